This is an optimization exercise on Yosys and OpenROAD, whose aim is small area, not a production implementation.
The RTL was checked by simulation tests, not by an equivalence proof against the original design.
Runs are listed by start time; runs that overlapped did not see each other's results, and the first one shown may already differ from the original design.
Some runs may be left out. An edit can pass the tests and still lose a function that they never use.

==> run.sh <==
#!/bin/bash
# synth_recipe.tcl (not shown) runs the flow's synth.tcl, then flattens the netlist and writes it again
# the make line also repeats each setting of config.mk as NAME=value (left out here)
make -C /OpenROAD-flow-scripts/flow DESIGN_CONFIG=/design/flow/config.mk WORK_HOME=/design/flow/orfs CLKGATE_MAP_FILE= SYNTH_SCRIPT=/design/flow/synth_recipe.tcl finish
==> config.mk <==
export PLATFORM = sky130hd
export DESIGN_NAME = tresholding
export DESIGN_NICKNAME = tresholding
export VERILOG_FILES = /design/flow/design.v
export SDC_FILE = /design/flow/constraint.sdc
export NUM_CORES = 4
export LEC_CHECK = 0
export CAP_MARGIN = 20
export CORE_MARGIN = 2
export CORE_UTILIZATION = 40
export PLACE_DENSITY = 0.6
export SLEW_MARGIN = 20
==> constraint.sdc <==
create_clock -name core_clock -period 8.0 [get_ports {clk}]
set_input_delay 1.6000 -clock core_clock [delete_from_list [all_inputs] [get_ports {clk}]]
set_output_delay 1.6000 -clock core_clock [all_outputs]
set_load 0.01 [all_outputs]
==> design.v <==
`timescale 1ns / 1ps
module median_searcher_i # 
(
    parameter ADC_WIDTH= 14,  
    parameter MAX_WINDOW_SIZE = 1024,  
    localparam MAX_WINDOW_LOG = $clog2(MAX_WINDOW_SIZE)  
)
(
    input  [ADC_WIDTH-1:0]  		median_i,
	input  [ADC_WIDTH-1:0]			detail_level,
	input  [MAX_WINDOW_LOG-1:0]		window_size_cfg,
    input                   		clk,
    input                           rst,
    input                           reset,
    output [MAX_WINDOW_LOG:0]    median_i_out,
	output reg						a_or_b
);
    reg	[MAX_WINDOW_LOG:0]      bigger_than_cnt;
	reg	[MAX_WINDOW_LOG:0]      smaller_than_cnt;
	reg [MAX_WINDOW_LOG:0]	   substact_reg;
	wire 							a_or_b_temp;
	wire 							biggen_than;
	wire [MAX_WINDOW_LOG:0]  	a_bigger_than_b;
	wire [MAX_WINDOW_LOG:0]  	b_biger_than_a;
	assign biggen_than = detail_level>=median_i;
	assign a_or_b_temp = bigger_than_cnt>=smaller_than_cnt;
	assign a_bigger_than_b = a_or_b_temp ? bigger_than_cnt : smaller_than_cnt;
	assign b_biger_than_a = a_or_b_temp ?  smaller_than_cnt : bigger_than_cnt;
	assign median_i_out = substact_reg;
always @(posedge clk) 
    begin
        if(rst | reset)
			bigger_than_cnt <= {{MAX_WINDOW_LOG{1'b0}}};
		else begin
			if(biggen_than)
				bigger_than_cnt <= bigger_than_cnt + {{MAX_WINDOW_LOG-1{1'b0}},1'b1};
		    else
				bigger_than_cnt <= bigger_than_cnt;
		end 
    end 
always @(posedge clk) 
    begin
		if(rst | reset)
			smaller_than_cnt <= {{MAX_WINDOW_LOG{1'b0}}};
		else begin
			if(~biggen_than)
				smaller_than_cnt <= smaller_than_cnt + {{MAX_WINDOW_LOG-1{1'b0}},1'b1};
		    else
				smaller_than_cnt <= smaller_than_cnt;
		end
    end 	
always@(posedge clk)
	if(rst)
        begin
            substact_reg <= 'b0;
            a_or_b <= 1'b0;
        end
	else if(reset)
        begin
            substact_reg <= a_bigger_than_b-b_biger_than_a;
            a_or_b <= a_or_b_temp;
        end
endmodule
`timescale 1ns / 1ps
module median_searcher # 
(
    parameter ADC_WIDTH = 14,
    parameter MAX_WINDOW_SIZE = 1024,
    localparam MAX_WINDOW_LOG = $clog2(MAX_WINDOW_SIZE)
)
(
    input [ADC_WIDTH*8 - 1:0] median_i,
    input [ADC_WIDTH-1:0] detail_level,
    input [MAX_WINDOW_LOG-1:0] window_size_cfg,
    input clk,
    input rst,
    input denoised_en,
    output reg median_dist_i_valid_out,
    output [(MAX_WINDOW_LOG+1)*8 -1:0] median_dist_i_out,
    output[7:0] a_or_b
);
	reg	[MAX_WINDOW_LOG-1:0]	   rst_cnt;
    wire reset;
    reg not_first;
    wire [ADC_WIDTH - 1:0] median_i_array[7:0];
    wire [MAX_WINDOW_LOG:0] median_i_out_array[7:0];
genvar i;
generate
  for (i = 0; i < 8; i = i + 1) begin
    assign median_i_array[i] = median_i[(i+1)*ADC_WIDTH - 1:i*ADC_WIDTH];
  end
endgenerate
assign reset = rst_cnt == 'b0;
always @(posedge clk) begin
    if(rst)
        rst_cnt <= 'b0;
    else if(reset | ~denoised_en)
        rst_cnt <= window_size_cfg;
	else
        rst_cnt <= rst_cnt-1'b1;
    end
always @(posedge clk) begin
        if(rst) begin
            not_first <= 1'b0;
            median_dist_i_valid_out <= 1'b0;
        end else if(not_first)
            median_dist_i_valid_out <= reset;
        else
            not_first <= 1'b1;
    end
generate
    for (i = 0; i < 8; i = i + 1) begin : median_searcher_i_inst
        median_searcher_i #(
            .ADC_WIDTH(ADC_WIDTH),
            .MAX_WINDOW_SIZE(MAX_WINDOW_SIZE)
        ) median_inst (
            .median_i(median_i_array[i]),
            .detail_level(detail_level),
            .window_size_cfg(window_size_cfg),
            .clk(clk),
            .rst(rst),
            .reset(reset),
            .median_i_out(median_i_out_array[i]),
            .a_or_b(a_or_b[i])
        );
    end
endgenerate
assign median_dist_i_out = {median_i_out_array[7],median_i_out_array[6],median_i_out_array[5],median_i_out_array[4],median_i_out_array[3],median_i_out_array[2],median_i_out_array[1],median_i_out_array[0]};
endmodule
`timescale 1ns / 1ps
module find_min # 
(
    parameter ADC_WIDTH = 14,
    parameter MAX_WINDOW_SIZE = 1024,
    localparam MAX_WINDOW_LOG = $clog2(MAX_WINDOW_SIZE)
)
(
    input clk,
    input rst,
    input [(MAX_WINDOW_LOG+1)*8 -1:0] median_i,
    input                    median_i_valid_in,
    output [MAX_WINDOW_LOG:0] min_median_out,
    output reg                   min_median_valid_out,
    output [2:0] min_index
);
wire [MAX_WINDOW_LOG:0] median_i_array[7:0];
genvar i;
generate
  for (i = 0; i < 8; i = i + 1) begin
    assign median_i_array[i] = median_i[(i+1)*(MAX_WINDOW_LOG+1) - 1:i*(MAX_WINDOW_LOG+1)];
  end
endgenerate
    reg [MAX_WINDOW_LOG:0] sampled_median_i[7:0];
    reg [MAX_WINDOW_LOG:0] median_i_stage_1[3:0];
    reg [MAX_WINDOW_LOG:0] median_i_stage_2[1:0];
    reg [MAX_WINDOW_LOG:0] median_i_stage_3;
    reg [2:0] i_stage_1[3:0];
    reg [2:0] i_stage_2[1:0];
    reg [2:0] i_stage_3;
    reg sampled_1_median_i_valid;
    reg sampled_2_median_i_valid;
    reg sampled_3_median_i_valid;
    always @(posedge clk) begin
        sampled_median_i[0] <= median_i_array[0];
        sampled_median_i[1] <= median_i_array[1];
        sampled_median_i[2] <= median_i_array[2];
        sampled_median_i[3] <= median_i_array[3];
        sampled_median_i[4] <= median_i_array[4];
        sampled_median_i[5] <= median_i_array[5];
        sampled_median_i[6] <= median_i_array[6];
        sampled_median_i[7] <= median_i_array[7];
        if (rst) begin
            sampled_1_median_i_valid <= 1'b0;
            sampled_2_median_i_valid <= 1'b0;
            sampled_3_median_i_valid <= 1'b0;
            min_median_valid_out <= 1'b0;
        end else begin
            sampled_1_median_i_valid <= median_i_valid_in;
            sampled_2_median_i_valid <= sampled_1_median_i_valid;
            sampled_3_median_i_valid <= sampled_2_median_i_valid;
            min_median_valid_out <= sampled_3_median_i_valid;
        end
    end
    genvar j;
    generate
        for (j = 0; j < 4; j = j + 1) begin : stage1
            always @(posedge clk) begin
                if (sampled_median_i[j*2] <= sampled_median_i[j*2 + 1]) begin
                    median_i_stage_1[j] <= sampled_median_i[j*2];
                    i_stage_1[j] <= j*2;
                end else begin
                    median_i_stage_1[j] <= sampled_median_i[j*2 + 1];
                    i_stage_1[j] <= j*2 + 1;
                end
            end
        end
    endgenerate
    genvar k;
    generate
        for (k = 0; k < 2; k = k + 1) begin : stage2
            always @(posedge clk) begin
                if (median_i_stage_1[k*2] <= median_i_stage_1[k*2 + 1]) begin
                    median_i_stage_2[k] <= median_i_stage_1[k*2];
                    i_stage_2[k] <= i_stage_1[k*2];
                end else begin
                    median_i_stage_2[k] <= median_i_stage_1[k*2 + 1];
                    i_stage_2[k] <= i_stage_1[k*2 + 1];
                end
            end
        end
    endgenerate
    always @(posedge clk) begin
        if (median_i_stage_2[0] <= median_i_stage_2[1]) begin
            median_i_stage_3 <= median_i_stage_2[0];
            i_stage_3 <= i_stage_2[0];
        end else begin
            median_i_stage_3 <= median_i_stage_2[1];
            i_stage_3 <= i_stage_2[1];
        end
    end
    assign min_median_out = median_i_stage_3;
    assign min_index =  i_stage_3;
endmodule
`timescale 1ns / 1ps
module binary_searcher # 
(
    parameter ADC_WIDTH = 14,
    parameter MAX_WINDOW_SIZE = 1024,
    localparam MAX_WINDOW_LOG = $clog2(MAX_WINDOW_SIZE),
    localparam ADC_WIDTH_LOG = $clog2(ADC_WIDTH)
)
(
    input clk,
    input rst,
    input [ADC_WIDTH*8 -1:0] median_i,
    input [(ADC_WIDTH_LOG+1)*8 -1:0] median_log_i,
    input [7:0]median_a_or_b,
    input [2:0] min_index,
    input[ADC_WIDTH-1:0] min_median_out,
    input min_median_valid,
    input [ADC_WIDTH-1:0] detail_level,
    input [MAX_WINDOW_LOG-1:0] window_size_cfg,
    output   lock_median_posedge,
    output reg [ADC_WIDTH:0] median_out
);
    reg[2:0] sampled_index;
    reg reset_median;
    reg [ADC_WIDTH-1:0] sampled_median_i_array;
    reg [ADC_WIDTH-1:0] sampled_median_low;
    reg [ADC_WIDTH-1:0] sampled_median_high;
    reg [ADC_WIDTH_LOG:0] sampled_median_log_i;
    reg[ADC_WIDTH-1:0] sampled_min_median_out;
    reg sample_median_a_or_b;
    reg not_first;
    reg [ADC_WIDTH-1:0] sampled_final_median_i;
    reg [ADC_WIDTH-1:0] sampled_final_median_low;
    reg [ADC_WIDTH-1:0] sampled_final_median_high;
    reg [ADC_WIDTH-1:0] sampled_final_median_log_i_array;
    reg [ADC_WIDTH-1:0] sampled_min_median_out_2;
     reg [ADC_WIDTH-1:0] bs_dist_median_i_sampled;
     reg [ADC_WIDTH-1:0] prev_bs_dist_median_i_sampled;
    reg                  lock_median;
    reg                  lock_median_s1;
    reg [ADC_WIDTH-1:0]  final_avg_low;
    reg [ADC_WIDTH-1:0]  final_avg_high;
    reg [ADC_WIDTH-1:0] bs_median_i;
    wire  bs_median_a_or_b;
    wire [MAX_WINDOW_LOG:0] bs_dist_median_i;
    reg [1:0] state;
    parameter IDLE = 2'b00;
    parameter CAL_VALUES_1 = 2'b01;
    parameter CAL_VALUES_2 = 2'b10;
    parameter CAL_AVG = 2'b11;
    reg[ADC_WIDTH_LOG:0] iter_cnt; 
    always @(posedge clk) begin
        case (state)
            IDLE: begin
                if (min_median_valid && ~(lock_median)) begin
                    state <= CAL_VALUES_1;
                end
            end       
            CAL_VALUES_1: begin
                state <= CAL_VALUES_2;
            end
            CAL_VALUES_2: begin
                state <= CAL_AVG;              
            end
            CAL_AVG: begin  
                state <= IDLE;              
            end
            default: begin 
                state <= IDLE;
            end
        endcase
        if (rst) begin
            state <= 'd0;
        end
    end
wire [ADC_WIDTH - 1:0] median_i_array[7:0];
wire [ADC_WIDTH_LOG:0] median_log_i_array[7:0];
genvar i;
generate
  for (i = 0; i < 8; i = i + 1) begin
    assign median_i_array[i] = median_i[(i+1)*ADC_WIDTH - 1:i*ADC_WIDTH];
  end
endgenerate
generate
  for (i = 0; i < 8; i = i + 1) begin
    assign median_log_i_array[i] = median_log_i[(i+1)*(ADC_WIDTH_LOG+1) - 1:i*(ADC_WIDTH_LOG+1)];
  end
endgenerate    
    always @(posedge clk) begin
        case (min_index)  
            3'd0: begin
                if(min_median_valid) begin
                    sampled_median_i_array <= median_i_array[0];  
                    sampled_median_low <= median_i_array[0] >> 1;  
                    sampled_median_high <= median_i_array[1];    
                    sampled_median_log_i <= median_log_i_array[0];  
                    sample_median_a_or_b <= median_a_or_b[0];  
                end
            end
            3'd1: begin
                if(min_median_valid) begin
                    sampled_median_i_array <= median_i_array[1];
                    sampled_median_low <= median_i_array[0];
                    sampled_median_high <= median_i_array[2];
                    sampled_median_log_i <= median_log_i_array[1];
                    sample_median_a_or_b <= median_a_or_b[1];
                end
            end
            3'd2: begin
                if(min_median_valid) begin
                    sampled_median_i_array <= median_i_array[2];
                    sampled_median_low <= median_i_array[1];
                    sampled_median_high <= median_i_array[3];
                    sampled_median_log_i <= median_log_i_array[2];
                    sample_median_a_or_b <= median_a_or_b[2];
                end
            end
            3'd3: begin
                if(min_median_valid) begin
                    sampled_median_i_array <= median_i_array[3];
                    sampled_median_low <= median_i_array[2];
                    sampled_median_high <= median_i_array[4];
                    sampled_median_log_i <= median_log_i_array[3];
                    sample_median_a_or_b <= median_a_or_b[3];
                end
            end
            3'd4: begin
                if(min_median_valid) begin
                    sampled_median_i_array <= median_i_array[4];
                    sampled_median_low <= median_i_array[3];
                    sampled_median_high <= median_i_array[5];
                    sampled_median_log_i <= median_log_i_array[4];
                    sample_median_a_or_b <= median_a_or_b[4];
                end
            end
            3'd5: begin
                if(min_median_valid) begin
                    sampled_median_i_array <= median_i_array[5];
                    sampled_median_low <= median_i_array[4];
                    sampled_median_high <= median_i_array[6];
                    sampled_median_log_i <= median_log_i_array[5];
                    sample_median_a_or_b <= median_a_or_b[5];
                end
            end
            3'd6: begin
                if(min_median_valid) begin
                    sampled_median_i_array <= median_i_array[6];
                    sampled_median_low <= median_i_array[5];
                    sampled_median_high <= median_i_array[7];
                    sampled_median_log_i <= median_log_i_array[6];
                    sample_median_a_or_b <= median_a_or_b[6];
                end
            end
            3'd7: begin
                if(min_median_valid) begin
                    sampled_median_i_array <= median_i_array[7];
                    sampled_median_low <= median_i_array[6];
                    sampled_median_high <= median_i_array[7] << 1;
                    sampled_median_log_i <= median_log_i_array[7];
                    sample_median_a_or_b <= median_a_or_b[7];
                end
            end
            default: begin
                    sampled_median_i_array <= median_i_array[3];
                    sampled_median_low <= median_i_array[2];
                    sampled_median_high <= median_i_array[4];
                    sampled_median_log_i <= median_log_i_array[3];
                    sample_median_a_or_b <= median_a_or_b[3];
                end
        endcase
        if (rst) begin
            sampled_median_i_array <= 'd0;
            sampled_median_low <= 'd0;
            sampled_median_high <= 'd0;
            sampled_median_log_i <= 'd0;
            sample_median_a_or_b <= 'd0;
        end
    end
    always @(posedge clk) begin
        if(min_median_valid) begin  
            sampled_index <= min_index;  
            sampled_min_median_out <= min_median_out;  
            if(iter_cnt != 0) begin  
                if(state == CAL_VALUES_1)  
                    reset_median <= 1'b0;
                if((state == IDLE) && (sampled_index != min_index))  
                    reset_median <=1'b1;  
            end
        end
        if (rst) begin
            sampled_index <= 'd0;
            sampled_min_median_out <= 'd0;
            reset_median <= 'd0;
        end
    end
    always @(posedge clk) begin
        if(state == CAL_VALUES_1) begin  
            if (~reset_median && not_first) begin  
                iter_cnt <= iter_cnt +1;  
                sampled_final_median_log_i_array <= sampled_final_median_log_i_array;  
                if (bs_median_a_or_b) begin  
                    sampled_final_median_low <= bs_median_i;
                    sampled_final_median_high <= sampled_final_median_high;
                end else begin
                    sampled_final_median_low <= sampled_final_median_low;
                    sampled_final_median_high <= bs_median_i;
                end 
            end else begin
                iter_cnt <= 0;  
                if (sample_median_a_or_b) begin  
                    sampled_final_median_low <= sampled_median_i_array;
                    sampled_final_median_high <= sampled_median_high;
                    sampled_final_median_log_i_array <= sampled_median_log_i + 14'd1;
                end else begin
                    sampled_final_median_low <= sampled_median_low;
                    sampled_final_median_high <= sampled_median_i_array;
                    sampled_final_median_log_i_array <= sampled_median_log_i;
                end
            end
        end
        if (rst) begin
            iter_cnt <= 'd0;
            sampled_final_median_low <= 'd0;
            sampled_final_median_high <= 'd0;
            sampled_final_median_log_i_array <= 'd0;
        end
    end
    always @(posedge clk) begin
        if(state == CAL_VALUES_1) begin
            bs_dist_median_i_sampled <= bs_dist_median_i;
            sampled_min_median_out_2 <= sampled_min_median_out;
            not_first <= 1'b1;  
        end
        if (rst) begin
            bs_dist_median_i_sampled <= 'd0;
            sampled_min_median_out_2 <= 'd0;
            not_first <= 'd0;
        end
    end
        always @(posedge clk) begin
            if(state == CAL_VALUES_1) begin
                if (reset_median || ~not_first) begin  
                    lock_median <= 0;
                    median_out <= sampled_median_i_array;
                    prev_bs_dist_median_i_sampled <=sampled_median_i_array;
                end
            end
            if((state == CAL_VALUES_2)) begin   
                if(iter_cnt !=0 && bs_dist_median_i_sampled == 0 || bs_dist_median_i_sampled == {{(ADC_WIDTH-1){1'b0}},1'b1}) begin 
                    lock_median <= 1'b1;
                    median_out <= bs_median_i;
                end
                else if(sampled_min_median_out_2 == 0 || sampled_min_median_out_2 == {{(ADC_WIDTH-1){1'b0}},1'b1}) begin
                    lock_median <= 1'b1;
                    median_out <= sampled_median_i_array;
                end
                else if(iter_cnt == sampled_final_median_log_i_array-14'b1) begin
                    lock_median <= 1'b1;
                    median_out <= median_out;
                end
                else begin  
                    if(iter_cnt ==0 || prev_bs_dist_median_i_sampled < bs_dist_median_i_sampled) begin
                        median_out <= median_out;
                    end else begin
                        median_out <= bs_median_i;  
                        prev_bs_dist_median_i_sampled <= bs_dist_median_i_sampled;  
                    end
                end
            end
            if (rst) begin
            lock_median <= 'd0;
            median_out <= 'd0;
            prev_bs_dist_median_i_sampled <= 'd0;
            end
        end
    always @(posedge clk) begin
        if (rst)
            lock_median_s1 <= 1'b0;
        else
            lock_median_s1 <= lock_median;
    end
assign lock_median_posedge = lock_median & ~lock_median_s1;
        wire reset_bs_median;
        assign reset_bs_median = (state == CAL_AVG) & ~lock_median;  
        always @(posedge clk) begin
            if(reset_bs_median) begin 
                bs_median_i <= (sampled_final_median_high + sampled_final_median_low) >> 1;  
            end
            if (rst) begin
            bs_median_i <= 'd0;
            end
         end
    median_searcher_i #(
        .ADC_WIDTH(ADC_WIDTH),
        .MAX_WINDOW_SIZE(MAX_WINDOW_SIZE)
    ) median_i_arraynst (
        .median_i(bs_median_i),
        .detail_level(detail_level),
        .window_size_cfg(window_size_cfg), 
        .clk(clk),
        .rst(rst),
        .reset(min_median_valid | reset_bs_median),
        .median_i_out(bs_dist_median_i),
        .a_or_b(bs_median_a_or_b)
    );
endmodule
`timescale 1ns / 1ps
module median_estimator # 
(
    parameter ADC_WIDTH = 14,
    parameter MAX_WINDOW_SIZE = 1024,
    localparam MAX_WINDOW_LOG = $clog2(MAX_WINDOW_SIZE),
    localparam ADC_WIDTH_LOG = $clog2(ADC_WIDTH)
)
(
    input                   		clk,
    input                           rst,
    input [ADC_WIDTH*8-1:0] median_i,
    input [(ADC_WIDTH_LOG+1)*8-1:0] median_log_i,
	input  [ADC_WIDTH-1:0]			detail_level,
	input  [MAX_WINDOW_LOG-1:0]		window_size_cfg,
    input    denoised_en,
    output    lock_median_posedge,
    output [ADC_WIDTH:0] median_out
);
wire median_dist_i_valid_out;
wire [(MAX_WINDOW_LOG+1)*8-1:0] median_dist_i_out;
wire [7:0] a_or_b;
median_searcher #(ADC_WIDTH, MAX_WINDOW_SIZE) inst_median_searcher (
    .median_i(median_i),    
    .detail_level(detail_level),
    .window_size_cfg(window_size_cfg),
    .denoised_en(denoised_en),
    .clk(clk),
    .rst(rst),
    .median_dist_i_valid_out(median_dist_i_valid_out),
    .median_dist_i_out(median_dist_i_out),    
    .a_or_b(a_or_b)
);
wire [MAX_WINDOW_LOG:0] min_median_out;
wire                    min_median_valid_out;
wire [2:0]              min_index;
find_min #(ADC_WIDTH, MAX_WINDOW_SIZE) inst_find_min (
    .clk(clk),
    .rst(rst),
    .median_i(median_dist_i_out),
    .median_i_valid_in(median_dist_i_valid_out),
    .min_median_out(min_median_out),
    .min_median_valid_out(min_median_valid_out),
    .min_index(min_index)
);
binary_searcher #(ADC_WIDTH, MAX_WINDOW_SIZE) inst_binary_searcher (
    .clk(clk),
    .rst(rst),
    .median_i(median_i),
    .median_log_i(median_log_i),
    .median_a_or_b(a_or_b),
    .min_index(min_index),
    .min_median_out(min_median_out),
    .min_median_valid(min_median_valid_out),
    .detail_level(detail_level),
    .window_size_cfg(window_size_cfg),
    .lock_median_posedge(lock_median_posedge),
    .median_out(median_out)
);
endmodule
`timescale 1ns / 1ps
module apply_thresholding #(
    parameter ADC_WIDTH = 14,
    parameter MAX_WINDOW_SIZE = 1024,
    localparam MAX_WINDOW_LOG = $clog2(MAX_WINDOW_SIZE)
)
(
    input clk,
    input [ADC_WIDTH-1:0] detail_level,
    input soft_or_hard,
    input signed[ADC_WIDTH-1:0] universal_threshold_positive,
    input signed[ADC_WIDTH-1:0] universal_threshold_negative,
    output reg [ADC_WIDTH-1:0] threshold_detail_level
);
    reg [ADC_WIDTH-1:0] soft_threshold_detail_level_reg;
    reg [ADC_WIDTH-1:0] hard_threshold_detail_level_reg;
    always @(posedge clk) begin
        if (detail_level[ADC_WIDTH-1] == 1'b0) begin
            if ($signed(detail_level) >= $signed(universal_threshold_positive))
                soft_threshold_detail_level_reg <= detail_level - universal_threshold_positive;
            else
                soft_threshold_detail_level_reg <= 0;
        end
        else begin
            if ($signed(detail_level) <= $signed(universal_threshold_negative))
                soft_threshold_detail_level_reg <= detail_level - universal_threshold_negative;
            else
                soft_threshold_detail_level_reg <= 0;
        end
        if (detail_level[ADC_WIDTH-1] == 1'b0) begin
            if ($signed(detail_level) >= $signed(universal_threshold_positive))
                hard_threshold_detail_level_reg <= detail_level;
            else
                hard_threshold_detail_level_reg <= 0;
        end
        else begin
            if ($signed(detail_level) <= $signed(universal_threshold_negative))
                hard_threshold_detail_level_reg <= detail_level;
            else
                hard_threshold_detail_level_reg <= 0;
        end
    end
    always @(posedge clk) begin
        if (soft_or_hard)
            threshold_detail_level <= soft_threshold_detail_level_reg;
        else
            threshold_detail_level <= hard_threshold_detail_level_reg;
    end
endmodule
`timescale 1ns / 1ps
module tresholding # 
(
    parameter ADC_WIDTH = 14
)
(
    input                   		        clk,
    input                                   rst,
	input  signed[ADC_WIDTH-1:0]			detail_level,
	input  [31:0]		                    gpio_cfg,
	input  [31:0]		                    gpio_cfg_2,
	input  [27:0]		                    multresult,
    output [ADC_WIDTH-1:0]                  threshold_detail_level,
	output  [ADC_WIDTH-1:0]			        median_out,
	output  [ADC_WIDTH-1:0]			        threshold_out_dbg,
	output  [5:0]universal_threshold_constant_level_1,
	output  [5:0]universal_threshold_constant_level_2,
    output  [31:0]window_len,
    output      window_len_valid,
	output  denoise_lvl_1,	
	output  denoise_lvl_2,	
	output  reconsruct_lvl_2
);
    localparam MAX_WINDOW_SIZE = 17'h1_FFFF;
    localparam MAX_WINDOW_LOG = $clog2(MAX_WINDOW_SIZE);
    localparam ADC_WIDTH_LOG = $clog2(ADC_WIDTH);
    wire [ADC_WIDTH-1:0] median_i[7:0];
    wire [ADC_WIDTH_LOG:0] median_log_i[7:0];
    wire[MAX_WINDOW_LOG-1:0]		window_size_cfg;
    wire                            soft_or_hard;
    wire                            one_time_lock;
    wire                            release_median;
	reg  [ADC_WIDTH-1:0]			abs_detail_level;
    assign {median_i[0],median_i[1],median_i[2],median_i[3],median_i[4],median_i[5],median_i[6],median_i[7]} = {14'd8,14'd16,14'd32,14'd64,14'd128,14'd256,14'd512,14'd1024};
    assign {median_log_i[0],median_log_i[1],median_log_i[2],median_log_i[3],median_log_i[4],median_log_i[5],median_log_i[6],median_log_i[7]} = {5'd3,5'd4,5'd5,5'd6,5'd7,5'd8,5'd9,5'd10};
    assign window_size_cfg = gpio_cfg_2[MAX_WINDOW_LOG-1:0];
    assign universal_threshold_constant_level_1 = gpio_cfg[30:25];
    assign universal_threshold_constant_level_2 = gpio_cfg[24:19];
    assign soft_or_hard = gpio_cfg[31];
    assign denoise_lvl_1 =  gpio_cfg[14];
    assign denoise_lvl_2 =  gpio_cfg[15];
    assign reconsruct_lvl_2 =  gpio_cfg[16];
    assign one_time_lock =  gpio_cfg[17];
    assign release_median =  gpio_cfg[18];
    assign window_len = window_size_cfg; 
    assign window_len_valid = 1'b1; 
    always @(posedge clk) begin
        if ($signed(detail_level) < 0) begin
            abs_detail_level <= -detail_level;
        end else begin
            abs_detail_level <= detail_level;
    end
    end
wire lock_median_posedge;
median_estimator #(
    .ADC_WIDTH(ADC_WIDTH),
    .MAX_WINDOW_SIZE(MAX_WINDOW_SIZE)
) median_inst (
    .clk(clk),
    .rst(rst),
    .median_i({median_i[7],median_i[6],median_i[5],median_i[4],median_i[3],median_i[2],median_i[1],median_i[0]}),
    .median_log_i({median_log_i[7],median_log_i[6],median_log_i[5],median_log_i[4],median_log_i[3],median_log_i[2],median_log_i[1],median_log_i[0]}),
    .detail_level(abs_detail_level),
    .window_size_cfg(window_size_cfg),
    .denoised_en(denoise_lvl_1),
    .lock_median_posedge(lock_median_posedge),
    .median_out(median_out)
);
    wire [27:0] shifted_value;
    wire [27:0] positive_value;
    wire [27:0] negative_value;
    reg [ADC_WIDTH-1:0] universal_threshold_positive;
    reg [ADC_WIDTH-1:0] universal_threshold_negative;
assign shifted_value = multresult >> 28'd4;
assign threshold_out_dbg = shifted_value[ADC_WIDTH-1:0];
assign positive_value = shifted_value;
assign negative_value = -shifted_value;
reg lock_threshold;
always @(posedge clk) begin
    if (rst) begin
        lock_threshold <= 1'b0;
    end else begin
     if(release_median) begin
        lock_threshold <= 1'b0;
    end
    if(lock_median_posedge && one_time_lock) begin
        lock_threshold <= 1'b1;
    end
    end
end
always @(posedge clk) begin
    if(~lock_threshold) begin
        universal_threshold_positive <= positive_value[ADC_WIDTH-1:0];
        universal_threshold_negative <=    negative_value[ADC_WIDTH-1:0];
    end else begin
        universal_threshold_positive <= universal_threshold_positive;
        universal_threshold_negative <= universal_threshold_negative;
    end
end
apply_thresholding instance_name (
    .clk(clk),
    .detail_level(detail_level),
    .soft_or_hard(soft_or_hard),
    .universal_threshold_positive(universal_threshold_positive),
    .universal_threshold_negative(universal_threshold_negative),
    .threshold_detail_level(threshold_detail_level)
);  
endmodule
==> results of run 1 <==
## critical path, stage by stage (launching register included)
cell and delay, ns:
dfxtp_1 0.38, inv_1 0.10, ha_1 0.38, a21oi_1 0.17, o21ai_1 0.10, a221oi_1 0.70, nand2b_1 0.64, o31a_1 0.44
ha_1 0.20, a2bb2oi_1 0.14, o211ai_1 0.15, o31ai_1 0.43, a21oi_1 0.13, or4_1 0.62, a221oi_1 0.44, o21ai_1 0.13
xnor2_1 0.17, o21ai_1 0.07
## kinds of logic after synthesis
logic type / count (synthesis) / share of synthesized area [%]
and+or+nand+nor: 2231 / 19.7
xor gates and xnor gates: 443 / 7.19
muxes: 250 / 4.98
other: 2 / 0.0139
DFF: 1012 / 38.0
buffers and inverters: 765 / 5.89
adders and majority gates: 395 / 9.20
AOI/OAI and AO/OA: 1227 / 15.0
## per-layer routing
metal / routed length (um) / share of wire (%) / vias up
li1: - / - / 21900
met1: 65700 / 50 / 20300
met2: 58700 / 45 / 540
met3: 4090 / 3.1 / 154
met4: 2930 / 2.2 / 0
met5: 0 / 0 / -
## final cells by class
class,instances,area (um^2)
clock inverter,48,599
fill,12900,73700
inverter,446,1670
multi-input combinational,4563,30400
clock buffer,148,3120
sequential,1012,20500
tap,1768,2210
timing repair buffer,148,1410
## Yosys cell counts (all sizes together), types with 19 or more instances
cell type	n
dfxtp	985
mux2i	104
xor2	163
o21ai	220
or4	20
nor2	622
o21bai	22
and3	90
nand3b	21
and4	24
o21a	27
nor4	28
o31ai	22
inv	446
a211oi	83
nand2b	103
a21oi	341
nand4	157
a311oi	26
mux2	146
nand3	188
a211o	19
a221o	23
ha	392
o211ai	44
nand2	630
nor2b	72
buf	117
a21o	112
nor3	141
a31oi	54
edfxtp	27
a221oi	23
or3	54
and2	29
o22ai	54
xnor2	280
clkbuf	202
nor3b	27
## stage by stage
step / cell area, um^2 / util [%] / instances / setup slack, ns / hold slack [ns]
after floorplan: 54000 / - / 6340 / 3.16 / 0.323
after global placement: 56200 / 42.1 / 7936 / 2.23 / 0.333
after detailed placement: 56200 / 42.1 / 7936 / 2.18 / 0.333
after CTS: 59900 / 44.8 / 8132 / 2.53 / 0.301
after global routing: 59900 / 44.9 / 8133 / 2.01 / 0.313
final: 59900 / 44.9 / 8133 / 2.43 / 0.306
## layout by cell type, fill, tap and decap left out, types with 24 or more instances in the layout
master           count
edfxtp_1            27
clkbuf_16          111
o21a_1              26
o21ai_0            191
buf_4               37
ha_1               391
a211oi_1            81
a21o_1             112
xnor2_1            280
and2_1              26
xor2_1             163
nor3b_1             27
mux2_2             145
a311oi_1            24
o22ai_1             54
nand2_1            628
nor4_1              27
o211ai_1            44
nor3_1             139
o21ai_1             25
or3_1               54
nand4_1            157
a31oi_1             52
nand2b_1           103
inv_1              444
nor2b_1             72
a21oi_1            340
clkdlybuf4s50_1    108
nor2_1             616
mux2i_1            104
nand3_1            188
and3_1              90
dfxtp_1            984
## worst max path at each step
stage	start	end	slack, ns	cells after the start
4_1_cts	flop	flop	2.53	17
3_3_place_gp	detail_level[0]	instance_name.hard_threshold_detail_level_reg[2]$_DFF_P_	2.23	18
3_5_place_dp	detail_level[0]	instance_name.hard_threshold_detail_level_reg[11]$_DFF_P_	2.18	18
5_1_grt	flop	flop	2.01	17
2_1_floorplan	detail_level[0]	instance_name.hard_threshold_detail_level_reg[10]$_DFF_P_	3.16	17
6_report	flop	flop	2.43	17
==> impl_results.md, run 1 <==
- Final WL: 131000 um
- Setup Buffers After CTS: 0
- Total track usage: 18.8%
- Final period demand of the worst path: 5.57 ns
- Reg2Reg Setup Slack: 2.43 ns
- Clock sinks: 1012
- Syn-to-layout area delta: 11.1%
- Total vias in the final route: 42900
- Pin count of the biggest net entering global routing: 113
- Period utilization: 69.7%
- Worst reg-to-reg path cell count: 17
- Max cap viols: 0
- Synth top area cells: dfxtp_1 (37%), ha_1 (9.1%), xnor2_1 (4.5%), nand2_1 (4.4%), nor2_1 (4.3%)
- First-pass GRT wire length: 214000 um
- Clock tree buffer depth: 3
- CTS tree: built
- Resize count post-CTS: 0
- Fraction of registers with async set/reset: 0%
- Max-slew violations: 0
- Post-synthesis cell type count: 96
- Cts hold-fix bufs: 0
- Worst EP required: 8.54 ns
- CTS Root Cell: clkbuf_16
- Initial Utilization: 40.4%
- NumNets Final: 6782
- Post-route ant nets: 0
- Register area share after synthesis: 38.0%
- Flops & latches, synth: 1012
- H-tree Lvls: 3
- Worst-path clk slew: 0.06 ns
- Worst slew pin tran: 1.06 ns
- Syn Inst Count: 6325
- 1st-iter DRT viols: 2591
- Synthesis Warnings: 13
- Vias per Instance: 5.28
- Post-synth top area cell: dfxtp_1
- IO Pins: 198
- Routed len/inst: 16.2 um
- Drt first pass iters: 6
- Latest clock arrival within the worst-skew pair: 0.74 ns
- Max Clk Rate: 0.179 GHz
- Vias in the first global route: 40900
- Number of synthesized flops with an enable pin: 27
- Met3 usage: 2.14%
- Yosys top cell area share: 36.5%
- M2 GR Usage: 29.8%
- Hold Crit Class: reg -> reg
- Met1 Use GR: 26.7%
- Chip Height: 371 um
- Initial antenna violation count: 0
- CTS Buf Count: 108
- DRC Markers: 0
- Die Area: 138000 um^2
- Global placement routability congestion: 0.864
- Crit Path Category: reg -> reg
- Die width: 371 um
- Worst setup EP type: flop
- Hold Vio Cnt, Final: 0
- I/O Buffers: 109
- Max Clock Skew: 0.0577 ns
- Arrival time worst endpoint: 6.11 ns
- FP Rows: 134
- Startpoint types: flop
- Most common flop cell mapped by yosys: dfxtp_1
- Rel. slew slack: 29.1%
- Critical-path maximum fanout: 20
- Setup violations, final: 0
- Dpl hpwl: 95200 um
- Antenna Cells: 0
- Placeable Area: 134000 um^2
- Hold Path Sink: median_inst.inst_find_min.sampled_median_i[5][16]$_DFF_P_
- Status: finished clean
- Layout cells sized above 1: 6.76%
- Cell Area, Synth: 54000 um^2
- Mean Syn Cell Area: 8.53 um^2
- Hold Path Depth: 0
- Layer with the highest usage: met2
- Overflow after GRT: 0
- RSZ-0062 raised after global routing: no
- Fin Setup TNS: 0 ns
Power of run 1 is not shown: the default activity estimate is doubtful for this run.
==> run 2, diff against run 1 <==
==> design.v (replaced) <==
`timescale 1ns / 1ps
module tresholding #
(
    parameter ADC_WIDTH = 14
)
(
    input                                   clk,
    input                                   rst,
    input  signed [ADC_WIDTH-1:0]           detail_level,
    input  [31:0]                           gpio_cfg,
    input  [31:0]                           gpio_cfg_2,
    input  [27:0]                           multresult,
    output [ADC_WIDTH-1:0]                  threshold_detail_level,
    output [ADC_WIDTH-1:0]                  median_out,
    output [ADC_WIDTH-1:0]                  threshold_out_dbg,
    output [5:0]                            universal_threshold_constant_level_1,
    output [5:0]                            universal_threshold_constant_level_2,
    output [31:0]                           window_len,
    output                                  window_len_valid,
    output                                  denoise_lvl_1,
    output                                  denoise_lvl_2,
    output                                  reconsruct_lvl_2
);
    wire [16:0] window_size_cfg = gpio_cfg_2[16:0];
    wire        soft_or_hard    = gpio_cfg[31];
    wire        one_time_lock   = gpio_cfg[17];
    wire        release_median  = gpio_cfg[18];
    wire        denoised_en     = gpio_cfg[14];
    assign universal_threshold_constant_level_1 = gpio_cfg[30:25];
    assign universal_threshold_constant_level_2 = gpio_cfg[24:19];
    assign denoise_lvl_1    = gpio_cfg[14];
    assign denoise_lvl_2    = gpio_cfg[15];
    assign reconsruct_lvl_2 = gpio_cfg[16];
    assign window_len       = {15'd0, window_size_cfg};
    assign window_len_valid = 1'b1;
    assign threshold_out_dbg = multresult[17:4];
    wire [13:0] dabs = detail_level[13] ? (14'd0 - detail_level) : detail_level;
    reg  [7:0]  ge;         
    reg         bs_ge;      
    wire [10:0] bs_median_nx;
    reg  [10:0] bs_median;
    always @(posedge clk) begin
        ge[0] <= |dabs[13:3];
        ge[1] <= |dabs[13:4];
        ge[2] <= |dabs[13:5];
        ge[3] <= |dabs[13:6];
        ge[4] <= |dabs[13:7];
        ge[5] <= |dabs[13:8];
        ge[6] <= |dabs[13:9];
        ge[7] <= |dabs[13:10];
        bs_ge <= dabs >= {3'd0, bs_median_nx};
    end
    reg  [16:0] rst_cnt;
    wire        wend = (rst_cnt == 17'd0);
    reg         ms_not_first;
    reg  [4:0]  vpipe;       
    always @(posedge clk) begin
        if (rst)
            rst_cnt <= 17'd0;
        else if (wend | ~denoised_en)
            rst_cnt <= window_size_cfg;
        else
            rst_cnt <= rst_cnt - 17'd1;
    end
    always @(posedge clk) begin
        if (rst) begin
            ms_not_first <= 1'b0;
            vpipe        <= 5'd0;
        end else begin
            ms_not_first <= 1'b1;
            vpipe        <= {vpipe[3:0], ms_not_first & wend};
        end
    end
    reg  [17:0] cnt_all;
    reg  [17:0] cnt_ge [0:7];
    reg  [7:0]  a_or_b;
    wire [17:0] cdist [0:7];
    wire [7:0]  a_or_b_nx;
    always @(posedge clk) begin
        if (wend)
            cnt_all <= 18'd0;
        else
            cnt_all <= cnt_all + 18'd1;
    end
    genvar k;
    generate
        for (k = 0; k < 8; k = k + 1) begin : srch
            wire [17:0] big = cnt_ge[k];
            wire [17:0] sml = cnt_all - cnt_ge[k];
            assign a_or_b_nx[k] = big >= sml;
            assign cdist[k] = a_or_b_nx[k] ? (big - sml) : (sml - big);
            always @(posedge clk) begin
                if (wend)
                    cnt_ge[k] <= 18'd0;
                else
                    cnt_ge[k] <= cnt_ge[k] + {17'd0, ge[k]};
                if (wend)
                    a_or_b[k] <= a_or_b_nx[k];
            end
        end
    endgenerate
    wire        c10 = cdist[0] <= cdist[1];
    wire        c11 = cdist[2] <= cdist[3];
    wire        c12 = cdist[4] <= cdist[5];
    wire        c13 = cdist[6] <= cdist[7];
    wire [17:0] m10 = c10 ? cdist[0] : cdist[1];
    wire [17:0] m11 = c11 ? cdist[2] : cdist[3];
    wire [17:0] m12 = c12 ? cdist[4] : cdist[5];
    wire [17:0] m13 = c13 ? cdist[6] : cdist[7];
    wire [2:0]  i10 = c10 ? 3'd0 : 3'd1;
    wire [2:0]  i11 = c11 ? 3'd2 : 3'd3;
    wire [2:0]  i12 = c12 ? 3'd4 : 3'd5;
    wire [2:0]  i13 = c13 ? 3'd6 : 3'd7;
    wire        c20 = m10 <= m11;
    wire        c21 = m12 <= m13;
    wire [17:0] m20 = c20 ? m10 : m11;
    wire [17:0] m21 = c21 ? m12 : m13;
    wire [2:0]  i20 = c20 ? i10 : i11;
    wire [2:0]  i21 = c21 ? i12 : i13;
    wire        c30 = m20 <= m21;
    wire [17:0] m30 = c30 ? m20 : m21;
    wire [2:0]  i30 = c30 ? i20 : i21;
    wire        min_le1 = (m30[13:1] == 13'd0);
    reg  [3:0]  pd1, pd2, pd3, pd4, pd5;
    always @(posedge clk) begin
        pd1 <= {i30, min_le1};
        pd2 <= pd1;
        pd3 <= pd2;
        pd4 <= pd3;
        pd5 <= pd4;
    end
    wire        min_valid = vpipe[4];
    wire [2:0]  min_index = pd5[3:1];
    wire        min_flag  = pd5[0];
    localparam IDLE = 2'd0, CAL1 = 2'd1, CAL2 = 2'd2, CAVG = 2'd3;
    reg  [1:0]  state;
    reg         lock_median;
    reg         lock_median_s1;
    reg  [2:0]  sidx;           
    reg         sa;             
    reg         reset_median;
    reg         bs_not_first;
    reg         iter_nz;
    reg  [3:0]  rcode;          
    reg  [10:0] flow;           
    reg  [13:0] bsd;            
    reg         bsa;            
    reg         mm_flag;        
    reg  [13:0] prev_bsd;
    reg  [10:0] med;
    wire        go = min_valid & ~lock_median & (state == IDLE);
    wire [10:0] smi = 11'd8 << sidx;
    wire        reset_bs = (state == CAVG) & ~lock_median;
    wire [10:0] half_rng = (rcode == 4'd0) ? 11'd0 : (11'd1 << (rcode - 4'd1));
    wire [10:0] mid = flow | half_rng;
    assign bs_median_nx = rst ? 11'd0 : (reset_bs ? mid : bs_median);
    always @(posedge clk) begin
        if (rst)
            state <= IDLE;
        else case (state)
            IDLE: if (go) state <= CAL1;
            CAL1: state <= CAL2;
            CAL2: state <= CAVG;
            default: state <= IDLE;
        endcase
    end
    always @(posedge clk) begin
        if (min_valid)
            sidx <= min_index;
        if (go)
            sa <= a_or_b[min_index];
    end
    always @(posedge clk) begin
        if (rst)
            reset_median <= 1'b0;
        else if (min_valid & iter_nz) begin
            if (state == CAL1)
                reset_median <= 1'b0;
            if ((state == IDLE) && (sidx != min_index))
                reset_median <= 1'b1;
        end
    end
    always @(posedge clk) begin
        if (state == CAL1) begin
            if (~reset_median & bs_not_first) begin
                iter_nz <= 1'b1;
                rcode   <= rcode - 4'd1;
                if (bsa)
                    flow <= bs_median;
            end else begin
                iter_nz <= 1'b0;
                rcode   <= {1'b0, sidx} + 4'd2 + {3'd0, sa};
                flow    <= (sa ? 11'd8 : 11'd4) << sidx;
            end
        end
        if (rst)
            iter_nz <= 1'b0;
    end
    always @(posedge clk) begin
        if (rst)
            bs_not_first <= 1'b0;
        else if (state == CAL1)
            bs_not_first <= 1'b1;
    end
    reg  [17:0] bs_big, bs_sml;
    wire        bs_clr = min_valid | reset_bs;
    wire        bsa_nx = bs_big >= bs_sml;
    wire [17:0] bsd_nx = bsa_nx ? (bs_big - bs_sml) : (bs_sml - bs_big);
    always @(posedge clk) begin
        if (rst | bs_clr) begin
            bs_big <= 18'd0;
            bs_sml <= 18'd0;
        end else if (bs_ge)
            bs_big <= bs_big + 18'd1;
        else
            bs_sml <= bs_sml + 18'd1;
    end
    always @(posedge clk) begin
        if (go) begin
            bsd     <= bsd_nx[13:0];
            bsa     <= bsa_nx;
            mm_flag <= min_flag;
        end
    end
    always @(posedge clk) begin
        if (state == CAL1) begin
            if (reset_median | ~bs_not_first) begin
                med      <= smi;
                prev_bsd <= {3'd0, smi};
            end
        end
        if (state == CAL2) begin
            if ((iter_nz && bsd == 14'd0) || bsd == 14'd1) begin
                lock_median <= 1'b1;
                med         <= bs_median;
            end else if (mm_flag) begin
                lock_median <= 1'b1;
                med         <= smi;
            end else if (rcode == 4'd0) begin
                lock_median <= 1'b1;
            end else if (iter_nz && !(prev_bsd < bsd)) begin
                med      <= bs_median;
                prev_bsd <= bsd;
            end
        end
        if (rst) begin
            lock_median <= 1'b0;
            med         <= 11'd0;
        end
    end
    always @(posedge clk) begin
        if (rst)
            lock_median_s1 <= 1'b0;
        else
            lock_median_s1 <= lock_median;
        bs_median <= bs_median_nx;
    end
    assign median_out = {3'd0, med};
    wire lock_median_posedge = lock_median & ~lock_median_s1;
    reg         lock_threshold;
    reg  [13:0] thr_pos;
    wire [13:0] thr_neg = 14'd0 - thr_pos;
    always @(posedge clk) begin
        if (rst)
            lock_threshold <= 1'b0;
        else if (lock_median_posedge && one_time_lock)
            lock_threshold <= 1'b1;
        else if (release_median)
            lock_threshold <= 1'b0;
    end
    always @(posedge clk) begin
        if (~lock_threshold)
            thr_pos <= multresult[17:4];
    end
    reg  [13:0] soft_r, hard_r, thr_out;
    wire        pass = detail_level[13] ? ($signed(detail_level) <= $signed(thr_neg))
                                        : ($signed(detail_level) >= $signed(thr_pos));
    wire [13:0] soft_val = detail_level - (detail_level[13] ? thr_neg : thr_pos);
    always @(posedge clk) begin
        soft_r  <= pass ? soft_val : 14'd0;
        hard_r  <= pass ? detail_level : 14'd0;
        thr_out <= soft_or_hard ? soft_r : hard_r;
    end
    assign threshold_detail_level = thr_out;
endmodule
==> run 2 against run 1 <==
- now fails the layout checks on setup timing
- cell count is 1.9% higher
- synthesized cell count is 16% lower
- non-clock buffer count is 1570 higher
- critical path type unchanged
- maximum frequency is 50% lower
- via count is 1.0% lower
- sequential share of layout area is 20 points lower
- area after synthesis is 22% lower
- first-iteration DRC count is 6.0% lower
==> impl_results.md, run 2 <==
- Dpl hpwl: 112000 um (+18%)
- Register area share after synthesis: 20.0% (-18 points)
- Most frequent cells in the layout: buf_4 (1552), ha_1 (655), inv_1 (514)
- Max Clk Rate: 0.0902 GHz (-50%)
- Critical-path maximum fanout: 6 (-70%)
- Vias per Instance: 5.12 (-2.9%)
- Fillers: 9616 (-26%)
- Worst EP required: 8.58 ns (+0.04 ns)
- Drt first pass iters: 5 (-1)
- Compound-gate portion of the synthesized area: 19.2% (+4.2 points)
- Die Area: 108000 um^2 (-21%)
- Post-Synth Simple-Gate Area: 17.6% (-2.0 points)
- Post-synthesis cell type count: 106 (+10%)
- Syn-to-layout area delta: 41.1%
- CTS Buf Count: 49 (-55%)
- First-pass GRT wire length: 221000 um (+3.0%)
- CTS tree: built
- Post-route ant nets: 0 (unchanged)
- Cell Area, Synth: 42200 um^2 (-22%)
- Number of synthesized flops with an enable pin: 57 (+110%)
- IO Pins: 198 (unchanged)
- Synth top area cells: ha_1 (20%), dfxtp_1 (16%), xnor2_1 (6.9%), inv_1 (4.6%), a21oi_1 (4.4%)
- Rel. slew slack: 29.9% (+0.88 points)
- Status: complete, but fails checks
- Max cap viols: 0 (unchanged)
- Final WL: 139000 um (+5.7%)
- Worst-path clk slew: 0.07 ns (about the same)
- Fraction of registers with async set/reset: 0% (unchanged)
- Flops & latches, synth: 393 (-61%)
- Hold Crit Class: reg -> reg
- Worst setup EP type: flop
- Chip Height: 329 um (-11%)
- Clock sinks: 393 (-61%)
- Mux cell area share after synthesis: 4.06% (-0.92 points)
- Placeable Area: 105000 um^2 (-21%)
- Arrival time worst endpoint: 11.67 ns (+5.56 ns)
- Max reg flops: 144
- Setup violations, final: 4 (+4)
- DRC Markers: 0 (unchanged)
- Post-synth top area cell: ha_1
- Die width: 329 um (-11%)
- Routed len/inst: 16.8 um (+3.8%)
- Overflow after GRT: 0 (unchanged)
- Post-synth top cells: ha_1 (671), inv_1 (519), nor2_1 (471), a21oi_1 (371), dfxtp_1 (336)
- Crit path top cell by count: buf_4
- Latest clock arrival within the worst-skew pair: 0.67 ns (-0.07 ns)
- Startpoint types: flop
- Fin worst setup slack: -3.09 ns (-5.51 ns)
- CTS Root Cell: clkbuf_16
- Synthesis Warnings: 2 (-11)
- FP Rows: 119 (-11%)
- Initial Utilization: 40.2% (-0.13 points)
- RSZ-0062 raised after global routing: yes
- XOR/XNOR share of the synthesized area: 10.5% (+3.4 points)
- Main combinational cell family by area after synthesis: adder cells
- Worst slew pin tran: 1.04 ns (-0.0227 ns)
- Cts hold-fix bufs: 0 (unchanged)
- Placed cell areas: 55600 um^2 (-1.1%)
- Final period demand of the worst path: 11.09 ns (+5.51 ns)
- Antenna Cells: 0 (unchanged)
- Total track usage: 25.2% (+6.4 points)
- Pin count of the biggest net entering global routing: 71 (-37%)
- Most common flop cell mapped by yosys: dfxtp_1
- Clock tree buffer depth: 3 (unchanged)
- Max Clock Skew: 0.0430 ns (-0.0147 ns)
- Register with the most flip-flops: cnt_ge
- Yosys top cell area share: 19.9% (-17 points)
- CP max stage delay: 0.55 ns (-0.15 ns)
- Total vias in the final route: 42500 (-1.0%)
- Most common cell in the netlist: ha_1
- Most common cell after layout, fill and taps aside: buf_4
- Vias in the first global route: 42200 (+3.2%)
- Mean Syn Cell Area: 7.98 um^2 (-6.4%)
- Crit Path Category: reg -> reg
- Slowest cell on crit path: or4_4
- Max-slew violations: 0 (unchanged)
- H-tree Lvls: 2 (-1)
- Hold Vio Cnt, Final: 0 (unchanged)
- Global placement routability congestion: 0.966 (+12%)
- Period utilization: 139% (+69 points)
- 1st-iter DRT viols: 2435 (-6.0%)
- I/O Buffers: 107 (-1.8%)
- Layout cells sized above 1: 29.0% (+22 points)
- Initial antenna violation count: 2 (+2)
- NumNets Final: 7663 (+13%)
- SO Faults: setup timing
- Post-synthesis adder-cell area fraction: 21.2% (+12 points)
- Syn Inst Count: 5291 (-16%)
- Post-route cell area: 59600 um^2 (-0.53%)
==> run 2: changes by cell type after synthesis, moves of 46 or more <==
cell and delta:
inv_1 +74, o21ai_0 +47, nand3_1 -56, xnor2_1 +54
mux2_2 -108, dfxtp_1 -649, ha_1 +279, nor2_1 -149
clkbuf_1 -103, a21o_1 +78, nor2b_1 +56, nand4_1 -66
and3_1 -46, nand2_1 -328
==> run 2: layer usage <==
layer	vias up	wire (um)	part of all wire (%)	track usage [%]
li1	21500	-	-	-
met5	-	20	0.014	0
met4	2	4570	3.3	7.80
met3	206	6710	4.8	3.17
met2	915	61800	44	41.2
met1	19800	65900	47	34.4
==> run 2: layout make-up <==
cell class	count	area, um^2	share of cell area [%]
inverter	524	1990	3.33
clock buffer	71	1430	2.40
tap	1391	1740	2.92
clock inverter	20	265	0.445
timing repair buffer	1718	13600	22.9
multi-input combinational	4171	32100	53.9
sequential	393	8450	14.2
==> run 2: path summary, 6_finish.rpt <==
check	end	from	slack, ns	cells after the start
hold reg to reg	pd3[2]$_DFF_P_	pd2[2]$_DFF_P_	0.32	0
setup reg to reg	pd1[0]$_DFF_P_	cnt_all[1]$_SDFF_PP0_	-3.09	65
hold / removal	pd3[2]$_DFF_P_	pd2[2]$_DFF_P_	0.32	0
setup / recovery	pd1[0]$_DFF_P_	cnt_all[1]$_SDFF_PP0_	-3.09	65
==> run 2: kinds of logic after synthesis <==
group,Yosys count
and+or+nand+nor,1529
AOI/OAI and AO/OA,1254
buffers and inverters,744
adders and majority gates,698
xor gates and xnor gates,507
DFF,393
muxes,164
other,2
==> run 2: metrics by stage <==
stage	instances	hold WS (ns)	setup WS [ns]	util [%]	setup TNS (ns)
6_report	8288	0.319	-3.09	56.8	-10.81
3_3_place_gp	8073	0.311	-3.54	53.0	-12.52
4_1_cts	8274	0.324	-2.79	56.2	-9.63
2_1_floorplan	5308	0.310	-2.57	-	-8.06
3_5_place_dp	8073	0.314	-3.67	53.0	-12.93
5_1_grt	8288	0.330	-3.69	56.8	-13.10
==> run 2: critical path, delay by kind of cell (launching register included) <==
kind,cells,cell delay (ns)
AND/OR/NAND/NOR,18,2.99
AO/OA/AOI/OAI,17,2.98
buffers and inverters,22,2.36
adder cells (fa/ha/maj),5,1.42
multiplexers,3,0.79
flip-flops,1,0.43
==> run 2: what timing repair did <==
| item | CTS | global route |
|---|---|---|
| buffers inserted | 107 | 16 |
| cloned | 4 | 0 |
| pin swaps | 131 | 81 |
| endpoints found under the setup margin | 4 | 4 |
| resized for setup | 222 | 96 |
| hold endpoints to repair | 0 | 0 |
Power of run 2 is left out: the tool's default activity adds up to more than one toggle a clock period on the data nets, which glitch-free logic cannot reach.
==> run 3, diff against run 2 <==
--- a/design.v
+++ b/design.v
@@ -73,61 +73,126 @@
     end
     reg  [17:0] cnt_all;
     reg  [17:0] cnt_ge [0:7];
+    reg  [2:0]  y_all;           
+    reg  [2:0]  y_ge [0:7];
     reg  [7:0]  a_or_b;
-    wire [17:0] cdist [0:7];
-    wire [7:0]  a_or_b_nx;
-    always @(posedge clk) begin
-        if (wend)
-            cnt_all <= 18'd0;
-        else
-            cnt_all <= cnt_all + 18'd1;
-    end
+    reg  [2:0]  ph;              
+    reg         cancel;          
+    reg  [17:0] run_min;
+    reg  [2:0]  run_idx;
+    wire        young  = (y_all != 3'd5);
+    wire        frozen = (ph == 3'd1) || (ph == 3'd2) || (ph == 3'd3);
+    wire        start_long = (ph == 3'd0) & wend & ~young;
+    wire [2:0]  y_all_nx = wend ? 3'd0 : ((y_all == 3'd5) ? 3'd5 : y_all + 3'd1);
+    wire [2:0]  y_ge_nx [0:7];
+    wire [2:0]  sd [0:7];
+    wire [7:0]  sa_nx;
     genvar k;
     generate
         for (k = 0; k < 8; k = k + 1) begin : srch
-            wire [17:0] big = cnt_ge[k];
-            wire [17:0] sml = cnt_all - cnt_ge[k];
-            assign a_or_b_nx[k] = big >= sml;
-            assign cdist[k] = a_or_b_nx[k] ? (big - sml) : (sml - big);
+            wire signed [4:0] sx = $signed({1'b0, y_ge[k], 1'b0}) - $signed({2'b0, y_all});
+            assign sa_nx[k] = ~sx[4];
+            assign sd[k] = sx[4] ? -sx[2:0] : sx[2:0];
+            assign y_ge_nx[k] = wend ? 3'd0 : y_ge[k] + {2'd0, ge[k]};
             always @(posedge clk) begin
-                if (wend)
-                    cnt_ge[k] <= 18'd0;
-                else
-                    cnt_ge[k] <= cnt_ge[k] + {17'd0, ge[k]};
-                if (wend)
-                    a_or_b[k] <= a_or_b_nx[k];
+                y_ge[k] <= y_ge_nx[k];
+                if (ph == 3'd3)
+                    cnt_ge[k] <= {15'd0, y_ge_nx[k]};
+                else if (!frozen) begin
+                    if (wend) begin
+                        if (young)
+                            cnt_ge[k] <= 18'd0;
+                    end else
+                        cnt_ge[k] <= cnt_ge[k] + {17'd0, ge[k]};
+                end
             end
         end
     endgenerate
-    wire        c10 = cdist[0] <= cdist[1];
-    wire        c11 = cdist[2] <= cdist[3];
-    wire        c12 = cdist[4] <= cdist[5];
-    wire        c13 = cdist[6] <= cdist[7];
-    wire [17:0] m10 = c10 ? cdist[0] : cdist[1];
-    wire [17:0] m11 = c11 ? cdist[2] : cdist[3];
-    wire [17:0] m12 = c12 ? cdist[4] : cdist[5];
-    wire [17:0] m13 = c13 ? cdist[6] : cdist[7];
+    always @(posedge clk) begin
+        y_all <= y_all_nx;
+        if (ph == 3'd3)
+            cnt_all <= {15'd0, y_all_nx};
+        else if (!frozen) begin
+            if (wend) begin
+                if (young)
+                    cnt_all <= 18'd0;
+            end else
+                cnt_all <= cnt_all + 18'd1;
+        end
+    end
+    always @(posedge clk) begin
+        if (rst)
+            ph <= 3'd0;
+        else if (ph == 3'd0)
+            ph <= start_long ? 3'd1 : 3'd0;
+        else
+            ph <= (ph == 3'd4) ? 3'd0 : ph + 3'd1;
+    end
+    wire [17:0] lb0 = cnt_ge[{ph[1:0], 1'b0}];
+    wire [17:0] lb1 = cnt_ge[{ph[1:0], 1'b1}];
+    wire [17:0] ls0 = cnt_all - lb0;
+    wire [17:0] ls1 = cnt_all - lb1;
+    wire [18:0] lx0 = {1'b0, lb0} - {1'b0, ls0};
+    wire [18:0] lx1 = {1'b0, lb1} - {1'b0, ls1};
+    wire        la0 = ~lx0[18];
+    wire        la1 = ~lx1[18];
+    wire [17:0] ld0 = la0 ? lx0[17:0] : (18'd0 - lx0[17:0]);
+    wire [17:0] ld1 = la1 ? lx1[17:0] : (18'd0 - lx1[17:0]);
+    wire        lc  = ld0 <= ld1;
+    wire [17:0] lpd = lc ? ld0 : ld1;
+    wire [2:0]  lpi = {ph[1:0], ~lc};
+    always @(posedge clk) begin
+        if (ph == 3'd0) begin
+            run_min <= lpd;
+            run_idx <= lpi;
+        end else if (lpd < run_min) begin
+            run_min <= lpd;
+            run_idx <= lpi;
+        end
+    end
+    always @(posedge clk) begin
+        if (ph == 3'd0)
+            cancel <= 1'b0;
+        else if (wend)
+            cancel <= 1'b1;
+    end
+    always @(posedge clk) begin
+        if (start_long || (frozen && !cancel)) begin
+            a_or_b[{ph[1:0], 1'b0}] <= la0;
+            a_or_b[{ph[1:0], 1'b1}] <= la1;
+        end
+        if (wend && young)
+            a_or_b <= sa_nx;
+    end
+    wire        c10 = sd[0] <= sd[1];
+    wire        c11 = sd[2] <= sd[3];
+    wire        c12 = sd[4] <= sd[5];
+    wire        c13 = sd[6] <= sd[7];
+    wire [2:0]  m10 = c10 ? sd[0] : sd[1];
+    wire [2:0]  m11 = c11 ? sd[2] : sd[3];
+    wire [2:0]  m12 = c12 ? sd[4] : sd[5];
+    wire [2:0]  m13 = c13 ? sd[6] : sd[7];
     wire [2:0]  i10 = c10 ? 3'd0 : 3'd1;
     wire [2:0]  i11 = c11 ? 3'd2 : 3'd3;
     wire [2:0]  i12 = c12 ? 3'd4 : 3'd5;
     wire [2:0]  i13 = c13 ? 3'd6 : 3'd7;
     wire        c20 = m10 <= m11;
     wire        c21 = m12 <= m13;
-    wire [17:0] m20 = c20 ? m10 : m11;
-    wire [17:0] m21 = c21 ? m12 : m13;
+    wire [2:0]  m20 = c20 ? m10 : m11;
+    wire [2:0]  m21 = c21 ? m12 : m13;
     wire [2:0]  i20 = c20 ? i10 : i11;
     wire [2:0]  i21 = c21 ? i12 : i13;
     wire        c30 = m20 <= m21;
-    wire [17:0] m30 = c30 ? m20 : m21;
+    wire [2:0]  m30 = c30 ? m20 : m21;
     wire [2:0]  i30 = c30 ? i20 : i21;
-    wire        min_le1 = (m30[13:1] == 13'd0);
+    wire        min_le1 = (m30[2:1] == 2'd0);
     reg  [3:0]  pd1, pd2, pd3, pd4, pd5;
     always @(posedge clk) begin
         pd1 <= {i30, min_le1};
         pd2 <= pd1;
         pd3 <= pd2;
         pd4 <= pd3;
-        pd5 <= pd4;
+        pd5 <= (ph == 3'd4) ? {run_idx, run_min[13:1] == 13'd0} : pd4;
     end
     wire        min_valid = vpipe[4];
     wire [2:0]  min_index = pd5[3:1];
==> run 3 against run 2 <==
- the layout still fails its checks (setup timing)
- clock-buffer cell count rose by 1
- maximum frequency increased by 22%
- flip-flop and latch count is 52 higher
- largest cell class unchanged
- highest routed layer is now met4
==> impl_results.md, run 3 <==
- Latest clock arrival within the worst-skew pair: 0.61 ns (-0.06 ns)
- Mean Syn Cell Area: 8.70 um^2 (+8.9%)
- CP max stage delay: 0.61 ns (+0.06 ns)
- Dpl hpwl: 57700 um (-48%)
- Final WL: 76200 um (-45%)
- NumNets Final: 4299 (-44%)
- Max Clock Skew: 0.0355 ns (-0.00745 ns)
- Largest regs: cnt_ge (144), y_ge (24)
- CTS tree: built
- Drt first pass iters: 6 (+1)
- Total track usage: 19.3% (-5.9 points)
- Pin count of the biggest net entering global routing: 50 (-30%)
- Startpoint types: flop
- 1st-iter DRT viols: 1370 (-44%)
- Fraction of registers with async set/reset: 0% (unchanged)
- Synthesis Warnings: 3 (+1)
- Most frequent cells in the layout: buf_4 (453), dfxtp_1 (338), nor2_1 (336)
- Antenna Cells: 0 (unchanged)
- Reg2Reg Setup Slack: -1.06 ns (+2.03 ns)
- Overflow after GRT: 0 (unchanged)
- Crit path top cell by count: a21o_1
- Post-synth top area cell: dfxtp_1
- Pre-CTS setup slack: -1.56 ns (+2.11 ns)
- Status: complete, but fails checks
- Yosys top cell area share: 22.8% (+2.9 points)
- Syn Inst Count: 3430 (-35%)
- Die Area: 76800 um^2 (-29%)
- Cell Area, Synth: 29800 um^2 (-29%)
- Syn-to-layout area delta: 24.6%
- Crit Path Category: reg -> reg
- Layout cells sized above 1: 18.9% (-10 points)
- Max-slew violations: 0 (unchanged)
- I/O Buffers: 107 (unchanged)
- Vias in the first global route: 24200 (-43%)
- Period utilization: 113% (-25 points)
- Reg area: 9970 um^2 (+18%)
- CTS Buf Count: 51 (+4.1%)
- Most common cell in the netlist: nor2_1
- Clock tree buffer depth: 3 (unchanged)
- Max reg flops: 144 (unchanged)
- Total vias in the final route: 25100 (-41%)
- Post-layout util: 50.1% (-6.7 points)
- Fillers: 6968 (-28%)
- Worst-path clk slew: 0.06 ns (about the same)
- Post-synth top cells: nor2_1 (342), dfxtp_1 (340), ha_1 (291), nand2_1 (250), inv_1 (219)
- Final period demand of the worst path: 9.06 ns (-2.03 ns)
- Critical-path maximum fanout: 8 (+2)
- CTS Root Cell: clkbuf_16
- SO Faults: setup timing
- Placed cell areas: 34600 um^2 (-38%)
- Post-synthesis cell type count: 98 (-7.5%)
- RR Endpoint: run_min[2]$_DFFE_PP_
- Number of synthesized flops with an enable pin: 105 (+84%)
- Initial antenna violation count: 1 (-1)
- Hold Vio Cnt, Final: 0 (unchanged)
- Worst reg-to-reg path cell count: 50 (-23%)
- First-pass GRT wire length: 123000 um (-44%)
- Vias per Instance: 5.13 (+0.12%)
- Max cap viols: 0 (unchanged)
- Most common cell after layout, fill and taps aside: buf_4
- Hold Path Depth: 0 (unchanged)
- Fin worst setup slack: -1.06 ns (+2.03 ns)
- Slowest cell on crit path: or4_4
- Register area share after synthesis: 33.4% (+13 points)
- R2R Path Start: ph[1]$_SDFF_PP0_
- DRC Markers: 0 (unchanged)
- Register with the most flip-flops: cnt_ge
- Routed len/inst: 15.6 um (-7.2%)
- Worst slew pin tran: 1.04 ns (-0.00477 ns)
- Worst setup EP type: flop
- Initial Utilization: 40.2% (-0.042 points)
- Min-delay src: pd2[1]$_DFF_P_
- Post-route ant nets: 0 (unchanged)
- Max Clk Rate: 0.110 GHz (+22%)
- Post-route cell area: 37200 um^2 (-38%)
- IO Pins: 198 (unchanged)
- Rel. slew slack: 30.7% (+0.77 points)
- Setup violations, final: 21 (+17)
- Die width: 277 um (-16%)
- H-tree Lvls: 2 (unchanged)
- Clock sinks: 445 (+13%)
- Synth top area cells: dfxtp_1 (23%), ha_1 (12%), edfxtp_1 (11%), xnor2_1 (5.2%), xor2_1 (4.6%)
- Hold Path Sink: pd3[1]$_DFF_P_
- Area occupied by multi-input gates: 18800 um^2 (-41%)
- Arrival time worst endpoint: 9.35 ns (-2.32 ns)
- Worst EP required: 8.30 ns (-0.28 ns)
- Global placement routability congestion: 0.908 (-6.1%)
- FP Rows: 100 (-16%)
- Hold Crit Class: reg -> reg
- RSZ-0062 raised after global routing: yes
- Flops & latches, synth: 445 (+13%)
- Placeable Area: 74200 um^2 (-29%)
- Cts hold-fix bufs: 0 (unchanged)
- Chip Height: 277 um (-16%)
- Most common flop cell mapped by yosys: dfxtp_1
run 3: worst max path at each step:
stage,startpoint,end,slack [ns]
final,ph[1]$_SDFF_PP0_,run_min[2]$_DFFE_PP_,-1.06
after global routing,ph[1]$_SDFF_PP0_,run_min[4]$_DFFE_PP_,-1.59
after CTS,ph[1]$_SDFF_PP0_,run_min[7]$_DFFE_PP_,-1.20
after detailed placement,ph[0]$_SDFF_PP0_,run_idx[1]$_DFFE_PP_,-1.56
after global placement,ph[1]$_SDFF_PP0_,run_idx[0]$_DFFE_PP_,-1.40
after floorplan,ph[0]$_SDFF_PP0_,run_idx[0]$_DFFE_PP_,-1.18
run 3: repair_timing:
item | 4_1_cts | 5_1_grt
gates cloned | 3 | 0
endpoints found under the setup margin | 21 | 24
setup buffers | 17 | 15
pin swaps | 20 | 44
resized for setup | 39 | 59
run 3: area by class of cell:
cell class	instances	share of cell area [%]
multi-input combinational	2596	50.6
sequential	445	26.8
timing repair buffer	569	12.3
clock buffer	72	4.15
tap	969	3.26
inverter	222	2.25
clock inverter	23	0.586
run 3: cells by family (layout without fill, tap and decap cells):
family          Yosys count  after routing  synth area share, %
compound gates          698            701                 15.5
xor+xnor                331            331                 9.72
fa+ha+maj               309            309                 13.3
buf+inv                 409            886                 6.02
flops                   445            445                 33.4
mux                      95             95                 3.49
other cells               2             19               0.0252
simple gates           1141           1141                 18.5
run 3: layer usage:
metal  wire length, um  GRT usage [%]
met5                 0              0
met4              1400           4.42
met3              2720           2.30
met2             34900           32.0
met1             37200           26.9
run 3: critical path, delay by kind of cell, from the launching register on:
kind	cells	cell delay [ns]
AO/OA/AOI/OAI	31	4.90
adder cells (fa/ha/maj)	6	1.49
buffers and inverters	7	0.87
AND/OR/NAND/NOR	4	0.80
flip-flops	1	0.37
XOR/XNOR	2	0.31
run 3: through the flow:
step / cells / hold WS (ns) / setup TNS (ns)
2_1_floorplan: 3447 / 0.310 / -24.87
3_3_place_gp: 4766 / 0.312 / -29.35
3_5_place_dp: 4766 / 0.312 / -32.73
4_1_cts: 4881 / 0.326 / -24.04
5_1_grt: 4896 / 0.330 / -32.95
6_report: 4896 / 0.323 / -21.91
Power of run 3 is left out for the same reason.
==> run 4, diff against run 3 <==
--- a/design.v
+++ b/design.v
@@ -83,6 +83,8 @@
     wire        young  = (y_all != 3'd5);
     wire        frozen = (ph == 3'd1) || (ph == 3'd2) || (ph == 3'd3);
     wire        start_long = (ph == 3'd0) & wend & ~young;
+    wire        cnt_clr = ~frozen & wend & young;
+    wire        cnt_en  = ~frozen & ~wend;
     wire [2:0]  y_all_nx = wend ? 3'd0 : ((y_all == 3'd5) ? 3'd5 : y_all + 3'd1);
     wire [2:0]  y_ge_nx [0:7];
     wire [2:0]  sd [0:7];
@@ -98,13 +100,10 @@
                 y_ge[k] <= y_ge_nx[k];
                 if (ph == 3'd3)
                     cnt_ge[k] <= {15'd0, y_ge_nx[k]};
-                else if (!frozen) begin
-                    if (wend) begin
-                        if (young)
-                            cnt_ge[k] <= 18'd0;
-                    end else
-                        cnt_ge[k] <= cnt_ge[k] + {17'd0, ge[k]};
-                end
+                else if (cnt_clr)
+                    cnt_ge[k] <= 18'd0;
+                else
+                    cnt_ge[k] <= cnt_ge[k] + {17'd0, ge[k] & cnt_en};
             end
         end
     endgenerate
@@ -112,13 +111,10 @@
         y_all <= y_all_nx;
         if (ph == 3'd3)
             cnt_all <= {15'd0, y_all_nx};
-        else if (!frozen) begin
-            if (wend) begin
-                if (young)
-                    cnt_all <= 18'd0;
-            end else
-                cnt_all <= cnt_all + 18'd1;
-        end
+        else if (cnt_clr)
+            cnt_all <= 18'd0;
+        else
+            cnt_all <= cnt_all + {17'd0, cnt_en};
     end
     always @(posedge clk) begin
         if (rst)
@@ -130,14 +126,16 @@
     end
     wire [17:0] lb0 = cnt_ge[{ph[1:0], 1'b0}];
     wire [17:0] lb1 = cnt_ge[{ph[1:0], 1'b1}];
-    wire [17:0] ls0 = cnt_all - lb0;
-    wire [17:0] ls1 = cnt_all - lb1;
-    wire [18:0] lx0 = {1'b0, lb0} - {1'b0, ls0};
-    wire [18:0] lx1 = {1'b0, lb1} - {1'b0, ls1};
-    wire        la0 = ~lx0[18];
-    wire        la1 = ~lx1[18];
-    wire [17:0] ld0 = la0 ? lx0[17:0] : (18'd0 - lx0[17:0]);
-    wire [17:0] ld1 = la1 ? lx1[17:0] : (18'd0 - lx1[17:0]);
+    wire [19:0] lu0 = {1'b0, lb0, 1'b0} - {2'b0, cnt_all};
+    wire [19:0] lu1 = {1'b0, lb1, 1'b0} - {2'b0, cnt_all};
+    wire [17:0] lv0 = cnt_all - {lb0[16:0], 1'b0};
+    wire [17:0] lv1 = cnt_all - {lb1[16:0], 1'b0};
+    wire        lw0 = lb0 > cnt_all;
+    wire        lw1 = lb1 > cnt_all;
+    wire        la0 = lw0 ? (~lu0[19] & lu0[18]) : ~lu0[19];
+    wire        la1 = lw1 ? (~lu1[19] & lu1[18]) : ~lu1[19];
+    wire [17:0] ld0 = la0 ? lu0[17:0] : lv0;
+    wire [17:0] ld1 = la1 ? lu1[17:0] : lv1;
     wire        lc  = ld0 <= ld1;
     wire [17:0] lpd = lc ? ld0 : ld1;
     wire [2:0]  lpi = {ph[1:0], ~lc};
@@ -324,7 +322,6 @@
     wire lock_median_posedge = lock_median & ~lock_median_s1;
     reg         lock_threshold;
     reg  [13:0] thr_pos;
-    wire [13:0] thr_neg = 14'd0 - thr_pos;
     always @(posedge clk) begin
         if (rst)
             lock_threshold <= 1'b0;
@@ -338,11 +335,14 @@
             thr_pos <= multresult[17:4];
     end
     reg  [13:0] soft_r, hard_r, thr_out;
-    wire        pass = detail_level[13] ? ($signed(detail_level) <= $signed(thr_neg))
-                                        : ($signed(detail_level) >= $signed(thr_pos));
-    wire [13:0] soft_val = detail_level - (detail_level[13] ? thr_neg : thr_pos);
+    wire        dneg = detail_level[13];
+    wire [14:0] thr_x = {thr_pos[13], thr_pos} ^ {15{~dneg}};
+    wire [14:0] tsum  = {detail_level[13], detail_level} + thr_x + {14'd0, ~dneg};
+    wire        tsum_lo0 = (tsum[13:0] == 14'd0);
+    wire        p_min = (thr_pos == 14'h2000);
+    wire        pass = dneg ? (tsum_lo0 | (tsum[14] & ~p_min)) : ~tsum[14];
     always @(posedge clk) begin
-        soft_r  <= pass ? soft_val : 14'd0;
+        soft_r  <= pass ? tsum[13:0] : 14'd0;
         hard_r  <= pass ? detail_level : 14'd0;
         thr_out <= soft_or_hard ? soft_r : hard_r;
     end
==> run 4 against run 3 <==
- the layout still fails its checks (setup timing)
- die area shrank 4.7%
- area after synthesis shrank 4.8%
- flip-flop and latch count is the same
- worst hold slack gained 0.0027 ns
- maximum frequency grew 12%
- global-route usage shrank 0.16 points
- sequential share of layout area grew 2.1 points
- core utilization shrank 2.4 points
- clock skew grew 0.025 ns
- highest routed layer unchanged
==> impl_results.md, run 4 <==
- Status: complete, but fails checks
- SO Faults: setup timing
- Cell Area, Synth: 28400 um^2 (-4.8%)
- Max-slew violations: 0 (unchanged)
- Startpoint types: flop
- Fin worst setup slack: -0.0516 ns (+1.00 ns)
- Drt first pass iters: 5 (-1)
- Register with the most flip-flops: cnt_ge
- Hold Crit Class: reg -> reg
- Post-synthesis adder-cell area fraction: 14.4% (+1.0 points)
- NumNets Final: 3842 (-11%)
- Antenna Cells: 0 (unchanged)
- Worst hold margin: 0.326 ns (+0.00268 ns)
- Max Clock Skew: 0.0607 ns (+0.0252 ns)
- Max Clk Rate: 0.124 GHz (+12%)
- Chip Height: 270 um (-2.4%)
- Post-layout util: 47.7% (-2.4 points)
- Post-route cell area: 33500 um^2 (-9.9%)
- Mux cell area share after synthesis: 4.07% (+0.58 points)
- Cts hold-fix bufs: 0 (unchanged)
- Vias per Instance: 5.19 (+1.2%)
- Dpl hpwl: 53500 um (-7.4%)
- CTS Root Cell: clkbuf_16
- Most common cell after layout, fill and taps aside: nor2_1
- DRC Markers: 0 (unchanged)
- Clock tree buffer depth: 3 (unchanged)
- Post-route ant nets: 0 (unchanged)
- Syn-to-layout area delta: 17.9%
- Total vias in the final route: 22800 (-9.1%)
- 1st-iter DRT viols: 1522 (+11%)
- Placed cell areas: 31100 um^2 (-10%)
- Final period demand of the worst path: 8.05 ns (-1.00 ns)
- Crit Path Category: reg -> reg
- Worst reg-to-reg path cell count: 40 (-20%)
- Main combinational cell family by area after synthesis: simple AND/OR/NAND/NOR gates
- CTS tree: built
- RSZ-0062 raised after global routing: yes
- Overflow after GRT: 0 (unchanged)
- Post-synth top area cell: dfxtp_1
- Flops & latches, synth: 445 (unchanged)
- Critical-path maximum fanout: 12 (+4)
- FP Rows: 97 (-3.0%)
- Hold Path Depth: 0 (unchanged)
- Final WL: 71000 um (-6.9%)
- Worst slew pin tran: 1.10 ns (+0.0662 ns)
- Hold Path Sink: pd2[1]$_DFF_P_
- Largest regs: cnt_ge (144), y_ge (24)
- Worst EP required: 8.29 ns (about the same)
- Period utilization: 101% (-13 points)
- Compound-gate portion of the synthesized area: 14.6% (-0.85 points)
- Placeable Area: 70100 um^2 (-5.5%)
- R2R Path Start: ph[1]$_SDFF_PP0_
- Die width: 270 um (-2.4%)
- First-pass GRT wire length: 116000 um (-6.1%)
- Pin count of the biggest net entering global routing: 107 (+110%)
- CP max stage delay: 0.58 ns (-0.03 ns)
- Worst setup EP type: flop
- Setup violations, final: 17 (-19%)
- Post-synth top cells: nor2_1 (382), dfxtp_1 (367), ha_1 (302), inv_1 (214), nand2_1 (208)
- Clock sinks: 445 (unchanged)
- Yosys top cell area share: 25.9% (+3.0 points)
- IO Pins: 198 (unchanged)
- I/O Buffers: 107 (unchanged)
- Routed len/inst: 16.1 um (+3.7%)
- Worst-path clk slew: 0.06 ns (about the same)
- CTS Buf Count: 51 (unchanged)
- Total track usage: 19.2% (-0.16 points)
- Reg2Reg Setup Slack: -0.05 ns (+1.00 ns)
- Die Area: 73200 um^2 (-4.7%)
- Initial antenna violation count: 0 (-1)
- Initial Utilization: 40.5% (+0.29 points)
- Hold Vio Cnt, Final: 0 (unchanged)
- Most frequent cells in the layout: nor2_1 (382), dfxtp_1 (365), ha_1 (289)
- Most common flop cell mapped by yosys: dfxtp_1
- Rel. slew slack: 26.5% (-4.2 points)
- Fraction of registers with async set/reset: 0% (unchanged)
- Slowest cell on crit path: or4_4
- Crit path top cell by count: buf_4
- RR Endpoint: run_min[9]$_DFFE_PP_
- Syn Inst Count: 3238 (-5.6%)
- Vias in the first global route: 22200 (-8.5%)
- Fillers: 6761 (-3.0%)
- Max reg flops: 144 (unchanged)
- Layout cells sized above 1: 11.1% (-7.8 points)
- Mean Syn Cell Area: 8.77 um^2 (+0.86%)
- Min-delay src: pd1[1]$_DFF_P_
- Max cap viols: 0 (unchanged)
- Global placement routability congestion: 0.854 (-5.9%)
- Synthesis Warnings: 3 (unchanged)
- Latest clock arrival within the worst-skew pair: 0.63 ns (+0.02 ns)
- Most common cell in the netlist: nor2_1
- Synth top area cells: dfxtp_1 (26%), ha_1 (13%), edfxtp_1 (8.2%), xnor2_1 (5.4%), nor2_1 (5.0%)
- Number of synthesized flops with an enable pin: 78 (-26%)
- Register area share after synthesis: 34.1% (+0.73 points)
- Post-Synth Simple-Gate Area: 17.7% (-0.89 points)
- Post-synthesis cell type count: 87 (-11%)
- H-tree Lvls: 2 (unchanged)
- Arrival time worst endpoint: 8.34 ns (-1.01 ns)
- XOR/XNOR share of the synthesized area: 9.06% (-0.66 points)
[run 4: cell types whose count changed in the layout (fill, tap and decap cells not counted), sizes merged, moves of 18 or more]
| cell | change |
|---|---|
| nand3 | +32 |
| and2 | +18 |
| nand2 | -43 |
| or3 | -39 |
| xor2 | -38 |
| nand4 | -24 |
| dfxtp | +27 |
| buf | -285 |
| nor3 | -26 |
| nor2b | -26 |
| nor2 | +37 |
| o21ai | -46 |
| edfxtp | -27 |
| a21oi | -47 |
[run 4: worst max-delay path by stage]
stage                     start                     to  slack, ns  depth (start not counted)
3_5_place_dp   ph[1]$_SDFF_PP0_   run_idx[2]$_DFFE_PP_      -0.15                         39
5_1_grt        ph[1]$_SDFF_PP0_   run_min[3]$_DFFE_PP_      -0.40                         41
6_report       ph[1]$_SDFF_PP0_   run_min[9]$_DFFE_PP_      -0.05                         40
4_1_cts        ph[0]$_SDFF_PP0_  run_min[17]$_DFFE_PP_      0.003                         39
3_3_place_gp   ph[1]$_SDFF_PP0_   run_idx[1]$_DFFE_PP_      -0.14                         40
2_1_floorplan  ph[0]$_SDFF_PP0_   run_idx[0]$_DFFE_PP_      -0.17                         40
[run 4: logic make-up after synthesis]
| logic type | count (synthesis) |
|---|---|
| XOR/XNOR | 293 |
| other | 2 |
| multiplexers | 108 |
| AND/OR/NAND/NOR | 1065 |
| AO/OA/AOI/OAI | 616 |
| adder cells (fa/ha/maj) | 317 |
| buffers and inverters | 392 |
| flip-flops | 445 |
[run 4: final cells by class]
type,instances,area (um^2),share of cell area [%]
sequential,445,9700,29.0
inverter,215,812,2.42
tap,940,1180,3.51
clock inverter,31,382,1.14
timing repair buffer,286,2560,7.66
multi-input combinational,2418,17500,52.3
clock buffer,63,1350,4.04
[run 4: critical path, delay by kind of cell, from the launching register on]
family / cells / cell delay, ns
AO/OA/AOI/OAI: 15 / 2.58
XOR/XNOR: 1 / 0.18
adder cells (fa/ha/maj): 4 / 1.04
buffers and inverters: 11 / 1.63
flip-flops: 1 / 0.39
multiplexers: 1 / 0.32
AND/OR/NAND/NOR: 8 / 1.57
[run 4: metrics by stage]
step | instances | setup slack [ns] | TNS, ns
2_1_floorplan | 3255 | -0.174 | -3.65
3_3_place_gp | 4276 | -0.140 | -2.77
3_5_place_dp | 4276 | -0.145 | -2.89
4_1_cts | 4388 | 0.00254 | 0
5_1_grt | 4398 | -0.398 | -7.68
6_report | 4398 | -0.0516 | -0.726
[run 4: timing repair]
action	in CTS	in global routing
buffers inserted	13	11
cloned	5	0
pin swaps	6	2
gates resized for setup	45	28
setup endpoints to repair	21	21
[run 4: layer usage]
layer  vias up  part of all wire (%)  GRT usage [%]
met2       437                    44           30.3
met5         -                     0              0
met4         0                   1.9           4.54
met1     10700                    50           27.4
met3        81                   4.3           2.79
li1      11600                     -              -
Power of run 4 is not shown: the default activity estimate is doubtful for this run.
==> run 5, diff against run 4 <==
--- a/design.v
+++ b/design.v
@@ -124,8 +124,15 @@
         else
             ph <= (ph == 3'd4) ? 3'd0 : ph + 3'd1;
     end
-    wire [17:0] lb0 = cnt_ge[{ph[1:0], 1'b0}];
-    wire [17:0] lb1 = cnt_ge[{ph[1:0], 1'b1}];
+    reg  [17:0] lb0, lb1;
+    always @(*) begin
+        case (ph[1:0])
+            2'd0:    begin lb0 = cnt_ge[0]; lb1 = cnt_ge[1]; end
+            2'd1:    begin lb0 = cnt_ge[2]; lb1 = cnt_ge[3]; end
+            2'd2:    begin lb0 = cnt_ge[4]; lb1 = cnt_ge[5]; end
+            default: begin lb0 = cnt_ge[6]; lb1 = cnt_ge[7]; end
+        endcase
+    end
     wire [19:0] lu0 = {1'b0, lb0, 1'b0} - {2'b0, cnt_all};
     wire [19:0] lu1 = {1'b0, lb1, 1'b0} - {2'b0, cnt_all};
     wire [17:0] lv0 = cnt_all - {lb0[16:0], 1'b0};
@@ -139,11 +146,11 @@
     wire        lc  = ld0 <= ld1;
     wire [17:0] lpd = lc ? ld0 : ld1;
     wire [2:0]  lpi = {ph[1:0], ~lc};
+    wire        lt0 = ld0 < run_min;
+    wire        lt1 = ld1 < run_min;
+    wire        upd = (ph == 3'd0) | (lc ? lt0 : lt1);
     always @(posedge clk) begin
-        if (ph == 3'd0) begin
-            run_min <= lpd;
-            run_idx <= lpi;
-        end else if (lpd < run_min) begin
+        if (upd) begin
             run_min <= lpd;
             run_idx <= lpi;
         end
==> run 5 against run 4 <==
- sequential share of layout area rose by 0.71 points
- now clean on timing, DRC and antenna
- maximum frequency grew 6.7%
- highest routed layer is now met5
- first-iteration DRC count fell by 0.72%
==> impl_results.md, run 5 <==
- Crit path top cell by count: a21o_1
- CTS Buf Count: 51 (unchanged)
- Hold Crit Class: reg -> reg
- Initial antenna violation count: 1 (+1)
- Global placement routability congestion: 0.896 (+4.9%)
- Initial Utilization: 40.5% (about the same)
- Worst setup EP type: flop
- Max cap viols: 0 (unchanged)
- Die width: 273 um (+1.0%)
- Pin count of the biggest net entering global routing: 90 (-16%)
- H-tree Lvls: 2 (unchanged)
- CTS Root Cell: clkbuf_16
- Total vias in the final route: 22900 (+0.19%)
- Placeable Area: 71600 um^2 (+2.1%)
- Hold Path Sink: pd4[0]$_DFF_P_
- FP Rows: 98 (+1.0%)
- Flops & latches, synth: 445 (unchanged)
- Drt first pass iters: 5 (unchanged)
- CP Launch Point: ph[1]$_SDFF_PP0_
- Most common flop cell mapped by yosys: dfxtp_1
- Fillers: 7095 (+4.9%)
- Worst hold margin: 0.323 ns (-0.00282 ns)
- Yosys top cell area share: 25.3% (-0.54 points)
- I/O Buffers: 107 (unchanged)
- Syn Inst Count: 3324 (+2.7%)
- Syn-to-layout area delta: 12.6%
- Clock sinks: 445 (unchanged)
- Post-synth top cells: dfxtp_1 (367), nor2_1 (327), ha_1 (315), nand2_1 (259), inv_1 (235)
- Hold Vio Cnt, Final: 0 (unchanged)
- Area occupied by multi-input gates: 17600 um^2 (+0.53%)
- Min-delay src: pd3[0]$_DFF_P_
- Routed len/inst: 16.4 um (+1.8%)
- Setup violations, final: 0 (-17)
- Total track usage: 19.0% (-0.19 points)
- Mean Syn Cell Area: 8.73 um^2 (-0.52%)
- Status: finished clean
- CP max stage delay: 0.51 ns (-0.07 ns)
- Synth top area cells: dfxtp_1 (25%), ha_1 (14%), edfxtp_1 (8.1%), xnor2_1 (5.9%), nor2_1 (4.2%)
- Latest clock arrival within the worst-skew pair: 0.60 ns (-0.03 ns)
- Hold Path Depth: 0 (unchanged)
- Register with the most flip-flops: cnt_ge
- Post-synthesis cell type count: 81 (-6.9%)
- Max Clk Rate: 0.133 GHz (+6.7%)
- Register area share after synthesis: 33.4% (-0.71 points)
- Post-route ant nets: 0 (unchanged)
- Final WL: 71600 um (+0.86%)
- Cts hold-fix bufs: 0 (unchanged)
- Fraction of registers with async set/reset: 0% (unchanged)
- Chip Height: 273 um (+1.0%)
- Vias in the first global route: 22100 (-0.36%)
- Critical-path maximum fanout: 19 (+7)
- Arrival time worst endpoint: 7.89 ns (-0.45 ns)
- DRC Markers: 0 (unchanged)
- Final period demand of the worst path: 7.54 ns (-0.508 ns)
- Period utilization: 94.3% (-6.3 points)
- R2R Path Start: ph[1]$_SDFF_PP0_
- Most frequent cells in the layout: dfxtp_1 (367), nor2_1 (327), ha_1 (310)
- Max-slew violations: 0 (unchanged)
- Slowest cell on crit path: a221oi_1
- Antenna Cells: 0 (unchanged)
- RR Endpoint: run_min[15]$_DFFE_PP_
- Crit Path Category: reg -> reg
- Overflow after GRT: 0 (unchanged)
- Reg2Reg Setup Slack: 0.46 ns (+0.51 ns)
- Post-synth top area cell: dfxtp_1
- Reg area: 9690 um^2 (about the same)
- Synthesis Warnings: 3 (unchanged)
- Vias per Instance: 5.25 (+1.1%)
- CTS tree: built
- Startpoint types: flop
- Dpl hpwl: 54400 um (+1.8%)
- Layout cells sized above 1: 6.99% (-4.1 points)
- First-pass GRT wire length: 116000 um (about the same)
- Fin Setup TNS: 0 ns (+0.726 ns)
- Most common cell after layout, fill and taps aside: dfxtp_1
- Worst EP required: 8.34 ns (+0.05 ns)
- Rel. slew slack: 29.7% (+3.2 points)
- Max reg flops: 144 (unchanged)
- Largest regs: cnt_ge (144), y_ge (24)
- Worst slew pin tran: 1.05 ns (-0.0521 ns)
- Number of synthesized flops with an enable pin: 78 (unchanged)
- Cell Area, Synth: 29000 um^2 (+2.1%)
- Worst-path clk slew: 0.06 ns (about the same)
- Clock tree buffer depth: 3 (unchanged)
- Most common cell in the netlist: dfxtp_1
- Die Area: 74700 um^2 (+2.1%)
- NumNets Final: 3803 (-1.0%)
- 1st-iter DRT viols: 1511 (-0.72%)
- Worst reg-to-reg path cell count: 29 (-28%)
- Max Clock Skew: 0.0152 ns (-0.0455 ns)
- IO Pins: 198 (unchanged)
==> run 5: worst max path at each step <==
stage / endpoint / slack (ns) / depth (start not counted)
floorplan: run_idx[0]$_DFFE_PP_ / 0.31 / 30
global placement: run_min[10]$_DFFE_PP_ / 0.35 / 29
detailed placement: run_min[1]$_DFFE_PP_ / 0.31 / 29
CTS: run_min[11]$_DFFE_PP_ / 0.26 / 29
global route: run_min[9]$_DFFE_PP_ / -0.004 / 30
finish: run_min[15]$_DFFE_PP_ / 0.46 / 29
==> run 5: cell families after synthesis <==
logic type	after synthesis	share of synthesized area, %
other	2	0.0259
buffers and inverters	421	6.33
AND/OR/NAND/NOR	1054	17.3
XOR/XNOR	298	9.00
adder cells (fa/ha/maj)	331	14.7
AO/OA/AOI/OAI	650	14.7
flip-flops	445	33.4
multiplexers	123	4.61
==> run 5: layer usage <==
| metal | vias up | global-route usage [%] | part of all wire, % |
|---|---|---|---|
| met5 | - | 0 | 0.011 |
| met4 | 2 | 4.60 | 1.9 |
| met3 | 85 | 2.68 | 4.2 |
| met2 | 452 | 30.4 | 44 |
| met1 | 10700 | 26.8 | 50 |
| li1 | 11600 | - | - |
==> run 5: final cells by class <==
class                   instances  share of cell area [%]
clock buffers                  72                    4.72
clock inverters                23                   0.931
inverters                     235                    2.70
multi-input cells            2476                    53.9
flip-flops and latches        445                    29.7
well taps                     950                    3.64
repair buffers                156                    4.47
==> run 5: worst max-delay path: cells and delay by family (launching register included) <==
family / cells / cell delay [ns]
adders and majority gates: 3 / 0.87
muxes: 3 / 0.98
and+or+nand+nor: 4 / 0.44
xor gates and xnor gates: 1 / 0.21
DFF: 1 / 0.47
AOI/OAI and AO/OA: 14 / 3.39
buffers and inverters: 4 / 0.86
==> run 5: timing repair <==
item                       CTS  global route
buffers inserted             0             2
setup endpoints to repair    0            36
gates resized for setup      0             3
==> run 5: stage by stage <==
| stage | util [%] | instances | setup WS [ns] | instance area, um^2 |
|---|---|---|---|---|
| after CTS | 45.6 | 4354 | 0.263 | 32600 |
| after floorplan | - | 3341 | 0.314 | 29100 |
| final | 45.6 | 4357 | 0.456 | 32700 |
| after global routing | 45.6 | 4357 | -0.00385 | 32700 |
| after detailed placement | 43.0 | 4259 | 0.307 | 30800 |
| after global placement | 43.0 | 4259 | 0.345 | 30800 |
Power of run 5 is not shown: the default activity estimate is doubtful for this run.
==> run 6, diff against run 5 <==
--- a/config.mk
+++ b/config.mk
@@ -7,6 +7,6 @@
 export LEC_CHECK = 0
 export CAP_MARGIN = 20
 export CORE_MARGIN = 2
-export CORE_UTILIZATION = 40
-export PLACE_DENSITY = 0.6
+export CORE_UTILIZATION = 60
+export PLACE_DENSITY = 0.75
 export SLEW_MARGIN = 20
==> run 6 against run 5 <==
- first-iteration DRC count up 8.2%
- maximum frequency shrank 2.0%
- worst hold slack better by 0.0036 ns
- core utilization grew 21 points
- die area fell by 33%
- design area decreased by 2.0%
- area after synthesis unchanged
==> impl_results.md, run 6 <==
- Total vias in the final route: 23900 (+4.4%)
- Drt first pass iters: 7 (+2)
- Layout cells sized above 1: 6.49% (-0.50 points)
- CP Launch Point: ph[0]$_SDFF_PP0_
- Register area share after synthesis: 33.4% (unchanged)
- Worst setup endpoint: run_min[3]$_DFFE_PP_
- Reg area: 9690 um^2 (unchanged)
- RR Endpoint: run_min[3]$_DFFE_PP_
- Die width: 224 um (-18%)
- CTS tree: built
- Flops & latches, synth: 445 (unchanged)
- Register with the most flip-flops: cnt_ge
- Hold Path Depth: 0 (unchanged)
- RSZ-0062 raised after global routing: no
- Rel. slew slack: 24.5% (-5.2 points)
- H-tree Lvls: 2 (unchanged)
- Hold Vio Cnt, Final: 0 (unchanged)
- IO Pins: 198 (unchanged)
- Post-synthesis cell type count: 81 (unchanged)
- NumNets Final: 3793 (-0.26%)
- DRC Markers: 0 (unchanged)
- Arrival time worst endpoint: 8.01 ns (+0.12 ns)
- Overflow after GRT: 0 (unchanged)
- Period utilization: 96.2% (+1.9 points)
- Mean Syn Cell Area: 8.73 um^2 (unchanged)
- Clock sinks: 445 (unchanged)
- Slowest cell on crit path: a222oi_1
- Worst reg-to-reg path cell count: 30 (+3.4%)
- Cell Area, Synth: 29000 um^2 (unchanged)
- Max Clk Rate: 0.130 GHz (-2.0%)
- Post-route ant nets: 0 (unchanged)
- Routed len/inst: 18.3 um (+11%)
- Status: finished clean
- Fillers: 3875 (-45%)
- Routed met2 length: 34000 um (+7.2%)
- CTS Root Cell: clkbuf_16
- Dpl hpwl: 55900 um (+2.7%)
- Critical-path maximum fanout: 22 (+3)
- Most common flop cell mapped by yosys: dfxtp_1
- Setup Buffers After CTS: 0 (unchanged)
- M1 WL: 33100 um (-6.7%)
- Syn Inst Count: 3324 (unchanged)
- Area occupied by multi-input gates: 17600 um^2 (about the same)
- FP Rows: 80 (-18%)
- Met3 routed WL: 4170 um (+38%)
- Max Clock Skew: 0.0114 ns (-0.00379 ns)
- Max Used Layer: met4
- Most common cell in the netlist: dfxtp_1
- Fin Setup TNS: 0 ns (unchanged)
- Clock tree buffer depth: 3 (unchanged)
- Worst EP required: 8.31 ns (-0.03 ns)
- CP max stage delay: 0.59 ns (+0.08 ns)
- Worst slew pin tran: 1.12 ns (+0.0669 ns)
- Setup violations, final: 0 (unchanged)
- I/O Buffers: 107 (unchanged)
- Global placement routability congestion: 0.894 (-0.27%)
- Hold Crit Class: reg -> reg
- Max cap viols: 0 (unchanged)
- Post-synth top area cell: dfxtp_1
- Total track usage: 28.8% (+9.8 points)
- Number of synthesized flops with an enable pin: 78 (unchanged)
- Max-slew violations: 0 (unchanged)
- Initial antenna violation count: 1 (unchanged)
- Initial Utilization: 60.8% (+20 points)
- Final period demand of the worst path: 7.70 ns (+0.155 ns)
- Final WL: 73200 um (+2.2%)
- Crit path top cell by count: a21o_1
- Reg2Reg Setup Slack: 0.30 ns (-0.15 ns)
- Syn-to-layout area delta: 10.3%
- Synthesis Warnings: 3 (unchanged)
- Die Area: 50100 um^2 (-33%)
- CTS Buf Count: 49 (-3.9%)
- Vias in the first global route: 23300 (+5.7%)
- Chip Height: 224 um (-18%)
- Worst setup EP type: flop
- Most common cell after layout, fill and taps aside: dfxtp_1
- Vias per Instance: 5.96 (+13%)
- 1st-iter DRT viols: 1635 (+8.2%)
- First-pass GRT wire length: 118000 um (+1.7%)
- Largest regs: cnt_ge (144), y_ge (24)
- Placeable Area: 47700 um^2 (-33%)
- Worst-path clk slew: 0.06 ns (about the same)
- Most frequent cells in the layout: dfxtp_1 (367), nor2_1 (327), ha_1 (313)
- Yosys top cell area share: 25.3% (unchanged)
- Max reg flops: 144 (unchanged)
- R2R Path Start: ph[0]$_SDFF_PP0_
- Latest clock arrival within the worst-skew pair: 0.60 ns (about the same)
- Startpoint types: flop
- Synth top area cells: dfxtp_1 (25%), ha_1 (14%), edfxtp_1 (8.1%), xnor2_1 (5.9%), nor2_1 (4.2%)
- Pin count of the biggest net entering global routing: 80 (-11%)
- Crit Path Category: reg -> reg
- Fraction of registers with async set/reset: 0% (unchanged)
- Post-synth top cells: dfxtp_1 (367), nor2_1 (327), ha_1 (315), nand2_1 (259), inv_1 (235)
## run 6: cell counts after synthesis
Identical to the previous run, type by type.
## run 6: worst min path at each step
stage	startpoint	end
final	pd1[3]$_DFF_P_	pd2[3]$_DFF_P_
after global routing	pd3[1]$_DFF_P_	pd4[1]$_DFF_P_
after CTS	pd3[1]$_DFF_P_	pd4[1]$_DFF_P_
after detailed placement	pd1[2]$_DFF_P_	pd2[2]$_DFF_P_
after global placement	pd1[1]$_DFF_P_	pd2[1]$_DFF_P_
after floorplan	pd1[0]$_DFF_P_	pd2[0]$_DFF_P_
## run 6: cell families (layout without fill, tap and decap cells)
logic type | count (synthesis) | after routing | synth area share (%)
DFF | 445 | 445 | 33.4
and+or+nand+nor | 1054 | 1054 | 17.3
adders and majority gates | 331 | 331 | 14.7
AOI/OAI and AO/OA | 650 | 650 | 14.7
other | 2 | 20 | 0.0259
muxes | 123 | 123 | 4.61
xor gates and xnor gates | 298 | 298 | 9.00
buffers and inverters | 421 | 472 | 6.33
## run 6: what timing repair did
item                                   CTS  global route
gates resized for setup                  0             3
hold buffers                             0             0
endpoints found under the hold margin    0             0
setup endpoints to repair                0            31
## run 6: layout make-up
| cell class | instances | share of cell area, % |
|---|---|---|
| repair buffers | 149 | 4.57 |
| multi-input cells | 2475 | 54.9 |
| clock inverters | 16 | 0.547 |
| diodes | 1 | 0.00782 |
| well taps | 615 | 2.40 |
| flip-flops and latches | 445 | 30.3 |
| inverters | 235 | 2.76 |
| clock buffers | 72 | 4.51 |
## run 6: through the flow
stage / hold WS, ns / util [%] / setup WS, ns / instances / instance area [um^2]
floorplan: 0.310 / - / 0.314 / 3341 / 29100
CTS: 0.327 / 67.0 / 0.415 / 4007 / 32000
global placement: 0.315 / 63.6 / 0.583 / 3919 / 30400
finish: 0.326 / 67.0 / 0.301 / 4008 / 32000
global route: 0.331 / 67.0 / 0.0155 / 4008 / 32000
detailed placement: 0.312 / 63.6 / 0.476 / 3919 / 30400
## run 6: per-layer routing
| layer | up-vias | track usage [%] |
|---|---|---|
| met1 | 11500 | 38.6 |
| met3 | 126 | 4.09 |
| met4 | 0 | 8.09 |
| li1 | 11600 | - |
| met5 | - | 0 |
| met2 | 724 | 48.4 |
## run 6: worst max-delay path: cells and delay by family, from the launching register on
family          cells  cell delay (ns)
xor+xnor            1             0.34
flops               1             0.53
buf+inv             6             1.14
fa+ha+maj           3             0.99
mux                 3             0.87
compound gates     12             2.58
simple gates        5             0.91
Power of run 6 is not shown: the default activity estimate is doubtful for this run.
==> run 7, diff against run 6 <==
--- a/design.v
+++ b/design.v
@@ -74,32 +74,32 @@
     reg  [17:0] cnt_all;
     reg  [17:0] cnt_ge [0:7];
     reg  [2:0]  y_all;           
-    reg  [2:0]  y_ge [0:7];
+    reg  [1:0]  y_ge [0:7];
     reg  [7:0]  a_or_b;
     reg  [2:0]  ph;              
     reg         cancel;          
     reg  [17:0] run_min;
     reg  [2:0]  run_idx;
-    wire        young  = (y_all != 3'd5);
+    wire        young  = (y_all != 3'd4);
     wire        frozen = (ph == 3'd1) || (ph == 3'd2) || (ph == 3'd3);
     wire        start_long = (ph == 3'd0) & wend & ~young;
     wire        cnt_clr = ~frozen & wend & young;
     wire        cnt_en  = ~frozen & ~wend;
-    wire [2:0]  y_all_nx = wend ? 3'd0 : ((y_all == 3'd5) ? 3'd5 : y_all + 3'd1);
-    wire [2:0]  y_ge_nx [0:7];
-    wire [2:0]  sd [0:7];
+    wire [2:0]  y_all_nx = wend ? 3'd0 : ((y_all == 3'd4) ? 3'd4 : y_all + 3'd1);
+    wire [1:0]  y_ge_nx [0:7];
+    wire [7:0]  smid;
     wire [7:0]  sa_nx;
     genvar k;
     generate
         for (k = 0; k < 8; k = k + 1) begin : srch
-            wire signed [4:0] sx = $signed({1'b0, y_ge[k], 1'b0}) - $signed({2'b0, y_all});
-            assign sa_nx[k] = ~sx[4];
-            assign sd[k] = sx[4] ? -sx[2:0] : sx[2:0];
-            assign y_ge_nx[k] = wend ? 3'd0 : y_ge[k] + {2'd0, ge[k]};
+            assign sa_nx[k] = {y_ge[k], 1'b0} >= y_all;
+            assign smid[k] = (y_all[1:0] == 2'd2) ? (y_ge[k] == 2'd1) :
+                             (y_all[1:0] == 2'd3) ? (y_ge[k] == 2'd1 || y_ge[k] == 2'd2) : 1'b1;
+            assign y_ge_nx[k] = wend ? 2'd0 : y_ge[k] + {1'd0, ge[k]};
             always @(posedge clk) begin
                 y_ge[k] <= y_ge_nx[k];
                 if (ph == 3'd3)
-                    cnt_ge[k] <= {15'd0, y_ge_nx[k]};
+                    cnt_ge[k] <= {16'd0, y_ge_nx[k]};
                 else if (cnt_clr)
                     cnt_ge[k] <= 18'd0;
                 else
@@ -169,28 +169,21 @@
         if (wend && young)
             a_or_b <= sa_nx;
     end
-    wire        c10 = sd[0] <= sd[1];
-    wire        c11 = sd[2] <= sd[3];
-    wire        c12 = sd[4] <= sd[5];
-    wire        c13 = sd[6] <= sd[7];
-    wire [2:0]  m10 = c10 ? sd[0] : sd[1];
-    wire [2:0]  m11 = c11 ? sd[2] : sd[3];
-    wire [2:0]  m12 = c12 ? sd[4] : sd[5];
-    wire [2:0]  m13 = c13 ? sd[6] : sd[7];
-    wire [2:0]  i10 = c10 ? 3'd0 : 3'd1;
-    wire [2:0]  i11 = c11 ? 3'd2 : 3'd3;
-    wire [2:0]  i12 = c12 ? 3'd4 : 3'd5;
-    wire [2:0]  i13 = c13 ? 3'd6 : 3'd7;
-    wire        c20 = m10 <= m11;
-    wire        c21 = m12 <= m13;
-    wire [2:0]  m20 = c20 ? m10 : m11;
-    wire [2:0]  m21 = c21 ? m12 : m13;
-    wire [2:0]  i20 = c20 ? i10 : i11;
-    wire [2:0]  i21 = c21 ? i12 : i13;
-    wire        c30 = m20 <= m21;
-    wire [2:0]  m30 = c30 ? m20 : m21;
-    wire [2:0]  i30 = c30 ? i20 : i21;
-    wire        min_le1 = (m30[2:1] == 2'd0);
+    reg  [2:0]  i30;
+    always @(*) begin
+        casez (smid)
+            8'b???????1: i30 = 3'd0;
+            8'b??????10: i30 = 3'd1;
+            8'b?????100: i30 = 3'd2;
+            8'b????1000: i30 = 3'd3;
+            8'b???10000: i30 = 3'd4;
+            8'b??100000: i30 = 3'd5;
+            8'b?1000000: i30 = 3'd6;
+            8'b10000000: i30 = 3'd7;
+            default:     i30 = 3'd0;
+        endcase
+    end
+    wire        min_le1 = |smid;
     reg  [3:0]  pd1, pd2, pd3, pd4, pd5;
     always @(posedge clk) begin
         pd1 <= {i30, min_le1};
==> run 7 against run 6 <==
- synthesized cell count fell by 4.7%
- setup slack improved by 0.027 ns
- area after synthesis fell by 4.7%
- die area fell by 4.6%
- critical path depth fell by 3
- cell count fell by 3.8%
- register-to-register slack improved by 0.03 ns
- critical endpoint is now run_min[17]$_DFFE_PP_
- highest routed layer unchanged
==> impl_results.md, run 7 <==
- CTS Root Cell: clkbuf_16
- Max-slew violations: 0 (unchanged)
- Crit path top cell by count: ha_1
- Synthesis Warnings: 3 (unchanged)
- Worst-path clk slew: 0.06 ns (about the same)
- Overflow after GRT: 0 (unchanged)
- Vias per Instance: 5.80 (-2.6%)
- CP Launch Point: ph[1]$_SDFF_PP0_
- Top delay family on crit path: compound AO/OA/AOI/OAI gates
- Layer with the highest usage: met2
- 1st-iter DRT viols: 1493 (-8.7%)
- Chip Height: 219 um (-2.3%)
- Worst hold margin: 0.326 ns (-0.000519 ns)
- Syn-to-layout area delta: 10.8%
- Worst EP required: 8.33 ns (+0.02 ns)
- Die width: 219 um (-2.3%)
- Post-synth top cells: nor2_1 (382), dfxtp_1 (359), ha_1 (296), nand2_1 (227), inv_1 (223)
- Worst slew pin tran: 1.12 ns (-0.00257 ns)
- Max reg flops: 144 (unchanged)
- Register with the most flip-flops: cnt_ge
- Final WL: 67500 um (-7.7%)
- Fin worst setup slack: 0.328 ns (+0.0267 ns)
- Cts hold-fix bufs: 0 (unchanged)
- Post-synthesis cell type count: 75 (-7.4%)
- Total track usage: 28.2% (-0.57 points)
- H-tree Lvls: 2 (unchanged)
- Placeable Area: 45400 um^2 (-5.0%)
- Layout Cells excl Fill: 3854 (-3.8%)
- Pre-CTS setup slack: 0.151 ns (-0.325 ns)
- Buf/Inv on CP: 3 (-3)
- Clock sinks: 437 (-1.8%)
- Routed len/inst: 17.5 um (-4.0%)
- Pin count of the biggest net entering global routing: 102 (+28%)
- R2R Path Start: ph[1]$_SDFF_PP0_
- Synth top area cells: dfxtp_1 (26%), ha_1 (13%), edfxtp_1 (8.5%), xnor2_1 (5.7%), nor2_1 (5.2%)
- Setup violations, final: 0 (unchanged)
- DRC Markers: 0 (unchanged)
- First-pass GRT wire length: 110000 um (-6.6%)
- Post-route ant nets: 0 (unchanged)
- Most common cell after layout, fill and taps aside: nor2_1
- Fin Setup TNS: 0 ns (unchanged)
- Antenna Cells: 0 (-1)
- Period utilization: 95.9% (-0.33 points)
- Min-delay src: pd3[0]$_DFF_P_
- Final period demand of the worst path: 7.67 ns (-0.0267 ns)
- Hold Path Depth: 0 (unchanged)
- Dpl hpwl: 51100 um (-8.5%)
- IO Pins: 198 (unchanged)
- Stages on the worst setup path: 27 (-10%)
- M2 GR Usage: 46.6% (-1.8 points)
- Drt first pass iters: 6 (-1)
- Layout cells sized above 1: 7.16% (+0.67 points)
- Syn Inst Count: 3169 (-4.7%)
- I/O Buffers: 107 (unchanged)
- FP Rows: 78 (-2.5%)
- Yosys top cell area share: 26.0% (+0.67 points)
- Status: finished clean
- Fraction of registers with async set/reset: 0% (unchanged)
- Crit Path Category: reg -> reg
- Initial Utilization: 60.9% (+0.15 points)
- Latest clock arrival within the worst-skew pair: 0.61 ns (about the same)
- Total vias in the final route: 22400 (-6.3%)
- Hold Vio Cnt, Final: 0 (unchanged)
- Clock tree buffer depth: 3 (unchanged)
- Max Clock Skew: 0.0298 ns (+0.0184 ns)
- Max Clk Rate: 0.130 GHz (+0.35%)
- Startpoint types: flop
- Most common cell in the netlist: nor2_1
- Most frequent cells in the layout: nor2_1 (382), dfxtp_1 (358), ha_1 (294)
- Slowest cell on crit path: clkinvlp_2
- Arrival time worst endpoint: 8.01 ns (about the same)
- Post-synth top area cell: dfxtp_1
- CTS Buf Count: 46 (-6.1%)
- Placed Cells: 3770 (-3.8%)
- Worst setup EP type: flop
- Most common flop cell mapped by yosys: dfxtp_1
- Hold Crit Class: reg -> reg
- Number of synthesized flops with an enable pin: 78 (unchanged)
- NumNets Final: 3631 (-4.3%)
- CTS tree: built
- Critical-path maximum fanout: 11 (-50%)
- Mean Syn Cell Area: 8.72 um^2 (about the same)
- Flops & latches, synth: 437 (-1.8%)
- Cell Area, Synth: 27600 um^2 (-4.7%)
- CP max stage delay: 0.54 ns (-0.05 ns)
- Register area share after synthesis: 34.5% (+1.1 points)
- Initial antenna violation count: 0 (-1)
- Met1 Use GR: 39.1% (+0.57 points)
- Rel. slew slack: 24.9% (+0.37 points)
- Global placement routability congestion: 0.904 (+1.1%)
- Met3 usage: 3.62% (-0.47 points)
- Max cap viols: 0 (unchanged)
- Vias in the first global route: 21800 (-6.8%)
- Worst reg-to-reg path cell count: 27 (-10%)
- Die Area: 47800 um^2 (-4.6%)
==> run 7: cell families (layout without fill, tap and decap cells) <==
family | after synthesis | after routing | share of synthesized area [%]
mux | 106 | 106 | 4.35
flops | 437 | 437 | 34.5
other cells | 2 | 19 | 0.0272
simple gates | 1025 | 1025 | 17.2
xor+xnor | 280 | 280 | 8.87
buf+inv | 403 | 471 | 6.48
compound gates | 612 | 612 | 14.6
fa+ha+maj | 304 | 304 | 13.9
==> run 7: final cells by class <==
type | count | area (um^2)
timing repair buffer | 164 | 1530
clock inverter | 17 | 193
sequential | 437 | 9530
inverter | 224 | 845
multi-input combinational | 2346 | 16500
tap | 600 | 751
timing repair inverter | 1 | 5.00
clock buffer | 65 | 1320
fill | 3687 | 14700
==> run 7: through the flow <==
stage	cell area, um^2	util [%]
after floorplan	27700	-
after detailed placement	29100	64.0
after global placement	29100	64.0
final	30600	67.5
after CTS	30600	67.4
after global routing	30600	67.5
==> run 7: path summary, 6_finish.rpt <==
| kind | to | slack [ns] |
|---|---|---|
| worst max-delay path | run_min[17]$_DFFE_PP_ | 0.33 |
| worst min-delay path | pd4[0]$_DFF_P_ | 0.33 |
| worst max register to register | run_min[17]$_DFFE_PP_ | 0.33 |
| worst min register to register | pd4[0]$_DFF_P_ | 0.33 |
==> run 7: routing by layer <==
| metal | up-vias | wire, um |
|---|---|---|
| li1 | 11000 | - |
| met1 | 10700 | 31800 |
| met2 | 588 | 30800 |
| met3 | 94 | 3660 |
| met4 | 0 | 1280 |
| met5 | - | 0 |
==> run 7: repair_timing <==
item                                   CTS  global route
gates resized for setup                  0            12
endpoints found under the hold margin    0             0
setup endpoints to repair                0            39
buffers inserted                         0             1
Power of run 7 is not shown: the default activity estimate is doubtful for this run.
==> run 8, diff against run 7 <==
--- a/config.mk
+++ b/config.mk
@@ -5,8 +5,8 @@
 export SDC_FILE = /design/flow/constraint.sdc
 export NUM_CORES = 4
 export LEC_CHECK = 0
-export CAP_MARGIN = 20
+export CAP_MARGIN = 5
 export CORE_MARGIN = 2
 export CORE_UTILIZATION = 60
 export PLACE_DENSITY = 0.75
-export SLEW_MARGIN = 20
+export SLEW_MARGIN = 5
==> run 8 against run 7 <==
- critical path type unchanged
- core utilization stayed put
- sequential share of layout area stayed put
- design area stayed put
- clock-buffer cell count stayed put
- wire length stayed put
- synthesized cell count stayed put
- setup slack stayed put
- via count stayed put
- register-to-register slack hardly changed
- worst hold slack stayed put
==> impl_results.md, run 8 <==
- Post-route ant nets: 0 (unchanged)
- Die width: 219 um (unchanged)
- Fraction of registers with async set/reset: 0% (unchanged)
- Global placement routability congestion: 0.904 (unchanged)
- Pin count of the biggest net entering global routing: 102 (unchanged)
- RR Endpoint: run_min[17]$_DFFE_PP_
- Max reg flops: 144 (unchanged)
- DRC Markers: 0 (unchanged)
- H-tree Lvls: 2 (unchanged)
- Total track usage: 28.2% (unchanged)
- Yosys top cell area share: 26.0% (unchanged)
- Slowest cell on crit path: clkinvlp_2
- Vias in the first global route: 21800 (unchanged)
- Hold Vio Cnt, Final: 0 (unchanged)
- Number of synthesized flops with an enable pin: 78 (unchanged)
- Period utilization: 95.9% (unchanged)
- Initial antenna violation count: 0 (unchanged)
- Max cap viols: 0 (unchanged)
- Clock tree buffer depth: 3 (unchanged)
- Final WL: 67500 um (unchanged)
- Layout cells sized above 1: 7.16% (unchanged)
- Drt first pass iters: 6 (unchanged)
- Total vias in the final route: 22400 (unchanged)
- Chip Height: 219 um (unchanged)
- Latest clock arrival within the worst-skew pair: 0.61 ns (about the same)
- Startpoint types: flop
- Dpl hpwl: 51100 um (unchanged)
- Max Clk Rate: 0.130 GHz (unchanged)
- Setup violations, final: 0 (unchanged)
- Worst-path clk slew: 0.06 ns (about the same)
- Critical-path maximum fanout: 11 (unchanged)
- I/O Buffers: 107 (unchanged)
- Hold Crit Class: reg -> reg
- Post-synthesis cell type count: 75 (unchanged)
- Crit path top cell by count: ha_1
- Initial Utilization: 60.9% (unchanged)
- CTS tree: built
- Max Clock Skew: 0.0298 ns (unchanged)
- Flops & latches, synth: 437 (unchanged)
- Worst setup EP type: flop
- Overflow after GRT: 0 (unchanged)
- Cell Area, Synth: 27600 um^2 (unchanged)
- Clock sinks: 437 (unchanged)
- IO Pins: 198 (unchanged)
- Post-synth top cells: nor2_1 (382), dfxtp_1 (359), ha_1 (296), nand2_1 (227), inv_1 (223)
- NumNets Final: 3631 (unchanged)
- Most common cell after layout, fill and taps aside: nor2_1
- First-pass GRT wire length: 110000 um (unchanged)
- Most common flop cell mapped by yosys: dfxtp_1
- Post-layout util: 67.5% (unchanged)
- Min-delay src: pd3[0]$_DFF_P_
- CTS Buf Count: 46 (unchanged)
- Max-slew violations: 0 (unchanged)
- FP Rows: 78 (unchanged)
- Post-synth top area cell: dfxtp_1
- Die Area: 47800 um^2 (unchanged)
- 1st-iter DRT viols: 1493 (unchanged)
- Hold Path Depth: 0 (unchanged)
- Reg2Reg Setup Slack: 0.33 ns (about the same)
- Syn-to-layout area delta: 10.8% (unchanged)
- Status: finished clean
- Most common cell in the netlist: nor2_1
- Mean Syn Cell Area: 8.72 um^2 (unchanged)
- Worst slew pin tran: 1.12 ns (unchanged)
- Arrival time worst endpoint: 8.01 ns (about the same)
- Most frequent cells in the layout: nor2_1 (382), dfxtp_1 (358), ha_1 (294)
- Final period demand of the worst path: 7.67 ns (unchanged)
- R2R Path Start: ph[1]$_SDFF_PP0_
- CP max stage delay: 0.54 ns (about the same)
- Hold Path Sink: pd4[0]$_DFF_P_
- Placeable Area: 45400 um^2 (unchanged)
- Rel. slew slack: 24.9% (unchanged)
- Synth top area cells: dfxtp_1 (26%), ha_1 (13%), edfxtp_1 (8.5%), xnor2_1 (5.7%), nor2_1 (5.2%)
- Vias per Instance: 5.80 (unchanged)
- Syn Inst Count: 3169 (unchanged)
- Routed len/inst: 17.5 um (unchanged)
- Cts hold-fix bufs: 0 (unchanged)
- Antenna Cells: 0 (unchanged)
- Register with the most flip-flops: cnt_ge
- Register area share after synthesis: 34.5% (unchanged)
- CTS Root Cell: clkbuf_16
- Crit Path Category: reg -> reg
- Synthesis Warnings: 3 (unchanged)
- Worst EP required: 8.33 ns (about the same)
- Worst reg-to-reg path cell count: 27 (unchanged)
## run 8: cell counts after synthesis
No cell type changed its count.
## run 8: cell families (layout without fill, tap and decap cells)
logic type | Yosys count | count (layout) | share of synthesized area [%]
other cells | 2 | 19 | 0.0272
mux | 106 | 106 | 4.35
simple gates | 1025 | 1025 | 17.2
fa+ha+maj | 304 | 304 | 13.9
compound gates | 612 | 612 | 14.6
flops | 437 | 437 | 34.5
xor+xnor | 280 | 280 | 8.87
buf+inv | 403 | 471 | 6.48
## run 8: worst max-delay path: cells and delay by family (launching register included)
family                   cells  cell delay (ns)
XOR/XNOR                     1             0.23
flip-flops                   1             0.47
buffers and inverters        3             0.90
multiplexers                 3             1.09
AND/OR/NAND/NOR              3             0.61
AO/OA/AOI/OAI               14             2.92
adder cells (fa/ha/maj)      3             1.15
## run 8: metrics by stage
stage	hold slack (ns)	instances	TNS, ns	setup WS, ns	instance area (um^2)
6_report	0.326	3854	0	0.328	30600
3_3_place_gp	0.315	3770	0	0.295	29100
4_1_cts	0.327	3852	0	0.0833	30600
2_1_floorplan	0.310	3186	0	0.122	27700
5_1_grt	0.326	3854	-0.0453	-0.00601	30600
3_5_place_dp	0.313	3770	0	0.151	29100
## run 8: repair_timing
item | 4_1_cts | 5_1_grt
gates resized for setup | 0 | 12
buffers inserted | 0 | 1
endpoints found under the setup margin | 0 | 39
## run 8: final cells by class
| class | instances | area, um^2 |
|---|---|---|
| Timing Repair Buffer | 164 | 1530 |
| Sequential cell | 437 | 9530 |
| Clock inverter | 17 | 193 |
| Timing Repair inverter | 1 | 5.00 |
| Fill cell | 3687 | 14700 |
| Tap cell | 600 | 751 |
| Clock buffer | 65 | 1320 |
| Inverter | 224 | 845 |
| Multi-Input combinational cell | 2346 | 16500 |
## run 8: metal layers
| metal | up-vias | GRT usage, % | share of wire (%) |
|---|---|---|---|
| met3 | 94 | 3.62 | 5.4 |
| li1 | 11000 | - | - |
| met4 | 0 | 6.49 | 1.9 |
| met5 | - | 0 | 0 |
| met1 | 10700 | 39.1 | 47 |
| met2 | 588 | 46.6 | 46 |
## run 8: worst max-delay path by stage
stage,from,endpoint,slack (ns),depth (start not counted)
after floorplan,ph[0]$_SDFF_PP0_,run_idx[0]$_DFFE_PP_,0.12,32
after CTS,ph[0]$_SDFF_PP0_,run_min[10]$_DFFE_PP_,0.08,31
after detailed placement,ph[0]$_SDFF_PP0_,run_idx[1]$_DFFE_PP_,0.15,31
after global placement,ph[0]$_SDFF_PP0_,run_idx[1]$_DFFE_PP_,0.29,27
final,ph[1]$_SDFF_PP0_,run_min[17]$_DFFE_PP_,0.33,27
after global routing,ph[0]$_SDFF_PP0_,run_min[10]$_DFFE_PP_,-0.006,31
Power of run 8 is not shown: the default activity estimate is doubtful for this run.
==> run 9, diff against run 8 <==
--- a/design.v
+++ b/design.v
@@ -133,16 +133,16 @@
             default: begin lb0 = cnt_ge[6]; lb1 = cnt_ge[7]; end
         endcase
     end
-    wire [19:0] lu0 = {1'b0, lb0, 1'b0} - {2'b0, cnt_all};
-    wire [19:0] lu1 = {1'b0, lb1, 1'b0} - {2'b0, cnt_all};
-    wire [17:0] lv0 = cnt_all - {lb0[16:0], 1'b0};
-    wire [17:0] lv1 = cnt_all - {lb1[16:0], 1'b0};
+    wire [19:0] ly0 = {1'b0, lb0, 1'b0} + {2'b11, ~cnt_all};
+    wire [19:0] ly1 = {1'b0, lb1, 1'b0} + {2'b11, ~cnt_all};
+    wire [19:0] lu0 = ly0 + 20'd1;
+    wire [19:0] lu1 = ly1 + 20'd1;
     wire        lw0 = lb0 > cnt_all;
     wire        lw1 = lb1 > cnt_all;
     wire        la0 = lw0 ? (~lu0[19] & lu0[18]) : ~lu0[19];
     wire        la1 = lw1 ? (~lu1[19] & lu1[18]) : ~lu1[19];
-    wire [17:0] ld0 = la0 ? lu0[17:0] : lv0;
-    wire [17:0] ld1 = la1 ? lu1[17:0] : lv1;
+    wire [17:0] ld0 = la0 ? lu0[17:0] : ~ly0[17:0];
+    wire [17:0] ld1 = la1 ? lu1[17:0] : ~ly1[17:0];
     wire        lc  = ld0 <= ld1;
     wire [17:0] lpd = lc ? ld0 : ld1;
     wire [2:0]  lpi = {ph[1:0], ~lc};
@@ -206,7 +206,7 @@
     reg         iter_nz;
     reg  [3:0]  rcode;          
     reg  [10:0] flow;           
-    reg  [13:0] bsd;            
+    reg  [13:0] bsx;            
     reg         bsa;            
     reg         mm_flag;        
     reg  [13:0] prev_bsd;
@@ -267,8 +267,9 @@
     end
     reg  [17:0] bs_big, bs_sml;
     wire        bs_clr = min_valid | reset_bs;
-    wire        bsa_nx = bs_big >= bs_sml;
-    wire [17:0] bsd_nx = bsa_nx ? (bs_big - bs_sml) : (bs_sml - bs_big);
+    wire [13:0] bsd = bsa ? bsx : (14'd0 - bsx);
+    wire [18:0] bsx_nx = {1'b0, bs_big} - {1'b0, bs_sml};
+    wire        bsa_nx = ~bsx_nx[18];
     always @(posedge clk) begin
         if (rst | bs_clr) begin
             bs_big <= 18'd0;
@@ -280,7 +281,7 @@
     end
     always @(posedge clk) begin
         if (go) begin
-            bsd     <= bsd_nx[13:0];
+            bsx     <= bsx_nx[13:0];
             bsa     <= bsa_nx;
             mm_flag <= min_flag;
         end
--- a/config.mk
+++ b/config.mk
@@ -5,8 +5,8 @@
 export SDC_FILE = /design/flow/constraint.sdc
 export NUM_CORES = 4
 export LEC_CHECK = 0
-export CAP_MARGIN = 5
+export CAP_MARGIN = 20
 export CORE_MARGIN = 2
 export CORE_UTILIZATION = 60
 export PLACE_DENSITY = 0.75
-export SLEW_MARGIN = 5
+export SLEW_MARGIN = 20
==> run 9 against run 8 <==
- die area shrank 2.7%
- sequential share of layout area grew 0.23 points
- via count shrank 1.3%
- first-iteration DRC count grew 6.8%
- wire length shrank 2.1%
- setup slack lost 0.071 ns
- critical endpoint is now run_min[0]$_DFFE_PP_
- design area shrank 0.72%
- core utilization grew 1.3 points
- still clean on timing, DRC and antenna
- synthesized cell count shrank 4.0%
- clock skew is essentially flat
==> impl_results.md, run 9 <==
- Status: finished clean
- DRC Markers: 0 (unchanged)
- CTS Buf Count: 47 (+2.2%)
- RR Endpoint: run_min[0]$_DFFE_PP_
- Post-route ant nets: 0 (unchanged)
- Worst-path clk slew: 0.06 ns (about the same)
- NumNets Final: 3502 (-3.6%)
- Min-delay src: pd2[3]$_DFF_P_
- Initial Utilization: 60.8% (-0.15 points)
- Worst setup EP type: flop
- Worst EP required: 8.27 ns (-0.06 ns)
- Top delay family on crit path: compound AO/OA/AOI/OAI gates
- Placeable Area: 44200 um^2 (-2.6%)
- Vias per Instance: 5.87 (+1.1%)
- Max reg flops: 144 (unchanged)
- Syn-to-layout area delta: 13.2%
- Max cap viols: 0 (unchanged)
- Fraction of registers with async set/reset: 0% (unchanged)
- Hold Vio Cnt, Final: 0 (unchanged)
- Chip Height: 216 um (-1.4%)
- Max Clk Rate: 0.129 GHz (-0.91%)
- Hold Path Depth: 0 (unchanged)
- FP Rows: 77 (-1.3%)
- First-pass GRT wire length: 108000 um (-2.1%)
- CTS Root Cell: clkbuf_16
- Layout cells sized above 1: 8.64% (+1.5 points)
- Post-route cell area: 30400 um^2 (-0.72%)
- Buf/Inv on CP: 5 (+2)
- Most common cell after layout, fill and taps aside: dfxtp_1
- Worst reg-to-reg path cell count: 31 (+15%)
- Cell Area, Synth: 26900 um^2 (-2.8%)
- Synthesis Warnings: 3 (unchanged)
- Worst hold margin: 0.326 ns (-0.000399 ns)
- Hold Path Sink: pd3[3]$_DFF_P_
- Initial antenna violation count: 0 (unchanged)
- Routed len/inst: 17.6 um (+0.31%)
- Crit path top cell by count: a21o_1
- Setup violations, final: 0 (unchanged)
- Final WL: 66100 um (-2.1%)
- Cts hold-fix bufs: 0 (unchanged)
- Yosys top cell area share: 26.7% (+0.75 points)
- Total track usage: 27.8% (-0.35 points)
- H-tree Lvls: 2 (unchanged)
- Die width: 216 um (-1.4%)
- Slowest cell on crit path: a2111oi_1
- Startpoint types: flop
- R2R Path Start: ph[0]$_SDFF_PP0_
- Reg2Reg Setup Slack: 0.26 ns (-0.07 ns)
- Register area share after synthesis: 35.5% (+0.99 points)
- Crit Path Category: reg -> reg
- Syn Inst Count: 3041 (-4.0%)
- Post-synthesis cell type count: 93 (+24%)
- Die Area: 46500 um^2 (-2.7%)
- Most common cell in the netlist: dfxtp_1
- 1st-iter DRT viols: 1595 (+6.8%)
- Register with the most flip-flops: cnt_ge
- Post-synth top area cell: dfxtp_1
- Overflow after GRT: 0 (unchanged)
- Hold Crit Class: reg -> reg
- Placed cell areas: 28500 um^2 (-1.8%)
- Final period demand of the worst path: 7.74 ns (+0.0708 ns)
- Most common flop cell mapped by yosys: dfxtp_1
- Period utilization: 96.8% (+0.88 points)
- I/O Buffers: 107 (unchanged)
- Pin count of the biggest net entering global routing: 83 (-19%)
- CTS tree: built
- Most frequent cells in the layout: dfxtp_1 (357), nor2_1 (356), ha_1 (248)
- Mean Syn Cell Area: 8.83 um^2 (+1.3%)
- Global placement routability congestion: 0.911 (+0.82%)
- Drt first pass iters: 7 (+1)
- Antenna Cells: 0 (unchanged)
- Worst slew pin tran: 1.16 ns (+0.0403 ns)
- Total vias in the final route: 22100 (-1.3%)
- Critical-path maximum fanout: 17 (+6)
- Max Clock Skew: 0.0302 ns (+0.000436 ns)
- Flops & latches, synth: 437 (unchanged)
- Synth top area cells: dfxtp_1 (27%), ha_1 (12%), edfxtp_1 (8.7%), xnor2_1 (6.6%), nor2_1 (5.0%)
- Vias in the first global route: 21800 (+0.34%)
- Number of synthesized flops with an enable pin: 78 (unchanged)
- Max-slew violations: 0 (unchanged)
- Placed Cells: 3670 (-2.7%)
- Clock tree buffer depth: 3 (unchanged)
- Layout Cells excl Fill: 3763 (-2.4%)
- IO Pins: 198 (unchanged)
- Clock sinks: 437 (unchanged)
- Rel. slew slack: 22.4% (-2.5 points)
- Post-synth top cells: dfxtp_1 (359), nor2_1 (358), ha_1 (255), inv_1 (204), xnor2_1 (201)
- Latest clock arrival within the worst-skew pair: 0.59 ns (-0.02 ns)
- Dpl hpwl: 49500 um (-3.1%)
- Arrival time worst endpoint: 8.01 ns (about the same)
- CP max stage delay: 0.46 ns (-0.08 ns)
run 9: cell types whose count changed in the layout (fill, tap and decap cells not counted), moves of 20 or more:
cell,delta
o21ai_0,-28
buf_4,+28
mux2_2,-40
a222oi_1,+29
ha_1,-46
nand3_1,+46
xnor2_1,+20
a22oi_1,-32
a21o_1,-45
nand2_1,-28
nor2_1,-26
run 9: logic make-up after synthesis:
family          share of synthesized area (%)
other cells                            0.0280
fa+ha+maj                                12.2
flops                                    35.5
buf+inv                                  6.17
mux                                      3.77
compound gates                           14.1
xor+xnor                                 10.3
simple gates                             18.0
run 9: how the worst max path moves through the flow:
stage | start | to | slack, ns | cells after the start
after floorplan | ph[0]$_SDFF_PP0_ | run_idx[0]$_DFFE_PP_ | 0.02 | 34
after global placement | ph[1]$_SDFF_PP0_ | run_min[4]$_DFFE_PP_ | 0.04 | 35
after detailed placement | ph[1]$_SDFF_PP0_ | run_idx[1]$_DFFE_PP_ | -0.07 | 31
after CTS | ph[1]$_SDFF_PP0_ | run_min[13]$_DFFE_PP_ | 0.02 | 30
after global routing | ph[1]$_SDFF_PP0_ | run_idx[2]$_DFFE_PP_ | -0.06 | 32
final | ph[0]$_SDFF_PP0_ | run_min[0]$_DFFE_PP_ | 0.26 | 31
run 9: area by class of cell:
cell class | instances | area (um^2)
well taps | 592 | 741
flip-flops and latches | 437 | 9530
multi-input cells | 2249 | 16000
inverters | 206 | 773
repair buffers | 194 | 1770
clock inverters | 25 | 333
clock buffers | 60 | 1290
fillers | 3394 | 13800
run 9: repair_timing:
item	in CTS	in global routing
pin swaps	0	15
buffers inserted	0	8
resized for setup	8	39
endpoints found under the setup margin	35	39
run 9: layer usage:
| layer | vias to the layer above | share of wire [%] | track usage, % |
|---|---|---|---|
| li1 | 10800 | - | - |
| met1 | 10500 | 44 | 36.6 |
| met2 | 642 | 48 | 48.1 |
| met3 | 131 | 5.1 | 3.17 |
| met4 | 0 | 2.4 | 8.28 |
| met5 | - | 0 | 0 |
run 9: stage by stage:
step	util, %	TNS [ns]	setup slack (ns)
after floorplan	-	0	0.0232
after global placement	64.5	0	0.0437
after detailed placement	64.5	-1.56	-0.0734
after CTS	68.2	0	0.0191
after global routing	68.8	-1.05	-0.0599
final	68.8	0	0.257
Power of run 9 is not shown: the default activity estimate is doubtful for this run.
==> run 10, diff against run 9 <==
--- a/config.mk
+++ b/config.mk
@@ -7,6 +7,7 @@
 export LEC_CHECK = 0
 export CAP_MARGIN = 20
 export CORE_MARGIN = 2
-export CORE_UTILIZATION = 60
-export PLACE_DENSITY = 0.75
+export CORE_UTILIZATION = 65
+export CTS_BUF_LIST = sky130_fd_sc_hd__clkbuf_4 sky130_fd_sc_hd__clkbuf_8
+export PLACE_DENSITY = 0.8
 export SLEW_MARGIN = 20
==> run 10 against run 9 <==
- critical path depth unchanged
- maximum frequency down 1.2%
- clock skew fell by 0.0041 ns
- highest routed layer unchanged
==> impl_results.md, run 10 <==
- Status: finished clean
- Synthesis Warnings: 3 (unchanged)
- Post-synth top area cell: dfxtp_1
- Crit path top cell by count: a21o_1
- RR Endpoint: run_min[0]$_DFFE_PP_
- Hold Path Depth: 0 (unchanged)
- Most frequent cells in the layout: dfxtp_1 (357), nor2_1 (356), ha_1 (244)
- Global placement routability congestion: 0.921 (+1.0%)
- CTS tree: built
- 1st-iter DRT viols: 1893 (+19%)
- CTS Buf Count: 73 (+55%)
- Layout cells sized above 1: 10.5% (+1.9 points)
- FP Rows: 74 (-3.9%)
- Cell Area, Synth: 26900 um^2 (unchanged)
- Arrival time worst endpoint: 8.17 ns (+0.16 ns)
- CP max stage delay: 0.50 ns (+0.04 ns)
- Worst reg-to-reg path cell count: 31 (unchanged)
- Most common cell after layout, fill and taps aside: dfxtp_1
- Synth top area cells: dfxtp_1 (27%), ha_1 (12%), edfxtp_1 (8.7%), xnor2_1 (6.6%), nor2_1 (5.0%)
- Chip Height: 207 um (-3.9%)
- Drt first pass iters: 6 (-1)
- Die Area: 43000 um^2 (-7.6%)
- Die width: 207 um (-3.9%)
- CTS Root Cell: clkbuf_8
- Pin count of the biggest net entering global routing: 116 (+40%)
- Startpoint types: flop
- Initial antenna violation count: 1 (+1)
- Dpl hpwl: 49700 um (+0.32%)
- Hold Crit Class: reg -> reg
- Clock tree buffer depth: 3 (unchanged)
- NumNets Final: 3528 (+0.74%)
- Overflow after GRT: 0 (unchanged)
- Hold Path Sink: pd4[0]$_DFF_P_
- Post-route ant nets: 0 (unchanged)
- Crit Path Category: reg -> reg
- Vias in the first global route: 22300 (+2.0%)
- Critical-path maximum fanout: 17 (unchanged)
- Max Clk Rate: 0.128 GHz (-1.2%)
- Reg2Reg Setup Slack: 0.16 ns (-0.09 ns)
- Hold Vio Cnt, Final: 0 (unchanged)
- H-tree Lvls: 3 (+1)
- Initial Utilization: 65.8% (+5.0 points)
- Max reg flops: 144 (unchanged)
- Post-synth top cells: dfxtp_1 (359), nor2_1 (358), ha_1 (255), inv_1 (204), xnor2_1 (201)
- Rel. slew slack: 26.1% (+3.7 points)
- Period utilization: 97.9% (+1.2 points)
- Post-synthesis cell type count: 93 (unchanged)
- Latest clock arrival within the worst-skew pair: 0.63 ns (+0.04 ns)
- Most common cell in the netlist: dfxtp_1
- Vias per Instance: 6.01 (+2.4%)
- Final WL: 67900 um (+2.7%)
- Total vias in the final route: 22500 (+2.1%)
- R2R Path Start: ph[1]$_SDFF_PP0_
- Max Clock Skew: 0.0261 ns (-0.00410 ns)
- Flops & latches, synth: 437 (unchanged)
- Slowest cell on crit path: ha_1
- I/O Buffers: 107 (unchanged)
- Syn Inst Count: 3041 (unchanged)
- Min-delay src: pd3[0]$_DFF_P_
- Final period demand of the worst path: 7.84 ns (+0.0928 ns)
- IO Pins: 198 (unchanged)
- Routed len/inst: 18.1 um (+3.0%)
- Cts hold-fix bufs: 0 (unchanged)
- Clock sinks: 437 (unchanged)
- Worst-path clk slew: 0.06 ns (about the same)
- Register area share after synthesis: 35.5% (unchanged)
- Total track usage: 30.4% (+2.6 points)
- Placeable Area: 40800 um^2 (-7.7%)
- Worst setup EP type: flop
- Worst EP required: 8.34 ns (+0.07 ns)
- Register with the most flip-flops: cnt_ge
- Fin Setup TNS: 0 ns (unchanged)
- Max-slew violations: 0 (unchanged)
- Setup violations, final: 0 (unchanged)
- First-pass GRT wire length: 109000 um (+1.5%)
- Number of synthesized flops with an enable pin: 78 (unchanged)
- Mean Syn Cell Area: 8.83 um^2 (unchanged)
- Worst slew pin tran: 1.10 ns (-0.0558 ns)
- Fraction of registers with async set/reset: 0% (unchanged)
- Yosys top cell area share: 26.7% (unchanged)
- DRC Markers: 0 (unchanged)
- Max cap viols: 0 (unchanged)
- Syn-to-layout area delta: 14.0%
- Most common flop cell mapped by yosys: dfxtp_1
-- run 10: cell types whose count changed in the layout (fill, tap and decap cells not counted), sizes merged --
cell,previous run,this run
clkbuf,60,117
clkinvlp,4,2
inv,206,205
buf,88,86
bufinv,7,5
diode,0,1
clkinv,14,13
-- run 10: area by class of cell --
class                   count  area (um^2)
multi-input cells        2249        16100
well taps                 532          666
inverters                 206          773
fillers                  2889        10200
flip-flops and latches    437         9530
clock buffers             115         1480
repair buffers            194         1840
clock inverters            19          226
diodes                      1         2.50
-- run 10: worst max path at each step --
stage	from	depth (start not counted)	endpoint	slack, ns
3_3_place_gp	ph[1]$_SDFF_PP0_	31	run_idx[1]$_DFFE_PP_	0.13
3_5_place_dp	ph[1]$_SDFF_PP0_	33	run_min[17]$_DFFE_PP_	-0.19
2_1_floorplan	ph[0]$_SDFF_PP0_	34	run_idx[0]$_DFFE_PP_	0.02
4_1_cts	ph[0]$_SDFF_PP0_	31	run_idx[2]$_DFFE_PP_	0.03
5_1_grt	ph[0]$_SDFF_PP0_	31	run_min[0]$_DFFE_PP_	-0.05
6_report	ph[1]$_SDFF_PP0_	31	run_min[0]$_DFFE_PP_	0.16
-- run 10: per-layer routing --
metal  global-route usage [%]  vias up  wire [um]
li1                         -    10800          -
met1                     38.2    10800      28800
met2                     52.1      772      33100
met3                     4.64      170       3850
met4                     13.0        0       2210
met5                        0        -          0
-- run 10: logic make-up after synthesis --
family	share of synthesized area, %
adders and majority gates	12.2
buffers and inverters	6.17
muxes	3.77
and+or+nand+nor	18.0
AOI/OAI and AO/OA	14.1
other	0.0280
xor gates and xnor gates	10.3
DFF	35.5
-- run 10: worst max-delay path: cells and delay by family (launching register included) --
family                   cells  cell delay (ns)
AO/OA/AOI/OAI               17             4.03
XOR/XNOR                     1             0.17
adder cells (fa/ha/maj)      3             1.00
buffers and inverters        4             0.62
flip-flops                   1             0.39
multiplexers                 3             0.82
AND/OR/NAND/NOR              3             0.50
-- run 10: metrics by stage --
stage	worst slack, ns	utilization, %	cell area (um^2)	std cells	hold WS (ns)
after floorplan	0.0232	-	26900	3058	0.310
after global placement	0.127	69.5	28400	3603	0.313
after detailed placement	-0.193	69.5	28400	3603	0.313
after CTS	0.0329	73.8	30100	3739	0.328
after global routing	-0.0493	75.0	30600	3752	0.330
final	0.164	75.0	30600	3753	0.328
-- run 10: what timing repair did --
action | CTS | global route
cloned | 0 | 2
pin swaps | 1 | 19
resized for setup | 4 | 62
endpoints found under the setup margin | 38 | 39
buffers inserted | 2 | 10
Power of run 10 is not shown: the default activity estimate is doubtful for this run.
==> run 11, diff against run 10 <==
--- a/design.v
+++ b/design.v
@@ -146,15 +146,19 @@
     wire        lc  = ld0 <= ld1;
     wire [17:0] lpd = lc ? ld0 : ld1;
     wire [2:0]  lpi = {ph[1:0], ~lc};
-    wire        lt0 = ld0 < run_min;
-    wire        lt1 = ld1 < run_min;
-    wire        upd = (ph == 3'd0) | (lc ? lt0 : lt1);
-    always @(posedge clk) begin
-        if (upd) begin
-            run_min <= lpd;
-            run_idx <= lpi;
+    reg  [17:0] pair_min;
+    reg  [2:0]  pair_idx;
+    wire        pair_lt = pair_min < run_min;
+    always @(posedge clk) begin
+        pair_min <= lpd;
+        pair_idx <= lpi;
+        if ((ph == 3'd1) || pair_lt) begin
+            run_min <= pair_min;
+            run_idx <= pair_idx;
         end
     end
+    wire [17:0] fin_min = pair_lt ? pair_min : run_min;
+    wire [2:0]  fin_idx = pair_lt ? pair_idx : run_idx;
     always @(posedge clk) begin
         if (ph == 3'd0)
             cancel <= 1'b0;
@@ -190,7 +194,7 @@
         pd2 <= pd1;
         pd3 <= pd2;
         pd4 <= pd3;
-        pd5 <= (ph == 3'd4) ? {run_idx, run_min[13:1] == 13'd0} : pd4;
+        pd5 <= (ph == 3'd4) ? {fin_idx, fin_min[13:1] == 13'd0} : pd4;
     end
     wire        min_valid = vpipe[4];
     wire [2:0]  min_index = pd5[3:1];
@@ -198,7 +202,6 @@
     localparam IDLE = 2'd0, CAL1 = 2'd1, CAL2 = 2'd2, CAVG = 2'd3;
     reg  [1:0]  state;
     reg         lock_median;
-    reg         lock_median_s1;
     reg  [2:0]  sidx;           
     reg         sa;             
     reg         reset_median;
@@ -313,14 +316,10 @@
         end
     end
     always @(posedge clk) begin
-        if (rst)
-            lock_median_s1 <= 1'b0;
-        else
-            lock_median_s1 <= lock_median;
         bs_median <= bs_median_nx;
     end
     assign median_out = {3'd0, med};
-    wire lock_median_posedge = lock_median & ~lock_median_s1;
+    wire lock_median_posedge = lock_median & (state == CAVG);
     reg         lock_threshold;
     reg  [13:0] thr_pos;
     always @(posedge clk) begin
--- a/config.mk
+++ b/config.mk
@@ -7,7 +7,6 @@
 export LEC_CHECK = 0
 export CAP_MARGIN = 20
 export CORE_MARGIN = 2
-export CORE_UTILIZATION = 65
-export CTS_BUF_LIST = sky130_fd_sc_hd__clkbuf_4 sky130_fd_sc_hd__clkbuf_8
-export PLACE_DENSITY = 0.8
+export CORE_UTILIZATION = 60
+export PLACE_DENSITY = 0.75
 export SLEW_MARGIN = 20
==> run 11 against run 10 <==
- flip-flop and latch count up 20
- clock-buffer cell count down 41
- via count fell by 4.7%
- die area is 7.4% higher
- first-iteration DRC count down 11%
- critical path depth rose by 2
- non-clock buffer count shrank 41
- maximum frequency up 3.8%
- synthesized cell count down 2.4%
- critical endpoint is now pair_min[4]$_DFF_P_
==> impl_results.md, run 11 <==
- Status: finished clean
- Max Clock Skew: 0.0237 ns (-0.00245 ns)
- Post-synthesis cell type count: 105 (+13%)
- Most frequent cells in the layout: nor2_1 (381), dfxtp_1 (379), ha_1 (238)
- Antenna Cells: 0 (-1)
- Fraction of registers with async set/reset: 0% (unchanged)
- CP Launch Point: ph[0]$_SDFF_PP0_
- IO Pins: 198 (unchanged)
- Post-route cell area: 29600 um^2 (-3.3%)
- Reg2Reg Setup Slack: 0.45 ns (+0.28 ns)
- Post-synth top cells: nor2_1 (381), dfxtp_1 (379), ha_1 (240), inv_1 (186), xnor2_1 (183)
- DRC Markers: 0 (unchanged)
- Number of synthesized flops with an enable pin: 78 (unchanged)
- R2R Path Start: ph[0]$_SDFF_PP0_
- Total track usage: 27.4% (-3.0 points)
- Placed cell areas: 28000 um^2 (-1.5%)
- Cts hold-fix bufs: 0 (unchanged)
- RR Endpoint: pair_min[4]$_DFF_P_
- Overflow after GRT: 0 (unchanged)
- Syn-to-layout area delta: 11.0%
- Mean Syn Cell Area: 8.99 um^2 (+1.7%)
- Worst setup EP type: flop
- Fillers: 3485 (+21%)
- Setup violations, final: 0 (unchanged)
- Slowest cell on crit path: dfxtp_1
- NumNets Final: 3381 (-4.2%)
- CTS tree: built
- Die Area: 46200 um^2 (+7.4%)
- Hold Vio Cnt, Final: 0 (unchanged)
- Post-route ant nets: 0 (unchanged)
- Most common cell in the netlist: nor2_1
- First-pass GRT wire length: 105000 um (-4.2%)
- CTS Root Cell: clkbuf_16
- Layout cells sized above 1: 6.19% (-4.3 points)
- Initial antenna violation count: 0 (-1)
- Syn Inst Count: 2968 (-2.4%)
- FP Rows: 77 (+4.1%)
- Synth top area cells: dfxtp_1 (28%), ha_1 (11%), edfxtp_1 (8.8%), xnor2_1 (6.0%), nor2_1 (5.4%)
- Register with the most flip-flops: cnt_ge
- Worst setup endpoint: pair_min[4]$_DFF_P_
- Register area share after synthesis: 37.2% (+1.8 points)
- Startpoint types: flop
- Clock tree buffer depth: 3 (unchanged)
- Final WL: 64200 um (-5.5%)
- Worst EP required: 8.45 ns (+0.11 ns)
- Most common flop cell mapped by yosys: dfxtp_1
- H-tree Lvls: 2 (-1)
- Placed Cells: 3561 (-1.2%)
- Worst reg-to-reg path cell count: 33 (+6.5%)
- Initial Utilization: 60.6% (-5.2 points)
- Crit Path Category: reg -> reg
- Vias per Instance: 5.87 (-2.3%)
- Arrival time worst endpoint: 8.00 ns (-0.17 ns)
- Max Clk Rate: 0.132 GHz (+3.8%)
- Max-slew violations: 0 (unchanged)
- Pin count of the biggest net entering global routing: 92 (-21%)
- Dpl hpwl: 48300 um (-2.8%)
- Layout Cells excl Fill: 3660 (-2.5%)
- Most common cell after layout, fill and taps aside: nor2_1
- Total vias in the final route: 21500 (-4.7%)
- Worst slew pin tran: 1.06 ns (-0.0373 ns)
- Reg area: 9930 um^2 (+4.2%)
- Yosys top cell area share: 28.4% (+1.7 points)
- CTS Buf Count: 49 (-33%)
- Worst hold margin: 0.323 ns (-0.00423 ns)
- Drt first pass iters: 7 (+1)
- Flops & latches, synth: 457 (+4.6%)
- Hold Crit Class: reg -> reg
- Synthesis Warnings: 3 (unchanged)
- 1st-iter DRT viols: 1679 (-11%)
- Final period demand of the worst path: 7.55 ns (-0.284 ns)
- I/O Buffers: 107 (unchanged)
- Chip Height: 215 um (+3.6%)
- Clock sinks: 457 (+4.6%)
- Max reg flops: 144 (unchanged)
- Global placement routability congestion: 0.942 (+2.3%)
- Die width: 215 um (+3.6%)
- Post-synth top area cell: dfxtp_1
- Worst-path clk slew: 0.06 ns (about the same)
- Max cap viols: 0 (unchanged)
- Placeable Area: 44000 um^2 (+7.8%)
- Area occupied by multi-input gates: 15300 um^2 (-5.3%)
- Routed len/inst: 17.5 um (-3.1%)
- Critical-path maximum fanout: 24 (+7)
- Period utilization: 94.4% (-3.5 points)
- Rel. slew slack: 28.4% (+2.3 points)
- CP max stage delay: 0.53 ns (+0.03 ns)
- Cell Area, Synth: 26700 um^2 (-0.71%)
- Latest clock arrival within the worst-skew pair: 0.59 ns (-0.04 ns)
- Vias in the first global route: 21100 (-5.2%)
run 11: cell count changes in the layout (fill, tap and decap cells not counted), moves of 15 or more:
cell       change
buf_4         -32
clkbuf_16     +48
clkbuf_4      -16
nand2_1       -37
o21ai_0       -15
and3_1        +16
nand3_1       -42
inv_1         -17
nor2_1        +25
clkbuf_8      -92
clkbuf_1      +17
dfxtp_1       +22
run 11: final cells by class:
cell class / instances / area share [%]
tap: 592 / 2.50
timing repair buffer: 153 / 4.81
clock inverter: 16 / 0.490
clock buffer: 74 / 4.77
sequential: 457 / 33.5
inverter: 188 / 2.38
multi-input combinational: 2180 / 51.5
run 11: kinds of logic (layout without fill, tap and decap cells):
family | count (synthesis) | after routing | synth area share [%]
buf+inv | 348 | 431 | 5.96
mux | 76 | 76 | 3.03
fa+ha+maj | 244 | 244 | 11.6
other cells | 2 | 19 | 0.0282
simple gates | 1009 | 1009 | 18.4
compound gates | 528 | 528 | 13.8
xor+xnor | 304 | 304 | 10.0
flops | 457 | 457 | 37.2
run 11: critical path, delay by kind of cell, from the launching register on:
kind,cells,cell delay (ns)
compound gates,13,2.56
xor+xnor,2,0.53
fa+ha+maj,4,1.32
buf+inv,5,0.89
flops,1,0.53
mux,2,0.42
simple gates,7,1.16
run 11: how the worst min path moves through the flow:
| stage | start | endpoint | slack, ns | cells past startpoint |
|---|---|---|---|---|
| floorplan | pd1[0]$_DFF_P_ | pd2[0]$_DFF_P_ | 0.31 | 0 |
| global placement | pd1[3]$_SDFF_PN0_ | pd2[3]$_DFF_P_ | 0.32 | 0 |
| detailed placement | pd2[2]$_DFF_P_ | pd3[2]$_DFF_P_ | 0.31 | 0 |
| CTS | pd2[2]$_DFF_P_ | pd3[2]$_DFF_P_ | 0.33 | 0 |
| global route | pd2[2]$_DFF_P_ | pd3[2]$_DFF_P_ | 0.34 | 0 |
| finish | pd2[2]$_DFF_P_ | pd3[2]$_DFF_P_ | 0.32 | 0 |
run 11: metrics by stage:
step                worst slack, ns  utilization (%)  setup TNS, ns
floorplan                     0.997                -              0
global placement              0.318             63.5              0
detailed placement            0.121             63.5              0
CTS                          0.0806             67.0              0
global route                -0.0415             67.2         -0.159
finish                        0.448             67.2              0
run 11: timing repair:
| item | 4_1_cts | 5_1_grt |
|---|---|---|
| gates resized for setup | 0 | 3 |
| setup endpoints to repair | 0 | 18 |
| setup buffers | 0 | 9 |
| hold endpoints to repair | 0 | 0 |
run 11: layer usage:
metal	global-route usage (%)	share of wire, %
met1	37.8	46
met2	44.8	45
met3	3.68	5.9
met4	8.29	2.5
met5	0	0
Power of run 11 is not shown: the default activity estimate is doubtful for this run.
==> run 12, diff against run 11 <==
--- a/config.mk
+++ b/config.mk
@@ -8,5 +8,7 @@
 export CAP_MARGIN = 20
 export CORE_MARGIN = 2
 export CORE_UTILIZATION = 60
+export CTS_CLUSTER_DIAMETER = 100
+export CTS_CLUSTER_SIZE = 30
 export PLACE_DENSITY = 0.75
 export SLEW_MARGIN = 20
==> run 12 against run 11 <==
- cell count fell by 1.6%
- synthesized cell count did not move
- largest cell class unchanged
- critical endpoint is now pair_min[3]$_DFF_P_
- worst hold slack improved by 0.0023 ns
- global-route usage fell by 0.82 points
- flip-flop and latch count did not move
- design area fell by 3.1%
- still clean on timing, DRC and antenna
- critical path type unchanged
==> impl_results.md, run 12 <==
- Post-route ant nets: 0 (unchanged)
- Top delay family on crit path: compound AO/OA/AOI/OAI gates
- Initial antenna violation count: 0 (unchanged)
- FP Rows: 77 (unchanged)
- Clock sinks: 457 (unchanged)
- Met3 usage: 3.04% (-0.64 points)
- Flops & latches, synth: 457 (unchanged)
- Placed cell areas: 28000 um^2 (unchanged)
- Worst-path clk slew: 0.11 ns (+0.05 ns)
- DRC Markers: 0 (unchanged)
- Dpl hpwl: 48300 um (unchanged)
- Worst EP required: 8.45 ns (about the same)
- Post-synth top cells: nor2_1 (381), dfxtp_1 (379), ha_1 (240), inv_1 (186), xnor2_1 (183)
- CTS Buf Count: 20 (-59%)
- Layout cells sized above 1: 4.82% (-1.4 points)
- Clock tree buffer depth: 3 (unchanged)
- Hold Crit Class: reg -> reg
- Routed len/inst: 17.4 um (-0.67%)
- Slowest cell on crit path: dfxtp_2
- Max Clock Skew: 0.0298 ns (+0.00615 ns)
- Latest clock arrival within the worst-skew pair: 0.58 ns (about the same)
- Compound-gate portion of the synthesized area: 13.8% (unchanged)
- Cell Area, Synth: 26700 um^2 (unchanged)
- Global placement routability congestion: 0.942 (unchanged)
- Initial Utilization: 60.6% (unchanged)
- Max cap viols: 0 (unchanged)
- Vias per Instance: 5.87 (about the same)
- Die Area: 46200 um^2 (unchanged)
- XOR/XNOR share of the synthesized area: 10.0% (unchanged)
- Hold Vio Cnt, Final: 0 (unchanged)
- IO Pins: 198 (unchanged)
- Final period demand of the worst path: 7.46 ns (-0.0898 ns)
- Period utilization: 93.3% (-1.1 points)
- Rel. slew slack: 28.9% (+0.50 points)
- Syn Inst Count: 2968 (unchanged)
- CP Launch Point: ph[0]$_SDFF_PP0_
- I/O Buffers: 107 (unchanged)
- RR Endpoint: pair_min[3]$_DFF_P_
- CP max stage delay: 0.45 ns (-0.08 ns)
- CTS Root Cell: clkbuf_16
- Number of synthesized flops with an enable pin: 78 (unchanged)
- Worst slew pin tran: 1.05 ns (-0.00740 ns)
- Setup violations, final: 0 (unchanged)
- Synthesis Warnings: 3 (unchanged)
- First-pass GRT wire length: 102000 um (-2.4%)
- Overflow after GRT: 0 (unchanged)
- Fraction of registers with async set/reset: 0% (unchanged)
- H-tree Lvls: 1 (-1)
- R2R Path Start: ph[0]$_SDFF_PP0_
- Register area share after synthesis: 37.2% (unchanged)
- Mean Syn Cell Area: 8.99 um^2 (unchanged)
- M2 GR Usage: 43.5% (-1.3 points)
- Post-synthesis cell type count: 105 (unchanged)
- NumNets Final: 3352 (-0.86%)
- Register with the most flip-flops: cnt_ge
- Worst setup endpoint: pair_min[3]$_DFF_P_
- Area occupied by multi-input gates: 15200 um^2 (about the same)
- Max Clk Rate: 0.134 GHz (+1.2%)
- Syn-to-layout area delta: 7.53%
- Buf/Inv on CP: 5 (unchanged)
- Chip Height: 215 um (unchanged)
- Reg area: 9930 um^2 (about the same)
- Post-synthesis adder-cell area fraction: 11.6% (unchanged)
- Synth top area cells: dfxtp_1 (28%), ha_1 (11%), edfxtp_1 (8.8%), xnor2_1 (6.0%), nor2_1 (5.4%)
- Layer with the highest usage: met2
- Total track usage: 26.6% (-0.82 points)
- Crit path top cell by count: ha_1
- Met1 Use GR: 37.8% (about the same)
- Fillers: 3615 (+3.7%)
- Mux cell area share after synthesis: 3.03% (unchanged)
- Vias in the first global route: 20600 (-2.5%)
- Placeable Area: 44000 um^2 (unchanged)
- Post-Synth Simple-Gate Area: 18.4% (unchanged)
- CTS tree: built
- Most common cell in the netlist: nor2_1
- Critical-path maximum fanout: 24 (unchanged)
- Die width: 215 um (unchanged)
- Worst setup EP type: flop
- Post-synth top area cell: dfxtp_1
- Main combinational cell family by area after synthesis: simple AND/OR/NAND/NOR gates
- 1st-iter DRT viols: 1670 (-0.54%)
- Hold Path Depth: 0 (unchanged)
- Post-layout util: 65.1% (-2.1 points)
- Antenna Cells: 0 (unchanged)
- Drt first pass iters: 6 (-1)
- Status: finished clean
- Most common flop cell mapped by yosys: dfxtp_1
- Most frequent cells in the layout: nor2_1 (381), dfxtp_1 (378), ha_1 (240)
- Arrival time worst endpoint: 7.92 ns (-0.08 ns)
- Pin count of the biggest net entering global routing: 92 (unchanged)
- Crit Path Category: reg -> reg
- Post-route cell area: 28700 um^2 (-3.1%)
- Reg2Reg Setup Slack: 0.54 ns (+0.09 ns)
- Final WL: 62800 um (-2.2%)
- Startpoint types: flop
- Total vias in the final route: 21100 (-1.6%)
- Stages on the worst setup path: 33 (unchanged)
- Yosys top cell area share: 28.4% (unchanged)
- Most common cell after layout, fill and taps aside: nor2_1
- Worst reg-to-reg path cell count: 33 (unchanged)
- Max-slew violations: 0 (unchanged)
- Worst hold margin: 0.326 ns (+0.00232 ns)
- Max reg flops: 144 (unchanged)
## run 12: cell counts after synthesis
No cell type changed its count.
## run 12: how the worst min path moves through the flow
stage / to / start
final: pd3[2]$_DFF_P_ / pd2[2]$_DFF_P_
after global routing: pd3[2]$_DFF_P_ / pd2[2]$_DFF_P_
after CTS: pd3[2]$_DFF_P_ / pd2[2]$_DFF_P_
after detailed placement: pd3[2]$_DFF_P_ / pd2[2]$_DFF_P_
after global placement: pd2[3]$_DFF_P_ / pd1[3]$_SDFF_PN0_
after floorplan: pd2[0]$_DFF_P_ / pd1[0]$_DFF_P_
## run 12: final cells by class
type	count	share of cell area, %
flip-flops and latches	457	34.6
inverters	188	2.46
clock buffers	27	1.91
multi-input cells	2180	53.2
repair buffers	153	4.96
clock inverters	5	0.305
well taps	592	2.58
## run 12: timing repair
action                                  4_1_cts  5_1_grt
setup buffers                                 0        9
endpoints found under the setup margin        0       18
hold buffers                                  0        0
hold endpoints to repair                      0        0
resized for setup                             0        2
## run 12: cells by family (layout without fill, tap and decap cells)
kind of cell,count (synthesis),count (layout)
other,2,19
DFF,457,457
muxes,76,76
buffers and inverters,348,373
AOI/OAI and AO/OA,528,528
adders and majority gates,244,244
xor gates and xnor gates,304,304
and+or+nand+nor,1009,1009
## run 12: layer usage
metal | routed length [um] | up-vias
met1 | 29600 | 10000
met5 | 0 | -
met4 | 1170 | 0
li1 | - | 10400
met3 | 3640 | 86
met2 | 28400 | 609
## run 12: per-stage QoR
stage	setup WS (ns)	std cells	setup TNS, ns
2_1_floorplan	0.997	2985	0
3_3_place_gp	0.318	3561	0
3_5_place_dp	0.121	3561	0
4_1_cts	0.0708	3593	0
5_1_grt	-0.0318	3602	-0.0921
6_report	0.538	3602	0
Power of run 12 is not shown: the default activity estimate is doubtful for this run.
==> run 13, diff against run 12 <==
--- a/config.mk
+++ b/config.mk
@@ -8,7 +8,7 @@
 export CAP_MARGIN = 20
 export CORE_MARGIN = 2
 export CORE_UTILIZATION = 60
-export CTS_CLUSTER_DIAMETER = 100
-export CTS_CLUSTER_SIZE = 30
+export CTS_CLUSTER_DIAMETER = 80
+export CTS_CLUSTER_SIZE = 24
 export PLACE_DENSITY = 0.75
 export SLEW_MARGIN = 20
==> run 13 against run 12 <==
- maximum frequency fell by 0.34%
- clock-buffer cell count rose by 7
- largest cell class unchanged
- critical endpoint is now pair_min[9]$_DFF_P_
- setup slack got worse by 0.025 ns
- die area did not move
- worst hold slack improved by 0.0085 ns
- synthesized cell count did not move
- core utilization rose by 0.49 points
- flip-flop and latch count did not move
- wire length rose by 0.22%
- via count rose by 0.29%
- still clean
- cell count rose by 0.31%
==> impl_results.md, run 13 <==
- Number of synthesized flops with an enable pin: 78 (unchanged)
- Syn-to-layout area delta: 8.33%
- Critical-path maximum fanout: 21 (-13%)
- NumNets Final: 3358 (+0.18%)
- Post-synthesis cell type count: 105 (unchanged)
- Clock tree buffer depth: 3 (unchanged)
- Worst-path clk slew: 0.09 ns (-0.02 ns)
- Fillers: 3589 (-0.72%)
- Final period demand of the worst path: 7.49 ns (+0.0255 ns)
- Initial antenna violation count: 0 (unchanged)
- RR Endpoint: pair_min[9]$_DFF_P_
- Pre-CTS setup slack: 0.121 ns (unchanged)
- I/O Buffers: 107 (unchanged)
- Worst slew pin tran: 1.24 ns (+0.182 ns)
- Routed met2 length: 28300 um (-0.25%)
- Worst EP required: 8.45 ns (about the same)
- Min-delay src: pd3[0]$_DFF_P_
- Rel. slew slack: 16.7% (-12 points)
- Vias in the first global route: 20700 (+0.42%)
- R2R Path Start: ph[0]$_SDFF_PP0_
- Most common cell in the netlist: nor2_1
- Flops & latches, synth: 457 (unchanged)
- Clock sinks: 457 (unchanged)
- Final WL: 62900 um (+0.22%)
- Max-slew violations: 0 (unchanged)
- Chip Height: 215 um (unchanged)
- Most frequent cells in the layout: nor2_1 (381), dfxtp_1 (378), ha_1 (240)
- Placeable Area: 44000 um^2 (unchanged)
- Hold Path Sink: pd4[0]$_DFF_P_
- Yosys top cell area share: 28.4% (unchanged)
- Most common cell after layout, fill and taps aside: nor2_1
- Startpoint types: flop
- Buf/Inv on CP: 5 (unchanged)
- XOR/XNOR share of the synthesized area: 10.0% (unchanged)
- Max Clock Skew: 0.0300 ns (+0.000159 ns)
- Hold Vio Cnt, Final: 0 (unchanged)
- Cell Area, Synth: 26700 um^2 (unchanged)
- Synthesis Warnings: 3 (unchanged)
- Max cap viols: 0 (unchanged)
- Routed len/inst: 17.4 um (about the same)
- Post-synth top cells: nor2_1 (381), dfxtp_1 (379), ha_1 (240), inv_1 (186), xnor2_1 (183)
- Layout cells sized above 1: 5.16% (+0.35 points)
- Die width: 215 um (unchanged)
- Drt first pass iters: 8 (+2)
- Global placement routability congestion: 0.942 (unchanged)
- M1 WL: 29600 um (+0.22%)
- Post-route ant nets: 0 (unchanged)
- Worst reg-to-reg path cell count: 33 (unchanged)
- Compound-gate portion of the synthesized area: 13.8% (unchanged)
- Initial Utilization: 60.6% (unchanged)
- First-pass GRT wire length: 103000 um (+0.57%)
- Stages on the worst setup path: 33 (unchanged)
- Arrival time worst endpoint: 7.94 ns (+0.02 ns)
- CTS tree: built
- Hold Crit Class: reg -> reg
- Syn Inst Count: 2968 (unchanged)
- Overflow after GRT: 0 (unchanged)
- Top delay family on crit path: compound AO/OA/AOI/OAI gates
- Total track usage: 26.7% (+0.12 points)
- Main combinational cell family by area after synthesis: simple AND/OR/NAND/NOR gates
- Status: finished clean
- Max reg flops: 144 (unchanged)
- Mean Syn Cell Area: 8.99 um^2 (unchanged)
- Max Clk Rate: 0.134 GHz (-0.34%)
- Most common flop cell mapped by yosys: dfxtp_1
- CP max stage delay: 0.44 ns (about the same)
- Reg area: 9930 um^2 (unchanged)
- Die Area: 46200 um^2 (unchanged)
- Post-synth top area cell: dfxtp_1
- CTS Root Cell: clkbuf_16
- Pin count of the biggest net entering global routing: 92 (unchanged)
- 1st-iter DRT viols: 1649 (-1.3%)
- DRC Markers: 0 (unchanged)
- Antenna Cells: 0 (unchanged)
- Post-synthesis adder-cell area fraction: 11.6% (unchanged)
- Period utilization: 93.6% (+0.32 points)
- Total vias in the final route: 21200 (+0.29%)
- Mux cell area share after synthesis: 3.03% (unchanged)
- Slowest cell on crit path: dfxtp_2
- Met3 routed WL: 3710 um (+2.0%)
- Fraction of registers with async set/reset: 0% (unchanged)
- Max Used Layer: met4
- Reg2Reg Setup Slack: 0.51 ns (-0.03 ns)
- Latest clock arrival within the worst-skew pair: 0.59 ns (about the same)
- Post-Synth Simple-Gate Area: 18.4% (unchanged)
- Crit path top cell by count: ha_1
- Register area share after synthesis: 37.2% (unchanged)
- Vias per Instance: 5.87 (about the same)
- Register with the most flip-flops: cnt_ge
- IO Pins: 198 (unchanged)
- Fin worst setup slack: 0.513 ns (-0.0255 ns)
- H-tree Lvls: 1 (unchanged)
- Worst setup EP type: flop
- Crit Path Category: reg -> reg
- CTS Buf Count: 26 (+30%)
- Setup violations, final: 0 (unchanged)
- FP Rows: 77 (unchanged)
- Hold Path Depth: 0 (unchanged)
- Area occupied by multi-input gates: 15200 um^2 (unchanged)
- Dpl hpwl: 48300 um (unchanged)
- Synth top area cells: dfxtp_1 (28%), ha_1 (11%), edfxtp_1 (8.8%), xnor2_1 (6.0%), nor2_1 (5.4%)
-- run 13: cells by family (layout without fill, tap and decap cells) --
group | count (synthesis) | count (layout)
AOI/OAI and AO/OA | 528 | 528
xor gates and xnor gates | 304 | 304
adders and majority gates | 244 | 244
buffers and inverters | 348 | 384
DFF | 457 | 457
muxes | 76 | 76
other | 2 | 19
and+or+nand+nor | 1009 | 1009
-- run 13: worst max path at each step --
| stage | to | startpoint | slack, ns |
|---|---|---|---|
| floorplan | pair_min[10]$_DFF_P_ | ph[0]$_SDFF_PP0_ | 1.0 |
| global placement | pair_min[5]$_DFF_P_ | ph[0]$_SDFF_PP0_ | 0.32 |
| detailed placement | pair_min[3]$_DFF_P_ | ph[0]$_SDFF_PP0_ | 0.12 |
| CTS | pair_min[3]$_DFF_P_ | ph[0]$_SDFF_PP0_ | 0.07 |
| global route | pair_min[11]$_DFF_P_ | ph[0]$_SDFF_PP0_ | -0.03 |
| finish | pair_min[9]$_DFF_P_ | ph[0]$_SDFF_PP0_ | 0.51 |
-- run 13: timing repair --
action / CTS / global route
setup buffers: 0 / 9
hold buffers: 0 / 0
gates resized for setup: 0 / 2
endpoints found under the setup margin: 0 / 18
-- run 13: area by class of cell --
cell class	instances	area share (%)
sequential	457	34.4
tap	592	2.56
clock inverter	9	0.437
timing repair buffer	153	4.93
multi-input combinational	2180	52.8
inverter	188	2.44
clock buffer	34	2.50
-- run 13: routing by layer --
metal | GRT usage [%] | up-vias
met5 | 0 | -
met4 | 6.30 | 0
met3 | 3.13 | 87
met2 | 43.7 | 638
met1 | 37.8 | 10100
li1 | - | 10400
-- run 13: per-stage QoR --
stage	hold slack [ns]	utilization, %	cells	cell area, um^2	setup TNS, ns
global route	0.344	65.6	3613	28900	-0.117
finish	0.334	65.6	3613	28900	0
detailed placement	0.312	63.5	3561	28000	0
CTS	0.334	65.4	3604	28800	0
global placement	0.315	63.5	3561	28000	0
floorplan	0.310	-	2985	26700	0
-- run 13: worst reg2reg max path: cells and delay by family (launching register included) --
kind            cells  cell delay, ns
simple gates        7            1.17
compound gates     13            2.56
buf+inv             5            0.85
fa+ha+maj           4            1.40
xor+xnor            2            0.51
mux                 2            0.44
flops               1            0.44
Power of run 13 is not shown: the default activity estimate is doubtful for this run.
==> run 14, diff against run 13 <==
--- a/config.mk
+++ b/config.mk
@@ -8,7 +8,7 @@
 export CAP_MARGIN = 20
 export CORE_MARGIN = 2
 export CORE_UTILIZATION = 60
-export CTS_CLUSTER_DIAMETER = 80
-export CTS_CLUSTER_SIZE = 24
+export CTS_CLUSTER_DIAMETER = 50
+export CTS_CLUSTER_SIZE = 30
 export PLACE_DENSITY = 0.75
 export SLEW_MARGIN = 20
==> run 14 against run 13 <==
- still clean on timing, DRC and antenna
- clock skew decreased by 0.0034 ns
- first-iteration DRC count increased by 6.4%
- cell count is 0.97% higher
- die area did not move
- critical path depth is the same
==> impl_results.md, run 14 <==
- Status: finished clean
- FP Rows: 77 (unchanged)
- I/O Buffers: 107 (unchanged)
- Arrival time worst endpoint: 7.98 ns (+0.04 ns)
- NumNets Final: 3374 (+0.48%)
- Antenna Cells: 0 (unchanged)
- Post-synth top area cell: dfxtp_1
- Hold Crit Class: reg -> reg
- Buf/Inv on CP: 5 (unchanged)
- Global placement routability congestion: 0.942 (unchanged)
- Period utilization: 94.0% (+0.42 points)
- Final period demand of the worst path: 7.52 ns (+0.0340 ns)
- Register with the most flip-flops: cnt_ge
- Slowest cell on crit path: dfxtp_2
- Post-route ant nets: 0 (unchanged)
- Worst setup EP type: flop
- Syn-to-layout area delta: 11.1%
- Yosys top cell area share: 28.4% (unchanged)
- Post-synth top cells: nor2_1 (381), dfxtp_1 (379), ha_1 (240), inv_1 (186), xnor2_1 (183)
- IO Pins: 198 (unchanged)
- Critical-path maximum fanout: 21 (unchanged)
- Number of synthesized flops with an enable pin: 78 (unchanged)
- Most common cell after layout, fill and taps aside: nor2_1
- Initial Utilization: 60.6% (unchanged)
- CTS Buf Count: 42 (+62%)
- Most common cell in the netlist: nor2_1
- CP max stage delay: 0.44 ns (about the same)
- Mean Syn Cell Area: 8.99 um^2 (unchanged)
- Drt first pass iters: 10 (+2)
- Latest clock arrival within the worst-skew pair: 0.60 ns (about the same)
- Worst slew pin tran: 1.13 ns (-0.110 ns)
- Most common flop cell mapped by yosys: dfxtp_1
- Fillers: 3513 (-2.1%)
- Clock tree buffer depth: 3 (unchanged)
- Max Clock Skew: 0.0266 ns (-0.00344 ns)
- 1st-iter DRT viols: 1754 (+6.4%)
- Max reg flops: 144 (unchanged)
- CTS tree: built
- Total vias in the final route: 21400 (+0.99%)
- Most frequent cells in the layout: nor2_1 (381), dfxtp_1 (378), ha_1 (240)
- Max-slew violations: 0 (unchanged)
- Pin count of the biggest net entering global routing: 92 (unchanged)
- DRC Markers: 0 (unchanged)
- Max Clk Rate: 0.133 GHz (-0.45%)
- First-pass GRT wire length: 104000 um (+1.4%)
- Dpl hpwl: 48300 um (unchanged)
- Post-route cell area: 29600 um^2 (+2.5%)
- Synth top area cells: dfxtp_1 (28%), ha_1 (11%), edfxtp_1 (8.8%), xnor2_1 (6.0%), nor2_1 (5.4%)
- Layout cells sized above 1: 6.35% (+1.2 points)
- CTS Root Cell: clkbuf_16
- Startpoint types: flop
- Placed cell areas: 28000 um^2 (unchanged)
- H-tree Lvls: 2 (+1)
- Die width: 215 um (unchanged)
- Cell Area, Synth: 26700 um^2 (unchanged)
- Worst EP required: 8.45 ns (about the same)
- Post-synthesis cell type count: 105 (unchanged)
- Syn Inst Count: 2968 (unchanged)
- Total track usage: 27.3% (+0.57 points)
- Overflow after GRT: 0 (unchanged)
- Max cap viols: 0 (unchanged)
- Worst-path clk slew: 0.09 ns (about the same)
- Register area share after synthesis: 37.2% (unchanged)
- Clock sinks: 457 (unchanged)
- Setup violations, final: 0 (unchanged)
- Die Area: 46200 um^2 (unchanged)
- Initial antenna violation count: 0 (unchanged)
- Hold Vio Cnt, Final: 0 (unchanged)
- Rel. slew slack: 24.1% (+7.4 points)
- Placeable Area: 44000 um^2 (unchanged)
- Synthesis Warnings: 3 (unchanged)
- Crit Path Category: reg -> reg
- Vias per Instance: 5.87 (about the same)
- Flops & latches, synth: 457 (unchanged)
- Fraction of registers with async set/reset: 0% (unchanged)
- Chip Height: 215 um (unchanged)
- Crit path top cell by count: ha_1
- Top delay family on crit path: compound AO/OA/AOI/OAI gates
- Final WL: 63800 um (+1.4%)
- Routed len/inst: 17.5 um (+0.42%)
- Vias in the first global route: 21000 (+1.7%)
## run 14: area by class of cell
cell class                      instances  area (um^2)  share of cell area [%]
Tap cell                              592          741                    2.50
Inverter                              188          706                    2.38
Multi-Input combinational cell       2180        15200                    51.5
Timing Repair Buffer                  153         1420                    4.80
Sequential cell                       457         9930                    33.5
Clock buffer                           48         1140                    3.83
Clock inverter                         30          449                    1.52
## run 14: what timing repair did
item / in CTS / in global routing
setup endpoints to repair: 0 / 18
resized for setup: 0 / 2
buffers inserted: 0 / 9
hold buffers: 0 / 0
## run 14: cells by family (layout without fill, tap and decap cells)
group / Yosys count / count (layout) / share of synthesized area, %
AO/OA/AOI/OAI: 528 / 528 / 13.8
XOR/XNOR: 304 / 304 / 10.0
adder cells (fa/ha/maj): 244 / 244 / 11.6
buffers and inverters: 348 / 419 / 5.96
flip-flops: 457 / 457 / 37.2
multiplexers: 76 / 76 / 3.03
other: 2 / 19 / 0.0282
AND/OR/NAND/NOR: 1009 / 1009 / 18.4
## run 14: final timing paths
check | startpoint | endpoint | slack, ns | cells past startpoint
max | ph[0]$_SDFF_PP0_ | pair_min[3]$_DFF_P_ | 0.48 | 33
min | pd2[1]$_DFF_P_ | pd3[1]$_DFF_P_ | 0.31 | 0
max reg2reg | ph[0]$_SDFF_PP0_ | pair_min[3]$_DFF_P_ | 0.48 | 33
min reg2reg | pd2[1]$_DFF_P_ | pd3[1]$_DFF_P_ | 0.31 | 0
## run 14: through the flow
stage / utilization [%] / TNS, ns / hold slack (ns) / setup slack [ns] / std cells
floorplan: - / 0 / 0.310 / 0.997 / 2985
global placement: 63.5 / 0 / 0.315 / 0.318 / 3561
detailed placement: 63.5 / 0 / 0.312 / 0.121 / 3561
CTS: 67.1 / 0 / 0.316 / 0.0639 / 3639
global route: 67.3 / -0.0696 / 0.314 / -0.0324 / 3648
finish: 67.3 / 0 / 0.306 / 0.479 / 3648
## run 14: layer usage
layer  track usage, %  part of all wire (%)
met3             3.96                   6.1
met4             7.64                   2.3
met2             44.5                    45
met5                0                     0
met1             37.7                    46
Power of run 14 is not shown: the default activity estimate is doubtful for this run.
==> run 15, diff against run 14 <==
==> flow/run.sh (new file) <==
#!/bin/bash
# Layout flow: the standard ORFS flow (standard.sh, synthesis unchanged),
# with two layout-only changes passed through config.mk:
#  - the port buffers that global placement inserts are the smallest buffer
#    (buf_1) instead of the resizer's default choice;
#  - clock tree synthesis runs without dummy loads.
# Each tool's full output is kept in standard.log (ORFS keeps its per-step
# logs under orfs/logs).
set -euo pipefail
cat >> config.mk <<'EOC'
export BUFFER_PORTS_ARGS = -buffer_cell sky130_fd_sc_hd__buf_1
export CTS_ARGS = -sink_clustering_enable -repair_clock_nets -sink_clustering_size 30 -sink_clustering_max_diameter 100 -dont_use_dummy_load
EOC
bash standard.sh > standard.log 2>&1
==> standard.sh (new file) <==
#!/bin/bash
# synth_recipe.tcl (not shown) runs the flow's synth.tcl, then flattens the netlist and writes it again
# the make line also repeats each setting of config.mk as NAME=value (left out here)
make -C /OpenROAD-flow-scripts/flow DESIGN_CONFIG=/design/flow/config.mk WORK_HOME=/design/flow/orfs CLKGATE_MAP_FILE= SYNTH_SCRIPT=/design/flow/synth_recipe.tcl "${@:-finish}"
--- a/config.mk
+++ b/config.mk
@@ -8,7 +8,9 @@
 export CAP_MARGIN = 20
 export CORE_MARGIN = 2
 export CORE_UTILIZATION = 60
-export CTS_CLUSTER_DIAMETER = 50
+export CTS_CLUSTER_DIAMETER = 100
 export CTS_CLUSTER_SIZE = 30
 export PLACE_DENSITY = 0.75
 export SLEW_MARGIN = 20
+export BUFFER_PORTS_ARGS = -buffer_cell sky130_fd_sc_hd__buf_1
+export CTS_ARGS = -sink_clustering_enable -repair_clock_nets -sink_clustering_size 30 -sink_clustering_max_diameter 100 -dont_use_dummy_load
removed: run.sh
==> run 15 against run 14 <==
- flip-flop and latch count unchanged
- non-clock buffer count decreased by 7
- critical path type unchanged
- synthesized cell count unchanged
- sequential share of layout area increased by 2.2 points
- design area decreased by 6.1%
- wire length decreased by 3.6%
- setup slack improved by 0.096 ns
- worst hold slack improved by 0.029 ns
==> impl_results.md, run 15 <==
- Status: finished clean
- Register with the most flip-flops: cnt_ge
- Placed cell areas: 27300 um^2 (-2.4%)
- Register area share after synthesis: 37.2% (unchanged)
- Initial Utilization: 60.6% (unchanged)
- CTS Buf Count: 20 (-52%)
- Most frequent cells in the layout: nor2_1 (381), dfxtp_1 (378), ha_1 (240)
- Synth top area cells: dfxtp_1 (28%), ha_1 (11%), edfxtp_1 (8.8%), xnor2_1 (6.0%), nor2_1 (5.4%)
- Die Area: 46200 um^2 (unchanged)
- Most common cell in the netlist: nor2_1
- Max Clock Skew: 0.0517 ns (+0.0251 ns)
- Arrival time worst endpoint: 7.83 ns (-0.15 ns)
- Max-slew violations: 0 (unchanged)
- Worst-path clk slew: 0.11 ns (+0.02 ns)
- Post-synthesis cell type count: 105 (unchanged)
- Pin count of the biggest net entering global routing: 83 (-9.8%)
- Clock tree buffer depth: 3 (unchanged)
- Post-route cell area: 27800 um^2 (-6.1%)
- Post-route ant nets: 0 (unchanged)
- Cts hold-fix bufs: 0 (unchanged)
- RSZ-0062 raised after global routing: no
- FP Rows: 77 (unchanged)
- Overflow after GRT: 0 (unchanged)
- Synthesis Warnings: 3 (unchanged)
- Yosys top cell area share: 28.4% (unchanged)
- Hold Crit Class: reg -> reg
- Period utilization: 92.8% (-1.2 points)
- Most common flop cell mapped by yosys: dfxtp_1
- Rel. slew slack: 34.0% (+9.8 points)
- Startpoint types: flop
- Fraction of registers with async set/reset: 0% (unchanged)
- Number of synthesized flops with an enable pin: 78 (unchanged)
- Drt first pass iters: 8 (-2)
- Worst setup EP type: flop
- CP max stage delay: 0.48 ns (+0.04 ns)
- Chip Height: 215 um (unchanged)
- 1st-iter DRT viols: 1720 (-1.9%)
- Latest clock arrival within the worst-skew pair: 0.57 ns (-0.03 ns)
- CTS tree: built
- Global placement routability congestion: 0.913 (-3.1%)
- Cell Area, Synth: 26700 um^2 (unchanged)
- Total vias in the final route: 21000 (-2.0%)
- Initial antenna violation count: 2 (+2)
- Post-synth top area cell: dfxtp_1
- Syn Inst Count: 2968 (unchanged)
- I/O Buffers: 107 (unchanged)
- Setup violations, final: 0 (unchanged)
- Post-synth top cells: nor2_1 (381), dfxtp_1 (379), ha_1 (240), inv_1 (186), xnor2_1 (183)
- Flops & latches, synth: 457 (unchanged)
- Final WL: 61500 um (-3.6%)
- DRC Markers: 0 (unchanged)
- Vias per Instance: 5.85 (-0.26%)
- Max reg flops: 144 (unchanged)
- IO Pins: 198 (unchanged)
- NumNets Final: 3345 (-0.86%)
- Most common cell after layout, fill and taps aside: nor2_1
- Crit Path Category: reg -> reg
- Hold Vio Cnt, Final: 0 (unchanged)
- Vias in the first global route: 20200 (-4.0%)
- CTS Root Cell: clkbuf_16
- Layout cells sized above 1: 4.45% (-1.9 points)
- Routed len/inst: 17.2 um (-1.9%)
- Max Clk Rate: 0.135 GHz (+1.3%)
- Placeable Area: 44000 um^2 (unchanged)
- H-tree Lvls: 1 (-1)
- Critical-path maximum fanout: 22 (+4.8%)
- Total track usage: 26.1% (-1.2 points)
- Clock sinks: 457 (unchanged)
- Syn-to-layout area delta: 4.30%
- Max cap viols: 0 (unchanged)
- Dpl hpwl: 47500 um (-1.6%)
- Die width: 215 um (unchanged)
- First-pass GRT wire length: 101000 um (-3.4%)
- Final period demand of the worst path: 7.43 ns (-0.0961 ns)
- Fin Setup TNS: 0 ns (unchanged)
- Slowest cell on crit path: ha_1
- Worst slew pin tran: 0.991 ns (-0.135 ns)
- Worst EP required: 8.40 ns (-0.05 ns)
- Antenna Cells: 0 (unchanged)
- Mean Syn Cell Area: 8.99 um^2 (unchanged)
## run 15: cell counts after synthesis
No cell type changed its count.
## run 15: path summary, 6_finish.rpt
| check | start | end | slack [ns] | depth (start not counted) |
|---|---|---|---|---|
| max reg2reg | ph[1]$_SDFF_PP0_ | pair_min[1]$_DFF_P_ | 0.57 | 32 |
| min | pd3[2]$_DFF_P_ | pd4[2]$_DFF_P_ | 0.34 | 0 |
| max | ph[1]$_SDFF_PP0_ | pair_min[1]$_DFF_P_ | 0.57 | 32 |
| min reg2reg | pd3[2]$_DFF_P_ | pd4[2]$_DFF_P_ | 0.34 | 0 |
## run 15: kinds of logic (layout without fill, tap and decap cells)
| family | count (synthesis) | after routing | synth area share, % |
|---|---|---|---|
| AOI/OAI and AO/OA | 528 | 528 | 13.8 |
| adders and majority gates | 244 | 244 | 11.6 |
| other | 2 | 19 | 0.0282 |
| DFF | 457 | 457 | 37.2 |
| and+or+nand+nor | 1009 | 1009 | 18.4 |
| xor gates and xnor gates | 304 | 304 | 10.0 |
| buffers and inverters | 348 | 354 | 5.96 |
| muxes | 76 | 76 | 3.03 |
## run 15: critical path, delay by kind of cell, from the launching register on
family | cells | cell delay, ns
adders and majority gates | 4 | 1.47
buffers and inverters | 4 | 0.79
and+or+nand+nor | 8 | 1.26
DFF | 1 | 0.47
xor gates and xnor gates | 2 | 0.52
AOI/OAI and AO/OA | 12 | 2.31
muxes | 2 | 0.43
## run 15: final cells by class
class | count | area, um^2
fill | 3669 | 16200
multi-input combinational | 2180 | 15200
sequential | 457 | 9930
tap | 592 | 741
inverter | 188 | 706
timing repair buffer | 146 | 696
clock buffer | 20 | 500
## run 15: what timing repair did
item / CTS / global route
setup buffers: 0 / 4
hold endpoints to repair: 0 / 0
resized for setup: 0 / 2
endpoints found under the setup margin: 0 / 18
## run 15: metal layers
layer	part of all wire, %	GRT usage, %	up-vias
li1	-	-	10400
met1	47	36.2	9927
met2	45	42.8	585
met3	5.6	3.35	97
met4	2.5	6.99	0
met5	0	0	-
## run 15: per-stage QoR
step                setup slack, ns  std cells  util (%)  hold WS (ns)
finish                        0.575       3583      63.2         0.335
global route                 0.0251       3583      63.2         0.342
CTS                           0.152       3579      63.1         0.335
detailed placement            0.253       3559      62.0         0.312
global placement              0.315       3559      62.0         0.315
floorplan                     0.997       2985         -         0.310
Power of run 15 is not shown: the default activity estimate is doubtful for this run.
==> run 16, diff against run 15 <==
--- a/design.v
+++ b/design.v
@@ -39,6 +39,8 @@
     reg         bs_ge;      
     wire [10:0] bs_median_nx;
     reg  [10:0] bs_median;
+    wire        go;             
+    reg  [17:0] bs_big, bs_all;  
     always @(posedge clk) begin
         ge[0] <= |dabs[13:3];
         ge[1] <= |dabs[13:4];
@@ -74,32 +76,34 @@
     reg  [17:0] cnt_all;
     reg  [17:0] cnt_ge [0:7];
     reg  [2:0]  y_all;           
-    reg  [1:0]  y_ge [0:7];
+    reg  [2:0]  y_ge [0:7];
     reg  [7:0]  a_or_b;
     reg  [2:0]  ph;              
     reg         cancel;          
     reg  [17:0] run_min;
     reg  [2:0]  run_idx;
-    wire        young  = (y_all != 3'd4);
+    wire        young  = (y_all != 3'd5);
     wire        frozen = (ph == 3'd1) || (ph == 3'd2) || (ph == 3'd3);
     wire        start_long = (ph == 3'd0) & wend & ~young;
     wire        cnt_clr = ~frozen & wend & young;
     wire        cnt_en  = ~frozen & ~wend;
-    wire [2:0]  y_all_nx = wend ? 3'd0 : ((y_all == 3'd4) ? 3'd4 : y_all + 3'd1);
-    wire [1:0]  y_ge_nx [0:7];
-    wire [7:0]  smid;
+    wire [2:0]  y_all_nx = wend ? 3'd0 : ((y_all == 3'd5) ? 3'd5 : y_all + 3'd1);
+    wire [2:0]  y_ge_nx [0:7];
+    wire [7:0]  smid, salt;
     wire [7:0]  sa_nx;
     genvar k;
     generate
         for (k = 0; k < 8; k = k + 1) begin : srch
-            assign sa_nx[k] = {y_ge[k], 1'b0} >= y_all;
-            assign smid[k] = (y_all[1:0] == 2'd2) ? (y_ge[k] == 2'd1) :
-                             (y_all[1:0] == 2'd3) ? (y_ge[k] == 2'd1 || y_ge[k] == 2'd2) : 1'b1;
-            assign y_ge_nx[k] = wend ? 2'd0 : y_ge[k] + {1'd0, ge[k]};
+            assign sa_nx[k] = {y_ge[k], 1'b0} >= {1'b0, y_all};
+            assign smid[k] = (y_all == 3'd2) ? (y_ge[k] == 3'd1) :
+                             (y_all == 3'd3) ? (y_ge[k] == 3'd1 || y_ge[k] == 3'd2) :
+                             (y_all == 3'd4) ? (y_ge[k] == 3'd2) : 1'b1;
+            assign salt[k] = (y_ge[k] == 3'd1) || (y_ge[k] == 3'd3);
+            assign y_ge_nx[k] = wend ? 3'd0 : y_ge[k] + {2'd0, ge[k]};
             always @(posedge clk) begin
                 y_ge[k] <= y_ge_nx[k];
                 if (ph == 3'd3)
-                    cnt_ge[k] <= {16'd0, y_ge_nx[k]};
+                    cnt_ge[k] <= {15'd0, y_ge_nx[k]};
                 else if (cnt_clr)
                     cnt_ge[k] <= 18'd0;
                 else
@@ -125,19 +129,20 @@
             ph <= (ph == 3'd4) ? 3'd0 : ph + 3'd1;
     end
     reg  [17:0] lb0, lb1;
+    wire [17:0] lt0 = go ? bs_all : cnt_all;
     always @(*) begin
         case (ph[1:0])
-            2'd0:    begin lb0 = cnt_ge[0]; lb1 = cnt_ge[1]; end
+            2'd0:    begin lb0 = go ? bs_big : cnt_ge[0]; lb1 = cnt_ge[1]; end
             2'd1:    begin lb0 = cnt_ge[2]; lb1 = cnt_ge[3]; end
             2'd2:    begin lb0 = cnt_ge[4]; lb1 = cnt_ge[5]; end
             default: begin lb0 = cnt_ge[6]; lb1 = cnt_ge[7]; end
         endcase
     end
-    wire [19:0] ly0 = {1'b0, lb0, 1'b0} + {2'b11, ~cnt_all};
+    wire [19:0] ly0 = {1'b0, lb0, 1'b0} + {2'b11, ~lt0};
     wire [19:0] ly1 = {1'b0, lb1, 1'b0} + {2'b11, ~cnt_all};
     wire [19:0] lu0 = ly0 + 20'd1;
     wire [19:0] lu1 = ly1 + 20'd1;
-    wire        lw0 = lb0 > cnt_all;
+    wire        lw0 = lb0 > lt0;
     wire        lw1 = lb1 > cnt_all;
     wire        la0 = lw0 ? (~lu0[19] & lu0[18]) : ~lu0[19];
     wire        la1 = lw1 ? (~lu1[19] & lu1[18]) : ~lu1[19];
@@ -173,9 +178,10 @@
         if (wend && young)
             a_or_b <= sa_nx;
     end
+    wire [7:0]  ssel = (|smid) ? smid : ((y_all == 3'd4) ? salt : 8'd0);
     reg  [2:0]  i30;
     always @(*) begin
-        casez (smid)
+        casez (ssel)
             8'b???????1: i30 = 3'd0;
             8'b??????10: i30 = 3'd1;
             8'b?????100: i30 = 3'd2;
@@ -209,12 +215,12 @@
     reg         iter_nz;
     reg  [3:0]  rcode;          
     reg  [10:0] flow;           
-    reg  [13:0] bsx;            
+    reg  [13:0] bsd;            
     reg         bsa;            
     reg         mm_flag;        
     reg  [13:0] prev_bsd;
     reg  [10:0] med;
-    wire        go = min_valid & ~lock_median & (state == IDLE);
+    assign      go = min_valid & ~lock_median & (state == IDLE);
     wire [10:0] smi = 11'd8 << sidx;
     wire        reset_bs = (state == CAVG) & ~lock_median;
     wire [10:0] half_rng = (rcode == 4'd0) ? 11'd0 : (11'd1 << (rcode - 4'd1));
@@ -268,24 +274,20 @@
         else if (state == CAL1)
             bs_not_first <= 1'b1;
     end
-    reg  [17:0] bs_big, bs_sml;
     wire        bs_clr = min_valid | reset_bs;
-    wire [13:0] bsd = bsa ? bsx : (14'd0 - bsx);
-    wire [18:0] bsx_nx = {1'b0, bs_big} - {1'b0, bs_sml};
-    wire        bsa_nx = ~bsx_nx[18];
     always @(posedge clk) begin
         if (rst | bs_clr) begin
             bs_big <= 18'd0;
-            bs_sml <= 18'd0;
-        end else if (bs_ge)
-            bs_big <= bs_big + 18'd1;
-        else
-            bs_sml <= bs_sml + 18'd1;
+            bs_all <= 18'd0;
+        end else begin
+            bs_big <= bs_big + {17'd0, bs_ge};
+            bs_all <= bs_all + 18'd1;
+        end
     end
     always @(posedge clk) begin
         if (go) begin
-            bsx     <= bsx_nx[13:0];
-            bsa     <= bsa_nx;
+            bsd     <= ld0[13:0];
+            bsa     <= la0;
             mm_flag <= min_flag;
         end
     end
==> run.sh (new file) <==
#!/bin/bash
# synth_recipe.tcl (not shown) runs the flow's synth.tcl, then flattens the netlist and writes it again
# the make line also repeats each setting of config.mk as NAME=value (left out here)
make -C /OpenROAD-flow-scripts/flow DESIGN_CONFIG=/design/flow/config.mk WORK_HOME=/design/flow/orfs CLKGATE_MAP_FILE= SYNTH_SCRIPT=/design/flow/synth_recipe.tcl finish
--- a/config.mk
+++ b/config.mk
@@ -12,5 +12,3 @@
 export CTS_CLUSTER_SIZE = 30
 export PLACE_DENSITY = 0.75
 export SLEW_MARGIN = 20
-export BUFFER_PORTS_ARGS = -buffer_cell sky130_fd_sc_hd__buf_1
-export CTS_ARGS = -sink_clustering_enable -repair_clock_nets -sink_clustering_size 30 -sink_clustering_max_diameter 100 -dont_use_dummy_load
removed: flow/run.sh
removed: standard.sh
==> run 16 against run 15 <==
- flip-flop and latch count is 8 higher
- non-clock buffer count up 49
- sequential share of layout area fell by 2.3 points
- largest cell class unchanged
- die area is 4.0% higher
- critical path depth unchanged
==> impl_results.md, run 16 <==
- Rel. slew slack: 30.7% (-3.2 points)
- Clock sinks: 465 (+1.8%)
- Global placement routability congestion: 0.946 (+3.6%)
- Initial antenna violation count: 0 (-2)
- NumNets Final: 3556 (+6.3%)
- Hold Path Sink: pd3[0]$_DFF_P_
- Vias per Instance: 6.03 (+3.1%)
- IO Pins: 198 (unchanged)
- H-tree Lvls: 1 (unchanged)
- Cell Area, Synth: 27800 um^2 (+4.1%)
- Hold Path Depth: 0 (unchanged)
- R2R Path Start: state[0]$_SDFFE_PP0P_
- Most frequent cells in the layout: dfxtp_1 (386), nor2_1 (372), nand2_1 (247)
- Final period demand of the worst path: 7.56 ns (+0.138 ns)
- Min-delay src: pd2[0]$_DFF_P_
- I/O Buffers: 107 (unchanged)
- Register area share after synthesis: 36.3% (-0.88 points)
- Worst setup EP type: flop
- CTS Buf Count: 21 (+5.0%)
- Setup violations, final: 0 (unchanged)
- Arrival time worst endpoint: 7.99 ns (+0.16 ns)
- Status: finished clean
- Period utilization: 94.5% (+1.7 points)
- Drt first pass iters: 6 (-2)
- CP max stage delay: 0.45 ns (-0.03 ns)
- Synth top area cells: dfxtp_1 (28%), ha_1 (9.9%), edfxtp_1 (8.4%), xnor2_1 (5.7%), nor2_1 (5.0%)
- Mean Syn Cell Area: 8.73 um^2 (-2.8%)
- Total vias in the final route: 23100 (+10%)
- Post-layout util: 66.4% (+3.2 points)
- Clock tree buffer depth: 3 (unchanged)
- Max Clk Rate: 0.132 GHz (-1.8%)
- RR Endpoint: pair_min[7]$_DFF_P_
- Post-synthesis cell type count: 96 (-8.6%)
- Overflow after GRT: 0 (unchanged)
- Die Area: 48000 um^2 (+4.0%)
- CTS tree: built
- Post-synth top cells: dfxtp_1 (387), nor2_1 (373), nand2_1 (247), ha_1 (219), xnor2_1 (182)
- Most common cell after layout, fill and taps aside: dfxtp_1
- Top delay family on crit path: compound AO/OA/AOI/OAI gates
- Final WL: 72300 um (+18%)
- Post-synth top area cell: dfxtp_1
- Slowest cell on crit path: mux2i_2
- Placed cell areas: 29300 um^2 (+7.6%)
- First-pass GRT wire length: 116000 um (+15%)
- Worst reg-to-reg path cell count: 32 (unchanged)
- Post-route ant nets: 0 (unchanged)
- Hold Vio Cnt, Final: 0 (unchanged)
- Startpoint types: flop
- Stages on the worst setup path: 32 (unchanged)
- Placeable Area: 45500 um^2 (+3.3%)
- Initial Utilization: 61.0% (+0.45 points)
- Vias in the first global route: 22100 (+9.3%)
- Fraction of registers with async set/reset: 0% (unchanged)
- Worst-path clk slew: 0.11 ns (about the same)
- CTS Root Cell: clkbuf_16
- Max cap viols: 0 (unchanged)
- Chip Height: 219 um (+2.0%)
- Number of synthesized flops with an enable pin: 78 (unchanged)
- Total track usage: 29.8% (+3.7 points)
- FP Rows: 78 (+1.3%)
- Most common cell in the netlist: dfxtp_1
- Worst slew pin tran: 1.04 ns (+0.0483 ns)
- Die width: 219 um (+2.0%)
- Post-route cell area: 30200 um^2 (+8.6%)
- Most common flop cell mapped by yosys: dfxtp_1
- Latest clock arrival within the worst-skew pair: 0.58 ns (about the same)
- Worst EP required: 8.42 ns (+0.02 ns)
- Crit Path Category: reg -> reg
- 1st-iter DRT viols: 1830 (+6.4%)
- Reg2Reg Setup Slack: 0.44 ns (-0.14 ns)
- Synthesis Warnings: 3 (unchanged)
- Dpl hpwl: 55300 um (+16%)
- Syn-to-layout area delta: 8.82%
- Largest regs: cnt_ge (144), y_ge (24)
- Pin count of the biggest net entering global routing: 78 (-6.0%)
- Max Clock Skew: 0.0323 ns (-0.0194 ns)
- Max-slew violations: 0 (unchanged)
- Max reg flops: 144 (unchanged)
- Critical-path maximum fanout: 17 (-23%)
- Fillers: 3754 (+2.3%)
- Syn Inst Count: 3178 (+7.1%)
- Layout cells sized above 1: 6.52% (+2.1 points)
- Buf/Inv on CP: 6 (+2)
- Flops & latches, synth: 465 (+1.8%)
- Routed len/inst: 18.8 um (+9.8%)
- DRC Markers: 0 (unchanged)
- Hold Crit Class: reg -> reg
- Yosys top cell area share: 27.9% (-0.53 points)
- Register with the most flip-flops: cnt_ge
[run 16: cell count changes in the layout (fill, tap and decap cells not counted), moves of 27 or more]
cell / change
buf_4: +44
buf_1: -106
ha_1: -27
inv_1: -31
nand2_1: +85
o21ai_0: +34
clkdlybuf4s50_1: +107
[run 16: per-layer routing]
layer / global-route usage, % / vias up / wire length (um)
li1: - / 11300 / -
met1: 41.7 / 11100 / 32800
met2: 48.9 / 669 / 33500
met3: 2.62 / 124 / 3640
met4: 8.87 / 0 / 2340
met5: 0 / - / 0
[run 16: how the worst max path moves through the flow]
stage                     slack [ns]                   from                  end
final                           0.44  state[0]$_SDFFE_PP0P_  pair_min[7]$_DFF_P_
after floorplan                 0.01  state[0]$_SDFFE_PP0P_  pair_min[7]$_DFF_P_
after global routing          -0.009  state[0]$_SDFFE_PP0P_  pair_min[7]$_DFF_P_
after detailed placement        0.02       ph[1]$_SDFF_PP0_  pair_min[7]$_DFF_P_
after global placement          0.08       ph[1]$_SDFF_PP0_  pair_min[7]$_DFF_P_
after CTS                      0.003  state[0]$_SDFFE_PP0P_  pair_min[7]$_DFF_P_
[run 16: worst reg2reg max path, delay by kind of cell, from the launching register on]
kind | cells | cell delay (ns)
compound gates | 12 | 2.67
simple gates | 10 | 1.98
buf+inv | 6 | 0.98
fa+ha+maj | 3 | 0.95
mux | 1 | 0.46
flops | 1 | 0.35
[run 16: layout make-up]
cell class / count / area, um^2 / share of cell area (%)
Multi-Input combinational cell: 2383 / 16300 / 54.1
Sequential cell: 465 / 10100 / 33.4
Timing Repair Buffer: 195 / 1750 / 5.80
Tap cell: 600 / 751 / 2.49
Inverter: 160 / 606 / 2.00
Clock buffer: 26 / 544 / 1.80
Clock inverter: 6 / 114 / 0.377
Antenna cell: 1 / 2.50 / 0.00828
[run 16: cells by family after synthesis]
| kind of cell | synth area share (%) |
|---|---|
| multiplexers | 2.92 |
| XOR/XNOR | 9.40 |
| adder cells (fa/ha/maj) | 10.1 |
| buffers and inverters | 5.70 |
| other | 0.0271 |
| AND/OR/NAND/NOR | 20.5 |
| AO/OA/AOI/OAI | 15.0 |
| flip-flops | 36.3 |
[run 16: what timing repair did]
item	4_1_cts	5_1_grt
buffers inserted	0	2
hold buffers	0	0
cloned	0	1
resized for setup	3	44
setup endpoints to repair	2	18
pin swaps	0	6
[run 16: through the flow]
stage	hold slack (ns)	setup slack, ns	setup TNS, ns	cells
2_1_floorplan	0.310	0.0135	0	3195
3_3_place_gp	0.312	0.0768	0	3800
3_5_place_dp	0.312	0.0195	0	3800
4_1_cts	0.339	0.00312	0	3832
5_1_grt	0.352	-0.00886	-0.00886	3835
6_report	0.339	0.437	0	3836
Power of run 16 is not shown: the default activity estimate is doubtful for this run.
==> run 17, diff against run 16 <==
==> flow/run.sh (new file) <==
#!/bin/bash
# Layout flow: the standard ORFS flow (standard.sh, synthesis unchanged),
# with two layout-only changes passed through config.mk:
#  - the port buffers that global placement inserts are the smallest buffer
#    (buf_1) instead of the resizer's default choice;
#  - clock tree synthesis runs without dummy loads.
# Each tool's full output is kept in standard.log (ORFS keeps its per-step
# logs under orfs/logs).
set -euo pipefail
cat >> config.mk <<'EOC'
export BUFFER_PORTS_ARGS = -buffer_cell sky130_fd_sc_hd__buf_1
export CTS_ARGS = -sink_clustering_enable -repair_clock_nets -sink_clustering_size 30 -sink_clustering_max_diameter 100 -dont_use_dummy_load
EOC
bash standard.sh > standard.log 2>&1
==> standard.sh (new file) <==
#!/bin/bash
# synth_recipe.tcl (not shown) runs the flow's synth.tcl, then flattens the netlist and writes it again
# the make line also repeats each setting of config.mk as NAME=value (left out here)
make -C /OpenROAD-flow-scripts/flow DESIGN_CONFIG=/design/flow/config.mk WORK_HOME=/design/flow/orfs CLKGATE_MAP_FILE= SYNTH_SCRIPT=/design/flow/synth_recipe.tcl "${@:-finish}"
--- a/config.mk
+++ b/config.mk
@@ -12,3 +12,5 @@
 export CTS_CLUSTER_SIZE = 30
 export PLACE_DENSITY = 0.75
 export SLEW_MARGIN = 20
+export BUFFER_PORTS_ARGS = -buffer_cell sky130_fd_sc_hd__buf_1
+export CTS_ARGS = -sink_clustering_enable -repair_clock_nets -sink_clustering_size 30 -sink_clustering_max_diameter 100 -dont_use_dummy_load
removed: run.sh
==> run 17 against run 16 <==
- register-to-register slack got worse by 0.04 ns
- largest cell class unchanged
- setup slack got worse by 0.042 ns
- sequential share of layout area increased by 0.77 points
- worst hold slack got worse by 0.00068 ns
- flip-flop and latch count unchanged
- die area unchanged
- first-iteration DRC count unchanged
==> impl_results.md, run 17 <==
- Cell Area, Synth: 27800 um^2 (unchanged)
- Clock sinks: 465 (unchanged)
- Fraction of registers with async set/reset: 0% (unchanged)
- CP max stage delay: 0.42 ns (-0.03 ns)
- Dpl hpwl: 55000 um (-0.59%)
- Syn-to-layout area delta: 6.37%
- Number of synthesized flops with an enable pin: 78 (unchanged)
- Setup violations, final: 0 (unchanged)
- Cts hold-fix bufs: 0 (unchanged)
- IO Pins: 198 (unchanged)
- Max Clk Rate: 0.131 GHz (-0.55%)
- Worst setup EP type: flop
- Post-synth top cells: dfxtp_1 (387), nor2_1 (373), nand2_1 (247), ha_1 (219), xnor2_1 (182)
- Largest regs: cnt_ge (144), y_ge (24)
- Max-slew violations: 0 (unchanged)
- Hold Vio Cnt, Final: 0 (unchanged)
- Worst reg-to-reg path cell count: 37 (+16%)
- Worst setup endpoint: pair_min[11]$_DFF_P_
- M1 WL: 31800 um (-3.0%)
- Slowest cell on crit path: fa_1
- Total track usage: 29.2% (-0.54 points)
- Met3 routed WL: 3480 um (-4.2%)
- Overflow after GRT: 0 (unchanged)
- NumNets Final: 3578 (+0.62%)
- Crit Path Category: reg -> reg
- Post-route ant nets: 0 (unchanged)
- Global placement routability congestion: 0.951 (+0.51%)
- Post-synthesis cell type count: 96 (unchanged)
- Worst slew pin tran: 1.06 ns (+0.0246 ns)
- Placed cell areas: 28800 um^2 (-1.9%)
- Yosys top cell area share: 27.9% (unchanged)
- Die Area: 48000 um^2 (unchanged)
- Routed met2 length: 33700 um (+0.46%)
- Startpoint types: flop
- Area occupied by multi-input gates: 16300 um^2 (-0.42%)
- Total vias in the final route: 23100 (-0.12%)
- H-tree Lvls: 1 (unchanged)
- Syn Inst Count: 3178 (unchanged)
- Layout cells sized above 1: 6.59% (+0.070 points)
- CTS Root Cell: clkbuf_16
- Most common cell in the netlist: dfxtp_1
- Most frequent cells in the layout: dfxtp_1 (387), nor2_1 (372), nand2_1 (247)
- Synthesis Warnings: 3 (unchanged)
- Die width: 219 um (unchanged)
- Register with the most flip-flops: cnt_ge
- Max Clock Skew: 0.0835 ns (+0.0512 ns)
- Arrival time worst endpoint: 8.05 ns (+0.06 ns)
- First-pass GRT wire length: 113000 um (-2.1%)
- Hold Crit Class: reg -> reg
- Register area share after synthesis: 36.3% (unchanged)
- Pin count of the biggest net entering global routing: 108 (+38%)
- Clock tree buffer depth: 3 (unchanged)
- Synth top area cells: dfxtp_1 (28%), ha_1 (9.9%), edfxtp_1 (8.4%), xnor2_1 (5.7%), nor2_1 (5.0%)
- DRC Markers: 0 (unchanged)
- CP Launch Point: state[1]$_SDFFE_PP0P_
- CTS tree: built
- Initial Utilization: 61.0% (unchanged)
- Post-synth top area cell: dfxtp_1
- Reg2Reg Setup Slack: 0.40 ns (-0.04 ns)
- Flops & latches, synth: 465 (unchanged)
- Initial antenna violation count: 0 (unchanged)
- CTS Buf Count: 20 (-4.8%)
- Vias in the first global route: 21900 (-0.67%)
- Routed len/inst: 18.6 um (-1.2%)
- I/O Buffers: 107 (unchanged)
- Period utilization: 95.1% (+0.52 points)
- Chip Height: 219 um (unchanged)
- Most common flop cell mapped by yosys: dfxtp_1
- Worst EP required: 8.44 ns (+0.02 ns)
- Placeable Area: 45500 um^2 (unchanged)
- Post-route cell area: 29500 um^2 (-2.3%)
- Max Used Layer: met4
- Rel. slew slack: 28.8% (-2.0 points)
- 1st-iter DRT viols: 1830 (unchanged)
- Max reg flops: 144 (unchanged)
- Final WL: 71600 um (-0.91%)
- Antenna Cells: 0 (-1)
- Max cap viols: 0 (unchanged)
- Latest clock arrival within the worst-skew pair: 0.58 ns (about the same)
- Vias per Instance: 6.01 (-0.38%)
- Critical-path maximum fanout: 10 (-7)
- RR Endpoint: pair_min[11]$_DFF_P_
- Reg area: 10100 um^2 (about the same)
- Fillers: 3887 (+3.5%)
- Final period demand of the worst path: 7.60 ns (+0.0417 ns)
- Mean Syn Cell Area: 8.73 um^2 (unchanged)
- FP Rows: 78 (unchanged)
- Most common cell after layout, fill and taps aside: dfxtp_1
- R2R Path Start: state[1]$_SDFFE_PP0P_
- Drt first pass iters: 5 (-1)
- Status: finished clean
- Worst-path clk slew: 0.11 ns (about the same)
==> run 17: cell types whose count changed in the layout (fill, tap and decap cells not counted), moves of 3 or more <==
cell	change
clkdlybuf4s50_1	-107
buf_1	+106
buf_4	+18
clkbuf_1	-5
ha_1	+4
ha_2	-4
a21oi_1	+3
a21oi_2	-3
inv_6	-3
==> run 17: logic make-up (layout without fill, tap and decap cells) <==
group,Yosys count,after routing,synth area share (%)
muxes,74,74,2.92
adders and majority gates,222,222,10.1
AOI/OAI and AO/OA,607,607,15.0
other,2,19,0.0271
xor gates and xnor gates,298,298,9.40
and+or+nand+nor,1163,1163,20.5
DFF,465,465,36.3
buffers and inverters,347,398,5.70
==> run 17: worst max-delay path: cells and delay by family (launching register included) <==
family / cells / cell delay [ns]
fa+ha+maj: 4 / 1.14
mux: 2 / 0.38
compound gates: 8 / 1.55
buf+inv: 9 / 1.10
simple gates: 13 / 2.56
flops: 1 / 0.36
xor+xnor: 1 / 0.37
==> run 17: worst min-delay path by stage <==
stage | startpoint | endpoint | cells after the start
after floorplan | pd1[0]$_DFF_P_ | pd2[0]$_DFF_P_ | 0
after detailed placement | pd2[1]$_DFF_P_ | pd3[1]$_DFF_P_ | 0
after global routing | pd2[3]$_DFF_P_ | pd3[3]$_DFF_P_ | 0
after global placement | pd2[2]$_DFF_P_ | pd3[2]$_DFF_P_ | 0
after CTS | pd2[1]$_DFF_P_ | pd3[1]$_DFF_P_ | 0
final | pd3[2]$_DFF_P_ | pd4[2]$_DFF_P_ | 0
==> run 17: timing repair <==
item,CTS,global route
resized for setup,1,36
hold endpoints to repair,0,0
setup buffers,0,10
gates cloned,0,2
pin swaps,0,11
endpoints found under the setup margin,3,19
==> run 17: cell type report <==
| type | count | area share [%] |
|---|---|---|
| multi-input cells | 2383 | 55.1 |
| flip-flops and latches | 465 | 34.2 |
| repair buffers | 217 | 4.36 |
| well taps | 600 | 2.54 |
| inverters | 160 | 2.08 |
| clock buffers | 20 | 1.69 |
| repair inverters | 1 | 0.0254 |
==> run 17: per-layer routing <==
metal  global-route usage [%]  up-vias
met5                        0        -
met4                     9.95        0
met3                     2.45      135
met2                     48.7      670
met1                     40.0    11000
li1                         -    11300
==> run 17: stage by stage <==
stage / util [%] / setup TNS, ns / instances / hold slack, ns / worst slack [ns]
2_1_floorplan: - / 0 / 3195 / 0.310 / 0.0135
3_3_place_gp: 63.3 / 0 / 3814 / 0.310 / 0.216
3_5_place_dp: 63.3 / -0.0484 / 3814 / 0.312 / -0.0484
4_1_cts: 64.4 / 0 / 3834 / 0.338 / 0.0270
5_1_grt: 64.9 / -0.255 / 3846 / 0.344 / -0.0588
6_report: 64.9 / 0 / 3846 / 0.338 / 0.395
Power of run 17 is not shown: the default activity estimate is doubtful for this run.
==> run 18, diff against run 17 <==
==> design.v: back to that of run 11 <==
==> flow/run.sh (replaced) <==
#!/bin/bash
# Layout flow: the standard ORFS flow (standard.sh) with these changes:
#  - synthesis is ORFS's synthesis through synth_recipe.tcl, except that ABC
#    maps with an area-oriented script (flow/area.abc) instead of ORFS's
#    speed script (flow/abc_wrap.tcl swaps the script; registers, their
#    names and cell types are untouched);
#  - the port buffers that global placement inserts are the smallest buffer
#    (buf_1);
#  - clock tree synthesis runs without dummy loads.
# Each tool's full output is kept in standard.log (ORFS keeps its per-step
# logs under orfs/logs).
set -euo pipefail
here=$PWD
cat >> config.mk <<'EOC'
export BUFFER_PORTS_ARGS = -buffer_cell sky130_fd_sc_hd__buf_1
export CTS_ARGS = -sink_clustering_enable -repair_clock_nets -sink_clustering_size 30 -sink_clustering_max_diameter 100 -dont_use_dummy_load
EOC
cat flow/abc_wrap.tcl synth_recipe.tcl > area_synth.tcl
export FLOW_ABC_SCRIPT=$here/flow/area.abc
sed "s#SYNTH_SCRIPT=[^ ]*synth_recipe.tcl#SYNTH_SCRIPT=$here/area_synth.tcl#" standard.sh > area_standard.sh
grep -q "SYNTH_SCRIPT=$here/area_synth.tcl" area_standard.sh
bash area_standard.sh > standard.log 2>&1
==> flow/abc_wrap.tcl (new file) <==
# Map with an area-oriented ABC script instead of ORFS's speed script.
proc abc {args} {
  set i [lsearch -exact $args -script]
  if { $i >= 0 } { lset args [expr { $i + 1 }] $::env(FLOW_ABC_SCRIPT) }
  yosys abc {*}$args
}
==> flow/area.abc (new file) <==
strash
dc2
dch -f
&get -n
&nf -a -R 1000
&put
topo
stime -c
dnsize -c
--- a/config.mk
+++ b/config.mk
@@ -11,6 +11,7 @@
 export CTS_CLUSTER_DIAMETER = 100
 export CTS_CLUSTER_SIZE = 30
 export PLACE_DENSITY = 0.75
+export SETUP_SLACK_MARGIN = 0.15
 export SLEW_MARGIN = 20
 export BUFFER_PORTS_ARGS = -buffer_cell sky130_fd_sc_hd__buf_1
 export CTS_ARGS = -sink_clustering_enable -repair_clock_nets -sink_clustering_size 30 -sink_clustering_max_diameter 100 -dont_use_dummy_load
==> run 18 against run 17 <==
- still clean
- core utilization is 0.47 points higher
- design area fell by 10%
- global-route usage down 3.0 points
- critical path depth is 6 higher
- critical endpoint is now pair_min[10]$_DFF_P_
- largest cell class unchanged
- highest routed layer unchanged
==> impl_results.md, run 18 <==
- Status: finished clean
- Worst slew pin tran: 1.07 ns (+0.00794 ns)
- Final period demand of the worst path: 7.40 ns (-0.207 ns)
- Mean Syn Cell Area: 9.24 um^2 (+5.7%)
- Register with the most flip-flops: cnt_ge
- Flops & latches, synth: 457 (-1.7%)
- CTS Buf Count: 20 (unchanged)
- Cts hold-fix bufs: 0 (unchanged)
- Worst reg-to-reg path cell count: 43 (+16%)
- Max Clock Skew: 0.0885 ns (+0.00497 ns)
- CTS tree: built
- Vias per Instance: 5.98 (-0.45%)
- Layout Cells excl Fill: 3344 (-13%)
- Initial Utilization: 60.5% (-0.57 points)
- 1st-iter DRT viols: 1521 (-17%)
- Most common cell after layout, fill and taps aside: dfxtp_1
- Max reg flops: 144 (unchanged)
- Yosys top cell area share: 30.9% (+3.0 points)
- CTS Root Cell: clkbuf_16
- Most common flop cell mapped by yosys: dfxtp_1
- Most frequent cells in the layout: dfxtp_1 (377), a21oi_1 (247), ha_1 (234)
- Placed Cells: 3299 (-14%)
- Crit Path Category: reg -> reg
- Vias in the first global route: 18900 (-14%)
- First-pass GRT wire length: 91800 um (-19%)
- Antenna Cells: 0 (unchanged)
- Max cap viols: 0 (unchanged)
- Final WL: 56500 um (-21%)
- Die width: 206 um (-5.8%)
- Worst EP required: 8.38 ns (-0.06 ns)
- Slowest cell on crit path: ha_1
- Register area share after synthesis: 40.4% (+4.1 points)
- Total track usage: 26.2% (-3.0 points)
- Cell Area, Synth: 24600 um^2 (-11%)
- Hold Crit Class: reg -> reg
- DRC Markers: 0 (unchanged)
- Chip Height: 206 um (-5.8%)
- Total vias in the final route: 20000 (-13%)
- IO Pins: 198 (unchanged)
- Hold Vio Cnt, Final: 0 (unchanged)
- Latest clock arrival within the worst-skew pair: 0.59 ns (about the same)
- Layout cells sized above 1: 5.48% (-1.1 points)
- Synthesis Warnings: 3 (unchanged)
- Fillers: 3379 (-13%)
- Max-slew violations: 0 (unchanged)
- I/O Buffers: 107 (unchanged)
- Placeable Area: 40600 um^2 (-11%)
- Crit path top cell by count: a21oi_2
- Worst setup EP type: flop
- Reg2Reg Setup Slack: 0.60 ns (+0.21 ns)
- Post-synth top cells: dfxtp_1 (379), a21oi_1 (276), ha_1 (240), nor2_1 (191), nand2_1 (160)
- Arrival time worst endpoint: 7.78 ns (-0.27 ns)
- NumNets Final: 3166 (-12%)
- Hold Path Depth: 0 (unchanged)
- Drt first pass iters: 9 (+4)
- Number of synthesized flops with an enable pin: 78 (unchanged)
- Fraction of registers with async set/reset: 0% (unchanged)
- Setup violations, final: 0 (unchanged)
- Startpoint types: flop
- Die Area: 42600 um^2 (-11%)
- Rel. slew slack: 27.8% (-0.96 points)
- Clock sinks: 457 (-1.7%)
- Worst-path clk slew: 0.10 ns (about the same)
- Pin count of the biggest net entering global routing: 77 (-29%)
- Syn Inst Count: 2661 (-16%)
- Critical-path maximum fanout: 16 (+6)
- Routed len/inst: 16.9 um (-9.2%)
- Most common cell in the netlist: dfxtp_1
- Max Clk Rate: 0.135 GHz (+2.8%)
- Post-synth top area cell: dfxtp_1
- Post-route ant nets: 0 (unchanged)
- Clock tree buffer depth: 3 (unchanged)
- Synth top area cells: dfxtp_1 (31%), ha_1 (12%), edfxtp_1 (9.5%), a21oi_1 (5.6%), xnor2_1 (4.6%)
- Syn-to-layout area delta: 8.15%
- Overflow after GRT: 0 (unchanged)
- H-tree Lvls: 1 (unchanged)
- Initial antenna violation count: 0 (unchanged)
- CP max stage delay: 0.42 ns (about the same)
- Period utilization: 92.5% (-2.6 points)
- Global placement routability congestion: 0.872 (-8.2%)
- Post-synthesis cell type count: 59 (-39%)
- Dpl hpwl: 43000 um (-22%)
- FP Rows: 74 (-5.1%)
[run 18: area by class of cell]
| class | instances | area [um^2] | share of cell area, % |
|---|---|---|---|
| repair buffers | 178 | 962 | 3.62 |
| well taps | 532 | 666 | 2.50 |
| multi-input cells | 2002 | 13900 | 52.4 |
| inverters | 155 | 584 | 2.20 |
| flip-flops and latches | 457 | 9930 | 37.4 |
| clock buffers | 20 | 500 | 1.88 |
[run 18: worst max-delay path: cells and delay by family (launching register included)]
| kind | cells | cell delay, ns |
|---|---|---|
| simple gates | 7 | 0.87 |
| buf+inv | 5 | 0.78 |
| compound gates | 26 | 3.81 |
| xor+xnor | 2 | 0.51 |
| fa+ha+maj | 3 | 0.93 |
| flops | 1 | 0.34 |
[run 18: path summary, 6_finish.rpt]
kind,start,end
min reg2reg,pd2[1]$_DFF_P_,pd3[1]$_DFF_P_
max reg2reg,ph[1]$_SDFF_PP0_,pair_min[10]$_DFF_P_
max,ph[1]$_SDFF_PP0_,pair_min[10]$_DFF_P_
min,pd2[1]$_DFF_P_,pd3[1]$_DFF_P_
[run 18: what timing repair did]
action / 4_1_cts / 5_1_grt
setup buffers: 3 / 19
gates cloned: 1 / 1
endpoints found under the setup margin: 18 / 18
pin swaps: 6 / 34
resized for setup: 21 / 51
[run 18: cells by family (layout without fill, tap and decap cells)]
logic type / after synthesis / in the layout / share of synthesized area, %
flip-flops: 457 / 457 / 40.4
multiplexers: 37 / 37 / 1.69
adder cells (fa/ha/maj): 244 / 244 / 12.5
AO/OA/AOI/OAI: 629 / 629 / 15.9
XOR/XNOR: 192 / 192 / 6.84
other: 2 / 19 / 0.0306
buffers and inverters: 220 / 353 / 4.35
AND/OR/NAND/NOR: 880 / 881 / 18.3
[run 18: stage by stage]
step	util (%)	setup TNS, ns	cell area [um^2]	hold WS, ns	setup WS [ns]
2_1_floorplan	-	0	24700	0.310	0.227
3_3_place_gp	63.0	0	25600	0.312	0.215
3_5_place_dp	63.0	-1.48	25600	0.314	-0.124
4_1_cts	64.5	0	26200	0.339	0.133
5_1_grt	65.4	-0.579	26600	0.348	-0.0696
6_report	65.4	0	26600	0.340	0.602
[run 18: metal layers]
layer | vias to the layer above | GRT usage [%] | share of wire, %
met5 | - | 0 | 0
met2 | 475 | 47.4 | 50
li1 | 9920 | - | -
met1 | 9538 | 33.9 | 44
met4 | 0 | 5.23 | 1.7
met3 | 70 | 2.46 | 4.1
Power of run 18 is not shown: the default activity estimate is doubtful for this run.
==> run 19, diff against run 18 <==
==> flow/area.abc (replaced) <==
strash
dc2
dch -f
&get -n
&nf -R 1000
&put
topo
stime -c
upsize -c
dnsize -c
--- a/config.mk
+++ b/config.mk
@@ -11,7 +11,6 @@
 export CTS_CLUSTER_DIAMETER = 100
 export CTS_CLUSTER_SIZE = 30
 export PLACE_DENSITY = 0.75
-export SETUP_SLACK_MARGIN = 0.15
 export SLEW_MARGIN = 20
 export BUFFER_PORTS_ARGS = -buffer_cell sky130_fd_sc_hd__buf_1
 export CTS_ARGS = -sink_clustering_enable -repair_clock_nets -sink_clustering_size 30 -sink_clustering_max_diameter 100 -dont_use_dummy_load
==> run 19 against run 18 <==
- still clean on timing, DRC and antenna
- register-to-register slack got worse by 0.06 ns
- global-route usage shrank 0.31 points
- setup slack got worse by 0.062 ns
- critical path depth rose by 3
- die area increased by 0.27%
- area after synthesis increased by 0.27%
- worst hold slack got worse by 0.0078 ns
- design area about the same
- clock-buffer cell count unchanged
- largest cell class unchanged
- highest routed layer unchanged
==> impl_results.md, run 19 <==
- Status: finished clean
- NumNets Final: 3161 (-0.16%)
- I/O Buffers: 107 (unchanged)
- Post-synth top cells: dfxtp_1 (379), a21oi_1 (273), ha_1 (240), nor2_1 (190), nand2_1 (156)
- Post-synthesis cell type count: 70 (+19%)
- Worst EP required: 8.46 ns (+0.08 ns)
- Worst-path clk slew: 0.11 ns (about the same)
- Routed len/inst: 16.9 um (-0.14%)
- Period utilization: 93.2% (+0.77 points)
- Most frequent cells in the layout: dfxtp_1 (378), a21oi_1 (250), ha_1 (235)
- Routed met2 length: 27900 um (-1.7%)
- Setup violations, final: 0 (unchanged)
- Hold Crit Class: reg -> reg
- Fraction of registers with async set/reset: 0% (unchanged)
- IO Pins: 198 (unchanged)
- Latest clock arrival within the worst-skew pair: 0.57 ns (-0.02 ns)
- H-tree Lvls: 1 (unchanged)
- Placed Cells: 3306 (+0.21%)
- Cell Area, Synth: 24600 um^2 (+0.27%)
- Final WL: 56400 um (-0.29%)
- Dpl hpwl: 42400 um (-1.4%)
- Max reg flops: 144 (unchanged)
- Cts hold-fix bufs: 0 (unchanged)
- Layout Cells excl Fill: 3339 (-0.15%)
- Most common flop cell mapped by yosys: dfxtp_1
- Hold Vio Cnt, Final: 0 (unchanged)
- Initial antenna violation count: 0 (unchanged)
- Synth top area cells: dfxtp_1 (31%), ha_1 (12%), edfxtp_1 (9.5%), a21oi_1 (5.5%), xnor2_1 (4.6%)
- Most common cell after layout, fill and taps aside: dfxtp_1
- Vias in the first global route: 18700 (-1.1%)
- M1 WL: 25300 um (+2.1%)
- Rel. slew slack: 22.9% (-4.9 points)
- Clock tree buffer depth: 3 (unchanged)
- Top delay family on crit path: compound AO/OA/AOI/OAI gates
- CTS tree: built
- Max-slew violations: 0 (unchanged)
- Total vias in the final route: 19800 (-0.98%)
- Pin count of the biggest net entering global routing: 145 (+88%)
- Worst setup EP type: flop
- Flops & latches, synth: 457 (unchanged)
- Max Clock Skew: 0.0563 ns (-0.0322 ns)
- Syn-to-layout area delta: 7.85%
- Reg2Reg Setup Slack: 0.54 ns (-0.06 ns)
- Layout cells sized above 1: 5.42% (-0.061 points)
- Max Clk Rate: 0.134 GHz (-0.83%)
- Syn Inst Count: 2661 (unchanged)
- Met3 routed WL: 2060 um (-11%)
- Antenna Cells: 0 (unchanged)
- Yosys top cell area share: 30.8% (-0.085 points)
- Chip Height: 207 um (+0.14%)
- CTS Root Cell: clkbuf_16
- Register with the most flip-flops: cnt_ge
- Final period demand of the worst path: 7.46 ns (+0.0618 ns)
- Clock sinks: 457 (unchanged)
- Register area share after synthesis: 40.3% (-0.11 points)
- First-pass GRT wire length: 90700 um (-1.1%)
- Synthesis Warnings: 3 (unchanged)
- Critical-path maximum fanout: 16 (unchanged)
- Buf/Inv on CP: 5 (unchanged)
- Mean Syn Cell Area: 9.26 um^2 (+0.27%)
- Slowest cell on crit path: dfxtp_4
- Startpoint types: flop
- Arrival time worst endpoint: 7.92 ns (+0.14 ns)
- Worst slew pin tran: 1.14 ns (+0.0731 ns)
- Max cap viols: 0 (unchanged)
- Total track usage: 25.9% (-0.31 points)
- Most common cell in the netlist: dfxtp_1
- DRC Markers: 0 (unchanged)
- Post-route ant nets: 0 (unchanged)
- Die width: 207 um (+0.14%)
- FP Rows: 74 (unchanged)
- Vias per Instance: 5.93 (-0.84%)
- Global placement routability congestion: 0.896 (+2.7%)
- Die Area: 42700 um^2 (+0.27%)
- 1st-iter DRT viols: 1311 (-14%)
- Crit Path Category: reg -> reg
- Post-layout util: 65.4% (about the same)
- Placeable Area: 40600 um^2 (unchanged)
- CP max stage delay: 0.38 ns (-0.04 ns)
- Initial Utilization: 60.6% (+0.17 points)
- CTS Buf Count: 20 (unchanged)
- Drt first pass iters: 7 (-2)
- Number of synthesized flops with an enable pin: 78 (unchanged)
- Overflow after GRT: 0 (unchanged)
- Post-synth top area cell: dfxtp_1
- Max Used Layer: met4
==> run 19: changes by cell type after synthesis, sizes merged <==
cell	previous run	this run
inv	0	1
clkinv	155	154
==> run 19: logic make-up after synthesis <==
logic type	Yosys count	synth area share [%]
other	2	0.0305
AO/OA/AOI/OAI	629	16.0
XOR/XNOR	192	6.82
adder cells (fa/ha/maj)	244	12.5
multiplexers	37	1.69
AND/OR/NAND/NOR	880	18.4
flip-flops	457	40.3
buffers and inverters	220	4.34
==> run 19: area by class of cell <==
| class | count | area [um^2] |
|---|---|---|
| fillers | 3321 | 14100 |
| multi-input cells | 2001 | 14000 |
| flip-flops and latches | 457 | 9930 |
| repair buffers | 174 | 928 |
| well taps | 532 | 666 |
| inverters | 155 | 586 |
| clock buffers | 20 | 500 |
==> run 19: metrics by stage <==
stage	hold slack (ns)	TNS, ns	instance area [um^2]	setup slack [ns]
after global routing	0.350	-1.43	26600	-0.120
after floorplan	0.310	0	24700	0.0437
after CTS	0.338	0	26200	0.0313
after detailed placement	0.313	0	25700	0.0319
after global placement	0.311	0	25700	0.109
final	0.332	0	26600	0.541
==> run 19: layer usage <==
layer	global-route usage (%)	up-vias
li1	-	9924
met1	33.4	9395
met2	46.8	406
met3	2.35	81
met4	5.89	0
met5	0	-
==> run 19: path summary, 6_finish.rpt <==
check / from / end / depth (start not counted)
max reg2reg: ph[0]$_SDFF_PP0_ / pair_min[1]$_DFF_P_ / 46
min reg2reg: pd3[0]$_DFF_P_ / pd4[0]$_DFF_P_ / 0
max: ph[0]$_SDFF_PP0_ / pair_min[1]$_DFF_P_ / 46
min: pd3[0]$_DFF_P_ / pd4[0]$_DFF_P_ / 0
==> run 19: what timing repair did <==
| action | in CTS | in global routing |
|---|---|---|
| endpoints found under the setup margin | 12 | 18 |
| pin swaps | 1 | 18 |
| gates resized for setup | 0 | 62 |
| cloned | 0 | 1 |
| setup buffers | 3 | 8 |
Power of run 19 is not shown: the default activity estimate is doubtful for this run.
==> run 20, diff against run 19 <==
==> flow/area.abc (replaced) <==
strash
dc2
dc2
dc2
dc2
dc2
dch -f
&get -n
&nf -a -R 1000
&put
==> config.mk (replaced) <==
export PLATFORM = sky130hd
export DESIGN_NAME = tresholding
export DESIGN_NICKNAME = tresholding
export VERILOG_FILES = /design/flow/design.v
export SDC_FILE = /design/flow/constraint.sdc
export NUM_CORES = 4
export LEC_CHECK = 0
export CAP_MARGIN = 0
export CORE_MARGIN = 2
export CORE_UTILIZATION = 60
export PLACE_DENSITY = 0.75
export SETUP_SLACK_MARGIN = 0.15
export SLEW_MARGIN = 0
export BUFFER_PORTS_ARGS = -buffer_cell sky130_fd_sc_hd__buf_1
export CTS_ARGS = -sink_clustering_enable -repair_clock_nets -sink_clustering_size 30 -sink_clustering_max_diameter 100 -dont_use_dummy_load
==> run 20 against run 19 <==
- still clean
- sequential share of layout area grew 0.56 points
- non-clock buffer count shrank 25
- via count grew 0.20%
- clock skew grew 0.0070 ns
- flip-flop and latch count is the same
- register-to-register slack gained 0.12 ns
- first-iteration DRC count grew 2.4%
- cell count shrank 1.3%
- design area shrank 1.5%
- synthesized cell count shrank 0.45%
- critical endpoint is now pair_min[4]$_DFF_P_
- largest cell class unchanged
==> impl_results.md, run 20 <==
- Max cap viols: 0 (unchanged)
- Syn-to-layout area delta: 7.23%
- Max Clock Skew: 0.0633 ns (+0.00702 ns)
- Number of synthesized flops with an enable pin: 78 (unchanged)
- Vias per Instance: 6.02 (+1.6%)
- Post-synth top cells: dfxtp_1 (379), a21oi_1 (311), ha_1 (240), nor3_1 (173), nor2_1 (168)
- Most common cell in the netlist: dfxtp_1
- Pre-CTS setup slack: 0.0503 ns (+0.0184 ns)
- Worst slew pin tran: 1.22 ns (+0.0777 ns)
- Critical-path maximum fanout: 12 (-4)
- Syn Inst Count: 2649 (-0.45%)
- Pin count of the biggest net entering global routing: 85 (-41%)
- Initial antenna violation count: 0 (unchanged)
- Hold Crit Class: reg -> reg
- Cell Area, Synth: 24400 um^2 (-0.88%)
- Reg2Reg Setup Slack: 0.66 ns (+0.12 ns)
- R2R Path Start: ph[1]$_SDFF_PP0_
- Die Area: 42300 um^2 (-0.87%)
- CTS Root Cell: clkbuf_16
- Mean Syn Cell Area: 9.22 um^2 (-0.43%)
- Worst reg-to-reg path cell count: 41 (-11%)
- I/O Buffers: 107 (unchanged)
- Drt first pass iters: 10 (+3)
- Worst EP required: 8.42 ns (-0.04 ns)
- Hold Path Depth: 0 (unchanged)
- Yosys top cell area share: 31.1% (+0.27 points)
- 1st-iter DRT viols: 1343 (+2.4%)
- Synthesis Warnings: 3 (unchanged)
- CP max stage delay: 0.42 ns (+0.04 ns)
- Worst setup endpoint: pair_min[4]$_DFF_P_
- Most frequent cells in the layout: dfxtp_1 (377), a21oi_1 (283), ha_1 (236)
- Register area share after synthesis: 40.6% (+0.36 points)
- Crit Path Category: reg -> reg
- Hold Vio Cnt, Final: 0 (unchanged)
- Cts hold-fix bufs: 0 (unchanged)
- Final period demand of the worst path: 7.34 ns (-0.120 ns)
- Setup violations, final: 0 (unchanged)
- Status: finished clean
- Fin Setup TNS: 0 ns (unchanged)
- Vias in the first global route: 18700 (-0.10%)
- Latest clock arrival within the worst-skew pair: 0.57 ns (about the same)
- Fraction of registers with async set/reset: 0% (unchanged)
- IO Pins: 198 (unchanged)
- First-pass GRT wire length: 90600 um (-0.15%)
- Dpl hpwl: 42000 um (-1.1%)
- Post-route cell area: 26200 um^2 (-1.5%)
- NumNets Final: 3123 (-1.2%)
- Final WL: 55700 um (-1.2%)
- Antenna Cells: 0 (unchanged)
- Placed cell areas: 25400 um^2 (-1.4%)
- Flops & latches, synth: 457 (unchanged)
- Register with the most flip-flops: cnt_ge
- Most common cell after layout, fill and taps aside: dfxtp_1
- Routed len/inst: 16.9 um (+0.12%)
- Total vias in the final route: 19800 (+0.20%)
- Max-slew violations: 0 (unchanged)
- Post-route ant nets: 0 (unchanged)
- Slowest cell on crit path: dfxtp_4
- Overflow after GRT: 0 (unchanged)
- Initial Utilization: 61.2% (+0.57 points)
- Post-synth top area cell: dfxtp_1
- Rel. slew slack: 17.7% (-5.2 points)
- Placeable Area: 39900 um^2 (-1.8%)
- Startpoint types: flop
- Worst-path clk slew: 0.11 ns (about the same)
- Post-layout util: 65.6% (+0.23 points)
- Chip Height: 206 um (-0.44%)
- Global placement routability congestion: 0.896 (about the same)
- Most common flop cell mapped by yosys: dfxtp_1
- Layout cells sized above 1: 4.37% (-1.0 points)
- Period utilization: 91.7% (-1.5 points)
- RSZ-0062 raised after global routing: no
- CP Launch Point: ph[1]$_SDFF_PP0_
- Max reg flops: 144 (unchanged)
- Crit path top cell by count: a21oi_2
- Max Clk Rate: 0.136 GHz (+1.6%)
- DRC Markers: 0 (unchanged)
- Total track usage: 25.9% (+0.051 points)
- FP Rows: 73 (-1.4%)
- Post-synthesis cell type count: 54 (-23%)
- Arrival time worst endpoint: 7.76 ns (-0.16 ns)
- Clock sinks: 457 (unchanged)
- Clock tree buffer depth: 3 (unchanged)
- Synth top area cells: dfxtp_1 (31%), ha_1 (12%), edfxtp_1 (9.6%), a21oi_1 (6.4%), xnor2_1 (4.2%)
- Die width: 206 um (-0.44%)
- RR Endpoint: pair_min[4]$_DFF_P_
- Worst setup EP type: flop
- CTS Buf Count: 19 (-5.0%)
- CTS tree: built
- H-tree Lvls: 1 (unchanged)
- Fin worst setup slack: 0.660 ns (+0.120 ns)
## run 20: changes by cell type after synthesis, sizes merged, moves of 13 or more
cell   change
and2      -14
xnor2     -13
nor2      -23
and3      +14
a21oi     +35
nand2     -16
nor3      +23
## run 20: metal layers
metal	share of wire (%)	vias up	track usage, %
li1	-	9847	-
met5	0	-	0
met2	48	429	45.2
met3	4.6	93	3.23
met4	2.5	0	6.45
met1	45	9476	34.1
## run 20: stage by stage
stage / hold WS [ns] / cells
after floorplan: 0.310 / 2666
after global placement: 0.311 / 3258
after detailed placement: 0.312 / 3258
after CTS: 0.326 / 3277
after global routing: 0.335 / 3294
final: 0.330 / 3294
## run 20: kinds of logic after synthesis
kind of cell	count (synthesis)	share of synthesized area, %
AO/OA/AOI/OAI	653	16.4
XOR/XNOR	178	6.38
adder cells (fa/ha/maj)	244	12.6
buffers and inverters	221	4.39
flip-flops	457	40.6
multiplexers	29	1.37
other	2	0.0307
AND/OR/NAND/NOR	865	18.2
## run 20: final cells by class
class | count | area [um^2]
multi-input combinational | 1988 | 13800
fill | 3253 | 13700
sequential | 457 | 9930
timing repair buffer | 149 | 769
tap | 525 | 657
inverter | 156 | 591
clock buffer | 19 | 475
## run 20: how the worst min path moves through the flow
stage / endpoint / slack (ns) / startpoint
2_1_floorplan: pd2[0]$_DFF_P_ / 0.31 / pd1[0]$_DFF_P_
3_3_place_gp: pd4[1]$_DFF_P_ / 0.31 / pd3[1]$_DFF_P_
3_5_place_dp: pd4[0]$_DFF_P_ / 0.31 / pd3[0]$_DFF_P_
4_1_cts: pd4[0]$_DFF_P_ / 0.33 / pd3[0]$_DFF_P_
5_1_grt: pd4[0]$_DFF_P_ / 0.34 / pd3[0]$_DFF_P_
6_report: pd4[0]$_DFF_P_ / 0.33 / pd3[0]$_DFF_P_
## run 20: worst max-delay path, delay by kind of cell, from the launching register on
family                   cells  cell delay, ns
flip-flops                   1            0.42
adder cells (fa/ha/maj)      4            1.15
XOR/XNOR                     3            0.52
buffers and inverters        2            0.30
AND/OR/NAND/NOR              5            0.59
AO/OA/AOI/OAI               27            4.23
## run 20: what timing repair did
item,in CTS,in global routing
pin swaps,0,18
endpoints found under the hold margin,0,0
gates resized for setup,8,51
setup buffers,0,14
endpoints found under the setup margin,18,18
cloned,0,3
Power of run 20 is not shown: the default activity estimate is doubtful for this run.
==> run 21, diff against run 20 <==
==> config.mk (replaced) <==
export PLATFORM = sky130hd
export DESIGN_NAME = tresholding
export DESIGN_NICKNAME = tresholding
export VERILOG_FILES = /design/flow/design.v
export SDC_FILE = /design/flow/constraint.sdc
export NUM_CORES = 4
export LEC_CHECK = 0
export CAP_MARGIN = 20
export CORE_MARGIN = 2
export CORE_UTILIZATION = 70
export PLACE_DENSITY = 0.85
export SETUP_SLACK_MARGIN = 0.15
export SLEW_MARGIN = 20
export BUFFER_PORTS_ARGS = -buffer_cell sky130_fd_sc_hd__buf_1
export CTS_ARGS = -sink_clustering_enable -repair_clock_nets -sink_clustering_size 30 -sink_clustering_max_diameter 100 -dont_use_dummy_load
==> run 21 against run 20 <==
- still clean on timing, DRC and antenna
- synthesized cell count is the same
- cell count fell by 1.6%
- register-to-register slack lost 0.28 ns
- largest cell class unchanged
==> impl_results.md, run 21 <==
- CTS Buf Count: 20 (+1)
- 1st-iter DRT viols: 1506 (+12%)
- Total vias in the final route: 20500 (+3.5%)
- Final WL: 57100 um (+2.6%)
- Cell Area, Synth: 24400 um^2 (unchanged)
- Slowest cell on crit path: a222oi_1
- Post-synthesis cell type count: 54 (unchanged)
- Register with the most flip-flops: cnt_ge
- Pre-CTS setup slack: -0.133 ns (-0.183 ns)
- Synth top area cells: dfxtp_1 (31%), ha_1 (12%), edfxtp_1 (9.6%), a21oi_1 (6.4%), xnor2_1 (4.2%)
- Area occupied by multi-input gates: 13900 um^2 (+0.85%)
- Routed len/inst: 17.6 um (+4.3%)
- Setup violations, final: 0 (unchanged)
- Syn-to-layout area delta: 7.76%
- DRC Markers: 0 (unchanged)
- M1 WL: 23600 um (-5.4%)
- Max Clock Skew: 0.0526 ns (-0.0107 ns)
- Max reg flops: 144 (unchanged)
- Initial Utilization: 70.9% (+9.7 points)
- Post-synth top area cell: dfxtp_1
- Worst setup EP type: flop
- NumNets Final: 3139 (+0.51%)
- Layout cells sized above 1: 5.64% (+1.3 points)
- Hold Crit Class: reg -> reg
- Clock sinks: 457 (unchanged)
- Fraction of registers with async set/reset: 0% (unchanged)
- Clock tree buffer depth: 3 (unchanged)
- First-pass GRT wire length: 90700 um (+0.14%)
- Status: finished clean
- Post-route cell area: 26300 um^2 (+0.50%)
- Pin count of the biggest net entering global routing: 66 (-22%)
- Post-route ant nets: 0 (unchanged)
- IO Pins: 198 (unchanged)
- Syn Inst Count: 2649 (unchanged)
- Critical-path maximum fanout: 16 (+4)
- Crit path top cell by count: a21oi_2
- Initial antenna violation count: 1 (+1)
- Crit Path Category: reg -> reg
- Worst-path clk slew: 0.11 ns (about the same)
- Register area share after synthesis: 40.6% (unchanged)
- Fin worst setup slack: 0.383 ns (-0.278 ns)
- Flops & latches, synth: 457 (unchanged)
- Most common cell after layout, fill and taps aside: dfxtp_1
- Arrival time worst endpoint: 8.02 ns (+0.26 ns)
- Global placement routability congestion: 0.931 (+3.9%)
- Met3 routed WL: 3080 um (+20%)
- Vias in the first global route: 19300 (+3.4%)
- Max-slew violations: 0 (unchanged)
- Final period demand of the worst path: 7.62 ns (+0.278 ns)
- Vias per Instance: 6.34 (+5.2%)
- Overflow after GRT: 0 (unchanged)
- Worst slew pin tran: 1.24 ns (+0.0130 ns)
- Most common cell in the netlist: dfxtp_1
- Mean Syn Cell Area: 9.22 um^2 (unchanged)
- Max Clk Rate: 0.131 GHz (-3.6%)
- Most common flop cell mapped by yosys: dfxtp_1
- Fillers: 2442 (-25%)
- Antenna Cells: 0 (unchanged)
- Yosys top cell area share: 31.1% (unchanged)
- Period utilization: 95.2% (+3.5 points)
- Rel. slew slack: 16.8% (-0.88 points)
- Worst EP required: 8.40 ns (-0.02 ns)
- Hold Vio Cnt, Final: 0 (unchanged)
- Routed met2 length: 28700 um (+7.1%)
- Most frequent cells in the layout: dfxtp_1 (377), a21oi_1 (278), ha_1 (235)
- Number of synthesized flops with an enable pin: 78 (unchanged)
- Dpl hpwl: 41400 um (-1.2%)
- Total track usage: 30.0% (+4.1 points)
- Placeable Area: 34500 um^2 (-14%)
- CTS Root Cell: clkbuf_16
- Die width: 191 um (-7.3%)
- Chip Height: 191 um (-7.3%)
- Cts hold-fix bufs: 0 (unchanged)
- Max cap viols: 0 (unchanged)
- Latest clock arrival within the worst-skew pair: 0.56 ns (about the same)
- Die Area: 36400 um^2 (-14%)
- FP Rows: 68 (-6.8%)
- Reg area: 9930 um^2 (about the same)
- Drt first pass iters: 6 (-4)
- Placed cell areas: 25300 um^2 (-0.40%)
- Synthesis Warnings: 3 (unchanged)
- Startpoint types: flop
- CTS tree: built
- Max Used Layer: met5
- I/O Buffers: 107 (unchanged)
- H-tree Lvls: 1 (unchanged)
- CP max stage delay: 0.43 ns (about the same)
- Post-synth top cells: dfxtp_1 (379), a21oi_1 (311), ha_1 (240), nor3_1 (173), nor2_1 (168)
[run 21: kinds of logic after synthesis]
family | Yosys count | share of synthesized area [%]
other cells | 2 | 0.0307
flops | 457 | 40.6
xor+xnor | 178 | 6.38
compound gates | 653 | 16.4
buf+inv | 221 | 4.39
mux | 29 | 1.37
simple gates | 865 | 18.2
fa+ha+maj | 244 | 12.6
[run 21: what timing repair did]
item                                    in CTS  in global routing
buffers inserted                             5                 23
gates cloned                                 0                  4
endpoints found under the setup margin      18                 18
gates resized for setup                     14                 71
pin swaps                                    5                 38
[run 21: worst paths after layout]
| path | slack [ns] | to | cells after the start | from |
|---|---|---|---|---|
| max | 0.38 | pair_min[3]$_DFF_P_ | 41 | ph[1]$_SDFF_PP0_ |
| min | 0.34 | pd4[1]$_DFF_P_ | 0 | pd3[1]$_DFF_P_ |
| max reg2reg | 0.38 | pair_min[3]$_DFF_P_ | 41 | ph[1]$_SDFF_PP0_ |
| min reg2reg | 0.34 | pd4[1]$_DFF_P_ | 0 | pd3[1]$_DFF_P_ |
[run 21: final cells by class]
class                      count  share of cell area [%]
clock buffer                  20                    1.90
sequential                   457                    37.7
timing repair buffer         163                    3.22
multi-input combinational   1989                    52.7
inverter                     156                    2.24
tap                          455                    2.16
[run 21: layer usage]
metal | up-vias | global-route usage [%]
li1 | 9896 | -
met1 | 9824 | 37.0
met2 | 668 | 54.7
met3 | 149 | 3.53
met4 | 2 | 8.91
met5 | - | 0
[run 21: metrics by stage]
stage                     util (%)  TNS, ns  instances  hold WS, ns
final                         76.4        0       3240        0.339
after global routing          76.4    -1.29       3240        0.342
after CTS                     75.0        0       3213        0.338
after detailed placement      73.3    -1.70       3188        0.312
after global placement        73.3        0       3188        0.310
after floorplan                  -        0       2666        0.310
[run 21: worst max-delay path: cells and delay by family, from the launching register on]
| kind | cells | cell delay [ns] |
|---|---|---|
| buf+inv | 3 | 0.58 |
| compound gates | 27 | 4.43 |
| xor+xnor | 3 | 0.49 |
| simple gates | 5 | 0.71 |
| flops | 1 | 0.36 |
| fa+ha+maj | 3 | 0.88 |
Power of run 21 is not shown: the default activity estimate is doubtful for this run.
==> run 22, diff against run 21 <==
--- a/design.v
+++ b/design.v
@@ -209,8 +209,6 @@
     reg         iter_nz;
     reg  [3:0]  rcode;          
     reg  [10:0] flow;           
-    reg  [13:0] bsx;            
-    reg         bsa;            
     reg         mm_flag;        
     reg  [13:0] prev_bsd;
     reg  [10:0] med;
@@ -269,25 +267,25 @@
             bs_not_first <= 1'b1;
     end
     reg  [17:0] bs_big, bs_sml;
-    wire        bs_clr = min_valid | reset_bs;
-    wire [13:0] bsd = bsa ? bsx : (14'd0 - bsx);
-    wire [18:0] bsx_nx = {1'b0, bs_big} - {1'b0, bs_sml};
-    wire        bsa_nx = ~bsx_nx[18];
+    wire        bs_hold = go | (state == CAL1) | (state == CAL2);
+    wire        bs_clr  = (min_valid | reset_bs) & ~bs_hold;
+    wire [18:0] bsx = {1'b0, bs_big} - {1'b0, bs_sml};
+    wire        bsa = ~bsx[18];
+    wire [13:0] bsd = bsa ? bsx[13:0] : (14'd0 - bsx[13:0]);
     always @(posedge clk) begin
         if (rst | bs_clr) begin
             bs_big <= 18'd0;
             bs_sml <= 18'd0;
-        end else if (bs_ge)
-            bs_big <= bs_big + 18'd1;
-        else
-            bs_sml <= bs_sml + 18'd1;
+        end else if (!bs_hold) begin
+            if (bs_ge)
+                bs_big <= bs_big + 18'd1;
+            else
+                bs_sml <= bs_sml + 18'd1;
+        end
     end
     always @(posedge clk) begin
-        if (go) begin
-            bsx     <= bsx_nx[13:0];
-            bsa     <= bsa_nx;
+        if (go)
             mm_flag <= min_flag;
-        end
     end
     always @(posedge clk) begin
         if (state == CAL1) begin
==> config.mk (replaced) <==
export PLATFORM = sky130hd
export DESIGN_NAME = tresholding
export DESIGN_NICKNAME = tresholding
export VERILOG_FILES = /design/flow/design.v
export SDC_FILE = /design/flow/constraint.sdc
export NUM_CORES = 4
export LEC_CHECK = 0
export CAP_MARGIN = 0
export CORE_MARGIN = 2
export CORE_UTILIZATION = 60
export PLACE_DENSITY = 0.75
export SETUP_SLACK_MARGIN = 0.15
export SLEW_MARGIN = 0
export BUFFER_PORTS_ARGS = -buffer_cell sky130_fd_sc_hd__buf_1
export CTS_ARGS = -sink_clustering_enable -repair_clock_nets -sink_clustering_size 30 -sink_clustering_max_diameter 100 -dont_use_dummy_load
==> run 22 against run 21 <==
- still clean on timing, DRC and antenna
- design area down 1.7%
- non-clock buffer count fell by 7
- sequential share of layout area shrank 1.1 points
- register-to-register slack better by 0.04 ns
- via count shrank 5.3%
- clock skew rose by 0.026 ns
- area after synthesis fell by 1.8%
- critical endpoint is now pair_min[7]$_DFF_P_
- largest cell class unchanged
- highest routed layer is now met4
==> impl_results.md, run 22 <==
- Status: finished clean
- Flops & latches, synth: 442 (-3.3%)
- Register area share after synthesis: 39.5% (-1.1 points)
- Total vias in the final route: 19500 (-5.3%)
- Slowest cell on crit path: a222oi_1
- CTS tree: built
- Drt first pass iters: 6 (unchanged)
- Initial Utilization: 60.6% (-10 points)
- Hold Path Depth: 0 (unchanged)
- Critical-path maximum fanout: 8 (-8)
- Compound-gate portion of the synthesized area: 16.3% (about the same)
- Pre-CTS setup slack: -0.0576 ns (+0.0754 ns)
- Synth top area cells: dfxtp_1 (32%), ha_1 (12%), edfxtp_1 (7.9%), a21oi_1 (6.1%), xnor2_1 (4.4%)
- Worst-path clk slew: 0.11 ns (about the same)
- Dpl hpwl: 40400 um (-2.6%)
- Met3 usage: 3.05% (-0.49 points)
- Worst EP required: 8.41 ns (about the same)
- Max reg flops: 144 (unchanged)
- Latest clock arrival within the worst-skew pair: 0.56 ns (about the same)
- Max-slew violations: 0 (unchanged)
- Post-synth top cells: dfxtp_1 (379), a21oi_1 (292), ha_1 (239), nor2_1 (173), nor3_1 (168)
- Cts hold-fix bufs: 0 (unchanged)
- Rel. slew slack: 22.6% (+5.8 points)
- 1st-iter DRT viols: 1360 (-9.7%)
- Die width: 204 um (+6.9%)
- I/O Buffers: 107 (unchanged)
- DRC Markers: 0 (unchanged)
- H-tree Lvls: 1 (unchanged)
- Final period demand of the worst path: 7.58 ns (-0.0353 ns)
- Main combinational cell family by area after synthesis: simple AND/OR/NAND/NOR gates
- Max Clk Rate: 0.132 GHz (+0.47%)
- First-pass GRT wire length: 86900 um (-4.2%)
- Worst slew pin tran: 1.16 ns (-0.0775 ns)
- Syn-to-layout area delta: 7.95%
- CP max stage delay: 0.42 ns (about the same)
- Synthesis Warnings: 3 (unchanged)
- Global placement routability congestion: 0.878 (-5.7%)
- Setup violations, final: 0 (unchanged)
- Met1 Use GR: 33.9% (-3.1 points)
- Mux cell area share after synthesis: 1.65% (+0.28 points)
- Number of synthesized flops with an enable pin: 63 (-19%)
- Placeable Area: 39500 um^2 (+15%)
- RR Endpoint: pair_min[7]$_DFF_P_
- Most frequent cells in the layout: dfxtp_1 (378), a21oi_1 (264), ha_1 (233)
- Most common cell in the netlist: dfxtp_1
- Clock tree buffer depth: 3 (unchanged)
- Max cap viols: 0 (unchanged)
- CTS Buf Count: 19 (-5.0%)
- Pin count of the biggest net entering global routing: 129 (+95%)
- Post-route ant nets: 0 (unchanged)
- Max Clock Skew: 0.0782 ns (+0.0256 ns)
- Reg2Reg Setup Slack: 0.42 ns (+0.04 ns)
- Yosys top cell area share: 31.6% (+0.58 points)
- Cell Area, Synth: 24000 um^2 (-1.8%)
- Startpoint types: flop
- Routed len/inst: 16.5 um (-6.4%)
- Clock sinks: 442 (-3.3%)
- RSZ-0062 raised after global routing: yes
- Hold Vio Cnt, Final: 0 (unchanged)
- Initial antenna violation count: 0 (-1)
- Vias per Instance: 5.95 (-6.2%)
- Overflow after GRT: 0 (unchanged)
- NumNets Final: 3100 (-1.2%)
- FP Rows: 73 (+7.4%)
- Vias in the first global route: 18600 (-3.8%)
- Min-delay src: pd3[0]$_DFF_P_
- Mean Syn Cell Area: 9.16 um^2 (-0.71%)
- Crit path top cell by count: a21oi_2
- Post-synthesis cell type count: 59 (+9.3%)
- Final WL: 54000 um (-5.5%)
- Hold Path Sink: pd4[0]$_DFF_P_
- IO Pins: 198 (unchanged)
- Fin worst setup slack: 0.418 ns (+0.0353 ns)
- R2R Path Start: ph[1]$_SDFF_PP0_
- Total track usage: 25.0% (-5.0 points)
- CTS Root Cell: clkbuf_16
- Most common flop cell mapped by yosys: dfxtp_1
- Period utilization: 94.8% (-0.44 points)
- Die Area: 41600 um^2 (+14%)
- Arrival time worst endpoint: 8.00 ns (-0.02 ns)
- Worst reg-to-reg path cell count: 41 (unchanged)
- Chip Height: 204 um (+6.9%)
- Most common cell after layout, fill and taps aside: dfxtp_1
- Layout cells sized above 1: 5.06% (-0.58 points)
- Post-synth top area cell: dfxtp_1
- Layer with the highest usage: met2
- Hold Crit Class: reg -> reg
- Antenna Cells: 0 (unchanged)
- Crit Path Category: reg -> reg
- Fraction of registers with async set/reset: 0% (unchanged)
- M2 GR Usage: 42.5% (-12 points)
- Syn Inst Count: 2619 (-1.1%)
- Post-Synth Simple-Gate Area: 18.8% (+0.55 points)
- XOR/XNOR share of the synthesized area: 6.57% (+0.19 points)
- Post-synthesis adder-cell area fraction: 12.8% (+0.18 points)
- Worst setup EP type: flop
- Register with the most flip-flops: cnt_ge
run 22: cell count changes after synthesis, moves of 8 or more:
cell and delta:
a211oi_1 -8, a21oi_1 -19, and2_0 +11, clkinv_1 -10, edfxtp_1 -15, nand3_1 +8, nand4_1 -12
run 22: worst max path at each step:
stage,start,endpoint,cells past startpoint
3_5_place_dp,ph[0]$_SDFF_PP0_,pair_min[10]$_DFF_P_,42
2_1_floorplan,ph[0]$_SDFF_PP0_,pair_min[1]$_DFF_P_,41
4_1_cts,ph[0]$_SDFF_PP0_,pair_min[14]$_DFF_P_,43
6_report,ph[1]$_SDFF_PP0_,pair_min[7]$_DFF_P_,41
3_3_place_gp,ph[0]$_SDFF_PP0_,pair_min[10]$_DFF_P_,40
5_1_grt,ph[1]$_SDFF_PP0_,pair_min[3]$_DFF_P_,44
run 22: cell type report:
type / instances / area (um^2)
inverter: 146 / 553
fill: 3220 / 13700
sequential: 442 / 9480
clock buffer: 19 / 475
multi-input combinational: 1984 / 13900
timing repair buffer: 156 / 826
tap: 525 / 657
run 22: cells by family (layout without fill, tap and decap cells):
| group | after synthesis | in the layout |
|---|---|---|
| simple gates | 873 | 874 |
| other cells | 2 | 19 |
| mux | 35 | 35 |
| buf+inv | 211 | 321 |
| compound gates | 633 | 633 |
| fa+ha+maj | 243 | 243 |
| xor+xnor | 180 | 180 |
| flops | 442 | 442 |
run 22: per-layer routing:
| metal | vias to the layer above | routed length, um |
|---|---|---|
| li1 | 9754 | - |
| met1 | 9207 | 24900 |
| met2 | 428 | 25500 |
| met3 | 71 | 2420 |
| met4 | 0 | 1160 |
| met5 | - | 0 |
run 22: critical path, delay by kind of cell, from the launching register on:
family / cells / cell delay [ns]
AO/OA/AOI/OAI: 27 / 4.28
AND/OR/NAND/NOR: 4 / 0.48
buffers and inverters: 3 / 0.47
adder cells (fa/ha/maj): 4 / 1.15
flip-flops: 1 / 0.35
XOR/XNOR: 3 / 0.73
run 22: metrics by stage:
step                      area, um^2  hold WS [ns]  instances  util (%)  setup TNS (ns)
after floorplan                24100         0.310       2636         -               0
after global placement         25000         0.315       3238      63.1               0
after detailed placement       25000         0.314       3238      63.1          -0.376
after CTS                      25500         0.340       3257      64.4               0
after global routing           25900         0.350       3272      65.4               0
final                          25900         0.341       3272      65.4               0
run 22: timing repair:
item / CTS / global route
pin swaps: 0 / 28
gates resized for setup: 9 / 77
setup buffers: 0 / 11
setup endpoints to repair: 18 / 43
gates cloned: 0 / 4
Power of run 22 is not shown: the default activity estimate is doubtful for this run.
==> run 23, diff against run 22 <==
--- a/flow/run.sh
+++ b/flow/run.sh
@@ -2,8 +2,10 @@
 # Layout flow: the standard ORFS flow (standard.sh) with these changes:
 #  - synthesis is ORFS's synthesis through synth_recipe.tcl, except that ABC
 #    maps with an area-oriented script (flow/area.abc) instead of ORFS's
-#    speed script (flow/abc_wrap.tcl swaps the script; registers, their
-#    names and cell types are untouched);
+#    speed script (flow/abc_wrap.tcl swaps the script), and adders are left
+#    to ABC instead of being mapped to the library's adder cells
+#    (ADDER_MAP_FILE empty); registers, their names and cell types are
+#    untouched;
 #  - the port buffers that global placement inserts are the smallest buffer
 #    (buf_1);
 #  - clock tree synthesis runs without dummy loads.
@@ -12,6 +14,7 @@
 set -euo pipefail
 here=$PWD
 cat >> config.mk <<'EOC'
+export ADDER_MAP_FILE =
 export BUFFER_PORTS_ARGS = -buffer_cell sky130_fd_sc_hd__buf_1
 export CTS_ARGS = -sink_clustering_enable -repair_clock_nets -sink_clustering_size 30 -sink_clustering_max_diameter 100 -dont_use_dummy_load
 EOC
--- a/config.mk
+++ b/config.mk
@@ -11,5 +11,6 @@
 export PLACE_DENSITY = 0.75
 export SETUP_SLACK_MARGIN = 0.15
 export SLEW_MARGIN = 0
+export ADDER_MAP_FILE =
 export BUFFER_PORTS_ARGS = -buffer_cell sky130_fd_sc_hd__buf_1
 export CTS_ARGS = -sink_clustering_enable -repair_clock_nets -sink_clustering_size 30 -sink_clustering_max_diameter 100 -dont_use_dummy_load
==> run 23 against run 22 <==
- still clean
- clock-buffer cell count unchanged
- area after synthesis down 9.3%
- non-clock buffer count up 33
- core utilization up 1.4 points
- cell count down 4.8%
- via count down 5.4%
- design area down 7.8%
- register-to-register slack worse by 0.22 ns
- synthesized cell count down 4.7%
==> impl_results.md, run 23 <==
- Hold Path Depth: 0 (unchanged)
- Routed len/inst: 16.0 um (-3.0%)
- CTS tree: built
- CP max stage delay: 0.59 ns (+0.17 ns)
- Vias per Instance: 5.91 (-0.64%)
- Clock sinks: 442 (unchanged)
- Most frequent cells in the layout: dfxtp_1 (377), nor2_1 (279), a21oi_1 (250)
- Max reg flops: 144 (unchanged)
- Synth top area cells: dfxtp_1 (35%), edfxtp_1 (8.7%), a21oi_1 (6.0%), xnor2_1 (5.9%), nor2_1 (4.9%)
- Critical-path maximum fanout: 7 (-1)
- Post-synthesis cell type count: 66 (+12%)
- Drt first pass iters: 25 (+19)
- Startpoint types: flop
- Final period demand of the worst path: 7.81 ns (+0.225 ns)
- H-tree Lvls: 1 (unchanged)
- Vias in the first global route: 17200 (-7.5%)
- R2R Path Start: ph[1]$_SDFF_PP0_
- Status: finished clean
- Clock tree buffer depth: 3 (unchanged)
- Final WL: 49800 um (-7.7%)
- Latest clock arrival within the worst-skew pair: 0.56 ns (about the same)
- Worst-path clk slew: 0.11 ns (about the same)
- NumNets Final: 2765 (-11%)
- Post-route ant nets: 0 (unchanged)
- Max-slew violations: 0 (unchanged)
- Yosys top cell area share: 34.9% (+3.2 points)
- Syn-to-layout area delta: 9.68%
- Post-synth top area cell: dfxtp_1
- Worst slew pin tran: 1.21 ns (+0.0513 ns)
- Most common flop cell mapped by yosys: dfxtp_1
- Slowest cell on crit path: mux4_2
- Rel. slew slack: 18.1% (-4.5 points)
- Antenna Cells: 0 (unchanged)
- I/O Buffers: 107 (unchanged)
- Worst EP required: 8.45 ns (+0.04 ns)
- CTS Buf Count: 19 (unchanged)
- Synthesis Warnings: 3 (unchanged)
- Post-synth top cells: dfxtp_1 (379), nor2_1 (284), a21oi_1 (260), nand2_1 (172), nor3_1 (160)
- Hold Path Sink: pd2[0]$_DFF_P_
- Fillers: 2985 (-7.3%)
- Cell Area, Synth: 21700 um^2 (-9.3%)
- Number of synthesized flops with an enable pin: 63 (unchanged)
- Max Clk Rate: 0.128 GHz (-2.9%)
- Crit path top cell by count: buf_4
- Arrival time worst endpoint: 8.25 ns (+0.25 ns)
- Most common cell in the netlist: dfxtp_1
- Chip Height: 194 um (-4.7%)
- Initial antenna violation count: 0 (unchanged)
- Fin Setup TNS: 0 ns (unchanged)
- Layout cells sized above 1: 7.23% (+2.2 points)
- Post-layout util: 66.9% (+1.4 points)
- FP Rows: 69 (-5.5%)
- Initial Utilization: 61.0% (+0.36 points)
- RSZ-0062 raised after global routing: yes
- Reg2Reg Setup Slack: 0.19 ns (-0.22 ns)
- Crit Path Category: reg -> reg
- Max Clock Skew: 0.0625 ns (-0.0157 ns)
- Syn Inst Count: 2495 (-4.7%)
- First-pass GRT wire length: 81500 um (-6.3%)
- Most common cell after layout, fill and taps aside: dfxtp_1
- Mean Syn Cell Area: 8.72 um^2 (-4.8%)
- Worst reg-to-reg path cell count: 42 (+2.4%)
- Die width: 194 um (-4.7%)
- IO Pins: 198 (unchanged)
- Die Area: 37800 um^2 (-9.1%)
- Worst setup EP type: flop
- Hold Vio Cnt, Final: 0 (unchanged)
- Setup violations, final: 0 (unchanged)
- Total vias in the final route: 18400 (-5.4%)
- Max cap viols: 0 (unchanged)
- Overflow after GRT: 0 (unchanged)
- 1st-iter DRT viols: 1350 (-0.74%)
- Dpl hpwl: 35700 um (-12%)
- Total track usage: 25.5% (+0.47 points)
- Cts hold-fix bufs: 0 (unchanged)
- Placeable Area: 35700 um^2 (-9.8%)
- Hold Crit Class: reg -> reg
- Global placement routability congestion: 0.881 (+0.31%)
- CTS Root Cell: clkbuf_16
- RR Endpoint: pair_min[9]$_DFF_P_
- Flops & latches, synth: 442 (unchanged)
- Register area share after synthesis: 43.6% (+4.1 points)
- Pin count of the biggest net entering global routing: 80 (-38%)
- Period utilization: 97.6% (+2.8 points)
- Min-delay src: pd1[0]$_DFF_P_
- Register with the most flip-flops: cnt_ge
- Fraction of registers with async set/reset: 0% (unchanged)
- DRC Markers: 0 (unchanged)
## run 23: cell families after synthesis
kind of cell    Yosys count  synth area share (%)
simple gates            933                  20.7
compound gates          678                  19.2
flops                   442                  43.6
xor+xnor                213                  8.70
buf+inv                 158                  3.85
mux                      49                  2.96
fa+ha+maj                20                 0.921
other cells               2                0.0345
## run 23: worst max-delay path, delay by kind of cell (launching register included)
family                     cells  cell delay (ns)
adders and majority gates      7             2.30
AOI/OAI and AO/OA             12             1.60
buffers and inverters         11             1.34
and+or+nand+nor                8             0.90
muxes                          2             0.79
DFF                            1             0.45
xor gates and xnor gates       2             0.35
## run 23: metrics by stage
stage / hold WS, ns / instances / cell area (um^2) / worst slack (ns)
2_1_floorplan: 0.310 / 2512 / 21900 / 0.181
3_3_place_gp: 0.311 / 3053 / 22700 / 0.198
3_5_place_dp: 0.312 / 3053 / 22700 / -0.0496
4_1_cts: 0.338 / 3095 / 23500 / 0.160
5_1_grt: 0.342 / 3116 / 23900 / -0.178
6_report: 0.336 / 3116 / 23900 / 0.193
## run 23: how the worst max path moves through the flow
stage          slack (ns)              endpoint        startpoint  cells after the start
6_report             0.19   pair_min[9]$_DFF_P_  ph[1]$_SDFF_PP0_                     42
2_1_floorplan        0.18  pair_min[14]$_DFF_P_  ph[1]$_SDFF_PP0_                     39
4_1_cts              0.16   pair_min[9]$_DFF_P_  ph[1]$_SDFF_PP0_                     41
3_3_place_gp         0.20   pair_min[5]$_DFF_P_  ph[1]$_SDFF_PP0_                     40
5_1_grt             -0.18   pair_min[8]$_DFF_P_  ph[1]$_SDFF_PP0_                     42
3_5_place_dp        -0.05  pair_min[14]$_DFF_P_  ph[1]$_SDFF_PP0_                     40
## run 23: what timing repair did
item                       CTS  global route
gates resized for setup     15            60
pin swaps                   20            33
hold endpoints to repair     0             0
buffers inserted            21            20
cloned                       2             1
setup endpoints to repair   18            18
## run 23: cell type report
class | count | area [um^2] | share of cell area [%]
tap | 461 | 577 | 2.42
multi-input combinational | 1912 | 11900 | 49.7
sequential | 442 | 9480 | 39.8
clock buffer | 19 | 475 | 1.99
timing repair buffer | 189 | 1110 | 4.66
inverter | 93 | 350 | 1.47
## run 23: per-layer routing
| metal | routed length (um) | share of wire, % | track usage [%] |
|---|---|---|---|
| met5 | 0 | 0 | 0 |
| met4 | 1070 | 2.1 | 7.07 |
| met3 | 2840 | 5.7 | 3.35 |
| met2 | 23900 | 48 | 44.0 |
| met1 | 22000 | 44 | 33.5 |
Power of run 23 is not shown: the default activity estimate is doubtful for this run.
==> run 24, diff against run 23 <==
--- a/config.mk
+++ b/config.mk
@@ -9,7 +9,7 @@
 export CORE_MARGIN = 2
 export CORE_UTILIZATION = 60
 export PLACE_DENSITY = 0.75
-export SETUP_SLACK_MARGIN = 0.15
+export SETUP_SLACK_MARGIN = 0.4
 export SLEW_MARGIN = 0
 export ADDER_MAP_FILE =
 export BUFFER_PORTS_ARGS = -buffer_cell sky130_fd_sc_hd__buf_1
==> run 24 against run 23 <==
- area after synthesis is the same
- clock skew shrank 0.014 ns
- design area grew 1.7%
- non-clock buffer count grew 32
- register-to-register slack gained 0.14 ns
- global-route usage grew 0.38 points
==> impl_results.md, run 24 <==
- Status: finished clean
- Slowest cell on crit path: mux4_2
- Vias in the first global route: 17200 (+0.070%)
- Worst setup EP type: flop
- Overflow after GRT: 0 (unchanged)
- Crit Path Category: reg -> reg
- Total vias in the final route: 18400 (+0.18%)
- Max Clk Rate: 0.130 GHz (+1.8%)
- Register with the most flip-flops: cnt_ge
- RSZ-0062 raised after global routing: yes
- CTS tree: built
- Period utilization: 95.8% (-1.8 points)
- Post-synth top area cell: dfxtp_1
- I/O Buffers: 107 (unchanged)
- M1 WL: 22900 um (+4.3%)
- Cell Area, Synth: 21700 um^2 (unchanged)
- Global placement routability congestion: 0.875 (-0.66%)
- Most common cell in the netlist: dfxtp_1
- Most frequent cells in the layout: dfxtp_1 (377), nor2_1 (277), a21oi_1 (247)
- Chip Height: 194 um (unchanged)
- Latest clock arrival within the worst-skew pair: 0.56 ns (about the same)
- Die Area: 37800 um^2 (unchanged)
- Pin count of the biggest net entering global routing: 99 (+24%)
- Max Used Layer: met4
- FP Rows: 69 (unchanged)
- Initial antenna violation count: 0 (unchanged)
- Top delay family on crit path: adder cells
- CTS Root Cell: clkbuf_16
- Hold Crit Class: reg -> reg
- Vias per Instance: 5.86 (-0.83%)
- Fillers: 2907 (-2.6%)
- R2R Path Start: ph[1]$_SDFF_PP0_
- Max cap viols: 0 (unchanged)
- XOR/XNOR share of the synthesized area: 8.70% (unchanged)
- Hold Vio Cnt, Final: 0 (unchanged)
- Buf/Inv on CP: 6 (-5)
- Final WL: 51100 um (+2.5%)
- Worst reg-to-reg path cell count: 39 (-7.1%)
- CTS Buf Count: 19 (unchanged)
- Startpoint types: flop
- Synthesis Warnings: 3 (unchanged)
- NumNets Final: 2797 (+1.2%)
- Post-synthesis cell type count: 66 (unchanged)
- Max reg flops: 144 (unchanged)
- Worst EP required: 8.45 ns (about the same)
- DRC Markers: 0 (unchanged)
- Post-Synth Simple-Gate Area: 20.7% (unchanged)
- Worst slew pin tran: 1.27 ns (+0.0606 ns)
- Max Clock Skew: 0.0484 ns (-0.0141 ns)
- Register area share after synthesis: 43.6% (unchanged)
- Crit path top cell by count: maj3_2
- CP Launch Point: ph[1]$_SDFF_PP0_
- Total track usage: 25.8% (+0.38 points)
- Flops & latches, synth: 442 (unchanged)
- Rel. slew slack: 15.0% (-3.1 points)
- IO Pins: 198 (unchanged)
- Compound-gate portion of the synthesized area: 19.2% (unchanged)
- H-tree Lvls: 1 (unchanged)
- Met3 routed WL: 2350 um (-17%)
- Die width: 194 um (unchanged)
- Drt first pass iters: 24 (-4.0%)
- Min-delay src: pd2[0]$_DFF_P_
- CP max stage delay: 0.56 ns (-0.03 ns)
- First-pass GRT wire length: 82500 um (+1.2%)
- Number of synthesized flops with an enable pin: 63 (unchanged)
- Max-slew violations: 0 (unchanged)
- Yosys top cell area share: 34.9% (unchanged)
- Post-route ant nets: 0 (unchanged)
- Routed len/inst: 16.2 um (+1.4%)
- Synth top area cells: dfxtp_1 (35%), edfxtp_1 (8.7%), a21oi_1 (6.0%), xnor2_1 (5.9%), nor2_1 (4.9%)
- Fin Setup TNS: 0 ns (unchanged)
- Main combinational cell family by area after synthesis: simple AND/OR/NAND/NOR gates
- Clock tree buffer depth: 3 (unchanged)
- Hold Path Depth: 0 (unchanged)
- Stages on the worst setup path: 39 (-7.1%)
- Mean Syn Cell Area: 8.72 um^2 (unchanged)
- Post-synthesis adder-cell area fraction: 0.921% (unchanged)
- Arrival time worst endpoint: 8.12 ns (-0.13 ns)
- Placeable Area: 35700 um^2 (unchanged)
- Fraction of registers with async set/reset: 0% (unchanged)
- Antenna Cells: 0 (unchanged)
- Clock sinks: 442 (unchanged)
- Routed met2 length: 24900 um (+4.0%)
- Layout cells sized above 1: 8.97% (+1.7 points)
- Post-synth top cells: dfxtp_1 (379), nor2_1 (284), a21oi_1 (260), nand2_1 (172), nor3_1 (160)
- Worst-path clk slew: 0.11 ns (about the same)
- Syn-to-layout area delta: 11.5%
- Syn Inst Count: 2495 (unchanged)
- Most common flop cell mapped by yosys: dfxtp_1
- Most common cell after layout, fill and taps aside: dfxtp_1
- Dpl hpwl: 35800 um (+0.43%)
- Critical-path maximum fanout: 7 (unchanged)
- Final period demand of the worst path: 7.67 ns (-0.141 ns)
- 1st-iter DRT viols: 1314 (-2.7%)
- Setup violations, final: 0 (unchanged)
- Initial Utilization: 61.0% (unchanged)
- Mux cell area share after synthesis: 2.96% (unchanged)
run 24: kinds of logic (layout without fill, tap and decap cells):
family                     count (synthesis)  in the layout
xor gates and xnor gates                 213            213
and+or+nand+nor                          933            933
adders and majority gates                 20             20
muxes                                     49             49
other                                      2             19
buffers and inverters                    158            333
AOI/OAI and AO/OA                        678            678
DFF                                      442            442
run 24: repair_timing:
action / 4_1_cts / 5_1_grt
setup buffers: 67 / 16
resized for setup: 37 / 62
hold endpoints to repair: 0 / 0
endpoints found under the setup margin: 18 / 18
pin swaps: 35 / 38
gates cloned: 3 / 0
hold buffers: 0 / 0
run 24: metrics by stage:
step                      cell area [um^2]  setup slack, ns  std cells  utilization, %  hold WS, ns
after floorplan                      22000            0.314       2512               -        0.310
after global placement               22700            0.304       3043            63.6        0.314
after detailed placement             22700           0.0771       3043            63.6        0.312
after CTS                            23900            0.396       3132            66.9        0.337
after global routing                 24200          -0.0972       3148            68.0        0.342
final                                24200            0.334       3148            68.0        0.336
run 24: routing by layer:
metal,vias to the layer above,track usage [%]
met2,424,45.3
met5,-,0
met3,65,2.46
met1,8696,34.7
met4,0,5.73
li1,9263,-
run 24: path summary, 6_finish.rpt:
check	to	slack [ns]
max	pair_min[5]$_DFF_P_	0.33
max reg2reg	pair_min[5]$_DFF_P_	0.33
min reg2reg	pd3[0]$_DFF_P_	0.34
min	pd3[0]$_DFF_P_	0.34
run 24: area by class of cell:
class | count | area [um^2] | share of cell area, %
clock buffers | 19 | 475 | 1.96
inverters | 93 | 352 | 1.45
multi-input cells | 1912 | 12000 | 49.4
flip-flops and latches | 442 | 9480 | 39.1
well taps | 461 | 577 | 2.38
repair buffers | 221 | 1370 | 5.65
run 24: worst register-to-register path, delay by kind of cell, from the launching register on:
family | cells | cell delay, ns
AND/OR/NAND/NOR | 9 | 1.13
adder cells (fa/ha/maj) | 7 | 2.27
multiplexers | 2 | 0.79
AO/OA/AOI/OAI | 13 | 1.77
XOR/XNOR | 2 | 0.51
flip-flops | 1 | 0.42
buffers and inverters | 6 | 0.68
Power of run 24 is not shown: the default activity estimate is doubtful for this run.
==> run 25, diff against run 24 <==
==> flow/area.abc (replaced) <==
strash
dc2
dc2
dc2
dc2
dc2
dch -f
&get -n
&nf -a -R 1000
&put
topo
stime -c
upsize -c
dnsize -c
--- a/config.mk
+++ b/config.mk
@@ -9,7 +9,7 @@
 export CORE_MARGIN = 2
 export CORE_UTILIZATION = 60
 export PLACE_DENSITY = 0.75
-export SETUP_SLACK_MARGIN = 0.4
+export SETUP_SLACK_MARGIN = 0.15
 export SLEW_MARGIN = 0
 export ADDER_MAP_FILE =
 export BUFFER_PORTS_ARGS = -buffer_cell sky130_fd_sc_hd__buf_1
==> run 25 against run 24 <==
- clock-buffer cell count stayed put
- clock skew is 0.020 ns higher
- worst hold slack better by 0.00056 ns
- still clean
- non-clock buffer count is 30 lower
- wire length is 3.2% lower
- largest cell class unchanged
- setup slack worse by 0.17 ns
- critical endpoint is now pair_min[10]$_DFF_P_
- flip-flop and latch count stayed put
- design area is 1.2% lower
- maximum frequency is 2.2% lower
==> impl_results.md, run 25 <==
- Fillers: 2978 (+2.4%)
- Most common cell after layout, fill and taps aside: dfxtp_1
- Yosys top cell area share: 34.8% (-0.13 points)
- Die Area: 37900 um^2 (+0.38%)
- Hold Path Sink: pd4[3]$_DFF_P_
- CTS Root Cell: clkbuf_16
- Most common cell in the netlist: dfxtp_1
- Max-slew violations: 0 (unchanged)
- Most common flop cell mapped by yosys: dfxtp_1
- Worst hold margin: 0.337 ns (+0.000556 ns)
- Placed Cells: 3052 (+0.30%)
- Drt first pass iters: 9 (-63%)
- Worst slew pin tran: 1.31 ns (+0.0397 ns)
- Register with the most flip-flops: cnt_ge
- IO Pins: 198 (unchanged)
- Synthesis Warnings: 3 (unchanged)
- Placed cell areas: 22700 um^2 (+0.20%)
- Final period demand of the worst path: 7.84 ns (+0.171 ns)
- Number of synthesized flops with an enable pin: 63 (unchanged)
- Total track usage: 25.4% (-0.47 points)
- Clock sinks: 442 (unchanged)
- Initial Utilization: 61.1% (+0.087 points)
- Clock tree buffer depth: 3 (unchanged)
- RSZ-0062 raised after global routing: yes
- 1st-iter DRT viols: 1504 (+14%)
- Flops & latches, synth: 442 (unchanged)
- First-pass GRT wire length: 81900 um (-0.74%)
- FP Rows: 69 (unchanged)
- CTS tree: built
- Hold Vio Cnt, Final: 0 (unchanged)
- NumNets Final: 2767 (-1.1%)
- Synth top area cells: dfxtp_1 (35%), edfxtp_1 (8.7%), a21oi_1 (5.9%), xnor2_1 (5.9%), nor2_1 (4.9%)
- Pin count of the biggest net entering global routing: 163 (+65%)
- Crit path top cell by count: maj3_2
- Max Clk Rate: 0.128 GHz (-2.2%)
- Post-route cell area: 23900 um^2 (-1.2%)
- Pre-CTS setup slack: 0.120 ns (+0.0429 ns)
- Placeable Area: 35700 um^2 (+0.24%)
- CP max stage delay: 0.57 ns (about the same)
- Post-route ant nets: 0 (unchanged)
- Initial antenna violation count: 0 (unchanged)
- Arrival time worst endpoint: 8.26 ns (+0.14 ns)
- Overflow after GRT: 0 (unchanged)
- Register area share after synthesis: 43.4% (-0.17 points)
- CTS Buf Count: 19 (unchanged)
- Worst setup EP type: flop
- Period utilization: 98.0% (+2.1 points)
- I/O Buffers: 107 (unchanged)
- Max Clock Skew: 0.0682 ns (+0.0197 ns)
- Reg area: 9480 um^2 (unchanged)
- Final WL: 49400 um (-3.2%)
- Dpl hpwl: 35300 um (-1.5%)
- Vias in the first global route: 17200 (+0.11%)
- Antenna Cells: 0 (unchanged)
- Hold Path Depth: 0 (unchanged)
- Syn-to-layout area delta: 9.68%
- Syn Inst Count: 2495 (unchanged)
- Vias per Instance: 5.91 (+0.85%)
- Max reg flops: 144 (unchanged)
- Critical-path maximum fanout: 6 (-1)
- Worst-path clk slew: 0.11 ns (about the same)
- Post-synth top cells: dfxtp_1 (379), nor2_1 (283), a21oi_1 (258), nand2_1 (171), nor3_1 (159)
- Hold Crit Class: reg -> reg
- Total vias in the final route: 18400 (-0.11%)
- Fraction of registers with async set/reset: 0% (unchanged)
- Chip Height: 195 um (+0.19%)
- DRC Markers: 0 (unchanged)
- Max cap viols: 0 (unchanged)
- Startpoint types: flop
- Latest clock arrival within the worst-skew pair: 0.56 ns (about the same)
- Mean Syn Cell Area: 8.75 um^2 (+0.39%)
- R2R Path Start: ph[1]$_SDFF_PP0_
- Fin worst setup slack: 0.164 ns (-0.171 ns)
- Cell Area, Synth: 21800 um^2 (+0.39%)
- Post-synthesis cell type count: 77 (+17%)
- Area occupied by multi-input gates: 11900 um^2 (-0.68%)
- Slowest cell on crit path: mux4_2
- Layout Cells excl Fill: 3118 (-0.95%)
- Worst reg-to-reg path cell count: 39 (unchanged)
- Global placement routability congestion: 0.885 (+1.1%)
- Layout cells sized above 1: 7.79% (-1.2 points)
- Worst EP required: 8.42 ns (-0.03 ns)
- Status: finished clean
- Reg2Reg Setup Slack: 0.16 ns (-0.17 ns)
- Most frequent cells in the layout: dfxtp_1 (377), nor2_1 (278), a21oi_1 (247)
- Setup violations, final: 0 (unchanged)
- Min-delay src: pd3[3]$_DFF_P_
- Rel. slew slack: 11.3% (-3.7 points)
- Routed len/inst: 15.8 um (-2.3%)
- H-tree Lvls: 1 (unchanged)
- Post-synth top area cell: dfxtp_1
- Crit Path Category: reg -> reg
- RR Endpoint: pair_min[10]$_DFF_P_
- Die width: 195 um (+0.19%)
run 25: how the worst max path moves through the flow:
stage | start | end | slack, ns
global placement | ph[1]$_SDFF_PP0_ | pair_min[5]$_DFF_P_ | 0.30
finish | ph[1]$_SDFF_PP0_ | pair_min[10]$_DFF_P_ | 0.16
CTS | ph[0]$_SDFF_PP0_ | pair_min[5]$_DFF_P_ | 0.15
global route | ph[1]$_SDFF_PP0_ | pair_min[6]$_DFF_P_ | -0.14
floorplan | ph[1]$_SDFF_PP0_ | pair_min[14]$_DFF_P_ | 0.17
detailed placement | ph[1]$_SDFF_PP0_ | pair_min[8]$_DFF_P_ | 0.12
run 25: worst max-delay path, delay by kind of cell (launching register included):
kind	cells	cell delay [ns]
compound gates	17	2.44
xor+xnor	1	0.36
fa+ha+maj	7	2.25
buf+inv	4	0.44
flops	1	0.42
mux	1	0.57
simple gates	9	1.20
run 25: area by class of cell:
cell class,count,area share (%)
Multi-Input combinational cell,1912,49.7
Clock buffer,19,1.99
Inverter,93,1.46
Tap cell,461,2.41
Sequential cell,442,39.6
Timing Repair Buffer,191,4.81
run 25: metal layers:
metal | GRT usage, % | share of wire, % | up-vias
li1 | - | - | 9224
met1 | 34.6 | 45 | 8699
met4 | 6.22 | 2.2 | 0
met3 | 2.53 | 4.7 | 82
met2 | 43.5 | 48 | 423
met5 | 0 | 0 | -
run 25: timing repair:
| item | 4_1_cts | 5_1_grt |
|---|---|---|
| pin swaps | 14 | 36 |
| endpoints found under the setup margin | 17 | 18 |
| resized for setup | 17 | 66 |
| buffers inserted | 27 | 17 |
| hold buffers | 0 | 0 |
| cloned | 2 | 1 |
run 25: through the flow:
step / TNS [ns] / util (%)
5_1_grt: -1.64 / 67.0
3_5_place_dp: 0 / 63.6
4_1_cts: 0 / 65.8
3_3_place_gp: 0 / 63.6
6_report: 0 / 67.0
2_1_floorplan: 0 / -
run 25: logic make-up (layout without fill, tap and decap cells):
logic type               after synthesis  in the layout  share of synthesized area, %
XOR/XNOR                             213            213                          8.67
multiplexers                          49             49                          2.95
AO/OA/AOI/OAI                        678            678                          19.3
adder cells (fa/ha/maj)               20             20                         0.969
AND/OR/NAND/NOR                      933            933                          20.8
other                                  2             19                        0.0344
flip-flops                           442            442                          43.4
buffers and inverters                158            303                          3.83
Power of run 25 is not shown: the default activity estimate is doubtful for this run.
==> run 26, diff against run 25 <==
==> flow/area.abc (replaced) <==
strash
&get -n
&deepsyn -T 60
&put
dch -f
&get -n
&nf -a -R 1000
&put
==> run 26 against run 25 <==
- now fails the layout checks on setup timing
- highest routed layer unchanged
- core utilization rose by 1.7 points
- wire length rose by 2.5%
- critical path depth up 17
- global-route usage is 1.1 points higher
- maximum frequency down 3.4%
- worst hold slack improved by 0.00089 ns
- synthesized cell count decreased by 6.9%
- via count down 3.7%
- largest cell class unchanged
- flip-flop and latch count stayed put
==> impl_results.md, run 26 <==
- Routed len/inst: 16.9 um (+6.5%)
- FP Rows: 68 (-1.4%)
- Placeable Area: 34500 um^2 (-3.4%)
- Post-route ant nets: 0 (unchanged)
- Worst EP required: 8.45 ns (+0.03 ns)
- Layout cells sized above 1: 10.6% (+2.8 points)
- Startpoint types: flop
- Number of synthesized flops with an enable pin: 63 (unchanged)
- Fin Setup TNS: -1.49 ns (-1.49 ns)
- Worst-path clk slew: 0.11 ns (about the same)
- Placed Cells: 2892 (-5.2%)
- RSZ-0062 raised after global routing: yes
- Dpl hpwl: 34400 um (-2.5%)
- I/O Buffers: 107 (unchanged)
- Syn Inst Count: 2323 (-6.9%)
- Crit path top cell by count: buf_4
- Slowest cell on crit path: dfxtp_4
- Latest clock arrival within the worst-skew pair: 0.55 ns (about the same)
- Fraction of registers with async set/reset: 0% (unchanged)
- Clock tree buffer depth: 3 (unchanged)
- Most common flop cell mapped by yosys: dfxtp_1
- Register with the most flip-flops: cnt_ge
- H-tree Lvls: 1 (unchanged)
- Cts hold-fix bufs: 0 (unchanged)
- Buf/Inv on CP: 42 (+38)
- CTS Root Cell: clkbuf_16
- Status: complete, but fails checks
- Post-synth top area cell: dfxtp_1
- Worst slew pin tran: 1.22 ns (-0.0910 ns)
- Synthesis Warnings: 3 (unchanged)
- Antenna Cells: 0 (unchanged)
- Max Clk Rate: 0.123 GHz (-3.4%)
- Mean Syn Cell Area: 9.05 um^2 (+3.4%)
- Period utilization: 101% (+3.4 points)
- SO Faults: setup timing
- Chip Height: 191 um (-1.8%)
- NumNets Final: 2655 (-4.0%)
- Overflow after GRT: 0 (unchanged)
- Max cap viols: 0 (unchanged)
- CP max stage delay: 0.42 ns (-0.15 ns)
- Top delay family on crit path: buffers and inverters
- Total track usage: 26.5% (+1.1 points)
- Max-slew violations: 0 (unchanged)
- Yosys top cell area share: 36.1% (+1.3 points)
- Die Area: 36500 um^2 (-3.6%)
- Pre-CTS setup slack: -0.0762 ns (-0.196 ns)
- Cell Area, Synth: 21000 um^2 (-3.7%)
- Register area share after synthesis: 45.1% (+1.7 points)
- Reg2Reg Setup Slack: -0.11 ns (-0.27 ns)
- Setup violations, final: 16 (+16)
- Global placement routability congestion: 0.878 (-0.80%)
- Worst hold margin: 0.337 ns (+0.000888 ns)
- Initial Utilization: 60.9% (-0.23 points)
- DRC Markers: 0 (unchanged)
- CTS tree: built
- Synth top area cells: dfxtp_1 (36%), edfxtp_1 (9.0%), xnor2_1 (5.3%), a21oi_1 (4.6%), nor2_1 (4.2%)
- CTS Buf Count: 19 (unchanged)
- Post-synthesis cell type count: 60 (-22%)
- Post-synth top cells: dfxtp_1 (379), nor2_1 (233), a21oi_1 (193), nor3_1 (147), nand2_1 (144)
- Die width: 191 um (-1.8%)
- Max reg flops: 144 (unchanged)
- Most frequent cells in the layout: dfxtp_1 (374), nor2_1 (224), a21oi_1 (180)
- Clock sinks: 442 (unchanged)
- Hold Vio Cnt, Final: 0 (unchanged)
- Hold Crit Class: reg -> reg
- Total vias in the final route: 17700 (-3.7%)
- Final period demand of the worst path: 8.11 ns (+0.275 ns)
- Flops & latches, synth: 442 (unchanged)
- Most common cell in the netlist: dfxtp_1
- Max Clock Skew: 0.0327 ns (-0.0355 ns)
- Fin worst setup slack: -0.111 ns (-0.275 ns)
- Layout Cells excl Fill: 3000 (-3.8%)
- 1st-iter DRT viols: 1045 (-31%)
- First-pass GRT wire length: 79800 um (-2.6%)
- Final WL: 50600 um (+2.5%)
- Worst setup EP type: flop
- Arrival time worst endpoint: 8.56 ns (+0.30 ns)
- Vias per Instance: 5.92 (about the same)
- Drt first pass iters: 5 (-4)
- Pin count of the biggest net entering global routing: 83 (-49%)
- IO Pins: 198 (unchanged)
- Most common cell after layout, fill and taps aside: dfxtp_1
- Critical-path maximum fanout: 8 (+2)
- Crit Path Category: reg -> reg
- Rel. slew slack: 18.6% (+7.3 points)
- Initial antenna violation count: 0 (unchanged)
- Vias in the first global route: 16400 (-4.9%)
- Syn-to-layout area delta: 12.9%
run 26: cell count changes after synthesis, moves of 24 or more:
cell,change
a21oi_1,-65
and2_0,+24
a221oi_1,+26
maj3_1,+33
nand2_1,-27
nor2_1,-50
run 26: final cells by class:
cell class	count	area, um^2
fill	2757	10800
clock buffer	19	475
sequential	442	9490
timing repair inverter	1	6.26
timing repair buffer	249	1580
multi-input combinational	1759	11300
tap	455	569
inverter	75	294
run 26: cells by family (layout without fill, tap and decap cells):
kind of cell	after synthesis	after routing	synth area share [%]
muxes	37	37	1.98
xor gates and xnor gates	198	198	8.25
AOI/OAI and AO/OA	636	637	19.6
and+or+nand+nor	824	824	19.3
buffers and inverters	140	344	3.66
DFF	442	442	45.1
other	2	19	0.0357
adders and majority gates	44	44	2.10
run 26: layer usage:
layer  track usage, %  wire [um]
met1             34.7      22300
met2             46.9      24700
met3             2.53       2340
met4             6.83       1330
met5                0          0
run 26: metrics by stage:
stage	area, um^2	utilization (%)
after global placement	22200	64.2
after detailed placement	22200	64.2
after global routing	23700	68.7
final	23700	68.7
after CTS	23300	67.3
after floorplan	21300	-
run 26: final timing paths:
kind,depth (start not counted),from,endpoint
setup / recovery,56,ph[0]$_SDFF_PP0_,pair_min[12]$_DFF_P_
hold / removal,0,pd1[1]$_SDFF_PN0_,pd2[1]$_DFF_P_
setup reg to reg,56,ph[0]$_SDFF_PP0_,pair_min[12]$_DFF_P_
hold reg to reg,0,pd1[1]$_SDFF_PN0_,pd2[1]$_DFF_P_
run 26: worst register-to-register path, delay by kind of cell (launching register included):
| family | cells | cell delay, ns |
|---|---|---|
| multiplexers | 1 | 0.18 |
| buffers and inverters | 42 | 5.23 |
| AND/OR/NAND/NOR | 5 | 0.74 |
| AO/OA/AOI/OAI | 7 | 1.33 |
| XOR/XNOR | 1 | 0.12 |
| flip-flops | 1 | 0.42 |
run 26: repair_timing:
item | 4_1_cts | 5_1_grt
hold endpoints to repair | 0 | 0
pin swaps | 24 | 42
gates cloned | 3 | 0
gates resized for setup | 22 | 87
endpoints found under the setup margin | 34 | 47
buffers inserted | 63 | 23
Power of run 26 is not shown: the default activity estimate is doubtful for this run.
==> run 27, diff against run 26 <==
==> flow/area.abc (replaced) <==
strash
dc2
dc2
dc2
dc2
dc2
dch -f
&get -n
&nf -a -R 1000
&put
--- a/config.mk
+++ b/config.mk
@@ -9,7 +9,7 @@
 export CORE_MARGIN = 2
 export CORE_UTILIZATION = 60
 export PLACE_DENSITY = 0.75
-export SETUP_SLACK_MARGIN = 0.15
+export SETUP_SLACK_MARGIN = 0
 export SLEW_MARGIN = 0
 export ADDER_MAP_FILE =
 export BUFFER_PORTS_ARGS = -buffer_cell sky130_fd_sc_hd__buf_1
==> run 27 against run 26 <==
- now clean on timing, DRC and antenna
- clock skew grew 0.032 ns
- global-route usage shrank 1.2 points
- via count grew 3.5%
- die area grew 3.4%
- area after synthesis grew 3.5%
- flip-flop and latch count is the same
==> impl_results.md, run 27 <==
- Worst EP required: 8.43 ns (-0.02 ns)
- Yosys top cell area share: 34.9% (-1.2 points)
- Crit path top cell by count: maj3_2
- Worst setup endpoint: pair_min[16]$_DFF_P_
- Clock tree buffer depth: 3 (unchanged)
- Routed len/inst: 16.0 um (-5.2%)
- Worst hold margin: 0.332 ns (-0.00500 ns)
- Final period demand of the worst path: 7.79 ns (-0.319 ns)
- CP max stage delay: 0.41 ns (about the same)
- Most common cell in the netlist: dfxtp_1
- Critical-path maximum fanout: 9 (+1)
- Worst setup EP type: flop
- Synth top area cells: dfxtp_1 (35%), edfxtp_1 (8.7%), a21oi_1 (6.0%), xnor2_1 (5.9%), nor2_1 (4.9%)
- Vias per Instance: 5.93 (+0.19%)
- Fraction of registers with async set/reset: 0% (unchanged)
- Latest clock arrival within the worst-skew pair: 0.56 ns (about the same)
- Clock sinks: 442 (unchanged)
- Period utilization: 97.4% (-4.0 points)
- Area occupied by multi-input gates: 11800 um^2 (+4.5%)
- Syn Inst Count: 2495 (+7.4%)
- FP Rows: 69 (+1.5%)
- Dpl hpwl: 35900 um (+4.3%)
- CTS Root Cell: clkbuf_16
- Max cap viols: 0 (unchanged)
- Drt first pass iters: 25 (+20)
- 1st-iter DRT viols: 1428 (+37%)
- Chip Height: 194 um (+1.7%)
- Hold Crit Class: reg -> reg
- Cts hold-fix bufs: 0 (unchanged)
- Startpoint types: flop
- Syn-to-layout area delta: 8.87%
- H-tree Lvls: 1 (unchanged)
- I/O Buffers: 107 (unchanged)
- Placeable Area: 35700 um^2 (+3.2%)
- Post-synthesis cell type count: 66 (+10%)
- Global placement routability congestion: 0.880 (+0.25%)
- Mean Syn Cell Area: 8.72 um^2 (-3.7%)
- Pin count of the biggest net entering global routing: 163 (+96%)
- RR Endpoint: pair_min[16]$_DFF_P_
- CTS Buf Count: 19 (unchanged)
- Initial Utilization: 61.0% (+0.14 points)
- Overflow after GRT: 0 (unchanged)
- Fin worst setup slack: 0.208 ns (+0.319 ns)
- Cell Area, Synth: 21700 um^2 (+3.5%)
- Pre-CTS setup slack: -0.0347 ns (+0.0415 ns)
- Arrival time worst endpoint: 8.23 ns (-0.33 ns)
- Hold Vio Cnt, Final: 0 (unchanged)
- CP Launch Point: ph[0]$_SDFF_PP0_
- DRC Markers: 0 (unchanged)
- Number of synthesized flops with an enable pin: 63 (unchanged)
- First-pass GRT wire length: 80900 um (+1.5%)
- Register with the most flip-flops: cnt_ge
- Most frequent cells in the layout: dfxtp_1 (377), nor2_1 (280), a21oi_1 (248)
- Flops & latches, synth: 442 (unchanged)
- Die Area: 37800 um^2 (+3.4%)
- Rel. slew slack: 15.8% (-2.8 points)
- Reg area: 9490 um^2 (about the same)
- Worst reg-to-reg path cell count: 41 (-27%)
- Total track usage: 25.3% (-1.2 points)
- IO Pins: 198 (unchanged)
- Most common flop cell mapped by yosys: dfxtp_1
- Post-layout util: 66.4% (-2.3 points)
- Final WL: 49600 um (-2.0%)
- Vias in the first global route: 17000 (+3.9%)
- Reg2Reg Setup Slack: 0.21 ns (+0.32 ns)
- Slowest cell on crit path: dfxtp_4
- Synthesis Warnings: 3 (unchanged)
- Crit Path Category: reg -> reg
- Setup violations, final: 0 (-16)
- Max-slew violations: 0 (unchanged)
- NumNets Final: 2748 (+3.5%)
- Die width: 194 um (+1.7%)
- Most common cell after layout, fill and taps aside: dfxtp_1
- Total vias in the final route: 18400 (+3.5%)
- Post-synth top cells: dfxtp_1 (379), nor2_1 (284), a21oi_1 (260), nand2_1 (172), nor3_1 (160)
- Status: finished clean
- Worst slew pin tran: 1.26 ns (+0.0405 ns)
- R2R Path Start: ph[0]$_SDFF_PP0_
- Max Clock Skew: 0.0645 ns (+0.0319 ns)
- Worst-path clk slew: 0.11 ns (about the same)
- Post-synth top area cell: dfxtp_1
- Antenna Cells: 0 (unchanged)
- Max Clk Rate: 0.128 GHz (+4.1%)
- Fillers: 2968 (+7.7%)
- Initial antenna violation count: 1 (+1)
- Max reg flops: 144 (unchanged)
- CTS tree: built
- Post-route ant nets: 0 (unchanged)
- Layout cells sized above 1: 6.22% (-4.4 points)
- Register area share after synthesis: 43.6% (-1.5 points)
==> run 27: cell count changes in the layout (fill, tap and decap cells not counted), moves of 31 or more <==
cell	previous run	this run
a21oi_1	180	248
buf_4	121	59
nor2_1	224	280
nand2_1	136	167
==> run 27: metrics by stage <==
step	cell area (um^2)	TNS, ns	instances
final	23700	0	3099
after global routing	23700	-2.64	3099
after CTS	23200	0	3071
after detailed placement	22700	-0.0698	3049
after global placement	22700	0	3049
after floorplan	21900	0	2512
==> run 27: cell families after synthesis <==
| group | synth area share, % |
|---|---|
| simple gates | 20.7 |
| compound gates | 19.2 |
| flops | 43.6 |
| xor+xnor | 8.70 |
| buf+inv | 3.85 |
| mux | 2.96 |
| fa+ha+maj | 0.921 |
| other cells | 0.0345 |
==> run 27: worst max-delay path: cells and delay by family (launching register included) <==
family | cells | cell delay [ns]
AOI/OAI and AO/OA | 22 | 3.03
adders and majority gates | 7 | 2.29
and+or+nand+nor | 8 | 1.22
DFF | 1 | 0.41
buffers and inverters | 2 | 0.36
muxes | 1 | 0.17
xor gates and xnor gates | 1 | 0.16
==> run 27: timing repair <==
action,in CTS,in global routing
pin swaps,2,34
resized for setup,0,63
buffers inserted,3,26
gates cloned,0,2
endpoints found under the setup margin,10,18
==> run 27: metal layers <==
metal  part of all wire (%)  routed length, um  track usage [%]  up-vias
li1                       -                  -                -     9150
met1                     45              22300             34.4     8689
met2                     48              23600             43.0      456
met3                    5.3               2610             2.62       72
met4                    2.2               1080             7.07        0
met5                      0                  0                0        -
==> run 27: worst min-delay path by stage <==
stage	cells past startpoint	to	slack [ns]	startpoint
2_1_floorplan	0	pd2[0]$_DFF_P_	0.31	pd1[0]$_DFF_P_
3_3_place_gp	0	pd2[2]$_DFF_P_	0.31	pd1[2]$_SDFF_PN0_
3_5_place_dp	0	pd2[0]$_DFF_P_	0.31	pd1[0]$_DFF_P_
4_1_cts	0	pd2[0]$_DFF_P_	0.34	pd1[0]$_DFF_P_
5_1_grt	0	pd2[3]$_DFF_P_	0.34	pd1[3]$_SDFF_PN0_
6_report	0	pd2[1]$_DFF_P_	0.33	pd1[1]$_SDFF_PN0_
==> run 27: layout make-up <==
class                           count  share of cell area, %
Timing Repair Buffer              172                   4.05
Multi-Input combinational cell   1912                   49.9
Inverter                           93                   1.49
Sequential cell                   442                   40.1
Clock buffer                       19                   2.01
Tap cell                          461                   2.44
Power of run 27 is not shown: the default activity estimate is doubtful for this run.
==> run 28, diff against run 27 <==
--- a/config.mk
+++ b/config.mk
@@ -8,8 +8,8 @@
 export CAP_MARGIN = 0
 export CORE_MARGIN = 2
 export CORE_UTILIZATION = 60
-export PLACE_DENSITY = 0.75
-export SETUP_SLACK_MARGIN = 0
+export PLACE_DENSITY = 0.65
+export SETUP_SLACK_MARGIN = 0.1
 export SLEW_MARGIN = 0
 export ADDER_MAP_FILE =
 export BUFFER_PORTS_ARGS = -buffer_cell sky130_fd_sc_hd__buf_1
==> run 28 against run 27 <==
- still clean on timing, DRC and antenna
- clock skew down 0.014 ns
- clock-buffer cell count unchanged
- synthesized cell count unchanged
==> impl_results.md, run 28 <==
- Post-synth top area cell: dfxtp_1
- Die width: 194 um (unchanged)
- Worst-path clk slew: 0.11 ns (about the same)
- Most common cell after layout, fill and taps aside: dfxtp_1
- Vias per Instance: 5.87 (-0.99%)
- DRC Markers: 0 (unchanged)
- Mux cell area share after synthesis: 2.96% (unchanged)
- Antenna Cells: 0 (unchanged)
- Register area share after synthesis: 43.6% (unchanged)
- Total track usage: 25.2% (-0.051 points)
- Reg2Reg Setup Slack: 0.26 ns (+0.05 ns)
- Startpoint types: flop
- NumNets Final: 2752 (+0.15%)
- Final WL: 49300 um (-0.52%)
- Worst hold margin: 0.338 ns (+0.00543 ns)
- Top delay family on crit path: adder cells
- Crit Path Category: reg -> reg
- Max reg flops: 144 (unchanged)
- Buf/Inv on CP: 5 (+3)
- Post-route ant nets: 0 (unchanged)
- Clock tree buffer depth: 3 (unchanged)
- Compound-gate portion of the synthesized area: 19.2% (unchanged)
- Global placement routability congestion: 0.845 (-4.0%)
- Synthesis Warnings: 3 (unchanged)
- First-pass GRT wire length: 80500 um (-0.55%)
- Period utilization: 96.8% (-0.61 points)
- CP Launch Point: ph[1]$_SDFF_PP0_
- Max Clk Rate: 0.129 GHz (+0.64%)
- Number of synthesized flops with an enable pin: 63 (unchanged)
- CP max stage delay: 0.56 ns (+0.15 ns)
- Worst reg-to-reg path cell count: 42 (+2.4%)
- Critical-path maximum fanout: 7 (-2)
- Chip Height: 194 um (unchanged)
- I/O Buffers: 107 (unchanged)
- Clock sinks: 442 (unchanged)
- Routed len/inst: 15.9 um (-0.65%)
- Max Clock Skew: 0.0507 ns (-0.0138 ns)
- Initial antenna violation count: 0 (-1)
- CTS tree: built
- Arrival time worst endpoint: 8.15 ns (-0.08 ns)
- Most frequent cells in the layout: dfxtp_1 (377), nor2_1 (279), a21oi_1 (248)
- Final period demand of the worst path: 7.74 ns (-0.0491 ns)
- Setup violations, final: 0 (unchanged)
- Total vias in the final route: 18200 (-0.86%)
- Dpl hpwl: 35800 um (-0.12%)
- Most common flop cell mapped by yosys: dfxtp_1
- Post-synthesis cell type count: 66 (unchanged)
- Yosys top cell area share: 34.9% (unchanged)
- Mean Syn Cell Area: 8.72 um^2 (unchanged)
- Hold Vio Cnt, Final: 0 (unchanged)
- FP Rows: 69 (unchanged)
- Flops & latches, synth: 442 (unchanged)
- Drt first pass iters: 27 (+8.0%)
- Max cap viols: 0 (unchanged)
- Syn-to-layout area delta: 9.30%
- RR Endpoint: pair_min[10]$_DFF_P_
- CTS Buf Count: 19 (unchanged)
- RSZ-0062 raised after global routing: yes
- Stages on the worst setup path: 42 (+2.4%)
- Fraction of registers with async set/reset: 0% (unchanged)
- Cts hold-fix bufs: 0 (unchanged)
- Worst setup endpoint: pair_min[10]$_DFF_P_
- Hold Path Depth: 0 (unchanged)
- Worst slew pin tran: 1.22 ns (-0.0345 ns)
- Worst setup EP type: flop
- Die Area: 37800 um^2 (unchanged)
- Initial Utilization: 61.0% (unchanged)
- Post-Synth Simple-Gate Area: 20.7% (unchanged)
- Pin count of the biggest net entering global routing: 163 (unchanged)
- Latest clock arrival within the worst-skew pair: 0.56 ns (about the same)
- Register with the most flip-flops: cnt_ge
- Max-slew violations: 0 (unchanged)
- Slowest cell on crit path: mux4_2
- Syn Inst Count: 2495 (unchanged)
- Post-synth top cells: dfxtp_1 (379), nor2_1 (284), a21oi_1 (260), nand2_1 (172), nor3_1 (160)
- Post-synthesis adder-cell area fraction: 0.921% (unchanged)
- Status: finished clean
- R2R Path Start: ph[1]$_SDFF_PP0_
- Vias in the first global route: 16700 (-1.8%)
- Worst EP required: 8.41 ns (-0.02 ns)
- H-tree Lvls: 1 (unchanged)
- 1st-iter DRT viols: 1018 (-29%)
- Synth top area cells: dfxtp_1 (35%), edfxtp_1 (8.7%), a21oi_1 (6.0%), xnor2_1 (5.9%), nor2_1 (4.9%)
- Most common cell in the netlist: dfxtp_1
- IO Pins: 198 (unchanged)
- Cell Area, Synth: 21700 um^2 (unchanged)
- Rel. slew slack: 18.1% (+2.3 points)
- XOR/XNOR share of the synthesized area: 8.70% (unchanged)
- Placeable Area: 35700 um^2 (unchanged)
- Hold Crit Class: reg -> reg
- Layout cells sized above 1: 7.00% (+0.79 points)
- CTS Root Cell: clkbuf_16
- Crit path top cell by count: maj3_2
- Overflow after GRT: 0 (unchanged)
- Main combinational cell family by area after synthesis: simple AND/OR/NAND/NOR gates
==> run 28: cell counts after synthesis <==
No cell type changed its count.
==> run 28: cell type report <==
class                   count  area [um^2]
well taps                 461          577
clock buffers              19          475
flip-flops and latches    442         9490
repair buffers            176          991
fillers                  3048        11900
multi-input cells        1912        11900
inverters                  93          353
==> run 28: worst min-delay path by stage <==
stage,start,endpoint
6_report,pd1[2]$_SDFF_PN0_,pd2[2]$_DFF_P_
5_1_grt,pd3[0]$_DFF_P_,pd4[0]$_DFF_P_
4_1_cts,pd1[0]$_DFF_P_,pd2[0]$_DFF_P_
3_5_place_dp,pd1[0]$_DFF_P_,pd2[0]$_DFF_P_
3_3_place_gp,pd1[2]$_SDFF_PN0_,pd2[2]$_DFF_P_
2_1_floorplan,pd1[0]$_DFF_P_,pd2[0]$_DFF_P_
==> run 28: through the flow <==
stage	worst slack [ns]	cells	util, %	setup TNS [ns]	area [um^2]
floorplan	0.103	2512	-	0	21900
global placement	0.176	3057	63.8	0	22800
detailed placement	-0.0511	3057	63.8	-0.216	22800
CTS	0.100	3082	65.5	0	23300
global route	-0.0681	3103	66.7	-0.561	23800
finish	0.257	3103	66.7	0	23800
==> run 28: worst register-to-register path: cells and delay by family (launching register included) <==
family	cells	cell delay, ns
compound gates	18	2.31
xor+xnor	2	0.40
fa+ha+maj	7	2.33
buf+inv	5	0.65
flops	1	0.43
mux	1	0.57
simple gates	9	0.94
==> run 28: cell families (layout without fill, tap and decap cells) <==
group,Yosys count,in the layout
and+or+nand+nor,933,933
AOI/OAI and AO/OA,678,678
DFF,442,442
xor gates and xnor gates,213,213
buffers and inverters,158,288
muxes,49,49
adders and majority gates,20,20
other,2,19
==> run 28: routing by layer <==
| layer | vias to the layer above | global-route usage (%) | routed length [um] | part of all wire (%) |
|---|---|---|---|---|
| met3 | 70 | 2.26 | 2030 | 4.1 |
| met5 | - | 0 | 0 | 0 |
| li1 | 9177 | - | - | - |
| met2 | 358 | 43.6 | 23500 | 48 |
| met1 | 8604 | 34.4 | 22700 | 46 |
| met4 | 0 | 5.78 | 1100 | 2.2 |
==> run 28: what timing repair did <==
| item | CTS | global route |
|---|---|---|
| pin swaps | 5 | 37 |
| endpoints found under the hold margin | 0 | 0 |
| gates cloned | 1 | 1 |
| setup buffers | 5 | 20 |
| endpoints found under the setup margin | 17 | 18 |
| resized for setup | 6 | 80 |
Power of run 28 is not shown: the default activity estimate is doubtful for this run.
==> run 29, diff against run 28 <==
--- a/config.mk
+++ b/config.mk
@@ -7,9 +7,9 @@
 export LEC_CHECK = 0
 export CAP_MARGIN = 0
 export CORE_MARGIN = 2
-export CORE_UTILIZATION = 60
-export PLACE_DENSITY = 0.65
-export SETUP_SLACK_MARGIN = 0.1
+export CORE_UTILIZATION = 66
+export PLACE_DENSITY = 0.75
+export SETUP_SLACK_MARGIN = 0
 export SLEW_MARGIN = 0
 export ADDER_MAP_FILE =
 export BUFFER_PORTS_ARGS = -buffer_cell sky130_fd_sc_hd__buf_1
==> run 29 against run 28 <==
- critical endpoint is now pair_min[12]$_DFF_P_
- wire length grew 0.67%
- first-iteration DRC count grew 48%
- still clean
- synthesized cell count is the same
- clock-buffer cell count is the same
- cell count shrank 0.61%
- via count grew 0.85%
- area after synthesis is the same
- flip-flop and latch count is the same
==> impl_results.md, run 29 <==
- Status: finished clean
- Synth top area cells: dfxtp_1 (35%), edfxtp_1 (8.7%), a21oi_1 (6.0%), xnor2_1 (5.9%), nor2_1 (4.9%)
- Clock tree buffer depth: 3 (unchanged)
- Dpl hpwl: 35900 um (+0.21%)
- Reg2Reg Setup Slack: 0.28 ns (+0.02 ns)
- Post-synthesis cell type count: 66 (unchanged)
- Critical-path maximum fanout: 7 (unchanged)
- Register with the most flip-flops: cnt_ge
- Antenna Cells: 0 (unchanged)
- Cts hold-fix bufs: 0 (unchanged)
- Initial Utilization: 67.0% (+6.0 points)
- Most frequent cells in the layout: dfxtp_1 (377), nor2_1 (280), a21oi_1 (250)
- CTS Buf Count: 19 (unchanged)
- DRC Markers: 0 (unchanged)
- Worst-path clk slew: 0.11 ns (about the same)
- Latest clock arrival within the worst-skew pair: 0.56 ns (about the same)
- Clock sinks: 442 (unchanged)
- Most common flop cell mapped by yosys: dfxtp_1
- Max-slew violations: 0 (unchanged)
- Most common cell in the netlist: dfxtp_1
- Synthesis Warnings: 3 (unchanged)
- Post-layout util: 73.0% (+6.4 points)
- IO Pins: 198 (unchanged)
- Flops & latches, synth: 442 (unchanged)
- Setup violations, final: 0 (unchanged)
- Most common cell after layout, fill and taps aside: dfxtp_1
- CTS Root Cell: clkbuf_16
- Initial antenna violation count: 0 (unchanged)
- First-pass GRT wire length: 80300 um (-0.23%)
- Slowest cell on crit path: mux4_2
- Reg area: 9490 um^2 (unchanged)
- FP Rows: 66 (-4.3%)
- Number of synthesized flops with an enable pin: 63 (unchanged)
- Mean Syn Cell Area: 8.72 um^2 (unchanged)
- Arrival time worst endpoint: 8.18 ns (+0.03 ns)
- Crit path top cell by count: maj3_2
- Total track usage: 28.3% (+3.1 points)
- Final period demand of the worst path: 7.72 ns (-0.0181 ns)
- Hold Vio Cnt, Final: 0 (unchanged)
- Crit Path Category: reg -> reg
- H-tree Lvls: 1 (unchanged)
- Met3 routed WL: 2480 um (+22%)
- CP max stage delay: 0.56 ns (about the same)
- Worst setup EP type: flop
- Placeable Area: 32500 um^2 (-9.0%)
- Fin worst setup slack: 0.276 ns (+0.0181 ns)
- Vias in the first global route: 17000 (+1.8%)
- Chip Height: 186 um (-4.6%)
- Post-synth top area cell: dfxtp_1
- Routed met2 length: 24500 um (+4.1%)
- Die Area: 34400 um^2 (-8.9%)
- Global placement routability congestion: 0.853 (+0.96%)
- Pre-CTS setup slack: -0.0595 ns (-0.00835 ns)
- Hold Crit Class: reg -> reg
- Max reg flops: 144 (unchanged)
- Fillers: 2549 (-16%)
- M1 WL: 21700 um (-4.2%)
- NumNets Final: 2752 (unchanged)
- Max Clk Rate: 0.129 GHz (+0.23%)
- Cell Area, Synth: 21700 um^2 (unchanged)
- Pin count of the biggest net entering global routing: 163 (unchanged)
- I/O Buffers: 107 (unchanged)
- Yosys top cell area share: 34.9% (unchanged)
- Drt first pass iters: 8 (-70%)
- Vias per Instance: 5.95 (+1.5%)
- Syn-to-layout area delta: 9.00%
- Post-route ant nets: 0 (unchanged)
- Fraction of registers with async set/reset: 0% (unchanged)
- Overflow after GRT: 0 (unchanged)
- Post-synth top cells: dfxtp_1 (379), nor2_1 (284), a21oi_1 (260), nand2_1 (172), nor3_1 (160)
- Layout cells sized above 1: 6.43% (-0.57 points)
- RSZ-0062 raised after global routing: yes
- Routed len/inst: 16.1 um (+1.3%)
- Period utilization: 96.6% (-0.23 points)
- Max cap viols: 0 (unchanged)
- Rel. slew slack: 18.2% (+0.17 points)
- Area occupied by multi-input gates: 11800 um^2 (-0.57%)
- Die width: 186 um (-4.6%)
- 1st-iter DRT viols: 1510 (+48%)
- Final WL: 49700 um (+0.67%)
- Syn Inst Count: 2495 (unchanged)
- Max Used Layer: met4
- Total vias in the final route: 18400 (+0.85%)
- Worst EP required: 8.46 ns (+0.05 ns)
- Register area share after synthesis: 43.6% (unchanged)
- CTS tree: built
- Startpoint types: flop
- Max Clock Skew: 0.0736 ns (+0.0229 ns)
- Worst slew pin tran: 1.21 ns (-0.0171 ns)
run 29: cell counts after synthesis:
No cell type changed its count.
run 29: cell type report:
class                      instances  area share [%]
multi-input combinational       1912            49.9
tap                              442            2.33
clock buffer                      19            2.01
inverter                          93            1.49
sequential                       442            40.0
timing repair buffer             176            4.29
run 29: timing repair:
action	CTS	global route
resized for setup	4	66
pin swaps	5	34
setup endpoints to repair	17	18
cloned	1	2
buffers inserted	6	18
run 29: through the flow:
stage	hold WS [ns]	area, um^2	instances	setup TNS, ns
2_1_floorplan	0.310	21900	2512	0
3_3_place_gp	0.311	22700	3038	0
3_5_place_dp	0.313	22700	3038	-0.276
4_1_cts	0.337	23300	3064	0
5_1_grt	0.344	23700	3084	-1.57
6_report	0.337	23700	3084	0
run 29: path summary, 6_finish.rpt:
path,cells past startpoint,start,endpoint
hold reg to reg,0,pd2[0]$_DFF_P_,pd3[0]$_DFF_P_
setup reg to reg,42,ph[1]$_SDFF_PP0_,pair_min[12]$_DFF_P_
setup / recovery,42,ph[1]$_SDFF_PP0_,pair_min[12]$_DFF_P_
hold / removal,0,pd2[0]$_DFF_P_,pd3[0]$_DFF_P_
run 29: cells by family after synthesis:
group	count (synthesis)	synth area share (%)
multiplexers	49	2.96
adder cells (fa/ha/maj)	20	0.921
buffers and inverters	158	3.85
AO/OA/AOI/OAI	678	19.2
other	2	0.0345
AND/OR/NAND/NOR	933	20.7
flip-flops	442	43.6
XOR/XNOR	213	8.70
run 29: routing by layer:
layer	global-route usage (%)	vias up
li1	-	9168
met5	0	-
met4	6.92	0
met3	2.72	72
met2	50.6	490
met1	36.9	8634
run 29: worst max-delay path, delay by kind of cell (launching register included):
kind / cells / cell delay (ns)
AO/OA/AOI/OAI: 18 / 2.26
multiplexers: 1 / 0.56
buffers and inverters: 4 / 0.41
AND/OR/NAND/NOR: 10 / 1.27
flip-flops: 1 / 0.43
adder cells (fa/ha/maj): 7 / 2.35
XOR/XNOR: 2 / 0.36
Power of run 29 is not shown: the default activity estimate is doubtful for this run.
==> run 30, diff against run 29 <==
--- a/flow/run.sh
+++ b/flow/run.sh
@@ -8,7 +8,8 @@
 #    untouched;
 #  - the port buffers that global placement inserts are the smallest buffer
 #    (buf_1);
-#  - clock tree synthesis runs without dummy loads.
+#  - clock tree synthesis runs without dummy loads, with clkbuf_8 below a
+#    clkbuf_16 root.
 # Each tool's full output is kept in standard.log (ORFS keeps its per-step
 # logs under orfs/logs).
 set -euo pipefail
@@ -16,7 +17,7 @@
 cat >> config.mk <<'EOC'
 export ADDER_MAP_FILE =
 export BUFFER_PORTS_ARGS = -buffer_cell sky130_fd_sc_hd__buf_1
-export CTS_ARGS = -sink_clustering_enable -repair_clock_nets -sink_clustering_size 30 -sink_clustering_max_diameter 100 -dont_use_dummy_load
+export CTS_ARGS = -sink_clustering_enable -repair_clock_nets -sink_clustering_size 20 -sink_clustering_max_diameter 70 -buf_list sky130_fd_sc_hd__clkbuf_8 -root_buf sky130_fd_sc_hd__clkbuf_16 -dont_use_dummy_load
 EOC
 cat flow/abc_wrap.tcl synth_recipe.tcl > area_synth.tcl
 export FLOW_ABC_SCRIPT=$here/flow/area.abc
==> config.mk (replaced) <==
export PLATFORM = sky130hd
export DESIGN_NAME = tresholding
export DESIGN_NICKNAME = tresholding
export VERILOG_FILES = /design/flow/design.v
export SDC_FILE = /design/flow/constraint.sdc
export NUM_CORES = 4
export LEC_CHECK = 0
export CAP_MARGIN = 0
export CORE_MARGIN = 2
export CORE_UTILIZATION = 60
export PLACE_DENSITY = 0.75
export SETUP_SLACK_MARGIN = 0
export SLEW_MARGIN = 0
export ADDER_MAP_FILE =
export BUFFER_PORTS_ARGS = -buffer_cell sky130_fd_sc_hd__buf_1
export CTS_ARGS = -sink_clustering_enable -repair_clock_nets -sink_clustering_size 20 -sink_clustering_max_diameter 70 -buf_list sky130_fd_sc_hd__clkbuf_8 -root_buf sky130_fd_sc_hd__clkbuf_16 -dont_use_dummy_load
==> run 30 against run 29 <==
- still clean
- die area rose by 9.8%
- non-clock buffer count fell by 5
- worst hold slack got worse by 0.021 ns
- design area rose by 0.12%
- cell count rose by 0.94%
- sequential share of layout area barely moved
- highest routed layer unchanged
==> impl_results.md, run 30 <==
- XOR/XNOR share of the synthesized area: 8.70% (unchanged)
- Most common cell after layout, fill and taps aside: dfxtp_1
- Placeable Area: 35700 um^2 (+9.9%)
- Total vias in the final route: 18400 (+0.082%)
- Mux cell area share after synthesis: 2.96% (unchanged)
- Hold Vio Cnt, Final: 0 (unchanged)
- Vias in the first global route: 17200 (+1.0%)
- Min-delay src: pd1[1]$_SDFF_PN0_
- Reg2Reg Setup Slack: 0.22 ns (-0.06 ns)
- Post-synthesis cell type count: 66 (unchanged)
- Layout cells sized above 1: 7.13% (+0.69 points)
- Final period demand of the worst path: 7.78 ns (+0.0566 ns)
- Post-route ant nets: 0 (unchanged)
- Reg area: 9490 um^2 (unchanged)
- Compound-gate portion of the synthesized area: 19.2% (unchanged)
- Initial Utilization: 61.0% (-6.0 points)
- Startpoint types: flop
- R2R Path Start: ph[1]$_SDFF_PP0_
- Max Clk Rate: 0.129 GHz (-0.73%)
- Max-slew violations: 0 (unchanged)
- Flops & latches, synth: 442 (unchanged)
- Vias per Instance: 5.90 (-0.85%)
- Worst slew pin tran: 1.21 ns (+0.00253 ns)
- Setup violations, final: 0 (unchanged)
- Global placement routability congestion: 0.880 (+3.1%)
- RR Endpoint: pair_min[10]$_DFF_P_
- Pin count of the biggest net entering global routing: 163 (unchanged)
- Post-Synth Simple-Gate Area: 20.7% (unchanged)
- CTS tree: built
- Max Used Layer: met4
- Pre-CTS setup slack: -0.0347 ns (+0.0247 ns)
- Hold Crit Class: reg -> reg
- Fin worst setup slack: 0.219 ns (-0.0566 ns)
- Number of synthesized flops with an enable pin: 63 (unchanged)
- Post-synth top cells: dfxtp_1 (379), nor2_1 (284), a21oi_1 (260), nand2_1 (172), nor3_1 (160)
- Max Clock Skew: 0.0850 ns (+0.0113 ns)
- Post-route cell area: 23700 um^2 (+0.12%)
- Max cap viols: 0 (unchanged)
- Max reg flops: 144 (unchanged)
- Worst-path clk slew: 0.11 ns (about the same)
- Overflow after GRT: 0 (unchanged)
- Die width: 194 um (+4.8%)
- Drt first pass iters: 25 (+17)
- Syn Inst Count: 2495 (unchanged)
- Fin Setup TNS: 0 ns (unchanged)
- Hold Path Sink: pd2[1]$_DFF_P_
- Latest clock arrival within the worst-skew pair: 0.53 ns (-0.03 ns)
- Fillers: 2967 (+16%)
- Post-synth top area cell: dfxtp_1
- Most common cell in the netlist: dfxtp_1
- Antenna Cells: 0 (unchanged)
- Dpl hpwl: 35900 um (about the same)
- Worst setup EP type: flop
- H-tree Lvls: 2 (+1)
- Most frequent cells in the layout: dfxtp_1 (377), nor2_1 (279), a21oi_1 (247)
- Synthesis Warnings: 3 (unchanged)
- Post-synthesis adder-cell area fraction: 0.921% (unchanged)
- Arrival time worst endpoint: 8.16 ns (-0.02 ns)
- Clock tree buffer depth: 3 (unchanged)
- Main combinational cell family by area after synthesis: simple AND/OR/NAND/NOR gates
- Hold Path Depth: 0 (unchanged)
- Die Area: 37800 um^2 (+9.8%)
- I/O Buffers: 107 (unchanged)
- Critical-path maximum fanout: 13 (+6)
- Layout Cells excl Fill: 3113 (+0.94%)
- Period utilization: 97.3% (+0.71 points)
- Met3 routed WL: 2690 um (+8.6%)
- Worst EP required: 8.38 ns (-0.08 ns)
- Worst reg-to-reg path cell count: 42 (unchanged)
- First-pass GRT wire length: 81900 um (+1.9%)
- Register with the most flip-flops: cnt_ge
- Area occupied by multi-input gates: 11900 um^2 (+0.31%)
- CP max stage delay: 0.58 ns (+0.02 ns)
- Fraction of registers with async set/reset: 0% (unchanged)
- Mean Syn Cell Area: 8.72 um^2 (unchanged)
- M1 WL: 22300 um (+2.6%)
- Crit Path Category: reg -> reg
- Total track usage: 25.8% (-2.5 points)
- NumNets Final: 2762 (+0.36%)
- CTS Root Cell: clkbuf_16
- Cell Area, Synth: 21700 um^2 (unchanged)
- IO Pins: 198 (unchanged)
- Crit path top cell by count: maj3_2
- Syn-to-layout area delta: 9.13%
- Yosys top cell area share: 34.9% (unchanged)
- 1st-iter DRT viols: 1350 (-11%)
- Synth top area cells: dfxtp_1 (35%), edfxtp_1 (8.7%), a21oi_1 (6.0%), xnor2_1 (5.9%), nor2_1 (4.9%)
- DRC Markers: 0 (unchanged)
- Status: finished clean
- Initial antenna violation count: 1 (+1)
- FP Rows: 69 (+4.5%)
- CTS Buf Count: 34 (+15)
- Clock sinks: 442 (unchanged)
- Register area share after synthesis: 43.6% (unchanged)
- Placed cell areas: 22700 um^2 (-0.16%)
- Routed len/inst: 16.1 um (about the same)
- Chip Height: 194 um (+4.8%)
- Most common flop cell mapped by yosys: dfxtp_1
- Placed Cells: 3049 (+0.36%)
- Rel. slew slack: 18.1% (-0.17 points)
- Final WL: 50100 um (+0.85%)
- Routed met2 length: 23800 um (-2.7%)
- Slowest cell on crit path: mux4_2
run 30: cell counts after synthesis:
Identical to the previous run, type by type.
run 30: kinds of logic after synthesis:
group	count (synthesis)
other	2
flip-flops	442
AND/OR/NAND/NOR	933
XOR/XNOR	213
AO/OA/AOI/OAI	678
buffers and inverters	158
multiplexers	49
adder cells (fa/ha/maj)	20
run 30: layer usage:
| layer | GRT usage (%) | vias to the layer above |
|---|---|---|
| li1 | - | 9162 |
| met1 | 34.4 | 8620 |
| met2 | 43.6 | 507 |
| met3 | 3.21 | 90 |
| met4 | 8.26 | 0 |
| met5 | 0 | - |
run 30: final cells by class:
| cell class | count | share of cell area, % |
|---|---|---|
| multi-input cells | 1912 | 50.0 |
| flip-flops and latches | 442 | 40.0 |
| repair buffers | 171 | 3.94 |
| well taps | 461 | 2.43 |
| clock buffers | 34 | 2.21 |
| inverters | 93 | 1.49 |
run 30: timing repair:
item                                    4_1_cts  5_1_grt
pin swaps                                     7       37
buffers inserted                             10       20
gates cloned                                  1        0
endpoints found under the setup margin       17       18
hold buffers                                  0        0
resized for setup                            12       62
run 30: worst max-delay path by stage:
| stage | depth (start not counted) | end | from |
|---|---|---|---|
| after floorplan | 42 | pair_min[14]$_DFF_P_ | ph[1]$_SDFF_PP0_ |
| after global placement | 40 | pair_min[5]$_DFF_P_ | ph[1]$_SDFF_PP0_ |
| after detailed placement | 40 | pair_min[1]$_DFF_P_ | ph[1]$_SDFF_PP0_ |
| after CTS | 39 | pair_min[1]$_DFF_P_ | ph[1]$_SDFF_PP0_ |
| after global routing | 42 | pair_min[10]$_DFF_P_ | ph[1]$_SDFF_PP0_ |
| final | 42 | pair_min[10]$_DFF_P_ | ph[1]$_SDFF_PP0_ |
run 30: critical path, delay by kind of cell, from the launching register on:
family / cells / cell delay, ns
AO/OA/AOI/OAI: 18 / 2.31
multiplexers: 1 / 0.58
flip-flops: 1 / 0.44
XOR/XNOR: 2 / 0.33
buffers and inverters: 4 / 0.38
AND/OR/NAND/NOR: 10 / 1.30
adder cells (fa/ha/maj): 7 / 2.28
run 30: per-stage QoR:
step,hold slack (ns),utilization (%)
floorplan,0.310,-
global placement,0.314,63.6
detailed placement,0.312,63.6
CTS,0.310,65.5
global route,0.327,66.6
finish,0.316,66.6
Power of run 30 is not shown: the default activity estimate is doubtful for this run.
==> run 31, diff against run 30 <==
--- a/flow/run.sh
+++ b/flow/run.sh
@@ -17,7 +17,7 @@
 cat >> config.mk <<'EOC'
 export ADDER_MAP_FILE =
 export BUFFER_PORTS_ARGS = -buffer_cell sky130_fd_sc_hd__buf_1
-export CTS_ARGS = -sink_clustering_enable -repair_clock_nets -sink_clustering_size 20 -sink_clustering_max_diameter 70 -buf_list sky130_fd_sc_hd__clkbuf_8 -root_buf sky130_fd_sc_hd__clkbuf_16 -dont_use_dummy_load
+export CTS_ARGS = -sink_clustering_enable -repair_clock_nets -sink_clustering_size 16 -sink_clustering_max_diameter 60 -buf_list sky130_fd_sc_hd__clkbuf_8 -root_buf sky130_fd_sc_hd__clkbuf_16 -dont_use_dummy_load
 EOC
 cat flow/abc_wrap.tcl synth_recipe.tcl > area_synth.tcl
 export FLOW_ABC_SCRIPT=$here/flow/area.abc
--- a/config.mk
+++ b/config.mk
@@ -13,4 +13,4 @@
 export SLEW_MARGIN = 0
 export ADDER_MAP_FILE =
 export BUFFER_PORTS_ARGS = -buffer_cell sky130_fd_sc_hd__buf_1
-export CTS_ARGS = -sink_clustering_enable -repair_clock_nets -sink_clustering_size 20 -sink_clustering_max_diameter 70 -buf_list sky130_fd_sc_hd__clkbuf_8 -root_buf sky130_fd_sc_hd__clkbuf_16 -dont_use_dummy_load
+export CTS_ARGS = -sink_clustering_enable -repair_clock_nets -sink_clustering_size 16 -sink_clustering_max_diameter 60 -buf_list sky130_fd_sc_hd__clkbuf_8 -root_buf sky130_fd_sc_hd__clkbuf_16 -dont_use_dummy_load
==> run 31 against run 30 <==
- via count increased by 0.17%
- area after synthesis unchanged
- worst hold slack improved by 0.015 ns
- core utilization about the same
- die area unchanged
- non-clock buffer count decreased by 4
- first-iteration DRC count decreased by 3.7%
- setup slack got worse by 0.11 ns
- critical path depth decreased by 2
- clock-buffer cell count increased by 4
- largest cell class unchanged
==> impl_results.md, run 31 <==
- Startpoint types: flop
- Global placement routability congestion: 0.880 (unchanged)
- CTS Root Cell: clkbuf_16
- Die Area: 37800 um^2 (unchanged)
- Placed Cells: 3049 (unchanged)
- Most frequent cells in the layout: dfxtp_1 (377), nor2_1 (280), a21oi_1 (247)
- Routed len/inst: 16.1 um (+0.25%)
- Hold Path Depth: 0 (unchanged)
- Layout Cells excl Fill: 3113 (unchanged)
- CP max stage delay: 0.58 ns (about the same)
- Hold Vio Cnt, Final: 0 (unchanged)
- Worst hold margin: 0.331 ns (+0.0148 ns)
- H-tree Lvls: 2 (unchanged)
- Antenna Cells: 0 (unchanged)
- Register area share after synthesis: 43.6% (unchanged)
- Area occupied by multi-input gates: 11800 um^2 (-0.19%)
- Initial antenna violation count: 1 (unchanged)
- Syn Inst Count: 2495 (unchanged)
- Vias per Instance: 5.91 (+0.17%)
- Syn-to-layout area delta: 9.19% (about the same)
- Pre-CTS setup slack: -0.0347 ns (unchanged)
- Reg area: 9490 um^2 (unchanged)
- Rel. slew slack: 18.9% (+0.84 points)
- Overflow after GRT: 0 (unchanged)
- Total vias in the final route: 18400 (+0.17%)
- Slowest cell on crit path: mux4_2
- Max Clk Rate: 0.127 GHz (-1.3%)
- Worst setup EP type: flop
- Fillers: 2976 (+0.30%)
- First-pass GRT wire length: 81700 um (-0.18%)
- Post-synthesis cell type count: 66 (unchanged)
- Final WL: 50200 um (+0.25%)
- Latest clock arrival within the worst-skew pair: 0.55 ns (+0.02 ns)
- Register with the most flip-flops: cnt_ge
- DRC Markers: 0 (unchanged)
- Stages on the worst setup path: 40 (-4.8%)
- Most common cell after layout, fill and taps aside: dfxtp_1
- Top delay family on crit path: compound AO/OA/AOI/OAI gates
- Fraction of registers with async set/reset: 0% (unchanged)
- Synth top area cells: dfxtp_1 (35%), edfxtp_1 (8.7%), a21oi_1 (6.0%), xnor2_1 (5.9%), nor2_1 (4.9%)
- 1st-iter DRT viols: 1300 (-3.7%)
- Initial Utilization: 61.0% (unchanged)
- Setup violations, final: 0 (unchanged)
- Placeable Area: 35700 um^2 (unchanged)
- Total track usage: 25.8% (+0.078 points)
- CTS Buf Count: 38 (+12%)
- Most common flop cell mapped by yosys: dfxtp_1
- I/O Buffers: 107 (unchanged)
- Yosys top cell area share: 34.9% (unchanged)
- Crit Path Category: reg -> reg
- Cts hold-fix bufs: 0 (unchanged)
- Flops & latches, synth: 442 (unchanged)
- Arrival time worst endpoint: 8.31 ns (+0.15 ns)
- Clock sinks: 442 (unchanged)
- RSZ-0062 raised after global routing: yes
- Final period demand of the worst path: 7.89 ns (+0.106 ns)
- NumNets Final: 2762 (unchanged)
- Post-synth top area cell: dfxtp_1
- Mean Syn Cell Area: 8.72 um^2 (unchanged)
- Chip Height: 194 um (unchanged)
- Worst-path clk slew: 0.09 ns (-0.02 ns)
- Synthesis Warnings: 3 (unchanged)
- Buf/Inv on CP: 2 (-2)
- Most common cell in the netlist: dfxtp_1
- Crit path top cell by count: maj3_2
- Die width: 194 um (unchanged)
- Clock tree buffer depth: 3 (unchanged)
- Max cap viols: 0 (unchanged)
- Cell Area, Synth: 21700 um^2 (unchanged)
- Worst EP required: 8.42 ns (+0.04 ns)
- Vias in the first global route: 17100 (-0.49%)
- Pin count of the biggest net entering global routing: 163 (unchanged)
- Max-slew violations: 0 (unchanged)
- IO Pins: 198 (unchanged)
- Critical-path maximum fanout: 8 (-5)
- Post-synth top cells: dfxtp_1 (379), nor2_1 (284), a21oi_1 (260), nand2_1 (172), nor3_1 (160)
- Reg2Reg Setup Slack: 0.11 ns (-0.11 ns)
- FP Rows: 69 (unchanged)
- Status: finished clean
- Number of synthesized flops with an enable pin: 63 (unchanged)
- Max reg flops: 144 (unchanged)
- Worst slew pin tran: 1.21 ns (+0.00208 ns)
- Post-route ant nets: 0 (unchanged)
- Worst reg-to-reg path cell count: 40 (-4.8%)
- CTS tree: built
- Max Clock Skew: 0.0670 ns (-0.0180 ns)
- Layout cells sized above 1: 7.01% (-0.11 points)
- Dpl hpwl: 35900 um (unchanged)
- Period utilization: 98.6% (+1.3 points)
- Hold Crit Class: reg -> reg
- Drt first pass iters: 24 (-4.0%)
- Fin worst setup slack: 0.113 ns (-0.106 ns)
## run 31: cell counts after synthesis
Identical to the previous run, type by type.
## run 31: final timing paths
| check | startpoint | to |
|---|---|---|
| worst max register to register | ph[1]$_SDFF_PP0_ | pair_min[16]$_DFF_P_ |
| worst max-delay path | ph[1]$_SDFF_PP0_ | pair_min[16]$_DFF_P_ |
| worst min register to register | pd3[1]$_DFF_P_ | pd4[1]$_DFF_P_ |
| worst min-delay path | pd3[1]$_DFF_P_ | pd4[1]$_DFF_P_ |
## run 31: what timing repair did
| action | in CTS | in global routing |
|---|---|---|
| gates resized for setup | 1 | 67 |
| setup endpoints to repair | 16 | 18 |
| gates cloned | 0 | 2 |
| pin swaps | 2 | 32 |
| setup buffers | 4 | 20 |
## run 31: metrics by stage
stage	area (um^2)	TNS (ns)	util, %
3_3_place_gp	22700	0	63.6
5_1_grt	23700	-4.01	66.6
4_1_cts	23300	0	65.4
3_5_place_dp	22700	-0.0698	63.6
2_1_floorplan	21900	0	-
6_report	23700	0	66.6
## run 31: layer usage
layer | vias to the layer above | track usage [%] | wire [um]
met5 | - | 0 | 0
met4 | 0 | 7.86 | 1160
met3 | 88 | 3.82 | 2590
met2 | 484 | 43.4 | 23800
met1 | 8667 | 34.6 | 22600
li1 | 9172 | - | -
## run 31: cell type report
cell class / count / area share [%]
Timing Repair Buffer: 167 / 3.86
Inverter: 93 / 1.49
Multi-Input combinational cell: 1912 / 49.8
Clock buffer: 38 / 2.44
Sequential cell: 442 / 39.9
Tap cell: 461 / 2.43
## run 31: kinds of logic (layout without fill, tap and decap cells)
kind of cell    Yosys count  count (layout)  synth area share, %
compound gates          678             678                 19.2
xor+xnor                213             213                 8.70
fa+ha+maj                20              20                0.921
buf+inv                 158             298                 3.85
flops                   442             442                 43.6
mux                      49              49                 2.96
other cells               2              19               0.0345
simple gates            933             933                 20.7
## run 31: worst reg2reg max path: cells and delay by family (launching register included)
family | cells | cell delay (ns)
mux | 2 | 0.75
simple gates | 8 | 1.19
flops | 1 | 0.43
fa+ha+maj | 7 | 2.28
buf+inv | 2 | 0.26
xor+xnor | 1 | 0.16
compound gates | 20 | 2.70
Power of run 31 is not shown: the default activity estimate is doubtful for this run.

[afterwards: timing with drivers on the ports]
Ports are ideal in the flow. The routed layouts listed here were re-timed in OpenROAD. Step 1 assumes that a clkbuf_16 drives the clock port and a buf_2 every other input. Step 2 adds t to the input delays and takes it off the output delays; t is the mean of the earliest and latest rising clock arrival at the registers after step 1. Input paths then give back, and output paths get back, about the clock's delay inside the block. Three values: ideal ports, drivers, drivers and shift; two values: the first two.
| run | t, ns | setup slack, ns | clock arrival spread, ns | worst data-port slew with drivers (ns) | pins driven straight from the clock port |
|---|---|---|---|---|---|
| run 1 | 0.776 | 2.426 / 2.426 / 2.164 | 0.058 / 0.058 | 0.08 | 1 |
| run 2 | 0.717 | -3.088 / -3.088 / -3.088 | 0.043 / 0.044 | 0.07 | 1 |
| run 3 | 0.651 | -1.056 / -1.056 / -1.056 | 0.040 / 0.039 | 0.07 | 1 |
| run 4 | 0.666 | -0.052 / -0.052 / -0.052 | 0.062 / 0.063 | 0.06 | 1 |
| run 5 | 0.657 | 0.456 / 0.456 / 0.456 | 0.017 / 0.017 | 0.07 | 1 |
| run 6 | 0.653 | 0.301 / 0.301 / 0.301 | 0.011 / 0.011 | 0.07 | 1 |
| run 7 | 0.652 | 0.328 / 0.328 / 0.328 | 0.030 / 0.030 | 0.07 | 1 |
| run 8 | 0.652 | 0.328 / 0.328 / 0.328 | 0.030 / 0.030 | 0.07 | 1 |
| run 9 | 0.633 | 0.257 / 0.257 / 0.257 | 0.030 / 0.031 | 0.06 | 1 |
| run 10 | 0.678 | 0.164 / 0.164 / 0.164 | 0.029 / 0.029 | 0.07 | 1 |
| run 11 | 0.639 | 0.448 / 0.448 / 0.448 | 0.025 / 0.024 | 0.07 | 1 |
| run 12 | 0.623 | 0.538 / 0.538 / 0.538 | 0.036 / 0.036 | 0.07 | 1 |
| run 13 | 0.639 | 0.513 / 0.513 / 0.513 | 0.033 / 0.033 | 0.07 | 1 |
| run 14 | 0.643 | 0.479 / 0.479 / 0.479 | 0.026 / 0.027 | 0.07 | 1 |
| run 15 | 0.600 | 0.575 / 0.575 / 0.575 | 0.056 / 0.056 | 0.07 | 1 |
| run 16 | 0.621 | 0.437 / 0.437 / 0.437 | 0.034 / 0.033 | 0.12 | 1 |
| run 17 | 0.603 | 0.395 / 0.395 / 0.395 | 0.084 / 0.083 | 0.07 | 1 |
| run 18 | 0.599 | 0.602 / 0.602 / 0.602 | 0.091 / 0.092 | 0.09 | 1 |
| run 19 | 0.604 | 0.541 / 0.541 / 0.541 | 0.058 / 0.058 | 0.09 | 1 |
| run 20 | 0.603 | 0.660 / 0.660 / 0.660 | 0.068 / 0.067 | 0.07 | 1 |
| run 21 | 0.587 | 0.383 / 0.383 / 0.383 | 0.058 / 0.057 | 0.07 | 1 |
| run 22 | 0.580 | 0.418 / 0.418 / 0.418 | 0.079 / 0.079 | 0.06 | 1 |
| run 23 | 0.585 | 0.193 / 0.193 / 0.193 | 0.062 / 0.062 | 0.08 | 1 |
| run 24 | 0.589 | 0.334 / 0.334 / 0.334 | 0.050 / 0.050 | 0.08 | 1 |
| run 25 | 0.580 | 0.164 / 0.164 / 0.164 | 0.069 / 0.070 | 0.08 | 1 |
| run 26 | 0.583 | -0.111 / -0.111 / -0.111 | 0.035 / 0.035 | 0.07 | 1 |
| run 27 | 0.586 | 0.208 / 0.208 / 0.208 | 0.066 / 0.067 | 0.08 | 1 |
| run 28 | 0.584 | 0.257 / 0.257 / 0.257 | 0.064 / 0.064 | 0.07 | 1 |
| run 29 | 0.576 | 0.276 / 0.276 / 0.276 | 0.075 / 0.075 | 0.07 | 1 |
| run 30 | 0.545 | 0.219 / 0.219 / 0.219 | 0.085 / 0.085 | 0.08 | 1 |
| run 31 | 0.575 | 0.113 / 0.113 / 0.113 | 0.068 / 0.068 | 0.08 | 1 |
For run 1, which loses most, drivers alone change the setup slack by 0.000 ns; drivers and shift together by -0.262 ns.
